This design comes from an exercise in tuning for small area, a short achievable clock period and few clock cycles per item on the open sky130 flow, not from production work.
Where RTL was checked, it was by simulation tests only, not by an equivalence proof against the original.
The runs stand in the order in which they began. Some may have run side by side, so a run need not build on the results above it, and the first need not be the original design.
The series may have gaps, and a smaller design here may also do less where the tests do not look.
Function not checked in runs 2, 6 to 10, 12, 14, 17 to 19 and 23: the RTL went through the layout flow alone.
Power and IR drop assume default switching activity.

==> design.v <==
module divider #
(
    parameter N = 32
)
(
    input wire [N-1:0] dividend,
    input wire [N-1:0] divisor,
    input wire start,
    input wire rst,
    input wire clk,
    output wire [N-1:0] quotient,
    output wire [N-1:0] remainder,
    output wire done
);
    wire [N-1:0] xq0 = dividend;
    wire [N-1:0] d0 = divisor;
    wire v0 = start;
    wire [0:0] c0 = xq0[N-1];
    wire [1:0] s0 = {1'b0, c0} - {1'b0, d0[0:0]};
    wire ge0 = ~s0[1] & ~|d0[N-1:1];
    wire [0:0] r1 = ge0 ? s0[0:0] : c0;
    wire [N-1:0] xq1 = {xq0[N-2:0], ge0};
    wire [N-1:0] d1 = d0;
    wire v1 = v0;
    reg [0:0] r1_q;
    reg [N-1:0] xq1_q;
    reg [N-1:0] d1_q;
    reg v1_q;
    always @(posedge clk) begin
        r1_q <= r1;
        xq1_q <= xq1;
        d1_q <= d1;
    end
    always @(posedge clk, posedge rst) begin
        if (rst) v1_q <= 1'b0;
        else v1_q <= v1;
    end
    wire [1:0] c1 = {r1_q, xq1_q[N-1]};
    wire [2:0] s1 = {1'b0, c1} - {1'b0, d1_q[1:0]};
    wire ge1 = ~s1[2] & ~|d1_q[N-1:2];
    wire [1:0] r2 = ge1 ? s1[1:0] : c1;
    wire [N-1:0] xq2 = {xq1_q[N-2:0], ge1};
    wire [N-1:0] d2 = d1_q;
    wire v2 = v1_q;
    reg [1:0] r2_q;
    reg [N-1:0] xq2_q;
    reg [N-1:0] d2_q;
    reg v2_q;
    always @(posedge clk) begin
        r2_q <= r2;
        xq2_q <= xq2;
        d2_q <= d2;
    end
    always @(posedge clk, posedge rst) begin
        if (rst) v2_q <= 1'b0;
        else v2_q <= v2;
    end
    wire [2:0] c2 = {r2_q, xq2_q[N-1]};
    wire [3:0] s2 = {1'b0, c2} - {1'b0, d2_q[2:0]};
    wire ge2 = ~s2[3] & ~|d2_q[N-1:3];
    wire [2:0] r3 = ge2 ? s2[2:0] : c2;
    wire [N-1:0] xq3 = {xq2_q[N-2:0], ge2};
    wire [N-1:0] d3 = d2_q;
    wire v3 = v2_q;
    reg [2:0] r3_q;
    reg [N-1:0] xq3_q;
    reg [N-1:0] d3_q;
    reg v3_q;
    always @(posedge clk) begin
        r3_q <= r3;
        xq3_q <= xq3;
        d3_q <= d3;
    end
    always @(posedge clk, posedge rst) begin
        if (rst) v3_q <= 1'b0;
        else v3_q <= v3;
    end
    wire [3:0] c3 = {r3_q, xq3_q[N-1]};
    wire [4:0] s3 = {1'b0, c3} - {1'b0, d3_q[3:0]};
    wire ge3 = ~s3[4] & ~|d3_q[N-1:4];
    wire [3:0] r4 = ge3 ? s3[3:0] : c3;
    wire [N-1:0] xq4 = {xq3_q[N-2:0], ge3};
    wire [N-1:0] d4 = d3_q;
    wire v4 = v3_q;
    reg [3:0] r4_q;
    reg [N-1:0] xq4_q;
    reg [N-1:0] d4_q;
    reg v4_q;
    always @(posedge clk) begin
        r4_q <= r4;
        xq4_q <= xq4;
        d4_q <= d4;
    end
    always @(posedge clk, posedge rst) begin
        if (rst) v4_q <= 1'b0;
        else v4_q <= v4;
    end
    wire [4:0] c4 = {r4_q, xq4_q[N-1]};
    wire [5:0] s4 = {1'b0, c4} - {1'b0, d4_q[4:0]};
    wire ge4 = ~s4[5] & ~|d4_q[N-1:5];
    wire [4:0] r5 = ge4 ? s4[4:0] : c4;
    wire [N-1:0] xq5 = {xq4_q[N-2:0], ge4};
    wire [N-1:0] d5 = d4_q;
    wire v5 = v4_q;
    reg [4:0] r5_q;
    reg [N-1:0] xq5_q;
    reg [N-1:0] d5_q;
    reg v5_q;
    always @(posedge clk) begin
        r5_q <= r5;
        xq5_q <= xq5;
        d5_q <= d5;
    end
    always @(posedge clk, posedge rst) begin
        if (rst) v5_q <= 1'b0;
        else v5_q <= v5;
    end
    wire [5:0] c5 = {r5_q, xq5_q[N-1]};
    wire [6:0] s5 = {1'b0, c5} - {1'b0, d5_q[5:0]};
    wire ge5 = ~s5[6] & ~|d5_q[N-1:6];
    wire [5:0] r6 = ge5 ? s5[5:0] : c5;
    wire [N-1:0] xq6 = {xq5_q[N-2:0], ge5};
    wire [N-1:0] d6 = d5_q;
    wire v6 = v5_q;
    reg [5:0] r6_q;
    reg [N-1:0] xq6_q;
    reg [N-1:0] d6_q;
    reg v6_q;
    always @(posedge clk) begin
        r6_q <= r6;
        xq6_q <= xq6;
        d6_q <= d6;
    end
    always @(posedge clk, posedge rst) begin
        if (rst) v6_q <= 1'b0;
        else v6_q <= v6;
    end
    wire [6:0] c6 = {r6_q, xq6_q[N-1]};
    wire [7:0] s6 = {1'b0, c6} - {1'b0, d6_q[6:0]};
    wire ge6 = ~s6[7] & ~|d6_q[N-1:7];
    wire [6:0] r7 = ge6 ? s6[6:0] : c6;
    wire [N-1:0] xq7 = {xq6_q[N-2:0], ge6};
    wire [N-1:0] d7 = d6_q;
    wire v7 = v6_q;
    reg [6:0] r7_q;
    reg [N-1:0] xq7_q;
    reg [N-1:0] d7_q;
    reg v7_q;
    always @(posedge clk) begin
        r7_q <= r7;
        xq7_q <= xq7;
        d7_q <= d7;
    end
    always @(posedge clk, posedge rst) begin
        if (rst) v7_q <= 1'b0;
        else v7_q <= v7;
    end
    wire [7:0] c7 = {r7_q, xq7_q[N-1]};
    wire [8:0] s7 = {1'b0, c7} - {1'b0, d7_q[7:0]};
    wire ge7 = ~s7[8] & ~|d7_q[N-1:8];
    wire [7:0] r8 = ge7 ? s7[7:0] : c7;
    wire [N-1:0] xq8 = {xq7_q[N-2:0], ge7};
    wire [N-1:0] d8 = d7_q;
    wire v8 = v7_q;
    reg [7:0] r8_q;
    reg [N-1:0] xq8_q;
    reg [N-1:0] d8_q;
    reg v8_q;
    always @(posedge clk) begin
        r8_q <= r8;
        xq8_q <= xq8;
        d8_q <= d8;
    end
    always @(posedge clk, posedge rst) begin
        if (rst) v8_q <= 1'b0;
        else v8_q <= v8;
    end
    wire [8:0] c8 = {r8_q, xq8_q[N-1]};
    wire [9:0] s8 = {1'b0, c8} - {1'b0, d8_q[8:0]};
    wire ge8 = ~s8[9] & ~|d8_q[N-1:9];
    wire [8:0] r9 = ge8 ? s8[8:0] : c8;
    wire [N-1:0] xq9 = {xq8_q[N-2:0], ge8};
    wire [N-1:0] d9 = d8_q;
    wire v9 = v8_q;
    reg [8:0] r9_q;
    reg [N-1:0] xq9_q;
    reg [N-1:0] d9_q;
    reg v9_q;
    always @(posedge clk) begin
        r9_q <= r9;
        xq9_q <= xq9;
        d9_q <= d9;
    end
    always @(posedge clk, posedge rst) begin
        if (rst) v9_q <= 1'b0;
        else v9_q <= v9;
    end
    wire [9:0] c9 = {r9_q, xq9_q[N-1]};
    wire [10:0] s9 = {1'b0, c9} - {1'b0, d9_q[9:0]};
    wire ge9 = ~s9[10] & ~|d9_q[N-1:10];
    wire [9:0] r10 = ge9 ? s9[9:0] : c9;
    wire [N-1:0] xq10 = {xq9_q[N-2:0], ge9};
    wire [N-1:0] d10 = d9_q;
    wire v10 = v9_q;
    reg [9:0] r10_q;
    reg [N-1:0] xq10_q;
    reg [N-1:0] d10_q;
    reg v10_q;
    always @(posedge clk) begin
        r10_q <= r10;
        xq10_q <= xq10;
        d10_q <= d10;
    end
    always @(posedge clk, posedge rst) begin
        if (rst) v10_q <= 1'b0;
        else v10_q <= v10;
    end
    wire [10:0] c10 = {r10_q, xq10_q[N-1]};
    wire [11:0] s10 = {1'b0, c10} - {1'b0, d10_q[10:0]};
    wire ge10 = ~s10[11] & ~|d10_q[N-1:11];
    wire [10:0] r11 = ge10 ? s10[10:0] : c10;
    wire [N-1:0] xq11 = {xq10_q[N-2:0], ge10};
    wire [N-1:0] d11 = d10_q;
    wire v11 = v10_q;
    reg [10:0] r11_q;
    reg [N-1:0] xq11_q;
    reg [N-1:0] d11_q;
    reg v11_q;
    always @(posedge clk) begin
        r11_q <= r11;
        xq11_q <= xq11;
        d11_q <= d11;
    end
    always @(posedge clk, posedge rst) begin
        if (rst) v11_q <= 1'b0;
        else v11_q <= v11;
    end
    wire [11:0] c11 = {r11_q, xq11_q[N-1]};
    wire [12:0] s11 = {1'b0, c11} - {1'b0, d11_q[11:0]};
    wire ge11 = ~s11[12] & ~|d11_q[N-1:12];
    wire [11:0] r12 = ge11 ? s11[11:0] : c11;
    wire [N-1:0] xq12 = {xq11_q[N-2:0], ge11};
    wire [N-1:0] d12 = d11_q;
    wire v12 = v11_q;
    reg [11:0] r12_q;
    reg [N-1:0] xq12_q;
    reg [N-1:0] d12_q;
    reg v12_q;
    always @(posedge clk) begin
        r12_q <= r12;
        xq12_q <= xq12;
        d12_q <= d12;
    end
    always @(posedge clk, posedge rst) begin
        if (rst) v12_q <= 1'b0;
        else v12_q <= v12;
    end
    wire [12:0] c12 = {r12_q, xq12_q[N-1]};
    wire [13:0] s12 = {1'b0, c12} - {1'b0, d12_q[12:0]};
    wire ge12 = ~s12[13] & ~|d12_q[N-1:13];
    wire [12:0] r13 = ge12 ? s12[12:0] : c12;
    wire [N-1:0] xq13 = {xq12_q[N-2:0], ge12};
    wire [N-1:0] d13 = d12_q;
    wire v13 = v12_q;
    reg [12:0] r13_q;
    reg [N-1:0] xq13_q;
    reg [N-1:0] d13_q;
    reg v13_q;
    always @(posedge clk) begin
        r13_q <= r13;
        xq13_q <= xq13;
        d13_q <= d13;
    end
    always @(posedge clk, posedge rst) begin
        if (rst) v13_q <= 1'b0;
        else v13_q <= v13;
    end
    wire [13:0] c13 = {r13_q, xq13_q[N-1]};
    wire [14:0] s13 = {1'b0, c13} - {1'b0, d13_q[13:0]};
    wire ge13 = ~s13[14] & ~|d13_q[N-1:14];
    wire [13:0] r14 = ge13 ? s13[13:0] : c13;
    wire [N-1:0] xq14 = {xq13_q[N-2:0], ge13};
    wire [N-1:0] d14 = d13_q;
    wire v14 = v13_q;
    reg [13:0] r14_q;
    reg [N-1:0] xq14_q;
    reg [N-1:0] d14_q;
    reg v14_q;
    always @(posedge clk) begin
        r14_q <= r14;
        xq14_q <= xq14;
        d14_q <= d14;
    end
    always @(posedge clk, posedge rst) begin
        if (rst) v14_q <= 1'b0;
        else v14_q <= v14;
    end
    wire [14:0] c14 = {r14_q, xq14_q[N-1]};
    wire [15:0] s14 = {1'b0, c14} - {1'b0, d14_q[14:0]};
    wire ge14 = ~s14[15] & ~|d14_q[N-1:15];
    wire [14:0] r15 = ge14 ? s14[14:0] : c14;
    wire [N-1:0] xq15 = {xq14_q[N-2:0], ge14};
    wire [N-1:0] d15 = d14_q;
    wire v15 = v14_q;
    reg [14:0] r15_q;
    reg [N-1:0] xq15_q;
    reg [N-1:0] d15_q;
    reg v15_q;
    always @(posedge clk) begin
        r15_q <= r15;
        xq15_q <= xq15;
        d15_q <= d15;
    end
    always @(posedge clk, posedge rst) begin
        if (rst) v15_q <= 1'b0;
        else v15_q <= v15;
    end
    wire [15:0] c15 = {r15_q, xq15_q[N-1]};
    wire [16:0] s15 = {1'b0, c15} - {1'b0, d15_q[15:0]};
    wire ge15 = ~s15[16] & ~|d15_q[N-1:16];
    wire [15:0] r16 = ge15 ? s15[15:0] : c15;
    wire [N-1:0] xq16 = {xq15_q[N-2:0], ge15};
    wire [N-1:0] d16 = d15_q;
    wire v16 = v15_q;
    reg [15:0] r16_q;
    reg [N-1:0] xq16_q;
    reg [N-1:0] d16_q;
    reg v16_q;
    always @(posedge clk) begin
        r16_q <= r16;
        xq16_q <= xq16;
        d16_q <= d16;
    end
    always @(posedge clk, posedge rst) begin
        if (rst) v16_q <= 1'b0;
        else v16_q <= v16;
    end
    wire [16:0] c16 = {r16_q, xq16_q[N-1]};
    wire [17:0] s16 = {1'b0, c16} - {1'b0, d16_q[16:0]};
    wire ge16 = ~s16[17] & ~|d16_q[N-1:17];
    wire [16:0] r17 = ge16 ? s16[16:0] : c16;
    wire [N-1:0] xq17 = {xq16_q[N-2:0], ge16};
    wire [N-1:0] d17 = d16_q;
    wire v17 = v16_q;
    reg [16:0] r17_q;
    reg [N-1:0] xq17_q;
    reg [N-1:0] d17_q;
    reg v17_q;
    always @(posedge clk) begin
        r17_q <= r17;
        xq17_q <= xq17;
        d17_q <= d17;
    end
    always @(posedge clk, posedge rst) begin
        if (rst) v17_q <= 1'b0;
        else v17_q <= v17;
    end
    wire [17:0] c17 = {r17_q, xq17_q[N-1]};
    wire [18:0] s17 = {1'b0, c17} - {1'b0, d17_q[17:0]};
    wire ge17 = ~s17[18] & ~|d17_q[N-1:18];
    wire [17:0] r18 = ge17 ? s17[17:0] : c17;
    wire [N-1:0] xq18 = {xq17_q[N-2:0], ge17};
    wire [N-1:0] d18 = d17_q;
    wire v18 = v17_q;
    reg [17:0] r18_q;
    reg [N-1:0] xq18_q;
    reg [N-1:0] d18_q;
    reg v18_q;
    always @(posedge clk) begin
        r18_q <= r18;
        xq18_q <= xq18;
        d18_q <= d18;
    end
    always @(posedge clk, posedge rst) begin
        if (rst) v18_q <= 1'b0;
        else v18_q <= v18;
    end
    wire [18:0] c18 = {r18_q, xq18_q[N-1]};
    wire [19:0] s18 = {1'b0, c18} - {1'b0, d18_q[18:0]};
    wire ge18 = ~s18[19] & ~|d18_q[N-1:19];
    wire [18:0] r19 = ge18 ? s18[18:0] : c18;
    wire [N-1:0] xq19 = {xq18_q[N-2:0], ge18};
    wire [N-1:0] d19 = d18_q;
    wire v19 = v18_q;
    reg [18:0] r19_q;
    reg [N-1:0] xq19_q;
    reg [N-1:0] d19_q;
    reg v19_q;
    always @(posedge clk) begin
        r19_q <= r19;
        xq19_q <= xq19;
        d19_q <= d19;
    end
    always @(posedge clk, posedge rst) begin
        if (rst) v19_q <= 1'b0;
        else v19_q <= v19;
    end
    wire [19:0] c19 = {r19_q, xq19_q[N-1]};
    wire [20:0] s19 = {1'b0, c19} - {1'b0, d19_q[19:0]};
    wire ge19 = ~s19[20] & ~|d19_q[N-1:20];
    wire [19:0] r20 = ge19 ? s19[19:0] : c19;
    wire [N-1:0] xq20 = {xq19_q[N-2:0], ge19};
    wire [N-1:0] d20 = d19_q;
    wire v20 = v19_q;
    reg [19:0] r20_q;
    reg [N-1:0] xq20_q;
    reg [N-1:0] d20_q;
    reg v20_q;
    always @(posedge clk) begin
        r20_q <= r20;
        xq20_q <= xq20;
        d20_q <= d20;
    end
    always @(posedge clk, posedge rst) begin
        if (rst) v20_q <= 1'b0;
        else v20_q <= v20;
    end
    wire [20:0] c20 = {r20_q, xq20_q[N-1]};
    wire [21:0] s20 = {1'b0, c20} - {1'b0, d20_q[20:0]};
    wire ge20 = ~s20[21] & ~|d20_q[N-1:21];
    wire [20:0] r21 = ge20 ? s20[20:0] : c20;
    wire [N-1:0] xq21 = {xq20_q[N-2:0], ge20};
    wire [N-1:0] d21 = d20_q;
    wire v21 = v20_q;
    reg [20:0] r21_q;
    reg [N-1:0] xq21_q;
    reg [N-1:0] d21_q;
    reg v21_q;
    always @(posedge clk) begin
        r21_q <= r21;
        xq21_q <= xq21;
        d21_q <= d21;
    end
    always @(posedge clk, posedge rst) begin
        if (rst) v21_q <= 1'b0;
        else v21_q <= v21;
    end
    wire [21:0] c21 = {r21_q, xq21_q[N-1]};
    wire [22:0] s21 = {1'b0, c21} - {1'b0, d21_q[21:0]};
    wire ge21 = ~s21[22] & ~|d21_q[N-1:22];
    wire [21:0] r22 = ge21 ? s21[21:0] : c21;
    wire [N-1:0] xq22 = {xq21_q[N-2:0], ge21};
    wire [N-1:0] d22 = d21_q;
    wire v22 = v21_q;
    reg [21:0] r22_q;
    reg [N-1:0] xq22_q;
    reg [N-1:0] d22_q;
    reg v22_q;
    always @(posedge clk) begin
        r22_q <= r22;
        xq22_q <= xq22;
        d22_q <= d22;
    end
    always @(posedge clk, posedge rst) begin
        if (rst) v22_q <= 1'b0;
        else v22_q <= v22;
    end
    wire [22:0] c22 = {r22_q, xq22_q[N-1]};
    wire [23:0] s22 = {1'b0, c22} - {1'b0, d22_q[22:0]};
    wire ge22 = ~s22[23] & ~|d22_q[N-1:23];
    wire [22:0] r23 = ge22 ? s22[22:0] : c22;
    wire [N-1:0] xq23 = {xq22_q[N-2:0], ge22};
    wire [N-1:0] d23 = d22_q;
    wire v23 = v22_q;
    reg [22:0] r23_q;
    reg [N-1:0] xq23_q;
    reg [N-1:0] d23_q;
    reg v23_q;
    always @(posedge clk) begin
        r23_q <= r23;
        xq23_q <= xq23;
        d23_q <= d23;
    end
    always @(posedge clk, posedge rst) begin
        if (rst) v23_q <= 1'b0;
        else v23_q <= v23;
    end
    wire [23:0] c23 = {r23_q, xq23_q[N-1]};
    wire [24:0] s23 = {1'b0, c23} - {1'b0, d23_q[23:0]};
    wire ge23 = ~s23[24] & ~|d23_q[N-1:24];
    wire [23:0] r24 = ge23 ? s23[23:0] : c23;
    wire [N-1:0] xq24 = {xq23_q[N-2:0], ge23};
    wire [N-1:0] d24 = d23_q;
    wire v24 = v23_q;
    reg [23:0] r24_q;
    reg [N-1:0] xq24_q;
    reg [N-1:0] d24_q;
    reg v24_q;
    always @(posedge clk) begin
        r24_q <= r24;
        xq24_q <= xq24;
        d24_q <= d24;
    end
    always @(posedge clk, posedge rst) begin
        if (rst) v24_q <= 1'b0;
        else v24_q <= v24;
    end
    wire [24:0] c24 = {r24_q, xq24_q[N-1]};
    wire [25:0] s24 = {1'b0, c24} - {1'b0, d24_q[24:0]};
    wire ge24 = ~s24[25] & ~|d24_q[N-1:25];
    wire [24:0] r25 = ge24 ? s24[24:0] : c24;
    wire [N-1:0] xq25 = {xq24_q[N-2:0], ge24};
    wire [N-1:0] d25 = d24_q;
    wire v25 = v24_q;
    reg [24:0] r25_q;
    reg [N-1:0] xq25_q;
    reg [N-1:0] d25_q;
    reg v25_q;
    always @(posedge clk) begin
        r25_q <= r25;
        xq25_q <= xq25;
        d25_q <= d25;
    end
    always @(posedge clk, posedge rst) begin
        if (rst) v25_q <= 1'b0;
        else v25_q <= v25;
    end
    wire [25:0] c25 = {r25_q, xq25_q[N-1]};
    wire [26:0] s25 = {1'b0, c25} - {1'b0, d25_q[25:0]};
    wire ge25 = ~s25[26] & ~|d25_q[N-1:26];
    wire [25:0] r26 = ge25 ? s25[25:0] : c25;
    wire [N-1:0] xq26 = {xq25_q[N-2:0], ge25};
    wire [N-1:0] d26 = d25_q;
    wire v26 = v25_q;
    reg [25:0] r26_q;
    reg [N-1:0] xq26_q;
    reg [N-1:0] d26_q;
    reg v26_q;
    always @(posedge clk) begin
        r26_q <= r26;
        xq26_q <= xq26;
        d26_q <= d26;
    end
    always @(posedge clk, posedge rst) begin
        if (rst) v26_q <= 1'b0;
        else v26_q <= v26;
    end
    wire [26:0] c26 = {r26_q, xq26_q[N-1]};
    wire [27:0] s26 = {1'b0, c26} - {1'b0, d26_q[26:0]};
    wire ge26 = ~s26[27] & ~|d26_q[N-1:27];
    wire [26:0] r27 = ge26 ? s26[26:0] : c26;
    wire [N-1:0] xq27 = {xq26_q[N-2:0], ge26};
    wire [N-1:0] d27 = d26_q;
    wire v27 = v26_q;
    reg [26:0] r27_q;
    reg [N-1:0] xq27_q;
    reg [N-1:0] d27_q;
    reg v27_q;
    always @(posedge clk) begin
        r27_q <= r27;
        xq27_q <= xq27;
        d27_q <= d27;
    end
    always @(posedge clk, posedge rst) begin
        if (rst) v27_q <= 1'b0;
        else v27_q <= v27;
    end
    wire [27:0] c27 = {r27_q, xq27_q[N-1]};
    wire [28:0] s27 = {1'b0, c27} - {1'b0, d27_q[27:0]};
    wire ge27 = ~s27[28] & ~|d27_q[N-1:28];
    wire [27:0] r28 = ge27 ? s27[27:0] : c27;
    wire [N-1:0] xq28 = {xq27_q[N-2:0], ge27};
    wire [N-1:0] d28 = d27_q;
    wire v28 = v27_q;
    reg [27:0] r28_q;
    reg [N-1:0] xq28_q;
    reg [N-1:0] d28_q;
    reg v28_q;
    always @(posedge clk) begin
        r28_q <= r28;
        xq28_q <= xq28;
        d28_q <= d28;
    end
    always @(posedge clk, posedge rst) begin
        if (rst) v28_q <= 1'b0;
        else v28_q <= v28;
    end
    wire [28:0] c28 = {r28_q, xq28_q[N-1]};
    wire [29:0] s28 = {1'b0, c28} - {1'b0, d28_q[28:0]};
    wire ge28 = ~s28[29] & ~|d28_q[N-1:29];
    wire [28:0] r29 = ge28 ? s28[28:0] : c28;
    wire [N-1:0] xq29 = {xq28_q[N-2:0], ge28};
    wire [N-1:0] d29 = d28_q;
    wire v29 = v28_q;
    reg [28:0] r29_q;
    reg [N-1:0] xq29_q;
    reg [N-1:0] d29_q;
    reg v29_q;
    always @(posedge clk) begin
        r29_q <= r29;
        xq29_q <= xq29;
        d29_q <= d29;
    end
    always @(posedge clk, posedge rst) begin
        if (rst) v29_q <= 1'b0;
        else v29_q <= v29;
    end
    wire [29:0] c29 = {r29_q, xq29_q[N-1]};
    wire [30:0] s29 = {1'b0, c29} - {1'b0, d29_q[29:0]};
    wire ge29 = ~s29[30] & ~|d29_q[N-1:30];
    wire [29:0] r30 = ge29 ? s29[29:0] : c29;
    wire [N-1:0] xq30 = {xq29_q[N-2:0], ge29};
    wire [N-1:0] d30 = d29_q;
    wire v30 = v29_q;
    reg [29:0] r30_q;
    reg [N-1:0] xq30_q;
    reg [N-1:0] d30_q;
    reg v30_q;
    always @(posedge clk) begin
        r30_q <= r30;
        xq30_q <= xq30;
        d30_q <= d30;
    end
    always @(posedge clk, posedge rst) begin
        if (rst) v30_q <= 1'b0;
        else v30_q <= v30;
    end
    wire [30:0] c30 = {r30_q, xq30_q[N-1]};
    wire [31:0] s30 = {1'b0, c30} - {1'b0, d30_q[30:0]};
    wire ge30 = ~s30[31] & ~|d30_q[N-1:31];
    wire [30:0] r31 = ge30 ? s30[30:0] : c30;
    wire [N-1:0] xq31 = {xq30_q[N-2:0], ge30};
    wire [N-1:0] d31 = d30_q;
    wire v31 = v30_q;
    reg [30:0] r31_q;
    reg [N-1:0] xq31_q;
    reg [N-1:0] d31_q;
    reg v31_q;
    always @(posedge clk) begin
        r31_q <= r31;
        xq31_q <= xq31;
        d31_q <= d31;
    end
    always @(posedge clk, posedge rst) begin
        if (rst) v31_q <= 1'b0;
        else v31_q <= v31;
    end
    wire [31:0] c31 = {r31_q, xq31_q[N-1]};
    wire [32:0] s31 = {1'b0, c31} - {1'b0, d31_q[31:0]};
    wire ge31 = ~s31[32];
    wire [31:0] r32 = ge31 ? s31[31:0] : c31;
    wire [N-1:0] xq32 = {xq31_q[N-2:0], ge31};
    wire [N-1:0] d32 = d31_q;
    wire v32 = v31_q;
    reg [31:0] r32_q;
    reg [N-1:0] xq32_q;
    reg v32_q;
    always @(posedge clk) begin
        r32_q <= r32;
        xq32_q <= xq32;
    end
    always @(posedge clk, posedge rst) begin
        if (rst) v32_q <= 1'b0;
        else v32_q <= v32;
    end
    assign quotient = xq32_q;
    assign remainder = r32_q;
    assign done = v32_q;
endmodule
==> run.sh <==
#!/bin/bash
# synth_recipe.tcl (not shown) runs the flow's synth.tcl, then flattens the netlist and writes it again
# the make line also repeats each setting of config.mk as NAME=value (left out here)
make -C /OpenROAD-flow-scripts/flow DESIGN_CONFIG=/design/flow/config.mk WORK_HOME=/design/flow/orfs CLKGATE_MAP_FILE= SYNTH_SCRIPT=/design/flow/synth_recipe.tcl finish
==> config.mk <==
export PLATFORM = sky130hd
export DESIGN_NAME = divider
export DESIGN_NICKNAME = divider
export VERILOG_FILES = /design/flow/design.v
export SDC_FILE = /design/flow/constraint.sdc
export NUM_CORES = 4
export LEC_CHECK = 0
export CAP_MARGIN = 20
export CORE_MARGIN = 2
export CORE_UTILIZATION = 40
export SLEW_MARGIN = 20
==> constraint.sdc <==
create_clock -name core_clock -period 4.5 [get_ports {clk}]
set_input_delay 0.9000 -clock core_clock [delete_from_list [all_inputs] [get_ports {clk}]]
set_output_delay 0.9000 -clock core_clock [all_outputs]
set_load 0.01 [all_outputs]
==> results.txt, run 1 <==
- Outcome: timing/DRC/antenna clean
- Hpwl dp: 104.5 mm
- Setup TNS: 0 ps
- R2R Setup Slk: 240 ps
- Largest net degree at the start of global routing: 60
- Min-delay worst type: reg2reg
- # DRC: 0
- Switching share of power: 0.2335
- Period Utilization, post-route: 0.9457
- Design Area, Final: 98460 um2
- Initial antenna violation count: 3
- Slew @ Worst Pin: 965.9 ps
- Mapped Avg Cell Area: 11.50 um2
- Unrepaired setup endpoints after global routing: false
- Seq pwr share: 0.471
- Via density: 4.703
- Yosys warns: 1
- Routed WL: 145.1 mm
- Synthesized area: 84770 um2
- Final net count: 8354
- Number of H-tree levels: 5
- Combinational Power Share: 0.110
- Vias in the first global route: 51.54k
- Die height: 464.4 um
- Longest Clk Path Bufs: 4
- Post-CTS Setup Bufs: 0
- Worst Hold Endpoint: xq29_q[7]
- Crit path required time: 5230 ps
- PwrDens: 532.5 nW/um2
- Commonest non-fill, non-tap cell in the layout: dfxtp_1
- P_int: 40.19 mW
- Worst setup EP type: flop
- NetSw: 12.24 mW
- Initial core utilization: 0.4033
- PortBufs: 131
- Clock transition at path regs: 60 ps
- Max-cap violation count: 0
- Critical path class: reg2reg
- Post-synth EDFFs: 0
- Critical path peak fanout: 59
- DR pass1 iterations: 7
- Count of cell types in the netlist: 94
- Area Overhead vs Synth: 16.15%
- Reg2Reg Depth: 11
- Starting DRC count in detailed routing: 1952
- Post-synth net total: 7999
- Hold path start: xq28_q[6]
- FF+latch count, synth: 2576
- Placement row count: 168
- Clock period minus worst slack: 4256 ps
- Core area: 210200 um2
- Critical Path Start Type: flop
- Die footprint: 215600 um2
- Total leakage power: 43.67 nW
- Predominant post-synthesis flop cell: dfxtp_1
- Slew HR: 0.3561
- Hold_buf cts: 0
- CTS resizes: 0
- Peak supply drop: 404.0 uV
- Clk sinks: 2576
- Total CTS buffers: 286
- Total number of vias: 50.44k
- CTS tree: built
- Post-synthesis sequential area ratio: 0.6102
- Worst hold path cell count: 0
- Grt total ovfl: 0
- First-pass GRT wire length: 243.4 mm
- WL/cell: 13.53 um
- Cells after synthesis: 7374
- Reg2reg end: r30_q[4]
- Clk pwr share: 0.419
- ANT nets after route: 0
- Final hold vios: 0
- Skew final: 70.06 ps
- GRT Total Usage: 0.1326
- Most frequent cells in the layout: 2544 x dfxtp_1, 717 x inv_1, 527 x ha_1
- Worst-Skew Late Latency: 910 ps
- Placed inst area: 89450 um2
- Layout cell share with drive strength beyond 1: 0.1049
- Worst Setup SP: xq29_q[31]
- Root Driver: clkbuf_16
- IO Pins: 132
- R2r startpoint: xq29_q[31]
- Share of flip-flops with an asynchronous set or reset: 0.01242
- Setup violators final: 0
- Fmax: 235.0 MHz
- Fin. max-slew vios: 0
- Die Span X: 464.4 um
- Worst Path Arrival: 4990 ps
- Routability congestion estimate: 0.8866
[worst max path at each step]
stage,end,slack (ps)
finish,r30_q[4],240
CTS,r30_q[4],280
floorplan,r22_q[12],1250
detailed placement,r30_q[4],290
global route,r30_q[4],30
global placement,r30_q[4],280
[cell usage after synthesis, drive strengths merged (10+ instances only)]
library cell     n  area (um2)
or4             10       75.07
xnor2          253        2216
nor2           300        1126
o211ai          29       227.7
dfxtp         2544       50930
o31ai           45       342.8
a211o           15       131.4
nor2b           76       475.5
dfrtp           32       800.8
ha             527        6594
mux2i           50       500.5
a2111oi         17       168.9
o21bai          47       352.8
nand4           54       337.8
a21boi          37       277.8
a21o           175        1314
buf             30       160.2
nand3           95       475.5
o2111ai         14       122.6
or2             19       118.9
o311ai          16       147.7
nand2          370        1389
nor3           105       525.5
inv            717        2691
nor4           120       765.7
and2            22       140.1
nand2b          51       319.1
o31a            18       157.7
a31o            12       105.1
xor2           130        1139
a31oi           44       275.3
o21a            70       525.5
or3             39       249.0
and3            44       275.3
a211oi          43       322.8
mux2           324        3705
clkbuf          60       225.2
a21oi          313        1567
fa              31       620.6
o21ai          363        1817
[through the flow]
| stage | power [mW] | utilization | setup slack (ps) | instances | hold slack (ps) |
|---|---|---|---|---|---|
| after CTS | 53.21 | 0.4684 | 280.2 | 10720 | 283.0 |
| after global placement | 30.76 | 0.4255 | 277.1 | 10250 | 309.5 |
| after global routing | 54.95 | 0.4684 | 31.08 | 10730 | 288.7 |
| final | 52.43 | 0.4684 | 244.3 | 10730 | 281.6 |
| after floorplan | 29.35 | - | 1255 | 7374 | 309.6 |
| after detailed placement | 30.89 | 0.4255 | 285.5 | 10250 | 312.1 |
[cells by family after synthesis]
logic type               share of synthesized area
adder cells (fa/ha/maj)                    0.08511
AO/OA/AOI/OAI                               0.1022
AND/OR/NAND/NOR                            0.07697
multiplexers                               0.04961
XOR/XNOR                                   0.03957
flip-flops                                  0.6102
buffers and inverters                      0.03629
[power groups by stage]
stage | clock (mW) | sequential [mW] | combinational, mW
final | 22.0 | 24.7 | 5.77
after global routing | 23.7 | 24.8 | 6.43
after CTS | 22.8 | 24.7 | 5.75
after detailed placement | 0 | 25.2 | 5.71
after global placement | 0 | 25.2 | 5.57
after floorplan | 0 | 25.0 | 4.33
[per-layer routing]
layer / part of all wire / wire length (um) / GRT usage / vias to the layer above
met5: 0 / 0 / 0 / -
met4: 0.041 / 5922 / 0.06139 / 0
met3: 0.038 / 5519 / 0.02626 / 447
met2: 0.48 / 69130 / 0.2324 / 868
met1: 0.44 / 64560 / 0.1553 / 23210
li1: - / - / - / 25910
[critical path, cell delays in order (launching register included)]
cell	delay, ps
dfxtp_1	320
inv_1	40
ha_1	200
fa_1	420
nor2b_1	170
o31a_1	170
o21ai_1	100
a2111oi_0	840
o311ai_1	390
a211o_1	340
a311o_2	710
mux2_2	400
[area by class of cell]
cell class / instances / area (um2)
repair buffers: 157 / 1519
fillers: 18850 / 111700
flip-flops and latches: 2576 / 51730
clock buffers: 402 / 8288
clock inverters: 76 / 715.7
multi-input cells: 3991 / 30010
well taps: 2805 / 3510
inverters: 717 / 2691
diodes: 1 / 2.502
Testbench counts, summed over its fixed seeds: cycles 2,296, items 2,048.
==> run 2: changes to the inputs <==
--- a/design.v
+++ b/design.v
@@ -22,26 +22,13 @@
     wire [N-1:0] xq1 = {xq0[N-2:0], ge0};
     wire [N-1:0] d1 = d0;
     wire v1 = v0;
-    reg [0:0] r1_q;
-    reg [N-1:0] xq1_q;
-    reg [N-1:0] d1_q;
-    reg v1_q;
-    always @(posedge clk) begin
-        r1_q <= r1;
-        xq1_q <= xq1;
-        d1_q <= d1;
-    end
-    always @(posedge clk, posedge rst) begin
-        if (rst) v1_q <= 1'b0;
-        else v1_q <= v1;
-    end
-    wire [1:0] c1 = {r1_q, xq1_q[N-1]};
-    wire [2:0] s1 = {1'b0, c1} - {1'b0, d1_q[1:0]};
-    wire ge1 = ~s1[2] & ~|d1_q[N-1:2];
+    wire [1:0] c1 = {r1, xq1[N-1]};
+    wire [2:0] s1 = {1'b0, c1} - {1'b0, d1[1:0]};
+    wire ge1 = ~s1[2] & ~|d1[N-1:2];
     wire [1:0] r2 = ge1 ? s1[1:0] : c1;
-    wire [N-1:0] xq2 = {xq1_q[N-2:0], ge1};
-    wire [N-1:0] d2 = d1_q;
-    wire v2 = v1_q;
+    wire [N-1:0] xq2 = {xq1[N-2:0], ge1};
+    wire [N-1:0] d2 = d1;
+    wire v2 = v1;
     reg [1:0] r2_q;
     reg [N-1:0] xq2_q;
     reg [N-1:0] d2_q;
@@ -62,26 +49,13 @@
     wire [N-1:0] xq3 = {xq2_q[N-2:0], ge2};
     wire [N-1:0] d3 = d2_q;
     wire v3 = v2_q;
-    reg [2:0] r3_q;
-    reg [N-1:0] xq3_q;
-    reg [N-1:0] d3_q;
-    reg v3_q;
-    always @(posedge clk) begin
-        r3_q <= r3;
-        xq3_q <= xq3;
-        d3_q <= d3;
-    end
-    always @(posedge clk, posedge rst) begin
-        if (rst) v3_q <= 1'b0;
-        else v3_q <= v3;
-    end
-    wire [3:0] c3 = {r3_q, xq3_q[N-1]};
-    wire [4:0] s3 = {1'b0, c3} - {1'b0, d3_q[3:0]};
-    wire ge3 = ~s3[4] & ~|d3_q[N-1:4];
+    wire [3:0] c3 = {r3, xq3[N-1]};
+    wire [4:0] s3 = {1'b0, c3} - {1'b0, d3[3:0]};
+    wire ge3 = ~s3[4] & ~|d3[N-1:4];
     wire [3:0] r4 = ge3 ? s3[3:0] : c3;
-    wire [N-1:0] xq4 = {xq3_q[N-2:0], ge3};
-    wire [N-1:0] d4 = d3_q;
-    wire v4 = v3_q;
+    wire [N-1:0] xq4 = {xq3[N-2:0], ge3};
+    wire [N-1:0] d4 = d3;
+    wire v4 = v3;
     reg [3:0] r4_q;
     reg [N-1:0] xq4_q;
     reg [N-1:0] d4_q;
@@ -102,26 +76,13 @@
     wire [N-1:0] xq5 = {xq4_q[N-2:0], ge4};
     wire [N-1:0] d5 = d4_q;
     wire v5 = v4_q;
-    reg [4:0] r5_q;
-    reg [N-1:0] xq5_q;
-    reg [N-1:0] d5_q;
-    reg v5_q;
-    always @(posedge clk) begin
-        r5_q <= r5;
-        xq5_q <= xq5;
-        d5_q <= d5;
-    end
-    always @(posedge clk, posedge rst) begin
-        if (rst) v5_q <= 1'b0;
-        else v5_q <= v5;
-    end
-    wire [5:0] c5 = {r5_q, xq5_q[N-1]};
-    wire [6:0] s5 = {1'b0, c5} - {1'b0, d5_q[5:0]};
-    wire ge5 = ~s5[6] & ~|d5_q[N-1:6];
+    wire [5:0] c5 = {r5, xq5[N-1]};
+    wire [6:0] s5 = {1'b0, c5} - {1'b0, d5[5:0]};
+    wire ge5 = ~s5[6] & ~|d5[N-1:6];
     wire [5:0] r6 = ge5 ? s5[5:0] : c5;
-    wire [N-1:0] xq6 = {xq5_q[N-2:0], ge5};
-    wire [N-1:0] d6 = d5_q;
-    wire v6 = v5_q;
+    wire [N-1:0] xq6 = {xq5[N-2:0], ge5};
+    wire [N-1:0] d6 = d5;
+    wire v6 = v5;
     reg [5:0] r6_q;
     reg [N-1:0] xq6_q;
     reg [N-1:0] d6_q;
@@ -142,26 +103,13 @@
     wire [N-1:0] xq7 = {xq6_q[N-2:0], ge6};
     wire [N-1:0] d7 = d6_q;
     wire v7 = v6_q;
-    reg [6:0] r7_q;
-    reg [N-1:0] xq7_q;
-    reg [N-1:0] d7_q;
-    reg v7_q;
-    always @(posedge clk) begin
-        r7_q <= r7;
-        xq7_q <= xq7;
-        d7_q <= d7;
-    end
-    always @(posedge clk, posedge rst) begin
-        if (rst) v7_q <= 1'b0;
-        else v7_q <= v7;
-    end
-    wire [7:0] c7 = {r7_q, xq7_q[N-1]};
-    wire [8:0] s7 = {1'b0, c7} - {1'b0, d7_q[7:0]};
-    wire ge7 = ~s7[8] & ~|d7_q[N-1:8];
+    wire [7:0] c7 = {r7, xq7[N-1]};
+    wire [8:0] s7 = {1'b0, c7} - {1'b0, d7[7:0]};
+    wire ge7 = ~s7[8] & ~|d7[N-1:8];
     wire [7:0] r8 = ge7 ? s7[7:0] : c7;
-    wire [N-1:0] xq8 = {xq7_q[N-2:0], ge7};
-    wire [N-1:0] d8 = d7_q;
-    wire v8 = v7_q;
+    wire [N-1:0] xq8 = {xq7[N-2:0], ge7};
+    wire [N-1:0] d8 = d7;
+    wire v8 = v7;
     reg [7:0] r8_q;
     reg [N-1:0] xq8_q;
     reg [N-1:0] d8_q;
==> run 2 against run 1 <==
  * Still clean
  * Final cell count shrank 6.9%
  * Utilization grew 0.11 points
  * Die area shrank 8.0%
  * Area after synthesis shrank 8.1%
  * Power shrank 9.6%
  * First-iteration DRC count shrank 14%
==> results.txt, run 2 <==
- Outcome: timing/DRC/antenna clean
- Period Utilization, post-route: 0.9237 (-0.02203)
- Die Span X: 445.3 um (-4.1%)
- Worst setup EP type: flop
- Yosys top cell by area: dfxtp_1
- Critical Path Start Type: flop
- Global routing's busiest layer: met2
- Area Overhead vs Synth: 16.30%
- Routability congestion estimate: 0.8494 (-4.2%)
- Setup violators final: 0 (unchanged)
- Total number of vias: 47.07k (-6.7%)
- Final hold vios: 0 (unchanged)
- Vias in the first global route: 48.70k (-5.5%)
- Yosys warns: 1 (unchanged)
- Peak supply drop: 353.8 uV (-12%)
- FF+latch count, synth: 2300 (-11%)
- Total CTS buffers: 229 (-20%)
- Hold_buf cts: 0 (unchanged)
- Top cell type's share of synthesized area: 0.5838 (-0.01699)
- Initial antenna violation count: 1 (-2)
- Total leakage power: 40.35 nW (-7.6%)
- # DRC: 0 (unchanged)
- Final core occ: 0.4695 (+0.001111)
- Critical path peak fanout: 28 (-53%)
- Met1 Track Usage GR: 0.1347 (-0.02059)
- GRT Total Usage: 0.1312 (-0.001398)
- Die footprint: 198300 um2 (-8.0%)
- IO Pins: 132 (unchanged)
- Post-synth net total: 7566 (-5.4%)
- Min-delay worst type: reg2reg
- Post-synth EDFFs: 0 (unchanged)
- Hold path start: xq15_q[26]
- Mapped Avg Cell Area: 11.22 um2 (-2.4%)
- R2r startpoint: xq27_q[31]
- Area contributors post-synth: dfxtp_1 58%, ha_1 8.5%, mux2_2 3.9%
- Total power: 47.38 mW (-9.6%)
- Fmax: 240.6 MHz (+2.4%)
- Routed WL: 130.3 mm (-10%)
- Worst-Skew Late Latency: 870 ps (-40 ps)
- Critical path class: reg2reg
- Reg2reg end: r28_q[9]
- Number of H-tree levels: 4 (-1)
- Slew HR: 0.3639 (+0.007828)
- Longest Clk Path Bufs: 3 (-1)
- Largest net degree at the start of global routing: 52 (-13%)
- Root Driver: clkbuf_16
- Die height: 445.3 um (-4.1%)
- PwrDens: 522.9 nW/um2 (-1.8%)
- Worst Hold Endpoint: xq16_q[27]
- Crit path required time: 5210 ps (-20 ps)
- Clk sinks: 2300 (-11%)
- Slew @ Worst Pin: 945.4 ps (-20.46 ps)
- Placement row count: 161 (-4.2%)
- Worst Path Arrival: 4870 ps (-120 ps)
- Met3 global-route usage: 0.02595 (-0.0003133)
- Predominant post-synthesis flop cell: dfxtp_1
- WL/cell: 13.04 um (-3.6%)
- Clock transition at path regs: 60 ps (about the same)
- Core area: 193000 um2 (-8.2%)
- Post-synthesis sequential area ratio: 0.5928 (-0.01744)
- Cells after synthesis: 6941 (-5.9%)
- Fin. max-slew vios: 0 (unchanged)
- CTS tree: built
- Unrepaired setup endpoints after global routing: false
- Skew final: 70.35 ps (+0.2911 ps)
- Post-CTS Setup Bufs: 0 (unchanged)
- Worst hold path cell count: 0 (unchanged)
- PortBufs: 131 (unchanged)
- Worst setup margin: 343.5 ps (+99.15 ps)
- Hpwl dp: 95.33 mm (-8.8%)
- Setup WS pre-CTS: 182.6 ps (-102.9 ps)
- Final net count: 7891 (-5.5%)
- Most frequent cells in the layout: 2272 x dfxtp_1, 673 x inv_1, 527 x ha_1
- Initial core utilization: 0.4037 (+0.0004340)
- Via density: 4.713 (+0.21%)
- Most numerous cell in the Yosys netlist: dfxtp_1
- Post-synth top cells: 2272 x dfxtp_1, 674 x inv_1, 527 x ha_1
- ANT nets after route: 0 (unchanged)
- Count of cell types in the netlist: 84 (-11%)
- Reg2Reg Depth: 14 (+3)
- Commonest non-fill, non-tap cell in the layout: dfxtp_1
- R2R Setup Slk: 340 ps (+100 ps)
- First-pass GRT wire length: 221.6 mm (-8.9%)
- Share of flip-flops with an asynchronous set or reset: 0.01217 (-0.0002484)
- DR pass1 iterations: 5 (-2)
- Grt total ovfl: 0 (unchanged)
- Max-cap violation count: 0 (unchanged)
- Layout cell share with drive strength beyond 1: 0.1009 (-0.003999)
- Setup TNS: 0 ps (unchanged)
- Clock period minus worst slack: 4157 ps (-99.15 ps)
- Worst hold margin: 287.9 ps (+6.289 ps)
- Synthesized area: 77910 um2 (-8.1%)
- Grt met2 use: 0.2537 (+0.02130)
- Starting DRC count in detailed routing: 1684 (-14%)
[run 2: changes by cell type after synthesis, moves of 25 or more]
cell	previous run	this run
a21oi_1	313	342
dfxtp_1	2544	2272
inv_1	717	674
mux2_1	0	27
mux2_2	309	271
nand2b_1	51	77
nand4_1	54	29
nor4_1	119	91
[run 2: worst max path at each step]
stage	to	slack [ps]	startpoint
5_1_grt	r28_q[9]	60	xq27_q[31]
4_1_cts	r8_q[1]	170	d6_q[1]
3_3_place_gp	r8_q[7]	260	d6_q[1]
6_report	r28_q[9]	340	xq27_q[31]
3_5_place_dp	r8_q[3]	180	d6_q[1]
2_1_floorplan	r8_q[5]	110	d6_q[1]
[run 2: worst max-delay path, stage by stage (launching register included)]
cell and delay (ps):
dfxtp_1 300, inv_1 40, ha_1 200, fa_1 420, nand2b_1 160, a21boi_0 290, o21ai_1 170, a2111oi_0 440
nor2_1 210, o211ai_1 410, a21oi_1 180, nor3_1 390, a31o_2 250, buf_12 190, mux2_2 360
[run 2: metrics by stage]
stage / cell area [um2] / cells
floorplan: 77910 / 6941
global placement: 82480 / 9561
detailed placement: 82480 / 9561
CTS: 90600 / 9986
global route: 90610 / 9986
finish: 90610 / 9987
[run 2: metal layers]
layer  vias up  part of all wire  routed length (um)
li1      24300                 -                   -
met1     21780              0.40               52080
met2       633              0.53               69000
met3       352             0.034                4435
met4         0             0.036                4750
met5         -                 0                   0
[run 2: layout make-up]
| class | count | area, um2 |
|---|---|---|
| clock inverter | 103 | 1515 |
| sequential | 2300 | 46180 |
| clock buffer | 322 | 6600 |
| multi-input combinational | 3885 | 28910 |
| inverter | 674 | 2530 |
| antenna | 1 | 2.502 |
| tap | 2526 | 3161 |
| fill | 17260 | 102400 |
| timing repair buffer | 176 | 1712 |
[run 2: timing repair]
| action | in CTS | in global routing |
|---|---|---|
| hold endpoints to repair | 0 | 0 |
| resized for setup | 0 | 5 |
| endpoints found under the setup margin | 0 | 9 |
[run 2: power breakdown]
group	internal (mW)	total, mW	leakage [nW]	switching (mW)
logic	2.76	5.76	17.1	3.00
registers	21.5	22.0	19.3	0.513
clock network	11.6	19.6	3.94	7.95
[run 2: cell families after synthesis]
group | count (synthesis) | share of synthesized area
flip-flops | 2300 | 0.5928
AO/OA/AOI/OAI | 1315 | 0.1066
buffers and inverters | 756 | 0.03724
XOR/XNOR | 376 | 0.04227
AND/OR/NAND/NOR | 1294 | 0.07982
multiplexers | 342 | 0.04872
adder cells (fa/ha/maj) | 558 | 0.09260
==> run 3: changes to the inputs <==
==> design.v: back to that of run 1 <==
--- a/config.mk
+++ b/config.mk
@@ -5,7 +5,11 @@
 export SDC_FILE = /design/flow/constraint.sdc
 export NUM_CORES = 4
 export LEC_CHECK = 0
+export ABC_AREA = 1
 export CAP_MARGIN = 20
 export CORE_MARGIN = 2
-export CORE_UTILIZATION = 40
+export CORE_UTILIZATION = 60
+export CTS_BUF_LIST = sky130_fd_sc_hd__clkbuf_8
+export CTS_CLUSTER_SIZE = 24
+export SETUP_SLACK_MARGIN = 2.0
 export SLEW_MARGIN = 20
==> run 3 against run 2 <==
  * The layout now fails its checks (max-capacitance violations, max-slew violations)
  * Clock skew grew 29 ps
  * Via count grew 49%
  * Wire length grew 76%
  * Worst hold slack lost 35 ps
  * Register-to-register slack gained 1700 ps
  * Sequential cell count grew 276
  * Synthesized cell count grew 60%
==> results.txt, run 3 <==
- Outcome: complete, but fails checks
- SO Faults: max-capacitance violations, max-slew violations
- Hold_buf cts: 0 (unchanged)
- First-pass GRT wire length: 357.4 mm (+61%)
- CTS tree: built
- Setup WS pre-CTS: 1614 ps (+1432 ps)
- Max-cap violation count: 1 (+1)
- Worst-Skew Late Latency: 1090 ps (+220 ps)
- Total leakage power: 54.88 nW (+36%)
- Clk sinks: 2576 (+12%)
- Grt total ovfl: 0 (unchanged)
- Routability congestion estimate: 1.010 (+19%)
- Min-delay worst type: reg2reg
- Share of flip-flops with an asynchronous set or reset: 0.01242 (+0.0002484)
- Crit-path leading delay family: simple AND/OR/NAND/NOR gates
- Largest net degree at the start of global routing: 44 (-15%)
- IO Pins: 132 (unchanged)
- Final hold vios: 0 (unchanged)
- Post-synth net total: 11.73k (+55%)
- Yosys top cell by area: dfxtp_1
- Critical path peak fanout: 5 (-82%)
- Critical path's slowest cell: o21ai_0
- Hold path start: xq30_q[13]
- Top cell type's share of synthesized area: 0.5450 (-0.03885)
- Longest Clk Path Bufs: 4 (+1)
- Clock transition at path regs: 70 ps (about the same)
- CP cell instances: inv_1 > ha_1 > nand2_1 > nand2_1 > nor2_1 > nor2_1 > o21ai_0 > nand3_1 > nand2_1 > nand2_1 > nand2_1 > nand2_1
- Unrepaired setup endpoints after global routing: true
- Worst Path Arrival: 3360 ps (-1510 ps)
- WL/cell: 16.45 um (+26%)
- Fillers: 12.30k (-29%)
- Final net count: 12.21k (+55%)
- Slew @ Worst Pin: 1498 ps (+553.1 ps)
- Number of H-tree levels: 5 (+1)
- Worst setup EP type: flop
- # DRC: 0 (unchanged)
- R2r startpoint: d25_q[2]
- Buffers & Inverters on Critical Path: 1 (-1)
- Hpwl dp: 171.7 mm (+80%)
- Critical Path Stages: 12 (-2)
- Skew final: 99.20 ps (+28.86 ps)
- Total CTS buffers: 390 (+70%)
- Critical path class: reg2reg
- FF+latch count, synth: 2576 (+12%)
- Via density: 5.026 (+6.7%)
- Die footprint: 158900 um2 (-20%)
- Cells after synthesis: 11.10k (+60%)
- Area Overhead vs Synth: 13.13%
- Crit path required time: 5400 ps (+190 ps)
- Area contributors post-synth: dfxtp_1 54%, nand2_1 14%, ha_1 7.1%
- Yosys warns: 1 (unchanged)
- Area of the multi-input gates: 35280 um2 (+22%)
- Max incr delay on CP: 490 ps (+50 ps)
- Post-synthesis sequential area ratio: 0.5535 (-0.03927)
- Critical Path Start Type: flop
- DR pass1 iterations: 9 (+4)
- ANT nets after route: 0 (unchanged)
- Reg2reg end: r26_q[23]
- Synthesized area: 93460 um2 (+20%)
- Worst Hold Endpoint: xq31_q[14]
- Clock period minus worst slack: 2467 ps (-1690 ps)
- Initial antenna violation count: 7 (+6)
- PortBufs: 131 (unchanged)
- Post-synth EDFFs: 0 (unchanged)
- Reg2Reg Depth: 12 (-2)
- Post-synth top cells: 3527 x nand2_1, 2544 x dfxtp_1, 1709 x inv_1
- Worst hold path cell count: 0 (unchanged)
- Fmax: 405.4 MHz (+69%)
- Period Utilization, post-route: 0.5481 (-0.3755)
- R2R Setup Slk: 2030 ps (+1690 ps)
- Peak supply drop: 485.8 uV (+37%)
- Predominant post-synthesis flop cell: dfxtp_1
- Setup violators final: 0 (unchanged)
- Vias in the first global route: 68.98k (+42%)
- Core area: 154400 um2 (-20%)
- Starting DRC count in detailed routing: 5255 (+210%)
- Register area: 51750 um2 (+12%)
- Root Driver: clkbuf_8
- PwrDens: 487.8 nW/um2 (-6.7%)
- CP dominant cell by count: nand2_1
- Slew HR: -0.002660 (-0.3666)
- Initial core utilization: 0.6053 (+0.2015)
- Most numerous cell in the Yosys netlist: nand2_1
- Commonest non-fill, non-tap cell in the layout: nand2_1
- Die Span X: 398.7 um (-10%)
- Setup TNS: 0 ps (unchanged)
- Worst setup margin: 2033 ps (+1690 ps)
- Count of cell types in the netlist: 56 (-33%)
- Fin. max-slew vios: 1 (+1)
- Routed WL: 229.0 mm (+76%)
- Mapped Avg Cell Area: 8.419 um2 (-25%)
- Total number of vias: 69.98k (+49%)
- GRT Total Usage: 0.2840 (+0.1528)
- Most frequent cells in the layout: 3505 x nand2_1, 2525 x dfxtp_1, 1803 x inv_1
- Die height: 398.7 um (-10%)
- Placement row count: 144 (-11%)
- Layout cell share with drive strength beyond 1: 0.07278 (-0.02816)
[run 3: cell count changes after synthesis, moves of 86 or more]
cell	change
nand2_1	+3156
inv_1	+1035
nand3_1	+411
nor2_1	+280
dfxtp_1	+272
mux2_2	-271
a21o_1	-142
o21ai_0	-120
o21ai_1	+115
xnor2_1	-86
[run 3: how the worst max path moves through the flow]
stage                         endpoint  slack (ps)       start
after floorplan              r24_q[11]        2430  xq23_q[31]
after global placement        r30_q[1]        1690   d29_q[10]
after detailed placement      r30_q[1]        1610   d29_q[10]
after CTS                 quotient[20]        1810  xq32_q[20]
after global routing              done        1960       v32_q
final                        r26_q[23]        2030    d25_q[2]
[run 3: repair_timing]
item / CTS / global route
gates resized for setup: 284 / 110
endpoints found under the setup margin: 424 / 376
setup buffers: 9 / 21
pin swaps: 4 / 11
gates cloned: 2 / 12
[run 3: per-layer routing]
metal  share of wire  GRT usage  up-vias
met2            0.46     0.4725     2084
li1                -          -    35500
met3           0.064    0.04743      470
met5               0          0        -
met4           0.034     0.1055        0
met1            0.44     0.3712    31930
[run 3: cell families (layout without fill, tap and decap cells)]
kind of cell,after synthesis,count (layout),synth area share
simple gates,5014,5023,0.2185
flops,2576,2576,0.5535
buf+inv,1811,2572,0.07508
compound gates,868,870,0.05017
fa+ha+maj,558,558,0.07720
xor+xnor,273,273,0.02558
other cells,0,7,0
[run 3: report_power, final]
part           internal (mW)  switching (mW)  total [mW]
sequential              24.1           0.796        24.9
clock                   10.8            8.74        19.5
combinational           2.57            4.59        7.16
total                   37.5            14.1        51.6
[run 3: metrics by stage]
stage | util | instances | instance area (um2) | power [mW] | hold slack [ps]
after floorplan | - | 11100 | 93460 | 30.12 | 309.6
after global placement | 0.6271 | 13200 | 96830 | 32.22 | 309.6
after detailed placement | 0.6271 | 13200 | 96830 | 32.32 | 312.1
after CTS | 0.6799 | 13880 | 105000 | 51.81 | 179.6
after global routing | 0.6847 | 13920 | 105700 | 54.02 | 207.1
final | 0.6848 | 13920 | 105700 | 51.58 | 253.2
[run 3: cell type report]
class                           count  area share
Inverter                         1727     0.06175
Sequential cell                  2576      0.4895
Tap cell                         2044     0.02419
Timing Repair Buffer              168     0.01453
Antenna cell                        7   0.0001657
Clock inverter                    192     0.01316
Timing Repair inverter              1  0.00007100
Multi-Input combinational cell   6724      0.3337
Clock buffer                      484     0.06300
Testbench counts for the RTL of run 3, summed over its fixed seeds: cycles 2,296, items 2,048.
==> run 4: changes to the inputs <==
--- a/config.mk
+++ b/config.mk
@@ -8,8 +8,6 @@
 export ABC_AREA = 1
 export CAP_MARGIN = 20
 export CORE_MARGIN = 2
-export CORE_UTILIZATION = 60
-export CTS_BUF_LIST = sky130_fd_sc_hd__clkbuf_8
-export CTS_CLUSTER_SIZE = 24
+export CORE_UTILIZATION = 40
 export SETUP_SLACK_MARGIN = 2.0
 export SLEW_MARGIN = 20
==> run 4 against run 3 <==
  * The run now finishes clean
  * Power rose by 8.2%
  * Clock power rose by 19%
  * Combinational power rose by 5.3%
  * Sequential cell count did not move
  * Area after synthesis did not move
==> results.txt, run 4 <==
- PwrDens: 510.5 nW/um2 (+4.7%)
- Outcome: timing/DRC/antenna clean
- Final net count: 12.15k (-0.53%)
- Layout cell share with drive strength beyond 1: 0.06808 (-0.004693)
- CP dominant cell by count: nand2_1
- Clock period minus worst slack: 2423 ps (-44.13 ps)
- Core area: 232500 um2 (+51%)
- Total number of vias: 68.94k (-1.5%)
- Routability congestion estimate: 0.9372 (-7.2%)
- Cells after synthesis: 11.10k (unchanged)
- Die height: 487.4 um (+22%)
- Initial core utilization: 0.4019 (-0.2034)
- Predominant post-synthesis flop cell: dfxtp_1
- Placement row count: 177 (+23%)
- CTS tree: built
- Mapped Avg Cell Area: 8.419 um2 (unchanged)
- Number of H-tree levels: 5 (unchanged)
- Most frequent cells in the layout: 3497 x nand2_1, 2505 x dfxtp_1, 1705 x inv_1
- Root Driver: clkbuf_16
- Worst Path Arrival: 3190 ps (-170 ps)
- Post-synth EDFFs: 0 (unchanged)
- Setup violators final: 0 (unchanged)
- Share of flip-flops with an asynchronous set or reset: 0.01242 (unchanged)
- Setup WS pre-CTS: 1254 ps (-360.1 ps)
- Total CTS buffers: 289 (-26%)
- Max incr delay on CP: 530 ps (+40 ps)
- Die Span X: 487.4 um (+22%)
- Worst-Skew Late Latency: 940 ps (-150 ps)
- Placed cells: 14.20k (+7.6%)
- Yosys top cell by area: dfxtp_1
- Die footprint: 237500 um2 (+49%)
- Final hold vios: 0 (unchanged)
- Post-synth net total: 11.73k (unchanged)
- Top cell type's share of synthesized area: 0.5450 (unchanged)
- Final Non-Filler Cells: 14.77k (+6.1%)
- IO Pins: 132 (unchanged)
- Final core occ: 0.4700 (-0.2147)
- Critical Path Start Type: flop
- GRT Total Usage: 0.2132 (-0.07077)
- Grt total ovfl: 0 (unchanged)
- Yosys warns: 1 (unchanged)
- Largest net degree at the start of global routing: 44 (unchanged)
- Hpwl dp: 200.6 mm (+17%)
- Slew HR: 0.2626 (+0.2653)
- Critical path peak fanout: 10 (+5)
- Clk sinks: 2576 (unchanged)
- Worst setup margin: 2077 ps (+44.13 ps)
- Via density: 4.668 (-7.1%)
- Worst setup EP type: flop
- Min-delay worst type: reg2reg
- Critical path class: reg2reg
- Count of cell types in the netlist: 56 (unchanged)
- Post-synth top cells: 3527 x nand2_1, 2544 x dfxtp_1, 1709 x inv_1
- Clock transition at path regs: 60 ps (about the same)
- Longest Clk Path Bufs: 4 (unchanged)
- Area contributors post-synth: dfxtp_1 54%, nand2_1 14%, ha_1 7.1%
- FF+latch count, synth: 2576 (unchanged)
- # DRC: 0 (unchanged)
- Commonest non-fill, non-tap cell in the layout: nand2_1
- Most numerous cell in the Yosys netlist: nand2_1
- WL/cell: 17.38 um (+5.7%)
- PortBufs: 131 (unchanged)
- Total leakage power: 55.32 nW (+0.81%)
- Synthesized area: 93460 um2 (unchanged)
- Max-cap violation count: 0 (-1)
- Vias in the first global route: 69.01k (+0.033%)
- Area Overhead vs Synth: 16.95%
- Fmax: 412.8 MHz (+1.8%)
- Slew @ Worst Pin: 1098 ps (-400.8 ps)
- Crit path required time: 5270 ps (-130 ps)
- DR pass1 iterations: 9 (unchanged)
- Skew final: 98.66 ps (-0.5478 ps)
- Starting DRC count in detailed routing: 4567 (-13%)
- Critical path's slowest cell: dfxtp_1
- First-pass GRT wire length: 392.9 mm (+9.9%)
- CP cell instances: ha_2 > nand2_1 > nand2_1 > nand2_1 > nand2_1 > a21oi_1 > nand3_2 > nand2_4 > nand2_8 > buf_4 > nand3_1 > nand2_1
- Initial antenna violation count: 10 (+3)
- Period Utilization, post-route: 0.5383 (-0.009807)
- Fin. max-slew vios: 0 (-1)
- Unrepaired setup endpoints after global routing: true
- Post-synthesis sequential area ratio: 0.5535 (unchanged)
- Routed WL: 256.7 mm (+12%)
- Peak supply drop: 419.4 uV (-14%)
- ANT nets after route: 0 (unchanged)
- Setup TNS: 0 ps (unchanged)
[run 4: stage by stage]
step	power [mW]	hold slack (ps)	cell area (um2)
finish	55.80	286.0	109300
global route	58.48	290.2	109300
CTS	56.13	282.3	108300
detailed placement	32.70	312.1	98100
global placement	32.69	309.5	98100
floorplan	30.12	309.6	93460
[run 4: final cells by class]
type	count	area, um2
antenna	5	12.51
clock buffer	388	8362
clock inverter	101	1170
fill	22550	123200
inverter	1727	6534
multi-input combinational	6721	35550
sequential	2576	51790
tap	3043	3807
timing repair buffer	205	2043
timing repair inverter	3	25.02
[run 4: final timing paths]
check | from | endpoint | slack [ps] | depth (start not counted)
max | r30_q[19] | r31_q[25] | 2080 | 12
min | xq29_q[14] | xq30_q[15] | 290 | 0
max reg2reg | r30_q[19] | r31_q[25] | 2080 | 12
min reg2reg | xq29_q[14] | xq30_q[15] | 290 | 0
max in group asynchronous | rst | v32_q | 3720 | 3
min in group asynchronous | rst | v1_q | 360 | 3
[run 4: cell families after synthesis]
logic type	synth area share
and+or+nand+nor	0.2185
DFF	0.5535
buffers and inverters	0.07508
AOI/OAI and AO/OA	0.05017
adders and majority gates	0.07720
xor gates and xnor gates	0.02558
[run 4: report_power, final]
part,internal (mW),switching (mW)
clock,14.2,9.06
sequential,24.1,0.911
combinational,2.68,4.86
total,41.0,14.8
[run 4: repair_timing]
action / CTS / global route
hold buffers: 0 / 0
resized for setup: 184 / 169
setup endpoints to repair: 471 / 416
gates cloned: 6 / 11
pin swaps: 14 / 13
buffers inserted: 27 / 34
[run 4: critical path, delay by kind of cell (launching register included)]
kind | cells | cell delay (ps)
flops | 1 | 530
compound gates | 1 | 210
buf+inv | 1 | 170
fa+ha+maj | 1 | 400
simple gates | 9 | 950
[run 4: routing by layer]
metal,part of all wire,track usage
met4,0.027,0.06441
met3,0.044,0.03200
met5,0,0
met1,0.48,0.2879
met2,0.45,0.3511
==> run 5: changes to the inputs <==
--- a/config.mk
+++ b/config.mk
@@ -8,6 +8,7 @@
 export ABC_AREA = 1
 export CAP_MARGIN = 20
 export CORE_MARGIN = 2
-export CORE_UTILIZATION = 40
+export CORE_UTILIZATION = 60
+export CTS_CLUSTER_SIZE = 30
 export SETUP_SLACK_MARGIN = 2.0
 export SLEW_MARGIN = 20
==> run 5 against run 4 <==
  * Still clean
  * Power shrank 5.0%
  * Worst setup slack lost 19 ps
  * Die area shrank 33%
  * Utilization grew 22 points
  * Critical path type unchanged
==> results.txt, run 5 <==
- Critical path peak fanout: 23 (+13)
- Synthesized area: 93460 um2 (unchanged)
- Setup WS pre-CTS: 1614 ps (+360.1 ps)
- R2r startpoint: xq29_q[31]
- Worst-Skew Late Latency: 870 ps (-70 ps)
- Mapped Avg Cell Area: 8.419 um2 (unchanged)
- GRT Total Usage: 0.2868 (+0.07354)
- Post-synth EDFFs: 0 (unchanged)
- Longest Clk Path Bufs: 3 (-1)
- Skew final: 88.10 ps (-10.56 ps)
- Largest family of logic cells by synthesized area: simple AND/OR/NAND/NOR gates
- Most frequent cells in the layout: 3508 x nand2_1, 2526 x dfxtp_1, 1704 x inv_1
- DR pass1 iterations: 9 (unchanged)
- Initial core utilization: 0.6053 (+0.2034)
- Die height: 398.7 um (-18%)
- Cells after synthesis: 11.10k (unchanged)
- Crit path required time: 5270 ps (about the same)
- Reg2Reg Depth: 12 (unchanged)
- Setup violators final: 0 (unchanged)
- Worst hold path cell count: 0 (unchanged)
- Total number of vias: 69.39k (+0.66%)
- Count of cell types in the netlist: 56 (unchanged)
- Period Utilization, post-route: 0.5425 (+0.004193)
- Largest net degree at the start of global routing: 44 (unchanged)
- PwrDens: 499.4 nW/um2 (-2.2%)
- Compound-Gate Fraction of Synth Area: 0.05017 (unchanged)
- Post-synth net total: 11.73k (unchanged)
- Post-synthesis mux area share: 0 (unchanged)
- Layout cell share with drive strength beyond 1: 0.05203 (-0.01605)
- Yosys warns: 1 (unchanged)
- Total leakage power: 54.47 nW (-1.5%)
- ANT nets after route: 0 (unchanged)
- Area contributors post-synth: dfxtp_1 54%, nand2_1 14%, ha_1 7.1%
- Most numerous cell in the Yosys netlist: nand2_1
- Root Driver: clkbuf_16
- Commonest non-fill, non-tap cell in the layout: nand2_1
- Clock period minus worst slack: 2441 ps (+18.87 ps)
- Total CTS buffers: 233 (-19%)
- Fmax: 409.6 MHz (-0.77%)
- Die footprint: 158900 um2 (-33%)
- Placement row count: 144 (-19%)
- XOR/XNOR Fraction of Synth Area: 0.02558 (unchanged)
- Critical Path Start Type: flop
- Clock transition at path regs: 70 ps (about the same)
- CTS tree: built
- Reg2reg end: r30_q[1]
- Worst setup margin: 2059 ps (-18.87 ps)
- Hold_buf cts: 0 (unchanged)
- Routed WL: 231.0 mm (-10%)
- WL/cell: 16.90 um (-2.8%)
- Final hold vios: 0 (unchanged)
- First-pass GRT wire length: 360.3 mm (-8.3%)
- Area Overhead vs Synth: 13.54%
- Min-delay worst type: reg2reg
- Slew HR: 0.1687 (-0.09394)
- PortBufs: 131 (unchanged)
- # DRC: 0 (unchanged)
- Critical path class: reg2reg
- Core area: 154400 um2 (-34%)
- Simple-Gate Fraction of Synth Area: 0.2185 (unchanged)
- Worst Path Arrival: 3210 ps (+20 ps)
- Final net count: 12.05k (-0.78%)
- Initial antenna violation count: 3 (-7)
- Vias in the first global route: 68.27k (-1.1%)
- Post-synth top cells: 3527 x nand2_1, 2544 x dfxtp_1, 1709 x inv_1
- Peak supply drop: 457.8 uV (+9.2%)
- Outcome: timing/DRC/antenna clean
- Die Span X: 398.7 um (-18%)
- Predominant post-synthesis flop cell: dfxtp_1
- Slew @ Worst Pin: 1242 ps (+144.8 ps)
- Hpwl dp: 171.7 mm (-14%)
- Yosys top cell by area: dfxtp_1
- Post-synthesis sequential area ratio: 0.5535 (unchanged)
- Routability congestion estimate: 1.010 (+7.7%)
- Worst hold margin: 293.5 ps (+7.478 ps)
- Via density: 5.075 (+8.7%)
- Max-cap violation count: 0 (unchanged)
- Number of H-tree levels: 4 (-1)
- Post-Synth Adder-Cell Area: 0.07720 (unchanged)
- Top cell type's share of synthesized area: 0.5450 (unchanged)
- IO Pins: 132 (unchanged)
- Grt total ovfl: 0 (unchanged)
- Fin. max-slew vios: 0 (unchanged)
- Hold path start: xq19_q[4]
- Setup TNS: 0 ps (unchanged)
- Starting DRC count in detailed routing: 5384 (+18%)
- R2R Setup Slk: 2060 ps (-20 ps)
- Unrepaired setup endpoints after global routing: true
- FF+latch count, synth: 2576 (unchanged)
- Clk sinks: 2576 (unchanged)
- Worst setup EP type: flop
- Worst Hold Endpoint: xq20_q[5]
- Share of flip-flops with an asynchronous set or reset: 0.01242 (unchanged)
==> run 5: cell count changes in the layout (fill, tap and decap cells not counted), moves of 12 or more <==
| cell | change |
|---|---|
| buf_4 | -30 |
| clkbuf_16 | -64 |
| clkbuf_8 | -32 |
| clkinv_16 | +14 |
| dfxtp_1 | +21 |
| dfxtp_2 | -17 |
| dlygate4sd2_1 | +13 |
| ha_1 | +14 |
| ha_2 | -12 |
| nor2_1 | +18 |
==> run 5: repair_timing <==
action	CTS	global route
pin swaps	5	12
cloned	3	10
setup buffers	10	18
endpoints found under the setup margin	454	372
resized for setup	120	92
==> run 5: cell families (layout without fill, tap and decap cells) <==
family | Yosys count | in the layout
adder cells (fa/ha/maj) | 558 | 558
AO/OA/AOI/OAI | 868 | 870
AND/OR/NAND/NOR | 5014 | 5021
other | 0 | 1
XOR/XNOR | 273 | 273
buffers and inverters | 1811 | 2330
flip-flops | 2576 | 2576
==> run 5: per-layer routing <==
metal / track usage / wire length, um / vias to the layer above
li1: - / - / 35160
met1: 0.3808 / 102800 / 31840
met2: 0.4820 / 107500 / 1991
met3: 0.04180 / 13780 / 405
met4: 0.09063 / 7003 / 0
met5: 0 / 0 / -
==> run 5: worst max-delay path, stage by stage (launching register included) <==
cell and delay (ps):
dfxtp_1 360, inv_1 60, ha_1 230, fa_2 400, inv_1 100, nand2_1 70
nand3_2 130, nand2_1 80, nand2_2 130, nand2_2 140, nand2_8 160, nand2_8 160
o21ai_1 300
==> run 5: where the power goes <==
part | switching, mW | total, mW | internal (mW)
sequential | 0.803 | 24.9 | 24.1
combinational | 4.61 | 7.23 | 2.62
clock | 8.91 | 20.9 | 12.0
total | 14.3 | 53.0 | 38.7
==> run 5: worst max path at each step <==
| stage | end | cells after the start | start |
|---|---|---|---|
| floorplan | r24_q[11] | 15 | xq23_q[31] |
| global placement | r30_q[1] | 11 | d29_q[10] |
| detailed placement | r30_q[1] | 11 | d29_q[10] |
| CTS | r32_q[13] | 15 | xq31_q[31] |
| global route | r25_q[3] | 9 | d24_q[24] |
| finish | r30_q[1] | 12 | xq29_q[31] |
==> run 5: area by class of cell <==
cell class | instances | area, um2
Fill cell | 12180 | 48300
Timing Repair inverter | 1 | 7.507
Clock buffer | 305 | 6411
Tap cell | 2044 | 2557
Clock inverter | 130 | 1939
Inverter | 1727 | 6520
Multi-Input combinational cell | 6722 | 35240
Antenna cell | 1 | 2.502
Timing Repair Buffer | 167 | 1685
Sequential cell | 2576 | 51750
==> run 5: stage by stage <==
stage / cell area [um2] / utilization / power, mW / std cells
2_1_floorplan: 93460 / - / 30.12 / 11100
3_3_place_gp: 96830 / 0.6271 / 32.22 / 13200
3_5_place_dp: 96830 / 0.6271 / 32.32 / 13200
4_1_cts: 105500 / 0.6832 / 53.14 / 13640
5_1_grt: 106100 / 0.6872 / 55.30 / 13670
6_report: 106100 / 0.6872 / 53.00 / 13670
==> run 6: changes to the inputs <==
--- a/design.v
+++ b/design.v
@@ -18,7 +18,8 @@
     wire [0:0] c0 = xq0[N-1];
     wire [1:0] s0 = {1'b0, c0} - {1'b0, d0[0:0]};
     wire ge0 = ~s0[1] & ~|d0[N-1:1];
-    wire [0:0] r1 = ge0 ? s0[0:0] : c0;
+    wire [0:0] df0 = s0[0:0];
+    wire [0:0] r1 = ge0 ? df0 : c0;
     wire [N-1:0] xq1 = {xq0[N-2:0], ge0};
     wire [N-1:0] d1 = d0;
     wire v1 = v0;
@@ -38,7 +39,8 @@
     wire [1:0] c1 = {r1_q, xq1_q[N-1]};
     wire [2:0] s1 = {1'b0, c1} - {1'b0, d1_q[1:0]};
     wire ge1 = ~s1[2] & ~|d1_q[N-1:2];
-    wire [1:0] r2 = ge1 ? s1[1:0] : c1;
+    wire [1:0] df1 = s1[1:0];
+    wire [1:0] r2 = ge1 ? df1 : c1;
     wire [N-1:0] xq2 = {xq1_q[N-2:0], ge1};
     wire [N-1:0] d2 = d1_q;
     wire v2 = v1_q;
@@ -58,7 +60,8 @@
     wire [2:0] c2 = {r2_q, xq2_q[N-1]};
     wire [3:0] s2 = {1'b0, c2} - {1'b0, d2_q[2:0]};
     wire ge2 = ~s2[3] & ~|d2_q[N-1:3];
-    wire [2:0] r3 = ge2 ? s2[2:0] : c2;
+    wire [2:0] df2 = s2[2:0];
+    wire [2:0] r3 = ge2 ? df2 : c2;
     wire [N-1:0] xq3 = {xq2_q[N-2:0], ge2};
     wire [N-1:0] d3 = d2_q;
     wire v3 = v2_q;
@@ -78,7 +81,8 @@
     wire [3:0] c3 = {r3_q, xq3_q[N-1]};
     wire [4:0] s3 = {1'b0, c3} - {1'b0, d3_q[3:0]};
     wire ge3 = ~s3[4] & ~|d3_q[N-1:4];
-    wire [3:0] r4 = ge3 ? s3[3:0] : c3;
+    wire [3:0] df3 = s3[3:0];
+    wire [3:0] r4 = ge3 ? df3 : c3;
     wire [N-1:0] xq4 = {xq3_q[N-2:0], ge3};
     wire [N-1:0] d4 = d3_q;
     wire v4 = v3_q;
@@ -98,7 +102,8 @@
     wire [4:0] c4 = {r4_q, xq4_q[N-1]};
     wire [5:0] s4 = {1'b0, c4} - {1'b0, d4_q[4:0]};
     wire ge4 = ~s4[5] & ~|d4_q[N-1:5];
-    wire [4:0] r5 = ge4 ? s4[4:0] : c4;
+    wire [4:0] df4 = s4[4:0];
+    wire [4:0] r5 = ge4 ? df4 : c4;
     wire [N-1:0] xq5 = {xq4_q[N-2:0], ge4};
     wire [N-1:0] d5 = d4_q;
     wire v5 = v4_q;
@@ -118,7 +123,8 @@
     wire [5:0] c5 = {r5_q, xq5_q[N-1]};
     wire [6:0] s5 = {1'b0, c5} - {1'b0, d5_q[5:0]};
     wire ge5 = ~s5[6] & ~|d5_q[N-1:6];
-    wire [5:0] r6 = ge5 ? s5[5:0] : c5;
+    wire [5:0] df5 = s5[5:0];
+    wire [5:0] r6 = ge5 ? df5 : c5;
     wire [N-1:0] xq6 = {xq5_q[N-2:0], ge5};
     wire [N-1:0] d6 = d5_q;
     wire v6 = v5_q;
@@ -138,7 +144,8 @@
     wire [6:0] c6 = {r6_q, xq6_q[N-1]};
     wire [7:0] s6 = {1'b0, c6} - {1'b0, d6_q[6:0]};
     wire ge6 = ~s6[7] & ~|d6_q[N-1:7];
-    wire [6:0] r7 = ge6 ? s6[6:0] : c6;
+    wire [6:0] df6 = s6[6:0];
+    wire [6:0] r7 = ge6 ? df6 : c6;
     wire [N-1:0] xq7 = {xq6_q[N-2:0], ge6};
     wire [N-1:0] d7 = d6_q;
     wire v7 = v6_q;
@@ -158,7 +165,8 @@
     wire [7:0] c7 = {r7_q, xq7_q[N-1]};
     wire [8:0] s7 = {1'b0, c7} - {1'b0, d7_q[7:0]};
     wire ge7 = ~s7[8] & ~|d7_q[N-1:8];
-    wire [7:0] r8 = ge7 ? s7[7:0] : c7;
+    wire [7:0] df7 = s7[7:0];
+    wire [7:0] r8 = ge7 ? df7 : c7;
     wire [N-1:0] xq8 = {xq7_q[N-2:0], ge7};
     wire [N-1:0] d8 = d7_q;
     wire v8 = v7_q;
@@ -178,7 +186,8 @@
     wire [8:0] c8 = {r8_q, xq8_q[N-1]};
     wire [9:0] s8 = {1'b0, c8} - {1'b0, d8_q[8:0]};
     wire ge8 = ~s8[9] & ~|d8_q[N-1:9];
-    wire [8:0] r9 = ge8 ? s8[8:0] : c8;
+    wire [8:0] df8 = s8[8:0];
+    wire [8:0] r9 = ge8 ? df8 : c8;
     wire [N-1:0] xq9 = {xq8_q[N-2:0], ge8};
     wire [N-1:0] d9 = d8_q;
     wire v9 = v8_q;
@@ -198,7 +207,8 @@
     wire [9:0] c9 = {r9_q, xq9_q[N-1]};
     wire [10:0] s9 = {1'b0, c9} - {1'b0, d9_q[9:0]};
     wire ge9 = ~s9[10] & ~|d9_q[N-1:10];
-    wire [9:0] r10 = ge9 ? s9[9:0] : c9;
+    wire [9:0] df9 = s9[9:0];
+    wire [9:0] r10 = ge9 ? df9 : c9;
     wire [N-1:0] xq10 = {xq9_q[N-2:0], ge9};
     wire [N-1:0] d10 = d9_q;
     wire v10 = v9_q;
@@ -218,7 +228,8 @@
     wire [10:0] c10 = {r10_q, xq10_q[N-1]};
     wire [11:0] s10 = {1'b0, c10} - {1'b0, d10_q[10:0]};
     wire ge10 = ~s10[11] & ~|d10_q[N-1:11];
-    wire [10:0] r11 = ge10 ? s10[10:0] : c10;
+    wire [10:0] df10 = s10[10:0];
+    wire [10:0] r11 = ge10 ? df10 : c10;
     wire [N-1:0] xq11 = {xq10_q[N-2:0], ge10};
     wire [N-1:0] d11 = d10_q;
     wire v11 = v10_q;
@@ -238,7 +249,8 @@
     wire [11:0] c11 = {r11_q, xq11_q[N-1]};
     wire [12:0] s11 = {1'b0, c11} - {1'b0, d11_q[11:0]};
     wire ge11 = ~s11[12] & ~|d11_q[N-1:12];
-    wire [11:0] r12 = ge11 ? s11[11:0] : c11;
+    wire [11:0] df11 = s11[11:0];
+    wire [11:0] r12 = ge11 ? df11 : c11;
     wire [N-1:0] xq12 = {xq11_q[N-2:0], ge11};
     wire [N-1:0] d12 = d11_q;
     wire v12 = v11_q;
@@ -258,7 +270,8 @@
     wire [12:0] c12 = {r12_q, xq12_q[N-1]};
     wire [13:0] s12 = {1'b0, c12} - {1'b0, d12_q[12:0]};
     wire ge12 = ~s12[13] & ~|d12_q[N-1:13];
-    wire [12:0] r13 = ge12 ? s12[12:0] : c12;
+    wire [12:0] df12 = s12[12:0];
+    wire [12:0] r13 = ge12 ? df12 : c12;
     wire [N-1:0] xq13 = {xq12_q[N-2:0], ge12};
     wire [N-1:0] d13 = d12_q;
     wire v13 = v12_q;
@@ -278,7 +291,8 @@
     wire [13:0] c13 = {r13_q, xq13_q[N-1]};
     wire [14:0] s13 = {1'b0, c13} - {1'b0, d13_q[13:0]};
     wire ge13 = ~s13[14] & ~|d13_q[N-1:14];
-    wire [13:0] r14 = ge13 ? s13[13:0] : c13;
+    wire [13:0] df13 = s13[13:0];
+    wire [13:0] r14 = ge13 ? df13 : c13;
     wire [N-1:0] xq14 = {xq13_q[N-2:0], ge13};
     wire [N-1:0] d14 = d13_q;
     wire v14 = v13_q;
@@ -298,7 +312,8 @@
     wire [14:0] c14 = {r14_q, xq14_q[N-1]};
     wire [15:0] s14 = {1'b0, c14} - {1'b0, d14_q[14:0]};
     wire ge14 = ~s14[15] & ~|d14_q[N-1:15];
-    wire [14:0] r15 = ge14 ? s14[14:0] : c14;
+    wire [14:0] df14 = s14[14:0];
+    wire [14:0] r15 = ge14 ? df14 : c14;
     wire [N-1:0] xq15 = {xq14_q[N-2:0], ge14};
     wire [N-1:0] d15 = d14_q;
     wire v15 = v14_q;
@@ -318,7 +333,8 @@
     wire [15:0] c15 = {r15_q, xq15_q[N-1]};
     wire [16:0] s15 = {1'b0, c15} - {1'b0, d15_q[15:0]};
     wire ge15 = ~s15[16] & ~|d15_q[N-1:16];
-    wire [15:0] r16 = ge15 ? s15[15:0] : c15;
+    wire [15:0] df15 = s15[15:0];
+    wire [15:0] r16 = ge15 ? df15 : c15;
     wire [N-1:0] xq16 = {xq15_q[N-2:0], ge15};
     wire [N-1:0] d16 = d15_q;
     wire v16 = v15_q;
@@ -338,7 +354,8 @@
     wire [16:0] c16 = {r16_q, xq16_q[N-1]};
     wire [17:0] s16 = {1'b0, c16} - {1'b0, d16_q[16:0]};
     wire ge16 = ~s16[17] & ~|d16_q[N-1:17];
-    wire [16:0] r17 = ge16 ? s16[16:0] : c16;
+    wire [16:0] df16 = s16[16:0];
+    wire [16:0] r17 = ge16 ? df16 : c16;
     wire [N-1:0] xq17 = {xq16_q[N-2:0], ge16};
     wire [N-1:0] d17 = d16_q;
     wire v17 = v16_q;
@@ -358,7 +375,8 @@
     wire [17:0] c17 = {r17_q, xq17_q[N-1]};
     wire [18:0] s17 = {1'b0, c17} - {1'b0, d17_q[17:0]};
     wire ge17 = ~s17[18] & ~|d17_q[N-1:18];
-    wire [17:0] r18 = ge17 ? s17[17:0] : c17;
+    wire [17:0] df17 = s17[17:0];
+    wire [17:0] r18 = ge17 ? df17 : c17;
     wire [N-1:0] xq18 = {xq17_q[N-2:0], ge17};
     wire [N-1:0] d18 = d17_q;
     wire v18 = v17_q;
@@ -378,7 +396,8 @@
     wire [18:0] c18 = {r18_q, xq18_q[N-1]};
     wire [19:0] s18 = {1'b0, c18} - {1'b0, d18_q[18:0]};
     wire ge18 = ~s18[19] & ~|d18_q[N-1:19];
-    wire [18:0] r19 = ge18 ? s18[18:0] : c18;
+    wire [18:0] df18 = s18[18:0];
+    wire [18:0] r19 = ge18 ? df18 : c18;
     wire [N-1:0] xq19 = {xq18_q[N-2:0], ge18};
     wire [N-1:0] d19 = d18_q;
     wire v19 = v18_q;
@@ -398,7 +417,8 @@
     wire [19:0] c19 = {r19_q, xq19_q[N-1]};
     wire [20:0] s19 = {1'b0, c19} - {1'b0, d19_q[19:0]};
     wire ge19 = ~s19[20] & ~|d19_q[N-1:20];
-    wire [19:0] r20 = ge19 ? s19[19:0] : c19;
+    wire [19:0] df19 = s19[19:0];
+    wire [19:0] r20 = ge19 ? df19 : c19;
     wire [N-1:0] xq20 = {xq19_q[N-2:0], ge19};
     wire [N-1:0] d20 = d19_q;
     wire v20 = v19_q;
@@ -418,7 +438,8 @@
     wire [20:0] c20 = {r20_q, xq20_q[N-1]};
     wire [21:0] s20 = {1'b0, c20} - {1'b0, d20_q[20:0]};
     wire ge20 = ~s20[21] & ~|d20_q[N-1:21];
-    wire [20:0] r21 = ge20 ? s20[20:0] : c20;
+    wire [20:0] df20 = s20[20:0];
+    wire [20:0] r21 = ge20 ? df20 : c20;
     wire [N-1:0] xq21 = {xq20_q[N-2:0], ge20};
     wire [N-1:0] d21 = d20_q;
     wire v21 = v20_q;
@@ -438,7 +459,8 @@
     wire [21:0] c21 = {r21_q, xq21_q[N-1]};
     wire [22:0] s21 = {1'b0, c21} - {1'b0, d21_q[21:0]};
     wire ge21 = ~s21[22] & ~|d21_q[N-1:22];
-    wire [21:0] r22 = ge21 ? s21[21:0] : c21;
+    wire [21:0] df21 = s21[21:0];
+    wire [21:0] r22 = ge21 ? df21 : c21;
     wire [N-1:0] xq22 = {xq21_q[N-2:0], ge21};
     wire [N-1:0] d22 = d21_q;
     wire v22 = v21_q;
@@ -458,7 +480,8 @@
     wire [22:0] c22 = {r22_q, xq22_q[N-1]};
     wire [23:0] s22 = {1'b0, c22} - {1'b0, d22_q[22:0]};
     wire ge22 = ~s22[23] & ~|d22_q[N-1:23];
-    wire [22:0] r23 = ge22 ? s22[22:0] : c22;
+    wire [22:0] df22 = s22[22:0];
+    wire [22:0] r23 = ge22 ? df22 : c22;
     wire [N-1:0] xq23 = {xq22_q[N-2:0], ge22};
     wire [N-1:0] d23 = d22_q;
     wire v23 = v22_q;
@@ -478,7 +501,8 @@
     wire [23:0] c23 = {r23_q, xq23_q[N-1]};
     wire [24:0] s23 = {1'b0, c23} - {1'b0, d23_q[23:0]};
     wire ge23 = ~s23[24] & ~|d23_q[N-1:24];
-    wire [23:0] r24 = ge23 ? s23[23:0] : c23;
+    wire [23:0] df23 = s23[23:0];
+    wire [23:0] r24 = ge23 ? df23 : c23;
     wire [N-1:0] xq24 = {xq23_q[N-2:0], ge23};
     wire [N-1:0] d24 = d23_q;
     wire v24 = v23_q;
@@ -498,7 +522,8 @@
     wire [24:0] c24 = {r24_q, xq24_q[N-1]};
     wire [25:0] s24 = {1'b0, c24} - {1'b0, d24_q[24:0]};
     wire ge24 = ~s24[25] & ~|d24_q[N-1:25];
-    wire [24:0] r25 = ge24 ? s24[24:0] : c24;
+    wire [24:0] df24 = s24[24:0];
+    wire [24:0] r25 = ge24 ? df24 : c24;
     wire [N-1:0] xq25 = {xq24_q[N-2:0], ge24};
     wire [N-1:0] d25 = d24_q;
     wire v25 = v24_q;
@@ -518,7 +543,8 @@
     wire [25:0] c25 = {r25_q, xq25_q[N-1]};
     wire [26:0] s25 = {1'b0, c25} - {1'b0, d25_q[25:0]};
     wire ge25 = ~s25[26] & ~|d25_q[N-1:26];
-    wire [25:0] r26 = ge25 ? s25[25:0] : c25;
+    wire [25:0] df25 = s25[25:0];
+    wire [25:0] r26 = ge25 ? df25 : c25;
     wire [N-1:0] xq26 = {xq25_q[N-2:0], ge25};
     wire [N-1:0] d26 = d25_q;
     wire v26 = v25_q;
@@ -538,7 +564,8 @@
     wire [26:0] c26 = {r26_q, xq26_q[N-1]};
     wire [27:0] s26 = {1'b0, c26} - {1'b0, d26_q[26:0]};
     wire ge26 = ~s26[27] & ~|d26_q[N-1:27];
-    wire [26:0] r27 = ge26 ? s26[26:0] : c26;
+    wire [26:0] df26 = s26[26:0];
+    wire [26:0] r27 = ge26 ? df26 : c26;
     wire [N-1:0] xq27 = {xq26_q[N-2:0], ge26};
     wire [N-1:0] d27 = d26_q;
     wire v27 = v26_q;
@@ -558,7 +585,8 @@
     wire [27:0] c27 = {r27_q, xq27_q[N-1]};
     wire [28:0] s27 = {1'b0, c27} - {1'b0, d27_q[27:0]};
     wire ge27 = ~s27[28] & ~|d27_q[N-1:28];
-    wire [27:0] r28 = ge27 ? s27[27:0] : c27;
+    wire [27:0] df27 = s27[27:0];
+    wire [27:0] r28 = ge27 ? df27 : c27;
     wire [N-1:0] xq28 = {xq27_q[N-2:0], ge27};
     wire [N-1:0] d28 = d27_q;
     wire v28 = v27_q;
@@ -578,7 +606,8 @@
     wire [28:0] c28 = {r28_q, xq28_q[N-1]};
     wire [29:0] s28 = {1'b0, c28} - {1'b0, d28_q[28:0]};
     wire ge28 = ~s28[29] & ~|d28_q[N-1:29];
-    wire [28:0] r29 = ge28 ? s28[28:0] : c28;
+    wire [28:0] df28 = s28[28:0];
+    wire [28:0] r29 = ge28 ? df28 : c28;
     wire [N-1:0] xq29 = {xq28_q[N-2:0], ge28};
     wire [N-1:0] d29 = d28_q;
     wire v29 = v28_q;
@@ -598,7 +627,8 @@
     wire [29:0] c29 = {r29_q, xq29_q[N-1]};
     wire [30:0] s29 = {1'b0, c29} - {1'b0, d29_q[29:0]};
     wire ge29 = ~s29[30] & ~|d29_q[N-1:30];
-    wire [29:0] r30 = ge29 ? s29[29:0] : c29;
+    wire [29:0] df29 = s29[29:0];
+    wire [29:0] r30 = ge29 ? df29 : c29;
     wire [N-1:0] xq30 = {xq29_q[N-2:0], ge29};
     wire [N-1:0] d30 = d29_q;
     wire v30 = v29_q;
@@ -618,7 +648,8 @@
     wire [30:0] c30 = {r30_q, xq30_q[N-1]};
     wire [31:0] s30 = {1'b0, c30} - {1'b0, d30_q[30:0]};
     wire ge30 = ~s30[31] & ~|d30_q[N-1:31];
-    wire [30:0] r31 = ge30 ? s30[30:0] : c30;
+    wire [30:0] df30 = s30[30:0];
+    wire [30:0] r31 = ge30 ? df30 : c30;
     wire [N-1:0] xq31 = {xq30_q[N-2:0], ge30};
     wire [N-1:0] d31 = d30_q;
     wire v31 = v30_q;
@@ -638,7 +669,8 @@
     wire [31:0] c31 = {r31_q, xq31_q[N-1]};
     wire [32:0] s31 = {1'b0, c31} - {1'b0, d31_q[31:0]};
     wire ge31 = ~s31[32];
-    wire [31:0] r32 = ge31 ? s31[31:0] : c31;
+    wire [31:0] df31 = s31[31:0];
+    wire [31:0] r32 = ge31 ? df31 : c31;
     wire [N-1:0] xq32 = {xq31_q[N-2:0], ge31};
     wire [N-1:0] d32 = d31_q;
     wire v32 = v31_q;
--- a/config.mk
+++ b/config.mk
@@ -9,6 +9,7 @@
 export CAP_MARGIN = 20
 export CORE_MARGIN = 2
 export CORE_UTILIZATION = 60
+export CTS_CLUSTER_DIAMETER = 120
 export CTS_CLUSTER_SIZE = 30
-export SETUP_SLACK_MARGIN = 2.0
+export SETUP_SLACK_MARGIN = 2.4
 export SLEW_MARGIN = 20
==> run 6 against run 5 <==
  * Clock power down 48%
  * Via count up 1.7%
  * Register-to-register slack improved by 260 ps
  * Count of clock-buffer cells in the layout down 199
  * Synthesized cell count unchanged
  * Area after synthesis is the same
  * Highest routed layer is now met5
  * Sequential power is essentially flat
  * Wire length rose by 2.9%
  * Global-route usage down 0.40 points
  * Sequential share of layout area fell by 1.2 points
  * First-iteration DRC count increased by 6.9%
  * Largest cell class unchanged
==> results.txt, run 6 <==
- Clock period minus worst slack: 2189 ps (-252.3 ps)
- Outcome: timing/DRC/antenna clean
- Vias in the first global route: 67.36k (-1.3%)
- Routability congestion estimate: 1.010 (unchanged)
- Total CTS buffers: 97 (-58%)
- Root Driver: clkbuf_16
- CP cell instances: buf_2
- R2R Setup Slk: 2320 ps (+260 ps)
- Period Utilization, post-route: 0.4865 (-0.05606)
- Worst Setup SP: v32_q
- Count of cell types in the netlist: 56 (unchanged)
- Fmax: 456.8 MHz (+12%)
- Share of flip-flops with an asynchronous set or reset: 0.01242 (unchanged)
- Cells after synthesis: 11.10k (unchanged)
- FF+latch count, synth: 2576 (unchanged)
- Most frequent cells in the layout: 3176 x nand2_1, 2288 x dfxtp_1, 1672 x inv_1
- # DRC: 0 (unchanged)
- Setup WS pre-CTS: 1614 ps (unchanged)
- Reg2reg end: r26_q[7]
- Min-delay worst type: reg2reg
- Worst setup EP type: output pin
- Die footprint: 158900 um2 (unchanged)
- Layout cell share with drive strength beyond 1: 0.1601 (+0.1081)
- ANT nets after route: 0 (unchanged)
- Clk sinks: 2576 (unchanged)
- Yosys top cell by area: dfxtp_1
- Max-cap violation count: 0 (unchanged)
- Hold path start: d17_q[26]
- Final Non-Filler Cells: 13.60k (-0.50%)
- Worst Path Arrival: 1290 ps (-1920 ps)
- Post-synth top cells: 3527 x nand2_1, 2544 x dfxtp_1, 1709 x inv_1
- Critical path class: reg2out
- Max incr delay on CP: 380 ps (-20 ps)
- Core area: 154400 um2 (unchanged)
- R2r startpoint: xq25_q[31]
- Final hold vios: 0 (unchanged)
- Predominant post-synthesis flop cell: dfxtp_1
- Yosys warns: 1 (unchanged)
- Reg2Reg Depth: 13 (+1)
- Met3 global-route usage: 0.03408 (-0.007714)
- Mapped Avg Cell Area: 8.419 um2 (unchanged)
- Buffers & Inverters on Critical Path: 1 (-1)
- Peak supply drop: 492.1 uV (+7.5%)
- Setup violators final: 0 (unchanged)
- Worst setup margin: 2311 ps (+252.3 ps)
- Skew final: 82.76 ps (-5.336 ps)
- Critical Path Stages: 1 (-11)
- Post-synthesis sequential area ratio: 0.5535 (unchanged)
- Met1 Track Usage GR: 0.3857 (+0.004919)
- Critical Path Start Type: flop
- Crit path required time: 3600 ps (-1670 ps)
- Grt met2 use: 0.4705 (-0.01148)
- Fin. max-slew vios: 0 (unchanged)
- Synthesized area: 93460 um2 (unchanged)
- Grt total ovfl: 0 (unchanged)
- CTS tree: built
- Initial antenna violation count: 6 (+3)
- Unrepaired setup endpoints after global routing: true
- WL/cell: 17.47 um (+3.4%)
- Largest net degree at the start of global routing: 33 (-25%)
- Slew HR: 0.3829 (+0.2142)
- DR pass1 iterations: 6 (-3)
- Area contributors post-synth: dfxtp_1 54%, nand2_1 14%, ha_1 7.1%
- Placement row count: 144 (unchanged)
- Longest Clk Path Bufs: 3 (unchanged)
- Commonest non-fill, non-tap cell in the layout: nand2_1
- Global routing's busiest layer: met2
- Post-synth net total: 11.73k (unchanged)
- GRT Total Usage: 0.2828 (-0.004005)
- Critical Path End: done
- Die height: 398.7 um (unchanged)
- Setup TNS: 0 ps (unchanged)
- Number of H-tree levels: 3 (-1)
- IO Pins: 132 (unchanged)
- Hpwl dp: 171.7 mm (unchanged)
- Routed WL: 237.6 mm (+2.9%)
- Most numerous cell in the Yosys netlist: nand2_1
- Post-synth EDFFs: 0 (unchanged)
- Placed cells: 13.20k (unchanged)
- Final core occ: 0.7108 (+0.02357)
- Total number of vias: 70.59k (+1.7%)
- Final net count: 12.16k (+0.92%)
- Starting DRC count in detailed routing: 5757 (+6.9%)
- Fillers: 11.87k (-2.6%)
- Area Overhead vs Synth: 17.44%
- Crit-path leading delay family: flip-flops
- Critical path's slowest cell: dfrtp_1
- First-pass GRT wire length: 355.8 mm (-1.2%)
- PwrDens: 407.8 nW/um2 (-18%)
- Die Span X: 398.7 um (unchanged)
- Total power: 44.75 mW (-16%)
- Total leakage power: 53.68 nW (-1.5%)
- Critical path peak fanout: 1 (-96%)
- Via density: 5.189 (+2.2%)
- Top cell type's share of synthesized area: 0.5450 (unchanged)
- Initial core utilization: 0.6053 (unchanged)
- Clock transition at path regs: 120 ps (+50 ps)
- Slew @ Worst Pin: 923.4 ps (-318.9 ps)
- Worst-Skew Late Latency: 810 ps (-60 ps)
- PortBufs: 131 (unchanged)
- Worst hold path cell count: 0 (unchanged)
- Hold_buf cts: 0 (unchanged)
## run 6: how the worst min path moves through the flow
stage / to / slack [ps]
6_report: d18_q[26] / 310
5_1_grt: d12_q[21] / 310
4_1_cts: xq31_q[1] / 300
3_5_place_dp: xq26_q[26] / 310
3_3_place_gp: xq4_q[14] / 310
2_1_floorplan: xq10_q[10] / 310
## run 6: repair_timing
item / in CTS / in global routing
gates cloned: 44 / 26
pin swaps: 102 / 223
setup buffers: 99 / 119
endpoints found under the setup margin: 609 / 602
gates resized for setup: 902 / 1179
## run 6: cell type report
type / instances / area [um2] / share of cell area
timing repair buffer: 374 / 3754 / 0.03420
timing repair inverter: 5 / 75.07 / 0.0006840
tap: 2044 / 2557 / 0.02330
sequential: 2576 / 52190 / 0.4755
inverter: 1727 / 6613 / 0.06025
antenna: 1 / 2.502 / 0.00002280
clock inverter: 13 / 251.5 / 0.002291
multi-input combinational: 6758 / 41830 / 0.3812
clock buffer: 106 / 2481 / 0.02261
## run 6: cells by family after synthesis
| kind of cell | share of synthesized area |
|---|---|
| buf+inv | 0.07508 |
| fa+ha+maj | 0.07720 |
| compound gates | 0.05017 |
| xor+xnor | 0.02558 |
| simple gates | 0.2185 |
| flops | 0.5535 |
## run 6: power breakdown
part / leakage [nW] / internal [mW] / switching [mW]
Combinational: 30.7 / 3.62 / 5.34
Clock: 1.32 / 4.06 / 6.72
Sequential: 21.7 / 24.1 / 0.925
## run 6: stage by stage
stage	area, um2	hold WS (ps)
final	109800	307.0
after global routing	109700	305.9
after CTS	103300	299.3
after detailed placement	96830	312.1
after global placement	96830	309.6
after floorplan	93460	309.6
## run 6: routing by layer
| layer | vias to the layer above | routed length [um] |
|---|---|---|
| met4 | 2 | 7461 |
| li1 | 35230 | - |
| met5 | - | 7 |
| met3 | 432 | 15880 |
| met1 | 32670 | 104300 |
| met2 | 2263 | 109900 |
==> run 7: changes to the inputs <==
--- a/config.mk
+++ b/config.mk
@@ -9,7 +9,7 @@
 export CAP_MARGIN = 20
 export CORE_MARGIN = 2
 export CORE_UTILIZATION = 60
-export CTS_CLUSTER_DIAMETER = 120
-export CTS_CLUSTER_SIZE = 30
-export SETUP_SLACK_MARGIN = 2.4
+export CTS_CLUSTER_DIAMETER = 100
+export CTS_CLUSTER_SIZE = 25
+export SETUP_SLACK_MARGIN = 2.6
 export SLEW_MARGIN = 20
==> run 7 against run 6 <==
  * Clock skew shrank 26 ps
  * Sequential power hardly changed
  * Worst hold slack improved by 7.0 ps
  * Final cell count rose by 3.1%
  * Utilization grew 6.7 points
  * Critical path depth did not move
  * Synthesized cell count stayed put
  * Worst setup slack worse by 52 ps
  * Die area unchanged
==> results.txt, run 7 <==
- Worst-Skew Late Latency: 820 ps (about the same)
- Peak supply drop: 475.7 uV (-3.3%)
- Die height: 398.7 um (unchanged)
- Fin. max-slew vios: 0 (unchanged)
- Clk pwr share: 0.246 (+0.005)
- Layout cell share with drive strength beyond 1: 0.2953 (+0.1352)
- Post-synth top cells: 3527 x nand2_1, 2544 x dfxtp_1, 1709 x inv_1
- Most frequent cells in the layout: 2583 x nand2_1, 2059 x dfxtp_1, 1568 x inv_1
- Seq pwr share: 0.528 (-0.031)
- Most numerous cell in the Yosys netlist: nand2_1
- Hold path start: xq10_q[26]
- Switching share of power: 0.2991 (+0.008806)
- Critical path peak fanout: 1 (unchanged)
- Routability congestion estimate: 0.9877 (-2.2%)
- Unrepaired setup endpoints after global routing: true
- Setup violators final: 0 (unchanged)
- Initial antenna violation count: 8 (+2)
- Max-cap violation count: 0 (unchanged)
- FF+latch count, synth: 2576 (unchanged)
- Area contributors post-synth: dfxtp_1 54%, nand2_1 14%, ha_1 7.1%
- IO Pins: 132 (unchanged)
- DR pass1 iterations: 9 (+3)
- Placed inst area: 96900 um2 (about the same)
- Yosys top cell by area: dfxtp_1
- Post-synth EDFFs: 0 (unchanged)
- Vias in the first global route: 70.30k (+4.4%)
- Root Driver: clkbuf_16
- Top cell type's share of synthesized area: 0.5450 (unchanged)
- Total CTS buffers: 114 (+18%)
- Design Area, Final: 120100 um2 (+9.5%)
- Final net count: 12.59k (+3.5%)
- Via density: 5.371 (+3.5%)
- Predominant post-synthesis flop cell: dfxtp_1
- Worst setup EP type: output pin
- Min-delay worst type: reg2reg
- CP cell instances: buf_2
- Register area: 52500 um2 (+0.60%)
- Total number of vias: 75.32k (+6.7%)
- Routed WL: 269.5 mm (+13%)
- Post-synthesis sequential area ratio: 0.5535 (unchanged)
- Critical path's slowest cell: dfrtp_1
- Skew final: 56.53 ps (-26.23 ps)
- Die Span X: 398.7 um (unchanged)
- Final hold vios: 0 (unchanged)
- Initial core utilization: 0.6053 (unchanged)
- Die footprint: 158900 um2 (unchanged)
- Largest net degree at the start of global routing: 33 (unchanged)
- Crit path required time: 3600 ps (about the same)
- Clock period minus worst slack: 2241 ps (+51.53 ps)
- NetSw: 14.24 mW (+9.6%)
- Yosys warns: 1 (unchanged)
- Slew HR: 0.2844 (-0.09858)
- Fmax: 446.3 MHz (-2.3%)
- Cells after synthesis: 11.10k (unchanged)
- Critical path class: reg2out
- Setup TNS: 0 ps (unchanged)
- Starting DRC count in detailed routing: 7140 (+24%)
- Buffers & Inverters on Critical Path: 1 (unchanged)
- Core area: 154400 um2 (unchanged)
- Share of flip-flops with an asynchronous set or reset: 0.01242 (unchanged)
- Hpwl dp: 172.4 mm (+0.44%)
- GRT Total Usage: 0.3055 (+0.02277)
- Synthesized area: 93460 um2 (unchanged)
- Worst Setup SP: v32_q
- Max incr delay on CP: 390 ps (about the same)
- PwrDens: 396.4 nW/um2 (-2.8%)
- First-pass GRT wire length: 382.2 mm (+7.4%)
- Post-synth net total: 11.73k (unchanged)
- Outcome: timing/DRC/antenna clean
- Mapped Avg Cell Area: 8.419 um2 (unchanged)
- PortBufs: 131 (unchanged)
- Critical Path Start Type: flop
- # DRC: 0 (unchanged)
- Clk sinks: 2576 (unchanged)
- Count of cell types in the netlist: 56 (unchanged)
- ANT nets after route: 0 (unchanged)
- Grt total ovfl: 0 (unchanged)
- Area of the multi-input gates: 48110 um2 (+15%)
- Slew @ Worst Pin: 1071 ps (+147.5 ps)
- Clock transition at path regs: 110 ps (about the same)
- Number of H-tree levels: 3 (unchanged)
- Area Overhead vs Synth: 28.55%
- R2r startpoint: d29_q[4]
- WL/cell: 19.22 um (+10%)
- CTS tree: built
- Commonest non-fill, non-tap cell in the layout: nand2_1
- P_int: 33.38 mW (+5.1%)
- Combinational Power Share: 0.226 (+0.026)
- Worst Path Arrival: 1340 ps (+50 ps)
- Hold_buf cts: 0 (unchanged)
- Fillers: 9928 (-16%)
- Total leakage power: 57.28 nW (+6.7%)
- Longest Clk Path Bufs: 3 (unchanged)
- Period Utilization, post-route: 0.4979 (+0.01145)
- Crit-path leading delay family: flip-flops
- Placement row count: 144 (unchanged)
-- run 7: cell counts after synthesis --
Identical to the previous run, type by type.
-- run 7: cells by family (layout without fill, tap and decap cells) --
logic type,after synthesis,count (layout),share of synthesized area
compound gates,868,873,0.05017
xor+xnor,273,273,0.02558
fa+ha+maj,558,558,0.07720
buf+inv,1811,2612,0.07508
flops,2576,2576,0.5535
other cells,0,2,0
simple gates,5014,5085,0.2185
-- run 7: final cells by class --
type / count / share of cell area
sequential: 2576 / 0.4370
multi-input combinational: 6789 / 0.4005
timing repair buffer: 741 / 0.05820
inverter: 1727 / 0.05537
clock buffer: 120 / 0.02411
tap: 2044 / 0.02129
clock inverter: 12 / 0.002218
timing repair inverter: 12 / 0.001333
antenna: 2 / 0.00004166
-- run 7: final timing paths --
kind                       slack, ps  cells after the start          to
max                             2260                      1        done
min                              310                      0  xq11_q[27]
max reg2reg                     2270                     13    r30_q[3]
min reg2reg                      310                      0  xq11_q[27]
max in group asynchronous       3510                      2       v20_q
min in group asynchronous        510                      2        v5_q
-- run 7: routing by layer --
metal  GRT usage  wire (um)  vias up  share of wire
met5           0         48        -        0.00018
met4     0.08854      10600        6          0.039
met3     0.04547      19910      725          0.074
met2      0.5115     127800     2992           0.47
met1      0.4100     111100    35420           0.41
li1            -          -    36180              -
-- run 7: timing repair --
action / in CTS / in global routing
setup buffers: 348 / 240
setup endpoints to repair: 618 / 611
pin swaps: 426 / 615
resized for setup: 2295 / 1524
cloned: 91 / 16
-- run 7: power by group through the flow --
stage	combinational (mW)	sequential, mW	clock (mW)
after floorplan	5.11	25.0	0
after global placement	6.87	25.4	0
after detailed placement	6.96	25.4	0
after CTS	9.08	25.0	11.9
after global routing	11.7	25.2	12.7
final	10.8	25.1	11.7
-- run 7: stage by stage --
stage / hold WS [ps] / cells / worst slack [ps] / power (mW) / util
finish: 314.0 / 14020 / 2259 / 47.62 / 0.7781
global route: 318.7 / 14020 / 2203 / 49.58 / 0.7780
CTS: 305.5 / 13770 / 2220 / 45.96 / 0.7284
detailed placement: 312.1 / 13190 / 1590 / 32.34 / 0.6275
global placement: 309.5 / 13190 / 1661 / 32.24 / 0.6275
floorplan: 309.5 / 11100 / 2583 / 30.15 / -
==> run 8: changes to the inputs <==
--- a/config.mk
+++ b/config.mk
@@ -11,5 +11,5 @@
 export CORE_UTILIZATION = 60
 export CTS_CLUSTER_DIAMETER = 100
 export CTS_CLUSTER_SIZE = 25
-export SETUP_SLACK_MARGIN = 2.6
+export SETUP_SLACK_MARGIN = 2.4
 export SLEW_MARGIN = 20
==> run 8 against run 7 <==
  * Critical path type is now reg2reg
  * Power shrank 3.9%
  * Global-route usage shrank 2.2 points
  * First-iteration DRC count shrank 18%
  * Largest cell class unchanged
  * Clock skew grew 6.2 ps
  * Via count shrank 6.0%
  * Count of clock-buffer cells in the layout grew 3
  * Worst hold slack lost 6.3 ps
  * Worst setup slack gained 26 ps
  * Critical endpoint is now r32_q[21]
==> results.txt, run 8 <==
- Outcome: timing/DRC/antenna clean
- CP dominant cell by count: nand2_2
- FF+latch count, synth: 2576 (unchanged)
- PortBufs: 131 (unchanged)
- First-pass GRT wire length: 357.1 mm (-6.6%)
- Register area: 52170 um2 (-0.64%)
- Post-synth EDFFs: 0 (unchanged)
- Total number of vias: 70.80k (-6.0%)
- Most frequent cells in the layout: 3175 x nand2_1, 2296 x dfxtp_1, 1672 x inv_1
- Area of the multi-input gates: 42040 um2 (-13%)
- Initial antenna violation count: 3 (-5)
- Clk sinks: 2576 (unchanged)
- Cells after synthesis: 11.10k (unchanged)
- Root Driver: clkbuf_16
- # DRC: 0 (unchanged)
- PwrDens: 414.8 nW/um2 (+4.6%)
- Share of flip-flops with an asynchronous set or reset: 0.01242 (unchanged)
- Critical path class: reg2reg
- Die height: 398.7 um (unchanged)
- Max-cap violation count: 0 (unchanged)
- Top cell type's share of synthesized area: 0.5450 (unchanged)
- Critical Path Start Type: flop
- Fin. max-slew vios: 0 (unchanged)
- Unrepaired setup endpoints after global routing: true
- Die Span X: 398.7 um (unchanged)
- Longest Clk Path Bufs: 3 (unchanged)
- Max incr delay on CP: 360 ps (-30 ps)
- Inserted Diodes: 0 (-2)
- Min-delay worst type: reg2reg
- Buffers & Inverters on Critical Path: 5 (+4)
- Count of cell types in the netlist: 56 (unchanged)
- Post-synth top cells: 3527 x nand2_1, 2544 x dfxtp_1, 1709 x inv_1
- Worst Path Arrival: 2830 ps (+1490 ps)
- Starting DRC count in detailed routing: 5833 (-18%)
- Worst setup EP type: flop
- Period Utilization, post-route: 0.4922 (-0.005711)
- Yosys warns: 1 (unchanged)
- Total power: 45.78 mW (-3.9%)
- Critical path peak fanout: 15 (+14)
- CP cell instances: inv_2 > ha_4 > fa_2 > inv_2 > nand3_2 > nand3_4 > nand2_2 > nand2_2 > nand2_2 > nand2_4 > nand2_4 > nand2_8 > buf_6 > buf_12 > inv_16 > nand2_2 > nand2_1
- Core area: 154400 um2 (unchanged)
- Total leakage power: 53.95 nW (-5.8%)
- Hpwl dp: 171.7 mm (-0.44%)
- Hold_buf cts: 0 (unchanged)
- Post-synth net total: 11.73k (unchanged)
- Total CTS buffers: 116 (+1.8%)
- Area contributors post-synth: dfxtp_1 54%, nand2_1 14%, ha_1 7.1%
- Commonest non-fill, non-tap cell in the layout: nand2_1
- Initial core utilization: 0.6053 (unchanged)
- Predominant post-synthesis flop cell: dfxtp_1
- Synthesized area: 93460 um2 (unchanged)
- DR pass1 iterations: 9 (unchanged)
- Crit path required time: 5110 ps (+1510 ps)
- Mapped Avg Cell Area: 8.419 um2 (unchanged)
- Area Overhead vs Synth: 18.10%
- Number of H-tree levels: 3 (unchanged)
- Yosys top cell by area: dfxtp_1
- Worst-Skew Late Latency: 780 ps (-40 ps)
- Final hold vios: 0 (unchanged)
- Slew HR: 0.4105 (+0.1261)
- Layout cell share with drive strength beyond 1: 0.1612 (-0.1341)
- IO Pins: 132 (unchanged)
- Routability congestion estimate: 1.010 (+2.2%)
- Final net count: 12.18k (-3.2%)
- Setup TNS: 0 ps (unchanged)
- Largest net degree at the start of global routing: 33 (unchanged)
- Via density: 5.198 (-3.2%)
- Clock period minus worst slack: 2215 ps (-25.70 ps)
- Die footprint: 158900 um2 (unchanged)
- GRT Total Usage: 0.2838 (-0.02171)
- Skew final: 62.72 ps (+6.189 ps)
- Crit-path leading delay family: simple AND/OR/NAND/NOR gates
- Routed WL: 238.9 mm (-11%)
- Grt total ovfl: 0 (unchanged)
- Vias in the first global route: 67.37k (-4.2%)
- Peak supply drop: 506.2 uV (+6.4%)
- Fmax: 451.5 MHz (+1.2%)
- Setup violators final: 0 (unchanged)
- ANT nets after route: 0 (unchanged)
- Post-synthesis sequential area ratio: 0.5535 (unchanged)
- WL/cell: 17.54 um (-8.7%)
- Critical path's slowest cell: fa_2
- Fillers: 11.73k (+18%)
- Clock transition at path regs: 100 ps (about the same)
- Placement row count: 144 (unchanged)
- Final core occ: 0.7148 (-0.06329)
- CTS tree: built
- Slew @ Worst Pin: 882.2 ps (-188.7 ps)
- Most numerous cell in the Yosys netlist: nand2_1
## run 8: cell counts after synthesis
No cell type changed its count.
## run 8: kinds of logic after synthesis
group,after synthesis,synth area share
xor+xnor,273,0.02558
simple gates,5014,0.2185
flops,2576,0.5535
compound gates,868,0.05017
buf+inv,1811,0.07508
fa+ha+maj,558,0.07720
## run 8: layout make-up
| class | instances | area share |
|---|---|---|
| sequential | 2576 | 0.4726 |
| tap | 2044 | 0.02317 |
| inverter | 1727 | 0.05985 |
| clock inverter | 18 | 0.002936 |
| timing repair inverter | 8 | 0.0008389 |
| multi-input combinational | 6761 | 0.3809 |
| clock buffer | 123 | 0.02663 |
| timing repair buffer | 364 | 0.03302 |
## run 8: stage by stage
step                setup WS [ps]  hold slack, ps  instance area, um2  instances
finish                       2285           307.7              110400      13620
global route                 2190           323.3              110400      13620
CTS                          2219           314.4              104100      13480
detailed placement           1614           312.1               96830      13200
global placement             1695           309.6               96830      13200
floorplan                    2431           309.6               93460      11100
## run 8: timing repair
item	CTS	global route
endpoints found under the setup margin	610	598
resized for setup	954	1128
cloned	47	28
pin swaps	106	215
setup buffers	99	110
hold endpoints to repair	0	0
## run 8: path summary, 6_finish.rpt
check                      slack [ps]  cells after the start       start        end
min in group asynchronous         510                      2         rst      v32_q
setup reg to reg                 2290                     17  xq31_q[31]  r32_q[21]
hold / removal                    310                      0   d30_q[15]  d31_q[15]
hold reg to reg                   310                      0   d30_q[15]  d31_q[15]
max in group asynchronous        3580                      2         rst      v25_q
setup / recovery                 2290                     17  xq31_q[31]  r32_q[21]
## run 8: power breakdown
group          switching, mW  internal [mW]
Clock                   6.94           4.82
Combinational           5.34           3.68
Sequential             0.930           24.1
Total                   13.2           32.6
## run 8: routing by layer
layer  routed length, um  track usage
met4                7626      0.07844
met5                   0            0
met3               15350      0.03747
met2              111300       0.4751
met1              104700       0.3856
## Run 9: large edit since run 8, in outline
design.v: 691 -> 6840 lines; modules unchanged: 0
  divider: edited, 691 -> 6840 lines, shown in part
==> module divider, changes in run 9, first 51 of 6629 lines <==
@@ -16,10 +16,11 @@
     wire [N-1:0] d0 = divisor;
     wire v0 = start;
     wire [0:0] c0 = xq0[N-1];
-    wire [1:0] s0 = {1'b0, c0} - {1'b0, d0[0:0]};
-    wire ge0 = ~s0[1] & ~|d0[N-1:1];
-    wire [0:0] df0 = s0[0:0];
-    wire [0:0] r1 = ge0 ? df0 : c0;
+    wire [0:0] g0_0 = ~c0 & d0[0:0];
+    wire [0:0] p0_0 = ~c0 | d0[0:0];
+    wire [0:0] bi0 = 1'b0;
+    wire ge0 = ~g0_0[0] & ~|d0[N-1:1];
+    wire [0:0] r1 = c0 ^ ({1{ge0}} & (d0[0:0] ^ bi0));
     wire [N-1:0] xq1 = {xq0[N-2:0], ge0};
     wire [N-1:0] d1 = d0;
     wire v1 = v0;
@@ -37,10 +38,16 @@
         else v1_q <= v1;
     end
     wire [1:0] c1 = {r1_q, xq1_q[N-1]};
-    wire [2:0] s1 = {1'b0, c1} - {1'b0, d1_q[1:0]};
-    wire ge1 = ~s1[2] & ~|d1_q[N-1:2];
-    wire [1:0] df1 = s1[1:0];
-    wire [1:0] r2 = ge1 ? df1 : c1;
+    wire [1:0] g1_0 = ~c1 & d1_q[1:0];
+    wire [1:0] p1_0 = ~c1 | d1_q[1:0];
+    wire [1:0] g1_1, p1_1;
+    assign g1_1[0] = g1_0[0];
+    assign p1_1[0] = p1_0[0];
+    assign g1_1[1] = g1_0[1] | (p1_0[1] & g1_0[0]);
+    assign p1_1[1] = p1_0[1] & p1_0[0];
+    wire [1:0] bi1 = {g1_1[0:0], 1'b0};
+    wire ge1 = ~g1_1[1] & ~|d1_q[N-1:2];
+    wire [1:0] r2 = c1 ^ ({2{ge1}} & (d1_q[1:0] ^ bi1));
     wire [N-1:0] xq2 = {xq1_q[N-2:0], ge1};
     wire [N-1:0] d2 = d1_q;
     wire v2 = v1_q;
@@ -58,10 +65,32 @@
         else v2_q <= v2;
     end
     wire [2:0] c2 = {r2_q, xq2_q[N-1]};
-    wire [3:0] s2 = {1'b0, c2} - {1'b0, d2_q[2:0]};
-    wire ge2 = ~s2[3] & ~|d2_q[N-1:3];
-    wire [2:0] df2 = s2[2:0];
-    wire [2:0] r3 = ge2 ? df2 : c2;
+    wire [2:0] g2_0 = ~c2 & d2_q[2:0];
+    wire [2:0] p2_0 = ~c2 | d2_q[2:0];
+    wire [2:0] g2_1, p2_1;
+    assign g2_1[0] = g2_0[0];
+    assign p2_1[0] = p2_0[0];
+    assign g2_1[1] = g2_0[1] | (p2_0[1] & g2_0[0]);
--- a/config.mk
+++ b/config.mk
@@ -11,5 +11,5 @@
 export CORE_UTILIZATION = 60
 export CTS_CLUSTER_DIAMETER = 100
 export CTS_CLUSTER_SIZE = 25
-export SETUP_SLACK_MARGIN = 2.4
+export SETUP_SLACK_MARGIN = 2.6
 export SLEW_MARGIN = 20
==> run 9 against run 8 <==
  * Clock power about the same
  * Global-route usage down 2.6 points
  * Sequential power about the same
  * Die area down 10%
  * Via count down 10%
  * Utilization up 5.5 points
  * Still clean
  * Critical endpoint is now r27_q[4]
==> results.txt, run 9 <==
- Inserted Diodes: 0 (unchanged)
- FF+latch count, synth: 2576 (unchanged)
- Total CTS buffers: 113 (-2.6%)
- Clock period minus worst slack: 2197 ps (-18.14 ps)
- Die height: 378.3 um (-5.1%)
- Yosys warns: 1 (unchanged)
- Starting DRC count in detailed routing: 4065 (-30%)
- PortBufs: 131 (unchanged)
- Worst Path Arrival: 2860 ps (+30 ps)
- Post-synth EDFFs: 0 (unchanged)
- Total power: 43.85 mW (-4.2%)
- First-pass GRT wire length: 296.4 mm (-17%)
- Total number of vias: 63.51k (-10%)
- Longest Clk Path Bufs: 3 (unchanged)
- Peak supply drop: 527.1 uV (+4.1%)
- Outcome: timing/DRC/antenna clean
- Area contributors post-synth: dfxtp_1 61%, nand2_1 12%, inv_1 5.6%
- IO Pins: 132 (unchanged)
- Post-synth top cells: 2660 x nand2_1, 2544 x dfxtp_1, 1248 x inv_1
- Final hold vios: 0 (unchanged)
- Clock transition at path regs: 100 ps (about the same)
- Design Area, Final: 107300 um2 (-2.8%)
- Grt total ovfl: 0 (unchanged)
- Worst Setup SP: r26_q[10]
- Fmax: 455.2 MHz (+0.83%)
- Placed cells: 11.50k (-13%)
- Skew final: 55.39 ps (-7.328 ps)
- Worst hold margin: 295.3 ps (-12.42 ps)
- Count of cell types in the netlist: 66 (+18%)
- Slew @ Worst Pin: 739.5 ps (-142.7 ps)
- Mapped Avg Cell Area: 8.808 um2 (+4.6%)
- Critical path class: reg2reg
- Core area: 139400 um2 (-9.7%)
- Min-delay worst type: reg2reg
- Yosys top cell by area: dfxtp_1
- Die footprint: 143100 um2 (-10%)
- Setup violators final: 0 (unchanged)
- ANT nets after route: 0 (unchanged)
- Number of H-tree levels: 3 (unchanged)
- # DRC: 0 (unchanged)
- Critical Path Start Type: flop
- Max-cap violation count: 0 (unchanged)
- Top cell type's share of synthesized area: 0.6059 (+0.06091)
- Initial antenna violation count: 5 (+2)
- Setup TNS: 0 ps (unchanged)
- Initial core utilization: 0.6032 (-0.002062)
- Hold path start: xq20_q[17]
- Vias in the first global route: 57.92k (-14%)
- R2R Setup Slk: 2300 ps (+20 ps)
- Worst setup margin: 2303 ps (+18.14 ps)
- Routed WL: 203.2 mm (-15%)
- Die Span X: 378.3 um (-5.1%)
- Placement row count: 137 (-4.9%)
- Predominant post-synthesis flop cell: dfxtp_1
- Area Overhead vs Synth: 27.62%
- GRT Total Usage: 0.2578 (-0.02606)
- Critical path peak fanout: 5 (-10)
- Final core occ: 0.7698 (+0.05501)
- Largest net degree at the start of global routing: 33 (unchanged)
- Share of flip-flops with an asynchronous set or reset: 0.01242 (unchanged)
- PwrDens: 408.7 nW/um2 (-1.5%)
- Slew HR: 0.5054 (+0.09494)
- Hpwl dp: 123.6 mm (-28%)
- Most numerous cell in the Yosys netlist: nand2_1
- Fin. max-slew vios: 0 (unchanged)
- Most frequent cells in the layout: 1942 x nand2_1, 1914 x dfxtp_1, 990 x inv_1
- Worst-Skew Late Latency: 790 ps (about the same)
- Placed inst area: 87270 um2 (-9.9%)
- Clk sinks: 2576 (unchanged)
- Total leakage power: 49.56 nW (-8.1%)
- Routability congestion estimate: 0.8797 (-13%)
- Unrepaired setup endpoints after global routing: true
- Synthesized area: 84060 um2 (-10%)
- DR pass1 iterations: 6 (-3)
- Final net count: 10.56k (-13%)
- Period Utilization, post-route: 0.4882 (-0.004031)
- Setup WS pre-CTS: 1407 ps (-207.3 ps)
- Via density: 5.126 (-1.4%)
- Cells after synthesis: 9544 (-14%)
- Layout cell share with drive strength beyond 1: 0.3492 (+0.1880)
- CTS tree: built
- Crit path required time: 5160 ps (+50 ps)
- Post-synth net total: 9611 (-18%)
- Post-synthesis sequential area ratio: 0.6154 (+0.06187)
- Root Driver: clkbuf_16
- Worst setup EP type: flop
- Final Non-Filler Cells: 12.39k (-9.0%)
- WL/cell: 16.40 um (-6.5%)
- Commonest non-fill, non-tap cell in the layout: nand2_1
- R2r startpoint: r26_q[10]
[run 9: cell types whose count changed in the layout (fill, tap and decap cells not counted), sizes merged, moves of 102 or more]
cell   delta
nand2   -883
ha      -527
buf     +480
inv     -467
xor2    +326
a21oi   -248
nor2    +143
o21ai   +136
xnor2   -102
[run 9: worst paths after layout]
check | to | depth (start not counted)
min | xq21_q[18] | 0
max reg2reg | r27_q[4] | 12
max | r27_q[4] | 12
min in group asynchronous | v2_q | 3
max in group asynchronous | v31_q | 3
min reg2reg | xq21_q[18] | 0
[run 9: final cells by class]
type | count | area (um2)
sequential | 2576 | 52770
fill | 9160 | 32080
timing repair buffer | 838 | 7589
timing repair inverter | 9 | 132.6
clock buffer | 121 | 2858
tap | 1876 | 2347
clock inverter | 11 | 242.7
inverter | 1271 | 4943
multi-input combinational | 5687 | 36390
[run 9: where the power goes]
part / internal (mW) / leakage [nW] / switching [mW]
combinational: 2.93 / 26.4 / 4.46
sequential: 24.1 / 21.7 / 0.909
clock: 4.65 / 1.50 / 6.83
total: 31.6 / 49.6 / 12.2
[run 9: repair_timing]
| item | in CTS | in global routing |
|---|---|---|
| gates resized for setup | 1664 | 2248 |
| pin swaps | 355 | 783 |
| setup endpoints to repair | 594 | 605 |
| gates cloned | 64 | 4 |
| hold buffers | 0 | 0 |
| setup buffers | 356 | 333 |
| endpoints found under the hold margin | 0 | 0 |
[run 9: critical path, cell delays in order, from the launching register on]
cell,delay (ps)
dfxtp_2,390
inv_1,90
nand2_2,70
nand2_2,70
nand2_4,90
o21ai_4,80
a21o_1,210
nand2_2,90
nand3_4,170
nand2_8,170
nand4_1,390
nand2_1,180
nand2_1,70
[run 9: kinds of logic after synthesis]
logic type,share of synthesized area
AO/OA/AOI/OAI,0.04674
XOR/XNOR,0.05187
buffers and inverters,0.06251
flip-flops,0.6154
AND/OR/NAND/NOR,0.2235
[run 9: metal layers]
| layer | global-route usage | vias to the layer above | part of all wire | wire length [um] |
|---|---|---|---|---|
| met4 | 0.06314 | 2 | 0.028 | 5676 |
| met3 | 0.03824 | 387 | 0.053 | 10760 |
| met5 | 0 | - | 0.000074 | 15 |
| li1 | - | 31520 | - | - |
| met2 | 0.4383 | 1570 | 0.49 | 98720 |
| met1 | 0.3452 | 30030 | 0.43 | 88030 |
## Run 10: large edit since run 9, in outline
design.v: 6840 -> 8395 lines; modules unchanged: 0
  divider: edited, 6840 -> 8395 lines, shown in part
==> module divider, changes in run 10, first 49 of 7011 lines <==
@@ -79,17 +79,10 @@
     assign p2_2[0] = p2_1[0];
     assign g2_2[1] = g2_1[1];
     assign p2_2[1] = p2_1[1];
-    assign g2_2[2] = g2_1[2];
-    assign p2_2[2] = p2_1[2];
-    wire [2:0] g2_3, p2_3;
-    assign g2_3[0] = g2_2[0];
-    assign p2_3[0] = p2_2[0];
-    assign g2_3[1] = g2_2[1];
-    assign p2_3[1] = p2_2[1];
-    assign g2_3[2] = g2_2[2] | (p2_2[2] & g2_2[1]);
-    assign p2_3[2] = p2_2[2] & p2_2[1];
-    wire [2:0] bi2 = {g2_3[1:0], 1'b0};
-    wire ge2 = ~g2_3[2] & ~|d2_q[N-1:3];
+    assign g2_2[2] = g2_1[2] | (p2_1[2] & g2_1[1]);
+    assign p2_2[2] = p2_1[2] & p2_1[1];
+    wire [2:0] bi2 = {g2_2[1:0], 1'b0};
+    wire ge2 = ~g2_2[2] & ~|d2_q[N-1:3];
     wire [2:0] r3 = c2 ^ ({3{ge2}} & (d2_q[2:0] ^ bi2));
     wire [N-1:0] xq3 = {xq2_q[N-2:0], ge2};
     wire [N-1:0] d3 = d2_q;
@@ -186,25 +179,14 @@
     assign p4_3[0] = p4_2[0];
     assign g4_3[1] = g4_2[1];
     assign p4_3[1] = p4_2[1];
-    assign g4_3[2] = g4_2[2];
-    assign p4_3[2] = p4_2[2];
+    assign g4_3[2] = g4_2[2] | (p4_2[2] & g4_2[1]);
+    assign p4_3[2] = p4_2[2] & p4_2[1];
     assign g4_3[3] = g4_2[3];
     assign p4_3[3] = p4_2[3];
-    assign g4_3[4] = g4_2[4];
-    assign p4_3[4] = p4_2[4];
-    wire [4:0] g4_4, p4_4;
-    assign g4_4[0] = g4_3[0];
-    assign p4_4[0] = p4_3[0];
-    assign g4_4[1] = g4_3[1];
-    assign p4_4[1] = p4_3[1];
-    assign g4_4[2] = g4_3[2] | (p4_3[2] & g4_3[1]);
-    assign p4_4[2] = p4_3[2] & p4_3[1];
-    assign g4_4[3] = g4_3[3];
-    assign p4_4[3] = p4_3[3];
-    assign g4_4[4] = g4_3[4] | (p4_3[4] & g4_3[3]);
-    assign p4_4[4] = p4_3[4] & p4_3[3];
-    wire [4:0] bi4 = {g4_4[3:0], 1'b0};
-    wire ge4 = ~g4_4[4] & ~|d4_q[N-1:5];
+    assign g4_3[4] = g4_2[4] | (p4_2[4] & g4_2[3]);
+    assign p4_3[4] = p4_2[4] & p4_2[3];
==> run 10 against run 9 <==
  * Global-route usage down 3.3 points
  * Still clean
  * Cell area decreased by 5.8%
  * Worst hold slack got worse by 6.0 ps
  * First-iteration DRC count decreased by 36%
  * Combinational power is 13% lower
  * Largest power group unchanged
  * Count of clock-buffer cells in the layout decreased by 2
  * Maximum frequency shrank 2.5%
==> results.txt, run 10 <==
- Hpwl dp: 97.52 mm (-21%)
- Top cell type's share of synthesized area: 0.6386 (+0.03274)
- Critical path peak fanout: 6 (+1)
- Routed WL: 166.0 mm (-18%)
- Via density: 5.033 (-1.8%)
- Clk sinks: 2576 (unchanged)
- Inserted Diodes: 0 (unchanged)
- Clock period minus worst slack: 2254 ps (+57.08 ps)
- Area contributors post-synth: dfxtp_1 64%, nand2_1 8.5%, xor2_1 5.1%
- Worst Path Arrival: 2920 ps (+60 ps)
- Worst-Skew Late Latency: 790 ps (about the same)
- Skew final: 71.83 ps (+16.44 ps)
- Yosys top cell by area: dfxtp_1
- Placement row count: 133 (-2.9%)
- Clock transition at path regs: 100 ps (about the same)
- Design Area, Final: 101100 um2 (-5.8%)
- Fin. max-slew vios: 0 (unchanged)
- Most numerous cell in the Yosys netlist: dfxtp_1
- Outcome: timing/DRC/antenna clean
- Max-cap violation count: 0 (unchanged)
- Count of cell types in the netlist: 67 (+1.5%)
- ANT nets after route: 0 (unchanged)
- Worst setup EP type: flop
- Longest Clk Path Bufs: 3 (unchanged)
- Area Overhead vs Synth: 26.73%
- Setup WS pre-CTS: 1601 ps (+193.6 ps)
- Placed inst area: 83160 um2 (-4.7%)
- Die Span X: 368.6 um (-2.6%)
- Share of flip-flops with an asynchronous set or reset: 0.01242 (unchanged)
- Peak supply drop: 426.2 uV (-19%)
- FF+latch count, synth: 2576 (unchanged)
- Setup TNS: 0 ps (unchanged)
- Die footprint: 135900 um2 (-5.1%)
- Critical path class: reg2reg
- PwrDens: 421.3 nW/um2 (+3.1%)
- Final net count: 9274 (-12%)
- First-pass GRT wire length: 252.9 mm (-15%)
- Root Driver: clkbuf_16
- Critical Path Start Type: flop
- Commonest non-fill, non-tap cell in the layout: dfxtp_1
- Period Utilization, post-route: 0.5009 (+0.01268)
- Post-synthesis sequential area ratio: 0.6486 (+0.03325)
- NetSw: 11.12 mW (-8.8%)
- Most frequent cells in the layout: 2158 x dfxtp_1, 1360 x nand2_1, 774 x inv_1
- Initial core utilization: 0.6059 (+0.002685)
- Post-synth top cells: 2544 x dfxtp_1, 1810 x nand2_1, 937 x inv_1
- Post-synth net total: 8349 (-13%)
- Largest family of logic cells by synthesized area: simple AND/OR/NAND/NOR gates
- Mapped Avg Cell Area: 9.629 um2 (+9.3%)
- Slew HR: 0.5121 (+0.006659)
- Placed cells: 10.12k (-12%)
- Vias in the first global route: 53.23k (-8.1%)
- Clk pwr share: 0.263 (about the same)
- Simple-Gate Fraction of Synth Area: 0.1872 (-0.03629)
- WL/cell: 15.12 um (-7.8%)
- Slew @ Worst Pin: 725.2 ps (-14.27 ps)
- Post-synth EDFFs: 0 (unchanged)
- Setup violators final: 0 (unchanged)
- Core area: 131600 um2 (-5.5%)
- Crit path required time: 5160 ps (about the same)
- P_int: 31.45 mW (-0.63%)
- Layout cell share with drive strength beyond 1: 0.3209 (-0.02833)
- Final core occ: 0.7678 (-0.001970)
- Seq pwr share: 0.586 (+0.016)
- Total CTS buffers: 113 (unchanged)
- Predominant post-synthesis flop cell: dfxtp_1
- Cells after synthesis: 8282 (-13%)
- Fillers: 8549 (-6.7%)
- Yosys warns: 1 (unchanged)
- IO Pins: 132 (unchanged)
- Total number of vias: 55.23k (-13%)
- # DRC: 0 (unchanged)
- Fmax: 443.7 MHz (-2.5%)
- Initial antenna violation count: 2 (-3)
- Routability congestion estimate: 0.8481 (-3.6%)
- Post-Synth Adder-Cell Area: 0.001647 (+0.001647)
- Worst setup margin: 2246 ps (-57.08 ps)
- Combinational Power Share: 0.152 (-0.016)
- Total leakage power: 45.70 nW (-7.8%)
- Final Non-Filler Cells: 10.97k (-11%)
- Number of H-tree levels: 3 (unchanged)
- Die height: 368.6 um (-2.6%)
- Grt total ovfl: 0 (unchanged)
- Final hold vios: 0 (unchanged)
- Largest net degree at the start of global routing: 33 (unchanged)
- Post-synthesis mux area share: 0 (unchanged)
- Synthesized area: 79750 um2 (-5.1%)
- XOR/XNOR Fraction of Synth Area: 0.06293 (+0.01106)
- CTS tree: built
- Starting DRC count in detailed routing: 2602 (-36%)
- Register area: 52300 um2 (-0.91%)
- DR pass1 iterations: 6 (unchanged)
- Min-delay worst type: reg2reg
- PortBufs: 131 (unchanged)
- Unrepaired setup endpoints after global routing: true
- Compound-Gate Fraction of Synth Area: 0.04951 (+0.002776)
- Area of the multi-input gates: 31820 um2 (-13%)
- GRT Total Usage: 0.2243 (-0.03344)
- Switching share of power: 0.2613 (-0.01690)
==> run 10: cell count changes after synthesis, moves of 24 or more <==
cell	change
or2_2	+43
nor2_1	-123
nand4_1	-26
a21oi_1	+43
nor3_1	-24
nand2_2	+24
xnor2_1	+59
inv_1	-311
o21bai_1	-24
nand2_1	-850
nand3_1	-54
o21ai_0	-33
o21ai_1	-68
==> run 10: path summary, 6_finish.rpt <==
kind                            start  cells past startpoint         end  slack, ps
max                          d29_q[9]                     18   r30_q[11]       2250
min                        xq25_q[24]                      0  xq26_q[25]        290
max reg2reg                  d29_q[9]                     18   r30_q[11]       2250
min reg2reg                xq25_q[24]                      0  xq26_q[25]        290
max in group asynchronous         rst                      2       v10_q       3560
min in group asynchronous         rst                      2       v30_q        530
==> run 10: through the flow <==
stage / power [mW] / hold slack [ps]
after detailed placement: 29.24 / 312.1
after global routing: 44.45 / 295.5
after global placement: 29.11 / 309.5
after floorplan: 28.07 / 309.5
final: 42.58 / 289.3
after CTS: 41.61 / 285.6
==> run 10: kinds of logic (layout without fill, tap and decap cells) <==
group | count (synthesis) | count (layout)
simple gates | 3407 | 3422
flops | 2576 | 2576
buf+inv | 1002 | 1923
compound gates | 711 | 712
xor+xnor | 573 | 573
fa+ha+maj | 13 | 13
==> run 10: critical path, cell delays in order (launching register included) <==
cell and delay [ps]:
dfxtp_4 360, inv_2 50, nand2_2 80, nand2_2 100
nand2_1 50, nand2_1 70, nand2_2 80, a21oi_2 180
nand2_4 90, nand2_4 80, nand2_4 50, nand2_2 60
nand2_2 60, nand2_2 90, nand3_4 130, buf_12 190
buf_12 140, nor2_2 90, xor2_1 180
==> run 10: timing repair <==
item,in CTS,in global routing
setup buffers,454,218
cloned,48,3
hold buffers,0,0
pin swaps,485,576
gates resized for setup,1793,1250
endpoints found under the setup margin,608,615
==> run 10: final cells by class <==
class / instances / area share
inverters: 953 / 0.03798
repair inverters: 27 / 0.004407
clock inverters: 8 / 0.001857
repair buffers: 816 / 0.07355
well taps: 1755 / 0.02173
multi-input cells: 4720 / 0.3149
clock buffers: 119 / 0.02820
flip-flops and latches: 2576 / 0.5174
==> run 10: layer usage <==
| metal | track usage | up-vias | part of all wire | wire length (um) |
|---|---|---|---|---|
| li1 | - | 27770 | - | - |
| met5 | 0 | - | 0 | 0 |
| met3 | 0.02786 | 364 | 0.034 | 5592 |
| met4 | 0.05557 | 0 | 0.029 | 4778 |
| met1 | 0.2703 | 26190 | 0.42 | 68980 |
| met2 | 0.4209 | 900 | 0.52 | 86620 |
==> run 10: power groups by stage <==
stage | combinational, mW | clock [mW] | sequential [mW]
after floorplan | 2.92 | 0 | 25.2
after global placement | 3.78 | 0 | 25.3
final | 6.46 | 11.2 | 24.9
after detailed placement | 3.89 | 0 | 25.3
after global routing | 7.04 | 12.3 | 25.1
after CTS | 5.21 | 11.5 | 24.9
==> run 11: too many edits to list; what changed since run 10 <==
design.v: 8395 -> 6900 lines; modules unchanged: 0
  divider: edited, 8395 -> 6900 lines, shown in part
==> module divider, changes in run 11, first 57 of 7494 lines <==
@@ -27,11 +27,13 @@
     reg [0:0] r1_q;
     reg [N-1:0] xq1_q;
     reg [N-1:0] d1_q;
+    reg z1_q;
     reg v1_q;
     always @(posedge clk) begin
         r1_q <= r1;
         xq1_q <= xq1;
         d1_q <= d1;
+        z1_q <= ~|d1[N-1:2];
     end
     always @(posedge clk, posedge rst) begin
         if (rst) v1_q <= 1'b0;
@@ -46,7 +48,7 @@
     assign g1_1[1] = g1_0[1] | (p1_0[1] & g1_0[0]);
     assign p1_1[1] = p1_0[1] & p1_0[0];
     wire [1:0] bi1 = {g1_1[0:0], 1'b0};
-    wire ge1 = ~g1_1[1] & ~|d1_q[N-1:2];
+    wire ge1 = ~g1_1[1] & z1_q;
     wire [1:0] r2 = c1 ^ ({2{ge1}} & (d1_q[1:0] ^ bi1));
     wire [N-1:0] xq2 = {xq1_q[N-2:0], ge1};
     wire [N-1:0] d2 = d1_q;
@@ -54,11 +56,13 @@
     reg [1:0] r2_q;
     reg [N-1:0] xq2_q;
     reg [N-1:0] d2_q;
+    reg z2_q;
     reg v2_q;
     always @(posedge clk) begin
         r2_q <= r2;
         xq2_q <= xq2;
         d2_q <= d2;
+        z2_q <= ~|d2[N-1:3];
     end
     always @(posedge clk, posedge rst) begin
         if (rst) v2_q <= 1'b0;
@@ -79,10 +83,17 @@
     assign p2_2[0] = p2_1[0];
     assign g2_2[1] = g2_1[1];
     assign p2_2[1] = p2_1[1];
-    assign g2_2[2] = g2_1[2] | (p2_1[2] & g2_1[1]);
-    assign p2_2[2] = p2_1[2] & p2_1[1];
-    wire [2:0] bi2 = {g2_2[1:0], 1'b0};
-    wire ge2 = ~g2_2[2] & ~|d2_q[N-1:3];
+    assign g2_2[2] = g2_1[2];
+    assign p2_2[2] = p2_1[2];
+    wire [2:0] g2_3, p2_3;
+    assign g2_3[0] = g2_2[0];
+    assign p2_3[0] = p2_2[0];
+    assign g2_3[1] = g2_2[1];
+    assign p2_3[1] = p2_2[1];
+    assign g2_3[2] = g2_2[2] | (p2_2[2] & g2_2[1]);
+    assign p2_3[2] = p2_2[2] & p2_2[1];
+    wire [2:0] bi2 = {g2_3[1:0], 1'b0};
+    wire ge2 = ~g2_3[2] & z2_q;
     wire [2:0] r3 = c2 ^ ({3{ge2}} & (d2_q[2:0] ^ bi2));
==> run 11 against run 10 <==
  * Still clean on timing, DRC and antenna
  * Register-to-register slack improved by 60 ps
  * Maximum frequency rose by 2.9%
  * Count of clock-buffer cells in the layout fell by 1
  * Worst setup slack better by 64 ps
  * Clock skew grew 2.1 ps
  * Synthesized cell count grew 14%
  * First-iteration DRC count is 64% higher
  * Sequential share of layout area fell by 2.3 points
  * Sequential cell count rose by 30
  * Global-route usage increased by 2.9 points
  * Sequential power hardly changed
  * Wire length increased by 23%
  * Critical endpoint is now r31_q[0]
  * Largest cell class unchanged
==> results.txt, run 11 <==
- Yosys top cell by area: dfxtp_1
- Top cell type's share of synthesized area: 0.6097 (-0.02889)
- PwrDens: 411.1 nW/um2 (-2.4%)
- Final hold vios: 0 (unchanged)
- Hold_buf cts: 0 (unchanged)
- Met1 Track Usage GR: 0.3421 (+0.07183)
- Global routing's busiest layer: met2
- Post-synth EDFFs: 0 (unchanged)
- Largest net degree at the start of global routing: 33 (unchanged)
- R2r startpoint: d30_q[0]
- Setup violators final: 0 (unchanged)
- Die footprint: 143900 um2 (+5.9%)
- Grt met2 use: 0.4328 (+0.01192)
- Area Overhead vs Synth: 27.43%
- Worst Path Arrival: 2860 ps (-60 ps)
- NetSw: 12.25 mW (+10%)
- Setup WS pre-CTS: 1787 ps (+186.1 ps)
- Synthesized area: 84520 um2 (+6.0%)
- Commonest non-fill, non-tap cell in the layout: dfxtp_1
- Initial antenna violation count: 1 (-1)
- Reg2Reg Depth: 17 (-1)
- Worst Hold Endpoint: xq19_q[24]
- Slew @ Worst Pin: 960.8 ps (+235.5 ps)
- Post-synth net total: 9548 (+14%)
- # DRC: 0 (unchanged)
- Post-synthesis sequential area ratio: 0.6192 (-0.02946)
- Most frequent cells in the layout: 1992 x dfxtp_1, 1930 x nand2_1, 983 x inv_1
- Worst setup margin: 2310 ps (+63.57 ps)
- Hold path start: xq18_q[23]
- Unrepaired setup endpoints after global routing: true
- GRT Total Usage: 0.2538 (+0.02950)
- First-pass GRT wire length: 293.5 mm (+16%)
- Vias in the first global route: 58.15k (+9.3%)
- Total number of vias: 63.49k (+15%)
- Predominant post-synthesis flop cell: dfxtp_1
- Final core occ: 0.7709 (+0.003108)
- Total CTS buffers: 115 (+1.8%)
- Critical Path Start Type: flop
- DR pass1 iterations: 7 (+1)
- Critical path peak fanout: 8 (+2)
- Critical path's slowest cell: dfxtp_2
- Fmax: 456.6 MHz (+2.9%)
- Cells after synthesis: 9481 (+14%)
- Post-synth top cells: 2601 x nand2_1, 2574 x dfxtp_1, 1218 x inv_1
- Count of cell types in the netlist: 60 (-10%)
- CP dominant cell by count: nand2_2
- Most numerous cell in the Yosys netlist: nand2_1
- Die height: 379.3 um (+2.9%)
- Placement row count: 137 (+3.0%)
- R2R Setup Slk: 2310 ps (+60 ps)
- Total leakage power: 49.57 nW (+8.5%)
- Worst hold path cell count: 0 (unchanged)
- Clk pwr share: 0.262 (about the same)
- Longest Clk Path Bufs: 3 (unchanged)
- Via density: 5.149 (+2.3%)
- Grt total ovfl: 0 (unchanged)
- Skew final: 73.91 ps (+2.078 ps)
- Worst setup EP type: flop
- Max incr delay on CP: 360 ps (about the same)
- Number of H-tree levels: 3 (unchanged)
- Inserted Diodes: 0 (unchanged)
- Critical path class: reg2reg
- Final net count: 10.51k (+13%)
- Reg2reg end: r31_q[0]
- ANT nets after route: 0 (unchanged)
- Peak supply drop: 512.7 uV (+20%)
- FF+latch count, synth: 2606 (+1.2%)
- Fin. max-slew vios: 0 (unchanged)
- Routability congestion estimate: 0.8943 (+5.4%)
- Starting DRC count in detailed routing: 4269 (+64%)
- Min-delay worst type: reg2reg
- PortBufs: 131 (unchanged)
- Yosys warns: 1 (unchanged)
- Clock transition at path regs: 100 ps (about the same)
- Core area: 139700 um2 (+6.1%)
- Hpwl dp: 122.8 mm (+26%)
- CP cell instances: inv_2 > nor2_1 > nand2_1 > nand2_2 > nand2_2 > nand3_4 > nand2_2 > nand2_2 > nand2_4 > nand2_4 > nand2_8 > nand3_4 > buf_12 > buf_12 > inv_12 > nand3b_1 > nand2_1
- Met3 global-route usage: 0.03304 (+0.005181)
- Setup TNS: 0 ps (unchanged)
- Layout cell share with drive strength beyond 1: 0.3447 (+0.02386)
- IO Pins: 132 (unchanged)
- Fillers: 9093 (+6.4%)
- Routed WL: 204.5 mm (+23%)
- Die Span X: 379.3 um (+2.9%)
- CTS tree: built
- Mapped Avg Cell Area: 8.914 um2 (-7.4%)
- Outcome: timing/DRC/antenna clean
- Seq pwr share: 0.570 (-0.016)
- Switching share of power: 0.2767 (+0.01544)
- Combinational Power Share: 0.168 (+0.016)
- P_int: 32.02 mW (+1.8%)
- Slew HR: 0.3586 (-0.1534)
- Crit path required time: 5170 ps (about the same)
- Root Driver: clkbuf_16
- WL/cell: 16.58 um (+9.7%)
- Max-cap violation count: 0 (unchanged)
- Clock period minus worst slack: 2190 ps (-63.57 ps)
- Clk sinks: 2606 (+1.2%)
- Initial core utilization: 0.6050 (-0.0009056)
- Period Utilization, post-route: 0.4867 (-0.01413)
- Area contributors post-synth: dfxtp_1 61%, nand2_1 12%, inv_1 5.4%
- Share of flip-flops with an asynchronous set or reset: 0.01228 (-0.0001430)
- Worst-Skew Late Latency: 790 ps (about the same)
run 11: changes by cell type after synthesis, moves of 29 or more:
cell     change
a21oi_1     -55
dfxtp_1     +30
inv_1      +281
nand2_1    +791
nand3_1     +29
nor2_1      +97
o21ai_0     +34
o21ai_1     +72
or2_2       -45
xnor2_1     -49
run 11: how the worst max path moves through the flow:
| stage | from | depth (start not counted) | slack (ps) | to |
|---|---|---|---|---|
| final | d30_q[0] | 17 | 2310 | r31_q[0] |
| after floorplan | d30_q[21] | 16 | 2730 | r31_q[7] |
| after detailed placement | d24_q[4] | 13 | 1790 | r25_q[23] |
| after global placement | d24_q[10] | 14 | 1850 | r25_q[23] |
| after CTS | v32_q | 1 | 2250 | done |
| after global routing | d30_q[7] | 15 | 2190 | r31_q[7] |
run 11: through the flow:
step	power, mW	std cells	instance area (um2)	hold slack (ps)
2_1_floorplan	28.62	9481	84520	309.6
3_3_place_gp	29.91	11430	87670	309.6
3_5_place_dp	30.02	11430	87670	312.1
4_1_cts	42.46	11980	97920	291.4
5_1_grt	46.09	12330	107700	286.6
6_report	44.28	12330	107700	298.5
run 11: routing by layer:
| metal | routed length [um] | up-vias | share of wire |
|---|---|---|---|
| li1 | - | 31340 | - |
| met1 | 88770 | 29910 | 0.43 |
| met2 | 99010 | 1777 | 0.48 |
| met3 | 11030 | 464 | 0.054 |
| met4 | 5687 | 0 | 0.028 |
| met5 | 0 | - | 0 |
run 11: critical path: cells and delay by family (launching register included):
kind          cells  cell delay, ps
flops             1             360
simple gates     13            1260
buf+inv           4             420
run 11: power by group through the flow:
stage               registers, mW  logic, mW  clock network (mW)
detailed placement           25.6       4.43                   0
global placement             25.6       4.33                   0
finish                       25.2       7.46                11.6
floorplan                    25.3       3.27                   0
CTS                          25.1       5.50                11.8
global route                 25.4       8.07                12.7
run 11: timing repair:
item,in CTS,in global routing
resized for setup,1594,2236
endpoints found under the setup margin,585,594
setup buffers,360,336
gates cloned,63,12
pin swaps,341,745
run 11: logic make-up after synthesis:
kind of cell	count (synthesis)	share of synthesized area
and+or+nand+nor	4309	0.2177
buffers and inverters	1309	0.06182
AOI/OAI and AO/OA	734	0.04697
DFF	2606	0.6192
xor gates and xnor gates	523	0.05429
run 11: cell type report:
| class | instances | area [um2] | area share |
|---|---|---|---|
| multi-input combinational | 5615 | 36320 | 0.3373 |
| inverter | 1250 | 4913 | 0.04562 |
| clock inverter | 11 | 244.0 | 0.002265 |
| sequential | 2606 | 53250 | 0.4944 |
| timing repair buffer | 838 | 7512 | 0.06975 |
| timing repair inverter | 17 | 219.0 | 0.002033 |
| clock buffer | 118 | 2889 | 0.02682 |
| tap | 1876 | 2347 | 0.02179 |
Testbench counts for the RTL of run 11, summed over its fixed seeds: cycles 2,296, items 2,048.
## Run 12: large edit since run 11, in outline
design.v: 6900 -> 8455 lines; modules unchanged: 0
  divider: edited, 6900 -> 8455 lines, shown in part
==> module divider, changes in run 12, first 49 of 7011 lines <==
@@ -83,17 +83,10 @@
     assign p2_2[0] = p2_1[0];
     assign g2_2[1] = g2_1[1];
     assign p2_2[1] = p2_1[1];
-    assign g2_2[2] = g2_1[2];
-    assign p2_2[2] = p2_1[2];
-    wire [2:0] g2_3, p2_3;
-    assign g2_3[0] = g2_2[0];
-    assign p2_3[0] = p2_2[0];
-    assign g2_3[1] = g2_2[1];
-    assign p2_3[1] = p2_2[1];
-    assign g2_3[2] = g2_2[2] | (p2_2[2] & g2_2[1]);
-    assign p2_3[2] = p2_2[2] & p2_2[1];
-    wire [2:0] bi2 = {g2_3[1:0], 1'b0};
-    wire ge2 = ~g2_3[2] & z2_q;
+    assign g2_2[2] = g2_1[2] | (p2_1[2] & g2_1[1]);
+    assign p2_2[2] = p2_1[2] & p2_1[1];
+    wire [2:0] bi2 = {g2_2[1:0], 1'b0};
+    wire ge2 = ~g2_2[2] & z2_q;
     wire [2:0] r3 = c2 ^ ({3{ge2}} & (d2_q[2:0] ^ bi2));
     wire [N-1:0] xq3 = {xq2_q[N-2:0], ge2};
     wire [N-1:0] d3 = d2_q;
@@ -194,25 +187,14 @@
     assign p4_3[0] = p4_2[0];
     assign g4_3[1] = g4_2[1];
     assign p4_3[1] = p4_2[1];
-    assign g4_3[2] = g4_2[2];
-    assign p4_3[2] = p4_2[2];
+    assign g4_3[2] = g4_2[2] | (p4_2[2] & g4_2[1]);
+    assign p4_3[2] = p4_2[2] & p4_2[1];
     assign g4_3[3] = g4_2[3];
     assign p4_3[3] = p4_2[3];
-    assign g4_3[4] = g4_2[4];
-    assign p4_3[4] = p4_2[4];
-    wire [4:0] g4_4, p4_4;
-    assign g4_4[0] = g4_3[0];
-    assign p4_4[0] = p4_3[0];
-    assign g4_4[1] = g4_3[1];
-    assign p4_4[1] = p4_3[1];
-    assign g4_4[2] = g4_3[2] | (p4_3[2] & g4_3[1]);
-    assign p4_4[2] = p4_3[2] & p4_3[1];
-    assign g4_4[3] = g4_3[3];
-    assign p4_4[3] = p4_3[3];
-    assign g4_4[4] = g4_3[4] | (p4_3[4] & g4_3[3]);
-    assign p4_4[4] = p4_3[4] & p4_3[3];
-    wire [4:0] bi4 = {g4_4[3:0], 1'b0};
-    wire ge4 = ~g4_4[4] & z4_q;
+    assign g4_3[4] = g4_2[4] | (p4_2[4] & g4_2[3]);
+    assign p4_3[4] = p4_2[4] & p4_2[3];
--- a/config.mk
+++ b/config.mk
@@ -11,5 +11,5 @@
 export CORE_UTILIZATION = 60
 export CTS_CLUSTER_DIAMETER = 100
 export CTS_CLUSTER_SIZE = 25
-export SETUP_SLACK_MARGIN = 2.6
+export SETUP_SLACK_MARGIN = 2.4
 export SLEW_MARGIN = 20
==> run 12 against run 11 <==
  * Still clean on timing, DRC and antenna
  * Power decreased by 5.0%
  * Wire length decreased by 26%
  * Die area decreased by 5.0%
  * Via count decreased by 16%
  * Critical path depth increased by 2
  * Clock power decreased by 3%
  * Utilization decreased by 4.8 points
==> results.txt, run 12 <==
- Placement row count: 134 (-2.2%)
- Most numerous cell in the Yosys netlist: dfxtp_1
- Grt total ovfl: 0 (unchanged)
- Total number of vias: 53.34k (-16%)
- Setup violators final: 0 (unchanged)
- Worst setup EP type: flop
- Yosys warns: 1 (unchanged)
- CTS tree: built
- Largest net degree at the start of global routing: 33 (unchanged)
- Core area: 133100 um2 (-4.7%)
- Outcome: timing/DRC/antenna clean
- Skew final: 62.06 ps (-11.85 ps)
- PortBufs: 131 (unchanged)
- Post-synth EDFFs: 0 (unchanged)
- Commonest non-fill, non-tap cell in the layout: dfxtp_1
- Layout cell share with drive strength beyond 1: 0.2392 (-0.1056)
- Most frequent cells in the layout: 2272 x dfxtp_1, 1499 x nand2_1, 818 x inv_1
- Setup TNS: 0 ps (unchanged)
- Longest Clk Path Bufs: 3 (unchanged)
- Die height: 369.8 um (-2.5%)
- Die Span X: 369.8 um (-2.5%)
- GRT Total Usage: 0.2065 (-0.04731)
- Starting DRC count in detailed routing: 2665 (-38%)
- Clk sinks: 2606 (unchanged)
- Max incr delay on CP: 370 ps (about the same)
- Worst Path Arrival: 2960 ps (+100 ps)
- CP dominant cell by count: nand2_4
- Clock period minus worst slack: 2285 ps (+94.50 ps)
- Crit path required time: 5170 ps (about the same)
- # DRC: 0 (unchanged)
- Routed WL: 152.3 mm (-26%)
- Root Driver: clkbuf_16
- Worst-Skew Late Latency: 780 ps (about the same)
- Final Non-Filler Cells: 10.77k (-13%)
- Critical path's slowest cell: dfxtp_4
- Die footprint: 136700 um2 (-5.0%)
- Top cell type's share of synthesized area: 0.6419 (+0.03221)
- Final hold vios: 0 (unchanged)
- Final net count: 9054 (-14%)
- Min-delay worst type: reg2reg
- Predominant post-synthesis flop cell: dfxtp_1
- Area contributors post-synth: dfxtp_1 64%, nand2_1 8.5%, xor2_1 4.9%
- Unrepaired setup endpoints after global routing: true
- IO Pins: 132 (unchanged)
- Peak supply drop: 416.3 uV (-19%)
- Via density: 4.954 (-3.8%)
- Total CTS buffers: 114 (-0.87%)
- Fin. max-slew vios: 0 (unchanged)
- Initial antenna violation count: 1 (unchanged)
- Placed cells: 10.17k (-11%)
- Share of flip-flops with an asynchronous set or reset: 0.01228 (unchanged)
- WL/cell: 14.15 um (-15%)
- Count of cell types in the netlist: 62 (+3.3%)
- Post-synth net total: 8372 (-12%)
- Routability congestion estimate: 0.8428 (-5.8%)
- Period Utilization, post-route: 0.5077 (+0.02100)
- Hpwl dp: 95.11 mm (-23%)
- Yosys top cell by area: dfxtp_1
- CP cell instances: or2_4 > nand2_4 > nor2_4 > nor2_4 > nand2_4 > nand2_4 > nand2_4 > nand2_4 > nand2_4 > nand2_4 > nand2_4 > nand2_4 > nand2_8 > nand2_8 > nand2_8 > buf_12 > buf_6 > o21bai_4 > nand2_1
- Post-synthesis sequential area ratio: 0.6519 (+0.03271)
- PwrDens: 436.8 nW/um2 (+6.2%)
- Clock transition at path regs: 100 ps (about the same)
- Slew HR: 0.2067 (-0.1519)
- Initial core utilization: 0.6030 (-0.001950)
- DR pass1 iterations: 5 (-2)
- Cells after synthesis: 8305 (-12%)
- Total leakage power: 43.52 nW (-12%)
- FF+latch count, synth: 2606 (unchanged)
- Design Area, Final: 96280 um2 (-11%)
- Placed inst area: 83490 um2 (-4.8%)
- Slew @ Worst Pin: 1179 ps (+218.6 ps)
- Max-cap violation count: 0 (unchanged)
- First-pass GRT wire length: 235.5 mm (-20%)
- Synthesized area: 80280 um2 (-5.0%)
- Vias in the first global route: 49.97k (-14%)
- Critical Path Start Type: flop
- Critical path class: reg2reg
- Fmax: 437.7 MHz (-4.1%)
- ANT nets after route: 0 (unchanged)
- Area Overhead vs Synth: 19.94%
- Mapped Avg Cell Area: 9.666 um2 (+8.4%)
- Number of H-tree levels: 3 (unchanged)
- Post-synth top cells: 2574 x dfxtp_1, 1815 x nand2_1, 931 x inv_1
- Critical path peak fanout: 8 (unchanged)
- Hold_buf cts: 0 (unchanged)
run 12: area by class of cell:
class                      count  area (um2)
antenna                        1       2.502
clock buffer                 119        2872
clock inverter                 8       181.4
fill                        9639       36840
inverter                     952        3796
multi-input combinational   4716       28900
sequential                  2606       52780
tap                         1768        2212
timing repair buffer         571        5182
timing repair inverter        26       354.1
run 12: timing repair:
| item | 4_1_cts | 5_1_grt |
|---|---|---|
| gates resized for setup | 981 | 1223 |
| endpoints found under the setup margin | 592 | 593 |
| cloned | 39 | 10 |
| setup buffers | 215 | 210 |
| pin swaps | 222 | 432 |
run 12: path summary, 6_finish.rpt:
check / startpoint / endpoint / slack (ps) / depth (start not counted)
setup / recovery: d30_q[5] / r31_q[29] / 2220 / 19
hold / removal: xq21_q[1] / xq22_q[2] / 310 / 0
setup reg to reg: d30_q[5] / r31_q[29] / 2220 / 19
hold reg to reg: xq21_q[1] / xq22_q[2] / 310 / 0
max in group asynchronous: rst / v30_q / 3550 / 2
min in group asynchronous: rst / v1_q / 520 / 2
run 12: worst max-delay path: cells and delay by family (launching register included):
| kind | cells | cell delay (ps) |
|---|---|---|
| simple gates | 16 | 1470 |
| buf+inv | 2 | 290 |
| compound gates | 1 | 90 |
| flops | 1 | 370 |
run 12: metrics by stage:
step / total power, mW / utilization / worst slack (ps) / hold slack, ps
after floorplan: 28.29 / - / 2502 / 309.6
after global routing: 43.96 / 0.7232 / 2136 / 305.8
after CTS: 41.27 / 0.6810 / 2211 / 301.3
after global placement: 29.31 / 0.6272 / 1768 / 309.5
final: 42.05 / 0.7232 / 2215 / 305.8
after detailed placement: 29.44 / 0.6272 / 1724 / 312.1
run 12: per-layer routing:
metal / GRT usage / share of wire / routed length, um / up-vias
met5: 0 / 0 / 0 / -
li1: - / - / - / 27440
met4: 0.05152 / 0.022 / 3299 / 0
met1: 0.2550 / 0.43 / 66020 / 24990
met2: 0.3790 / 0.51 / 78330 / 700
met3: 0.02728 / 0.031 / 4669 / 210
run 12: report_power, final:
part	leakage (nW)	total, mW	switching (mW)	internal [mW]
Sequential	21.9	25.1	0.797	24.3
Clock	1.48	11.2	6.64	4.60
Combinational	20.1	5.67	3.24	2.43
run 12: kinds of logic after synthesis:
group	share of synthesized area
compound gates	0.04969
xor+xnor	0.06219
fa+ha+maj	0.001621
buf+inv	0.04922
flops	0.6519
simple gates	0.1854
==> run 13: changes to the inputs <==
==> design.v: back to that of run 11 <==
--- a/config.mk
+++ b/config.mk
@@ -11,5 +11,5 @@
 export CORE_UTILIZATION = 60
 export CTS_CLUSTER_DIAMETER = 100
 export CTS_CLUSTER_SIZE = 25
-export SETUP_SLACK_MARGIN = 2.4
+export SETUP_SLACK_MARGIN = 2.3
 export SLEW_MARGIN = 20
==> run 13 against run 12 <==
  * Critical endpoint is now r31_q[4]
  * Clock power hardly changed
  * Cell area is 2.2% lower
  * Worst setup slack better by 96 ps
  * Global-route usage is 2.8 points higher
  * Maximum frequency is 4.4% higher
  * First-iteration DRC count is 48% higher
  * Still clean
  * Die area is 5.2% higher
  * Area after synthesis is 5.3% higher
  * Critical path type unchanged
  * Count of clock-buffer cells in the layout is 1 lower
  * Wire length is 16% higher
  * Power is 1.1% lower
==> results.txt, run 13 <==
- Count of cell types in the netlist: 60 (-3.2%)
- Worst setup margin: 2311 ps (+95.87 ps)
- Critical path class: reg2reg
- Crit path required time: 5150 ps (-20 ps)
- Unrepaired setup endpoints after global routing: true
- Routed WL: 176.5 mm (+16%)
- Critical Path Start Type: flop
- PortBufs: 131 (unchanged)
- IO Pins: 132 (unchanged)
- Vias in the first global route: 54.01k (+8.1%)
- CTS tree: built
- Skew final: 72.82 ps (+10.76 ps)
- Via density: 4.986 (+0.66%)
- GRT Total Usage: 0.2344 (+0.02786)
- Hpwl dp: 122.8 mm (+29%)
- Starting DRC count in detailed routing: 3947 (+48%)
- Slew HR: 0.3215 (+0.1148)
- Largest net degree at the start of global routing: 33 (unchanged)
- Total CTS buffers: 115 (+0.88%)
- Post-synth top cells: 2601 x nand2_1, 2574 x dfxtp_1, 1218 x inv_1
- Setup violators final: 0 (unchanged)
- P_int: 30.77 mW (-1.9%)
- Longest Clk Path Bufs: 3 (unchanged)
- Placed cells: 11.43k (+12%)
- Predominant post-synthesis flop cell: dfxtp_1
- Post-synthesis sequential area ratio: 0.6192 (-0.03271)
- # DRC: 0 (unchanged)
- Seq pwr share: 0.603 (+0.005)
- Share of flip-flops with an asynchronous set or reset: 0.01228 (unchanged)
- Placement row count: 137 (+2.2%)
- Met3 global-route usage: 0.02825 (+0.0009668)
- Die height: 379.3 um (+2.6%)
- Root Driver: clkbuf_16
- Fmax: 456.8 MHz (+4.4%)
- Most frequent cells in the layout: 2470 x nand2_1, 2449 x dfxtp_1, 1184 x inv_1
- Grt total ovfl: 0 (unchanged)
- Clock period minus worst slack: 2189 ps (-95.87 ps)
- Yosys top cell by area: dfxtp_1
- Setup TNS: 0 ps (unchanged)
- Die footprint: 143900 um2 (+5.2%)
- DR pass1 iterations: 7 (+2)
- Area contributors post-synth: dfxtp_1 61%, nand2_1 12%, inv_1 5.4%
- Worst setup EP type: flop
- Die Span X: 379.3 um (+2.6%)
- Final net count: 9915 (+9.5%)
- FF+latch count, synth: 2606 (unchanged)
- Switching share of power: 0.2598 (+0.005973)
- WL/cell: 15.04 um (+6.3%)
- Total leakage power: 45.00 nW (+3.4%)
- Mapped Avg Cell Area: 8.914 um2 (-7.8%)
- Final core occ: 0.6737 (-0.04957)
- Fin. max-slew vios: 0 (unchanged)
- Worst Path Arrival: 2840 ps (-120 ps)
- PwrDens: 441.8 nW/um2 (+1.1%)
- Cells after synthesis: 9481 (+14%)
- Period Utilization, post-route: 0.4864 (-0.02130)
- Synthesized area: 84520 um2 (+5.3%)
- Clock transition at path regs: 110 ps (about the same)
- Yosys warns: 1 (unchanged)
- Initial core utilization: 0.6050 (+0.001950)
- Setup WS pre-CTS: 1787 ps (+63.11 ps)
- Critical path peak fanout: 6 (-2)
- Initial antenna violation count: 2 (+1)
- ANT nets after route: 0 (unchanged)
- Outcome: timing/DRC/antenna clean
- Routability congestion estimate: 0.8943 (+6.1%)
- Number of H-tree levels: 3 (unchanged)
- Layout cell share with drive strength beyond 1: 0.1056 (-0.1336)
- Global routing's busiest layer: met2
- Final hold vios: 0 (unchanged)
- Total number of vias: 58.52k (+9.7%)
- Max-cap violation count: 0 (unchanged)
- NetSw: 10.80 mW (+1.2%)
- Core area: 139700 um2 (+4.9%)
- Most numerous cell in the Yosys netlist: nand2_1
- Slew @ Worst Pin: 1016 ps (-163.8 ps)
- Met1 Track Usage GR: 0.3224 (+0.06741)
- Commonest non-fill, non-tap cell in the layout: nand2_1
- Grt met2 use: 0.3956 (+0.01656)
- Combinational Power Share: 0.120 (-0.015)
- Final Non-Filler Cells: 11.74k (+9.0%)
- Worst-Skew Late Latency: 790 ps (about the same)
- Area Overhead vs Synth: 11.36%
- Top cell type's share of synthesized area: 0.6097 (-0.03221)
- Clk pwr share: 0.277 (+0.010)
- First-pass GRT wire length: 271.9 mm (+15%)
- Clk sinks: 2606 (unchanged)
- Min-delay worst type: reg2reg
- Inserted Diodes: 0 (-1)
- Post-synth EDFFs: 0 (unchanged)
- Peak supply drop: 512.9 uV (+23%)
- Post-synth net total: 9548 (+14%)
## run 13: cell count changes after synthesis, moves of 30 or more
cell and change:
inv_1 +287, xnor2_1 -59, a21oi_1 -58, o21ai_1 +51
nor3_1 +30, nand2_1 +786, nor2_1 +108, or2_2 -38
o21ai_0 +48
## run 13: cells by family after synthesis
group                  synth area share
buffers and inverters           0.06182
AO/OA/AOI/OAI                   0.04697
XOR/XNOR                        0.05429
AND/OR/NAND/NOR                  0.2177
flip-flops                       0.6192
## run 13: final timing paths
path	start	end	slack [ps]	cells after the start
min in group asynchronous	rst	v1_q	520	2
setup / recovery	d30_q[9]	r31_q[4]	2310	16
hold reg to reg	xq18_q[23]	xq19_q[24]	300	0
setup reg to reg	d30_q[9]	r31_q[4]	2310	16
max in group asynchronous	rst	v13_q	3570	2
hold / removal	xq18_q[23]	xq19_q[24]	300	0
## run 13: timing repair
| item | in CTS | in global routing |
|---|---|---|
| gates cloned | 26 | 21 |
| endpoints found under the setup margin | 450 | 491 |
| setup buffers | 29 | 100 |
| gates resized for setup | 410 | 527 |
| pin swaps | 29 | 108 |
| hold buffers | 0 | 0 |
## run 13: layout make-up
class,count,area [um2]
Fill cell,10940,45590
Inverter,1250,4822
Timing Repair inverter,4,28.78
Multi-Input combinational cell,5604,28940
Sequential cell,2606,52500
Clock buffer,118,2889
Clock inverter,11,244.0
Tap cell,1876,2347
Timing Repair Buffer,267,2335
## run 13: layer usage
metal / vias to the layer above / routed length (um)
met3: 263 / 9175
li1: 30110 / -
met2: 1287 / 81730
met4: 0 / 3642
met5: - / 0
met1: 26860 / 81940
## run 13: through the flow
step	instance area (um2)	hold slack, ps	power, mW
floorplan	84520	309.6	28.62
global placement	87670	309.6	29.91
detailed placement	87670	312.1	30.02
CTS	91650	291.4	41.44
global route	94110	286.5	43.48
finish	94110	297.0	41.58
## run 13: critical path, cell delays in order (launching register included)
cell     delay [ps]
dfxtp_2         360
inv_1            50
nand2_1          70
nand2_2         100
inv_1            60
nand2_1          80
nand2_2          70
a21oi_2         150
nand2_2         120
nand2_4         120
nand2_4          90
nand2_8         130
nand3_4         110
buf_12          210
buf_6           140
o21ai_1         110
nand2_1         100
## run 13: power groups by stage
| stage | clock, mW | combinational, mW | sequential (mW) |
|---|---|---|---|
| 5_1_grt | 12.6 | 5.61 | 25.2 |
| 2_1_floorplan | 0 | 3.27 | 25.3 |
| 3_3_place_gp | 0 | 4.33 | 25.6 |
| 6_report | 11.5 | 4.99 | 25.1 |
| 4_1_cts | 11.8 | 4.52 | 25.1 |
| 3_5_place_dp | 0 | 4.43 | 25.6 |
Testbench counts for the RTL of run 13, summed over its fixed seeds: cycles 2,296, items 2,048.
==> run 14: changes to the inputs <==
--- a/design.v
+++ b/design.v
@@ -28,12 +28,14 @@
     reg [N-1:0] xq1_q;
     reg [N-1:0] d1_q;
     reg z1_q;
+    reg z2_q;
     reg v1_q;
     always @(posedge clk) begin
         r1_q <= r1;
         xq1_q <= xq1;
         d1_q <= d1;
         z1_q <= ~|d1[N-1:2];
+        z2_q <= ~|d1[N-1:3];
     end
     always @(posedge clk, posedge rst) begin
         if (rst) v1_q <= 1'b0;
@@ -53,24 +55,9 @@
     wire [N-1:0] xq2 = {xq1_q[N-2:0], ge1};
     wire [N-1:0] d2 = d1_q;
     wire v2 = v1_q;
-    reg [1:0] r2_q;
-    reg [N-1:0] xq2_q;
-    reg [N-1:0] d2_q;
-    reg z2_q;
-    reg v2_q;
-    always @(posedge clk) begin
-        r2_q <= r2;
-        xq2_q <= xq2;
-        d2_q <= d2;
-        z2_q <= ~|d2[N-1:3];
-    end
-    always @(posedge clk, posedge rst) begin
-        if (rst) v2_q <= 1'b0;
-        else v2_q <= v2;
-    end
-    wire [2:0] c2 = {r2_q, xq2_q[N-1]};
-    wire [2:0] g2_0 = ~c2 & d2_q[2:0];
-    wire [2:0] p2_0 = ~c2 | d2_q[2:0];
+    wire [2:0] c2 = {r2, xq2[N-1]};
+    wire [2:0] g2_0 = ~c2 & d2[2:0];
+    wire [2:0] p2_0 = ~c2 | d2[2:0];
     wire [2:0] g2_1, p2_1;
     assign g2_1[0] = g2_0[0];
     assign p2_1[0] = p2_0[0];
@@ -94,20 +81,22 @@
     assign p2_3[2] = p2_2[2] & p2_2[1];
     wire [2:0] bi2 = {g2_3[1:0], 1'b0};
     wire ge2 = ~g2_3[2] & z2_q;
-    wire [2:0] r3 = c2 ^ ({3{ge2}} & (d2_q[2:0] ^ bi2));
-    wire [N-1:0] xq3 = {xq2_q[N-2:0], ge2};
-    wire [N-1:0] d3 = d2_q;
-    wire v3 = v2_q;
+    wire [2:0] r3 = c2 ^ ({3{ge2}} & (d2[2:0] ^ bi2));
+    wire [N-1:0] xq3 = {xq2[N-2:0], ge2};
+    wire [N-1:0] d3 = d2;
+    wire v3 = v2;
     reg [2:0] r3_q;
     reg [N-1:0] xq3_q;
     reg [N-1:0] d3_q;
     reg z3_q;
+    reg z4_q;
     reg v3_q;
     always @(posedge clk) begin
         r3_q <= r3;
         xq3_q <= xq3;
         d3_q <= d3;
         z3_q <= ~|d3[N-1:4];
+        z4_q <= ~|d3[N-1:5];
     end
     always @(posedge clk, posedge rst) begin
         if (rst) v3_q <= 1'b0;
@@ -149,24 +138,9 @@
     wire [N-1:0] xq4 = {xq3_q[N-2:0], ge3};
     wire [N-1:0] d4 = d3_q;
     wire v4 = v3_q;
-    reg [3:0] r4_q;
-    reg [N-1:0] xq4_q;
-    reg [N-1:0] d4_q;
-    reg z4_q;
-    reg v4_q;
-    always @(posedge clk) begin
-        r4_q <= r4;
-        xq4_q <= xq4;
-        d4_q <= d4;
-        z4_q <= ~|d4[N-1:5];
-    end
-    always @(posedge clk, posedge rst) begin
-        if (rst) v4_q <= 1'b0;
-        else v4_q <= v4;
-    end
-    wire [4:0] c4 = {r4_q, xq4_q[N-1]};
-    wire [4:0] g4_0 = ~c4 & d4_q[4:0];
-    wire [4:0] p4_0 = ~c4 | d4_q[4:0];
+    wire [4:0] c4 = {r4, xq4[N-1]};
+    wire [4:0] g4_0 = ~c4 & d4[4:0];
+    wire [4:0] p4_0 = ~c4 | d4[4:0];
     wire [4:0] g4_1, p4_1;
     assign g4_1[0] = g4_0[0];
     assign p4_1[0] = p4_0[0];
@@ -213,20 +187,22 @@
     assign p4_4[4] = p4_3[4] & p4_3[3];
     wire [4:0] bi4 = {g4_4[3:0], 1'b0};
     wire ge4 = ~g4_4[4] & z4_q;
-    wire [4:0] r5 = c4 ^ ({5{ge4}} & (d4_q[4:0] ^ bi4));
-    wire [N-1:0] xq5 = {xq4_q[N-2:0], ge4};
-    wire [N-1:0] d5 = d4_q;
-    wire v5 = v4_q;
+    wire [4:0] r5 = c4 ^ ({5{ge4}} & (d4[4:0] ^ bi4));
+    wire [N-1:0] xq5 = {xq4[N-2:0], ge4};
+    wire [N-1:0] d5 = d4;
+    wire v5 = v4;
     reg [4:0] r5_q;
     reg [N-1:0] xq5_q;
     reg [N-1:0] d5_q;
     reg z5_q;
+    reg z6_q;
     reg v5_q;
     always @(posedge clk) begin
         r5_q <= r5;
         xq5_q <= xq5;
         d5_q <= d5;
         z5_q <= ~|d5[N-1:6];
+        z6_q <= ~|d5[N-1:7];
     end
     always @(posedge clk, posedge rst) begin
         if (rst) v5_q <= 1'b0;
@@ -293,24 +269,9 @@
     wire [N-1:0] xq6 = {xq5_q[N-2:0], ge5};
     wire [N-1:0] d6 = d5_q;
     wire v6 = v5_q;
-    reg [5:0] r6_q;
-    reg [N-1:0] xq6_q;
-    reg [N-1:0] d6_q;
-    reg z6_q;
-    reg v6_q;
-    always @(posedge clk) begin
-        r6_q <= r6;
-        xq6_q <= xq6;
-        d6_q <= d6;
-        z6_q <= ~|d6[N-1:7];
-    end
-    always @(posedge clk, posedge rst) begin
-        if (rst) v6_q <= 1'b0;
-        else v6_q <= v6;
-    end
-    wire [6:0] c6 = {r6_q, xq6_q[N-1]};
-    wire [6:0] g6_0 = ~c6 & d6_q[6:0];
-    wire [6:0] p6_0 = ~c6 | d6_q[6:0];
+    wire [6:0] c6 = {r6, xq6[N-1]};
+    wire [6:0] g6_0 = ~c6 & d6[6:0];
+    wire [6:0] p6_0 = ~c6 | d6[6:0];
     wire [6:0] g6_1, p6_1;
     assign g6_1[0] = g6_0[0];
     assign p6_1[0] = p6_0[0];
@@ -373,10 +334,10 @@
     assign p6_4[6] = p6_3[6] & p6_3[5];
     wire [6:0] bi6 = {g6_4[5:0], 1'b0};
     wire ge6 = ~g6_4[6] & z6_q;
-    wire [6:0] r7 = c6 ^ ({7{ge6}} & (d6_q[6:0] ^ bi6));
-    wire [N-1:0] xq7 = {xq6_q[N-2:0], ge6};
-    wire [N-1:0] d7 = d6_q;
-    wire v7 = v6_q;
+    wire [6:0] r7 = c6 ^ ({7{ge6}} & (d6[6:0] ^ bi6));
+    wire [N-1:0] xq7 = {xq6[N-2:0], ge6};
+    wire [N-1:0] d7 = d6;
+    wire v7 = v6;
     reg [6:0] r7_q;
     reg [N-1:0] xq7_q;
     reg [N-1:0] d7_q;
==> run 14 against run 13 <==
  * Critical path type unchanged
  * Still clean on timing, DRC and antenna
  * Maximum frequency down 7.6%
  * Worst hold slack better by 8.3 ps
  * Largest power group unchanged
  * Worst setup slack worse by 180 ps
  * Sequential share of layout area down 2.7 points
  * Final cell count down 9.4%
  * Combinational power up 14%
  * Wire length down 6.4%
==> results.txt, run 14 <==
- Design Area, Final: 91410 um2 (-2.9%)
- Vias in the first global route: 50.08k (-7.3%)
- Routability congestion estimate: 0.9400 (+5.1%)
- Reg2Reg Depth: 17 (+1)
- R2R Setup Slk: 2130 ps (-180 ps)
- CP cell instances: nand2_1 > nand2_1 > o21ai_2 > nand3_2 > nand2_2 > buf_4 > buf_4 > buf_4 > nand3_1 > nand3_2 > nand2_2 > nand3_4 > nand2_2 > nand2_1 > xor2_1 > nor2_4 > xor2_1
- Area contributors post-synth: dfxtp_1 61%, nand2_1 8.2%, xor2_1 5.8%
- Critical path's slowest cell: dfxtp_1
- Placed cells: 10.13k (-11%)
- Total leakage power: 41.63 nW (-7.5%)
- Buffers & Inverters on Critical Path: 3 (-1)
- R2r startpoint: r22_q[0]
- Clock period minus worst slack: 2369 ps (+180.3 ps)
- Hold_buf cts: 0 (unchanged)
- Worst setup margin: 2131 ps (-180.3 ps)
- Crit path required time: 5130 ps (-20 ps)
- Reg2reg end: r23_q[20]
- Grt total ovfl: 0 (unchanged)
- Synthesized area: 77450 um2 (-8.4%)
- PortBufs: 131 (unchanged)
- Clock transition at path regs: 100 ps (about the same)
- Placement row count: 131 (-4.4%)
- Number of H-tree levels: 3 (unchanged)
- Worst hold path cell count: 0 (unchanged)
- GRT Total Usage: 0.2318 (-0.002512)
- Cells after synthesis: 8377 (-12%)
- Final net count: 9023 (-9.0%)
- Skew final: 37.31 ps (-35.51 ps)
- Setup WS pre-CTS: 1480 ps (-306.5 ps)
- Final hold vios: 0 (unchanged)
- Slew HR: 0.5501 (+0.2286)
- Slew @ Worst Pin: 673.9 ps (-341.7 ps)
- Critical path class: reg2reg
- Critical path peak fanout: 3 (-3)
- Root Driver: clkbuf_16
- Initial antenna violation count: 5 (+3)
- Top cell type's share of synthesized area: 0.6126 (+0.002901)
- PwrDens: 430.9 nW/um2 (-2.5%)
- Via density: 5.072 (+1.7%)
- Most frequent cells in the layout: 2156 x dfxtp_1, 1465 x nand2_1, 987 x inv_1
- Setup TNS: 0 ps (unchanged)
- Initial core utilization: 0.6058 (+0.0008230)
- Period Utilization, post-route: 0.5265 (+0.04007)
- Starting DRC count in detailed routing: 3214 (-19%)
- DR pass1 iterations: 8 (+1)
- Hold path start: xq29_q[11]
- IO Pins: 132 (unchanged)
- Largest net degree at the start of global routing: 30 (-9.1%)
- Post-synthesis sequential area ratio: 0.6220 (+0.002796)
- Hpwl dp: 112.1 mm (-8.8%)
- Fmax: 422.1 MHz (-7.6%)
- Total power: 39.39 mW (-5.3%)
- Post-synth top cells: 2370 x dfxtp_1, 1693 x nand2_1, 1067 x inv_1
- Fin. max-slew vios: 0 (unchanged)
- Total number of vias: 53.91k (-7.9%)
- Routed WL: 165.2 mm (-6.4%)
- Longest Clk Path Bufs: 3 (unchanged)
- Post-synth net total: 8444 (-12%)
- CTS tree: built
- Post-synth EDFFs: 0 (unchanged)
- Peak supply drop: 407.7 uV (-20%)
- Mapped Avg Cell Area: 9.245 um2 (+3.7%)
- Max-cap violation count: 0 (unchanged)
- Max incr delay on CP: 390 ps (+30 ps)
- Outcome: timing/DRC/antenna clean
- Final core occ: 0.7150 (+0.04133)
- ANT nets after route: 0 (unchanged)
- Most numerous cell in the Yosys netlist: dfxtp_1
- Die height: 363.3 um (-4.2%)
- Worst hold margin: 305.3 ps (+8.291 ps)
- Clk sinks: 2399 (-7.9%)
- # DRC: 0 (unchanged)
- WL/cell: 15.54 um (+3.3%)
- Core area: 127800 um2 (-8.5%)
- FF+latch count, synth: 2399 (-7.9%)
- Area Overhead vs Synth: 18.03%
- Critical Path Start Type: flop
- Total CTS buffers: 105 (-8.7%)
- Final Non-Filler Cells: 10.63k (-9.4%)
- Worst-Skew Late Latency: 750 ps (-40 ps)
- Placed inst area: 80520 um2 (-8.2%)
- Setup violators final: 0 (unchanged)
- Yosys top cell by area: dfxtp_1
- Die Span X: 363.3 um (-4.2%)
- Share of flip-flops with an asynchronous set or reset: 0.01209 (-0.0001910)
- Predominant post-synthesis flop cell: dfxtp_1
- Count of cell types in the netlist: 65 (+8.3%)
- Worst setup EP type: flop
- First-pass GRT wire length: 247.4 mm (-9.0%)
- Die footprint: 132000 um2 (-8.3%)
- Crit-path leading delay family: simple AND/OR/NAND/NOR gates
- Min-delay worst type: reg2reg
- Worst Hold Endpoint: xq30_q[12]
- Worst Path Arrival: 2990 ps (+150 ps)
- Commonest non-fill, non-tap cell in the layout: dfxtp_1
- Yosys warns: 1 (unchanged)
- Unrepaired setup endpoints after global routing: true
- Layout cell share with drive strength beyond 1: 0.2033 (+0.09772)
-- run 14: what timing repair did --
item / in CTS / in global routing
gates cloned: 18 / 18
endpoints found under the setup margin: 555 / 516
pin swaps: 112 / 345
gates resized for setup: 775 / 1128
setup buffers: 168 / 176
-- run 14: logic make-up after synthesis --
logic type	synth area share
adder cells (fa/ha/maj)	0.001292
flip-flops	0.6220
AO/OA/AOI/OAI	0.06538
buffers and inverters	0.05785
XOR/XNOR	0.07215
AND/OR/NAND/NOR	0.1814
-- run 14: worst max-delay path by stage --
stage          cells after the start         to         from  slack (ps)
2_1_floorplan                      6       r1_q  divisor[12]        2510
3_3_place_gp                       7       r1_q  divisor[12]        1440
3_5_place_dp                       7       r1_q  divisor[12]        1480
4_1_cts                           16  r23_q[18]    r22_q[12]        2210
5_1_grt                           17  r23_q[20]     r22_q[0]        1990
6_report                          17  r23_q[20]     r22_q[0]        2130
-- run 14: worst reg2reg max path, stage by stage (launching register included) --
cell and delay (ps):
dfxtp_1 390, nand2_1 100, nand2_1 100, o21ai_2 80
nand3_2 80, nand2_2 70, buf_4 140, buf_4 120
buf_4 130, nand3_1 80, nand3_2 120, nand2_2 110
nand3_4 110, nand2_2 120, nand2_1 70, xor2_1 240
nor2_4 70, xor2_1 140
-- run 14: power breakdown --
| group | leakage [nW] | switching (mW) | internal [mW] | total (mW) |
|---|---|---|---|---|
| Clock | 1.38 | 6.20 | 4.32 | 10.5 |
| Combinational | 20.1 | 3.39 | 2.29 | 5.68 |
| Sequential | 20.1 | 0.806 | 22.4 | 23.2 |
-- run 14: per-layer routing --
layer	GRT usage	part of all wire
met1	0.2767	0.41
met2	0.4273	0.51
met3	0.02993	0.042
met4	0.07949	0.037
met5	0	0.000085
-- run 14: final cells by class --
cell class	instances	area, um2
Multi-Input combinational cell	4845	29050
Fill cell	9517	36440
Sequential cell	2399	48500
Timing Repair Buffer	492	4423
Clock buffer	113	2700
Antenna cell	1	2.502
Inverter	1096	4332
Clock inverter	5	150.1
Timing Repair inverter	17	177.7
Tap cell	1662	2079
==> run 15: changes to the inputs <==
==> design.v: back to that of run 11 <==
--- a/config.mk
+++ b/config.mk
@@ -11,5 +11,5 @@
 export CORE_UTILIZATION = 60
 export CTS_CLUSTER_DIAMETER = 100
 export CTS_CLUSTER_SIZE = 25
-export SETUP_SLACK_MARGIN = 2.3
+export SETUP_SLACK_MARGIN = 2.15
 export SLEW_MARGIN = 20
==> run 15 against run 14 <==
  * Still clean on timing, DRC and antenna
  * Sequential cell count up 207
  * Cell area up 0.76%
  * Maximum frequency up 4.1%
  * Sequential share of layout area up 3.8 points
  * Wire length up 3.8%
  * Die area up 9.0%
  * Synthesized cell count up 13%
  * Largest cell class unchanged
==> results.txt, run 15 <==
- Die height: 379.3 um (+4.4%)
- Starting DRC count in detailed routing: 3667 (+14%)
- Die Span X: 379.3 um (+4.4%)
- Vias in the first global route: 53.52k (+6.9%)
- Mapped Avg Cell Area: 8.914 um2 (-3.6%)
- Critical path class: reg2out
- Root Driver: clkbuf_16
- Hold path start: xq18_q[23]
- CP cell instances: dlygate4sd2_1
- PortBufs: 131 (unchanged)
- Compound-Gate Fraction of Synth Area: 0.04697 (-0.01841)
- Via density: 4.949 (-2.4%)
- CTS tree: built
- Period Utilization, post-route: 0.5059 (-0.02059)
- Routed WL: 171.4 mm (+3.8%)
- Yosys warns: 1 (unchanged)
- Clk pwr share: 0.279 (+0.012)
- Skew final: 68.67 ps (+31.37 ps)
- Grt total ovfl: 0 (unchanged)
- WL/cell: 14.74 um (-5.1%)
- Fillers: 11.18k (+17%)
- Largest net degree at the start of global routing: 34 (+13%)
- Area Overhead vs Synth: 8.985%
- Total number of vias: 57.56k (+6.8%)
- First-pass GRT wire length: 266.3 mm (+7.7%)
- Longest Clk Path Bufs: 3 (unchanged)
- Commonest non-fill, non-tap cell in the layout: nand2_1
- Layout cell share with drive strength beyond 1: 0.05414 (-0.1492)
- Worst Setup SP: r32_q[9]
- Hold_buf cts: 0 (unchanged)
- Routability congestion estimate: 0.8943 (-4.9%)
- Synthesized area: 84520 um2 (+9.1%)
- Worst Path Arrival: 1380 ps (-1610 ps)
- Number of H-tree levels: 3 (unchanged)
- Cells after synthesis: 9481 (+13%)
- Max incr delay on CP: 330 ps (-60 ps)
- NetSw: 10.59 mW (+1.9%)
- Share of flip-flops with an asynchronous set or reset: 0.01228 (+0.0001910)
- Fmax: 439.3 MHz (+4.1%)
- Slew @ Worst Pin: 857.5 ps (+183.7 ps)
- GRT Total Usage: 0.2284 (-0.003439)
- Post-synthesis mux area share: 0 (unchanged)
- IO Pins: 132 (unchanged)
- Post-Synth Adder-Cell Area: 0 (-0.001292)
- Final hold vios: 0 (unchanged)
- Setup TNS: 0 ps (unchanged)
- Min-delay worst type: reg2reg
- Combinational Power Share: 0.113 (-0.031)
- Post-synth net total: 9548 (+13%)
- Total leakage power: 44.34 nW (+6.5%)
- Critical path peak fanout: 1 (-2)
- PwrDens: 447.2 nW/um2 (+3.8%)
- Clock transition at path regs: 100 ps (about the same)
- Simple-Gate Fraction of Synth Area: 0.2177 (+0.03638)
- Critical path's slowest cell: dfxtp_1
- XOR/XNOR Fraction of Synth Area: 0.05429 (-0.01786)
- Initial core utilization: 0.6050 (-0.0008230)
- Top cell type's share of synthesized area: 0.6097 (-0.002901)
- Count of cell types in the netlist: 60 (-7.7%)
- Final net count: 9808 (+8.7%)
- Register area: 52350 um2 (+7.9%)
- Most numerous cell in the Yosys netlist: nand2_1
- Worst hold margin: 295.8 ps (-9.516 ps)
- P_int: 30.60 mW (+5.5%)
- FF+latch count, synth: 2606 (+8.6%)
- Most frequent cells in the layout: 2567 x nand2_1, 2560 x dfxtp_1, 1213 x inv_1
- Largest family of logic cells by synthesized area: simple AND/OR/NAND/NOR gates
- Post-synth EDFFs: 0 (unchanged)
- Die footprint: 143900 um2 (+9.0%)
- Initial antenna violation count: 3 (-2)
- Slew HR: 0.4271 (-0.1231)
- Total CTS buffers: 115 (+9.5%)
- Unrepaired setup endpoints after global routing: true
- Buffers & Inverters on Critical Path: 1 (-2)
- Peak supply drop: 512.8 uV (+26%)
- Core area: 139700 um2 (+9.3%)
- Clk sinks: 2606 (+8.6%)
- # DRC: 0 (unchanged)
- Hpwl dp: 122.8 mm (+9.6%)
- Placement row count: 137 (+4.6%)
- R2r startpoint: d21_q[1]
- Post-synthesis sequential area ratio: 0.6192 (-0.002796)
- Clock period minus worst slack: 2277 ps (-92.65 ps)
- Area of the multi-input gates: 27860 um2 (-4.1%)
- Crit path required time: 3600 ps (-1530 ps)
- Setup violators final: 0 (unchanged)
- ANT nets after route: 0 (unchanged)
- Post-synth top cells: 2601 x nand2_1, 2574 x dfxtp_1, 1218 x inv_1
- DR pass1 iterations: 6 (-2)
- Worst setup EP type: output pin
- Outcome: timing/DRC/antenna clean
- Seq pwr share: 0.608 (+0.019)
- Yosys top cell by area: dfxtp_1
- Worst-Skew Late Latency: 780 ps (+30 ps)
- Predominant post-synthesis flop cell: dfxtp_1
- Fin. max-slew vios: 0 (unchanged)
- Switching share of power: 0.2572 (-0.006693)
- Critical Path Start Type: flop
- Max-cap violation count: 0 (unchanged)
- Area contributors post-synth: dfxtp_1 61%, nand2_1 12%, inv_1 5.4%
- Crit-path leading delay family: flip-flops
-- run 15: kinds of logic after synthesis --
family / count (synthesis)
AO/OA/AOI/OAI: 734
XOR/XNOR: 523
AND/OR/NAND/NOR: 4309
flip-flops: 2606
buffers and inverters: 1309
-- run 15: routing by layer --
metal  vias to the layer above  global-route usage  routed length [um]
met1                     26290              0.3114               80720
met3                       236             0.02852                8102
met5                         -                   0                   0
met2                      1153              0.3874               79090
met4                         0             0.05301                3521
li1                      29870                   -                   -
-- run 15: what timing repair did --
item,in CTS,in global routing
endpoints found under the setup margin,290,374
gates resized for setup,111,179
buffers inserted,11,28
pin swaps,2,30
cloned,10,20
-- run 15: area by class of cell --
| class | instances | area share |
|---|---|---|
| timing repair buffer | 173 | 0.01781 |
| timing repair inverter | 2 | 0.0001630 |
| tap | 1876 | 0.02548 |
| clock buffer | 118 | 0.03137 |
| inverter | 1250 | 0.05167 |
| sequential | 2606 | 0.5683 |
| clock inverter | 11 | 0.002649 |
| multi-input combinational | 5593 | 0.3025 |
| antenna | 1 | 0.00002717 |
-- run 15: per-stage QoR --
| stage | cells | cell area, um2 | util | total power [mW] | setup WS (ps) |
|---|---|---|---|---|---|
| final | 11630 | 92110 | 0.6593 | 41.19 | 2223 |
| after global routing | 11630 | 92110 | 0.6593 | 43.09 | 2127 |
| after CTS | 11580 | 91120 | 0.6522 | 41.35 | 1983 |
| after detailed placement | 11430 | 87670 | 0.6275 | 30.02 | 1787 |
| after global placement | 11430 | 87670 | 0.6275 | 29.91 | 1855 |
| after floorplan | 9481 | 84520 | - | 28.62 | 2731 |
-- run 15: power by group through the flow --
stage / Combinational (mW) / Clock, mW / Sequential, mW
after floorplan: 3.27 / 0 / 25.3
after global placement: 4.33 / 0 / 25.6
after detailed placement: 4.43 / 0 / 25.6
after CTS: 4.43 / 11.8 / 25.1
after global routing: 5.26 / 12.6 / 25.2
final: 4.65 / 11.5 / 25.1
-- run 15: final timing paths --
path / to / slack (ps) / cells after the start
max: remainder[9] / 2220 / 1
min: xq19_q[24] / 300 / 0
max reg2reg: r22_q[3] / 2230 / 10
min reg2reg: xq19_q[24] / 300 / 0
max in group asynchronous: v13_q / 3570 / 2
min in group asynchronous: v1_q / 520 / 2
Testbench counts for the RTL of run 15, summed over its fixed seeds: cycles 2,296, items 2,048.
==> run 16: changes to the inputs <==
--- a/design.v
+++ b/design.v
@@ -24,35 +24,20 @@
     wire [N-1:0] xq1 = {xq0[N-2:0], ge0};
     wire [N-1:0] d1 = d0;
     wire v1 = v0;
-    reg [0:0] r1_q;
-    reg [N-1:0] xq1_q;
-    reg [N-1:0] d1_q;
-    reg z1_q;
-    reg v1_q;
-    always @(posedge clk) begin
-        r1_q <= r1;
-        xq1_q <= xq1;
-        d1_q <= d1;
-        z1_q <= ~|d1[N-1:2];
-    end
-    always @(posedge clk, posedge rst) begin
-        if (rst) v1_q <= 1'b0;
-        else v1_q <= v1;
-    end
-    wire [1:0] c1 = {r1_q, xq1_q[N-1]};
-    wire [1:0] g1_0 = ~c1 & d1_q[1:0];
-    wire [1:0] p1_0 = ~c1 | d1_q[1:0];
+    wire [1:0] c1 = {r1, xq1[N-1]};
+    wire [1:0] g1_0 = ~c1 & d1[1:0];
+    wire [1:0] p1_0 = ~c1 | d1[1:0];
     wire [1:0] g1_1, p1_1;
     assign g1_1[0] = g1_0[0];
     assign p1_1[0] = p1_0[0];
     assign g1_1[1] = g1_0[1] | (p1_0[1] & g1_0[0]);
     assign p1_1[1] = p1_0[1] & p1_0[0];
     wire [1:0] bi1 = {g1_1[0:0], 1'b0};
-    wire ge1 = ~g1_1[1] & z1_q;
-    wire [1:0] r2 = c1 ^ ({2{ge1}} & (d1_q[1:0] ^ bi1));
-    wire [N-1:0] xq2 = {xq1_q[N-2:0], ge1};
-    wire [N-1:0] d2 = d1_q;
-    wire v2 = v1_q;
+    wire ge1 = ~g1_1[1] & ~|d1[N-1:2];
+    wire [1:0] r2 = c1 ^ ({2{ge1}} & (d1[1:0] ^ bi1));
+    wire [N-1:0] xq2 = {xq1[N-2:0], ge1};
+    wire [N-1:0] d2 = d1;
+    wire v2 = v1;
     reg [1:0] r2_q;
     reg [N-1:0] xq2_q;
     reg [N-1:0] d2_q;
--- a/config.mk
+++ b/config.mk
@@ -11,5 +11,5 @@
 export CORE_UTILIZATION = 60
 export CTS_CLUSTER_DIAMETER = 100
 export CTS_CLUSTER_SIZE = 25
-export SETUP_SLACK_MARGIN = 2.15
+export SETUP_SLACK_MARGIN = 2.3
 export SLEW_MARGIN = 20
==> run 16 against run 15 <==
  * Non-clock buffer count is 46 higher
  * First-iteration DRC count rose by 6.4%
  * Register-to-register slack gained 100 ps
  * Clock skew down 6.4 ps
  * Via count is 0.89% higher
  * Cell area about the same
  * Sequential cell count decreased by 67
  * Wire length grew 1.3%
  * Worst hold slack got worse by 8.1 ps
  * Sequential share of layout area down 1.3 points
  * Final cell count is 0.59% lower
  * Area after synthesis is 1.5% lower
==> results.txt, run 16 <==
- Switching share of power: 0.2612 (+0.003984)
- Layout cell share with drive strength beyond 1: 0.09523 (+0.04109)
- Share of flip-flops with an asynchronous set or reset: 0.01221 (-0.00006982)
- Max-cap violation count: 0 (unchanged)
- Number of H-tree levels: 3 (unchanged)
- Outcome: timing/DRC/antenna clean
- Placed cells: 11.30k (-1.1%)
- Post-synth top cells: 2611 x nand2_1, 2508 x dfxtp_1, 1230 x inv_1
- Global routing's busiest layer: met2
- Compound-Gate Fraction of Synth Area: 0.04803 (+0.001057)
- Largest family of logic cells by synthesized area: simple AND/OR/NAND/NOR gates
- Critical path's slowest cell: dfrtp_1
- Setup TNS: 0 ps (unchanged)
- Total leakage power: 44.18 nW (-0.35%)
- Grt met2 use: 0.4049 (+0.01750)
- Total number of vias: 58.07k (+0.89%)
- ANT nets after route: 0 (unchanged)
- Clk sinks: 2539 (-2.6%)
- Max incr delay on CP: 370 ps (+40 ps)
- Starting DRC count in detailed routing: 3901 (+6.4%)
- Combinational Power Share: 0.121 (+0.008)
- Crit-path leading delay family: flip-flops
- Final hold vios: 0 (unchanged)
- Met3 global-route usage: 0.03144 (+0.002923)
- Count of cell types in the netlist: 58 (-3.3%)
- Most numerous cell in the Yosys netlist: nand2_1
- Most frequent cells in the layout: 2519 x nand2_1, 2402 x dfxtp_1, 1210 x inv_1
- FF+latch count, synth: 2539 (-2.6%)
- Die footprint: 141800 um2 (-1.5%)
- WL/cell: 15.02 um (+1.9%)
- Simple-Gate Fraction of Synth Area: 0.2223 (+0.004543)
- CTS tree: built
- Peak supply drop: 511.5 uV (-0.25%)
- Vias in the first global route: 54.99k (+2.7%)
- Commonest non-fill, non-tap cell in the layout: nand2_1
- Routability congestion estimate: 0.8881 (-0.69%)
- Post-Synth Adder-Cell Area: 0 (unchanged)
- Final Non-Filler Cells: 11.56k (-0.59%)
- Fillers: 10.99k (-1.6%)
- Buffers & Inverters on Critical Path: 1 (unchanged)
- Post-synthesis mux area share: 0 (unchanged)
- Final net count: 9816 (+0.082%)
- Period Utilization, post-route: 0.4845 (-0.02140)
- Largest net degree at the start of global routing: 32 (-5.9%)
- Clk pwr share: 0.277 (-0.002)
- Yosys top cell by area: dfxtp_1
- Mapped Avg Cell Area: 8.827 um2 (-0.98%)
- Core area: 137700 um2 (-1.5%)
- DR pass1 iterations: 8 (+2)
- PwrDens: 440.5 nW/um2 (-1.5%)
- Worst setup EP type: output pin
- GRT Total Usage: 0.2372 (+0.008824)
- Via density: 5.023 (+1.5%)
- Cells after synthesis: 9432 (-0.52%)
- Met1 Track Usage GR: 0.3189 (+0.007493)
- Predominant post-synthesis flop cell: dfxtp_1
- PortBufs: 131 (unchanged)
- CP cell instances: buf_2
- Routed WL: 173.7 mm (+1.3%)
- Die Span X: 376.5 um (-0.74%)
- Initial antenna violation count: 3 (unchanged)
- # DRC: 0 (unchanged)
- Fmax: 458.7 MHz (+4.4%)
- Total power: 40.57 mW (-1.5%)
- Grt total ovfl: 0 (unchanged)
- Unrepaired setup endpoints after global routing: true
- Slew HR: 0.3265 (-0.1006)
- Clock period minus worst slack: 2180 ps (-96.31 ps)
- Critical path class: reg2out
- Worst-Skew Late Latency: 780 ps (about the same)
- Post-synthesis sequential area ratio: 0.6124 (-0.006800)
- P_int: 29.98 mW (-2.0%)
- Placement row count: 136 (-0.73%)
- Worst hold margin: 287.7 ps (-8.066 ps)
- Hpwl dp: 122.4 mm (-0.32%)
- R2R Setup Slk: 2330 ps (+100 ps)
- Post-synth EDFFs: 0 (unchanged)
- IO Pins: 132 (unchanged)
- Area contributors post-synth: dfxtp_1 60%, nand2_1 12%, inv_1 5.5%
- Setup violators final: 0 (unchanged)
- Min-delay worst type: reg2reg
- Root Driver: clkbuf_16
- Crit path required time: 3600 ps (about the same)
- Setup WS pre-CTS: 1674 ps (-112.8 ps)
- Die height: 376.5 um (-0.74%)
- Fin. max-slew vios: 0 (unchanged)
- Skew final: 62.31 ps (-6.363 ps)
- Slew @ Worst Pin: 1009 ps (+151.3 ps)
- Seq pwr share: 0.602 (-0.006)
- Critical Path Start Type: flop
- Yosys warns: 1 (unchanged)
- Synthesized area: 83260 um2 (-1.5%)
- Worst setup margin: 2320 ps (+96.31 ps)
- Critical path peak fanout: 1 (unchanged)
- Top cell type's share of synthesized area: 0.6031 (-0.006643)
- Worst Path Arrival: 1280 ps (-100 ps)
- Initial core utilization: 0.6048 (about the same)
- Area Overhead vs Synth: 10.65%
- Post-synth net total: 9499 (-0.51%)
- NetSw: 10.60 mW (about the same)
- First-pass GRT wire length: 273.5 mm (+2.7%)
- Clock transition at path regs: 90 ps (about the same)
- Total CTS buffers: 112 (-2.6%)
- XOR/XNOR Fraction of Synth Area: 0.05470 (+0.0004158)
- Longest Clk Path Bufs: 3 (unchanged)
run 16: cell types whose count changed in the layout (fill, tap and decap cells not counted), sizes merged, moves of 8 or more:
cell           before   now
nand2            2665  2676
clkinv              7    15
dlygate4sd2        46     0
or2                69    82
dfxtp            2574  2508
buf                42   152
clkdlybuf4s15      15     0
run 16: path summary, 6_finish.rpt:
kind                            cells past startpoint          to  startpoint
min in group asynchronous                           2        v9_q         rst
worst min register to register                      0  xq26_q[18]  xq25_q[17]
worst max register to register                     15   r31_q[19]   d30_q[22]
max in group asynchronous                           2       v24_q         rst
worst max-delay path                                1        done       v32_q
worst min-delay path                                0  xq26_q[18]  xq25_q[17]
run 16: repair_timing:
item                       4_1_cts  5_1_grt
buffers inserted                24       57
cloned                          28       17
resized for setup              374      460
setup endpoints to repair      383      453
pin swaps                       15       75
hold buffers                     0        0
hold endpoints to repair         0        0
run 16: cells by family (layout without fill, tap and decap cells):
kind of cell	count (synthesis)	count (layout)
AO/OA/AOI/OAI	732	732
AND/OR/NAND/NOR	4333	4368
buffers and inverters	1308	1607
other	0	1
flip-flops	2539	2539
XOR/XNOR	520	520
run 16: layout make-up:
type | count | area [um2] | share of cell area
Antenna cell | 1 | 2.502 | 0.00002716
Clock buffer | 118 | 2835 | 0.03078
Clock inverter | 13 | 246.5 | 0.002676
Inverter | 1250 | 4795 | 0.05205
Multi-Input combinational cell | 5620 | 28830 | 0.3130
Sequential cell | 2539 | 51130 | 0.5551
Tap cell | 1794 | 2245 | 0.02437
Timing Repair Buffer | 219 | 1964 | 0.02132
Timing Repair inverter | 7 | 65.06 | 0.0007063
run 16: through the flow:
step	cell area (um2)	util
after floorplan	83260	-
after global placement	86340	0.6272
after detailed placement	86340	0.6272
after CTS	90110	0.6546
after global routing	92120	0.6692
final	92120	0.6692
run 16: power groups by stage:
| stage | sequential [mW] | combinational [mW] | clock [mW] |
|---|---|---|---|
| 2_1_floorplan | 24.7 | 3.25 | 0 |
| 3_3_place_gp | 24.9 | 4.32 | 0 |
| 3_5_place_dp | 24.9 | 4.42 | 0 |
| 4_1_cts | 24.4 | 4.48 | 11.6 |
| 5_1_grt | 24.6 | 5.53 | 12.3 |
| 6_report | 24.4 | 4.91 | 11.2 |
run 16: per-layer routing:
metal / vias to the layer above / share of wire
met2: 1264 / 0.47
met4: 0 / 0.023
met1: 26730 / 0.46
met5: - / 0
li1: 29830 / -
met3: 237 / 0.050
Testbench counts for the RTL of run 16, summed over its fixed seeds: cycles 2,288, items 2,048.
==> run 17: changes to the inputs <==
--- a/design.v
+++ b/design.v
@@ -38,24 +38,9 @@
     wire [N-1:0] xq2 = {xq1[N-2:0], ge1};
     wire [N-1:0] d2 = d1;
     wire v2 = v1;
-    reg [1:0] r2_q;
-    reg [N-1:0] xq2_q;
-    reg [N-1:0] d2_q;
-    reg z2_q;
-    reg v2_q;
-    always @(posedge clk) begin
-        r2_q <= r2;
-        xq2_q <= xq2;
-        d2_q <= d2;
-        z2_q <= ~|d2[N-1:3];
-    end
-    always @(posedge clk, posedge rst) begin
-        if (rst) v2_q <= 1'b0;
-        else v2_q <= v2;
-    end
-    wire [2:0] c2 = {r2_q, xq2_q[N-1]};
-    wire [2:0] g2_0 = ~c2 & d2_q[2:0];
-    wire [2:0] p2_0 = ~c2 | d2_q[2:0];
+    wire [2:0] c2 = {r2, xq2[N-1]};
+    wire [2:0] g2_0 = ~c2 & d2[2:0];
+    wire [2:0] p2_0 = ~c2 | d2[2:0];
     wire [2:0] g2_1, p2_1;
     assign g2_1[0] = g2_0[0];
     assign p2_1[0] = p2_0[0];
@@ -78,11 +63,11 @@
     assign g2_3[2] = g2_2[2] | (p2_2[2] & g2_2[1]);
     assign p2_3[2] = p2_2[2] & p2_2[1];
     wire [2:0] bi2 = {g2_3[1:0], 1'b0};
-    wire ge2 = ~g2_3[2] & z2_q;
-    wire [2:0] r3 = c2 ^ ({3{ge2}} & (d2_q[2:0] ^ bi2));
-    wire [N-1:0] xq3 = {xq2_q[N-2:0], ge2};
-    wire [N-1:0] d3 = d2_q;
-    wire v3 = v2_q;
+    wire ge2 = ~g2_3[2] & ~|d2[N-1:3];
+    wire [2:0] r3 = c2 ^ ({3{ge2}} & (d2[2:0] ^ bi2));
+    wire [N-1:0] xq3 = {xq2[N-2:0], ge2};
+    wire [N-1:0] d3 = d2;
+    wire v3 = v2;
     reg [2:0] r3_q;
     reg [N-1:0] xq3_q;
     reg [N-1:0] d3_q;
==> run 17 against run 16 <==
  * Largest cell class unchanged
  * Final cell count down 5.1%
  * Worst setup slack worse by 35 ps
  * Still clean
  * Sequential share of layout area is 0.69 points lower
  * Register-to-register slack got worse by 40 ps
  * Clock power is essentially flat
  * Power decreased by 1.9%
  * Via count shrank 5.6%
  * Highest routed layer is now met5
  * Sequential cell count shrank 68
  * Critical endpoint is now r27_q[2]
  * Critical path depth is 16 higher
  * Die area fell by 4.0%
  * Non-clock buffer count grew 157
==> results.txt, run 17 <==
- Slew @ Worst Pin: 619.9 ps (-389.0 ps)
- Most frequent cells in the layout: 2231 x dfxtp_1, 1847 x nand2_1, 1016 x inv_1
- Via density: 5.001 (-0.44%)
- WL/cell: 15.19 um (+1.1%)
- Initial core utilization: 0.6060 (+0.001198)
- Setup violators final: 0 (unchanged)
- Hold path start: d24_q[29]
- Post-synth net total: 8810 (-7.3%)
- Crit path required time: 5150 ps (+1550 ps)
- FF+latch count, synth: 2471 (-2.7%)
- # DRC: 0 (unchanged)
- First-pass GRT wire length: 258.0 mm (-5.6%)
- Worst Hold Endpoint: d25_q[29]
- Unrepaired setup endpoints after global routing: true
- Worst hold path cell count: 0 (unchanged)
- Total leakage power: 42.08 nW (-4.8%)
- Number of H-tree levels: 3 (unchanged)
- Die height: 368.8 um (-2.0%)
- Final net count: 9267 (-5.6%)
- DR pass1 iterations: 5 (-3)
- Total CTS buffers: 109 (-2.7%)
- Clock transition at path regs: 100 ps (about the same)
- Longest Clk Path Bufs: 3 (unchanged)
- ANT nets after route: 0 (unchanged)
- Metal3 WL: 7.016 mm (-20%)
- Largest net degree at the start of global routing: 31 (-3.1%)
- Area contributors post-synth: dfxtp_1 61%, nand2_1 9.5%, xor2_1 5.8%
- Grt total ovfl: 0 (unchanged)
- Die Span X: 368.8 um (-2.0%)
- Worst Setup SP: r26_q[4]
- Mapped Avg Cell Area: 9.135 um2 (+3.5%)
- Synthesized area: 79870 um2 (-4.1%)
- Share of flip-flops with an asynchronous set or reset: 0.01214 (-0.00006870)
- CTS tree: built
- Vias in the first global route: 51.45k (-6.4%)
- Clock period minus worst slack: 2215 ps (+34.58 ps)
- Total number of vias: 54.84k (-5.6%)
- Worst-Skew Late Latency: 770 ps (about the same)
- Routed WL: 166.5 mm (-4.1%)
- Clk sinks: 2471 (-2.7%)
- Final hold vios: 0 (unchanged)
- Top cell type's share of synthesized area: 0.6119 (+0.008799)
- Met2 routed WL: 80.37 mm (-0.84%)
- Placement row count: 133 (-2.2%)
- Count of cell types in the netlist: 59 (+1.7%)
- PortBufs: 131 (unchanged)
- R2r startpoint: r26_q[4]
- Core area: 131800 um2 (-4.3%)
- M1 WL: 75.80 mm (-5.1%)
- Skew final: 57.18 ps (-5.131 ps)
- Max-cap violation count: 0 (unchanged)
- Min-delay worst type: reg2reg
- Top layer in use: met5
- Most numerous cell in the Yosys netlist: dfxtp_1
- Post-synthesis sequential area ratio: 0.6213 (+0.008881)
- Starting DRC count in detailed routing: 3716 (-4.7%)
- Setup TNS: 0 ps (unchanged)
- Worst Path Arrival: 2870 ps (+1590 ps)
- Post-synth top cells: 2441 x dfxtp_1, 2030 x nand2_1, 1081 x inv_1
- Hpwl dp: 117.0 mm (-4.4%)
- Worst setup EP type: flop
- Root Driver: clkbuf_16
- Area Overhead vs Synth: 14.02%
- Period Utilization, post-route: 0.4922 (+0.007684)
- Final Non-Filler Cells: 10.97k (-5.1%)
- Critical path peak fanout: 7 (+6)
- GRT Total Usage: 0.2324 (-0.004849)
- Reg2Reg Depth: 17 (+2)
- Critical Path Start Type: flop
- Routability congestion estimate: 0.8894 (+0.15%)
- Predominant post-synthesis flop cell: dfxtp_1
- Layout cell share with drive strength beyond 1: 0.1543 (+0.05904)
- Peak supply drop: 487.4 uV (-4.7%)
- Placed cells: 10.59k (-6.3%)
- Initial antenna violation count: 5 (+2)
- Reg2reg end: r27_q[2]
- Worst hold margin: 302.1 ps (+14.32 ps)
- Yosys top cell by area: dfxtp_1
- PwrDens: 436.9 nW/um2 (-0.80%)
- Post-synth EDFFs: 0 (unchanged)
- Fmax: 451.5 MHz (-1.6%)
- Critical path class: reg2reg
- Yosys warns: 1 (unchanged)
- Commonest non-fill, non-tap cell in the layout: dfxtp_1
- Die footprint: 136000 um2 (-4.0%)
- R2R Setup Slk: 2290 ps (-40 ps)
- Cells after synthesis: 8743 (-7.3%)
- IO Pins: 132 (unchanged)
- Slew HR: 0.5833 (+0.2568)
- Outcome: timing/DRC/antenna clean
- Fin. max-slew vios: 0 (unchanged)
==> run 17: cell types whose count changed after synthesis, sizes merged, moves of 36 or more <==
cell	delta
xor2	+70
inv	-152
a21oi	+38
xnor2	+36
nand2	-601
dfxtp	-67
==> run 17: repair_timing <==
| action | 4_1_cts | 5_1_grt |
|---|---|---|
| setup endpoints to repair | 479 | 475 |
| setup buffers | 71 | 158 |
| hold buffers | 0 | 0 |
| pin swaps | 47 | 202 |
| gates cloned | 13 | 12 |
| gates resized for setup | 551 | 879 |
==> run 17: cell families (layout without fill, tap and decap cells) <==
logic type      Yosys count  in the layout  synth area share
compound gates          817            817           0.05569
other cells               0              1                 0
xor+xnor                626            626           0.06893
buf+inv                1144           1605           0.05657
fa+ha+maj                 3              3         0.0003917
flops                  2471           2471            0.6213
simple gates           3682           3689            0.1972
==> run 17: worst max path at each step <==
stage                to  slack [ps]  cells after the start
2_1_floorplan   r3_q[1]        2330                     12
3_3_place_gp    r3_q[1]        1380                     14
3_5_place_dp    r3_q[1]        1420                     14
4_1_cts        r25_q[4]        2250                     15
5_1_grt        r27_q[2]        2140                     17
6_report       r27_q[2]        2290                     17
==> run 17: layout make-up <==
class | instances | area [um2]
inverters | 1097 | 4302
repair inverters | 10 | 123.9
clock buffers | 113 | 2743
fillers | 10160 | 40740
repair buffers | 376 | 3304
diodes | 1 | 2.502
multi-input cells | 5135 | 28260
well taps | 1755 | 2196
clock inverters | 9 | 212.7
flip-flops and latches | 2471 | 49920
==> run 17: through the flow <==
| stage | setup slack (ps) | cell area, um2 | util | power (mW) |
|---|---|---|---|---|
| detailed placement | 1416 | 83040 | 0.6301 | 28.51 |
| global placement | 1375 | 83040 | 0.6301 | 28.40 |
| CTS | 2248 | 87300 | 0.6624 | 39.38 |
| finish | 2285 | 91060 | 0.6909 | 39.79 |
| global route | 2140 | 91060 | 0.6909 | 41.57 |
| floorplan | 2334 | 79870 | - | 27.12 |
==> run 17: power by group <==
group          switching [mW]  internal (mW)  leakage (nW)  total [mW]
logic                    3.13           1.91          19.9        5.04
clock network            6.48           4.42          1.43        10.9
registers               0.784           23.1          20.7        23.8
==> run 17: critical path, stage by stage, from the launching register on <==
cell	delay (ps)
dfxtp_2	380
inv_2	70
o21ai_1	140
o21ai_1	110
inv_1	100
nand2_2	70
nand2_2	70
nand3_2	110
nand3b_1	130
nand2_2	110
o21ai_2	100
nand3_4	150
buf_12	190
buf_6	120
clkinvlp_4	100
nand2_1	60
nand2_1	60
nand2_1	40
==> run 17: per-layer routing <==
layer / up-vias / track usage
met3: 224 / 0.03090
met5: - / 0
met1: 25490 / 0.3101
li1: 28130 / -
met2: 992 / 0.4001
met4: 2 / 0.05487
==> run 18: changes to the inputs <==
--- a/design.v
+++ b/design.v
@@ -68,24 +68,9 @@
     wire [N-1:0] xq3 = {xq2[N-2:0], ge2};
     wire [N-1:0] d3 = d2;
     wire v3 = v2;
-    reg [2:0] r3_q;
-    reg [N-1:0] xq3_q;
-    reg [N-1:0] d3_q;
-    reg z3_q;
-    reg v3_q;
-    always @(posedge clk) begin
-        r3_q <= r3;
-        xq3_q <= xq3;
-        d3_q <= d3;
-        z3_q <= ~|d3[N-1:4];
-    end
-    always @(posedge clk, posedge rst) begin
-        if (rst) v3_q <= 1'b0;
-        else v3_q <= v3;
-    end
-    wire [3:0] c3 = {r3_q, xq3_q[N-1]};
-    wire [3:0] g3_0 = ~c3 & d3_q[3:0];
-    wire [3:0] p3_0 = ~c3 | d3_q[3:0];
+    wire [3:0] c3 = {r3, xq3[N-1]};
+    wire [3:0] g3_0 = ~c3 & d3[3:0];
+    wire [3:0] p3_0 = ~c3 | d3[3:0];
     wire [3:0] g3_1, p3_1;
     assign g3_1[0] = g3_0[0];
     assign p3_1[0] = p3_0[0];
@@ -114,11 +99,11 @@
     assign g3_3[3] = g3_2[3];
     assign p3_3[3] = p3_2[3];
     wire [3:0] bi3 = {g3_3[2:0], 1'b0};
-    wire ge3 = ~g3_3[3] & z3_q;
-    wire [3:0] r4 = c3 ^ ({4{ge3}} & (d3_q[3:0] ^ bi3));
-    wire [N-1:0] xq4 = {xq3_q[N-2:0], ge3};
-    wire [N-1:0] d4 = d3_q;
-    wire v4 = v3_q;
+    wire ge3 = ~g3_3[3] & ~|d3[N-1:4];
+    wire [3:0] r4 = c3 ^ ({4{ge3}} & (d3[3:0] ^ bi3));
+    wire [N-1:0] xq4 = {xq3[N-2:0], ge3};
+    wire [N-1:0] d4 = d3;
+    wire v4 = v3;
     reg [3:0] r4_q;
     reg [N-1:0] xq4_q;
     reg [N-1:0] d4_q;
==> run 18 against run 17 <==
  * Combinational power increased by 21%
  * Largest power group unchanged
  * Synthesized cell count decreased by 11%
  * Non-clock buffer count increased by 471
  * Power increased by 0.17%
  * Global-route usage decreased by 0.34 points
==> results.txt, run 18 <==
- Outcome: timing/DRC/antenna clean
- Area contributors post-synth: dfxtp_1 63%, xor2_1 6.5%, nand2_1 5.8%
- Layout cell share with drive strength beyond 1: 0.3083 (+0.1540)
- Total number of vias: 51.84k (-5.5%)
- Skew final: 35.62 ps (-21.56 ps)
- Critical Path Start Type: flop
- Fmax: 379.6 MHz (-16%)
- Number of H-tree levels: 3 (unchanged)
- Crit path required time: 5120 ps (-30 ps)
- Worst-Skew Late Latency: 760 ps (about the same)
- Slew HR: 0.3187 (-0.2647)
- Routability congestion estimate: 0.8758 (-1.5%)
- Yosys warns: 1 (unchanged)
- Yosys top cell by area: dfxtp_1
- Min-delay worst type: in2reg
- Final hold vios: 0 (unchanged)
- Placed inst area: 78660 um2 (-5.3%)
- Fillers: 8092 (-20%)
- Predominant post-synthesis flop cell: dfxtp_1
- Die Span X: 358.8 um (-2.7%)
- Critical path peak fanout: 8 (+1)
- First-pass GRT wire length: 241.3 mm (-6.5%)
- Area Overhead vs Synth: 26.86%
- CTS tree: built
- Count of cell types in the netlist: 67 (+14%)
- Total leakage power: 42.84 nW (+1.8%)
- DR pass1 iterations: 6 (+1)
- Mapped Avg Cell Area: 9.712 um2 (+6.3%)
- Hpwl dp: 95.36 mm (-18%)
- Post-synth net total: 7842 (-11%)
- Cells after synthesis: 7775 (-11%)
- Fin. max-slew vios: 0 (unchanged)
- Max-cap violation count: 0 (unchanged)
- Clock period minus worst slack: 2635 ps (+419.7 ps)
- Die footprint: 128700 um2 (-5.4%)
- Critical path class: reg2reg
- Starting DRC count in detailed routing: 2787 (-25%)
- Top cell type's share of synthesized area: 0.6291 (+0.01725)
- Setup violators final: 0 (unchanged)
- Die height: 358.8 um (-2.7%)
- IO Pins: 132 (unchanged)
- Most frequent cells in the layout: 2147 x dfxtp_1, 941 x inv_1, 843 x nand2_1
- Share of flip-flops with an asynchronous set or reset: 0.01207 (-0.00006756)
- Initial antenna violation count: 2 (-3)
- Worst Path Arrival: 3250 ps (+380 ps)
- R2R Setup Slk: 1870 ps (-420 ps)
- Largest net degree at the start of global routing: 30 (-3.2%)
- Design Area, Final: 95800 um2 (+5.2%)
- Commonest non-fill, non-tap cell in the layout: dfxtp_1
- Period Utilization, post-route: 0.5855 (+0.09328)
- R2r startpoint: d30_q[0]
- ANT nets after route: 0 (unchanged)
- Reg2reg end: r31_q[2]
- Hold_buf cts: 0 (unchanged)
- Worst Setup SP: d30_q[0]
- WL/cell: 15.35 um (+1.1%)
- Routed WL: 159.4 mm (-4.3%)
- FF+latch count, synth: 2402 (-2.8%)
- Register area: 48590 um2 (-2.7%)
- Post-synthesis sequential area ratio: 0.6387 (+0.01746)
- Placement row count: 130 (-2.3%)
- Post-synth top cells: 2373 x dfxtp_1, 1172 x nand2_1, 1087 x inv_1
- Critical Path End: r31_q[2]
- PwrDens: 416.0 nW/um2 (-4.8%)
- Post-synth EDFFs: 0 (unchanged)
- Longest Clk Path Bufs: 3 (unchanged)
- Inserted Diodes: 0 (-1)
- Area of the multi-input gates: 29990 um2 (+6.1%)
- Grt total ovfl: 0 (unchanged)
- Most numerous cell in the Yosys netlist: dfxtp_1
- Total CTS buffers: 106 (-2.8%)
- Root Driver: clkbuf_16
- PortBufs: 131 (unchanged)
- Synthesized area: 75510 um2 (-5.5%)
- # DRC: 0 (unchanged)
- Final net count: 8789 (-5.2%)
- Worst setup EP type: flop
- Core area: 125200 um2 (-5.0%)
- Setup TNS: 0 ps (unchanged)
- Clock transition at path regs: 100 ps (about the same)
- Initial core utilization: 0.6029 (-0.003068)
- Slew @ Worst Pin: 1022 ps (+402.2 ps)
- Unrepaired setup endpoints after global routing: true
- Peak supply drop: 413.5 uV (-15%)
- GRT Total Usage: 0.2289 (-0.003444)
- Clk sinks: 2402 (-2.8%)
- Vias in the first global route: 50.06k (-2.7%)
- Via density: 4.991 (-0.19%)
- Reg2Reg Depth: 18 (+1)
-- run 18: where the power goes --
part	leakage, nW	total, mW	switching [mW]	internal (mW)
logic	21.3	6.08	3.49	2.59
registers	20.2	23.2	0.764	22.4
clock network	1.40	10.6	6.20	4.38
-- run 18: what timing repair did --
item	CTS	global route
endpoints found under the hold margin	0	0
cloned	35	5
pin swaps	474	539
setup buffers	493	204
setup endpoints to repair	599	543
gates resized for setup	1736	1194
-- run 18: how the worst min path moves through the flow --
stage / startpoint / to / cells past startpoint
finish: divisor[23] / d4_q[23] / 1
global route: divisor[23] / d4_q[23] / 1
CTS: divisor[21] / d4_q[21] / 1
detailed placement: xq9_q[0] / xq10_q[1] / 0
global placement: xq6_q[6] / xq7_q[7] / 0
floorplan: d9_q[10] / d10_q[10] / 0
-- run 18: cell families (layout without fill, tap and decap cells) --
| group | after synthesis | count (layout) | share of synthesized area |
|---|---|---|---|
| AO/OA/AOI/OAI | 866 | 868 | 0.06649 |
| AND/OR/NAND/NOR | 2614 | 2623 | 0.1489 |
| XOR/XNOR | 702 | 702 | 0.08142 |
| buffers and inverters | 1155 | 2105 | 0.05962 |
| adder cells (fa/ha/maj) | 36 | 36 | 0.004838 |
| flip-flops | 2402 | 2402 | 0.6387 |
-- run 18: layout make-up --
| type | count | area share |
|---|---|---|
| timing repair inverter | 19 | 0.002808 |
| clock inverter | 6 | 0.001384 |
| tap | 1650 | 0.02155 |
| sequential | 2402 | 0.5072 |
| clock buffer | 116 | 0.02863 |
| inverter | 1117 | 0.04651 |
| multi-input combinational | 4229 | 0.3130 |
| timing repair buffer | 847 | 0.07891 |
-- run 18: stage by stage --
step | util | worst slack (ps) | std cells | power (mW) | hold slack [ps]
2_1_floorplan | - | 1775 | 7775 | 26.16 | 309.6
3_3_place_gp | 0.6280 | 682.0 | 9527 | 27.23 | 309.6
3_5_place_dp | 0.6280 | 778.7 | 9527 | 27.35 | 312.1
4_1_cts | 0.7167 | 1860 | 10180 | 38.91 | 203.1
5_1_grt | 0.7649 | 1761 | 10390 | 41.58 | 202.7
6_report | 0.7649 | 1865 | 10390 | 39.86 | 259.5
-- run 18: per-layer routing --
| metal | up-vias | wire length [um] | track usage |
|---|---|---|---|
| met5 | - | 0 | 0 |
| met4 | 0 | 4024 | 0.06233 |
| met3 | 271 | 6011 | 0.03076 |
| met2 | 889 | 81300 | 0.4105 |
| met1 | 24660 | 68060 | 0.2885 |
| li1 | 26030 | - | - |
-- run 18: worst max-delay path, stage by stage (launching register included) --
cell,delay (ps)
dfxtp_2,360
inv_2,60
nor2_4,90
o21ai_2,70
o21ai_2,80
nand2_2,90
o21ai_4,120
a21oi_2,90
o21ai_2,270
nand3_2,140
nand3_4,120
a21oi_4,80
o21ai_4,180
o21ai_4,100
nand3_4,170
buf_12,210
inv_16,60
nand4_1,100
nand2_1,90
==> run 19: changes to the inputs <==
--- a/design.v
+++ b/design.v
@@ -68,9 +68,24 @@
     wire [N-1:0] xq3 = {xq2[N-2:0], ge2};
     wire [N-1:0] d3 = d2;
     wire v3 = v2;
-    wire [3:0] c3 = {r3, xq3[N-1]};
-    wire [3:0] g3_0 = ~c3 & d3[3:0];
-    wire [3:0] p3_0 = ~c3 | d3[3:0];
+    reg [2:0] r3_q;
+    reg [N-1:0] xq3_q;
+    reg [N-1:0] d3_q;
+    reg z3_q;
+    reg v3_q;
+    always @(posedge clk) begin
+        r3_q <= r3;
+        xq3_q <= xq3;
+        d3_q <= d3;
+        z3_q <= ~|d3[N-1:4];
+    end
+    always @(posedge clk, posedge rst) begin
+        if (rst) v3_q <= 1'b0;
+        else v3_q <= v3;
+    end
+    wire [3:0] c3 = {r3_q, xq3_q[N-1]};
+    wire [3:0] g3_0 = ~c3 & d3_q[3:0];
+    wire [3:0] p3_0 = ~c3 | d3_q[3:0];
     wire [3:0] g3_1, p3_1;
     assign g3_1[0] = g3_0[0];
     assign p3_1[0] = p3_0[0];
@@ -99,11 +114,11 @@
     assign g3_3[3] = g3_2[3];
     assign p3_3[3] = p3_2[3];
     wire [3:0] bi3 = {g3_3[2:0], 1'b0};
-    wire ge3 = ~g3_3[3] & ~|d3[N-1:4];
-    wire [3:0] r4 = c3 ^ ({4{ge3}} & (d3[3:0] ^ bi3));
-    wire [N-1:0] xq4 = {xq3[N-2:0], ge3};
-    wire [N-1:0] d4 = d3;
-    wire v4 = v3;
+    wire ge3 = ~g3_3[3] & z3_q;
+    wire [3:0] r4 = c3 ^ ({4{ge3}} & (d3_q[3:0] ^ bi3));
+    wire [N-1:0] xq4 = {xq3_q[N-2:0], ge3};
+    wire [N-1:0] d4 = d3_q;
+    wire v4 = v3_q;
     reg [3:0] r4_q;
     reg [N-1:0] xq4_q;
     reg [N-1:0] d4_q;
--- a/config.mk
+++ b/config.mk
@@ -11,5 +11,6 @@
 export CORE_UTILIZATION = 60
 export CTS_CLUSTER_DIAMETER = 100
 export CTS_CLUSTER_SIZE = 25
+export PLACE_DENSITY = 0.72
 export SETUP_SLACK_MARGIN = 2.3
 export SLEW_MARGIN = 20
==> run 19 against run 18 <==
  * Largest cell class unchanged
  * Via count rose by 7.1%
  * Count of clock-buffer cells in the layout grew 2
  * Power about the same
  * Sequential share of layout area up 3.8 points
  * Maximum frequency up 21%
  * Still clean
  * First-iteration DRC count increased by 29%
  * Synthesized cell count up 12%
==> results.txt, run 19 <==
- Outcome: timing/DRC/antenna clean
- Post-synthesis sequential area ratio: 0.6213 (-0.01746)
- Final core occ: 0.6944 (-0.07044)
- Post-synth EDFFs: 0 (unchanged)
- Routability congestion estimate: 0.9031 (+3.1%)
- PwrDens: 435.5 nW/um2 (+4.7%)
- Setup violators final: 0 (unchanged)
- WL/cell: 15.48 um (+0.85%)
- Final Non-Filler Cells: 11.01k (+6.0%)
- Critical path peak fanout: 7 (-1)
- Clock transition at path regs: 100 ps (about the same)
- Area Overhead vs Synth: 14.60%
- ANT nets after route: 0 (unchanged)
- Cells after synthesis: 8743 (+12%)
- Total leakage power: 42.27 nW (-1.3%)
- Metal3 WL: 7.869 mm (+31%)
- Mapped Avg Cell Area: 9.135 um2 (-5.9%)
- Initial core utilization: 0.6060 (+0.003068)
- Vias in the first global route: 52.07k (+4.0%)
- Layout cell share with drive strength beyond 1: 0.1611 (-0.1472)
- Skew final: 67.62 ps (+32.00 ps)
- Die height: 368.8 um (+2.8%)
- Root Driver: clkbuf_16
- Fin. max-slew vios: 0 (unchanged)
- Initial antenna violation count: 4 (+2)
- Top layer in use: met5
- M1 WL: 77.70 mm (+14%)
- Total number of vias: 55.50k (+7.1%)
- Unrepaired setup endpoints after global routing: true
- Most numerous cell in the Yosys netlist: dfxtp_1
- Area contributors post-synth: dfxtp_1 61%, nand2_1 9.5%, xor2_1 5.8%
- Starting DRC count in detailed routing: 3605 (+29%)
- Max-cap violation count: 0 (unchanged)
- Count of cell types in the netlist: 59 (-12%)
- Worst setup EP type: flop
- Most frequent cells in the layout: 2237 x dfxtp_1, 1834 x nand2_1, 1015 x inv_1
- Clk sinks: 2471 (+2.9%)
- Worst-Skew Late Latency: 780 ps (+20 ps)
- IO Pins: 132 (unchanged)
- Clock period minus worst slack: 2186 ps (-449.1 ps)
- DR pass1 iterations: 6 (unchanged)
- Predominant post-synthesis flop cell: dfxtp_1
- Slew HR: 0.6062 (+0.2875)
- Period Utilization, post-route: 0.4857 (-0.09979)
- Post-synth net total: 8810 (+12%)
- Met2 routed WL: 81.30 mm (about the same)
- Longest Clk Path Bufs: 3 (unchanged)
- Fillers: 10.15k (+25%)
- Final hold vios: 0 (unchanged)
- GRT Total Usage: 0.2367 (+0.007781)
- Critical path class: reg2reg
- Slew @ Worst Pin: 589.9 ps (-432.1 ps)
- Via density: 5.043 (+1.0%)
- CTS tree: built
- Largest net degree at the start of global routing: 31 (+3.3%)
- Critical Path Start Type: flop
- Peak supply drop: 431.7 uV (+4.4%)
- Worst hold margin: 299.1 ps (+39.61 ps)
- Placed cells: 10.59k (+11%)
- Crit path required time: 5130 ps (about the same)
- Yosys top cell by area: dfxtp_1
- Setup TNS: 0 ps (unchanged)
- Fmax: 457.5 MHz (+21%)
- FF+latch count, synth: 2471 (+2.9%)
- Die Span X: 368.8 um (+2.8%)
- # DRC: 0 (unchanged)
- Grt total ovfl: 0 (unchanged)
- Commonest non-fill, non-tap cell in the layout: dfxtp_1
- Worst Path Arrival: 2820 ps (-430 ps)
- Share of flip-flops with an asynchronous set or reset: 0.01214 (+0.00006756)
- Yosys warns: 1 (unchanged)
- Final net count: 9301 (+5.8%)
- Post-synth top cells: 2441 x dfxtp_1, 2030 x nand2_1, 1081 x inv_1
- Synthesized area: 79870 um2 (+5.8%)
- First-pass GRT wire length: 261.9 mm (+8.5%)
- Min-delay worst type: reg2reg
- Core area: 131800 um2 (+5.2%)
- Placement row count: 133 (+2.3%)
- Routed WL: 170.4 mm (+6.9%)
- Hpwl dp: 118.3 mm (+24%)
- Number of H-tree levels: 3 (unchanged)
- Top cell type's share of synthesized area: 0.6119 (-0.01725)
- PortBufs: 131 (unchanged)
- Total CTS buffers: 109 (+2.8%)
- Die footprint: 136000 um2 (+5.7%)
- Inserted Diodes: 0 (unchanged)
[run 19: changes by cell type after synthesis, sizes merged, moves of 33 or more]
cell,before,now
nand2,1198,2072
nand3,272,449
xor2,563,529
nor2,843,757
nand4,40,117
maj3,36,3
xnor2,139,97
o21ai,493,530
dfxtp,2373,2441
[run 19: cell type report]
| type | instances | area, um2 | area share |
|---|---|---|---|
| inverter | 1097 | 4292 | 0.04689 |
| tap | 1755 | 2196 | 0.02399 |
| sequential | 2471 | 49930 | 0.5455 |
| multi-input combinational | 5141 | 28530 | 0.3117 |
| clock inverter | 10 | 212.7 | 0.002324 |
| timing repair buffer | 396 | 3410 | 0.03725 |
| clock buffer | 118 | 2771 | 0.03028 |
| timing repair inverter | 18 | 183.9 | 0.002010 |
[run 19: worst paths after layout]
| kind | startpoint | endpoint | slack, ps | cells past startpoint |
|---|---|---|---|---|
| max | r26_q[6] | r27_q[2] | 2310 | 14 |
| max in group asynchronous | rst | v31_q | 3570 | 2 |
| min reg2reg | xq25_q[21] | xq26_q[22] | 300 | 0 |
| min | xq25_q[21] | xq26_q[22] | 300 | 0 |
| min in group asynchronous | rst | v25_q | 510 | 2 |
| max reg2reg | r26_q[6] | r27_q[2] | 2310 | 14 |
[run 19: metrics by stage]
step	setup slack, ps	total power, mW	area (um2)
finish	2314	39.86	91530
global placement	1280	28.39	83040
floorplan	2334	27.12	79870
CTS	2225	39.39	87530
global route	2154	41.66	91530
detailed placement	1336	28.51	83040
[run 19: worst max-delay path: stages, from the launching register on]
cell and delay, ps:
dfxtp_2 370, inv_2 60, o21ai_2 140, o21ai_2 90
a21oi_2 180, nand3_2 130, nand3b_1 130, nand2_2 110
o21ai_2 90, nand3_4 200, buf_12 200, clkinvlp_4 150
nand2_2 70, nand2_2 60, nand2_1 40
[run 19: kinds of logic (layout without fill, tap and decap cells)]
logic type	Yosys count	after routing	synth area share
buf+inv	1144	1639	0.05657
compound gates	817	817	0.05569
xor+xnor	626	626	0.06893
flops	2471	2471	0.6213
simple gates	3682	3695	0.1972
fa+ha+maj	3	3	0.0003917
[run 19: per-layer routing]
metal  vias up  global-route usage
met5         -                   0
met4         2             0.05597
met3       231             0.02776
met2      1138              0.4048
met1     25930              0.3208
li1      28200                   -
[run 19: power by group]
part	switching [mW]	internal (mW)	total, mW
Combinational	3.20	1.91	5.11
Clock	6.46	4.45	10.9
Sequential	0.798	23.0	23.8
[run 19: repair_timing]
action | 4_1_cts | 5_1_grt
hold buffers | 0 | 0
pin swaps | 55 | 242
setup endpoints to repair | 498 | 493
buffers inserted | 91 | 160
resized for setup | 541 | 949
gates cloned | 21 | 16
==> run 20: changes to the inputs <==
--- a/design.v
+++ b/design.v
@@ -38,9 +38,24 @@
     wire [N-1:0] xq2 = {xq1[N-2:0], ge1};
     wire [N-1:0] d2 = d1;
     wire v2 = v1;
-    wire [2:0] c2 = {r2, xq2[N-1]};
-    wire [2:0] g2_0 = ~c2 & d2[2:0];
-    wire [2:0] p2_0 = ~c2 | d2[2:0];
+    reg [1:0] r2_q;
+    reg [N-1:0] xq2_q;
+    reg [N-1:0] d2_q;
+    reg z2_q;
+    reg v2_q;
+    always @(posedge clk) begin
+        r2_q <= r2;
+        xq2_q <= xq2;
+        d2_q <= d2;
+        z2_q <= ~|d2[N-1:3];
+    end
+    always @(posedge clk, posedge rst) begin
+        if (rst) v2_q <= 1'b0;
+        else v2_q <= v2;
+    end
+    wire [2:0] c2 = {r2_q, xq2_q[N-1]};
+    wire [2:0] g2_0 = ~c2 & d2_q[2:0];
+    wire [2:0] p2_0 = ~c2 | d2_q[2:0];
     wire [2:0] g2_1, p2_1;
     assign g2_1[0] = g2_0[0];
     assign p2_1[0] = p2_0[0];
@@ -63,11 +78,11 @@
     assign g2_3[2] = g2_2[2] | (p2_2[2] & g2_2[1]);
     assign p2_3[2] = p2_2[2] & p2_2[1];
     wire [2:0] bi2 = {g2_3[1:0], 1'b0};
-    wire ge2 = ~g2_3[2] & ~|d2[N-1:3];
-    wire [2:0] r3 = c2 ^ ({3{ge2}} & (d2[2:0] ^ bi2));
-    wire [N-1:0] xq3 = {xq2[N-2:0], ge2};
-    wire [N-1:0] d3 = d2;
-    wire v3 = v2;
+    wire ge2 = ~g2_3[2] & z2_q;
+    wire [2:0] r3 = c2 ^ ({3{ge2}} & (d2_q[2:0] ^ bi2));
+    wire [N-1:0] xq3 = {xq2_q[N-2:0], ge2};
+    wire [N-1:0] d3 = d2_q;
+    wire v3 = v2_q;
     reg [2:0] r3_q;
     reg [N-1:0] xq3_q;
     reg [N-1:0] d3_q;
==> run 20 against run 19 <==
  * Count of clock-buffer cells in the layout is the same
  * Maximum frequency grew 0.31%
  * Worst setup slack gained 6.8 ps
  * Sequential share of layout area grew 0.52 points
  * Critical endpoint is now done
  * Combinational power shrank 1%
  * Global-route usage grew 0.87 points
  * Synthesized cell count grew 7.9%
  * Highest routed layer unchanged
  * Sequential cell count grew 68
  * Still clean
  * Power grew 2.4%
==> results.txt, run 20 <==
- Routability congestion estimate: 0.9117 (+0.95%)
- Mapped Avg Cell Area: 8.827 um2 (-3.4%)
- Post-synth top cells: 2611 x nand2_1, 2508 x dfxtp_1, 1230 x inv_1
- IO Pins: 132 (unchanged)
- Slew HR: 0.4462 (-0.1599)
- Final Non-Filler Cells: 11.62k (+5.6%)
- Total CTS buffers: 112 (+2.8%)
- Clock transition at path regs: 90 ps (about the same)
- M1 WL: 83.62 mm (+7.6%)
- Slew @ Worst Pin: 829.5 ps (+239.6 ps)
- Total leakage power: 44.45 nW (+5.2%)
- Worst hold margin: 279.1 ps (-20.00 ps)
- Starting DRC count in detailed routing: 4016 (+11%)
- Predominant post-synthesis flop cell: dfxtp_1
- Post-Synth Adder-Cell Area: 0 (-0.0003917)
- Count of cell types in the netlist: 58 (-1.7%)
- Placed cells: 11.30k (+6.7%)
- Number of H-tree levels: 3 (unchanged)
- Layout cell share with drive strength beyond 1: 0.1110 (-0.05009)
- Share of flip-flops with an asynchronous set or reset: 0.01221 (+0.00006870)
- Post-synthesis mux area share: 0 (unchanged)
- Initial antenna violation count: 5 (+1)
- Fmax: 459.0 MHz (+0.31%)
- Critical path's slowest cell: dfrtp_1
- Most frequent cells in the layout: 2503 x nand2_1, 2366 x dfxtp_1, 1193 x inv_1
- Fillers: 10.61k (+4.5%)
- Final net count: 9874 (+6.2%)
- Post-synth EDFFs: 0 (unchanged)
- Max incr delay on CP: 360 ps (about the same)
- Worst Path Arrival: 1280 ps (-1540 ps)
- First-pass GRT wire length: 280.9 mm (+7.3%)
- Root Driver: clkbuf_16
- Post-synthesis sequential area ratio: 0.6124 (-0.008881)
- Longest Clk Path Bufs: 3 (unchanged)
- Min-delay worst type: reg2reg
- Design Area, Final: 92950 um2 (+1.6%)
- DR pass1 iterations: 8 (+2)
- Critical Path Start Type: flop
- Buffers & Inverters on Critical Path: 1 (-2)
- Hold_buf cts: 0 (unchanged)
- CP cell instances: buf_2
- Top cell type's share of synthesized area: 0.6031 (-0.008799)
- Met2 routed WL: 85.02 mm (+4.6%)
- Final core occ: 0.6752 (-0.01925)
- Crit-path leading delay family: flip-flops
- Total power: 40.80 mW (+2.4%)
- # DRC: 0 (unchanged)
- Via density: 5.058 (+0.30%)
- Fin. max-slew vios: 0 (unchanged)
- Yosys warns: 1 (unchanged)
- Crit path required time: 3600 ps (-1530 ps)
- Largest net degree at the start of global routing: 32 (+3.2%)
- Unrepaired setup endpoints after global routing: true
- Die footprint: 141800 um2 (+4.2%)
- Final hold vios: 0 (unchanged)
- Yosys top cell by area: dfxtp_1
- Die Span X: 376.5 um (+2.1%)
- Clk sinks: 2539 (+2.8%)
- Setup TNS: 0 ps (unchanged)
- ANT nets after route: 0 (unchanged)
- Period Utilization, post-route: 0.4842 (-0.001500)
- Clock period minus worst slack: 2179 ps (-6.750 ps)
- Synthesized area: 83260 um2 (+4.2%)
- GRT Total Usage: 0.2454 (+0.008685)
- Simple-Gate Fraction of Synth Area: 0.2223 (+0.02513)
- PwrDens: 439.0 nW/um2 (+0.79%)
- Hpwl dp: 127.8 mm (+8.0%)
- Setup violators final: 0 (unchanged)
- XOR/XNOR Fraction of Synth Area: 0.05470 (-0.01423)
- Setup WS pre-CTS: 1473 ps (+137.1 ps)
- Post-synth net total: 9499 (+7.8%)
- Skew final: 83.96 ps (+16.34 ps)
- Placed inst area: 86330 um2 (+4.0%)
- Grt total ovfl: 0 (unchanged)
- Routed WL: 181.5 mm (+6.5%)
- Initial core utilization: 0.6048 (-0.001198)
- Total number of vias: 58.76k (+5.9%)
- Area Overhead vs Synth: 11.64%
- Most numerous cell in the Yosys netlist: nand2_1
- Vias in the first global route: 54.70k (+5.0%)
- Commonest non-fill, non-tap cell in the layout: nand2_1
- Die height: 376.5 um (+2.1%)
- Metal3 WL: 8.844 mm (+12%)
- CTS tree: built
- Critical path peak fanout: 1 (-6)
- WL/cell: 15.62 um (+0.90%)
- FF+latch count, synth: 2539 (+2.8%)
- Compound-Gate Fraction of Synth Area: 0.04803 (-0.007663)
- Largest family of logic cells by synthesized area: simple AND/OR/NAND/NOR gates
- Placement row count: 136 (+2.3%)
- PortBufs: 131 (unchanged)
- Worst-Skew Late Latency: 790 ps (about the same)
- Critical path class: reg2out
- Top layer in use: met5
- Outcome: timing/DRC/antenna clean
- Core area: 137700 um2 (+4.5%)
- Cells after synthesis: 9432 (+7.9%)
- Peak supply drop: 469.7 uV (+8.8%)
- Area contributors post-synth: dfxtp_1 60%, nand2_1 12%, inv_1 5.5%
- Worst setup EP type: output pin
- Worst setup margin: 2321 ps (+6.750 ps)
- Max-cap violation count: 0 (unchanged)
## run 20: kinds of logic (layout without fill, tap and decap cells)
family / after synthesis / in the layout
AO/OA/AOI/OAI: 732 / 732
XOR/XNOR: 520 / 520
buffers and inverters: 1308 / 1662
flip-flops: 2539 / 2539
other: 0 / 3
AND/OR/NAND/NOR: 4333 / 4369
## run 20: path summary, 6_finish.rpt
check                           start         end  depth (start not counted)  slack, ps
hold reg to reg            xq23_q[13]  xq24_q[14]                          0        280
setup / recovery                v32_q        done                          1       2320
hold / removal             xq23_q[13]  xq24_q[14]                          0        280
setup reg to reg             d30_q[9]   r31_q[13]                         15       2350
max in group asynchronous         rst        v3_q                          2       3590
min in group asynchronous         rst       v29_q                          2        510
## run 20: cell type report
type                    instances  area [um2]  area share
inverters                    1250        4807     0.05172
clock buffers                 118        2835     0.03050
flip-flops and latches       2539       51190      0.5507
diodes                          3       7.507  0.00008077
well taps                    1794        2245     0.02415
repair buffers                273        2414     0.02597
repair inverters               10       85.08   0.0009154
multi-input cells            5621       29100      0.3131
clock inverters                11       260.3    0.002800
## run 20: what timing repair did
item / in CTS / in global routing
pin swaps: 17 / 108
gates cloned: 25 / 26
setup buffers: 37 / 97
gates resized for setup: 404 / 573
setup endpoints to repair: 426 / 468
## run 20: power breakdown
part	leakage (nW)	internal [mW]	switching, mW	total [mW]
clock	1.50	4.62	6.65	11.3
sequential	21.3	23.7	0.827	24.5
combinational	21.6	1.77	3.28	5.05
total	44.4	30.1	10.8	40.8
## run 20: per-layer routing
metal  track usage  up-vias
met1        0.3370    27310
met4       0.05872        2
met5             0        -
met2        0.4135     1231
li1              -    29960
met3       0.02994      263
Testbench counts for the RTL of run 20, summed over its fixed seeds: cycles 2,288, items 2,048.
==> run 21: changes to the inputs <==
--- a/config.mk
+++ b/config.mk
@@ -11,6 +11,6 @@
 export CORE_UTILIZATION = 60
 export CTS_CLUSTER_DIAMETER = 100
 export CTS_CLUSTER_SIZE = 25
-export PLACE_DENSITY = 0.72
+export PLACE_DENSITY = 0.82
 export SETUP_SLACK_MARGIN = 2.3
 export SLEW_MARGIN = 20
==> run 21 against run 20 <==
  * Still clean
  * Die area did not move
  * Utilization fell by 0.34 points
  * Wire length fell by 0.37%
  * Area after synthesis did not move
  * Maximum frequency fell by 1.3%
  * Clock skew fell by 11 ps
  * Synthesized cell count did not move
  * Global-route usage fell by 0.12 points
  * Count of clock-buffer cells in the layout rose by 1
  * Critical path depth rose by 10
  * Non-clock buffer count fell by 36
  * Power fell by 0.29%
  * Critical path type is now reg2reg
==> results.txt, run 21 <==
- Outcome: timing/DRC/antenna clean
- CP cell instances: inv_1 > nand2_1 > nand2_1 > o21ai_1 > a21o_1 > nand2_1 > nand3_4 > nand2_4 > nand4_1 > nand2_1 > nand2_1
- Peak supply drop: 489.0 uV (+4.1%)
- Max-cap violation count: 0 (unchanged)
- Critical Path Start Type: flop
- Buffers & Inverters on Critical Path: 1 (unchanged)
- Initial antenna violation count: 2 (-3)
- Worst-Skew Late Latency: 790 ps (about the same)
- Post-synth net total: 9499 (unchanged)
- Slew @ Worst Pin: 980.3 ps (+150.8 ps)
- Period Utilization, post-route: 0.4907 (+0.006542)
- CTS tree: built
- Setup TNS: 0 ps (unchanged)
- Clk pwr share: 0.276 (about the same)
- Placement row count: 136 (unchanged)
- PortBufs: 131 (unchanged)
- Total leakage power: 44.26 nW (-0.42%)
- Combinational Power Share: 0.123 (about the same)
- Placed inst area: 86310 um2 (about the same)
- Final net count: 9836 (-0.38%)
- Die Span X: 376.5 um (unchanged)
- Top cell type's share of synthesized area: 0.6031 (unchanged)
- Initial core utilization: 0.6048 (unchanged)
- Routability congestion estimate: 0.9099 (-0.20%)
- Largest net degree at the start of global routing: 32 (unchanged)
- Most frequent cells in the layout: 2515 x nand2_1, 2406 x dfxtp_1, 1203 x inv_1
- Clk sinks: 2539 (unchanged)
- Count of cell types in the netlist: 58 (unchanged)
- FF+latch count, synth: 2539 (unchanged)
- PwrDens: 439.9 nW/um2 (+0.21%)
- Share of flip-flops with an asynchronous set or reset: 0.01221 (unchanged)
- P_int: 30.00 mW (-0.17%)
- Predominant post-synthesis flop cell: dfxtp_1
- GRT Total Usage: 0.2442 (-0.001209)
- Yosys warns: 1 (unchanged)
- Synthesized area: 83260 um2 (unchanged)
- NetSw: 10.68 mW (-0.65%)
- CP dominant cell by count: nand2_1
- Cells after synthesis: 9432 (unchanged)
- Core area: 137700 um2 (unchanged)
- Setup violators final: 0 (unchanged)
- Fmax: 452.8 MHz (-1.3%)
- Clock transition at path regs: 100 ps (about the same)
- IO Pins: 132 (unchanged)
- Commonest non-fill, non-tap cell in the layout: nand2_1
- Total number of vias: 59.33k (+0.96%)
- Post-synth top cells: 2611 x nand2_1, 2508 x dfxtp_1, 1230 x inv_1
- Number of H-tree levels: 3 (unchanged)
- Switching share of power: 0.2625 (-0.0009323)
- Vias in the first global route: 56.29k (+2.9%)
- # DRC: 0 (unchanged)
- Die height: 376.5 um (unchanged)
- Clock period minus worst slack: 2208 ps (+29.44 ps)
- Area Overhead vs Synth: 11.08%
- Fin. max-slew vios: 0 (unchanged)
- Hpwl dp: 127.3 mm (-0.41%)
- Final core occ: 0.6718 (-0.003381)
- Critical path class: reg2reg
- Crit path required time: 5190 ps (+1590 ps)
- Min-delay worst type: reg2reg
- Total CTS buffers: 112 (unchanged)
- Design Area, Final: 92480 um2 (-0.50%)
- Skew final: 73.40 ps (-10.56 ps)
- Yosys top cell by area: dfxtp_1
- Via density: 5.124 (+1.3%)
- Worst Path Arrival: 2900 ps (+1620 ps)
- Final hold vios: 0 (unchanged)
- Area contributors post-synth: dfxtp_1 60%, nand2_1 12%, inv_1 5.5%
- Unrepaired setup endpoints after global routing: true
- Routed WL: 180.8 mm (-0.37%)
- Post-synthesis sequential area ratio: 0.6124 (unchanged)
- Worst setup EP type: flop
- Max incr delay on CP: 360 ps (about the same)
- Grt total ovfl: 0 (unchanged)
- Post-synth EDFFs: 0 (unchanged)
- Starting DRC count in detailed routing: 4205 (+4.7%)
- Slew HR: 0.3456 (-0.1006)
- Critical path peak fanout: 5 (+4)
- Critical path's slowest cell: dfxtp_1
- Most numerous cell in the Yosys netlist: nand2_1
- Crit-path leading delay family: simple AND/OR/NAND/NOR gates
- Placed cells: 11.30k (-0.018%)
- Final Non-Filler Cells: 11.58k (-0.35%)
- DR pass1 iterations: 7 (-1)
- ANT nets after route: 0 (unchanged)
- Root Driver: clkbuf_16
- Layout cell share with drive strength beyond 1: 0.1005 (-0.01049)
- First-pass GRT wire length: 281.3 mm (+0.13%)
- Longest Clk Path Bufs: 3 (unchanged)
- Mapped Avg Cell Area: 8.827 um2 (unchanged)
- Seq pwr share: 0.601 (about the same)
- WL/cell: 15.61 um (about the same)
- Die footprint: 141800 um2 (unchanged)
-- run 21: cell count changes in the layout (fill, tap and decap cells not counted), sizes merged --
cell	before	now
nand4	141	140
bufinv	1	0
clkbuf	124	122
nor2	745	746
clkinv	13	7
diode	3	1
buf	201	168
nand2	2675	2678
-- run 21: power by group through the flow --
stage / Sequential, mW / Combinational, mW / Clock (mW)
floorplan: 24.7 / 3.25 / 0
finish: 24.5 / 5.00 / 11.2
global placement: 24.9 / 4.30 / 0
global route: 24.6 / 5.61 / 12.2
CTS: 24.4 / 4.56 / 11.5
detailed placement: 24.9 / 4.46 / 0
-- run 21: final cells by class --
type | instances | area, um2
multi-input combinational | 5624 | 29140
fill | 10340 | 45180
clock buffer | 119 | 2872
clock inverter | 9 | 172.7
antenna | 1 | 2.502
inverter | 1250 | 4801
sequential | 2539 | 51130
timing repair buffer | 237 | 2082
timing repair inverter | 5 | 40.04
tap | 1794 | 2245
-- run 21: routing by layer --
metal  vias up  global-route usage  wire (um)
met3       347             0.03103       9655
li1      29900                   -          -
met4         0             0.07177       5393
met5         -                   0          0
met2      1589              0.4310      87150
met1     27490              0.3126      78580
-- run 21: worst register-to-register path: cells and delay by family (launching register included) --
family                 cells  cell delay, ps
buffers and inverters      1             100
AOI/OAI and AO/OA          2             360
and+or+nand+nor            8            1310
DFF                        1             360
-- run 21: what timing repair did --
item | CTS | global route
gates cloned | 28 | 19
hold buffers | 0 | 0
setup endpoints to repair | 446 | 476
pin swaps | 20 | 80
gates resized for setup | 376 | 512
buffers inserted | 30 | 72
-- run 21: cell families after synthesis --
family / Yosys count / synth area share
and+or+nand+nor: 4333 / 0.2223
DFF: 2539 / 0.6124
buffers and inverters: 1308 / 0.06261
xor gates and xnor gates: 520 / 0.05470
AOI/OAI and AO/OA: 732 / 0.04803
-- run 21: worst paths after layout --
check / slack (ps) / end / from / depth (start not counted)
worst max-delay path: 2290 / r27_q[4] / d26_q[12] / 11
worst min-delay path: 300 / xq9_q[13] / xq8_q[12] / 0
worst max register to register: 2290 / r27_q[4] / d26_q[12] / 11
worst min register to register: 300 / xq9_q[13] / xq8_q[12] / 0
max in group asynchronous: 3570 / v8_q / rst / 2
min in group asynchronous: 510 / v25_q / rst / 2
-- run 21: metrics by stage --
| stage | power [mW] | hold slack [ps] | worst slack (ps) |
|---|---|---|---|
| after floorplan | 27.95 | 309.6 | 2302 |
| final | 40.68 | 297.0 | 2292 |
| after CTS | 40.49 | 295.3 | 2162 |
| after detailed placement | 29.41 | 312.1 | 1642 |
| after global placement | 29.22 | 309.7 | 1588 |
| after global routing | 42.44 | 312.4 | 2241 |
==> run 22: changes to the inputs <==
--- a/config.mk
+++ b/config.mk
@@ -11,6 +11,6 @@
 export CORE_UTILIZATION = 60
 export CTS_CLUSTER_DIAMETER = 100
 export CTS_CLUSTER_SIZE = 25
-export PLACE_DENSITY = 0.82
-export SETUP_SLACK_MARGIN = 2.3
+export PLACE_DENSITY = 0.72
+export SETUP_SLACK_MARGIN = 2.4
 export SLEW_MARGIN = 20
==> run 22 against run 21 <==
  * Count of clock-buffer cells in the layout is 1 higher
  * First-iteration DRC count is 9.3% lower
  * Via count is 0.77% higher
  * Sequential cell count stayed put
  * Synthesized cell count stayed put
  * Clock power hardly changed
  * Final cell count is 1.8% higher
  * Power is 2.2% higher
  * Area after synthesis stayed put
  * Wire length is 4.0% higher
  * Global-route usage is 0.61 points higher
  * Non-clock buffer count is 198 higher
==> results.txt, run 22 <==
- Total leakage power: 45.66 nW (+3.2%)
- Fin. max-slew vios: 0 (unchanged)
- Post-synth EDFFs: 0 (unchanged)
- Predominant post-synthesis flop cell: dfxtp_1
- Commonest non-fill, non-tap cell in the layout: nand2_1
- Total CTS buffers: 112 (unchanged)
- Slew @ Worst Pin: 994.8 ps (+14.50 ps)
- Hpwl dp: 127.7 mm (+0.33%)
- Hold path start: xq29_q[9]
- Most numerous cell in the Yosys netlist: nand2_1
- Max incr delay on CP: 370 ps (about the same)
- Clk sinks: 2539 (unchanged)
- Initial core utilization: 0.6048 (unchanged)
- Design Area, Final: 96460 um2 (+4.3%)
- Total power: 41.58 mW (+2.2%)
- Largest net degree at the start of global routing: 32 (unchanged)
- Min-delay worst type: reg2reg
- Unrepaired setup endpoints after global routing: true
- Placed inst area: 86320 um2 (about the same)
- Die height: 376.5 um (unchanged)
- Critical path class: reg2out
- Final core occ: 0.7007 (+0.02885)
- Die Span X: 376.5 um (unchanged)
- Count of cell types in the netlist: 58 (unchanged)
- Crit path required time: 3600 ps (-1590 ps)
- Clock period minus worst slack: 2197 ps (-11.56 ps)
- Clock transition at path regs: 90 ps (about the same)
- Hold_buf cts: 0 (unchanged)
- Fmax: 455.2 MHz (+0.53%)
- Root Driver: clkbuf_16
- ANT nets after route: 0 (unchanged)
- Cells after synthesis: 9432 (unchanged)
- Crit-path leading delay family: flip-flops
- Outcome: timing/DRC/antenna clean
- Most frequent cells in the layout: 2331 x nand2_1, 2176 x dfxtp_1, 1137 x inv_1
- Post-synth top cells: 2611 x nand2_1, 2508 x dfxtp_1, 1230 x inv_1
- Worst Setup SP: v32_q
- Core area: 137700 um2 (unchanged)
- Total number of vias: 59.79k (+0.77%)
- Synthesized area: 83260 um2 (unchanged)
- Initial antenna violation count: 6 (+4)
- PortBufs: 131 (unchanged)
- Mapped Avg Cell Area: 8.827 um2 (unchanged)
- Skew final: 66.40 ps (-6.997 ps)
- Yosys warns: 1 (unchanged)
- Longest Clk Path Bufs: 3 (unchanged)
- Period Utilization, post-route: 0.4882 (-0.002569)
- Starting DRC count in detailed routing: 3816 (-9.3%)
- Final net count: 10.04k (+2.1%)
- Peak supply drop: 454.6 uV (-7.0%)
- Number of H-tree levels: 3 (unchanged)
- R2r startpoint: d30_q[9]
- PwrDens: 431.1 nW/um2 (-2.0%)
- Setup TNS: 0 ps (unchanged)
- CP cell instances: buf_2
- IO Pins: 132 (unchanged)
- Area Overhead vs Synth: 15.85%
- Share of flip-flops with an asynchronous set or reset: 0.01221 (unchanged)
- Via density: 5.073 (-1.0%)
- Routability congestion estimate: 0.8975 (-1.4%)
- Critical Path Start Type: flop
- GRT Total Usage: 0.2503 (+0.006064)
- Buffers & Inverters on Critical Path: 1 (unchanged)
- Slew HR: 0.3329 (-0.01266)
- First-pass GRT wire length: 286.1 mm (+1.7%)
- Setup WS pre-CTS: 1535 ps (-106.7 ps)
- Area of the multi-input gates: 30710 um2 (+5.4%)
- CTS tree: built
- Post-synthesis sequential area ratio: 0.6124 (unchanged)
- # DRC: 0 (unchanged)
- FF+latch count, synth: 2539 (unchanged)
- Setup violators final: 0 (unchanged)
- Critical path peak fanout: 1 (-4)
- Worst setup EP type: output pin
- Worst-Skew Late Latency: 790 ps (about the same)
- Top cell type's share of synthesized area: 0.6031 (unchanged)
- Area contributors post-synth: dfxtp_1 60%, nand2_1 12%, inv_1 5.5%
- Critical path's slowest cell: dfrtp_1
- Max-cap violation count: 0 (unchanged)
- Final hold vios: 0 (unchanged)
- Grt total ovfl: 0 (unchanged)
- WL/cell: 15.95 um (+2.2%)
- Post-synth net total: 9499 (unchanged)
- Register area: 51510 um2 (+0.75%)
- DR pass1 iterations: 5 (-2)
- Layout cell share with drive strength beyond 1: 0.1834 (+0.08288)
- Die footprint: 141800 um2 (unchanged)
- Fillers: 10.35k (+0.087%)
- Yosys top cell by area: dfxtp_1
- Vias in the first global route: 55.88k (-0.74%)
- Routed WL: 188.0 mm (+4.0%)
- Worst Path Arrival: 1300 ps (-1600 ps)
- Placement row count: 136 (unchanged)
- Worst setup margin: 2303 ps (+11.56 ps)
## run 22: cell counts after synthesis
No cell type changed its count.
## run 22: stage by stage
stage,std cells,hold slack (ps)
3_3_place_gp,11300,309.6
2_1_floorplan,9432,309.6
4_1_cts,11570,286.0
6_report,11790,284.3
3_5_place_dp,11300,312.1
5_1_grt,11790,297.3
## run 22: cells by family after synthesis
logic type,after synthesis,share of synthesized area
DFF,2539,0.6124
AOI/OAI and AO/OA,732,0.04803
buffers and inverters,1308,0.06261
and+or+nand+nor,4333,0.2223
xor gates and xnor gates,520,0.05470
## run 22: timing repair
action	4_1_cts	5_1_grt
resized for setup	618	1180
hold endpoints to repair	0	0
pin swaps	67	281
buffers inserted	105	195
endpoints found under the setup margin	497	578
cloned	34	19
## run 22: worst paths after layout
| kind | end | cells after the start | slack, ps |
|---|---|---|---|
| worst max-delay path | done | 1 | 2300 |
| min in group asynchronous | v26_q | 2 | 510 |
| worst min-delay path | xq30_q[10] | 0 | 280 |
| max in group asynchronous | v2_q | 2 | 3600 |
| worst max register to register | r31_q[23] | 15 | 2380 |
| worst min register to register | xq30_q[10] | 0 | 280 |
## run 22: cell type report
cell class                      instances  share of cell area
Clock buffer                          120             0.02958
Multi-Input combinational cell       5624              0.3183
Antenna cell                            1          0.00002594
Sequential cell                      2539              0.5340
Tap cell                             1794             0.02327
Inverter                             1250             0.05028
Clock inverter                         11            0.002607
Timing Repair Buffer                  435             0.04076
Timing Repair inverter                 12            0.001116
## run 22: routing by layer
layer,part of all wire,global-route usage,vias up
li1,-,-,30320
met1,0.46,0.3433,27820
met2,0.47,0.4244,1357
met3,0.050,0.02793,289
met4,0.023,0.05917,2
met5,0.000059,0,-
## run 22: report_power, final
group,internal [mW],switching [mW],leakage (nW),total [mW]
Sequential,23.7,0.848,21.3,24.5
Combinational,2.13,3.59,22.8,5.72
Clock,4.64,6.69,1.50,11.3
==> run 23: too many edits to list; what changed since run 22 <==
design.v: 6885 -> 7222 lines; modules unchanged: 0
  divider: edited, 6885 -> 689 lines, shown in part
  divider_step0: new, 13 lines
  divider_step1: new, 18 lines
  divider_step2: new, 34 lines
  divider_step3: new, 40 lines
  divider_step4: new, 57 lines
  divider_step5: new, 65 lines
  divider_step6: new, 73 lines
  divider_step7: new, 81 lines
  divider_step8: new, 108 lines
  divider_step9: new, 118 lines, not shown
  divider_step10: new, 128 lines, not shown
  divider_step11: new, 138 lines, not shown
  divider_step12: new, 148 lines, not shown
  divider_step13: new, 158 lines, not shown
  divider_step14: new, 168 lines, not shown
  divider_step15: new, 178 lines, not shown
  divider_step16: new, 223 lines, not shown
  divider_step17: new, 235 lines, not shown
  divider_step18: new, 247 lines, not shown
  divider_step19: new, 259 lines, not shown
  divider_step20: new, 271 lines, not shown
  divider_step21: new, 283 lines, not shown
  divider_step22: new, 295 lines, not shown
  divider_step23: new, 307 lines, not shown
  divider_step24: new, 319 lines, not shown
  divider_step25: new, 331 lines, not shown
  divider_step26: new, 343 lines, not shown
  divider_step27: new, 355 lines, not shown
  divider_step28: new, 367 lines, not shown
  and 3 more new or edited modules, 0 of them shown
==> module divider, changes in run 23, first 54 of 6613 lines <==
@@ -16,73 +16,26 @@
     wire [N-1:0] d0 = divisor;
     wire v0 = start;
     wire [0:0] c0 = xq0[N-1];
-    wire [0:0] g0_0 = ~c0 & d0[0:0];
-    wire [0:0] p0_0 = ~c0 | d0[0:0];
-    wire [0:0] bi0 = 1'b0;
-    wire ge0 = ~g0_0[0] & ~|d0[N-1:1];
-    wire [0:0] r1 = c0 ^ ({1{ge0}} & (d0[0:0] ^ bi0));
+    wire ge0;
+    wire [0:0] r1;
+    divider_step0 u_step0 (.c(c0), .d(d0[0:0]), .z(~|d0[N-1:1]), .ge(ge0), .r(r1));
     wire [N-1:0] xq1 = {xq0[N-2:0], ge0};
     wire [N-1:0] d1 = d0;
     wire v1 = v0;
     wire [1:0] c1 = {r1, xq1[N-1]};
-    wire [1:0] g1_0 = ~c1 & d1[1:0];
-    wire [1:0] p1_0 = ~c1 | d1[1:0];
-    wire [1:0] g1_1, p1_1;
-    assign g1_1[0] = g1_0[0];
-    assign p1_1[0] = p1_0[0];
-    assign g1_1[1] = g1_0[1] | (p1_0[1] & g1_0[0]);
-    assign p1_1[1] = p1_0[1] & p1_0[0];
-    wire [1:0] bi1 = {g1_1[0:0], 1'b0};
-    wire ge1 = ~g1_1[1] & ~|d1[N-1:2];
-    wire [1:0] r2 = c1 ^ ({2{ge1}} & (d1[1:0] ^ bi1));
+    wire ge1;
+    wire [1:0] r2;
+    divider_step1 u_step1 (.c(c1), .d(d1[1:0]), .z(~|d1[N-1:2]), .ge(ge1), .r(r2));
     wire [N-1:0] xq2 = {xq1[N-2:0], ge1};
     wire [N-1:0] d2 = d1;
     wire v2 = v1;
-    reg [1:0] r2_q;
-    reg [N-1:0] xq2_q;
-    reg [N-1:0] d2_q;
-    reg z2_q;
-    reg v2_q;
-    always @(posedge clk) begin
-        r2_q <= r2;
-        xq2_q <= xq2;
-        d2_q <= d2;
-        z2_q <= ~|d2[N-1:3];
-    end
-    always @(posedge clk, posedge rst) begin
-        if (rst) v2_q <= 1'b0;
-        else v2_q <= v2;
-    end
-    wire [2:0] c2 = {r2_q, xq2_q[N-1]};
-    wire [2:0] g2_0 = ~c2 & d2_q[2:0];
-    wire [2:0] p2_0 = ~c2 | d2_q[2:0];
-    wire [2:0] g2_1, p2_1;
-    assign g2_1[0] = g2_0[0];
-    assign p2_1[0] = p2_0[0];
-    assign g2_1[1] = g2_0[1] | (p2_0[1] & g2_0[0]);
==> module divider_step0 as of run 23 <==
module divider_step0 (
    input wire [0:0] c,
    input wire [0:0] d,
    input wire z,
    output wire ge,
    output wire [0:0] r
);
    wire [0:0] g_0 = ~c & d;
    wire [0:0] p_0 = ~c | d;
    wire [0:0] bi = 1'b0;
    assign ge = ~g_0[0] & z;
    assign r = c ^ ({1{ge}} & (d ^ bi));
endmodule
==> module divider_step1 as of run 23 <==
module divider_step1 (
    input wire [1:0] c,
    input wire [1:0] d,
    input wire z,
    output wire ge,
    output wire [1:0] r
);
    wire [1:0] g_0 = ~c & d;
    wire [1:0] p_0 = ~c | d;
    wire [1:0] g_1, p_1;
    assign g_1[0] = g_0[0];
    assign p_1[0] = p_0[0];
    assign g_1[1] = g_0[1] | (p_0[1] & g_0[0]);
    assign p_1[1] = p_0[1] & p_0[0];
    wire [1:0] bi = {g_1[0:0], 1'b0};
    assign ge = ~g_1[1] & z;
    assign r = c ^ ({2{ge}} & (d ^ bi));
endmodule
==> module divider_step2 as of run 23 <==
module divider_step2 (
    input wire [2:0] c,
    input wire [2:0] d,
    input wire z,
    output wire ge,
    output wire [2:0] r
);
    wire [2:0] g_0 = ~c & d;
    wire [2:0] p_0 = ~c | d;
    wire [2:0] g_1, p_1;
    assign g_1[0] = g_0[0];
    assign p_1[0] = p_0[0];
    assign g_1[1] = g_0[1] | (p_0[1] & g_0[0]);
    assign p_1[1] = p_0[1] & p_0[0];
    assign g_1[2] = g_0[2];
    assign p_1[2] = p_0[2];
    wire [2:0] g_2, p_2;
    assign g_2[0] = g_1[0];
    assign p_2[0] = p_1[0];
    assign g_2[1] = g_1[1];
    assign p_2[1] = p_1[1];
    assign g_2[2] = g_1[2];
    assign p_2[2] = p_1[2];
    wire [2:0] g_3, p_3;
    assign g_3[0] = g_2[0];
    assign p_3[0] = p_2[0];
    assign g_3[1] = g_2[1];
    assign p_3[1] = p_2[1];
    assign g_3[2] = g_2[2] | (p_2[2] & g_2[1]);
    assign p_3[2] = p_2[2] & p_2[1];
    wire [2:0] bi = {g_3[1:0], 1'b0};
    assign ge = ~g_3[2] & z;
    assign r = c ^ ({3{ge}} & (d ^ bi));
endmodule
==> module divider_step3 as of run 23 <==
module divider_step3 (
    input wire [3:0] c,
    input wire [3:0] d,
    input wire z,
    output wire ge,
    output wire [3:0] r
);
    wire [3:0] g_0 = ~c & d;
    wire [3:0] p_0 = ~c | d;
    wire [3:0] g_1, p_1;
    assign g_1[0] = g_0[0];
    assign p_1[0] = p_0[0];
    assign g_1[1] = g_0[1] | (p_0[1] & g_0[0]);
    assign p_1[1] = p_0[1] & p_0[0];
    assign g_1[2] = g_0[2];
    assign p_1[2] = p_0[2];
    assign g_1[3] = g_0[3] | (p_0[3] & g_0[2]);
    assign p_1[3] = p_0[3] & p_0[2];
    wire [3:0] g_2, p_2;
    assign g_2[0] = g_1[0];
    assign p_2[0] = p_1[0];
    assign g_2[1] = g_1[1];
    assign p_2[1] = p_1[1];
    assign g_2[2] = g_1[2];
    assign p_2[2] = p_1[2];
    assign g_2[3] = g_1[3] | (p_1[3] & g_1[1]);
    assign p_2[3] = p_1[3] & p_1[1];
    wire [3:0] g_3, p_3;
    assign g_3[0] = g_2[0];
    assign p_3[0] = p_2[0];
    assign g_3[1] = g_2[1];
    assign p_3[1] = p_2[1];
    assign g_3[2] = g_2[2] | (p_2[2] & g_2[1]);
    assign p_3[2] = p_2[2] & p_2[1];
    assign g_3[3] = g_2[3];
    assign p_3[3] = p_2[3];
    wire [3:0] bi = {g_3[2:0], 1'b0};
    assign ge = ~g_3[3] & z;
    assign r = c ^ ({4{ge}} & (d ^ bi));
endmodule
==> module divider_step4 as of run 23 <==
module divider_step4 (
    input wire [4:0] c,
    input wire [4:0] d,
    input wire z,
    output wire ge,
    output wire [4:0] r
);
    wire [4:0] g_0 = ~c & d;
    wire [4:0] p_0 = ~c | d;
    wire [4:0] g_1, p_1;
    assign g_1[0] = g_0[0];
    assign p_1[0] = p_0[0];
    assign g_1[1] = g_0[1] | (p_0[1] & g_0[0]);
    assign p_1[1] = p_0[1] & p_0[0];
    assign g_1[2] = g_0[2];
    assign p_1[2] = p_0[2];
    assign g_1[3] = g_0[3] | (p_0[3] & g_0[2]);
    assign p_1[3] = p_0[3] & p_0[2];
    assign g_1[4] = g_0[4];
    assign p_1[4] = p_0[4];
    wire [4:0] g_2, p_2;
    assign g_2[0] = g_1[0];
    assign p_2[0] = p_1[0];
    assign g_2[1] = g_1[1];
    assign p_2[1] = p_1[1];
    assign g_2[2] = g_1[2];
    assign p_2[2] = p_1[2];
    assign g_2[3] = g_1[3] | (p_1[3] & g_1[1]);
    assign p_2[3] = p_1[3] & p_1[1];
    assign g_2[4] = g_1[4];
    assign p_2[4] = p_1[4];
    wire [4:0] g_3, p_3;
    assign g_3[0] = g_2[0];
    assign p_3[0] = p_2[0];
    assign g_3[1] = g_2[1];
    assign p_3[1] = p_2[1];
    assign g_3[2] = g_2[2];
    assign p_3[2] = p_2[2];
    assign g_3[3] = g_2[3];
    assign p_3[3] = p_2[3];
    assign g_3[4] = g_2[4];
    assign p_3[4] = p_2[4];
    wire [4:0] g_4, p_4;
    assign g_4[0] = g_3[0];
    assign p_4[0] = p_3[0];
    assign g_4[1] = g_3[1];
    assign p_4[1] = p_3[1];
    assign g_4[2] = g_3[2] | (p_3[2] & g_3[1]);
    assign p_4[2] = p_3[2] & p_3[1];
    assign g_4[3] = g_3[3];
    assign p_4[3] = p_3[3];
    assign g_4[4] = g_3[4] | (p_3[4] & g_3[3]);
    assign p_4[4] = p_3[4] & p_3[3];
    wire [4:0] bi = {g_4[3:0], 1'b0};
    assign ge = ~g_4[4] & z;
    assign r = c ^ ({5{ge}} & (d ^ bi));
endmodule
==> module divider_step5 as of run 23 <==
module divider_step5 (
    input wire [5:0] c,
    input wire [5:0] d,
    input wire z,
    output wire ge,
    output wire [5:0] r
);
    wire [5:0] g_0 = ~c & d;
    wire [5:0] p_0 = ~c | d;
    wire [5:0] g_1, p_1;
    assign g_1[0] = g_0[0];
    assign p_1[0] = p_0[0];
    assign g_1[1] = g_0[1] | (p_0[1] & g_0[0]);
    assign p_1[1] = p_0[1] & p_0[0];
    assign g_1[2] = g_0[2];
    assign p_1[2] = p_0[2];
    assign g_1[3] = g_0[3] | (p_0[3] & g_0[2]);
    assign p_1[3] = p_0[3] & p_0[2];
    assign g_1[4] = g_0[4];
    assign p_1[4] = p_0[4];
    assign g_1[5] = g_0[5] | (p_0[5] & g_0[4]);
    assign p_1[5] = p_0[5] & p_0[4];
    wire [5:0] g_2, p_2;
    assign g_2[0] = g_1[0];
    assign p_2[0] = p_1[0];
    assign g_2[1] = g_1[1];
    assign p_2[1] = p_1[1];
    assign g_2[2] = g_1[2];
    assign p_2[2] = p_1[2];
    assign g_2[3] = g_1[3] | (p_1[3] & g_1[1]);
    assign p_2[3] = p_1[3] & p_1[1];
    assign g_2[4] = g_1[4];
    assign p_2[4] = p_1[4];
    assign g_2[5] = g_1[5] | (p_1[5] & g_1[3]);
    assign p_2[5] = p_1[5] & p_1[3];
    wire [5:0] g_3, p_3;
    assign g_3[0] = g_2[0];
    assign p_3[0] = p_2[0];
    assign g_3[1] = g_2[1];
    assign p_3[1] = p_2[1];
    assign g_3[2] = g_2[2];
    assign p_3[2] = p_2[2];
    assign g_3[3] = g_2[3];
    assign p_3[3] = p_2[3];
    assign g_3[4] = g_2[4];
    assign p_3[4] = p_2[4];
    assign g_3[5] = g_2[5] | (p_2[5] & g_2[1]);
    assign p_3[5] = p_2[5] & p_2[1];
    wire [5:0] g_4, p_4;
    assign g_4[0] = g_3[0];
    assign p_4[0] = p_3[0];
    assign g_4[1] = g_3[1];
    assign p_4[1] = p_3[1];
    assign g_4[2] = g_3[2] | (p_3[2] & g_3[1]);
    assign p_4[2] = p_3[2] & p_3[1];
    assign g_4[3] = g_3[3];
    assign p_4[3] = p_3[3];
    assign g_4[4] = g_3[4] | (p_3[4] & g_3[3]);
    assign p_4[4] = p_3[4] & p_3[3];
    assign g_4[5] = g_3[5];
    assign p_4[5] = p_3[5];
    wire [5:0] bi = {g_4[4:0], 1'b0};
    assign ge = ~g_4[5] & z;
    assign r = c ^ ({6{ge}} & (d ^ bi));
endmodule
==> module divider_step6 as of run 23 <==
module divider_step6 (
    input wire [6:0] c,
    input wire [6:0] d,
    input wire z,
    output wire ge,
    output wire [6:0] r
);
    wire [6:0] g_0 = ~c & d;
    wire [6:0] p_0 = ~c | d;
    wire [6:0] g_1, p_1;
    assign g_1[0] = g_0[0];
    assign p_1[0] = p_0[0];
    assign g_1[1] = g_0[1] | (p_0[1] & g_0[0]);
    assign p_1[1] = p_0[1] & p_0[0];
    assign g_1[2] = g_0[2];
    assign p_1[2] = p_0[2];
    assign g_1[3] = g_0[3] | (p_0[3] & g_0[2]);
    assign p_1[3] = p_0[3] & p_0[2];
    assign g_1[4] = g_0[4];
    assign p_1[4] = p_0[4];
    assign g_1[5] = g_0[5] | (p_0[5] & g_0[4]);
    assign p_1[5] = p_0[5] & p_0[4];
    assign g_1[6] = g_0[6];
    assign p_1[6] = p_0[6];
    wire [6:0] g_2, p_2;
    assign g_2[0] = g_1[0];
    assign p_2[0] = p_1[0];
    assign g_2[1] = g_1[1];
    assign p_2[1] = p_1[1];
    assign g_2[2] = g_1[2];
    assign p_2[2] = p_1[2];
    assign g_2[3] = g_1[3] | (p_1[3] & g_1[1]);
    assign p_2[3] = p_1[3] & p_1[1];
    assign g_2[4] = g_1[4];
    assign p_2[4] = p_1[4];
    assign g_2[5] = g_1[5] | (p_1[5] & g_1[3]);
    assign p_2[5] = p_1[5] & p_1[3];
    assign g_2[6] = g_1[6];
    assign p_2[6] = p_1[6];
    wire [6:0] g_3, p_3;
    assign g_3[0] = g_2[0];
    assign p_3[0] = p_2[0];
    assign g_3[1] = g_2[1];
    assign p_3[1] = p_2[1];
    assign g_3[2] = g_2[2];
    assign p_3[2] = p_2[2];
    assign g_3[3] = g_2[3];
    assign p_3[3] = p_2[3];
    assign g_3[4] = g_2[4];
    assign p_3[4] = p_2[4];
    assign g_3[5] = g_2[5] | (p_2[5] & g_2[1]);
    assign p_3[5] = p_2[5] & p_2[1];
    assign g_3[6] = g_2[6];
    assign p_3[6] = p_2[6];
    wire [6:0] g_4, p_4;
    assign g_4[0] = g_3[0];
    assign p_4[0] = p_3[0];
    assign g_4[1] = g_3[1];
    assign p_4[1] = p_3[1];
    assign g_4[2] = g_3[2] | (p_3[2] & g_3[1]);
    assign p_4[2] = p_3[2] & p_3[1];
    assign g_4[3] = g_3[3];
    assign p_4[3] = p_3[3];
    assign g_4[4] = g_3[4] | (p_3[4] & g_3[3]);
    assign p_4[4] = p_3[4] & p_3[3];
    assign g_4[5] = g_3[5];
    assign p_4[5] = p_3[5];
    assign g_4[6] = g_3[6] | (p_3[6] & g_3[5]);
    assign p_4[6] = p_3[6] & p_3[5];
    wire [6:0] bi = {g_4[5:0], 1'b0};
    assign ge = ~g_4[6] & z;
    assign r = c ^ ({7{ge}} & (d ^ bi));
endmodule
==> module divider_step7 as of run 23 <==
module divider_step7 (
    input wire [7:0] c,
    input wire [7:0] d,
    input wire z,
    output wire ge,
    output wire [7:0] r
);
    wire [7:0] g_0 = ~c & d;
    wire [7:0] p_0 = ~c | d;
    wire [7:0] g_1, p_1;
    assign g_1[0] = g_0[0];
    assign p_1[0] = p_0[0];
    assign g_1[1] = g_0[1] | (p_0[1] & g_0[0]);
    assign p_1[1] = p_0[1] & p_0[0];
    assign g_1[2] = g_0[2];
    assign p_1[2] = p_0[2];
    assign g_1[3] = g_0[3] | (p_0[3] & g_0[2]);
    assign p_1[3] = p_0[3] & p_0[2];
    assign g_1[4] = g_0[4];
    assign p_1[4] = p_0[4];
    assign g_1[5] = g_0[5] | (p_0[5] & g_0[4]);
    assign p_1[5] = p_0[5] & p_0[4];
    assign g_1[6] = g_0[6];
    assign p_1[6] = p_0[6];
    assign g_1[7] = g_0[7] | (p_0[7] & g_0[6]);
    assign p_1[7] = p_0[7] & p_0[6];
    wire [7:0] g_2, p_2;
    assign g_2[0] = g_1[0];
    assign p_2[0] = p_1[0];
    assign g_2[1] = g_1[1];
    assign p_2[1] = p_1[1];
    assign g_2[2] = g_1[2];
    assign p_2[2] = p_1[2];
    assign g_2[3] = g_1[3] | (p_1[3] & g_1[1]);
    assign p_2[3] = p_1[3] & p_1[1];
    assign g_2[4] = g_1[4];
    assign p_2[4] = p_1[4];
    assign g_2[5] = g_1[5] | (p_1[5] & g_1[3]);
    assign p_2[5] = p_1[5] & p_1[3];
    assign g_2[6] = g_1[6];
    assign p_2[6] = p_1[6];
    assign g_2[7] = g_1[7] | (p_1[7] & g_1[5]);
    assign p_2[7] = p_1[7] & p_1[5];
    wire [7:0] g_3, p_3;
    assign g_3[0] = g_2[0];
    assign p_3[0] = p_2[0];
    assign g_3[1] = g_2[1];
    assign p_3[1] = p_2[1];
    assign g_3[2] = g_2[2];
    assign p_3[2] = p_2[2];
    assign g_3[3] = g_2[3];
    assign p_3[3] = p_2[3];
    assign g_3[4] = g_2[4];
    assign p_3[4] = p_2[4];
    assign g_3[5] = g_2[5] | (p_2[5] & g_2[1]);
    assign p_3[5] = p_2[5] & p_2[1];
    assign g_3[6] = g_2[6];
    assign p_3[6] = p_2[6];
    assign g_3[7] = g_2[7] | (p_2[7] & g_2[3]);
    assign p_3[7] = p_2[7] & p_2[3];
    wire [7:0] g_4, p_4;
    assign g_4[0] = g_3[0];
    assign p_4[0] = p_3[0];
    assign g_4[1] = g_3[1];
    assign p_4[1] = p_3[1];
    assign g_4[2] = g_3[2] | (p_3[2] & g_3[1]);
    assign p_4[2] = p_3[2] & p_3[1];
    assign g_4[3] = g_3[3];
    assign p_4[3] = p_3[3];
    assign g_4[4] = g_3[4] | (p_3[4] & g_3[3]);
    assign p_4[4] = p_3[4] & p_3[3];
    assign g_4[5] = g_3[5];
    assign p_4[5] = p_3[5];
    assign g_4[6] = g_3[6] | (p_3[6] & g_3[5]);
    assign p_4[6] = p_3[6] & p_3[5];
    assign g_4[7] = g_3[7];
    assign p_4[7] = p_3[7];
    wire [7:0] bi = {g_4[6:0], 1'b0};
    assign ge = ~g_4[7] & z;
    assign r = c ^ ({8{ge}} & (d ^ bi));
endmodule
==> module divider_step8 as of run 23 <==
module divider_step8 (
    input wire [8:0] c,
    input wire [8:0] d,
    input wire z,
    output wire ge,
    output wire [8:0] r
);
    wire [8:0] g_0 = ~c & d;
    wire [8:0] p_0 = ~c | d;
    wire [8:0] g_1, p_1;
    assign g_1[0] = g_0[0];
    assign p_1[0] = p_0[0];
    assign g_1[1] = g_0[1] | (p_0[1] & g_0[0]);
    assign p_1[1] = p_0[1] & p_0[0];
    assign g_1[2] = g_0[2];
    assign p_1[2] = p_0[2];
    assign g_1[3] = g_0[3] | (p_0[3] & g_0[2]);
    assign p_1[3] = p_0[3] & p_0[2];
    assign g_1[4] = g_0[4];
    assign p_1[4] = p_0[4];
    assign g_1[5] = g_0[5] | (p_0[5] & g_0[4]);
    assign p_1[5] = p_0[5] & p_0[4];
    assign g_1[6] = g_0[6];
    assign p_1[6] = p_0[6];
    assign g_1[7] = g_0[7] | (p_0[7] & g_0[6]);
    assign p_1[7] = p_0[7] & p_0[6];
    assign g_1[8] = g_0[8];
    assign p_1[8] = p_0[8];
    wire [8:0] g_2, p_2;
    assign g_2[0] = g_1[0];
    assign p_2[0] = p_1[0];
    assign g_2[1] = g_1[1];
    assign p_2[1] = p_1[1];
    assign g_2[2] = g_1[2];
    assign p_2[2] = p_1[2];
    assign g_2[3] = g_1[3] | (p_1[3] & g_1[1]);
    assign p_2[3] = p_1[3] & p_1[1];
    assign g_2[4] = g_1[4];
    assign p_2[4] = p_1[4];
    assign g_2[5] = g_1[5] | (p_1[5] & g_1[3]);
    assign p_2[5] = p_1[5] & p_1[3];
    assign g_2[6] = g_1[6];
    assign p_2[6] = p_1[6];
    assign g_2[7] = g_1[7] | (p_1[7] & g_1[5]);
    assign p_2[7] = p_1[7] & p_1[5];
    assign g_2[8] = g_1[8];
    assign p_2[8] = p_1[8];
    wire [8:0] g_3, p_3;
    assign g_3[0] = g_2[0];
    assign p_3[0] = p_2[0];
    assign g_3[1] = g_2[1];
    assign p_3[1] = p_2[1];
    assign g_3[2] = g_2[2];
    assign p_3[2] = p_2[2];
    assign g_3[3] = g_2[3];
    assign p_3[3] = p_2[3];
    assign g_3[4] = g_2[4];
    assign p_3[4] = p_2[4];
    assign g_3[5] = g_2[5] | (p_2[5] & g_2[1]);
    assign p_3[5] = p_2[5] & p_2[1];
    assign g_3[6] = g_2[6];
    assign p_3[6] = p_2[6];
    assign g_3[7] = g_2[7] | (p_2[7] & g_2[3]);
    assign p_3[7] = p_2[7] & p_2[3];
    assign g_3[8] = g_2[8];
    assign p_3[8] = p_2[8];
    wire [8:0] g_4, p_4;
    assign g_4[0] = g_3[0];
    assign p_4[0] = p_3[0];
    assign g_4[1] = g_3[1];
    assign p_4[1] = p_3[1];
    assign g_4[2] = g_3[2];
    assign p_4[2] = p_3[2];
    assign g_4[3] = g_3[3];
    assign p_4[3] = p_3[3];
    assign g_4[4] = g_3[4];
    assign p_4[4] = p_3[4];
    assign g_4[5] = g_3[5];
    assign p_4[5] = p_3[5];
    assign g_4[6] = g_3[6];
    assign p_4[6] = p_3[6];
    assign g_4[7] = g_3[7];
    assign p_4[7] = p_3[7];
    assign g_4[8] = g_3[8];
    assign p_4[8] = p_3[8];
    wire [8:0] g_5, p_5;
    assign g_5[0] = g_4[0];
    assign p_5[0] = p_4[0];
    assign g_5[1] = g_4[1];
    assign p_5[1] = p_4[1];
    assign g_5[2] = g_4[2] | (p_4[2] & g_4[1]);
    assign p_5[2] = p_4[2] & p_4[1];
    assign g_5[3] = g_4[3];
    assign p_5[3] = p_4[3];
    assign g_5[4] = g_4[4] | (p_4[4] & g_4[3]);
    assign p_5[4] = p_4[4] & p_4[3];
    assign g_5[5] = g_4[5];
    assign p_5[5] = p_4[5];
    assign g_5[6] = g_4[6] | (p_4[6] & g_4[5]);
    assign p_5[6] = p_4[6] & p_4[5];
    assign g_5[7] = g_4[7];
    assign p_5[7] = p_4[7];
    assign g_5[8] = g_4[8] | (p_4[8] & g_4[7]);
    assign p_5[8] = p_4[8] & p_4[7];
    wire [8:0] bi = {g_5[7:0], 1'b0};
    assign ge = ~g_5[8] & z;
    assign r = c ^ ({9{ge}} & (d ^ bi));
endmodule
--- a/config.mk
+++ b/config.mk
@@ -12,5 +12,6 @@
 export CTS_CLUSTER_DIAMETER = 100
 export CTS_CLUSTER_SIZE = 25
 export PLACE_DENSITY = 0.72
-export SETUP_SLACK_MARGIN = 2.4
+export SETUP_SLACK_MARGIN = 2.3
 export SLEW_MARGIN = 20
+export SYNTH_HIERARCHICAL = 1
==> run 23 against run 22 <==
  * Still clean
  * Sequential cell count decreased by 68
  * First-iteration DRC count increased by 0.81%
  * Sequential share of layout area decreased by 0.86 points
  * Utilization decreased by 4.1 points
  * Clock skew decreased by 20 ps
  * Critical path type unchanged
==> results.txt, run 23 <==
- Min-delay worst type: in2reg
- Total leakage power: 46.51 nW (+1.9%)
- Synthesized area: 86900 um2 (+4.4%)
- Hpwl dp: 141.4 mm (+11%)
- Post-synth net total: 10.34k (+8.9%)
- WL/cell: 15.41 um (-3.4%)
- Critical Path End: done
- XOR/XNOR Fraction of Synth Area: 0.04312 (-0.01158)
- Clock period minus worst slack: 2175 ps (-22.14 ps)
- Core area: 143700 um2 (+4.4%)
- Top cell type's share of synthesized area: 0.5623 (-0.04075)
- Number of H-tree levels: 3 (unchanged)
- Reg2reg end: r29_q[2]
- Yosys top cell by area: dfxtp_1
- R2R Setup Slk: 2350 ps (-30 ps)
- Largest family of logic cells by synthesized area: simple AND/OR/NAND/NOR gates
- Mapped Avg Cell Area: 8.459 um2 (-4.2%)
- CP cell instances: buf_6
- Buffers & Inverters on Critical Path: 1 (unchanged)
- Fmax: 459.9 MHz (+1.0%)
- Period Utilization, post-route: 0.4832 (-0.004920)
- Placement row count: 139 (+2.2%)
- Post-synthesis mux area share: 0 (unchanged)
- FF+latch count, synth: 2471 (-2.7%)
- Critical Path Stages: 1 (unchanged)
- IO Pins: 132 (unchanged)
- Crit path required time: 3600 ps (about the same)
- Post-Synth Adder-Cell Area: 0 (unchanged)
- Post-synth top cells: 3043 x nand2_1, 2441 x dfxtp_1, 1165 x inv_1
- Clock transition at path regs: 90 ps (about the same)
- Share of flip-flops with an asynchronous set or reset: 0.01214 (-0.00006870)
- Grt total ovfl: 0 (unchanged)
- Initial antenna violation count: 1 (-5)
- First-pass GRT wire length: 299.7 mm (+4.7%)
- Slew @ Worst Pin: 1213 ps (+218.4 ps)
- Clk sinks: 2471 (-2.7%)
- Layout cell share with drive strength beyond 1: 0.1369 (-0.04649)
- Area contributors post-synth: dfxtp_1 56%, nand2_1 13%, inv_1 5.0%
- Predominant post-synthesis flop cell: dfxtp_1
- Simple-Gate Fraction of Synth Area: 0.2759 (+0.05357)
- Skew final: 46.12 ps (-20.29 ps)
- Final net count: 10.62k (+5.8%)
- Placed cells: 12.25k (+8.4%)
- Initial core utilization: 0.6050 (about the same)
- Critical Path Start Type: flop
- Final hold vios: 0 (unchanged)
- PwrDens: 425.3 nW/um2 (-1.4%)
- Largest net degree at the start of global routing: 33 (+3.1%)
- Longest Clk Path Bufs: 3 (unchanged)
- Setup TNS: 0 ps (unchanged)
- PortBufs: 131 (unchanged)
- Outcome: timing/DRC/antenna clean
- Crit-path leading delay family: flip-flops
- Slew HR: 0.1827 (-0.1503)
- R2r startpoint: d28_q[14]
- Max-cap violation count: 0 (unchanged)
- Setup violators final: 0 (unchanged)
- Compound-Gate Fraction of Synth Area: 0.03906 (-0.008970)
- Worst Setup SP: v32_q
- Critical path's slowest cell: dfrtp_1
- Critical path peak fanout: 1 (unchanged)
- Peak supply drop: 509.0 uV (+12%)
- Die height: 384.6 um (+2.1%)
- Routability congestion estimate: 0.9028 (+0.59%)
- Root Driver: clkbuf_16
- CTS tree: built
- Post-synth EDFFs: 0 (unchanged)
- Most frequent cells in the layout: 2996 x nand2_1, 2330 x dfxtp_1, 1150 x inv_1
- Count of cell types in the netlist: 64 (+10%)
- Vias in the first global route: 59.10k (+5.8%)
- Die footprint: 147900 um2 (+4.3%)
- Routed WL: 192.3 mm (+2.3%)
- Worst Path Arrival: 1270 ps (-30 ps)
- Unrepaired setup endpoints after global routing: true
- Cells after synthesis: 10.27k (+8.9%)
- Total CTS buffers: 110 (-1.8%)
- Via density: 4.985 (-1.7%)
- Die Span X: 384.6 um (+2.1%)
- GRT Total Usage: 0.2516 (+0.001359)
- Reg2Reg Depth: 15 (unchanged)
- Yosys warns: 7 (+6)
- Commonest non-fill, non-tap cell in the layout: nand2_1
- Critical path class: reg2out
- Area Overhead vs Synth: 8.980%
- Worst setup EP type: output pin
- Worst-Skew Late Latency: 770 ps (-20 ps)
- Hold_buf cts: 0 (unchanged)
- Fin. max-slew vios: 0 (unchanged)
- # DRC: 0 (unchanged)
- Final Non-Filler Cells: 12.48k (+5.9%)
- DR pass1 iterations: 17 (+12)
- ANT nets after route: 0 (unchanged)
- Most numerous cell in the Yosys netlist: nand2_1
- Max incr delay on CP: 380 ps (about the same)
- Total number of vias: 62.19k (+4.0%)
- Post-synthesis sequential area ratio: 0.5709 (-0.04143)
- Starting DRC count in detailed routing: 3847 (+0.81%)
## run 23: cell count changes after synthesis, sizes merged, moves of 61 or more
cell and change:
dfxtp -67, inv +176, nand2 +712, nand3 +82, nand4 +99, nor2 +211
nor4 -98, o21ai -69, xor2 -61
## run 23: cells by family after synthesis
| kind of cell | Yosys count |
|---|---|
| flip-flops | 2471 |
| XOR/XNOR | 421 |
| AND/OR/NAND/NOR | 5289 |
| buffers and inverters | 1501 |
| other | 1 |
| AO/OA/AOI/OAI | 591 |
## run 23: how the worst min path moves through the flow
stage                            from          to  slack, ps  depth (start not counted)
after floorplan              d9_q[10]   d10_q[10]        310                          0
after global placement      xq7_q[16]   xq8_q[17]        310                          0
after detailed placement    xq10_q[5]   xq11_q[6]        310                          0
after CTS                  xq19_q[12]  xq20_q[13]        300                          0
after global routing      divisor[13]    d3_q[13]        210                          1
final                     divisor[13]    d3_q[13]        260                          1
## run 23: layout make-up
type | count | area (um2)
tap | 1903 | 2381
antenna | 1 | 2.502
timing repair buffer | 209 | 1914
multi-input combinational | 6323 | 32100
inverter | 1437 | 5479
clock buffer | 116 | 2775
timing repair inverter | 2 | 28.78
fill | 11770 | 48950
sequential | 2471 | 49760
clock inverter | 14 | 271.5
## run 23: stage by stage
step                area [um2]  utilization  hold WS (ps)  setup slack (ps)  total power [mW]
floorplan                86950            -         309.6              2268             27.77
global placement         89900       0.6258         309.6              1118             29.10
detailed placement       89900       0.6258         312.1              1217             29.26
CTS                      93010       0.6474         303.4              2237             40.22
global route             94710       0.6593         212.3              2211             42.11
finish                   94710       0.6593         263.9              2325             40.28
## run 23: Yosys stat by module, one instance, submodules excluded, excerpt
module          copies in the design  flip-flops and latches  area [um2]
divider_step13                     1                       0       918.4
divider_step11                     1                       0       726.9
divider_step29                     1                       0        2127
divider_step9                      1                       0       585.6
divider_step23                     1                       0        1580
divider_step21                     1                       0        1481
divider_step0                      1                       0       21.27
divider_step8                      1                       0       528.0
## run 23: metal layers
metal / up-vias / global-route usage / routed length, um
li1: 31960 / - / -
met1: 28640 / 0.3271 / 85240
met2: 1278 / 0.4397 / 91950
met3: 322 / 0.02961 / 9528
met4: 0 / 0.07292 / 5553
met5: - / 0 / 0
## run 23: timing repair
item | 4_1_cts | 5_1_grt
setup buffers | 10 | 63
endpoints found under the setup margin | 236 | 265
resized for setup | 322 | 323
pin swaps | 6 | 84
gates cloned | 9 | 18
## run 23: report_power, final
part,leakage [nW],internal [mW],switching (mW),total (mW)
Sequential,20.7,23.0,0.836,23.8
Clock,1.48,4.54,6.58,11.1
Combinational,24.3,1.79,3.53,5.32

[afterwards: timing with drivers on the ports]
Ports are ideal in the flow. The routed layouts listed here were re-timed in OpenROAD.
Step 1 sets driving cells, clkbuf_16 on the clock port and buf_2 on the other inputs (assumed; they add their load-dependent delay and slew).
Step 2 moves the port delays by t, midway between the first and last clock arrival at a register: inputs arrive t later, outputs are due t later. That takes back most of the time a late clock gives input paths.
a / b / c = ideal ports / drivers / drivers and shift; a / b = the first two.
run | t, ns | setup WS [ns] | slew at the worst register clock pin (ns)
run 1 | 0.950 | 0.244 / 0.244 / 0.244 | 0.07 / 0.07
run 2 | 0.915 | 0.343 / 0.343 / 0.343 | 0.07 / 0.07
run 3 | 1.106 | 2.033 / 1.983 / 2.033 | 0.08 / 0.08
run 4 | 0.987 | 2.077 / 1.997 / 1.946 | 0.07 / 0.07
run 5 | 0.926 | 2.059 / 2.022 / 1.987 | 0.08 / 0.08
run 6 | 0.848 | 2.311 / 2.230 / 2.066 | 0.12 / 0.12
run 7 | 0.861 | 2.259 / 2.176 / 2.017 | 0.12 / 0.12
run 8 | 0.841 | 2.285 / 2.210 / 2.068 | 0.11 / 0.11
run 9 | 0.842 | 2.303 / 2.238 / 1.917 | 0.11 / 0.11
run 10 | 0.828 | 2.246 / 2.246 / 2.043 | 0.10 / 0.10
run 11 | 0.836 | 2.310 / 2.246 / 2.137 | 0.11 / 0.11
run 12 | 0.823 | 2.215 / 2.215 / 1.873 | 0.10 / 0.10
run 13 | 0.833 | 2.311 / 2.242 / 2.139 | 0.11 / 0.11
run 14 | 0.811 | 2.131 / 2.131 / 1.673 | 0.11 / 0.11
run 15 | 0.832 | 2.223 / 2.145 / 2.136 | 0.11 / 0.11
run 16 | 0.828 | 2.320 / 2.240 / 1.704 | 0.10 / 0.10
run 17 | 0.823 | 2.285 / 2.266 / 1.635 | 0.11 / 0.11
run 18 | 0.813 | 1.865 / 1.865 / 1.348 | 0.11 / 0.11
run 19 | 0.820 | 2.314 / 2.260 / 1.627 | 0.11 / 0.11
run 20 | 0.838 | 2.321 / 2.243 / 1.665 | 0.10 / 0.10
run 21 | 0.837 | 2.292 / 2.254 / 1.684 | 0.11 / 0.11
run 22 | 0.848 | 2.303 / 2.221 / 1.752 | 0.11 / 0.11
run 23 | 0.837 | 2.325 / 2.246 / 1.618 | 0.11 / 0.11
The setup slack of run 23, which loses most, moves by -0.079 ns with the drivers and by -0.707 ns with both steps.
